This is an optimization exercise on Yosys and OpenROAD, whose aim is small area, a short achievable clock period and few clock cycles, not a production implementation.
Where RTL was checked, it was by simulation tests only, not by an equivalence proof against the original.
Order is by start time. A run may have started before the one above it ended, and the first run may already hold edits.
Not every run is shown, and edits may drop behaviour that the tests do not exercise.
The RTL of runs 2 to 10 and 13 was laid out without a check of its function.

[design/flow/config.mk]
export PLATFORM = sky130hd
export DESIGN_NAME = booth_mul
export DESIGN_NICKNAME = booth_mul
export VERILOG_FILES = /design/flow/design.v
export SDC_FILE = /design/flow/constraint.sdc
export NUM_CORES = 4
export LEC_CHECK = 0
export CAP_MARGIN = 20
export CORE_MARGIN = 2
export CORE_UTILIZATION = 40
export PLACE_DENSITY = 0.6
export SLEW_MARGIN = 20
[design/flow/constraint.sdc]
create_clock -name core_clock -period 5.0 [get_ports {clk}]
set_input_delay 1.0000 -clock core_clock [delete_from_list [all_inputs] [get_ports {clk}]]
set_output_delay 1.0000 -clock core_clock [all_outputs]
set_load 0.01 [all_outputs]
[design/flow/design.v]
`timescale 1ns / 1ps
module ALU(out,in1,in2,add_sub);
input signed [32:0]in1;input signed [31:0]in2;input add_sub;output reg signed[32:0]out;
always @(*)begin 
if(add_sub) out<=in1+in2;
else out<=in1-in2;
end
endmodule
`timescale 1ns / 1ps
module COUNTER(count,eqz,Ld,dec,clk);
input clk,dec,Ld; output reg [5:0]count;output eqz;
assign eqz=~|count;
always @(posedge clk)begin 
if(Ld)count<=6'b100000;
else if(dec)count<=count-1;
end
endmodule
`timescale 1ns / 1ps
module D_FF(D,Q,clr,shift_en,clk);
input D,clk,clr,shift_en;output reg Q;
always @(posedge clk)begin 
if(clr)Q<=1'b0;
else if(shift_en)Q<=D;
end
endmodule
`timescale 1ns / 1ps
module PIPO(Ld,data_in,data_out,clk);
input Ld,clk;input signed[31:0]data_in; output  reg signed[31:0]data_out;
always @(posedge clk)begin 
if(Ld)data_out<=data_in;
end
endmodule
`timescale 1ns / 1ps
module shift_register(clr,Ld,shift_en,data_out,data_in,s_in,clk);
input clr,Ld,shift_en,s_in,clk;input signed[31:0]data_in;output reg signed[31:0]data_out;
always @(posedge clk)begin 
if(clr)data_out<=31'b0;
else if(Ld)data_out<=data_in;
else if(shift_en)data_out<={s_in,data_out[31:1]};
end
endmodule
`timescale 1ns / 1ps
module Data_path(LdA,LdQ,clrA,clrQ,LdM,add_sub,shift_en,A,Q,Q1,LdCNT,decCNT,eqz,data_in,clk);
input LdA,LdQ,clrA,clrQ,LdM,add_sub,shift_en,LdCNT,decCNT,clk; 
input signed[31:0]data_in; 
output signed[31:0]A,Q; 
output eqz,Q1;
wire signed [31:0]M;wire signed [32:0]Z;wire[5:0]count;
reg Ag;  
always @(posedge clk)begin 
if(clrA)Ag<=1'b0;
else if(LdA)Ag<=Z[32];
end
shift_register AR(clrA,LdA,shift_en,A,Z[31:0],Ag,clk);
shift_register QR(clrQ,LdQ,shift_en,Q,data_in,A[0],clk);
PIPO MR(LdM,data_in,M,clk);
ALU alu(Z,{Ag,A},M,add_sub);
COUNTER counter(count,eqz,LdCNT,decCNT,clk);
D_FF q_1(Q[0],Q1,LdQ,shift_en,clk);
endmodule
`timescale 1ns / 1ps
module Controller(Done,LdA,LdQ,LdM,clrA,clrQ,add_sub,shift_en,LdCNT,decCNT,Q1,Q0,eqz,Start,rst,clk);
input Start,rst,clk,eqz,Q1,Q0;
output reg Done,LdA,LdQ,LdM,clrA,clrQ,add_sub,shift_en,LdCNT,decCNT;
parameter S0=3'b000,S1=3'b001,S2=3'b010,S3=3'b011,S4=3'b100,S5=3'b101,S6=3'b110; 
reg [2:0]state,next;
always @(posedge clk)begin 
if(rst)state<=S0;
else state<=next;
end
always @(*)begin 
next=state;
Done=0;LdA=0;LdQ=0;LdM=0;clrA=0;clrQ=0;add_sub=0;shift_en=0;LdCNT=0;decCNT=0;
case(state)
S0:begin if(Start)next=S1;
end
S1:begin clrA=1;LdCNT=1;LdM=1;next=S2;
end
S2:begin LdQ=1;next=S5;
end
S5:begin if(eqz)next=S6;
         else if({Q0,Q1}==2'b01)begin LdA=1;add_sub=1;next=S3;end
         else if({Q0,Q1}==2'b10)begin LdA=1;add_sub=0;next=S3;end
         else begin shift_en=1;decCNT=1;end
end
S3:begin shift_en=1;decCNT=1;next=S5;
end
S6:begin Done=1;if(Start)next=S1;
end
default:begin next=S0;
end
endcase
end
endmodule
`timescale 1ns / 1ps
module booth_mul(clk,rst,start,data_in,done,product);
input clk,rst,start; input signed[31:0]data_in;
output done; output signed[63:0]product;
wire LdA,LdQ,LdM,clrA,clrQ,add_sub,shift_en,LdCNT,decCNT,Q1,eqz;
wire signed[31:0]A,Q;
Controller CNTRL(done,LdA,LdQ,LdM,clrA,clrQ,add_sub,shift_en,LdCNT,decCNT,Q1,Q[0],eqz,start,rst,clk);
Data_path DP(LdA,LdQ,clrA,clrQ,LdM,add_sub,shift_en,A,Q,Q1,LdCNT,decCNT,eqz,data_in,clk);
assign product={A,Q};
endmodule
[design/flow/run.sh]
#!/bin/bash
# synth_recipe.tcl (not shown) runs the flow's synth.tcl, then flattens the netlist and writes it again
# the make line also repeats each setting of config.mk as NAME=value (left out here)
make -C /OpenROAD-flow-scripts/flow DESIGN_CONFIG=/design/flow/config.mk WORK_HOME=/design/flow/orfs CLKGATE_MAP_FILE= SYNTH_SCRIPT=/design/flow/synth_recipe.tcl finish
==> summary.md, run 1 <==
| Metric | Value |
|---|---|
| Status | no timing/DRC/antenna violations |
| Syn_area_per_cell | slightly below 10 sq um |
| Clock root buffer | clkbuf_16 |
| Maximum fanout along the worst path | 7 |
| DR vias | roughly 5300 |
| Crit path required time | 5.21 ns |
| Post-Synth XOR/XNOR Area | 0.0807 |
| Die height | 133 microns |
| Post-synthesis cell count | 670 |
| Overall routed net length | 16700 microns |
| Post-route ant nets | 0 |
| Final Setup Violations | 0 |
| Hold_sp | DP.Ag$_SDFFE_PN0P_ |
| Worst Setup Start Kind | flop |
| Ys flop type | edfxtp_1 |
| Clock latency (worst-skew pair) | 0.35 ns |
| Grt total ovfl | 0 |
| Avg Vias per Cell | ~5.4 |
| Final hold viol count | 0 |
| Largest family of logic cells by synthesized area | compound AO/OA/AOI/OAI gates |
| Share of layout cells above drive strength 1 | 0.100 |
| Max Cap Viol | 0 |
| ANT cells | 0 |
| Synthesized flop and latch total | 107 |
| Hold_buf cts | 0 |
| CTS resizes | 0 |
| Core Box Area | 16400 sq um |
| FF-to-FF Start | DP.MR.data_out[6]$_DFFE_PN_ |
| Max-slew headroom | 0.421 |
| Total negative slack | 0 ns |
| Post-synthesis cell area | 6620 sq um |
| Detailed Route Iter0 Violations | between 300 and 400 |
| CTS Sinks | 107 |
| First-pass GRT wire length | 27200 microns |
| Compound-gate portion of the synthesized area | 0.202 |
| Area taken by multi-input logic gates | 3630 sq um |
| Initial antenna violation count | 0 |
| Critical path class | flop to flop |
| EDFF count, synth | 64 |
| Ys async rst share | 0 |
| CTS buffer count | 9 |
| Final Max Tran Viols | 0 |
| Clock Tree Buf Depth | 2 |
| GR Util All Layers | 0.192 |
| Area Overhead vs Synth | 22.7% |
| Worst Skew | 0.0124 ns |
| Vias in the first global route | 5254 |
| Post-synthesis sequential area ratio | 0.420 |
| Fmax | 220 MHz |
| Chip width | 133 microns |
| Die area | approximately 18000 sq um |
| Port Buffer Count | 99 |
| RD Place Congestion | 0.928 |
| Minimum clock period | ~4.5 ns |
| Largest net degree at the start of global routing | 41 |
| Post-Synth Adder-Cell Area | 0.0767 |
| # IOs | 100 |
| Register area | approximately 2800 sq um |
| Filler instances | 1497 |
| Post-synthesis mux area share | 0.0576 |
| Worst Hold End | DP.Ag$_SDFFE_PN0P_ |
| WHS Path Cells | 1 |
| FF-to-FF setup slack | 0.45 ns |
| Per-cell routed wire length | 17.1 microns |
| Unique cell type count in the Yosys netlist | 69 |
| Worst-Margin Slew | approximately 0.87 ns |
| Synth Warn # | 7 |
| R2r worst-path depth | 16 |
| Crit path capture type | flop |
| Worst reg2reg endpoint | DP.AR.data_out[29]$_SDFFE_PN0P_ |
| Yosys top cell area share | 0.290 |
| Initial Utilization | 0.404 |
| CP arrival | 4.76 ns |
| CTS tree | done |
| Nets | 829 |
| DRT Pass-1 Iters | 5 |
| Hold crit path type | flop to flop |
| RSZ-0062 raised after global routing | false |
| Post-CTS Setup Bufs | 0 |
| Synthesized net count | 745 |
| # rows | 47 |
| Drc violations | 0 |
| Dpl hpwl | 12500 microns |
| Fin crit share | 0.909 |
| Leading cell type in the layout, fill and taps excluded | clkdlybuf4s50_1 |
| Clk pin slew, worst setup/hold paths | 0.08 ns |
| Post-synthesis simple-gate area fraction | 0.130 |
| Biggest area consumer among synthesized cells | edfxtp_1 |
| Most frequent cells in the layout | clkdlybuf4s50_1, edfxtp_1, a21oi_1 |
| Area contributors post-synth | edfxtp_1, dfxtp_1, ha_1, xnor2_1, mux2_2 |
| H-tree levels | 3 |
## flip-flops by register name, summed over array words and instances, names as in the netlist
name,cells
DP.Ag,1
DP.q_1.Q,1
DP.AR.data_out,32
DP.counter.count,6
DP.QR.data_out,32
CNTRL.state,3
DP.MR.data_out,32
## cells by family after synthesis
logic type,after synthesis
AOI/OAI and AO/OA,194
and+or+nand+nor,178
DFF,107
xor gates and xnor gates,61
buffers and inverters,56
adders and majority gates,40
muxes,34
## how the worst max path moves through the flow
stage          depth (start not counted)                               to                         from
2_1_floorplan                         17  DP.AR.data_out[29]$_SDFFE_PN0P_  DP.MR.data_out[6]$_DFFE_PN_
3_3_place_gp                          16  DP.AR.data_out[29]$_SDFFE_PN0P_  DP.MR.data_out[6]$_DFFE_PN_
3_5_place_dp                          16  DP.AR.data_out[29]$_SDFFE_PN0P_  DP.MR.data_out[6]$_DFFE_PN_
4_1_cts                               16  DP.AR.data_out[29]$_SDFFE_PN0P_  DP.MR.data_out[6]$_DFFE_PN_
5_1_grt                               17  DP.AR.data_out[29]$_SDFFE_PN0P_  DP.MR.data_out[2]$_DFFE_PN_
6_report                              16  DP.AR.data_out[29]$_SDFFE_PN0P_  DP.MR.data_out[6]$_DFFE_PN_
## worst max-delay path, cell delays in order, from the launching register on
cell	delay [ns]
edfxtp_1	0.44
or4_4	0.57
or4_1	0.48
nor2_1	0.21
nand2_1	0.15
o41ai_1	0.36
xnor2_1	0.18
ha_1	0.32
and3_1	0.24
nand2_1	0.16
nor2_1	0.06
a211oi_1	0.30
a21o_1	0.20
o41ai_4	0.11
a221oi_2	0.32
xor2_1	0.21
o22ai_2	0.10
## synth_stat cells, types with 7 or more instances
library cell and n:
o21ai_1 8, o31ai_1 8, and3_1 9, clkbuf_1 31, nand2b_1 9, nand2_1 54
inv_1 19, a22oi_1 21, nand3_1 15, o22ai_1 7, nor3_1 11, edfxtp_1 64
a21o_1 21, a21oi_1 59, a31oi_1 7, xnor2_1 43, ha_1 39, xor2_1 18
nor4_1 7, dfxtp_1 43, nor2_1 49, mux2_2 33, o21ai_0 18
## stage by stage
step | hold slack, ns | utilization | worst slack, ns | instance area, sq um | cells
2_1_floorplan | 0.438 | - | 0.859 | 6620 | 670
3_3_place_gp | 0.451 | 0.477 | 0.599 | 7820 | 962
3_5_place_dp | 0.471 | 0.477 | 0.446 | 7820 | 962
4_1_cts | 0.482 | 0.495 | 0.436 | 8120 | 978
5_1_grt | 0.490 | 0.495 | 0.0971 | 8130 | 979
6_report | 0.479 | 0.495 | 0.453 | 8130 | 979
## area by class of cell
| class | count | share of cell area |
|---|---|---|
| inverters | 21 | 0.00970 |
| flip-flops and latches | 107 | 0.342 |
| clock inverters | 7 | 0.00924 |
| repair buffers | 108 | 0.130 |
| well taps | 220 | 0.0339 |
| clock buffers | 9 | 0.0277 |
| multi-input cells | 507 | 0.447 |
## metal layers
metal  GRT usage  part of all wire
met1       0.277              0.50
met2       0.298              0.44
met3      0.0326             0.046
met4      0.0544             0.014
met5           0                 0
Testbench counts, summed over its fixed seeds: cycles 79,223.
Power of run 1 is not shown: the default activity estimate is doubtful for this run.
==> inputs of run 2 (changes only) <==
==> design/flow/design.v (replaced) <==
module booth_mul(clk, rst, start, data_in, done, product);
  input clk, rst, start;
  input [31:0] data_in;
  output done;
  output [63:0] product;
  reg [31:0] M;             
  reg [31:0] Q;             
  reg        qm1;           
  reg [32:0] AS, AC;        
  reg        c;             
  reg        s_lm, s_lq, s_it, s_fin, s_dn;
  reg [3:0] cnt;
  assign done = s_dn;
  assign product = {AS[31:0], Q};
  wire idle = ~(s_lm | s_lq | s_it | s_fin);
  wire [3:0] x = s_lq ? data_in[3:0] : Q[3:0];
  wire xm1 = s_lq ? 1'b0 : qm1;
  wire [31:0] qin = s_lq ? data_in : Q;
  wire b0_2 = x[1], b0_1 = x[0], b0_0 = xm1;
  wire one0 = b0_1 ^ b0_0;
  wire two0 = (b0_2 & ~b0_1 & ~b0_0) | (~b0_2 & b0_1 & b0_0);
  wire ng0 = b0_2;
  wire [33:0] pp0;
  wire [32:0] mg0 = ({33{one0}} & {M[31], M}) | ({33{two0}} & {M, 1'b0});
  assign pp0[32:0] = mg0 ^ {33{ng0}};
  assign pp0[33] = ~pp0[32];
  wire b1_2 = x[3], b1_1 = x[2], b1_0 = x[1];
  wire one1 = b1_1 ^ b1_0;
  wire two1 = (b1_2 & ~b1_1 & ~b1_0) | (~b1_2 & b1_1 & b1_0);
  wire ng1 = b1_2;
  wire [33:0] pp1;
  wire [32:0] mg1 = ({33{one1}} & {M[31], M}) | ({33{two1}} & {M, 1'b0});
  assign pp1[32:0] = mg1 ^ {33{ng1}};
  assign pp1[33] = ~pp1[32];
  wire s1, k2, s3, k4, s5, k6, s7, k8, s9, k10, s11, k12, s13, k14, s15, k16, s17, k18, s19, k20, s21, k22, s23, k24, s25, k26, s27, k28, s29, k30, s31, k32, s33, k34, s35, k36, s37, k38, s39, k40, s41, k42, s43, k44, s45, k46, s47, k48, s49, k50, s51, k52, s53, k54, s55, k56, s57, k58, s59, k60, s61, k62, s63, k64, s65, k66, s67, k68, s69, k70, s71, k72, s73, k74, s75, k76, s77, k78, s79, k80, s81, k82, s83, k84, s85, k86, s87, k88, s89, k90, s91, k92, s93, k94, s95, k96, s97, k98, s99, k100, s101, k102, s103, k104, s105, k106, s107, k108, s109, k110, s111, k112, s113, k114, s115, k116, s117, k118, s119, k120, s121, k122, s123, k124, s125, k126, s127, k128, s129, k130, s131, k132, s133, k134, s135, k136, s137, k138, s139, k140, s141, k142, s143, k144, s145, k146, s147, k148, s149, k150, s151, k152, s153, k154, s155, k156, s157, k158, s159, k160, s161, k162, s163, k164, s165, k166, s167, k168, s169, k170, s171, k172, s173, k174, s175, k176, s177, k178, s179, k180, s181, k182, s183, k184, s185, k186, s187, k188, s189, k190, s191, k192, s193, k194;
  assign s1 = AS[0] ^ AC[0];
  assign k2 = AS[0] & AC[0];
  assign s3 = AS[2] ^ AC[2];
  assign k4 = AS[2] & AC[2];
  assign s5 = AS[3] ^ AC[3];
  assign k6 = AS[3] & AC[3];
  assign s7 = AS[4] ^ AC[4];
  assign k8 = AS[4] & AC[4];
  assign s9 = AS[5] ^ AC[5];
  assign k10 = AS[5] & AC[5];
  assign s11 = AS[6] ^ AC[6];
  assign k12 = AS[6] & AC[6];
  assign s13 = AS[7] ^ AC[7];
  assign k14 = AS[7] & AC[7];
  assign s15 = AS[8] ^ AC[8];
  assign k16 = AS[8] & AC[8];
  assign s17 = AS[9] ^ AC[9];
  assign k18 = AS[9] & AC[9];
  assign s19 = AS[10] ^ AC[10];
  assign k20 = AS[10] & AC[10];
  assign s21 = AS[11] ^ AC[11];
  assign k22 = AS[11] & AC[11];
  assign s23 = AS[12] ^ AC[12];
  assign k24 = AS[12] & AC[12];
  assign s25 = AS[13] ^ AC[13];
  assign k26 = AS[13] & AC[13];
  assign s27 = AS[14] ^ AC[14];
  assign k28 = AS[14] & AC[14];
  assign s29 = AS[15] ^ AC[15];
  assign k30 = AS[15] & AC[15];
  assign s31 = AS[16] ^ AC[16];
  assign k32 = AS[16] & AC[16];
  assign s33 = AS[17] ^ AC[17];
  assign k34 = AS[17] & AC[17];
  assign s35 = AS[18] ^ AC[18];
  assign k36 = AS[18] & AC[18];
  assign s37 = AS[19] ^ AC[19];
  assign k38 = AS[19] & AC[19];
  assign s39 = AS[20] ^ AC[20];
  assign k40 = AS[20] & AC[20];
  assign s41 = AS[21] ^ AC[21];
  assign k42 = AS[21] & AC[21];
  assign s43 = AS[22] ^ AC[22];
  assign k44 = AS[22] & AC[22];
  assign s45 = AS[23] ^ AC[23];
  assign k46 = AS[23] & AC[23];
  assign s47 = AS[24] ^ AC[24];
  assign k48 = AS[24] & AC[24];
  assign s49 = AS[25] ^ AC[25];
  assign k50 = AS[25] & AC[25];
  assign s51 = AS[26] ^ AC[26];
  assign k52 = AS[26] & AC[26];
  assign s53 = AS[27] ^ AC[27];
  assign k54 = AS[27] & AC[27];
  assign s55 = AS[28] ^ AC[28];
  assign k56 = AS[28] & AC[28];
  assign s57 = AS[29] ^ AC[29];
  assign k58 = AS[29] & AC[29];
  assign s59 = AS[30] ^ AC[30];
  assign k60 = AS[30] & AC[30];
  assign s61 = c ^ pp0[0];
  assign k62 = c & pp0[0];
  assign s63 = AS[1] ^ AC[1] ^ pp0[1];
  assign k64 = (AS[1] & AC[1]) | (AS[1] & pp0[1]) | (AC[1] & pp0[1]);
  assign s65 = pp0[2] ^ pp1[0] ^ ng1;
  assign k66 = (pp0[2] & pp1[0]) | (pp0[2] & ng1) | (pp1[0] & ng1);
  assign s67 = pp0[3] ^ pp1[1] ^ s5;
  assign k68 = (pp0[3] & pp1[1]) | (pp0[3] & s5) | (pp1[1] & s5);
  assign s69 = pp0[4] ^ pp1[2] ^ s7;
  assign k70 = (pp0[4] & pp1[2]) | (pp0[4] & s7) | (pp1[2] & s7);
  assign s71 = pp0[5] ^ pp1[3] ^ s9;
  assign k72 = (pp0[5] & pp1[3]) | (pp0[5] & s9) | (pp1[3] & s9);
  assign s73 = pp0[6] ^ pp1[4] ^ s11;
  assign k74 = (pp0[6] & pp1[4]) | (pp0[6] & s11) | (pp1[4] & s11);
  assign s75 = pp0[7] ^ pp1[5] ^ s13;
  assign k76 = (pp0[7] & pp1[5]) | (pp0[7] & s13) | (pp1[5] & s13);
  assign s77 = pp0[8] ^ pp1[6] ^ s15;
  assign k78 = (pp0[8] & pp1[6]) | (pp0[8] & s15) | (pp1[6] & s15);
  assign s79 = pp0[9] ^ pp1[7] ^ s17;
  assign k80 = (pp0[9] & pp1[7]) | (pp0[9] & s17) | (pp1[7] & s17);
  assign s81 = pp0[10] ^ pp1[8] ^ s19;
  assign k82 = (pp0[10] & pp1[8]) | (pp0[10] & s19) | (pp1[8] & s19);
  assign s83 = pp0[11] ^ pp1[9] ^ s21;
  assign k84 = (pp0[11] & pp1[9]) | (pp0[11] & s21) | (pp1[9] & s21);
  assign s85 = pp0[12] ^ pp1[10] ^ s23;
  assign k86 = (pp0[12] & pp1[10]) | (pp0[12] & s23) | (pp1[10] & s23);
  assign s87 = pp0[13] ^ pp1[11] ^ s25;
  assign k88 = (pp0[13] & pp1[11]) | (pp0[13] & s25) | (pp1[11] & s25);
  assign s89 = pp0[14] ^ pp1[12] ^ s27;
  assign k90 = (pp0[14] & pp1[12]) | (pp0[14] & s27) | (pp1[12] & s27);
  assign s91 = pp0[15] ^ pp1[13] ^ s29;
  assign k92 = (pp0[15] & pp1[13]) | (pp0[15] & s29) | (pp1[13] & s29);
  assign s93 = pp0[16] ^ pp1[14] ^ s31;
  assign k94 = (pp0[16] & pp1[14]) | (pp0[16] & s31) | (pp1[14] & s31);
  assign s95 = pp0[17] ^ pp1[15] ^ s33;
  assign k96 = (pp0[17] & pp1[15]) | (pp0[17] & s33) | (pp1[15] & s33);
  assign s97 = pp0[18] ^ pp1[16] ^ s35;
  assign k98 = (pp0[18] & pp1[16]) | (pp0[18] & s35) | (pp1[16] & s35);
  assign s99 = pp0[19] ^ pp1[17] ^ s37;
  assign k100 = (pp0[19] & pp1[17]) | (pp0[19] & s37) | (pp1[17] & s37);
  assign s101 = pp0[20] ^ pp1[18] ^ s39;
  assign k102 = (pp0[20] & pp1[18]) | (pp0[20] & s39) | (pp1[18] & s39);
  assign s103 = pp0[21] ^ pp1[19] ^ s41;
  assign k104 = (pp0[21] & pp1[19]) | (pp0[21] & s41) | (pp1[19] & s41);
  assign s105 = pp0[22] ^ pp1[20] ^ s43;
  assign k106 = (pp0[22] & pp1[20]) | (pp0[22] & s43) | (pp1[20] & s43);
  assign s107 = pp0[23] ^ pp1[21] ^ s45;
  assign k108 = (pp0[23] & pp1[21]) | (pp0[23] & s45) | (pp1[21] & s45);
  assign s109 = pp0[24] ^ pp1[22] ^ s47;
  assign k110 = (pp0[24] & pp1[22]) | (pp0[24] & s47) | (pp1[22] & s47);
  assign s111 = pp0[25] ^ pp1[23] ^ s49;
  assign k112 = (pp0[25] & pp1[23]) | (pp0[25] & s49) | (pp1[23] & s49);
  assign s113 = pp0[26] ^ pp1[24] ^ s51;
  assign k114 = (pp0[26] & pp1[24]) | (pp0[26] & s51) | (pp1[24] & s51);
  assign s115 = pp0[27] ^ pp1[25] ^ s53;
  assign k116 = (pp0[27] & pp1[25]) | (pp0[27] & s53) | (pp1[25] & s53);
  assign s117 = pp0[28] ^ pp1[26] ^ s55;
  assign k118 = (pp0[28] & pp1[26]) | (pp0[28] & s55) | (pp1[26] & s55);
  assign s119 = pp0[29] ^ pp1[27] ^ s57;
  assign k120 = (pp0[29] & pp1[27]) | (pp0[29] & s57) | (pp1[27] & s57);
  assign s121 = pp0[30] ^ pp1[28] ^ s59;
  assign k122 = (pp0[30] & pp1[28]) | (pp0[30] & s59) | (pp1[28] & s59);
  assign s123 = AS[31] ^ pp0[31] ^ pp1[29];
  assign k124 = (AS[31] & pp0[31]) | (AS[31] & pp1[29]) | (pp0[31] & pp1[29]);
  assign s125 = AS[32] ^ pp0[32];
  assign k126 = AS[32] & pp0[32];
  assign s127 = ng0 ^ s1;
  assign k128 = ng0 & s1;
  assign s129 = k2 ^ s63 ^ k62;
  assign k130 = (k2 & s63) | (k2 & k62) | (s63 & k62);
  assign s131 = s3 ^ s65 ^ k64;
  assign k132 = (s3 & s65) | (s3 & k64) | (s65 & k64);
  assign s133 = k4 ^ s67 ^ k66;
  assign k134 = (k4 & s67) | (k4 & k66) | (s67 & k66);
  assign s135 = k6 ^ s69 ^ k68;
  assign k136 = (k6 & s69) | (k6 & k68) | (s69 & k68);
  assign s137 = k8 ^ s71 ^ k70;
  assign k138 = (k8 & s71) | (k8 & k70) | (s71 & k70);
  assign s139 = k10 ^ s73 ^ k72;
  assign k140 = (k10 & s73) | (k10 & k72) | (s73 & k72);
  assign s141 = k12 ^ s75 ^ k74;
  assign k142 = (k12 & s75) | (k12 & k74) | (s75 & k74);
  assign s143 = k14 ^ s77 ^ k76;
  assign k144 = (k14 & s77) | (k14 & k76) | (s77 & k76);
  assign s145 = k16 ^ s79 ^ k78;
  assign k146 = (k16 & s79) | (k16 & k78) | (s79 & k78);
  assign s147 = k18 ^ s81 ^ k80;
  assign k148 = (k18 & s81) | (k18 & k80) | (s81 & k80);
  assign s149 = k20 ^ s83 ^ k82;
  assign k150 = (k20 & s83) | (k20 & k82) | (s83 & k82);
  assign s151 = k22 ^ s85 ^ k84;
  assign k152 = (k22 & s85) | (k22 & k84) | (s85 & k84);
  assign s153 = k24 ^ s87 ^ k86;
  assign k154 = (k24 & s87) | (k24 & k86) | (s87 & k86);
  assign s155 = k26 ^ s89 ^ k88;
  assign k156 = (k26 & s89) | (k26 & k88) | (s89 & k88);
  assign s157 = k28 ^ s91 ^ k90;
  assign k158 = (k28 & s91) | (k28 & k90) | (s91 & k90);
  assign s159 = k30 ^ s93 ^ k92;
  assign k160 = (k30 & s93) | (k30 & k92) | (s93 & k92);
  assign s161 = k32 ^ s95 ^ k94;
  assign k162 = (k32 & s95) | (k32 & k94) | (s95 & k94);
  assign s163 = k34 ^ s97 ^ k96;
  assign k164 = (k34 & s97) | (k34 & k96) | (s97 & k96);
  assign s165 = k36 ^ s99 ^ k98;
  assign k166 = (k36 & s99) | (k36 & k98) | (s99 & k98);
  assign s167 = k38 ^ s101 ^ k100;
  assign k168 = (k38 & s101) | (k38 & k100) | (s101 & k100);
  assign s169 = k40 ^ s103 ^ k102;
  assign k170 = (k40 & s103) | (k40 & k102) | (s103 & k102);
  assign s171 = k42 ^ s105 ^ k104;
  assign k172 = (k42 & s105) | (k42 & k104) | (s105 & k104);
  assign s173 = k44 ^ s107 ^ k106;
  assign k174 = (k44 & s107) | (k44 & k106) | (s107 & k106);
  assign s175 = k46 ^ s109 ^ k108;
  assign k176 = (k46 & s109) | (k46 & k108) | (s109 & k108);
  assign s177 = k48 ^ s111 ^ k110;
  assign k178 = (k48 & s111) | (k48 & k110) | (s111 & k110);
  assign s179 = k50 ^ s113 ^ k112;
  assign k180 = (k50 & s113) | (k50 & k112) | (s113 & k112);
  assign s181 = k52 ^ s115 ^ k114;
  assign k182 = (k52 & s115) | (k52 & k114) | (s115 & k114);
  assign s183 = k54 ^ s117 ^ k116;
  assign k184 = (k54 & s117) | (k54 & k116) | (s117 & k116);
  assign s185 = k56 ^ s119 ^ k118;
  assign k186 = (k56 & s119) | (k56 & k118) | (s119 & k118);
  assign s187 = k58 ^ s121 ^ k120;
  assign k188 = (k58 & s121) | (k58 & k120) | (s121 & k120);
  assign s189 = k60 ^ s123 ^ k122;
  assign k190 = (k60 & s123) | (k60 & k122) | (s123 & k122);
  assign s191 = pp1[30] ^ s125 ^ k124;
  assign k192 = (pp1[30] & s125) | (pp1[30] & k124) | (s125 & k124);
  assign s193 = pp0[33] ^ pp1[31] ^ k126;
  assign k194 = (pp0[33] & pp1[31]) | (pp0[33] & k126) | (pp1[31] & k126);
  wire [3:0] lr1 = {s133, s131, s129, s61};
  wire [3:0] lr2 = {k132, k130, k128, s127};
  wire [4:0] lo = lr1 + lr2;
  wire [32:0] nas = {1'b0, pp1[33], pp1[32], s193, s191, s189, s187, s185, s183, s181, s179, s177, s175, s173, s171, s169, s167, s165, s163, s161, s159, s157, s155, s153, s151, s149, s147, s145, s143, s141, s139, s137, s135};
  wire [32:0] nac = {1'b0, 1'b0, k194, k192, k190, k188, k186, k184, k182, k180, k178, k176, k174, k172, k170, k168, k166, k164, k162, k160, k158, k156, k154, k152, k150, k148, k146, k144, k142, k140, k138, k136, k134};
  localparam [31:0] KOFF = 32'h55555556;
  wire [31:0] fs = AS[31:0] ^ AC[31:0] ^ KOFF;
  wire [31:0] fc = (AS[31:0] & AC[31:0]) | (AS[31:0] & KOFF) | (AC[31:0] & KOFF);
  wire [31:0] phi = fs + {fc[30:0], 1'b0} + {31'd0, c};
  always @(posedge clk) begin
    if (rst) begin
      s_lm <= 1'b0; s_lq <= 1'b0; s_it <= 1'b0; s_fin <= 1'b0; s_dn <= 1'b0;
    end else begin
      s_lm <= idle & start;
      s_lq <= s_lm;
      s_it <= s_lq | (s_it & (cnt != 4'd7));
      s_fin <= s_it & (cnt == 4'd7);
      if (idle & start) s_dn <= 1'b0;
      else if (s_fin) s_dn <= 1'b1;
    end
  end
  always @(posedge clk) begin
    if (s_lq) cnt <= 4'd1;
    else if (s_it) cnt <= cnt + 4'd1;
  end
  always @(posedge clk) begin
    if (s_lm) M <= data_in;
  end
  always @(posedge clk) begin
    if (s_lq | s_it) begin
      Q <= {lo[3:0], qin[31:4]};
      qm1 <= x[3];
    end
  end
  always @(posedge clk) begin
    if (s_lm) begin
      AS <= 33'd0; AC <= 33'd0; c <= 1'b0;
    end else if (s_lq | s_it) begin
      AS <= nas; AC <= nac; c <= lo[4];
    end else if (s_fin) begin
      AS <= {1'b0, phi};
    end
  end
endmodule
==> run 2 against run 1 <==
  * Still clean on timing, DRC and antenna
  * Sequential cell count increased by 31
  * Design area up 53%
  * Via count up 57%
  * Cell count is 58% higher
  * Die area rose by 56%
  * Critical endpoint is now c$_SDFFE_PP0N_
  * Largest cell class unchanged
==> summary.md, run 2 <==
| Metric | Value |
|---|---|
| Area contributors post-synth | edfxtp_1, dfxtp_1, fa_1, ha_1, nor2_1 |
| CP peak stage delay | about 0.51 ns |
| Leading cell type in the layout, fill and taps excluded | nor2_1 |
| Crit path capture type | flop |
| Grt total ovfl | 0 |
| Synth Warn # | 1 |
| Die area | 27500 sq um |
| R2r worst-path depth | 13 |
| Post-route ant nets | 0 |
| First-pass GRT wire length | 44100 microns |
| Area Overhead vs Synth | 19.0% |
| FF-to-FF setup slack | around 1.0 ns |
| Hold_buf cts | 0 |
| Fin crit share | 0.829 |
| Yosys top cell area share | 0.187 |
| Clock Tree Buf Depth | 2 |
| # rows | a little under 60 |
| Initial antenna violation count | 0 |
| Setup crit start | data_in[2] |
| Crit-path leading delay family | adder cells |
| Worst Setup EP | c$_SDFFE_PP0N_ |
| Synthesized net count | 1307 |
| Max-slew headroom | 0.431 |
| Area taken by multi-input logic gates | 6500 sq um |
| Drc violations | 0 |
| Worst-Margin Slew | 0.854 ns |
| Buf/Inv on CP | 1 |
| Dpl hpwl | 20600 microns |
| Maximum fanout along the worst path | 14 |
| Detailed Route Iter0 Violations | 631 |
| Unique cell type count in the Yosys netlist | 55 |
| Post-CTS Setup Bufs | 0 |
| RSZ-0062 raised after global routing | false |
| Register area | 3420 sq um |
| DRT Pass-1 Iters | 6 |
| Cells along the critical path | clkdlybuf4s50_1, mux2i_1, or2_2, o21ai_0, nor2_1, nor2_1, a221oi_1, fa_1, fa_1, ha_1, a211oi_1, nor3_1 |
| Chip width | 166 microns |
| Crit path required time | 5.29 ns |
| Worst Setup Start Kind | input port |
| Initial Utilization | 0.405 |
| Per-cell routed wire length | 17.9 microns |
| Clk pin slew, worst setup/hold paths | about 0.070 ns |
| Most frequent cells in the layout | nor2_1, clkdlybuf4s50_1, nand2_1 |
| Fmax | ~240 MHz |
| EDFF count, synth | 65 |
| Slowest stage cell, crit path | fa_1 |
| Minimum clock period | 4.14 ns |
| Status | no timing/DRC/antenna violations |
| Final Setup Violations | 0 |
| Post-synthesis cell count | 1123 |
| Nets | approximately 1400 |
| Clock root buffer | clkbuf_16 |
| CTS Sinks | 138 |
| Largest regs | AS x32, M x32, Q x32 |
| Post-synthesis cell area | roughly 10000 sq um |
| Vias in the first global route | 8112 |
| Ys async rst share | 0 |
| Commonest cells in the netlist | nor2_1, nand2_1, ha_1, inv_1, a21oi_1 |
| Overall routed net length | 27700 microns |
| Final hold viol count | 0 |
| DR vias | around 8400 |
| # IOs | 100 |
| Worst Skew | 0.0138 ns |
| Critical path class | input port to flop |
| Syn_area_per_cell | between 9 and 10 sq um |
| Crit path depth | 12 |
| Port Buffer Count | 99 |
| Most common cell in the netlist | nor2_1 |
| Ys flop type | dfxtp_1 |
| Synthesized flop and latch total | 138 |
| H-tree levels | 4 |
| CTS buffer count | 17 |
| Total negative slack | 0 ns |
| Layout Cells excl Fill | 1545 |
| ANT cells | 0 |
| Biggest area consumer among synthesized cells | edfxtp_1 |
| Post-synthesis sequential area ratio | 0.326 |
| FF-to-FF Start | AS[0]$_SDFFE_PP0P_ |
| CP arrival | about 4.4 ns |
| CTS tree | done |
| CTS resizes | 0 |
| Share of layout cells above drive strength 1 | 0.0793 |
| Core Box Area | 25800 sq um |
| Hold crit path type | flop to flop |
| Die height | around 170 microns |
| Filler instances | 2474 |
| Total placed cells including tap cells | 1513 |
| Avg Vias per Cell | 5.43 |
| Largest net degree at the start of global routing | 78 |
| RD Place Congestion | 0.905 |
| GR Util All Layers | 0.200 |
| WHS Path Cells | 2 |
| Max Cap Viol | 0 |
| Final Max Tran Viols | 0 |
| Worst reg2reg endpoint | AS[30]$_SDFFE_PP0P_ |
| Clock latency (worst-skew pair) | 0.43 ns |
run 2: area by class of cell:
class	count	share of cell area
Clock buffer	20	0.0402
Clock inverter	12	0.0107
Inverter	86	0.0259
Multi-Input combinational cell	834	0.522
Sequential cell	138	0.275
Tap cell	335	0.0337
Timing Repair Buffer	120	0.0932
run 2: layer usage:
layer / share of wire / up-vias / global-route usage
met1: 0.51 / 3999 / 0.304
met2: 0.42 / 272 / 0.290
li1: - / 4080 / -
met5: 0 / - / 0
met3: 0.059 / 35 / 0.0331
met4: 0.019 / 0 / 0.0612
run 2: metrics by stage:
stage	hold WS (ns)	util	setup slack [ns]	instance area (sq um)
after floorplan	0.431	-	1.15	10500
after global placement	0.440	0.457	0.556	11800
after detailed placement	0.444	0.457	0.436	11800
after CTS	0.454	0.482	0.877	12500
after global routing	0.468	0.482	0.606	12500
final	0.453	0.482	0.855	12500
run 2: worst min path at each step:
stage,start,slack (ns),endpoint
finish,AC[1]$_SDFFE_PP0N_,0.45,AC[1]$_SDFFE_PP0N_
global placement,AC[1]$_SDFFE_PP0N_,0.44,AC[1]$_SDFFE_PP0N_
CTS,AC[1]$_SDFFE_PP0N_,0.45,AC[1]$_SDFFE_PP0N_
detailed placement,AC[1]$_SDFFE_PP0N_,0.44,AC[1]$_SDFFE_PP0N_
global route,AC[1]$_SDFFE_PP0N_,0.47,AC[1]$_SDFFE_PP0N_
floorplan,cnt[3]$_SDFFE_PP0P_,0.43,s_fin$_SDFF_PP0_
run 2: cell families (layout without fill, tap and decap cells):
| logic type | after synthesis | after routing | share of synthesized area |
|---|---|---|---|
| buf+inv | 151 | 238 | 0.0550 |
| simple gates | 277 | 277 | 0.110 |
| compound gates | 294 | 294 | 0.181 |
| mux | 44 | 44 | 0.0454 |
| flops | 138 | 138 | 0.326 |
| xor+xnor | 70 | 70 | 0.0586 |
| fa+ha+maj | 149 | 149 | 0.224 |
run 2: tightest hold or removal path, cell delays in order (launching register included):
cell     delay [ns]
dfxtp_1        0.31
nand2_1        0.05
a21oi_1        0.05
Power of run 2 is not shown: the default activity estimate is doubtful for this run.
==> inputs of run 3 (changes only) <==
==> design/flow/design.v (replaced) <==
module booth_mul(clk, rst, start, data_in, done, product);
  input clk, rst, start;
  input [31:0] data_in;
  output done;
  output [63:0] product;
  reg [31:0] M;             
  reg [31:0] Q;             
  reg        qm1;           
  reg [32:0] AS, AC;        
  reg        c;             
  reg        s_lm, s_lq, s_it, s_fin, s_dn;
  reg [2:0] cnt;
  assign done = s_dn;
  assign product = {AS[31:0], Q};
  wire idle = ~(s_lm | s_lq | s_it | s_fin);
  wire [7:0] x = s_lq ? data_in[7:0] : Q[7:0];
  wire xm1 = s_lq ? 1'b0 : qm1;
  wire [31:0] qin = s_lq ? data_in : Q;
  wire b0_2 = x[1], b0_1 = x[0], b0_0 = xm1;
  wire one0 = b0_1 ^ b0_0;
  wire two0 = (b0_2 & ~b0_1 & ~b0_0) | (~b0_2 & b0_1 & b0_0);
  wire ng0 = b0_2;
  wire [33:0] pp0;
  wire [32:0] mg0 = ({33{one0}} & {M[31], M}) | ({33{two0}} & {M, 1'b0});
  assign pp0[32:0] = mg0 ^ {33{ng0}};
  assign pp0[33] = ~pp0[32];
  wire b1_2 = x[3], b1_1 = x[2], b1_0 = x[1];
  wire one1 = b1_1 ^ b1_0;
  wire two1 = (b1_2 & ~b1_1 & ~b1_0) | (~b1_2 & b1_1 & b1_0);
  wire ng1 = b1_2;
  wire [33:0] pp1;
  wire [32:0] mg1 = ({33{one1}} & {M[31], M}) | ({33{two1}} & {M, 1'b0});
  assign pp1[32:0] = mg1 ^ {33{ng1}};
  assign pp1[33] = ~pp1[32];
  wire b2_2 = x[5], b2_1 = x[4], b2_0 = x[3];
  wire one2 = b2_1 ^ b2_0;
  wire two2 = (b2_2 & ~b2_1 & ~b2_0) | (~b2_2 & b2_1 & b2_0);
  wire ng2 = b2_2;
  wire [33:0] pp2;
  wire [32:0] mg2 = ({33{one2}} & {M[31], M}) | ({33{two2}} & {M, 1'b0});
  assign pp2[32:0] = mg2 ^ {33{ng2}};
  assign pp2[33] = ~pp2[32];
  wire b3_2 = x[7], b3_1 = x[6], b3_0 = x[5];
  wire one3 = b3_1 ^ b3_0;
  wire two3 = (b3_2 & ~b3_1 & ~b3_0) | (~b3_2 & b3_1 & b3_0);
  wire ng3 = b3_2;
  wire [33:0] pp3;
  wire [32:0] mg3 = ({33{one3}} & {M[31], M}) | ({33{two3}} & {M, 1'b0});
  assign pp3[32:0] = mg3 ^ {33{ng3}};
  assign pp3[33] = ~pp3[32];
  wire s1, k2, s3, k4, s5, k6, s7, k8, s9, k10, s11, k12, s13, k14, s15, k16, s17, k18, s19, k20, s21, k22, s23, k24, s25, k26, s27, k28, s29, k30, s31, k32, s33, k34, s35, k36, s37, k38, s39, k40, s41, k42, s43, k44, s45, k46, s47, k48, s49, k50, s51, k52, s53, k54, s55, k56, s57, k58, s59, k60, s61, k62, s63, k64, s65, k66, s67, k68, s69, k70, s71, k72, s73, k74, s75, k76, s77, k78, s79, k80, s81, k82, s83, k84, s85, k86, s87, k88, s89, k90, s91, k92, s93, k94, s95, k96, s97, k98, s99, k100, s101, k102, s103, k104, s105, k106, s107, k108, s109, k110, s111, k112, s113, k114, s115, k116, s117, k118, s119, k120, s121, k122, s123, k124, s125, k126, s127, k128, s129, k130, s131, k132, s133, k134, s135, k136, s137, k138, s139, k140, s141, k142, s143, k144, s145, k146, s147, k148, s149, k150, s151, k152, s153, k154, s155, k156, s157, k158, s159, k160, s161, k162, s163, k164, s165, k166, s167, k168, s169, k170, s171, k172, s173, k174, s175, k176, s177, k178, s179, k180, s181, k182, s183, k184, s185, k186, s187, k188, s189, k190, s191, k192, s193, k194, s195, k196, s197, k198, s199, k200, s201, k202, s203, k204, s205, k206, s207, k208, s209, k210, s211, k212, s213, k214, s215, k216, s217, k218, s219, k220, s221, k222, s223, k224, s225, k226, s227, k228, s229, k230, s231, k232, s233, k234, s235, k236, s237, k238, s239, k240, s241, k242, s243, k244, s245, k246, s247, k248, s249, k250, s251, k252, s253, k254, s255, k256, s257, k258, s259, k260, s261, k262, s263, k264, s265, k266, s267, k268, s269, k270, s271, k272, s273, k274, s275, k276, s277, k278, s279, k280, s281, k282, s283, k284, s285, k286, s287, k288, s289, k290, s291, k292, s293, k294, s295, k296, s297, k298, s299, k300, s301, k302, s303, k304, s305, k306, s307, k308, s309, k310, s311, k312, s313, k314, s315, k316, s317, k318, s319, k320, s321, k322;
  assign s1 = AS[6] ^ AC[6];
  assign k2 = AS[6] & AC[6];
  assign s3 = AS[7] ^ AC[7];
  assign k4 = AS[7] & AC[7];
  assign s5 = AS[8] ^ AC[8];
  assign k6 = AS[8] & AC[8];
  assign s7 = AS[9] ^ AC[9];
  assign k8 = AS[9] & AC[9];
  assign s9 = AS[10] ^ AC[10];
  assign k10 = AS[10] & AC[10];
  assign s11 = AS[11] ^ AC[11];
  assign k12 = AS[11] & AC[11];
  assign s13 = AS[12] ^ AC[12];
  assign k14 = AS[12] & AC[12];
  assign s15 = AS[13] ^ AC[13];
  assign k16 = AS[13] & AC[13];
  assign s17 = AS[14] ^ AC[14];
  assign k18 = AS[14] & AC[14];
  assign s19 = AS[15] ^ AC[15];
  assign k20 = AS[15] & AC[15];
  assign s21 = AS[16] ^ AC[16];
  assign k22 = AS[16] & AC[16];
  assign s23 = AS[17] ^ AC[17];
  assign k24 = AS[17] & AC[17];
  assign s25 = AS[18] ^ AC[18];
  assign k26 = AS[18] & AC[18];
  assign s27 = AS[19] ^ AC[19];
  assign k28 = AS[19] & AC[19];
  assign s29 = AS[20] ^ AC[20];
  assign k30 = AS[20] & AC[20];
  assign s31 = AS[21] ^ AC[21];
  assign k32 = AS[21] & AC[21];
  assign s33 = AS[22] ^ AC[22];
  assign k34 = AS[22] & AC[22];
  assign s35 = AS[23] ^ AC[23];
  assign k36 = AS[23] & AC[23];
  assign s37 = AS[24] ^ AC[24];
  assign k38 = AS[24] & AC[24];
  assign s39 = AS[25] ^ AC[25];
  assign k40 = AS[25] & AC[25];
  assign s41 = AS[26] ^ AC[26];
  assign k42 = AS[26] & AC[26];
  assign s43 = AS[27] ^ AC[27];
  assign k44 = AS[27] & AC[27];
  assign s45 = AS[28] ^ AC[28];
  assign k46 = AS[28] & AC[28];
  assign s47 = AS[29] ^ AC[29];
  assign k48 = AS[29] & AC[29];
  assign s49 = AS[30] ^ AC[30];
  assign k50 = AS[30] & AC[30];
  assign s51 = AS[0] ^ AC[0];
  assign k52 = AS[0] & AC[0];
  assign s53 = AS[2] ^ AC[2];
  assign k54 = AS[2] & AC[2];
  assign s55 = AS[3] ^ AC[3];
  assign k56 = AS[3] & AC[3];
  assign s57 = AS[4] ^ AC[4] ^ pp0[4];
  assign k58 = (AS[4] & AC[4]) | (AS[4] & pp0[4]) | (AC[4] & pp0[4]);
  assign s59 = pp1[2] ^ pp2[0];
  assign k60 = pp1[2] & pp2[0];
  assign s61 = AS[5] ^ AC[5] ^ pp0[5];
  assign k62 = (AS[5] & AC[5]) | (AS[5] & pp0[5]) | (AC[5] & pp0[5]);
  assign s63 = pp1[3] ^ pp2[1];
  assign k64 = pp1[3] & pp2[1];
  assign s65 = pp0[6] ^ pp1[4] ^ pp2[2];
  assign k66 = (pp0[6] & pp1[4]) | (pp0[6] & pp2[2]) | (pp1[4] & pp2[2]);
  assign s67 = pp3[0] ^ ng3 ^ s1;
  assign k68 = (pp3[0] & ng3) | (pp3[0] & s1) | (ng3 & s1);
  assign s69 = pp0[7] ^ pp1[5] ^ pp2[3];
  assign k70 = (pp0[7] & pp1[5]) | (pp0[7] & pp2[3]) | (pp1[5] & pp2[3]);
  assign s71 = pp3[1] ^ s3 ^ k2;
  assign k72 = (pp3[1] & s3) | (pp3[1] & k2) | (s3 & k2);
  assign s73 = pp0[8] ^ pp1[6] ^ pp2[4];
  assign k74 = (pp0[8] & pp1[6]) | (pp0[8] & pp2[4]) | (pp1[6] & pp2[4]);
  assign s75 = pp3[2] ^ s5 ^ k4;
  assign k76 = (pp3[2] & s5) | (pp3[2] & k4) | (s5 & k4);
  assign s77 = pp0[9] ^ pp1[7] ^ pp2[5];
  assign k78 = (pp0[9] & pp1[7]) | (pp0[9] & pp2[5]) | (pp1[7] & pp2[5]);
  assign s79 = pp3[3] ^ s7 ^ k6;
  assign k80 = (pp3[3] & s7) | (pp3[3] & k6) | (s7 & k6);
  assign s81 = pp0[10] ^ pp1[8] ^ pp2[6];
  assign k82 = (pp0[10] & pp1[8]) | (pp0[10] & pp2[6]) | (pp1[8] & pp2[6]);
  assign s83 = pp3[4] ^ s9 ^ k8;
  assign k84 = (pp3[4] & s9) | (pp3[4] & k8) | (s9 & k8);
  assign s85 = pp0[11] ^ pp1[9] ^ pp2[7];
  assign k86 = (pp0[11] & pp1[9]) | (pp0[11] & pp2[7]) | (pp1[9] & pp2[7]);
  assign s87 = pp3[5] ^ s11 ^ k10;
  assign k88 = (pp3[5] & s11) | (pp3[5] & k10) | (s11 & k10);
  assign s89 = pp0[12] ^ pp1[10] ^ pp2[8];
  assign k90 = (pp0[12] & pp1[10]) | (pp0[12] & pp2[8]) | (pp1[10] & pp2[8]);
  assign s91 = pp3[6] ^ s13 ^ k12;
  assign k92 = (pp3[6] & s13) | (pp3[6] & k12) | (s13 & k12);
  assign s93 = pp0[13] ^ pp1[11] ^ pp2[9];
  assign k94 = (pp0[13] & pp1[11]) | (pp0[13] & pp2[9]) | (pp1[11] & pp2[9]);
  assign s95 = pp3[7] ^ s15 ^ k14;
  assign k96 = (pp3[7] & s15) | (pp3[7] & k14) | (s15 & k14);
  assign s97 = pp0[14] ^ pp1[12] ^ pp2[10];
  assign k98 = (pp0[14] & pp1[12]) | (pp0[14] & pp2[10]) | (pp1[12] & pp2[10]);
  assign s99 = pp3[8] ^ s17 ^ k16;
  assign k100 = (pp3[8] & s17) | (pp3[8] & k16) | (s17 & k16);
  assign s101 = pp0[15] ^ pp1[13] ^ pp2[11];
  assign k102 = (pp0[15] & pp1[13]) | (pp0[15] & pp2[11]) | (pp1[13] & pp2[11]);
  assign s103 = pp3[9] ^ s19 ^ k18;
  assign k104 = (pp3[9] & s19) | (pp3[9] & k18) | (s19 & k18);
  assign s105 = pp0[16] ^ pp1[14] ^ pp2[12];
  assign k106 = (pp0[16] & pp1[14]) | (pp0[16] & pp2[12]) | (pp1[14] & pp2[12]);
  assign s107 = pp3[10] ^ s21 ^ k20;
  assign k108 = (pp3[10] & s21) | (pp3[10] & k20) | (s21 & k20);
  assign s109 = pp0[17] ^ pp1[15] ^ pp2[13];
  assign k110 = (pp0[17] & pp1[15]) | (pp0[17] & pp2[13]) | (pp1[15] & pp2[13]);
  assign s111 = pp3[11] ^ s23 ^ k22;
  assign k112 = (pp3[11] & s23) | (pp3[11] & k22) | (s23 & k22);
  assign s113 = pp0[18] ^ pp1[16] ^ pp2[14];
  assign k114 = (pp0[18] & pp1[16]) | (pp0[18] & pp2[14]) | (pp1[16] & pp2[14]);
  assign s115 = pp3[12] ^ s25 ^ k24;
  assign k116 = (pp3[12] & s25) | (pp3[12] & k24) | (s25 & k24);
  assign s117 = pp0[19] ^ pp1[17] ^ pp2[15];
  assign k118 = (pp0[19] & pp1[17]) | (pp0[19] & pp2[15]) | (pp1[17] & pp2[15]);
  assign s119 = pp3[13] ^ s27 ^ k26;
  assign k120 = (pp3[13] & s27) | (pp3[13] & k26) | (s27 & k26);
  assign s121 = pp0[20] ^ pp1[18] ^ pp2[16];
  assign k122 = (pp0[20] & pp1[18]) | (pp0[20] & pp2[16]) | (pp1[18] & pp2[16]);
  assign s123 = pp3[14] ^ s29 ^ k28;
  assign k124 = (pp3[14] & s29) | (pp3[14] & k28) | (s29 & k28);
  assign s125 = pp0[21] ^ pp1[19] ^ pp2[17];
  assign k126 = (pp0[21] & pp1[19]) | (pp0[21] & pp2[17]) | (pp1[19] & pp2[17]);
  assign s127 = pp3[15] ^ s31 ^ k30;
  assign k128 = (pp3[15] & s31) | (pp3[15] & k30) | (s31 & k30);
  assign s129 = pp0[22] ^ pp1[20] ^ pp2[18];
  assign k130 = (pp0[22] & pp1[20]) | (pp0[22] & pp2[18]) | (pp1[20] & pp2[18]);
  assign s131 = pp3[16] ^ s33 ^ k32;
  assign k132 = (pp3[16] & s33) | (pp3[16] & k32) | (s33 & k32);
  assign s133 = pp0[23] ^ pp1[21] ^ pp2[19];
  assign k134 = (pp0[23] & pp1[21]) | (pp0[23] & pp2[19]) | (pp1[21] & pp2[19]);
  assign s135 = pp3[17] ^ s35 ^ k34;
  assign k136 = (pp3[17] & s35) | (pp3[17] & k34) | (s35 & k34);
  assign s137 = pp0[24] ^ pp1[22] ^ pp2[20];
  assign k138 = (pp0[24] & pp1[22]) | (pp0[24] & pp2[20]) | (pp1[22] & pp2[20]);
  assign s139 = pp3[18] ^ s37 ^ k36;
  assign k140 = (pp3[18] & s37) | (pp3[18] & k36) | (s37 & k36);
  assign s141 = pp0[25] ^ pp1[23] ^ pp2[21];
  assign k142 = (pp0[25] & pp1[23]) | (pp0[25] & pp2[21]) | (pp1[23] & pp2[21]);
  assign s143 = pp3[19] ^ s39 ^ k38;
  assign k144 = (pp3[19] & s39) | (pp3[19] & k38) | (s39 & k38);
  assign s145 = pp0[26] ^ pp1[24] ^ pp2[22];
  assign k146 = (pp0[26] & pp1[24]) | (pp0[26] & pp2[22]) | (pp1[24] & pp2[22]);
  assign s147 = pp3[20] ^ s41 ^ k40;
  assign k148 = (pp3[20] & s41) | (pp3[20] & k40) | (s41 & k40);
  assign s149 = pp0[27] ^ pp1[25] ^ pp2[23];
  assign k150 = (pp0[27] & pp1[25]) | (pp0[27] & pp2[23]) | (pp1[25] & pp2[23]);
  assign s151 = pp3[21] ^ s43 ^ k42;
  assign k152 = (pp3[21] & s43) | (pp3[21] & k42) | (s43 & k42);
  assign s153 = pp0[28] ^ pp1[26] ^ pp2[24];
  assign k154 = (pp0[28] & pp1[26]) | (pp0[28] & pp2[24]) | (pp1[26] & pp2[24]);
  assign s155 = pp3[22] ^ s45 ^ k44;
  assign k156 = (pp3[22] & s45) | (pp3[22] & k44) | (s45 & k44);
  assign s157 = pp0[29] ^ pp1[27] ^ pp2[25];
  assign k158 = (pp0[29] & pp1[27]) | (pp0[29] & pp2[25]) | (pp1[27] & pp2[25]);
  assign s159 = pp3[23] ^ s47 ^ k46;
  assign k160 = (pp3[23] & s47) | (pp3[23] & k46) | (s47 & k46);
  assign s161 = pp0[30] ^ pp1[28] ^ pp2[26];
  assign k162 = (pp0[30] & pp1[28]) | (pp0[30] & pp2[26]) | (pp1[28] & pp2[26]);
  assign s163 = pp3[24] ^ s49 ^ k48;
  assign k164 = (pp3[24] & s49) | (pp3[24] & k48) | (s49 & k48);
  assign s165 = AS[31] ^ pp0[31] ^ pp1[29];
  assign k166 = (AS[31] & pp0[31]) | (AS[31] & pp1[29]) | (pp0[31] & pp1[29]);
  assign s167 = pp2[27] ^ pp3[25] ^ k50;
  assign k168 = (pp2[27] & pp3[25]) | (pp2[27] & k50) | (pp3[25] & k50);
  assign s169 = AS[32] ^ pp0[32] ^ pp1[30];
  assign k170 = (AS[32] & pp0[32]) | (AS[32] & pp1[30]) | (pp0[32] & pp1[30]);
  assign s171 = pp2[28] ^ pp3[26];
  assign k172 = pp2[28] & pp3[26];
  assign s173 = pp0[33] ^ pp1[31] ^ pp2[29];
  assign k174 = (pp0[33] & pp1[31]) | (pp0[33] & pp2[29]) | (pp1[31] & pp2[29]);
  assign s175 = c ^ pp0[0];
  assign k176 = c & pp0[0];
  assign s177 = AS[1] ^ AC[1] ^ pp0[1];
  assign k178 = (AS[1] & AC[1]) | (AS[1] & pp0[1]) | (AC[1] & pp0[1]);
  assign s179 = pp0[2] ^ pp1[0] ^ ng1;
  assign k180 = (pp0[2] & pp1[0]) | (pp0[2] & ng1) | (pp1[0] & ng1);
  assign s181 = pp0[3] ^ pp1[1] ^ s55;
  assign k182 = (pp0[3] & pp1[1]) | (pp0[3] & s55) | (pp1[1] & s55);
  assign s183 = ng2 ^ s57 ^ s59;
  assign k184 = (ng2 & s57) | (ng2 & s59) | (s57 & s59);
  assign s185 = s61 ^ s63 ^ k58;
  assign k186 = (s61 & s63) | (s61 & k58) | (s63 & k58);
  assign s187 = s65 ^ s67 ^ k62;
  assign k188 = (s65 & s67) | (s65 & k62) | (s67 & k62);
  assign s189 = s69 ^ s71 ^ k66;
  assign k190 = (s69 & s71) | (s69 & k66) | (s71 & k66);
  assign s191 = s73 ^ s75 ^ k70;
  assign k192 = (s73 & s75) | (s73 & k70) | (s75 & k70);
  assign s193 = s77 ^ s79 ^ k74;
  assign k194 = (s77 & s79) | (s77 & k74) | (s79 & k74);
  assign s195 = s81 ^ s83 ^ k78;
  assign k196 = (s81 & s83) | (s81 & k78) | (s83 & k78);
  assign s197 = s85 ^ s87 ^ k82;
  assign k198 = (s85 & s87) | (s85 & k82) | (s87 & k82);
  assign s199 = s89 ^ s91 ^ k86;
  assign k200 = (s89 & s91) | (s89 & k86) | (s91 & k86);
  assign s201 = s93 ^ s95 ^ k90;
  assign k202 = (s93 & s95) | (s93 & k90) | (s95 & k90);
  assign s203 = s97 ^ s99 ^ k94;
  assign k204 = (s97 & s99) | (s97 & k94) | (s99 & k94);
  assign s205 = s101 ^ s103 ^ k98;
  assign k206 = (s101 & s103) | (s101 & k98) | (s103 & k98);
  assign s207 = s105 ^ s107 ^ k102;
  assign k208 = (s105 & s107) | (s105 & k102) | (s107 & k102);
  assign s209 = s109 ^ s111 ^ k106;
  assign k210 = (s109 & s111) | (s109 & k106) | (s111 & k106);
  assign s211 = s113 ^ s115 ^ k110;
  assign k212 = (s113 & s115) | (s113 & k110) | (s115 & k110);
  assign s213 = s117 ^ s119 ^ k114;
  assign k214 = (s117 & s119) | (s117 & k114) | (s119 & k114);
  assign s215 = s121 ^ s123 ^ k118;
  assign k216 = (s121 & s123) | (s121 & k118) | (s123 & k118);
  assign s217 = s125 ^ s127 ^ k122;
  assign k218 = (s125 & s127) | (s125 & k122) | (s127 & k122);
  assign s219 = s129 ^ s131 ^ k126;
  assign k220 = (s129 & s131) | (s129 & k126) | (s131 & k126);
  assign s221 = s133 ^ s135 ^ k130;
  assign k222 = (s133 & s135) | (s133 & k130) | (s135 & k130);
  assign s223 = s137 ^ s139 ^ k134;
  assign k224 = (s137 & s139) | (s137 & k134) | (s139 & k134);
  assign s225 = s141 ^ s143 ^ k138;
  assign k226 = (s141 & s143) | (s141 & k138) | (s143 & k138);
  assign s227 = s145 ^ s147 ^ k142;
  assign k228 = (s145 & s147) | (s145 & k142) | (s147 & k142);
  assign s229 = s149 ^ s151 ^ k146;
  assign k230 = (s149 & s151) | (s149 & k146) | (s151 & k146);
  assign s231 = s153 ^ s155 ^ k150;
  assign k232 = (s153 & s155) | (s153 & k150) | (s155 & k150);
  assign s233 = s157 ^ s159 ^ k154;
  assign k234 = (s157 & s159) | (s157 & k154) | (s159 & k154);
  assign s235 = s161 ^ s163 ^ k158;
  assign k236 = (s161 & s163) | (s161 & k158) | (s163 & k158);
  assign s237 = s165 ^ s167 ^ k162;
  assign k238 = (s165 & s167) | (s165 & k162) | (s167 & k162);
  assign s239 = s169 ^ s171 ^ k166;
  assign k240 = (s169 & s171) | (s169 & k166) | (s171 & k166);
  assign s241 = pp3[27] ^ s173 ^ k170;
  assign k242 = (pp3[27] & s173) | (pp3[27] & k170) | (s173 & k170);
  assign s243 = pp1[32] ^ pp2[30] ^ pp3[28];
  assign k244 = (pp1[32] & pp2[30]) | (pp1[32] & pp3[28]) | (pp2[30] & pp3[28]);
  assign s245 = pp1[33] ^ pp2[31];
  assign k246 = pp1[33] & pp2[31];
  assign s247 = ng0 ^ s51;
  assign k248 = ng0 & s51;
  assign s249 = k52 ^ s177 ^ k176;
  assign k250 = (k52 & s177) | (k52 & k176) | (s177 & k176);
  assign s251 = s53 ^ s179 ^ k178;
  assign k252 = (s53 & s179) | (s53 & k178) | (s179 & k178);
  assign s253 = k54 ^ s181 ^ k180;
  assign k254 = (k54 & s181) | (k54 & k180) | (s181 & k180);
  assign s255 = k56 ^ s183 ^ k182;
  assign k256 = (k56 & s183) | (k56 & k182) | (s183 & k182);
  assign s257 = k60 ^ s185 ^ k184;
  assign k258 = (k60 & s185) | (k60 & k184) | (s185 & k184);
  assign s259 = k64 ^ s187 ^ k186;
  assign k260 = (k64 & s187) | (k64 & k186) | (s187 & k186);
  assign s261 = k68 ^ s189 ^ k188;
  assign k262 = (k68 & s189) | (k68 & k188) | (s189 & k188);
  assign s263 = k72 ^ s191 ^ k190;
  assign k264 = (k72 & s191) | (k72 & k190) | (s191 & k190);
  assign s265 = k76 ^ s193 ^ k192;
  assign k266 = (k76 & s193) | (k76 & k192) | (s193 & k192);
  assign s267 = k80 ^ s195 ^ k194;
  assign k268 = (k80 & s195) | (k80 & k194) | (s195 & k194);
  assign s269 = k84 ^ s197 ^ k196;
  assign k270 = (k84 & s197) | (k84 & k196) | (s197 & k196);
  assign s271 = k88 ^ s199 ^ k198;
  assign k272 = (k88 & s199) | (k88 & k198) | (s199 & k198);
  assign s273 = k92 ^ s201 ^ k200;
  assign k274 = (k92 & s201) | (k92 & k200) | (s201 & k200);
  assign s275 = k96 ^ s203 ^ k202;
  assign k276 = (k96 & s203) | (k96 & k202) | (s203 & k202);
  assign s277 = k100 ^ s205 ^ k204;
  assign k278 = (k100 & s205) | (k100 & k204) | (s205 & k204);
  assign s279 = k104 ^ s207 ^ k206;
  assign k280 = (k104 & s207) | (k104 & k206) | (s207 & k206);
  assign s281 = k108 ^ s209 ^ k208;
  assign k282 = (k108 & s209) | (k108 & k208) | (s209 & k208);
  assign s283 = k112 ^ s211 ^ k210;
  assign k284 = (k112 & s211) | (k112 & k210) | (s211 & k210);
  assign s285 = k116 ^ s213 ^ k212;
  assign k286 = (k116 & s213) | (k116 & k212) | (s213 & k212);
  assign s287 = k120 ^ s215 ^ k214;
  assign k288 = (k120 & s215) | (k120 & k214) | (s215 & k214);
  assign s289 = k124 ^ s217 ^ k216;
  assign k290 = (k124 & s217) | (k124 & k216) | (s217 & k216);
  assign s291 = k128 ^ s219 ^ k218;
  assign k292 = (k128 & s219) | (k128 & k218) | (s219 & k218);
  assign s293 = k132 ^ s221 ^ k220;
  assign k294 = (k132 & s221) | (k132 & k220) | (s221 & k220);
  assign s295 = k136 ^ s223 ^ k222;
  assign k296 = (k136 & s223) | (k136 & k222) | (s223 & k222);
  assign s297 = k140 ^ s225 ^ k224;
  assign k298 = (k140 & s225) | (k140 & k224) | (s225 & k224);
  assign s299 = k144 ^ s227 ^ k226;
  assign k300 = (k144 & s227) | (k144 & k226) | (s227 & k226);
  assign s301 = k148 ^ s229 ^ k228;
  assign k302 = (k148 & s229) | (k148 & k228) | (s229 & k228);
  assign s303 = k152 ^ s231 ^ k230;
  assign k304 = (k152 & s231) | (k152 & k230) | (s231 & k230);
  assign s305 = k156 ^ s233 ^ k232;
  assign k306 = (k156 & s233) | (k156 & k232) | (s233 & k232);
  assign s307 = k160 ^ s235 ^ k234;
  assign k308 = (k160 & s235) | (k160 & k234) | (s235 & k234);
  assign s309 = k164 ^ s237 ^ k236;
  assign k310 = (k164 & s237) | (k164 & k236) | (s237 & k236);
  assign s311 = k168 ^ s239 ^ k238;
  assign k312 = (k168 & s239) | (k168 & k238) | (s239 & k238);
  assign s313 = k172 ^ s241 ^ k240;
  assign k314 = (k172 & s241) | (k172 & k240) | (s241 & k240);
  assign s315 = k174 ^ s243 ^ k242;
  assign k316 = (k174 & s243) | (k174 & k242) | (s243 & k242);
  assign s317 = pp3[29] ^ s245 ^ k244;
  assign k318 = (pp3[29] & s245) | (pp3[29] & k244) | (s245 & k244);
  assign s319 = pp2[32] ^ pp3[30] ^ k246;
  assign k320 = (pp2[32] & pp3[30]) | (pp2[32] & k246) | (pp3[30] & k246);
  assign s321 = pp2[33] ^ pp3[31];
  assign k322 = pp2[33] & pp3[31];
  wire [7:0] lr1 = {s261, s259, s257, s255, s253, s251, s249, s175};
  wire [7:0] lr2 = {k260, k258, k256, k254, k252, k250, k248, s247};
  wire [8:0] lo = lr1 + lr2;
  wire [32:0] nas = {1'b0, pp3[33], pp3[32], s321, s319, s317, s315, s313, s311, s309, s307, s305, s303, s301, s299, s297, s295, s293, s291, s289, s287, s285, s283, s281, s279, s277, s275, s273, s271, s269, s267, s265, s263};
  wire [32:0] nac = {1'b0, 1'b0, k322, k320, k318, k316, k314, k312, k310, k308, k306, k304, k302, k300, k298, k296, k294, k292, k290, k288, k286, k284, k282, k280, k278, k276, k274, k272, k270, k268, k266, k264, k262};
  localparam [31:0] KOFF = 32'h55555556;
  wire [31:0] fs = AS[31:0] ^ AC[31:0] ^ KOFF;
  wire [31:0] fc = (AS[31:0] & AC[31:0]) | (AS[31:0] & KOFF) | (AC[31:0] & KOFF);
  wire [31:0] phi = fs + {fc[30:0], 1'b0} + {31'd0, c};
  always @(posedge clk) begin
    if (rst) begin
      s_lm <= 1'b0; s_lq <= 1'b0; s_it <= 1'b0; s_fin <= 1'b0; s_dn <= 1'b0;
    end else begin
      s_lm <= idle & start;
      s_lq <= s_lm;
      s_it <= s_lq | (s_it & (cnt != 3'd3));
      s_fin <= s_it & (cnt == 3'd3);
      if (idle & start) s_dn <= 1'b0;
      else if (s_fin) s_dn <= 1'b1;
    end
  end
  always @(posedge clk) begin
    if (s_lq) cnt <= 3'd1;
    else if (s_it) cnt <= cnt + 3'd1;
  end
  always @(posedge clk) begin
    if (s_lm) M <= data_in;
  end
  always @(posedge clk) begin
    if (s_lq | s_it) begin
      Q <= {lo[7:0], qin[31:8]};
      qm1 <= x[7];
    end
  end
  always @(posedge clk) begin
    if (s_lm) begin
      AS <= 33'd0; AC <= 33'd0; c <= 1'b0;
    end else if (s_lq | s_it) begin
      AS <= nas; AC <= nac; c <= lo[8];
    end else if (s_fin) begin
      AS <= {1'b0, phi};
    end
  end
endmodule
==> run 3 against run 2 <==
  * Sequential cell count fell by 1
  * Fmax decreased by 12%
  * Via count is 52% higher
  * Clock skew grew 0.0016 ns
  * Hold slack improved by 0.0027 ns
  * Critical path type unchanged
  * Highest routed layer unchanged
==> summary.md, run 3 <==
| Metric | Value |
|---|---|
| Maximum fanout along the worst path | 4 |
| Post-synthesis cell area | 14600 sq um |
| Initial Utilization | 0.408 |
| Yosys top cell area share | 0.172 |
| Clk pin slew, worst setup/hold paths | 0.06 ns |
| H-tree levels | 4 |
| Largest regs | AS x32, M x32, Q x32 |
| Synth Warn # | 1 |
| # rows | 69 |
| Fmax | approximately 210 MHz |
| Unique cell type count in the Yosys netlist | 66 |
| Crit path capture type | flop |
| Core Util, Final | 0.471 |
| Most frequent cells in the layout | nand2_1, inv_1, a21oi_1 |
| Leading cell type in the layout, fill and taps excluded | nand2_1 |
| Total negative slack | 0 ns |
| Worst-Margin Slew | 0.970 ns |
| Largest net degree at the start of global routing | 73 |
| Fin crit share | 0.938 |
| Most common cell in the netlist | nand2_1 |
| Max Cap Viol | 0 |
| Detailed Route Iter0 Violations | 1008 |
| Synthesized net count | 2046 |
| Avg Vias per Cell | ~5.5 |
| Hold crit path type | flop to flop |
| Minimum clock period | ~4.7 ns |
| Post-synthesis sequential area ratio | 0.233 |
| Area contributors post-synth | fa_1, edfxtp_1, dfxtp_1, ha_1, nand2_1 |
| DRT Pass-1 Iters | 5 |
| CTS resizes | 0 |
| Crit path required time | 5.32 ns |
| EDFF count, synth | 65 |
| Clock Tree Buf Depth | 2 |
| Worst Skew | 0.0155 ns |
| Post-route ant nets | 0 |
| First-pass GRT wire length | 71800 microns |
| Final Setup Violations | 0 |
| RD Place Congestion | 0.883 |
| CTS buffer count | 17 |
| Vias in the first global route | 12702 |
| Die height | 195 microns |
| Grt total ovfl | 0 |
| Post-CTS Setup Bufs | 0 |
| Nets | 2100 |
| Port Buffer Count | 99 |
| Syn_area_per_cell | 8.20 sq um |
| CP arrival | 5.01 ns |
| Commonest cells in the netlist | nand2_1, inv_1, a21oi_1 |
| Post-synthesis cell count | approximately 1800 |
| CTS Sinks | 137 |
| ANT cells | 0 |
| Max-slew headroom | 0.354 |
| Critical path class | input port to flop |
| # IOs | 100 |
| Biggest area consumer among synthesized cells | fa_1 |
| Chip width | between 150 and 200 microns |
| GR Util All Layers | 0.241 |
| Die area | 38000 sq um |
| Clock latency (worst-skew pair) | 0.45 ns |
| Dpl hpwl | 34200 microns |
| Clock root buffer | clkbuf_16 |
| Worst Setup Start Kind | input port |
| RSZ-0062 raised after global routing | false |
| Core Box Area | 35700 sq um |
| CTS tree | done |
| Filler instances | 3493 |
| Overall routed net length | 44900 microns |
| Hold_buf cts | 0 |
| Share of layout cells above drive strength 1 | 0.0904 |
| DR vias | 12783 |
| Initial antenna violation count | 0 |
| Area Overhead vs Synth | 15.5% |
| Per-cell routed wire length | 19.5 microns |
| Final hold viol count | 0 |
| Ys async rst share | 0 |
| Synthesized flop and latch total | 137 |
| Ys flop type | dfxtp_1 |
| Final Max Tran Viols | 0 |
| Status | no timing/DRC/antenna violations |
| Drc violations | 0 |
run 3: cells by family after synthesis:
group | count (synthesis) | synth area share
AOI/OAI and AO/OA | 501 | 0.217
and+or+nand+nor | 425 | 0.120
buffers and inverters | 376 | 0.0973
adders and majority gates | 231 | 0.262
DFF | 137 | 0.233
xor gates and xnor gates | 72 | 0.0432
muxes | 38 | 0.0284
run 3: routing by layer:
layer	up-vias	GRT usage	part of all wire
li1	6057	-	-
met1	6241	0.324	0.45
met2	420	0.405	0.48
met3	65	0.0307	0.047
met4	0	0.0727	0.023
met5	-	0	0
run 3: worst paths after layout:
check / cells past startpoint / endpoint / startpoint / slack [ns]
hold / removal: 2 / AC[4]$_SDFFE_PP0N_ / AC[4]$_SDFFE_PP0N_ / 0.46
hold reg to reg: 2 / AC[4]$_SDFFE_PP0N_ / AC[4]$_SDFFE_PP0N_ / 0.46
setup reg to reg: 14 / AS[26]$_SDFFE_PP0P_ / s_lq$_SDFF_PP0_ / 0.57
setup / recovery: 17 / c$_SDFFE_PP0N_ / data_in[2] / 0.31
run 3: cell type report:
class,instances,area (sq um),share of cell area
Clock inverter,15,140,0.00832
Clock buffer,17,425,0.0253
Multi-Input combinational cell,1267,9830,0.583
Timing Repair Buffer,169,1570,0.0930
Inverter,242,910,0.0540
Tap cell,461,577,0.0342
Sequential cell,137,3400,0.202
run 3: per-stage QoR:
stage / instance area, sq um / worst slack (ns) / hold WS (ns) / cells
after detailed placement: 16300 / -0.102 / 0.450 / 2276
after CTS: 16800 / 0.326 / 0.457 / 2308
after global placement: 16300 / -0.0197 / 0.439 / 2276
after global routing: 16800 / 0.0253 / 0.477 / 2308
final: 16800 / 0.309 / 0.455 / 2308
after floorplan: 14600 / 0.284 / 0.432 / 1780
run 3: worst max-delay path: stages:
cell and delay, ns:
clkdlybuf4s50_1 0.48, mux2i_1 0.15, buf_4 0.19, nor2_2 0.11, buf_4 0.14, nand2_1 0.05
a21oi_1 0.17, nor2_1 0.06, a221oi_1 0.28, fa_1 0.53, fa_1 0.59, fa_1 0.43
ha_1 0.33, o21ai_0 0.08, nand2b_1 0.08, a211oi_1 0.25, nor3_1 0.08
Power of run 3 is not shown: the default activity estimate is doubtful for this run.
==> inputs of run 4 (changes only) <==
==> design/flow/design.v (replaced) <==
module booth_mul(clk, rst, start, data_in, done, product);
  input clk, rst, start;
  input [31:0] data_in;
  output done;
  output [63:0] product;
  reg [31:0] M;              
  reg [31:0] Q;              
  reg [32:0] AS, AC;         
  reg [7:0] L1, L2;          
  reg [3:0] ONE, TWO, NEG;   
  reg [3:0] NG;              
  reg [1:0]  c;              
  reg        s_lm, s_lq, s_st, s_fin, s_dn;
  reg [1:0] cnt;
  assign done = s_dn;
  assign product = {AS[31:0], Q};
  wire idle = ~(s_lm | s_lq | s_st | s_fin);
  wire [8:0] nx = s_lq ? {data_in[7:0], 1'b0} : Q[15:7];
  wire nb0_2 = nx[2], nb0_1 = nx[1], nb0_0 = nx[0];
  wire nb1_2 = nx[4], nb1_1 = nx[3], nb1_0 = nx[2];
  wire nb2_2 = nx[6], nb2_1 = nx[5], nb2_0 = nx[4];
  wire nb3_2 = nx[8], nb3_1 = nx[7], nb3_0 = nx[6];
  wire [3:0] n_one = {nb3_1 ^ nb3_0, nb2_1 ^ nb2_0, nb1_1 ^ nb1_0, nb0_1 ^ nb0_0};
  wire [3:0] n_two = {(nb3_2 & ~nb3_1 & ~nb3_0) | (~nb3_2 & nb3_1 & nb3_0), (nb2_2 & ~nb2_1 & ~nb2_0) | (~nb2_2 & nb2_1 & nb2_0), (nb1_2 & ~nb1_1 & ~nb1_0) | (~nb1_2 & nb1_1 & nb1_0), (nb0_2 & ~nb0_1 & ~nb0_0) | (~nb0_2 & nb0_1 & nb0_0)};
  wire [3:0] n_neg = {nb3_2 & ~(nb3_1 & nb3_0), nb2_2 & ~(nb2_1 & nb2_0), nb1_2 & ~(nb1_1 & nb1_0), nb0_2 & ~(nb0_1 & nb0_0)};
  wire [32:0] x0 = {M[31], M} ^ {33{NEG[0]}};
  wire [33:0] pp0;
  assign pp0[32:0] = ({33{ONE[0]}} & x0) | ({33{TWO[0]}} & {x0[31:0], NEG[0]});
  assign pp0[33] = ~pp0[32];
  wire [32:0] x1 = {M[31], M} ^ {33{NEG[1]}};
  wire [33:0] pp1;
  assign pp1[32:0] = ({33{ONE[1]}} & x1) | ({33{TWO[1]}} & {x1[31:0], NEG[1]});
  assign pp1[33] = ~pp1[32];
  wire [32:0] x2 = {M[31], M} ^ {33{NEG[2]}};
  wire [33:0] pp2;
  assign pp2[32:0] = ({33{ONE[2]}} & x2) | ({33{TWO[2]}} & {x2[31:0], NEG[2]});
  assign pp2[33] = ~pp2[32];
  wire [32:0] x3 = {M[31], M} ^ {33{NEG[3]}};
  wire [33:0] pp3;
  assign pp3[32:0] = ({33{ONE[3]}} & x3) | ({33{TWO[3]}} & {x3[31:0], NEG[3]});
  assign pp3[33] = ~pp3[32];
  wire s1, k2, s3, k4, s5, k6, s7, k8, s9, k10, s11, k12, s13, k14, s15, k16, s17, k18, s19, k20, s21, k22, s23, k24, s25, k26, s27, k28, s29, k30, s31, k32, s33, k34, s35, k36, s37, k38, s39, k40, s41, k42, s43, k44, s45, k46, s47, k48, s49, k50, s51, k52, s53, k54, s55, k56, s57, k58, s59, k60, s61, k62, s63, k64, s65, k66, s67, k68, s69, k70, s71, k72, s73, k74, s75, k76, s77, k78, s79, k80, s81, k82, s83, k84, s85, k86, s87, k88, s89, k90, s91, k92, s93, k94, s95, k96, s97, k98, s99, k100, s101, k102, s103, k104, s105, k106, s107, k108, s109, k110, s111, k112, s113, k114, s115, k116, s117, k118, s119, k120, s121, k122, s123, k124, s125, k126, s127, k128, s129, k130, s131, k132, s133, k134, s135, k136, s137, k138, s139, k140, s141, k142, s143, k144, s145, k146, s147, k148, s149, k150, s151, k152, s153, k154, s155, k156, s157, k158, s159, k160, s161, k162, s163, k164, s165, k166, s167, k168, s169, k170, s171, k172, s173, k174, s175, k176, s177, k178, s179, k180, s181, k182, s183, k184, s185, k186, s187, k188, s189, k190, s191, k192, s193, k194, s195, k196, s197, k198, s199, k200, s201, k202, s203, k204, s205, k206, s207, k208, s209, k210, s211, k212, s213, k214, s215, k216, s217, k218, s219, k220, s221, k222, s223, k224, s225, k226, s227, k228, s229, k230, s231, k232, s233, k234, s235, k236, s237, k238, s239, k240, s241, k242, s243, k244, s245, k246, s247, k248, s249, k250, s251, k252, s253, k254, s255, k256, s257, k258;
  assign s1 = AS[4] ^ AC[4];
  assign k2 = AS[4] & AC[4];
  assign s3 = AS[5] ^ AC[5] ^ pp0[5];
  assign k4 = (AS[5] & AC[5]) | (AS[5] & pp0[5]) | (AC[5] & pp0[5]);
  assign s5 = AS[6] ^ AC[6] ^ pp0[6];
  assign k6 = (AS[6] & AC[6]) | (AS[6] & pp0[6]) | (AC[6] & pp0[6]);
  assign s7 = pp1[4] ^ pp2[2];
  assign k8 = pp1[4] & pp2[2];
  assign s9 = AS[7] ^ AC[7] ^ pp0[7];
  assign k10 = (AS[7] & AC[7]) | (AS[7] & pp0[7]) | (AC[7] & pp0[7]);
  assign s11 = pp1[5] ^ pp2[3] ^ pp3[1];
  assign k12 = (pp1[5] & pp2[3]) | (pp1[5] & pp3[1]) | (pp2[3] & pp3[1]);
  assign s13 = AS[8] ^ AC[8] ^ pp0[8];
  assign k14 = (AS[8] & AC[8]) | (AS[8] & pp0[8]) | (AC[8] & pp0[8]);
  assign s15 = pp1[6] ^ pp2[4] ^ pp3[2];
  assign k16 = (pp1[6] & pp2[4]) | (pp1[6] & pp3[2]) | (pp2[4] & pp3[2]);
  assign s17 = AS[9] ^ AC[9] ^ pp0[9];
  assign k18 = (AS[9] & AC[9]) | (AS[9] & pp0[9]) | (AC[9] & pp0[9]);
  assign s19 = pp1[7] ^ pp2[5] ^ pp3[3];
  assign k20 = (pp1[7] & pp2[5]) | (pp1[7] & pp3[3]) | (pp2[5] & pp3[3]);
  assign s21 = AS[10] ^ AC[10] ^ pp0[10];
  assign k22 = (AS[10] & AC[10]) | (AS[10] & pp0[10]) | (AC[10] & pp0[10]);
  assign s23 = pp1[8] ^ pp2[6] ^ pp3[4];
  assign k24 = (pp1[8] & pp2[6]) | (pp1[8] & pp3[4]) | (pp2[6] & pp3[4]);
  assign s25 = AS[11] ^ AC[11] ^ pp0[11];
  assign k26 = (AS[11] & AC[11]) | (AS[11] & pp0[11]) | (AC[11] & pp0[11]);
  assign s27 = pp1[9] ^ pp2[7] ^ pp3[5];
  assign k28 = (pp1[9] & pp2[7]) | (pp1[9] & pp3[5]) | (pp2[7] & pp3[5]);
  assign s29 = AS[12] ^ AC[12] ^ pp0[12];
  assign k30 = (AS[12] & AC[12]) | (AS[12] & pp0[12]) | (AC[12] & pp0[12]);
  assign s31 = pp1[10] ^ pp2[8] ^ pp3[6];
  assign k32 = (pp1[10] & pp2[8]) | (pp1[10] & pp3[6]) | (pp2[8] & pp3[6]);
  assign s33 = AS[13] ^ AC[13] ^ pp0[13];
  assign k34 = (AS[13] & AC[13]) | (AS[13] & pp0[13]) | (AC[13] & pp0[13]);
  assign s35 = pp1[11] ^ pp2[9] ^ pp3[7];
  assign k36 = (pp1[11] & pp2[9]) | (pp1[11] & pp3[7]) | (pp2[9] & pp3[7]);
  assign s37 = AS[14] ^ AC[14] ^ pp0[14];
  assign k38 = (AS[14] & AC[14]) | (AS[14] & pp0[14]) | (AC[14] & pp0[14]);
  assign s39 = pp1[12] ^ pp2[10] ^ pp3[8];
  assign k40 = (pp1[12] & pp2[10]) | (pp1[12] & pp3[8]) | (pp2[10] & pp3[8]);
  assign s41 = AS[15] ^ AC[15] ^ pp0[15];
  assign k42 = (AS[15] & AC[15]) | (AS[15] & pp0[15]) | (AC[15] & pp0[15]);
  assign s43 = pp1[13] ^ pp2[11] ^ pp3[9];
  assign k44 = (pp1[13] & pp2[11]) | (pp1[13] & pp3[9]) | (pp2[11] & pp3[9]);
  assign s45 = AS[16] ^ AC[16] ^ pp0[16];
  assign k46 = (AS[16] & AC[16]) | (AS[16] & pp0[16]) | (AC[16] & pp0[16]);
  assign s47 = pp1[14] ^ pp2[12] ^ pp3[10];
  assign k48 = (pp1[14] & pp2[12]) | (pp1[14] & pp3[10]) | (pp2[12] & pp3[10]);
  assign s49 = AS[17] ^ AC[17] ^ pp0[17];
  assign k50 = (AS[17] & AC[17]) | (AS[17] & pp0[17]) | (AC[17] & pp0[17]);
  assign s51 = pp1[15] ^ pp2[13] ^ pp3[11];
  assign k52 = (pp1[15] & pp2[13]) | (pp1[15] & pp3[11]) | (pp2[13] & pp3[11]);
  assign s53 = AS[18] ^ AC[18] ^ pp0[18];
  assign k54 = (AS[18] & AC[18]) | (AS[18] & pp0[18]) | (AC[18] & pp0[18]);
  assign s55 = pp1[16] ^ pp2[14] ^ pp3[12];
  assign k56 = (pp1[16] & pp2[14]) | (pp1[16] & pp3[12]) | (pp2[14] & pp3[12]);
  assign s57 = AS[19] ^ AC[19] ^ pp0[19];
  assign k58 = (AS[19] & AC[19]) | (AS[19] & pp0[19]) | (AC[19] & pp0[19]);
  assign s59 = pp1[17] ^ pp2[15] ^ pp3[13];
  assign k60 = (pp1[17] & pp2[15]) | (pp1[17] & pp3[13]) | (pp2[15] & pp3[13]);
  assign s61 = AS[20] ^ AC[20] ^ pp0[20];
  assign k62 = (AS[20] & AC[20]) | (AS[20] & pp0[20]) | (AC[20] & pp0[20]);
  assign s63 = pp1[18] ^ pp2[16] ^ pp3[14];
  assign k64 = (pp1[18] & pp2[16]) | (pp1[18] & pp3[14]) | (pp2[16] & pp3[14]);
  assign s65 = AS[21] ^ AC[21] ^ pp0[21];
  assign k66 = (AS[21] & AC[21]) | (AS[21] & pp0[21]) | (AC[21] & pp0[21]);
  assign s67 = pp1[19] ^ pp2[17] ^ pp3[15];
  assign k68 = (pp1[19] & pp2[17]) | (pp1[19] & pp3[15]) | (pp2[17] & pp3[15]);
  assign s69 = AS[22] ^ AC[22] ^ pp0[22];
  assign k70 = (AS[22] & AC[22]) | (AS[22] & pp0[22]) | (AC[22] & pp0[22]);
  assign s71 = pp1[20] ^ pp2[18] ^ pp3[16];
  assign k72 = (pp1[20] & pp2[18]) | (pp1[20] & pp3[16]) | (pp2[18] & pp3[16]);
  assign s73 = AS[23] ^ AC[23] ^ pp0[23];
  assign k74 = (AS[23] & AC[23]) | (AS[23] & pp0[23]) | (AC[23] & pp0[23]);
  assign s75 = pp1[21] ^ pp2[19] ^ pp3[17];
  assign k76 = (pp1[21] & pp2[19]) | (pp1[21] & pp3[17]) | (pp2[19] & pp3[17]);
  assign s77 = AS[24] ^ AC[24] ^ pp0[24];
  assign k78 = (AS[24] & AC[24]) | (AS[24] & pp0[24]) | (AC[24] & pp0[24]);
  assign s79 = pp1[22] ^ pp2[20] ^ pp3[18];
  assign k80 = (pp1[22] & pp2[20]) | (pp1[22] & pp3[18]) | (pp2[20] & pp3[18]);
  assign s81 = AS[25] ^ AC[25] ^ pp0[25];
  assign k82 = (AS[25] & AC[25]) | (AS[25] & pp0[25]) | (AC[25] & pp0[25]);
  assign s83 = pp1[23] ^ pp2[21] ^ pp3[19];
  assign k84 = (pp1[23] & pp2[21]) | (pp1[23] & pp3[19]) | (pp2[21] & pp3[19]);
  assign s85 = AS[26] ^ AC[26] ^ pp0[26];
  assign k86 = (AS[26] & AC[26]) | (AS[26] & pp0[26]) | (AC[26] & pp0[26]);
  assign s87 = pp1[24] ^ pp2[22] ^ pp3[20];
  assign k88 = (pp1[24] & pp2[22]) | (pp1[24] & pp3[20]) | (pp2[22] & pp3[20]);
  assign s89 = AS[27] ^ AC[27] ^ pp0[27];
  assign k90 = (AS[27] & AC[27]) | (AS[27] & pp0[27]) | (AC[27] & pp0[27]);
  assign s91 = pp1[25] ^ pp2[23] ^ pp3[21];
  assign k92 = (pp1[25] & pp2[23]) | (pp1[25] & pp3[21]) | (pp2[23] & pp3[21]);
  assign s93 = AS[28] ^ AC[28] ^ pp0[28];
  assign k94 = (AS[28] & AC[28]) | (AS[28] & pp0[28]) | (AC[28] & pp0[28]);
  assign s95 = pp1[26] ^ pp2[24] ^ pp3[22];
  assign k96 = (pp1[26] & pp2[24]) | (pp1[26] & pp3[22]) | (pp2[24] & pp3[22]);
  assign s97 = AS[29] ^ AC[29] ^ pp0[29];
  assign k98 = (AS[29] & AC[29]) | (AS[29] & pp0[29]) | (AC[29] & pp0[29]);
  assign s99 = pp1[27] ^ pp2[25] ^ pp3[23];
  assign k100 = (pp1[27] & pp2[25]) | (pp1[27] & pp3[23]) | (pp2[25] & pp3[23]);
  assign s101 = AS[30] ^ AC[30] ^ pp0[30];
  assign k102 = (AS[30] & AC[30]) | (AS[30] & pp0[30]) | (AC[30] & pp0[30]);
  assign s103 = pp1[28] ^ pp2[26] ^ pp3[24];
  assign k104 = (pp1[28] & pp2[26]) | (pp1[28] & pp3[24]) | (pp2[26] & pp3[24]);
  assign s105 = AS[31] ^ pp0[31] ^ pp1[29];
  assign k106 = (AS[31] & pp0[31]) | (AS[31] & pp1[29]) | (pp0[31] & pp1[29]);
  assign s107 = pp2[27] ^ pp3[25];
  assign k108 = pp2[27] & pp3[25];
  assign s109 = AS[32] ^ pp0[32] ^ pp1[30];
  assign k110 = (AS[32] & pp0[32]) | (AS[32] & pp1[30]) | (pp0[32] & pp1[30]);
  assign s111 = pp2[28] ^ pp3[26];
  assign k112 = pp2[28] & pp3[26];
  assign s113 = pp0[33] ^ pp1[31] ^ pp2[29];
  assign k114 = (pp0[33] & pp1[31]) | (pp0[33] & pp2[29]) | (pp1[31] & pp2[29]);
  assign s115 = AS[2] ^ AC[2];
  assign k116 = AS[2] & AC[2];
  assign s117 = AS[3] ^ AC[3] ^ pp0[3];
  assign k118 = (AS[3] & AC[3]) | (AS[3] & pp0[3]) | (AC[3] & pp0[3]);
  assign s119 = pp0[4] ^ pp1[2] ^ pp2[0];
  assign k120 = (pp0[4] & pp1[2]) | (pp0[4] & pp2[0]) | (pp1[2] & pp2[0]);
  assign s121 = pp1[3] ^ pp2[1] ^ s3;
  assign k122 = (pp1[3] & pp2[1]) | (pp1[3] & s3) | (pp2[1] & s3);
  assign s123 = pp3[0] ^ s5 ^ s7;
  assign k124 = (pp3[0] & s5) | (pp3[0] & s7) | (s5 & s7);
  assign s125 = s9 ^ s11 ^ k6;
  assign k126 = (s9 & s11) | (s9 & k6) | (s11 & k6);
  assign s127 = s13 ^ s15 ^ k10;
  assign k128 = (s13 & s15) | (s13 & k10) | (s15 & k10);
  assign s129 = s17 ^ s19 ^ k14;
  assign k130 = (s17 & s19) | (s17 & k14) | (s19 & k14);
  assign s131 = s21 ^ s23 ^ k18;
  assign k132 = (s21 & s23) | (s21 & k18) | (s23 & k18);
  assign s133 = s25 ^ s27 ^ k22;
  assign k134 = (s25 & s27) | (s25 & k22) | (s27 & k22);
  assign s135 = s29 ^ s31 ^ k26;
  assign k136 = (s29 & s31) | (s29 & k26) | (s31 & k26);
  assign s137 = s33 ^ s35 ^ k30;
  assign k138 = (s33 & s35) | (s33 & k30) | (s35 & k30);
  assign s139 = s37 ^ s39 ^ k34;
  assign k140 = (s37 & s39) | (s37 & k34) | (s39 & k34);
  assign s141 = s41 ^ s43 ^ k38;
  assign k142 = (s41 & s43) | (s41 & k38) | (s43 & k38);
  assign s143 = s45 ^ s47 ^ k42;
  assign k144 = (s45 & s47) | (s45 & k42) | (s47 & k42);
  assign s145 = s49 ^ s51 ^ k46;
  assign k146 = (s49 & s51) | (s49 & k46) | (s51 & k46);
  assign s147 = s53 ^ s55 ^ k50;
  assign k148 = (s53 & s55) | (s53 & k50) | (s55 & k50);
  assign s149 = s57 ^ s59 ^ k54;
  assign k150 = (s57 & s59) | (s57 & k54) | (s59 & k54);
  assign s151 = s61 ^ s63 ^ k58;
  assign k152 = (s61 & s63) | (s61 & k58) | (s63 & k58);
  assign s153 = s65 ^ s67 ^ k62;
  assign k154 = (s65 & s67) | (s65 & k62) | (s67 & k62);
  assign s155 = s69 ^ s71 ^ k66;
  assign k156 = (s69 & s71) | (s69 & k66) | (s71 & k66);
  assign s157 = s73 ^ s75 ^ k70;
  assign k158 = (s73 & s75) | (s73 & k70) | (s75 & k70);
  assign s159 = s77 ^ s79 ^ k74;
  assign k160 = (s77 & s79) | (s77 & k74) | (s79 & k74);
  assign s161 = s81 ^ s83 ^ k78;
  assign k162 = (s81 & s83) | (s81 & k78) | (s83 & k78);
  assign s163 = s85 ^ s87 ^ k82;
  assign k164 = (s85 & s87) | (s85 & k82) | (s87 & k82);
  assign s165 = s89 ^ s91 ^ k86;
  assign k166 = (s89 & s91) | (s89 & k86) | (s91 & k86);
  assign s167 = s93 ^ s95 ^ k90;
  assign k168 = (s93 & s95) | (s93 & k90) | (s95 & k90);
  assign s169 = s97 ^ s99 ^ k94;
  assign k170 = (s97 & s99) | (s97 & k94) | (s99 & k94);
  assign s171 = s101 ^ s103 ^ k98;
  assign k172 = (s101 & s103) | (s101 & k98) | (s103 & k98);
  assign s173 = s105 ^ s107 ^ k102;
  assign k174 = (s105 & s107) | (s105 & k102) | (s107 & k102);
  assign s175 = s109 ^ s111 ^ k106;
  assign k176 = (s109 & s111) | (s109 & k106) | (s111 & k106);
  assign s177 = pp3[27] ^ s113 ^ k110;
  assign k178 = (pp3[27] & s113) | (pp3[27] & k110) | (s113 & k110);
  assign s179 = pp1[32] ^ pp2[30] ^ pp3[28];
  assign k180 = (pp1[32] & pp2[30]) | (pp1[32] & pp3[28]) | (pp2[30] & pp3[28]);
  assign s181 = pp1[33] ^ pp2[31];
  assign k182 = pp1[33] & pp2[31];
  assign s183 = AS[0] ^ AC[0];
  assign k184 = AS[0] & AC[0];
  assign s185 = AS[1] ^ AC[1] ^ pp0[1];
  assign k186 = (AS[1] & AC[1]) | (AS[1] & pp0[1]) | (AC[1] & pp0[1]);
  assign s187 = pp0[2] ^ pp1[0] ^ s115;
  assign k188 = (pp0[2] & pp1[0]) | (pp0[2] & s115) | (pp1[0] & s115);
  assign s189 = pp1[1] ^ s117 ^ k116;
  assign k190 = (pp1[1] & s117) | (pp1[1] & k116) | (s117 & k116);
  assign s191 = s1 ^ s119 ^ k118;
  assign k192 = (s1 & s119) | (s1 & k118) | (s119 & k118);
  assign s193 = k2 ^ s121 ^ k120;
  assign k194 = (k2 & s121) | (k2 & k120) | (s121 & k120);
  assign s195 = k4 ^ s123 ^ k122;
  assign k196 = (k4 & s123) | (k4 & k122) | (s123 & k122);
  assign s197 = k8 ^ s125 ^ k124;
  assign k198 = (k8 & s125) | (k8 & k124) | (s125 & k124);
  assign s199 = k12 ^ s127 ^ k126;
  assign k200 = (k12 & s127) | (k12 & k126) | (s127 & k126);
  assign s201 = k16 ^ s129 ^ k128;
  assign k202 = (k16 & s129) | (k16 & k128) | (s129 & k128);
  assign s203 = k20 ^ s131 ^ k130;
  assign k204 = (k20 & s131) | (k20 & k130) | (s131 & k130);
  assign s205 = k24 ^ s133 ^ k132;
  assign k206 = (k24 & s133) | (k24 & k132) | (s133 & k132);
  assign s207 = k28 ^ s135 ^ k134;
  assign k208 = (k28 & s135) | (k28 & k134) | (s135 & k134);
  assign s209 = k32 ^ s137 ^ k136;
  assign k210 = (k32 & s137) | (k32 & k136) | (s137 & k136);
  assign s211 = k36 ^ s139 ^ k138;
  assign k212 = (k36 & s139) | (k36 & k138) | (s139 & k138);
  assign s213 = k40 ^ s141 ^ k140;
  assign k214 = (k40 & s141) | (k40 & k140) | (s141 & k140);
  assign s215 = k44 ^ s143 ^ k142;
  assign k216 = (k44 & s143) | (k44 & k142) | (s143 & k142);
  assign s217 = k48 ^ s145 ^ k144;
  assign k218 = (k48 & s145) | (k48 & k144) | (s145 & k144);
  assign s219 = k52 ^ s147 ^ k146;
  assign k220 = (k52 & s147) | (k52 & k146) | (s147 & k146);
  assign s221 = k56 ^ s149 ^ k148;
  assign k222 = (k56 & s149) | (k56 & k148) | (s149 & k148);
  assign s223 = k60 ^ s151 ^ k150;
  assign k224 = (k60 & s151) | (k60 & k150) | (s151 & k150);
  assign s225 = k64 ^ s153 ^ k152;
  assign k226 = (k64 & s153) | (k64 & k152) | (s153 & k152);
  assign s227 = k68 ^ s155 ^ k154;
  assign k228 = (k68 & s155) | (k68 & k154) | (s155 & k154);
  assign s229 = k72 ^ s157 ^ k156;
  assign k230 = (k72 & s157) | (k72 & k156) | (s157 & k156);
  assign s231 = k76 ^ s159 ^ k158;
  assign k232 = (k76 & s159) | (k76 & k158) | (s159 & k158);
  assign s233 = k80 ^ s161 ^ k160;
  assign k234 = (k80 & s161) | (k80 & k160) | (s161 & k160);
  assign s235 = k84 ^ s163 ^ k162;
  assign k236 = (k84 & s163) | (k84 & k162) | (s163 & k162);
  assign s237 = k88 ^ s165 ^ k164;
  assign k238 = (k88 & s165) | (k88 & k164) | (s165 & k164);
  assign s239 = k92 ^ s167 ^ k166;
  assign k240 = (k92 & s167) | (k92 & k166) | (s167 & k166);
  assign s241 = k96 ^ s169 ^ k168;
  assign k242 = (k96 & s169) | (k96 & k168) | (s169 & k168);
  assign s243 = k100 ^ s171 ^ k170;
  assign k244 = (k100 & s171) | (k100 & k170) | (s171 & k170);
  assign s245 = k104 ^ s173 ^ k172;
  assign k246 = (k104 & s173) | (k104 & k172) | (s173 & k172);
  assign s247 = k108 ^ s175 ^ k174;
  assign k248 = (k108 & s175) | (k108 & k174) | (s175 & k174);
  assign s249 = k112 ^ s177 ^ k176;
  assign k250 = (k112 & s177) | (k112 & k176) | (s177 & k176);
  assign s251 = k114 ^ s179 ^ k178;
  assign k252 = (k114 & s179) | (k114 & k178) | (s179 & k178);
  assign s253 = pp3[29] ^ s181 ^ k180;
  assign k254 = (pp3[29] & s181) | (pp3[29] & k180) | (s181 & k180);
  assign s255 = pp2[32] ^ pp3[30] ^ k182;
  assign k256 = (pp2[32] & pp3[30]) | (pp2[32] & k182) | (pp3[30] & k182);
  assign s257 = pp2[33] ^ pp3[31];
  assign k258 = pp2[33] & pp3[31];
  wire [7:0] t_l1 = {s197, s195, s193, s191, s189, s187, s185, pp0[0]};
  wire [7:0] t_l2 = {k196, k194, k192, k190, k188, k186, k184, s183};
  wire [32:0] t_h1 = {1'b0, pp3[33], pp3[32], s257, s255, s253, s251, s249, s247, s245, s243, s241, s239, s237, s235, s233, s231, s229, s227, s225, s223, s221, s219, s217, s215, s213, s211, s209, s207, s205, s203, s201, s199};
  wire [32:0] t_h2 = {1'b0, 1'b0, k258, k256, k254, k252, k250, k248, k246, k244, k242, k240, k238, k236, k234, k232, k230, k228, k226, k224, k222, k220, k218, k216, k214, k212, k210, k208, k206, k204, k202, k200, k198};
  wire [7:0] ngp = {1'b0, NG[3], 1'b0, NG[2], 1'b0, NG[1], c[1], NG[0]};
  wire [9:0] lo = L1 + L2 + ngp + {9'd0, c[0]};
  localparam [31:0] KOFF = 32'h55555556;
  wire [39:0] fa_a = {AS[31:0], L1};
  wire [39:0] fa_b = {AC[31:0], L2};
  wire [39:0] fa_k = {KOFF, ngp};
  wire [39:0] f_s = fa_a ^ fa_b ^ fa_k;
  wire [39:0] f_c = (fa_a & fa_b) | (fa_a & fa_k) | (fa_b & fa_k);
  wire [39:0] fin = f_s + {f_c[38:0], 1'b0} + {39'd0, c[0]};
  always @(posedge clk) begin
    if (rst) begin
      s_lm <= 1'b0; s_lq <= 1'b0; s_st <= 1'b0; s_fin <= 1'b0; s_dn <= 1'b0;
    end else begin
      s_lm <= idle & start;
      s_lq <= s_lm;
      s_st <= s_lq | (s_st & (cnt != 2'd3));
      s_fin <= s_st & (cnt == 2'd3);
      if (idle & start) s_dn <= 1'b0;
      else if (s_fin) s_dn <= 1'b1;
    end
  end
  always @(posedge clk) begin
    if (s_lq) cnt <= 2'd0;
    else if (s_st) cnt <= cnt + 2'd1;
  end
  always @(posedge clk) begin
    if (s_lm) M <= data_in;
  end
  always @(posedge clk) begin
    ONE <= n_one; TWO <= n_two; NEG <= n_neg;
    NG <= s_st ? NEG : 4'd0;
    L1 <= s_st ? t_l1 : 8'd0;
    L2 <= s_st ? t_l2 : 8'd0;
    AC <= s_st ? t_h2 : 33'd0;
    c <= s_st ? lo[9:8] : 2'd0;
  end
  always @(posedge clk) begin
    if (s_lq) Q <= data_in;
    else if (s_st | s_fin) Q <= {lo[7:0], Q[31:8]};
  end
  always @(posedge clk) begin
    if (s_lq) AS <= 33'd0;
    else if (s_st) AS <= t_h1;
    else if (s_fin) AS <= {1'b0, fin[39:8]};
  end
endmodule
==> run 4 against run 3 <==
  * Design area fell by 1.6%
  * Non-clock buffer count fell by 55
  * Worst setup slack improved by 0.87 ns
  * Via count fell by 8.2%
  * Sequential cell count rose by 31
  * Critical path type is now flop to flop
  * Global-route usage fell by 1.5 points
==> summary.md, run 4 <==
| Metric | Value |
|---|---|
| Crit path required time | 5.32 ns |
| CTS Sinks | 168 |
| Fmax | 261 MHz |
| Synthesized net count | 1810 |
| Initial Utilization | 0.405 |
| Worst-Margin Slew | 1.09 ns |
| Most frequent cells in the layout | inv_1, fa_1, nand2_1 |
| Final hold viol count | 0 |
| Crit path capture type | flop |
| Grt total ovfl | 0 |
| Ys flop type | dfxtp_1 |
| Commonest cells in the netlist | inv_1, fa_1, dfxtp_1 |
| Syn_area_per_cell | 9.51 sq um |
| First-pass GRT wire length | 67600 microns |
| Max-slew headroom | 0.271 |
| Total negative slack | 0 ns |
| Largest net degree at the start of global routing | 67 |
| Nets | 1805 |
| PnR worst setup slack | 1.17 ns |
| Initial antenna violation count | 0 |
| Dpl hpwl | 32400 microns |
| Slowest stage cell, crit path | inv_1 |
| Most common cell in the netlist | inv_1 |
| CP arrival | 4.14 ns |
| Minimum clock period | roughly 3.8 ns |
| H-tree levels | 4 |
| Share of layout cells above drive strength 1 | 0.0575 |
| Post-synthesis sequential area ratio | 0.271 |
| Area contributors post-synth | fa_1, dfxtp_1, edfxtp_1, ha_1, inv_1 |
| FF-to-FF setup slack | 1.17 ns |
| Max Cap Viol | 0 |
| Port Buffer Count | 99 |
| EDFF count, synth | 64 |
| Largest regs | AS x32, M x32, Q x32 |
| Worst Skew | ~0.016 ns |
| Ys async rst share | 0 |
| Buf/Inv on CP | 3 |
| Post-CTS Setup Bufs | 0 |
| RSZ-0062 raised after global routing | false |
| Overall routed net length | 42600 microns |
| RD Place Congestion | 0.881 |
| Clk pin slew, worst setup/hold paths | 0.08 ns |
| Final Max Tran Viols | 0 |
| DRT Pass-1 Iters | 7 |
| Maximum fanout along the worst path | 34 |
| Fin crit share | 0.765 |
| Clock Tree Buf Depth | 2 |
| CP peak stage delay | 0.57 ns |
| Synth Warn # | 1 |
| CTS buffer count | 17 |
| Clock root buffer | clkbuf_16 |
| Pre-CTS setup slack | 1.25 ns |
| Cells along the critical path | buf_4, inv_1, o221ai_1, nand2_1, fa_1, fa_1, inv_1, fa_1, a221oi_1, nor2_1 |
| Per-cell routed wire length | 20.9 microns |
| Detailed Route Iter0 Violations | 1185 |
| Post-synthesis cell area | 14800 sq um |
| Post-synthesis cell count | approximately 1600 |
| Post-route ant nets | 0 |
| # IOs | 100 |
| Crit-path leading delay family | adder cells |
| CTS resizes | 0 |
| # rows | 70 |
| Synthesized flop and latch total | roughly 170 |
| Status | no timing/DRC/antenna violations |
| Drc violations | 0 |
| Cell repeated most along the worst path | fa_1 |
| Hold_buf cts | 0 |
| Final Setup Violations | 0 |
| Biggest area consumer among synthesized cells | fa_1 |
| Chip width | 196 microns |
| Yosys top cell area share | 0.172 |
| Unique cell type count in the Yosys netlist | 73 |
| Area Overhead vs Synth | 12.0% |
| Avg Vias per Cell | 5.77 |
| ANT cells | 0 |
| DR vias | 11732 |
| CTS tree | done |
| Worst Setup Start Kind | flop |
| Clock latency (worst-skew pair) | between 0.4 and 0.5 ns |
| Leading cell type in the layout, fill and taps excluded | inv_1 |
| GR Util All Layers | 0.226 |
| Vias in the first global route | 11545 |
| Die height | 196 microns |
| Critical path class | flop to flop |
| Die area | 38600 sq um |
| Core Box Area | 36500 sq um |
| Hold crit path type | flop to flop |
run 4: metrics by stage:
step	hold slack [ns]	util	area (sq um)	cells
after detailed placement	0.497	0.436	15900	2001
after global placement	0.479	0.436	15900	2001
after CTS	0.514	0.454	16600	2033
after global routing	0.554	0.454	16600	2033
final	0.503	0.454	16600	2033
after floorplan	0.465	-	14800	1557
run 4: final cells by class:
cell class,instances,area [sq um]
multi-input combinational,1038,9440
timing repair buffer,114,1100
inverter,213,800
clock buffer,17,425
fill,3442,20000
tap,468,586
clock inverter,15,204
sequential,168,4020
run 4: kinds of logic (layout without fill, tap and decap cells):
family | Yosys count | after routing | synth area share
fa+ha+maj | 218 | 218 | 0.249
compound gates | 394 | 394 | 0.207
simple gates | 286 | 286 | 0.0943
buf+inv | 351 | 359 | 0.0919
flops | 168 | 168 | 0.271
mux | 40 | 40 | 0.0288
xor+xnor | 100 | 100 | 0.0592
run 4: layer usage:
metal | track usage | routed length, microns | up-vias
met5 | 0 | 0 | -
li1 | - | - | 5435
met3 | 0.0346 | 2640 | 35
met4 | 0.0497 | 539 | 0
met2 | 0.348 | 19000 | 450
met1 | 0.335 | 20400 | 5812
run 4: final timing paths:
check,start,end,cells past startpoint
max,ONE[1]$_DFF_P_,AS[9]$_SDFFE_PP0P_,10
min,cnt[1]$_SDFFE_PP0P_,cnt[1]$_SDFFE_PP0P_,2
max reg2reg,ONE[1]$_DFF_P_,AS[9]$_SDFFE_PP0P_,10
min reg2reg,cnt[1]$_SDFFE_PP0P_,cnt[1]$_SDFFE_PP0P_,2
run 4: tightest hold or removal path, stage by stage (launching register included):
cell and delay (ns):
dfxtp_1 0.33, mux2i_1 0.07, nor2_1 0.07
Power of run 4 is not shown: the default activity estimate is doubtful for this run.
==> inputs of run 5 (changes only) <==
==> design/flow/design.v (replaced) <==
module booth_mul(clk, rst, start, data_in, done, product);
  input clk, rst, start;
  input [31:0] data_in;
  output done;
  output [63:0] product;
  reg [31:0] M;              
  reg [31:0] Q;              
  reg [32:0] AS, AC;         
  reg [3:0] L1, L2;          
  reg [1:0] ONE, TWO, NEG;   
  reg [1:0] NG;              
  reg [1:0]  c;              
  reg        s_lm, s_lq, s_st, s_fin, s_dn;
  reg [2:0] cnt;
  assign done = s_dn;
  assign product = {AS[31:0], Q};
  wire idle = ~(s_lm | s_lq | s_st | s_fin);
  wire [4:0] nx = s_lq ? {data_in[3:0], 1'b0} : Q[7:3];
  wire nb0_2 = nx[2], nb0_1 = nx[1], nb0_0 = nx[0];
  wire nb1_2 = nx[4], nb1_1 = nx[3], nb1_0 = nx[2];
  wire [1:0] n_one = {nb1_1 ^ nb1_0, nb0_1 ^ nb0_0};
  wire [1:0] n_two = {(nb1_2 & ~nb1_1 & ~nb1_0) | (~nb1_2 & nb1_1 & nb1_0), (nb0_2 & ~nb0_1 & ~nb0_0) | (~nb0_2 & nb0_1 & nb0_0)};
  wire [1:0] n_neg = {nb1_2 & ~(nb1_1 & nb1_0), nb0_2 & ~(nb0_1 & nb0_0)};
  wire [32:0] x0 = {M[31], M} ^ {33{NEG[0]}};
  wire [33:0] pp0;
  assign pp0[32:0] = ({33{ONE[0]}} & x0) | ({33{TWO[0]}} & {x0[31:0], NEG[0]});
  assign pp0[33] = ~pp0[32];
  wire [32:0] x1 = {M[31], M} ^ {33{NEG[1]}};
  wire [33:0] pp1;
  assign pp1[32:0] = ({33{ONE[1]}} & x1) | ({33{TWO[1]}} & {x1[31:0], NEG[1]});
  assign pp1[33] = ~pp1[32];
  wire s1, k2, s3, k4, s5, k6, s7, k8, s9, k10, s11, k12, s13, k14, s15, k16, s17, k18, s19, k20, s21, k22, s23, k24, s25, k26, s27, k28, s29, k30, s31, k32, s33, k34, s35, k36, s37, k38, s39, k40, s41, k42, s43, k44, s45, k46, s47, k48, s49, k50, s51, k52, s53, k54, s55, k56, s57, k58, s59, k60, s61, k62, s63, k64, s65, k66, s67, k68, s69, k70, s71, k72, s73, k74, s75, k76, s77, k78, s79, k80, s81, k82, s83, k84, s85, k86, s87, k88, s89, k90, s91, k92, s93, k94, s95, k96, s97, k98, s99, k100, s101, k102, s103, k104, s105, k106, s107, k108, s109, k110, s111, k112, s113, k114, s115, k116, s117, k118, s119, k120, s121, k122, s123, k124, s125, k126, s127, k128, s129, k130;
  assign s1 = AS[2] ^ AC[2];
  assign k2 = AS[2] & AC[2];
  assign s3 = AS[3] ^ AC[3] ^ pp0[3];
  assign k4 = (AS[3] & AC[3]) | (AS[3] & pp0[3]) | (AC[3] & pp0[3]);
  assign s5 = AS[4] ^ AC[4] ^ pp0[4];
  assign k6 = (AS[4] & AC[4]) | (AS[4] & pp0[4]) | (AC[4] & pp0[4]);
  assign s7 = AS[5] ^ AC[5] ^ pp0[5];
  assign k8 = (AS[5] & AC[5]) | (AS[5] & pp0[5]) | (AC[5] & pp0[5]);
  assign s9 = AS[6] ^ AC[6] ^ pp0[6];
  assign k10 = (AS[6] & AC[6]) | (AS[6] & pp0[6]) | (AC[6] & pp0[6]);
  assign s11 = AS[7] ^ AC[7] ^ pp0[7];
  assign k12 = (AS[7] & AC[7]) | (AS[7] & pp0[7]) | (AC[7] & pp0[7]);
  assign s13 = AS[8] ^ AC[8] ^ pp0[8];
  assign k14 = (AS[8] & AC[8]) | (AS[8] & pp0[8]) | (AC[8] & pp0[8]);
  assign s15 = AS[9] ^ AC[9] ^ pp0[9];
  assign k16 = (AS[9] & AC[9]) | (AS[9] & pp0[9]) | (AC[9] & pp0[9]);
  assign s17 = AS[10] ^ AC[10] ^ pp0[10];
  assign k18 = (AS[10] & AC[10]) | (AS[10] & pp0[10]) | (AC[10] & pp0[10]);
  assign s19 = AS[11] ^ AC[11] ^ pp0[11];
  assign k20 = (AS[11] & AC[11]) | (AS[11] & pp0[11]) | (AC[11] & pp0[11]);
  assign s21 = AS[12] ^ AC[12] ^ pp0[12];
  assign k22 = (AS[12] & AC[12]) | (AS[12] & pp0[12]) | (AC[12] & pp0[12]);
  assign s23 = AS[13] ^ AC[13] ^ pp0[13];
  assign k24 = (AS[13] & AC[13]) | (AS[13] & pp0[13]) | (AC[13] & pp0[13]);
  assign s25 = AS[14] ^ AC[14] ^ pp0[14];
  assign k26 = (AS[14] & AC[14]) | (AS[14] & pp0[14]) | (AC[14] & pp0[14]);
  assign s27 = AS[15] ^ AC[15] ^ pp0[15];
  assign k28 = (AS[15] & AC[15]) | (AS[15] & pp0[15]) | (AC[15] & pp0[15]);
  assign s29 = AS[16] ^ AC[16] ^ pp0[16];
  assign k30 = (AS[16] & AC[16]) | (AS[16] & pp0[16]) | (AC[16] & pp0[16]);
  assign s31 = AS[17] ^ AC[17] ^ pp0[17];
  assign k32 = (AS[17] & AC[17]) | (AS[17] & pp0[17]) | (AC[17] & pp0[17]);
  assign s33 = AS[18] ^ AC[18] ^ pp0[18];
  assign k34 = (AS[18] & AC[18]) | (AS[18] & pp0[18]) | (AC[18] & pp0[18]);
  assign s35 = AS[19] ^ AC[19] ^ pp0[19];
  assign k36 = (AS[19] & AC[19]) | (AS[19] & pp0[19]) | (AC[19] & pp0[19]);
  assign s37 = AS[20] ^ AC[20] ^ pp0[20];
  assign k38 = (AS[20] & AC[20]) | (AS[20] & pp0[20]) | (AC[20] & pp0[20]);
  assign s39 = AS[21] ^ AC[21] ^ pp0[21];
  assign k40 = (AS[21] & AC[21]) | (AS[21] & pp0[21]) | (AC[21] & pp0[21]);
  assign s41 = AS[22] ^ AC[22] ^ pp0[22];
  assign k42 = (AS[22] & AC[22]) | (AS[22] & pp0[22]) | (AC[22] & pp0[22]);
  assign s43 = AS[23] ^ AC[23] ^ pp0[23];
  assign k44 = (AS[23] & AC[23]) | (AS[23] & pp0[23]) | (AC[23] & pp0[23]);
  assign s45 = AS[24] ^ AC[24] ^ pp0[24];
  assign k46 = (AS[24] & AC[24]) | (AS[24] & pp0[24]) | (AC[24] & pp0[24]);
  assign s47 = AS[25] ^ AC[25] ^ pp0[25];
  assign k48 = (AS[25] & AC[25]) | (AS[25] & pp0[25]) | (AC[25] & pp0[25]);
  assign s49 = AS[26] ^ AC[26] ^ pp0[26];
  assign k50 = (AS[26] & AC[26]) | (AS[26] & pp0[26]) | (AC[26] & pp0[26]);
  assign s51 = AS[27] ^ AC[27] ^ pp0[27];
  assign k52 = (AS[27] & AC[27]) | (AS[27] & pp0[27]) | (AC[27] & pp0[27]);
  assign s53 = AS[28] ^ AC[28] ^ pp0[28];
  assign k54 = (AS[28] & AC[28]) | (AS[28] & pp0[28]) | (AC[28] & pp0[28]);
  assign s55 = AS[29] ^ AC[29] ^ pp0[29];
  assign k56 = (AS[29] & AC[29]) | (AS[29] & pp0[29]) | (AC[29] & pp0[29]);
  assign s57 = AS[30] ^ AC[30] ^ pp0[30];
  assign k58 = (AS[30] & AC[30]) | (AS[30] & pp0[30]) | (AC[30] & pp0[30]);
  assign s59 = AS[31] ^ pp0[31];
  assign k60 = AS[31] & pp0[31];
  assign s61 = AS[32] ^ pp0[32];
  assign k62 = AS[32] & pp0[32];
  assign s63 = AS[0] ^ AC[0];
  assign k64 = AS[0] & AC[0];
  assign s65 = AS[1] ^ AC[1] ^ pp0[1];
  assign k66 = (AS[1] & AC[1]) | (AS[1] & pp0[1]) | (AC[1] & pp0[1]);
  assign s67 = pp0[2] ^ pp1[0] ^ s1;
  assign k68 = (pp0[2] & pp1[0]) | (pp0[2] & s1) | (pp1[0] & s1);
  assign s69 = pp1[1] ^ s3 ^ k2;
  assign k70 = (pp1[1] & s3) | (pp1[1] & k2) | (s3 & k2);
  assign s71 = pp1[2] ^ s5 ^ k4;
  assign k72 = (pp1[2] & s5) | (pp1[2] & k4) | (s5 & k4);
  assign s73 = pp1[3] ^ s7 ^ k6;
  assign k74 = (pp1[3] & s7) | (pp1[3] & k6) | (s7 & k6);
  assign s75 = pp1[4] ^ s9 ^ k8;
  assign k76 = (pp1[4] & s9) | (pp1[4] & k8) | (s9 & k8);
  assign s77 = pp1[5] ^ s11 ^ k10;
  assign k78 = (pp1[5] & s11) | (pp1[5] & k10) | (s11 & k10);
  assign s79 = pp1[6] ^ s13 ^ k12;
  assign k80 = (pp1[6] & s13) | (pp1[6] & k12) | (s13 & k12);
  assign s81 = pp1[7] ^ s15 ^ k14;
  assign k82 = (pp1[7] & s15) | (pp1[7] & k14) | (s15 & k14);
  assign s83 = pp1[8] ^ s17 ^ k16;
  assign k84 = (pp1[8] & s17) | (pp1[8] & k16) | (s17 & k16);
  assign s85 = pp1[9] ^ s19 ^ k18;
  assign k86 = (pp1[9] & s19) | (pp1[9] & k18) | (s19 & k18);
  assign s87 = pp1[10] ^ s21 ^ k20;
  assign k88 = (pp1[10] & s21) | (pp1[10] & k20) | (s21 & k20);
  assign s89 = pp1[11] ^ s23 ^ k22;
  assign k90 = (pp1[11] & s23) | (pp1[11] & k22) | (s23 & k22);
  assign s91 = pp1[12] ^ s25 ^ k24;
  assign k92 = (pp1[12] & s25) | (pp1[12] & k24) | (s25 & k24);
  assign s93 = pp1[13] ^ s27 ^ k26;
  assign k94 = (pp1[13] & s27) | (pp1[13] & k26) | (s27 & k26);
  assign s95 = pp1[14] ^ s29 ^ k28;
  assign k96 = (pp1[14] & s29) | (pp1[14] & k28) | (s29 & k28);
  assign s97 = pp1[15] ^ s31 ^ k30;
  assign k98 = (pp1[15] & s31) | (pp1[15] & k30) | (s31 & k30);
  assign s99 = pp1[16] ^ s33 ^ k32;
  assign k100 = (pp1[16] & s33) | (pp1[16] & k32) | (s33 & k32);
  assign s101 = pp1[17] ^ s35 ^ k34;
  assign k102 = (pp1[17] & s35) | (pp1[17] & k34) | (s35 & k34);
  assign s103 = pp1[18] ^ s37 ^ k36;
  assign k104 = (pp1[18] & s37) | (pp1[18] & k36) | (s37 & k36);
  assign s105 = pp1[19] ^ s39 ^ k38;
  assign k106 = (pp1[19] & s39) | (pp1[19] & k38) | (s39 & k38);
  assign s107 = pp1[20] ^ s41 ^ k40;
  assign k108 = (pp1[20] & s41) | (pp1[20] & k40) | (s41 & k40);
  assign s109 = pp1[21] ^ s43 ^ k42;
  assign k110 = (pp1[21] & s43) | (pp1[21] & k42) | (s43 & k42);
  assign s111 = pp1[22] ^ s45 ^ k44;
  assign k112 = (pp1[22] & s45) | (pp1[22] & k44) | (s45 & k44);
  assign s113 = pp1[23] ^ s47 ^ k46;
  assign k114 = (pp1[23] & s47) | (pp1[23] & k46) | (s47 & k46);
  assign s115 = pp1[24] ^ s49 ^ k48;
  assign k116 = (pp1[24] & s49) | (pp1[24] & k48) | (s49 & k48);
  assign s117 = pp1[25] ^ s51 ^ k50;
  assign k118 = (pp1[25] & s51) | (pp1[25] & k50) | (s51 & k50);
  assign s119 = pp1[26] ^ s53 ^ k52;
  assign k120 = (pp1[26] & s53) | (pp1[26] & k52) | (s53 & k52);
  assign s121 = pp1[27] ^ s55 ^ k54;
  assign k122 = (pp1[27] & s55) | (pp1[27] & k54) | (s55 & k54);
  assign s123 = pp1[28] ^ s57 ^ k56;
  assign k124 = (pp1[28] & s57) | (pp1[28] & k56) | (s57 & k56);
  assign s125 = pp1[29] ^ s59 ^ k58;
  assign k126 = (pp1[29] & s59) | (pp1[29] & k58) | (s59 & k58);
  assign s127 = pp1[30] ^ s61 ^ k60;
  assign k128 = (pp1[30] & s61) | (pp1[30] & k60) | (s61 & k60);
  assign s129 = pp0[33] ^ pp1[31] ^ k62;
  assign k130 = (pp0[33] & pp1[31]) | (pp0[33] & k62) | (pp1[31] & k62);
  wire [3:0] t_l1 = {s69, s67, s65, pp0[0]};
  wire [3:0] t_l2 = {k68, k66, k64, s63};
  wire [32:0] t_h1 = {1'b0, pp1[33], pp1[32], s129, s127, s125, s123, s121, s119, s117, s115, s113, s111, s109, s107, s105, s103, s101, s99, s97, s95, s93, s91, s89, s87, s85, s83, s81, s79, s77, s75, s73, s71};
  wire [32:0] t_h2 = {1'b0, 1'b0, k130, k128, k126, k124, k122, k120, k118, k116, k114, k112, k110, k108, k106, k104, k102, k100, k98, k96, k94, k92, k90, k88, k86, k84, k82, k80, k78, k76, k74, k72, k70};
  wire [3:0] ngp = {1'b0, NG[1], c[1], NG[0]};
  wire [5:0] lo = L1 + L2 + ngp + {5'd0, c[0]};
  localparam [31:0] KOFF = 32'h55555556;
  wire [35:0] fa_a = {AS[31:0], L1};
  wire [35:0] fa_b = {AC[31:0], L2};
  wire [35:0] fa_k = {KOFF, ngp};
  wire [35:0] f_s = fa_a ^ fa_b ^ fa_k;
  wire [35:0] f_c = (fa_a & fa_b) | (fa_a & fa_k) | (fa_b & fa_k);
  wire [35:0] fin = f_s + {f_c[34:0], 1'b0} + {35'd0, c[0]};
  always @(posedge clk) begin
    if (rst) begin
      s_lm <= 1'b0; s_lq <= 1'b0; s_st <= 1'b0; s_fin <= 1'b0; s_dn <= 1'b0;
    end else begin
      s_lm <= idle & start;
      s_lq <= s_lm;
      s_st <= s_lq | (s_st & (cnt != 3'd7));
      s_fin <= s_st & (cnt == 3'd7);
      if (idle & start) s_dn <= 1'b0;
      else if (s_fin) s_dn <= 1'b1;
    end
  end
  always @(posedge clk) begin
    if (s_lq) cnt <= 3'd0;
    else if (s_st) cnt <= cnt + 3'd1;
  end
  always @(posedge clk) begin
    if (s_lm) M <= data_in;
  end
  always @(posedge clk) begin
    ONE <= n_one; TWO <= n_two; NEG <= n_neg;
    NG <= s_st ? NEG : 2'd0;
    L1 <= s_st ? t_l1 : 4'd0;
    L2 <= s_st ? t_l2 : 4'd0;
    AC <= s_st ? t_h2 : 33'd0;
    c <= s_st ? lo[5:4] : 2'd0;
  end
  always @(posedge clk) begin
    if (s_lq) Q <= data_in;
    else if (s_st | s_fin) Q <= {lo[3:0], Q[31:4]};
  end
  always @(posedge clk) begin
    if (s_lq) AS <= 33'd0;
    else if (s_st) AS <= t_h1;
    else if (s_fin) AS <= {1'b0, fin[35:4]};
  end
endmodule
==> run 5 against run 4 <==
  * Worst setup slack improved by 0.50 ns
  * Sequential share of layout area up 5.2 points
  * Fmax grew 15%
  * Largest cell class unchanged
  * Cell count is 26% lower
==> summary.md, run 5 <==
| Metric | Value |
|---|---|
| Status | no timing/DRC/antenna violations |
| Total placed cells including tap cells | 1465 |
| Vias in the first global route | 8123 |
| Post-synthesis cell count | ~1100 |
| Chip width | 168 microns |
| Share of layout cells above drive strength 1 | 0.0740 |
| Post-route ant nets | 0 |
| Post-synthesis sequential area ratio | 0.345 |
| Detailed Route Iter0 Violations | 430 |
| Post-synthesis simple-gate area fraction | 0.108 |
| Post-Synth XOR/XNOR Area | 0.0661 |
| Synthesized net count | 1253 |
| GR Util All Layers | 0.195 |
| Dpl hpwl | roughly 20000 microns |
| Met3 WL post-DR | roughly 1100 microns |
| RD Place Congestion | ~0.84 |
| Overall routed net length | 26700 microns |
| Post-synthesis cell area | 10700 sq um |
| Register area | 3710 sq um |
| Post-Synth Adder-Cell Area | 0.211 |
| DRT Pass-1 Iters | 5 |
| Clock root buffer | clkbuf_16 |
| Synthesized flop and latch total | about 150 |
| Fmax | 301 MHz |
| Clock latency (worst-skew pair) | 0.44 ns |
| Commonest cells in the netlist | inv_1, dfxtp_1, ha_1 |
| Worst Setup Start Kind | flop |
| # IOs | 100 |
| Area contributors post-synth | edfxtp_1, dfxtp_1, fa_1, ha_1, inv_1 |
| Initial Utilization | 0.409 |
| Largest net degree at the start of global routing | 61 |
| Layout Cells excl Fill | 1497 |
| FF-to-FF Start | L1[2]$_SDFF_PN0_ |
| Worst reg2reg endpoint | AS[27]$_SDFFE_PP0P_ |
| Clk pin slew, worst setup/hold paths | ~0.080 ns |
| Die area | approximately 28000 sq um |
| Hold_sp | s_dn$_SDFFE_PP0P_ |
| Fin crit share | 0.665 |
| Port Buffer Count | a little under 100 |
| Crit path capture type | flop |
| Initial antenna violation count | 0 |
| Avg Vias per Cell | 5.22 |
| FF-to-FF setup slack | 1.67 ns |
| RSZ-0062 raised after global routing | false |
| Largest regs | AS x32, M x32, Q x32 |
| Ys flop type | dfxtp_1 |
| EDFF count, synth | 64 |
| Maximum fanout along the worst path | 5 |
| M1 WL | 13200 microns |
| Per-cell routed wire length | 17.9 microns |
| CTS buffer count | 17 |
| Area Overhead vs Synth | 17.4% |
| Hold crit path type | flop to flop |
| R2r worst-path depth | 10 |
| Most frequent cells in the layout | inv_1, clkdlybuf4s50_1, dfxtp_1 |
| Drc violations | 0 |
| Largest family of logic cells by synthesized area | adder cells |
| Leading cell type in the layout, fill and taps excluded | inv_1 |
| Core Box Area | 26200 sq um |
| DR vias | 7810 |
| Critical path class | flop to flop |
| Compound-gate portion of the synthesized area | 0.151 |
| CTS resizes | 0 |
| Worst Skew | 0.0161 ns |
| Yosys top cell area share | 0.179 |
| Die height | 168 microns |
| WHS Path Cells | 2 |
| Top Layer Used | met4 |
| CTS Sinks | about 150 |
| Met2 wire len | 12200 microns |
| First-pass GRT wire length | around 43000 microns |
| Filler instances | 2428 |
| Crit path required time | 5.33 ns |
| # rows | 59 |
| Area taken by multi-input logic gates | 6160 sq um |
| Most common cell in the netlist | inv_1 |
| Synth Warn # | 1 |
| Core Util, Final | 0.481 |
| Final hold viol count | 0 |
| Biggest area consumer among synthesized cells | edfxtp_1 |
| Worst-Margin Slew | ~1.0 ns |
| Hold_buf cts | 0 |
| Minimum clock period | 3.33 ns |
| CTS tree | done |
| CP arrival | 3.66 ns |
| H-tree levels | 4 |
| Ys async rst share | 0 |
| Max Cap Viol | 0 |
| Nets | between 1000 and 1500 |
| Clock Tree Buf Depth | 2 |
| Final Setup Violations | 0 |
| Post-CTS Setup Bufs | 0 |
| ANT cells | 0 |
| Final Max Tran Viols | 0 |
| WHS | 0.491 ns |
| Unique cell type count in the Yosys netlist | between 60 and 70 |
| Post-synthesis mux area share | 0.0386 |
| Max-slew headroom | 0.310 |
| Syn_area_per_cell | 9.97 sq um |
| Grt total ovfl | 0 |
| Worst Hold End | s_dn$_SDFFE_PP0P_ |
| Total negative slack | 0 ns |
## run 5: cell types whose count changed after synthesis, moves of 31 or more
cell,before,now
o221ai_1,54,0
inv_1,212,171
buf_1,41,8
a22oi_1,63,32
fa_1,127,65
nand2_1,100,27
clkbuf_1,89,43
a221o_1,54,2
## run 5: layout make-up
type / count / share of cell area
multi-input cells: 697 / 0.490
flip-flops and latches: 153 / 0.295
repair buffers: 109 / 0.0846
inverters: 171 / 0.0510
clock buffers: 17 / 0.0338
well taps: 335 / 0.0333
clock inverters: 15 / 0.0131
## run 5: metal layers
layer	track usage	vias up
li1	-	3820
met1	0.274	3801
met2	0.315	172
met3	0.0364	17
met4	0.0401	0
met5	0	-
## run 5: how the worst max path moves through the flow
stage | to | startpoint | slack (ns) | depth (start not counted)
2_1_floorplan | AS[21]$_SDFFE_PP0P_ | AS[8]$_SDFFE_PP0P_ | 1.96 | 13
3_3_place_gp | AS[31]$_SDFFE_PP0P_ | L1[2]$_SDFF_PN0_ | 1.77 | 10
3_5_place_dp | AS[31]$_SDFFE_PP0P_ | L1[2]$_SDFF_PN0_ | 1.70 | 10
4_1_cts | AS[24]$_SDFFE_PP0P_ | L1[2]$_SDFF_PN0_ | 1.67 | 10
5_1_grt | AS[30]$_SDFFE_PP0P_ | AS[8]$_SDFFE_PP0P_ | 1.45 | 12
6_report | AS[27]$_SDFFE_PP0P_ | L1[2]$_SDFF_PN0_ | 1.67 | 10
## run 5: metrics by stage
| step | cell area (sq um) | setup WS [ns] |
|---|---|---|
| after floorplan | 10700 | 1.96 |
| after global placement | 12000 | 1.77 |
| after detailed placement | 12000 | 1.70 |
| after CTS | 12600 | 1.67 |
| after global routing | 12600 | 1.45 |
| final | 12600 | 1.67 |
## run 5: logic make-up (layout without fill, tap and decap cells)
| logic type | count (synthesis) | in the layout |
|---|---|---|
| AOI/OAI and AO/OA | 224 | 224 |
| xor gates and xnor gates | 81 | 81 |
| adders and majority gates | 142 | 142 |
| buffers and inverters | 226 | 312 |
| DFF | 153 | 153 |
| muxes | 38 | 38 |
| and+or+nand+nor | 212 | 212 |
## run 5: critical path: stages, from the launching register on
cell      delay (ns)
dfxtp_1         0.32
fa_1            0.51
ha_1            0.32
a21oi_1         0.24
a21oi_1         0.17
a211oi_2        0.41
a211oi_1        0.26
o311ai_2        0.43
nand3_1         0.11
nor3b_1         0.15
o31a_1          0.31
Power of run 5 is not shown: the default activity estimate is doubtful for this run.
==> inputs of run 6 (changes only) <==
--- a/design/flow/config.mk
+++ b/design/flow/config.mk
@@ -8,5 +8,6 @@
 export CAP_MARGIN = 20
 export CORE_MARGIN = 2
-export CORE_UTILIZATION = 40
-export PLACE_DENSITY = 0.6
+export CORE_UTILIZATION = 60
+export PLACE_DENSITY = 0.75
+export SETUP_SLACK_MARGIN = 2.0
 export SLEW_MARGIN = 20
==> run 6 against run 5 <==
  * Critical path depth unchanged
  * Global-route usage grew 9.2 points
  * Non-clock buffer count increased by 8
  * Synthesized cell count stayed put
  * Critical path type unchanged
  * Still clean
  * Core utilization grew 26 points
  * Worst setup slack better by 0.27 ns
  * Via count up 3.7%
  * Count of clock-buffer cells in the layout is 2 higher
==> summary.md, run 6 <==
| Metric | Value |
|---|---|
| Die area | 19000 sq um |
| Max-slew headroom | 0.310 |
| FF-to-FF Start | c[1]$_SDFF_PN0_ |
| Yosys top cell area share | 0.179 |
| Largest net degree at the start of global routing | 67 |
| Post-synthesis sequential area ratio | 0.345 |
| Vias in the first global route | 8165 |
| Share of layout cells above drive strength 1 | 0.128 |
| Per-cell routed wire length | 18.7 microns |
| Most frequent cells in the layout | inv_1, clkdlybuf4s50_1, dfxtp_1 |
| Initial Utilization | 0.616 |
| Status | no timing/DRC/antenna violations |
| # rows | 48 |
| Ys async rst share | 0 |
| Largest regs | AS x32, M x32, Q x32 |
| Chip width | 138 microns |
| Drc violations | 0 |
| First-pass GRT wire length | 41500 microns |
| Area Overhead vs Synth | 20.0% |
| Setup crit start | c[1]$_SDFF_PN0_ |
| Core Util, Final | 0.739 |
| Clk pin slew, worst setup/hold paths | 0.07 ns |
| DR vias | 8098 |
| ANT cells | 0 |
| Die height | 138 microns |
| Pre-CTS setup slack | 1.70 ns |
| Filler instances | roughly 1300 |
| Detailed Route Iter0 Violations | 474 |
| RSZ-0062 raised after global routing | true |
| H-tree levels | 4 |
| Clock root buffer | clkbuf_16 |
| Area contributors post-synth | edfxtp_1, dfxtp_1, fa_1, ha_1, inv_1 |
| Clock Tree Buf Depth | 2 |
| Crit path required time | 5.35 ns |
| Initial antenna violation count | 0 |
| Clock latency (worst-skew pair) | 0.43 ns |
| Grt total ovfl | 0 |
| Synth Warn # | 1 |
| Synthesized flop and latch total | 153 |
| Syn_area_per_cell | about 10 sq um |
| Leading cell type in the layout, fill and taps excluded | inv_1 |
| Biggest area consumer among synthesized cells | edfxtp_1 |
| GR Util All Layers | 0.287 |
| Worst Skew | 0.0106 ns |
| DRT Pass-1 Iters | 5 |
| Fmax | 327 MHz |
| Critical path class | flop to flop |
| Total negative slack | 0 ns |
| Hold_sp | s_dn$_SDFFE_PP0P_ |
| Nets | 1334 |
| Most common cell in the netlist | inv_1 |
| RD Place Congestion | around 0.93 |
| Max Cap Viol | 0 |
| Core Box Area | 17400 sq um |
| CTS Sinks | 153 |
| Hold crit path type | flop to flop |
| Overall routed net length | 26100 microns |
| Minimum clock period | 3.06 ns |
| Commonest cells in the netlist | inv_1, dfxtp_1, ha_1 |
| Maximum fanout along the worst path | 3 |
| WHS | slightly above 0.5 ns |
| Final hold viol count | 0 |
| CP arrival | 3.40 ns |
| Post-route ant nets | 0 |
| Ys flop type | dfxtp_1 |
| PnR worst setup slack | 1.94 ns |
| CTS tree | done |
| Unique cell type count in the Yosys netlist | 64 |
| Crit path capture type | flop |
| Worst Setup Start Kind | flop |
| Dpl hpwl | 18900 microns |
| Fin crit share | 0.611 |
| Synthesized net count | 1253 |
| # IOs | 100 |
| Worst-Margin Slew | 1.03 ns |
| Final Max Tran Viols | 0 |
| CTS buffer count | 17 |
| Port Buffer Count | 99 |
| EDFF count, synth | 64 |
| Post-synthesis cell area | 10700 sq um |
| Final Setup Violations | 0 |
| Avg Vias per Cell | 5.81 |
| Post-synthesis cell count | ~1100 |
==> run 6: cell count changes in the layout (fill, tap and decap cells not counted), sizes merged <==
cell	change
clkbuf	+2
buf	+8
bufinv	+1
clkinv	-4
clkinvlp	+1
==> run 6: cells by family (layout without fill, tap and decap cells) <==
logic type | count (synthesis) | in the layout | share of synthesized area
compound gates | 224 | 224 | 0.151
xor+xnor | 81 | 81 | 0.0661
fa+ha+maj | 142 | 142 | 0.211
buf+inv | 226 | 320 | 0.0801
flops | 153 | 153 | 0.345
mux | 38 | 38 | 0.0386
simple gates | 212 | 212 | 0.108
==> run 6: final timing paths <==
check	to	slack, ns	cells after the start
max reg2reg	AS[21]$_SDFFE_PP0P_	1.94	10
min	s_dn$_SDFFE_PP0P_	0.51	2
min reg2reg	s_dn$_SDFFE_PP0P_	0.51	2
max	AS[21]$_SDFFE_PP0P_	1.94	10
==> run 6: worst max-delay path: stages, from the launching register on <==
cell	delay (ns)
dfxtp_1	0.32
fa_1	0.50
ha_1	0.30
nand4_1	0.12
a21o_1	0.22
a21o_1	0.20
and3b_2	0.25
a2111oi_4	0.42
nor3_1	0.09
or3_1	0.35
a221oi_2	0.21
==> run 6: stage by stage <==
| step | area (sq um) | cells |
|---|---|---|
| global placement | 11900 | 1354 |
| floorplan | 10700 | 1076 |
| global route | 12900 | 1395 |
| finish | 12900 | 1395 |
| CTS | 12600 | 1391 |
| detailed placement | 11900 | 1354 |
==> run 6: area by class of cell <==
type / count / area [sq um] / share of cell area
Tap cell: 225 / 282 / 0.0219
Timing Repair Buffer: 117 / 1130 / 0.0878
Clock buffer: 19 / 443 / 0.0344
Multi-Input combinational cell: 697 / 6500 / 0.505
Clock inverter: 13 / 149 / 0.0116
Sequential cell: 153 / 3720 / 0.289
Inverter: 171 / 642 / 0.0499
==> run 6: per-layer routing <==
metal / vias up / GRT usage / wire length [microns] / part of all wire
met5: - / 0 / 0 / 0
met2: 270 / 0.467 / 12400 / 0.48
met3: 26 / 0.0736 / 1760 / 0.068
met4: 0 / 0.0612 / 265 / 0.010
met1: 3961 / 0.390 / 11700 / 0.45
li1: 3841 / - / - / -
==> run 6: timing repair <==
| action | in CTS | in global routing |
|---|---|---|
| setup buffers | 5 | 4 |
| hold buffers | 0 | 0 |
| cloned | 0 | 0 |
| resized for setup | 24 | 45 |
| setup endpoints to repair | 13 | 26 |
| pin swaps | 22 | 23 |
Power of run 6 is not shown: the default activity estimate is doubtful for this run.
==> inputs of run 7 (changes only) <==
==> design/flow/design.v (replaced) <==
module booth_mul(clk, rst, start, data_in, done, product);
  input clk, rst, start;
  input [31:0] data_in;
  output done;
  output [63:0] product;
  reg [31:0] M;              
  reg [31:0] Q;              
  reg [33:0] AS, AC;         
  reg [7:0] L1, L2;          
  reg [3:0] ONE, TWO, NEG;   
  reg        NGL;            
  reg [1:0]  cl;             
  reg        s_lm, s_lq, s_st, s_f1, s_fin, s_dn;
  reg [1:0] cnt;
  assign done = s_dn;
  assign product = {M, Q};
  wire idle = ~(s_lm | s_lq | s_st | s_fin);
  wire [8:0] nx = s_lq ? {data_in[7:0], 1'b0} : Q[15:7];
  wire nb0_2 = nx[2], nb0_1 = nx[1], nb0_0 = nx[0];
  wire nb1_2 = nx[4], nb1_1 = nx[3], nb1_0 = nx[2];
  wire nb2_2 = nx[6], nb2_1 = nx[5], nb2_0 = nx[4];
  wire nb3_2 = nx[8], nb3_1 = nx[7], nb3_0 = nx[6];
  wire [3:0] n_one = {nb3_1 ^ nb3_0, nb2_1 ^ nb2_0, nb1_1 ^ nb1_0, nb0_1 ^ nb0_0};
  wire [3:0] n_two = {(nb3_2 & ~nb3_1 & ~nb3_0) | (~nb3_2 & nb3_1 & nb3_0), (nb2_2 & ~nb2_1 & ~nb2_0) | (~nb2_2 & nb2_1 & nb2_0), (nb1_2 & ~nb1_1 & ~nb1_0) | (~nb1_2 & nb1_1 & nb1_0), (nb0_2 & ~nb0_1 & ~nb0_0) | (~nb0_2 & nb0_1 & nb0_0)};
  wire [3:0] n_neg = {nb3_2 & ~(nb3_1 & nb3_0), nb2_2 & ~(nb2_1 & nb2_0), nb1_2 & ~(nb1_1 & nb1_0), nb0_2 & ~(nb0_1 & nb0_0)};
  wire [33:0] as_i = s_f1 ? {1'b1, 33'd0} : AS;
  wire [33:0] ac_i = s_f1 ? 34'd0 : AC;
  wire [32:0] x0 = {M[31], M} ^ {33{NEG[0]}};
  wire [33:0] pp0;
  assign pp0[32:0] = ({33{ONE[0]}} & x0) | ({33{TWO[0]}} & {x0[31:0], NEG[0]});
  assign pp0[33] = ~pp0[32];
  wire [32:0] x1 = {M[31], M} ^ {33{NEG[1]}};
  wire [33:0] pp1;
  assign pp1[32:0] = ({33{ONE[1]}} & x1) | ({33{TWO[1]}} & {x1[31:0], NEG[1]});
  assign pp1[33] = ~pp1[32];
  wire [32:0] x2 = {M[31], M} ^ {33{NEG[2]}};
  wire [33:0] pp2;
  assign pp2[32:0] = ({33{ONE[2]}} & x2) | ({33{TWO[2]}} & {x2[31:0], NEG[2]});
  assign pp2[33] = ~pp2[32];
  wire [32:0] x3 = {M[31], M} ^ {33{NEG[3]}};
  wire [33:0] pp3;
  assign pp3[32:0] = ({33{ONE[3]}} & x3) | ({33{TWO[3]}} & {x3[31:0], NEG[3]});
  assign pp3[33] = ~pp3[32];
  wire s1, k2, s3, k4, s5, k6, s7, k8, s9, k10, s11, k12, s13, k14, s15, k16, s17, k18, s19, k20, s21, k22, s23, k24, s25, k26, s27, k28, s29, k30, s31, k32, s33, k34, s35, k36, s37, k38, s39, k40, s41, k42, s43, k44, s45, k46, s47, k48, s49, k50, s51, k52, s53, k54, s55, k56, s57, k58, s59, k60, s61, k62, s63, k64, s65, k66, s67, k68, s69, k70, s71, k72, s73, k74, s75, k76, s77, k78, s79, k80, s81, k82, s83, k84, s85, k86, s87, k88, s89, k90, s91, k92, s93, k94, s95, k96, s97, k98, s99, k100, s101, k102, s103, k104, s105, k106, s107, k108, s109, k110, s111, k112, s113, k114, s115, k116, s117, k118, s119, k120, s121, k122, s123, k124, s125, k126, s127, k128, s129, k130, s131, k132, s133, k134, s135, k136, s137, k138, s139, k140, s141, k142, s143, k144, s145, k146, s147, k148, s149, k150, s151, k152, s153, k154, s155, k156, s157, k158, s159, k160, s161, k162, s163, k164, s165, k166, s167, k168, s169, k170, s171, k172, s173, k174, s175, k176, s177, k178, s179, k180, s181, k182, s183, k184, s185, k186, s187, k188, s189, k190, s191, k192, s193, k194, s195, k196, s197, k198, s199, k200, s201, k202, s203, k204, s205, k206, s207, k208, s209, k210, s211, k212, s213, k214, s215, k216, s217, k218, s219, k220, s221, k222, s223, k224, s225, k226, s227, k228, s229, k230, s231, k232, s233, k234, s235, k236, s237, k238, s239, k240, s241, k242, s243, k244, s245, k246, s247, k248, s249, k250, s251, k252, s253, k254, s255, k256, s257, k258, s259, k260, s261, k262, s263, k264, s265, k266, s267, k268, s269, k270, s271, k272, s273, k274, s275, k276, s277, k278;
  assign s1 = as_i[2] ^ ac_i[2];
  assign k2 = as_i[2] & ac_i[2];
  assign s3 = as_i[3] ^ ac_i[3];
  assign k4 = as_i[3] & ac_i[3];
  assign s5 = as_i[4] ^ ac_i[4] ^ pp0[4];
  assign k6 = (as_i[4] & ac_i[4]) | (as_i[4] & pp0[4]) | (ac_i[4] & pp0[4]);
  assign s7 = pp1[2] ^ pp2[0];
  assign k8 = pp1[2] & pp2[0];
  assign s9 = as_i[5] ^ ac_i[5] ^ pp0[5];
  assign k10 = (as_i[5] & ac_i[5]) | (as_i[5] & pp0[5]) | (ac_i[5] & pp0[5]);
  assign s11 = pp1[3] ^ pp2[1];
  assign k12 = pp1[3] & pp2[1];
  assign s13 = as_i[6] ^ ac_i[6] ^ pp0[6];
  assign k14 = (as_i[6] & ac_i[6]) | (as_i[6] & pp0[6]) | (ac_i[6] & pp0[6]);
  assign s15 = pp1[4] ^ pp2[2] ^ pp3[0];
  assign k16 = (pp1[4] & pp2[2]) | (pp1[4] & pp3[0]) | (pp2[2] & pp3[0]);
  assign s17 = as_i[7] ^ ac_i[7] ^ pp0[7];
  assign k18 = (as_i[7] & ac_i[7]) | (as_i[7] & pp0[7]) | (ac_i[7] & pp0[7]);
  assign s19 = pp1[5] ^ pp2[3] ^ pp3[1];
  assign k20 = (pp1[5] & pp2[3]) | (pp1[5] & pp3[1]) | (pp2[3] & pp3[1]);
  assign s21 = as_i[8] ^ ac_i[8] ^ pp0[8];
  assign k22 = (as_i[8] & ac_i[8]) | (as_i[8] & pp0[8]) | (ac_i[8] & pp0[8]);
  assign s23 = pp1[6] ^ pp2[4] ^ pp3[2];
  assign k24 = (pp1[6] & pp2[4]) | (pp1[6] & pp3[2]) | (pp2[4] & pp3[2]);
  assign s25 = as_i[9] ^ ac_i[9] ^ pp0[9];
  assign k26 = (as_i[9] & ac_i[9]) | (as_i[9] & pp0[9]) | (ac_i[9] & pp0[9]);
  assign s27 = pp1[7] ^ pp2[5] ^ pp3[3];
  assign k28 = (pp1[7] & pp2[5]) | (pp1[7] & pp3[3]) | (pp2[5] & pp3[3]);
  assign s29 = as_i[10] ^ ac_i[10] ^ pp0[10];
  assign k30 = (as_i[10] & ac_i[10]) | (as_i[10] & pp0[10]) | (ac_i[10] & pp0[10]);
  assign s31 = pp1[8] ^ pp2[6] ^ pp3[4];
  assign k32 = (pp1[8] & pp2[6]) | (pp1[8] & pp3[4]) | (pp2[6] & pp3[4]);
  assign s33 = as_i[11] ^ ac_i[11] ^ pp0[11];
  assign k34 = (as_i[11] & ac_i[11]) | (as_i[11] & pp0[11]) | (ac_i[11] & pp0[11]);
  assign s35 = pp1[9] ^ pp2[7] ^ pp3[5];
  assign k36 = (pp1[9] & pp2[7]) | (pp1[9] & pp3[5]) | (pp2[7] & pp3[5]);
  assign s37 = as_i[12] ^ ac_i[12] ^ pp0[12];
  assign k38 = (as_i[12] & ac_i[12]) | (as_i[12] & pp0[12]) | (ac_i[12] & pp0[12]);
  assign s39 = pp1[10] ^ pp2[8] ^ pp3[6];
  assign k40 = (pp1[10] & pp2[8]) | (pp1[10] & pp3[6]) | (pp2[8] & pp3[6]);
  assign s41 = as_i[13] ^ ac_i[13] ^ pp0[13];
  assign k42 = (as_i[13] & ac_i[13]) | (as_i[13] & pp0[13]) | (ac_i[13] & pp0[13]);
  assign s43 = pp1[11] ^ pp2[9] ^ pp3[7];
  assign k44 = (pp1[11] & pp2[9]) | (pp1[11] & pp3[7]) | (pp2[9] & pp3[7]);
  assign s45 = as_i[14] ^ ac_i[14] ^ pp0[14];
  assign k46 = (as_i[14] & ac_i[14]) | (as_i[14] & pp0[14]) | (ac_i[14] & pp0[14]);
  assign s47 = pp1[12] ^ pp2[10] ^ pp3[8];
  assign k48 = (pp1[12] & pp2[10]) | (pp1[12] & pp3[8]) | (pp2[10] & pp3[8]);
  assign s49 = as_i[15] ^ ac_i[15] ^ pp0[15];
  assign k50 = (as_i[15] & ac_i[15]) | (as_i[15] & pp0[15]) | (ac_i[15] & pp0[15]);
  assign s51 = pp1[13] ^ pp2[11] ^ pp3[9];
  assign k52 = (pp1[13] & pp2[11]) | (pp1[13] & pp3[9]) | (pp2[11] & pp3[9]);
  assign s53 = as_i[16] ^ ac_i[16] ^ pp0[16];
  assign k54 = (as_i[16] & ac_i[16]) | (as_i[16] & pp0[16]) | (ac_i[16] & pp0[16]);
  assign s55 = pp1[14] ^ pp2[12] ^ pp3[10];
  assign k56 = (pp1[14] & pp2[12]) | (pp1[14] & pp3[10]) | (pp2[12] & pp3[10]);
  assign s57 = as_i[17] ^ ac_i[17] ^ pp0[17];
  assign k58 = (as_i[17] & ac_i[17]) | (as_i[17] & pp0[17]) | (ac_i[17] & pp0[17]);
  assign s59 = pp1[15] ^ pp2[13] ^ pp3[11];
  assign k60 = (pp1[15] & pp2[13]) | (pp1[15] & pp3[11]) | (pp2[13] & pp3[11]);
  assign s61 = as_i[18] ^ ac_i[18] ^ pp0[18];
  assign k62 = (as_i[18] & ac_i[18]) | (as_i[18] & pp0[18]) | (ac_i[18] & pp0[18]);
  assign s63 = pp1[16] ^ pp2[14] ^ pp3[12];
  assign k64 = (pp1[16] & pp2[14]) | (pp1[16] & pp3[12]) | (pp2[14] & pp3[12]);
  assign s65 = as_i[19] ^ ac_i[19] ^ pp0[19];
  assign k66 = (as_i[19] & ac_i[19]) | (as_i[19] & pp0[19]) | (ac_i[19] & pp0[19]);
  assign s67 = pp1[17] ^ pp2[15] ^ pp3[13];
  assign k68 = (pp1[17] & pp2[15]) | (pp1[17] & pp3[13]) | (pp2[15] & pp3[13]);
  assign s69 = as_i[20] ^ ac_i[20] ^ pp0[20];
  assign k70 = (as_i[20] & ac_i[20]) | (as_i[20] & pp0[20]) | (ac_i[20] & pp0[20]);
  assign s71 = pp1[18] ^ pp2[16] ^ pp3[14];
  assign k72 = (pp1[18] & pp2[16]) | (pp1[18] & pp3[14]) | (pp2[16] & pp3[14]);
  assign s73 = as_i[21] ^ ac_i[21] ^ pp0[21];
  assign k74 = (as_i[21] & ac_i[21]) | (as_i[21] & pp0[21]) | (ac_i[21] & pp0[21]);
  assign s75 = pp1[19] ^ pp2[17] ^ pp3[15];
  assign k76 = (pp1[19] & pp2[17]) | (pp1[19] & pp3[15]) | (pp2[17] & pp3[15]);
  assign s77 = as_i[22] ^ ac_i[22] ^ pp0[22];
  assign k78 = (as_i[22] & ac_i[22]) | (as_i[22] & pp0[22]) | (ac_i[22] & pp0[22]);
  assign s79 = pp1[20] ^ pp2[18] ^ pp3[16];
  assign k80 = (pp1[20] & pp2[18]) | (pp1[20] & pp3[16]) | (pp2[18] & pp3[16]);
  assign s81 = as_i[23] ^ ac_i[23] ^ pp0[23];
  assign k82 = (as_i[23] & ac_i[23]) | (as_i[23] & pp0[23]) | (ac_i[23] & pp0[23]);
  assign s83 = pp1[21] ^ pp2[19] ^ pp3[17];
  assign k84 = (pp1[21] & pp2[19]) | (pp1[21] & pp3[17]) | (pp2[19] & pp3[17]);
  assign s85 = as_i[24] ^ ac_i[24] ^ pp0[24];
  assign k86 = (as_i[24] & ac_i[24]) | (as_i[24] & pp0[24]) | (ac_i[24] & pp0[24]);
  assign s87 = pp1[22] ^ pp2[20] ^ pp3[18];
  assign k88 = (pp1[22] & pp2[20]) | (pp1[22] & pp3[18]) | (pp2[20] & pp3[18]);
  assign s89 = as_i[25] ^ ac_i[25] ^ pp0[25];
  assign k90 = (as_i[25] & ac_i[25]) | (as_i[25] & pp0[25]) | (ac_i[25] & pp0[25]);
  assign s91 = pp1[23] ^ pp2[21] ^ pp3[19];
  assign k92 = (pp1[23] & pp2[21]) | (pp1[23] & pp3[19]) | (pp2[21] & pp3[19]);
  assign s93 = as_i[26] ^ ac_i[26] ^ pp0[26];
  assign k94 = (as_i[26] & ac_i[26]) | (as_i[26] & pp0[26]) | (ac_i[26] & pp0[26]);
  assign s95 = pp1[24] ^ pp2[22] ^ pp3[20];
  assign k96 = (pp1[24] & pp2[22]) | (pp1[24] & pp3[20]) | (pp2[22] & pp3[20]);
  assign s97 = as_i[27] ^ ac_i[27] ^ pp0[27];
  assign k98 = (as_i[27] & ac_i[27]) | (as_i[27] & pp0[27]) | (ac_i[27] & pp0[27]);
  assign s99 = pp1[25] ^ pp2[23] ^ pp3[21];
  assign k100 = (pp1[25] & pp2[23]) | (pp1[25] & pp3[21]) | (pp2[23] & pp3[21]);
  assign s101 = as_i[28] ^ ac_i[28] ^ pp0[28];
  assign k102 = (as_i[28] & ac_i[28]) | (as_i[28] & pp0[28]) | (ac_i[28] & pp0[28]);
  assign s103 = pp1[26] ^ pp2[24] ^ pp3[22];
  assign k104 = (pp1[26] & pp2[24]) | (pp1[26] & pp3[22]) | (pp2[24] & pp3[22]);
  assign s105 = as_i[29] ^ ac_i[29] ^ pp0[29];
  assign k106 = (as_i[29] & ac_i[29]) | (as_i[29] & pp0[29]) | (ac_i[29] & pp0[29]);
  assign s107 = pp1[27] ^ pp2[25] ^ pp3[23];
  assign k108 = (pp1[27] & pp2[25]) | (pp1[27] & pp3[23]) | (pp2[25] & pp3[23]);
  assign s109 = as_i[30] ^ ac_i[30] ^ pp0[30];
  assign k110 = (as_i[30] & ac_i[30]) | (as_i[30] & pp0[30]) | (ac_i[30] & pp0[30]);
  assign s111 = pp1[28] ^ pp2[26] ^ pp3[24];
  assign k112 = (pp1[28] & pp2[26]) | (pp1[28] & pp3[24]) | (pp2[26] & pp3[24]);
  assign s113 = as_i[31] ^ ac_i[31] ^ pp0[31];
  assign k114 = (as_i[31] & ac_i[31]) | (as_i[31] & pp0[31]) | (ac_i[31] & pp0[31]);
  assign s115 = pp1[29] ^ pp2[27] ^ pp3[25];
  assign k116 = (pp1[29] & pp2[27]) | (pp1[29] & pp3[25]) | (pp2[27] & pp3[25]);
  assign s117 = as_i[32] ^ pp0[32] ^ pp1[30];
  assign k118 = (as_i[32] & pp0[32]) | (as_i[32] & pp1[30]) | (pp0[32] & pp1[30]);
  assign s119 = pp2[28] ^ pp3[26];
  assign k120 = pp2[28] & pp3[26];
  assign s121 = as_i[33] ^ pp0[33] ^ pp1[31];
  assign k122 = (as_i[33] & pp0[33]) | (as_i[33] & pp1[31]) | (pp0[33] & pp1[31]);
  assign s123 = pp2[29] ^ pp3[27];
  assign k124 = pp2[29] & pp3[27];
  assign s125 = 1'b1 ^ pp1[32] ^ pp2[30];
  assign k126 = (1'b1 & pp1[32]) | (1'b1 & pp2[30]) | (pp1[32] & pp2[30]);
  assign s127 = as_i[0] ^ ac_i[0];
  assign k128 = as_i[0] & ac_i[0];
  assign s129 = as_i[1] ^ ac_i[1];
  assign k130 = as_i[1] & ac_i[1];
  assign s131 = pp0[2] ^ pp1[0] ^ NEG[1];
  assign k132 = (pp0[2] & pp1[0]) | (pp0[2] & NEG[1]) | (pp1[0] & NEG[1]);
  assign s133 = pp0[3] ^ pp1[1] ^ s3;
  assign k134 = (pp0[3] & pp1[1]) | (pp0[3] & s3) | (pp1[1] & s3);
  assign s135 = NEG[2] ^ s5 ^ s7;
  assign k136 = (NEG[2] & s5) | (NEG[2] & s7) | (s5 & s7);
  assign s137 = s9 ^ s11 ^ k6;
  assign k138 = (s9 & s11) | (s9 & k6) | (s11 & k6);
  assign s139 = s13 ^ s15 ^ k10;
  assign k140 = (s13 & s15) | (s13 & k10) | (s15 & k10);
  assign s141 = s17 ^ s19 ^ k14;
  assign k142 = (s17 & s19) | (s17 & k14) | (s19 & k14);
  assign s143 = s21 ^ s23 ^ k18;
  assign k144 = (s21 & s23) | (s21 & k18) | (s23 & k18);
  assign s145 = s25 ^ s27 ^ k22;
  assign k146 = (s25 & s27) | (s25 & k22) | (s27 & k22);
  assign s147 = s29 ^ s31 ^ k26;
  assign k148 = (s29 & s31) | (s29 & k26) | (s31 & k26);
  assign s149 = s33 ^ s35 ^ k30;
  assign k150 = (s33 & s35) | (s33 & k30) | (s35 & k30);
  assign s151 = s37 ^ s39 ^ k34;
  assign k152 = (s37 & s39) | (s37 & k34) | (s39 & k34);
  assign s153 = s41 ^ s43 ^ k38;
  assign k154 = (s41 & s43) | (s41 & k38) | (s43 & k38);
  assign s155 = s45 ^ s47 ^ k42;
  assign k156 = (s45 & s47) | (s45 & k42) | (s47 & k42);
  assign s157 = s49 ^ s51 ^ k46;
  assign k158 = (s49 & s51) | (s49 & k46) | (s51 & k46);
  assign s159 = s53 ^ s55 ^ k50;
  assign k160 = (s53 & s55) | (s53 & k50) | (s55 & k50);
  assign s161 = s57 ^ s59 ^ k54;
  assign k162 = (s57 & s59) | (s57 & k54) | (s59 & k54);
  assign s163 = s61 ^ s63 ^ k58;
  assign k164 = (s61 & s63) | (s61 & k58) | (s63 & k58);
  assign s165 = s65 ^ s67 ^ k62;
  assign k166 = (s65 & s67) | (s65 & k62) | (s67 & k62);
  assign s167 = s69 ^ s71 ^ k66;
  assign k168 = (s69 & s71) | (s69 & k66) | (s71 & k66);
  assign s169 = s73 ^ s75 ^ k70;
  assign k170 = (s73 & s75) | (s73 & k70) | (s75 & k70);
  assign s171 = s77 ^ s79 ^ k74;
  assign k172 = (s77 & s79) | (s77 & k74) | (s79 & k74);
  assign s173 = s81 ^ s83 ^ k78;
  assign k174 = (s81 & s83) | (s81 & k78) | (s83 & k78);
  assign s175 = s85 ^ s87 ^ k82;
  assign k176 = (s85 & s87) | (s85 & k82) | (s87 & k82);
  assign s177 = s89 ^ s91 ^ k86;
  assign k178 = (s89 & s91) | (s89 & k86) | (s91 & k86);
  assign s179 = s93 ^ s95 ^ k90;
  assign k180 = (s93 & s95) | (s93 & k90) | (s95 & k90);
  assign s181 = s97 ^ s99 ^ k94;
  assign k182 = (s97 & s99) | (s97 & k94) | (s99 & k94);
  assign s183 = s101 ^ s103 ^ k98;
  assign k184 = (s101 & s103) | (s101 & k98) | (s103 & k98);
  assign s185 = s105 ^ s107 ^ k102;
  assign k186 = (s105 & s107) | (s105 & k102) | (s107 & k102);
  assign s187 = s109 ^ s111 ^ k106;
  assign k188 = (s109 & s111) | (s109 & k106) | (s111 & k106);
  assign s189 = s113 ^ s115 ^ k110;
  assign k190 = (s113 & s115) | (s113 & k110) | (s115 & k110);
  assign s191 = s117 ^ s119 ^ k114;
  assign k192 = (s117 & s119) | (s117 & k114) | (s119 & k114);
  assign s193 = s121 ^ s123 ^ k118;
  assign k194 = (s121 & s123) | (s121 & k118) | (s123 & k118);
  assign s195 = pp3[28] ^ s125 ^ k122;
  assign k196 = (pp3[28] & s125) | (pp3[28] & k122) | (s125 & k122);
  assign s197 = pp1[33] ^ pp2[31] ^ pp3[29];
  assign k198 = (pp1[33] & pp2[31]) | (pp1[33] & pp3[29]) | (pp2[31] & pp3[29]);
  assign s199 = 1'b1 ^ pp2[32];
  assign k200 = 1'b1 & pp2[32];
  assign s201 = pp0[0] ^ NEG[0];
  assign k202 = pp0[0] & NEG[0];
  assign s203 = pp0[1] ^ s129 ^ k128;
  assign k204 = (pp0[1] & s129) | (pp0[1] & k128) | (s129 & k128);
  assign s205 = s1 ^ s131 ^ k130;
  assign k206 = (s1 & s131) | (s1 & k130) | (s131 & k130);
  assign s207 = k2 ^ s133 ^ k132;
  assign k208 = (k2 & s133) | (k2 & k132) | (s133 & k132);
  assign s209 = k4 ^ s135 ^ k134;
  assign k210 = (k4 & s135) | (k4 & k134) | (s135 & k134);
  assign s211 = k8 ^ s137 ^ k136;
  assign k212 = (k8 & s137) | (k8 & k136) | (s137 & k136);
  assign s213 = k12 ^ s139 ^ k138;
  assign k214 = (k12 & s139) | (k12 & k138) | (s139 & k138);
  assign s215 = k16 ^ s141 ^ k140;
  assign k216 = (k16 & s141) | (k16 & k140) | (s141 & k140);
  assign s217 = k20 ^ s143 ^ k142;
  assign k218 = (k20 & s143) | (k20 & k142) | (s143 & k142);
  assign s219 = k24 ^ s145 ^ k144;
  assign k220 = (k24 & s145) | (k24 & k144) | (s145 & k144);
  assign s221 = k28 ^ s147 ^ k146;
  assign k222 = (k28 & s147) | (k28 & k146) | (s147 & k146);
  assign s223 = k32 ^ s149 ^ k148;
  assign k224 = (k32 & s149) | (k32 & k148) | (s149 & k148);
  assign s225 = k36 ^ s151 ^ k150;
  assign k226 = (k36 & s151) | (k36 & k150) | (s151 & k150);
  assign s227 = k40 ^ s153 ^ k152;
  assign k228 = (k40 & s153) | (k40 & k152) | (s153 & k152);
  assign s229 = k44 ^ s155 ^ k154;
  assign k230 = (k44 & s155) | (k44 & k154) | (s155 & k154);
  assign s231 = k48 ^ s157 ^ k156;
  assign k232 = (k48 & s157) | (k48 & k156) | (s157 & k156);
  assign s233 = k52 ^ s159 ^ k158;
  assign k234 = (k52 & s159) | (k52 & k158) | (s159 & k158);
  assign s235 = k56 ^ s161 ^ k160;
  assign k236 = (k56 & s161) | (k56 & k160) | (s161 & k160);
  assign s237 = k60 ^ s163 ^ k162;
  assign k238 = (k60 & s163) | (k60 & k162) | (s163 & k162);
  assign s239 = k64 ^ s165 ^ k164;
  assign k240 = (k64 & s165) | (k64 & k164) | (s165 & k164);
  assign s241 = k68 ^ s167 ^ k166;
  assign k242 = (k68 & s167) | (k68 & k166) | (s167 & k166);
  assign s243 = k72 ^ s169 ^ k168;
  assign k244 = (k72 & s169) | (k72 & k168) | (s169 & k168);
  assign s245 = k76 ^ s171 ^ k170;
  assign k246 = (k76 & s171) | (k76 & k170) | (s171 & k170);
  assign s247 = k80 ^ s173 ^ k172;
  assign k248 = (k80 & s173) | (k80 & k172) | (s173 & k172);
  assign s249 = k84 ^ s175 ^ k174;
  assign k250 = (k84 & s175) | (k84 & k174) | (s175 & k174);
  assign s251 = k88 ^ s177 ^ k176;
  assign k252 = (k88 & s177) | (k88 & k176) | (s177 & k176);
  assign s253 = k92 ^ s179 ^ k178;
  assign k254 = (k92 & s179) | (k92 & k178) | (s179 & k178);
  assign s255 = k96 ^ s181 ^ k180;
  assign k256 = (k96 & s181) | (k96 & k180) | (s181 & k180);
  assign s257 = k100 ^ s183 ^ k182;
  assign k258 = (k100 & s183) | (k100 & k182) | (s183 & k182);
  assign s259 = k104 ^ s185 ^ k184;
  assign k260 = (k104 & s185) | (k104 & k184) | (s185 & k184);
  assign s261 = k108 ^ s187 ^ k186;
  assign k262 = (k108 & s187) | (k108 & k186) | (s187 & k186);
  assign s263 = k112 ^ s189 ^ k188;
  assign k264 = (k112 & s189) | (k112 & k188) | (s189 & k188);
  assign s265 = k116 ^ s191 ^ k190;
  assign k266 = (k116 & s191) | (k116 & k190) | (s191 & k190);
  assign s267 = k120 ^ s193 ^ k192;
  assign k268 = (k120 & s193) | (k120 & k192) | (s193 & k192);
  assign s269 = k124 ^ s195 ^ k194;
  assign k270 = (k124 & s195) | (k124 & k194) | (s195 & k194);
  assign s271 = k126 ^ s197 ^ k196;
  assign k272 = (k126 & s197) | (k126 & k196) | (s197 & k196);
  assign s273 = pp3[30] ^ s199 ^ k198;
  assign k274 = (pp3[30] & s199) | (pp3[30] & k198) | (s199 & k198);
  assign s275 = pp2[33] ^ pp3[31] ^ k200;
  assign k276 = (pp2[33] & pp3[31]) | (pp2[33] & k200) | (pp3[31] & k200);
  assign s277 = 1'b1 ^ pp3[32];
  assign k278 = 1'b1 & pp3[32];
  wire [7:0] t_l1 = {s215, s213, s211, s209, s207, s205, s203, s127};
  wire [7:0] t_l2 = {k214, k212, k210, k208, k206, k204, k202, s201};
  wire [33:0] t_h1 = {1'b0, 1'b1, pp3[33], s277, s275, s273, s271, s269, s267, s265, s263, s261, s259, s257, s255, s253, s251, s249, s247, s245, s243, s241, s239, s237, s235, s233, s231, s229, s227, s225, s223, s221, s219, s217};
  wire [33:0] t_h2 = {1'b0, 1'b0, k278, k276, k274, k272, k270, k268, k266, k264, k262, k260, k258, k256, k254, k252, k250, k248, k246, k244, k242, k240, k238, k236, k234, k232, k230, k228, k226, k224, k222, k220, k218, k216};
  wire [7:0] l1 = s_f1 ? 8'd0 : L1;
  wire [7:0] l2 = s_f1 ? 8'd0 : L2;
  wire [7:0] spr = s_f1 ? 8'd0 : {1'b0, NGL, 1'b0, 1'b0, 1'b0, 1'b0, cl[1], 1'b0};
  wire cl0 = ~s_f1 & cl[0];
  wire [9:0] lo = l1 + l2 + spr + {9'd0, cl0};
  wire [39:0] fin = {AS[31:0], L1} + {AC[31:0], L2} + {32'd0, spr} + {39'd0, cl0};
  wire [31:0] phi = fin[39:8];
  always @(posedge clk) begin
    if (rst) begin
      s_lm <= 1'b0; s_lq <= 1'b0; s_st <= 1'b0; s_f1 <= 1'b0; s_fin <= 1'b0; s_dn <= 1'b0;
    end else begin
      s_lm <= idle & start;
      s_lq <= s_lm;
      s_st <= s_lq | (s_st & (cnt != 2'd3));
      s_f1 <= s_lq;
      s_fin <= s_st & (cnt == 2'd3);
      if (idle & start) s_dn <= 1'b0;
      else if (s_fin) s_dn <= 1'b1;
    end
  end
  always @(posedge clk) begin
    if (s_lq) cnt <= 2'd0;
    else if (s_st) cnt <= cnt + 2'd1;
  end
  always @(posedge clk) begin
    ONE <= n_one; TWO <= n_two; NEG <= n_neg;
    NGL <= NEG[3];
    AS <= t_h1; AC <= t_h2;
    L1 <= t_l1; L2 <= t_l2;
    cl <= lo[9:8];
  end
  always @(posedge clk) begin
    if (s_lm) M <= data_in;
    else if (s_fin) M <= phi;
  end
  always @(posedge clk) begin
    if (s_lq) Q <= data_in;
    else if (s_st | s_fin) Q <= {lo[7:0], Q[31:8]};
  end
endmodule
--- a/design/flow/config.mk
+++ b/design/flow/config.mk
@@ -8,6 +8,5 @@
 export CAP_MARGIN = 20
 export CORE_MARGIN = 2
-export CORE_UTILIZATION = 60
-export PLACE_DENSITY = 0.75
-export SETUP_SLACK_MARGIN = 2.0
+export CORE_UTILIZATION = 40
+export PLACE_DENSITY = 0.6
 export SLEW_MARGIN = 20
==> run 7 against run 6 <==
  * Count of clock-buffer cells in the layout fell by 2
  * Critical path depth rose by 4
  * Worst setup slack got worse by 0.86 ns
  * Fmax fell by 22%
  * Largest cell class unchanged
  * Hold slack worse by 0.017 ns
  * Critical endpoint is now M[23]$_DFFE_PP_
  * Synthesized cell count up 25%
  * Core utilization shrank 27 points
  * Still clean on timing, DRC and antenna
  * Sequential share of layout area is 3.5 points lower
  * Register-to-register slack worse by 0.86 ns
  * Non-clock buffer count down 6
==> summary.md, run 7 <==
| Metric | Value |
|---|---|
| Status | no timing/DRC/antenna violations |
| Post-synthesis sequential area ratio | 0.290 |
| FF-to-FF Start | s_f1$_SDFF_PP0_ |
| Post-synthesis cell area | ~14000 sq um |
| Port Buffer Count | 99 |
| CP peak stage delay | 0.49 ns |
| DR vias | 10330 |
| Final Max Tran Viols | 0 |
| Met3 WL post-DR | about 2500 microns |
| Clk pin slew, worst setup/hold paths | 0.08 ns |
| Fin crit share | 0.783 |
| Placed instance area | 15100 sq um |
| Commonest cells in the netlist | xor2_1, fa_1, inv_1 |
| Max-slew headroom | 0.237 |
| Maximum fanout along the worst path | 61 |
| Nets | 1666 |
| Cell repeated most along the worst path | nand2_1 |
| Ys flop type | dfxtp_1 |
| Slowest stage cell, crit path | buf_4 |
| Most frequent cells in the layout | xor2_1, fa_1, inv_1 |
| CTS buffer count | 17 |
| Post-route ant nets | 0 |
| Avg Vias per Cell | 5.56 |
| Met2 wire len | between 15000 and 20000 microns |
| Grt total ovfl | 0 |
| Post-route cell area | between 15000 and 20000 sq um |
| Post-synthesis cell count | 1340 |
| GR Util All Layers | 0.230 |
| M1 WL | 18600 microns |
| First-pass GRT wire length | approximately 63000 microns |
| ANT cells | 0 |
| Largest family of logic cells by synthesized area | adder cells |
| Post-CTS Setup Bufs | 0 |
| Minimum clock period | 3.91 ns |
| Worst Skew | between 0.015 and 0.02 ns |
| Fmax | 256 MHz |
| Leading cell type in the layout, fill and taps excluded | xor2_1 |
| Post-synthesis simple-gate area fraction | 0.0879 |
| Post-Synth XOR/XNOR Area | 0.0999 |
| Total placed cells including tap cells | 1825 |
| DRT Pass-1 Iters | 6 |
| Compound-gate portion of the synthesized area | 0.152 |
| Top Layer Used | met4 |
| Critical path class | flop to flop |
| Hold_sp | s_dn$_SDFFE_PP0P_ |
| Dpl hpwl | 30900 microns |
| RD Place Congestion | around 0.87 |
| Share of layout cells above drive strength 1 | 0.0667 |
| Area contributors post-synth | fa_1, dfxtp_1, edfxtp_1, ha_1, xor2_1 |
| Most common cell in the netlist | xor2_1 |
| CTS Sinks | 166 |
| Detailed Route Iter0 Violations | 824 |
| Clock root buffer | clkbuf_16 |
| Initial Utilization | 0.407 |
| Area Overhead vs Synth | 14.6% |
| Largest net degree at the start of global routing | a little over 60 |
| Hold_buf cts | 0 |
| Synth Warn # | 1 |
| Clock latency (worst-skew pair) | 0.44 ns |
| Crit path required time | 5.17 ns |
| Setup crit start | s_f1$_SDFF_PP0_ |
| Post-Synth Adder-Cell Area | 0.287 |
| CTS resizes | 0 |
| Core Box Area | between 30000 and 40000 sq um |
| Buf/Inv on CP | 3 |
| Synthesized net count | 1610 |
| Hold crit path type | flop to flop |
| EDFF count, synth | 64 |
| Overall routed net length | 40500 microns |
| Layout Cells excl Fill | 1857 |
| Per-cell routed wire length | approximately 22 microns |
| # rows | 67 |
| Yosys top cell area share | 0.193 |
| Total negative slack | 0 ns |
| Final hold viol count | 0 |
| Chip width | 189 microns |
| Max Cap Viol | 0 |
| Crit path capture type | flop |
| Biggest area consumer among synthesized cells | fa_1 |
| Crit-path leading delay family | simple AND/OR/NAND/NOR gates |
| H-tree levels | 4 |
| Unique cell type count in the Yosys netlist | ~70 |
| Final Setup Violations | 0 |
| Largest regs | AC x32, M x32, Q x32 |
| Worst-Margin Slew | 1.14 ns |
| Drc violations | 0 |
| CP arrival | roughly 4 ns |
| Ys async rst share | 0 |
| Die height | 189 microns |
| Initial antenna violation count | 0 |
| Die area | approximately 36000 sq um |
| Cells along the critical path | inv_2, buf_4, nand2_1, fa_1, inv_1, ha_1, nor2b_1, o21a_1, o2111a_1, or3_4, and4_4, or4_1, nand2_1, o21ai_1 |
| # IOs | 100 |
| RSZ-0062 raised after global routing | false |
| Synthesized flop and latch total | 166 |
| Post-synthesis mux area share | 0.0254 |
| Clock Tree Buf Depth | 2 |
| Vias in the first global route | between 10000 and 15000 |
| Syn_area_per_cell | 10.2 sq um |
| Worst Setup Start Kind | flop |
| CTS tree | done |
## run 7: cell count changes in the layout (fill, tap and decap cells not counted), moves of 36 or more
cell     previous run  this run
a22oi_1            32       116
ha_1               58       103
xor2_1             72       141
fa_1               64       132
and2_1             39         3
nand2_1            27       120
## run 7: cell type report
type	count	area (sq um)
tap	448	561
clock inverter	15	196
inverter	133	499
sequential	166	3980
clock buffer	17	425
timing repair buffer	111	1080
multi-input combinational	967	8930
fill	3127	17900
## run 7: logic make-up (layout without fill, tap and decap cells)
family / Yosys count / after routing
fa+ha+maj: 235 / 235
buf+inv: 207 / 276
compound gates: 292 / 292
mux: 32 / 32
flops: 166 / 166
simple gates: 252 / 252
xor+xnor: 156 / 156
## run 7: worst paths after layout
kind	endpoint	slack [ns]	cells past startpoint
worst max-delay path	M[23]$_DFFE_PP_	1.09	14
worst min-delay path	s_dn$_SDFFE_PP0P_	0.50	2
worst max register to register	M[23]$_DFFE_PP_	1.09	14
worst min register to register	s_dn$_SDFFE_PP0P_	0.50	2
## run 7: worst reg2reg max path: stages, from the launching register on
cell and delay (ns):
dfxtp_1 0.33, inv_2 0.05, buf_4 0.49, nand2_1 0.24, fa_1 0.42, inv_1 0.06
ha_1 0.21, nor2b_1 0.12, o21a_1 0.18, o2111a_1 0.29, or3_4 0.43, and4_4 0.19
or4_1 0.48, nand2_1 0.09, o21ai_1 0.06
## run 7: layer usage
metal	vias to the layer above	track usage
met3	55	0.0432
li1	4725	-
met2	380	0.358
met5	-	0
met4	0	0.0772
met1	5170	0.322
## run 7: per-stage QoR
| stage | utilization | hold slack [ns] | setup slack, ns |
|---|---|---|---|
| finish | 0.466 | 0.497 | 1.09 |
| global route | 0.466 | 0.528 | 0.820 |
| CTS | 0.466 | 0.505 | 1.07 |
| detailed placement | 0.448 | 0.488 | 1.11 |
| global placement | 0.448 | 0.483 | 1.15 |
| floorplan | - | 0.329 | 1.22 |
Power of run 7 is not shown: the default activity estimate is doubtful for this run.
==> inputs of run 8 (changes only) <==
--- a/design/flow/config.mk
+++ b/design/flow/config.mk
@@ -8,5 +8,6 @@
 export CAP_MARGIN = 20
 export CORE_MARGIN = 2
-export CORE_UTILIZATION = 40
-export PLACE_DENSITY = 0.6
+export CORE_UTILIZATION = 60
+export PLACE_DENSITY = 0.75
+export SETUP_SLACK_MARGIN = 2.0
 export SLEW_MARGIN = 20
==> run 8 against run 7 <==
  * Still clean on timing, DRC and antenna
  * Synthesized cell count did not move
  * Register-to-register slack improved by 0.47 ns
  * Worst setup slack improved by 0.47 ns
  * First-iteration DRC count rose by 62%
  * Synthesized area did not move
  * Die area fell by 33%
  * Sequential cell count did not move
  * Critical endpoint is now M[29]$_DFFE_PP_
==> summary.md, run 8 <==
| Metric | Value |
|---|---|
| Status | no timing/DRC/antenna violations |
| Met3 WL post-DR | 3280 microns |
| Dpl hpwl | 28400 microns |
| GR Util All Layers | 0.344 |
| Ys flop type | dfxtp_1 |
| Overall routed net length | 40800 microns |
| Top Layer Used | met4 |
| Max-slew headroom | 0.328 |
| EDFF count, synth | 64 |
| Leading cell type in the layout, fill and taps excluded | xor2_1 |
| Post-Synth Adder-Cell Area | 0.287 |
| Initial antenna violation count | 0 |
| Port Buffer Count | 99 |
| Worst Skew | between 0.015 and 0.02 ns |
| Worst Setup Start Kind | flop |
| H-tree levels | 4 |
| Biggest area consumer among synthesized cells | fa_1 |
| RSZ-0062 raised after global routing | true |
| Post-Synth XOR/XNOR Area | 0.0999 |
| Compound-gate portion of the synthesized area | 0.152 |
| CTS tree | done |
| Core Box Area | 22500 sq um |
| Crit path capture type | flop |
| Grt total ovfl | 0 |
| Crit path required time | 5.28 ns |
| Synthesized flop and latch total | ~170 |
| Clk pin slew, worst setup/hold paths | 0.08 ns |
| Cells along the critical path | inv_16, nand2_4, fa_1, inv_2, ha_4, and3_4, a221o_1, or2_1, buf_4, o2111a_1, or2_4, a311oi_4, buf_4, nand4_1, o211ai_1 |
| Post-synthesis mux area share | 0.0254 |
| Detailed Route Iter0 Violations | around 1300 |
| Largest family of logic cells by synthesized area | adder cells |
| Final hold viol count | 0 |
| Initial Utilization | 0.608 |
| CP arrival | 3.73 ns |
| Most common cell in the netlist | xor2_1 |
| Fin crit share | 0.689 |
| Total negative slack | 0 ns |
| Yosys top cell area share | 0.193 |
| Ys async rst share | 0 |
| Per-cell routed wire length | roughly 23 microns |
| Post-synthesis cell area | 13700 sq um |
| Commonest cells in the netlist | xor2_1, fa_1, inv_1 |
| Largest regs | AC x32, M x32, Q x32 |
| Crit-path leading delay family | compound AO/OA/AOI/OAI gates |
| Minimum clock period | around 3.4 ns |
| Maximum fanout along the worst path | 3 |
| Drc violations | 0 |
| M1 WL | between 15000 and 20000 microns |
| Final Max Tran Viols | 0 |
| First-pass GRT wire length | 62900 microns |
| # rows | 55 |
| Met2 wire len | 18900 microns |
| Clock latency (worst-skew pair) | 0.45 ns |
| # IOs | 100 |
| Cell repeated most along the worst path | buf_4 |
| DR vias | 10911 |
| FF-to-FF Start | s_f1$_SDFF_PP0_ |
| Critical path class | flop to flop |
| Vias in the first global route | 11130 |
| Synth Warn # | 1 |
| Nets | 1714 |
| DRT Pass-1 Iters | 7 |
| Avg Vias per Cell | approximately 6.3 |
| Hold_buf cts | 0 |
| Slowest stage cell, crit path | fa_1 |
| Share of layout cells above drive strength 1 | 0.130 |
| Area Overhead vs Synth | 19.0% |
| Clock Tree Buf Depth | 2 |
| Chip width | 155 microns |
| Area contributors post-synth | fa_1, dfxtp_1, edfxtp_1, ha_1, xor2_1 |
| Buf/Inv on CP | 4 |
| Post-synthesis sequential area ratio | 0.290 |
| Hold crit path type | flop to flop |
| Post-synthesis simple-gate area fraction | 0.0879 |
| Syn_area_per_cell | just over 10 sq um |
| Unique cell type count in the Yosys netlist | 68 |
| Post-synthesis cell count | 1340 |
| Most frequent cells in the layout | xor2_1, fa_1, inv_1 |
| Core Util, Final | 0.723 |
| Die area | 24000 sq um |
| CTS buffer count | 17 |
| Final Setup Violations | 0 |
| Max Cap Viol | 0 |
| Worst-Margin Slew | 1.01 ns |
| Post-route ant nets | 0 |
| ANT cells | 0 |
| Setup crit start | s_f1$_SDFF_PP0_ |
| Filler instances | about 1600 |
| Synthesized net count | 1610 |
| Fmax | 290 MHz |
| CTS Sinks | about 170 |
| Hold_sp | cnt[1]$_SDFFE_PP0P_ |
| CP peak stage delay | 0.49 ns |
| Clock root buffer | clkbuf_16 |
| Largest net degree at the start of global routing | 44 |
| RD Place Congestion | 0.945 |
| Die height | about 160 microns |
run 8: metrics by stage:
| step | setup slack [ns] | area (sq um) | cells | hold WS [ns] |
|---|---|---|---|---|
| after floorplan | 1.67 | 13700 | 1340 | 0.329 |
| after global placement | 1.17 | 14900 | 1661 | 0.478 |
| after CTS | 1.61 | 15900 | 1715 | 0.515 |
| after detailed placement | 1.08 | 14900 | 1661 | 0.495 |
| final | 1.56 | 16300 | 1742 | 0.510 |
| after global routing | 1.48 | 16300 | 1742 | 0.538 |
run 8: tightest hold or removal path: cells and delay by family (launching register included):
kind / cells / cell delay, ns
flip-flops: 1 / 0.34
multiplexers: 1 / 0.07
AND/OR/NAND/NOR: 1 / 0.07
run 8: final cells by class:
type	instances	area, sq um	area share
flip-flops and latches	166	4000	0.246
clock buffers	17	425	0.0261
repair inverters	2	17.5	0.00108
multi-input cells	967	9210	0.565
clock inverters	15	206	0.0127
well taps	285	357	0.0219
inverters	133	515	0.0317
repair buffers	157	1550	0.0954
run 8: logic make-up after synthesis:
| family | Yosys count |
|---|---|
| AOI/OAI and AO/OA | 292 |
| xor gates and xnor gates | 156 |
| adders and majority gates | 235 |
| buffers and inverters | 207 |
| DFF | 166 |
| muxes | 32 |
| and+or+nand+nor | 252 |
run 8: worst paths after layout:
check                           slack [ns]  depth (start not counted)             endpoint
worst max-delay path                  1.56                         15      M[29]$_DFFE_PP_
worst min-delay path                  0.51                          2  cnt[1]$_SDFFE_PP0P_
worst max register to register        1.56                         15      M[29]$_DFFE_PP_
worst min register to register        0.51                          2  cnt[1]$_SDFFE_PP0P_
run 8: metal layers:
| metal | vias up | track usage |
|---|---|---|
| met5 | - | 0 |
| met3 | 80 | 0.0655 |
| met2 | 535 | 0.547 |
| li1 | 4841 | - |
| met4 | 0 | 0.121 |
| met1 | 5455 | 0.475 |
run 8: timing repair:
item                                    CTS  global route
gates cloned                              2             0
endpoints found under the setup margin  100            65
gates resized for setup                  40            44
setup buffers                            20            27
pin swaps                                18            23
Power of run 8 is not shown: the default activity estimate is doubtful for this run.
==> inputs of run 9 (changes only) <==
--- a/design/flow/design.v
+++ b/design/flow/design.v
@@ -329,6 +329,7 @@
   wire [7:0] spr = s_f1 ? 8'd0 : {1'b0, NGL, 1'b0, 1'b0, 1'b0, 1'b0, cl[1], 1'b0};
   wire cl0 = ~s_f1 & cl[0];
+  wire [7:0] spf = {1'b0, NGL, 1'b0, 1'b0, 1'b0, 1'b0, cl[1], 1'b0};
   wire [9:0] lo = l1 + l2 + spr + {9'd0, cl0};
-  wire [39:0] fin = {AS[31:0], L1} + {AC[31:0], L2} + {32'd0, spr} + {39'd0, cl0};
+  wire [39:0] fin = {AS[31:0], L1} + {AC[31:0], L2} + {32'd0, spf} + {39'd0, cl[0]};
   wire [31:0] phi = fin[39:8];
   always @(posedge clk) begin
==> design/flow/flow/run.sh (new file) <==
#!/bin/bash
# Own layout flow: the standard layout (standard.sh), with the input and
# output ports buffered by sky130_fd_sc_hd__buf_2 instead of the cell
# buffer_ports picks by default. Everything else is the standard flow.
# Runs in the standard flow's work folder; each tool's output goes to a log file here.
set -euo pipefail
work=$(pwd)
cp config.mk flow_config.mk
echo "export BUFFER_PORTS_ARGS = -buffer_cell sky130_fd_sc_hd__buf_2" >> flow_config.mk
sed "s#${work}/config.mk#${work}/flow_config.mk#g; s#DESIGN_CONFIG=config.mk#DESIGN_CONFIG=${work}/flow_config.mk#g" standard.sh > flow_standard.sh
grep -q flow_config.mk flow_standard.sh
bash flow_standard.sh > flow_standard.log 2>&1
==> design/flow/standard.sh (new file) <==
#!/bin/bash
# synth_recipe.tcl (not shown) runs the flow's synth.tcl, then flattens the netlist and writes it again
# the make line also repeats each setting of config.mk as NAME=value (left out here)
make -C /OpenROAD-flow-scripts/flow DESIGN_CONFIG=/design/flow/config.mk WORK_HOME=/design/flow/orfs CLKGATE_MAP_FILE= SYNTH_SCRIPT=/design/flow/synth_recipe.tcl "${@:-finish}"
removed: design/flow/run.sh
==> run 9 against run 8 <==
  * Critical path depth fell by 3
  * Synthesized area fell by 1.8%
  * Design area fell by 7.0%
  * Hold slack got worse by 0.0098 ns
  * Worst setup slack improved by 0.32 ns
  * Non-clock buffer count fell by 29
  * First-iteration DRC count fell by 14%
  * Die area fell by 1.7%
  * Via count fell by 5.8%
  * Global-route usage fell by 2.5 points
  * Still clean on timing, DRC and antenna
  * Fmax rose by 10%
  * Synthesized cell count fell by 2.1%
==> summary.md, run 9 <==
| Metric | Value |
|---|---|
| Avg Vias per Cell | 6.11 |
| Dpl hpwl | 26600 microns |
| Area contributors post-synth | fa_1, dfxtp_1, edfxtp_1, ha_1, xor2_1 |
| Yosys top cell area share | 0.197 |
| Largest regs | AC x32, M x32, Q x32 |
| CTS buffer count | 17 |
| Biggest area consumer among synthesized cells | fa_1 |
| Layout Cells excl Fill | 1682 |
| Total negative slack | 0 ns |
| Post-synthesis cell area | 13400 sq um |
| Most common cell in the netlist | inv_1 |
| Clock root buffer | clkbuf_16 |
| Final hold viol count | 0 |
| Post-synthesis sequential area ratio | 0.295 |
| Syn_area_per_cell | 10.2 sq um |
| Fin crit share | 0.625 |
| RD Place Congestion | 0.945 |
| Die height | 154 microns |
| Nets | between 1500 and 2000 |
| FF-to-FF setup slack | between 1.5 and 2 ns |
| Detailed Route Iter0 Violations | about 1200 |
| Clock Tree Buf Depth | 2 |
| First-pass GRT wire length | 57800 microns |
| Port Buffer Count | 99 |
| Hold crit path type | flop to flop |
| # rows | 54 |
| Vias in the first global route | 10323 |
| Grt total ovfl | 0 |
| Critical path class | flop to flop |
| Synth Warn # | 1 |
| Share of layout cells above drive strength 1 | 0.163 |
| Fmax | 320 MHz |
| Total placed cells including tap cells | 1630 |
| Maximum fanout along the worst path | 4 |
| Post-route ant nets | 0 |
| Synthesized flop and latch total | 166 |
| CTS tree | done |
| Final Setup Violations | 0 |
| Worst-Margin Slew | 0.985 ns |
| Synthesized net count | 1582 |
| EDFF count, synth | 64 |
| Crit path capture type | flop |
| Final Max Tran Viols | 0 |
| Ys async rst share | 0 |
| Clock latency (worst-skew pair) | between 0.4 and 0.5 ns |
| Status | no timing/DRC/antenna violations |
| Unique cell type count in the Yosys netlist | 55 |
| DRT Pass-1 Iters | 5 |
| Ys flop type | dfxtp_1 |
| Clk pin slew, worst setup/hold paths | about 0.080 ns |
| Worst reg2reg endpoint | M[8]$_DFFE_PP_ |
| GR Util All Layers | 0.319 |
| Commonest cells in the netlist | inv_1, xor2_1, fa_1 |
| CP arrival | 3.31 ns |
| Max Cap Viol | 0 |
| R2r worst-path depth | 12 |
| Die area | 23600 sq um |
| Hold_buf cts | 0 |
| Chip width | 154 microns |
| DR vias | 10282 |
| Overall routed net length | 37400 microns |
| Initial antenna violation count | 1 |
| Post-synthesis cell count | 1312 |
| Hold_sp | s_dn$_SDFFE_PP0P_ |
| Core Util, Final | 0.692 |
| Worst Skew | 0.0149 ns |
| Max-slew headroom | 0.344 |
| WHS Path Cells | 2 |
| Crit path required time | between 5 and 6 ns |
| # IOs | 100 |
| H-tree levels | 4 |
| CTS Sinks | about 170 |
| Largest net degree at the start of global routing | 44 |
| FF-to-FF Start | L1[1]$_DFF_P_ |
| Worst Hold End | s_dn$_SDFFE_PP0P_ |
| Worst Setup Start Kind | flop |
| Minimum clock period | ~3.1 ns |
| RSZ-0062 raised after global routing | true |
| Core Box Area | 21900 sq um |
| Area Overhead vs Synth | 12.7% |
| Most frequent cells in the layout | inv_1, xor2_1, fa_1 |
| Per-cell routed wire length | 22.2 microns |
| Drc violations | 0 |
| Initial Utilization | 0.614 |
[run 9: changes by cell type after synthesis, sizes merged, moves of 8 or more]
cell and delta:
a21o -19, a21oi +17, o21ai +10, xnor2 +10, nor2 -9, inv +8
[run 9: worst max-delay path by stage]
| stage | from | endpoint | slack (ns) | cells past startpoint |
|---|---|---|---|---|
| 6_report | L1[1]$_DFF_P_ | M[8]$_DFFE_PP_ | 1.88 | 12 |
| 5_1_grt | NGL$_DFF_P_ | M[28]$_DFFE_PP_ | 1.74 | 12 |
| 3_3_place_gp | NEG[1]$_DFF_P_ | AS[24]$_DFF_P_ | 1.58 | 6 |
| 4_1_cts | s_f1$_SDFF_PP0_ | Q[31]$_DFFE_PP_ | 1.88 | 16 |
| 2_1_floorplan | NEG[1]$_DFF_P_ | AS[24]$_DFF_P_ | 2.00 | 8 |
| 3_5_place_dp | NEG[1]$_DFF_P_ | AS[24]$_DFF_P_ | 1.52 | 6 |
[run 9: routing by layer]
layer	wire [microns]	GRT usage	part of all wire	up-vias
met2	16800	0.486	0.45	515
met5	0	0	0	-
li1	-	-	-	4630
met1	15800	0.451	0.42	5048
met3	3300	0.0598	0.088	89
met4	1480	0.130	0.040	0
[run 9: timing repair]
item / 4_1_cts / 5_1_grt
endpoints found under the setup margin: 86 / 52
cloned: 1 / 0
pin swaps: 22 / 16
resized for setup: 29 / 22
buffers inserted: 10 / 8
[run 9: critical path, cell delays in order (launching register included)]
cell      delay [ns]
dfxtp_1         0.35
inv_1           0.07
fa_1            0.41
inv_1           0.06
ha_1            0.22
nand4b_1        0.14
o22ai_1         0.16
a211oi_2        0.37
o31a_1          0.35
o21bai_1        0.15
a21oi_1         0.23
xor2_1          0.24
o21ai_0         0.12
[run 9: cell type report]
class	count	area [sq um]
clock inverter	14	178
fill	1661	6750
timing repair buffer	128	827
timing repair inverter	1	6.26
clock buffer	18	450
tap	280	350
multi-input combinational	934	8800
inverter	140	533
antenna	1	2.50
sequential	166	3990
[run 9: per-stage QoR]
stage | hold WS (ns) | setup slack [ns] | area, sq um
floorplan | 0.329 | 2.00 | 13400
global placement | 0.479 | 1.58 | 14100
detailed placement | 0.489 | 1.52 | 14100
CTS | 0.504 | 1.88 | 15000
global route | 0.547 | 1.74 | 15100
finish | 0.501 | 1.88 | 15100
[run 9: cells by family (layout without fill, tap and decap cells)]
logic type               Yosys count  count (layout)  synth area share
adder cells (fa/ha/maj)          235             235             0.293
AND/OR/NAND/NOR                  222             222            0.0771
multiplexers                      32              32            0.0260
XOR/XNOR                         163             163             0.106
flip-flops                       166             166             0.295
AO/OA/AOI/OAI                    282             282             0.144
buffers and inverters            212             301            0.0592
other                              0               1                 0
Power of run 9 is not shown: the default activity estimate is doubtful for this run.
==> inputs of run 10 (changes only) <==
==> design/flow/design.v (replaced) <==
module booth_mul(clk, rst, start, data_in, done, product);
  input clk, rst, start;
  input [31:0] data_in;
  output done;
  output [63:0] product;
  reg [31:0] M;              
  reg [31:0] Q;              
  reg [33:0] AS, AC;         
  reg [7:0] L1, L2;          
  reg [3:0] ONE, TWO, NEG;   
  reg        s_lm, s_lq, s_st, s_f1, s_fin, s_dn;
  reg [1:0] cnt;
  assign done = s_dn;
  assign product = {M, Q};
  wire idle = ~(s_lm | s_lq | s_st | s_fin);
  wire [8:0] nx = s_lm ? {data_in[7:0], 1'b0} : Q[15:7];
  wire nb0_2 = nx[2], nb0_1 = nx[1], nb0_0 = nx[0];
  wire nb1_2 = nx[4], nb1_1 = nx[3], nb1_0 = nx[2];
  wire nb2_2 = nx[6], nb2_1 = nx[5], nb2_0 = nx[4];
  wire nb3_2 = nx[8], nb3_1 = nx[7], nb3_0 = nx[6];
  wire [3:0] n_one = {nb3_1 ^ nb3_0, nb2_1 ^ nb2_0, nb1_1 ^ nb1_0, nb0_1 ^ nb0_0};
  wire [3:0] n_two = {(nb3_2 & ~nb3_1 & ~nb3_0) | (~nb3_2 & nb3_1 & nb3_0), (nb2_2 & ~nb2_1 & ~nb2_0) | (~nb2_2 & nb2_1 & nb2_0), (nb1_2 & ~nb1_1 & ~nb1_0) | (~nb1_2 & nb1_1 & nb1_0), (nb0_2 & ~nb0_1 & ~nb0_0) | (~nb0_2 & nb0_1 & nb0_0)};
  wire [3:0] n_neg = {nb3_2 & ~(nb3_1 & nb3_0), nb2_2 & ~(nb2_1 & nb2_0), nb1_2 & ~(nb1_1 & nb1_0), nb0_2 & ~(nb0_1 & nb0_0)};
  wire [33:0] as_i = s_f1 ? {1'b1, 33'd0} : AS;
  wire [33:0] ac_i = s_f1 ? 34'd0 : AC;
  wire [8:0] lo = s_f1 ? 9'd0 : L1 + L2;
  wire loc = lo[8];
  wire [31:0] mx = s_f1 ? data_in : M;
  wire [32:0] x0 = {mx[31], mx} ^ {33{NEG[0]}};
  wire [33:0] pp0;
  assign pp0[32:0] = ({33{ONE[0]}} & x0) | ({33{TWO[0]}} & {x0[31:0], NEG[0]});
  assign pp0[33] = ~pp0[32];
  wire [32:0] x1 = {mx[31], mx} ^ {33{NEG[1]}};
  wire [33:0] pp1;
  assign pp1[32:0] = ({33{ONE[1]}} & x1) | ({33{TWO[1]}} & {x1[31:0], NEG[1]});
  assign pp1[33] = ~pp1[32];
  wire [32:0] x2 = {mx[31], mx} ^ {33{NEG[2]}};
  wire [33:0] pp2;
  assign pp2[32:0] = ({33{ONE[2]}} & x2) | ({33{TWO[2]}} & {x2[31:0], NEG[2]});
  assign pp2[33] = ~pp2[32];
  wire [32:0] x3 = {mx[31], mx} ^ {33{NEG[3]}};
  wire [33:0] pp3;
  assign pp3[32:0] = ({33{ONE[3]}} & x3) | ({33{TWO[3]}} & {x3[31:0], NEG[3]});
  assign pp3[33] = ~pp3[32];
  wire s1, k2, s3, k4, s5, k6, s7, k8, s9, k10, s11, k12, s13, k14, s15, k16, s17, k18, s19, k20, s21, k22, s23, k24, s25, k26, s27, k28, s29, k30, s31, k32, s33, k34, s35, k36, s37, k38, s39, k40, s41, k42, s43, k44, s45, k46, s47, k48, s49, k50, s51, k52, s53, k54, s55, k56, s57, k58, s59, k60, s61, k62, s63, k64, s65, k66, s67, k68, s69, k70, s71, k72, s73, k74, s75, k76, s77, k78, s79, k80, s81, k82, s83, k84, s85, k86, s87, k88, s89, k90, s91, k92, s93, k94, s95, k96, s97, k98, s99, k100, s101, k102, s103, k104, s105, k106, s107, k108, s109, k110, s111, k112, s113, k114, s115, k116, s117, k118, s119, k120, s121, k122, s123, k124, s125, k126, s127, k128, s129, k130, s131, k132, s133, k134, s135, k136, s137, k138, s139, k140, s141, k142, s143, k144, s145, k146, s147, k148, s149, k150, s151, k152, s153, k154, s155, k156, s157, k158, s159, k160, s161, k162, s163, k164, s165, k166, s167, k168, s169, k170, s171, k172, s173, k174, s175, k176, s177, k178, s179, k180, s181, k182, s183, k184, s185, k186, s187, k188, s189, k190, s191, k192, s193, k194, s195, k196, s197, k198, s199, k200, s201, k202, s203, k204, s205, k206, s207, k208, s209, k210, s211, k212, s213, k214, s215, k216, s217, k218, s219, k220, s221, k222, s223, k224, s225, k226, s227, k228, s229, k230, s231, k232, s233, k234, s235, k236, s237, k238, s239, k240, s241, k242, s243, k244, s245, k246, s247, k248, s249, k250, s251, k252, s253, k254, s255, k256, s257, k258, s259, k260, s261, k262, s263, k264, s265, k266, s267, k268, s269, k270, s271, k272, s273, k274, s275, k276, s277, k278, s279, k280, s281, k282, s283, k284, s285, k286, s287, k288, s289, k290, s291, k292, s293, k294, s295, k296, s297, k298, s299, k300, s301, k302, s303, k304, s305, k306, s307, k308, s309, k310, s311, k312, s313, k314, s315, k316, s317, k318, s319, k320, s321, k322, s323, k324, s325, k326, s327, k328, s329, k330, s331, k332;
  assign s1 = ac_i[6] ^ as_i[6];
  assign k2 = ac_i[6] & as_i[6];
  assign s3 = ac_i[7] ^ as_i[7];
  assign k4 = ac_i[7] & as_i[7];
  assign s5 = ac_i[8] ^ as_i[8];
  assign k6 = ac_i[8] & as_i[8];
  assign s7 = ac_i[9] ^ as_i[9];
  assign k8 = ac_i[9] & as_i[9];
  assign s9 = ac_i[10] ^ as_i[10];
  assign k10 = ac_i[10] & as_i[10];
  assign s11 = ac_i[11] ^ as_i[11];
  assign k12 = ac_i[11] & as_i[11];
  assign s13 = ac_i[12] ^ as_i[12];
  assign k14 = ac_i[12] & as_i[12];
  assign s15 = ac_i[13] ^ as_i[13];
  assign k16 = ac_i[13] & as_i[13];
  assign s17 = ac_i[14] ^ as_i[14];
  assign k18 = ac_i[14] & as_i[14];
  assign s19 = ac_i[15] ^ as_i[15];
  assign k20 = ac_i[15] & as_i[15];
  assign s21 = ac_i[16] ^ as_i[16];
  assign k22 = ac_i[16] & as_i[16];
  assign s23 = ac_i[17] ^ as_i[17];
  assign k24 = ac_i[17] & as_i[17];
  assign s25 = ac_i[18] ^ as_i[18];
  assign k26 = ac_i[18] & as_i[18];
  assign s27 = ac_i[19] ^ as_i[19];
  assign k28 = ac_i[19] & as_i[19];
  assign s29 = ac_i[20] ^ as_i[20];
  assign k30 = ac_i[20] & as_i[20];
  assign s31 = ac_i[21] ^ as_i[21];
  assign k32 = ac_i[21] & as_i[21];
  assign s33 = ac_i[22] ^ as_i[22];
  assign k34 = ac_i[22] & as_i[22];
  assign s35 = ac_i[23] ^ as_i[23];
  assign k36 = ac_i[23] & as_i[23];
  assign s37 = ac_i[24] ^ as_i[24];
  assign k38 = ac_i[24] & as_i[24];
  assign s39 = ac_i[25] ^ as_i[25];
  assign k40 = ac_i[25] & as_i[25];
  assign s41 = ac_i[26] ^ as_i[26];
  assign k42 = ac_i[26] & as_i[26];
  assign s43 = ac_i[27] ^ as_i[27];
  assign k44 = ac_i[27] & as_i[27];
  assign s45 = ac_i[28] ^ as_i[28];
  assign k46 = ac_i[28] & as_i[28];
  assign s47 = ac_i[29] ^ as_i[29];
  assign k48 = ac_i[29] & as_i[29];
  assign s49 = ac_i[30] ^ as_i[30];
  assign k50 = ac_i[30] & as_i[30];
  assign s51 = ac_i[31] ^ as_i[31];
  assign k52 = ac_i[31] & as_i[31];
  assign s53 = ac_i[0] ^ as_i[0];
  assign k54 = ac_i[0] & as_i[0];
  assign s55 = ac_i[2] ^ as_i[2];
  assign k56 = ac_i[2] & as_i[2];
  assign s57 = ac_i[3] ^ as_i[3];
  assign k58 = ac_i[3] & as_i[3];
  assign s59 = ac_i[4] ^ as_i[4] ^ NEG[2];
  assign k60 = (ac_i[4] & as_i[4]) | (ac_i[4] & NEG[2]) | (as_i[4] & NEG[2]);
  assign s61 = pp0[4] ^ pp1[2];
  assign k62 = pp0[4] & pp1[2];
  assign s63 = ac_i[5] ^ as_i[5] ^ pp0[5];
  assign k64 = (ac_i[5] & as_i[5]) | (ac_i[5] & pp0[5]) | (as_i[5] & pp0[5]);
  assign s65 = pp1[3] ^ pp2[1];
  assign k66 = pp1[3] & pp2[1];
  assign s67 = NEG[3] ^ s1 ^ pp0[6];
  assign k68 = (NEG[3] & s1) | (NEG[3] & pp0[6]) | (s1 & pp0[6]);
  assign s69 = pp1[4] ^ pp2[2] ^ pp3[0];
  assign k70 = (pp1[4] & pp2[2]) | (pp1[4] & pp3[0]) | (pp2[2] & pp3[0]);
  assign s71 = k2 ^ s3 ^ pp0[7];
  assign k72 = (k2 & s3) | (k2 & pp0[7]) | (s3 & pp0[7]);
  assign s73 = pp1[5] ^ pp2[3] ^ pp3[1];
  assign k74 = (pp1[5] & pp2[3]) | (pp1[5] & pp3[1]) | (pp2[3] & pp3[1]);
  assign s75 = k4 ^ s5 ^ pp0[8];
  assign k76 = (k4 & s5) | (k4 & pp0[8]) | (s5 & pp0[8]);
  assign s77 = pp1[6] ^ pp2[4] ^ pp3[2];
  assign k78 = (pp1[6] & pp2[4]) | (pp1[6] & pp3[2]) | (pp2[4] & pp3[2]);
  assign s79 = k6 ^ s7 ^ pp0[9];
  assign k80 = (k6 & s7) | (k6 & pp0[9]) | (s7 & pp0[9]);
  assign s81 = pp1[7] ^ pp2[5] ^ pp3[3];
  assign k82 = (pp1[7] & pp2[5]) | (pp1[7] & pp3[3]) | (pp2[5] & pp3[3]);
  assign s83 = k8 ^ s9 ^ pp0[10];
  assign k84 = (k8 & s9) | (k8 & pp0[10]) | (s9 & pp0[10]);
  assign s85 = pp1[8] ^ pp2[6] ^ pp3[4];
  assign k86 = (pp1[8] & pp2[6]) | (pp1[8] & pp3[4]) | (pp2[6] & pp3[4]);
  assign s87 = k10 ^ s11 ^ pp0[11];
  assign k88 = (k10 & s11) | (k10 & pp0[11]) | (s11 & pp0[11]);
  assign s89 = pp1[9] ^ pp2[7] ^ pp3[5];
  assign k90 = (pp1[9] & pp2[7]) | (pp1[9] & pp3[5]) | (pp2[7] & pp3[5]);
  assign s91 = k12 ^ s13 ^ pp0[12];
  assign k92 = (k12 & s13) | (k12 & pp0[12]) | (s13 & pp0[12]);
  assign s93 = pp1[10] ^ pp2[8] ^ pp3[6];
  assign k94 = (pp1[10] & pp2[8]) | (pp1[10] & pp3[6]) | (pp2[8] & pp3[6]);
  assign s95 = k14 ^ s15 ^ pp0[13];
  assign k96 = (k14 & s15) | (k14 & pp0[13]) | (s15 & pp0[13]);
  assign s97 = pp1[11] ^ pp2[9] ^ pp3[7];
  assign k98 = (pp1[11] & pp2[9]) | (pp1[11] & pp3[7]) | (pp2[9] & pp3[7]);
  assign s99 = k16 ^ s17 ^ pp0[14];
  assign k100 = (k16 & s17) | (k16 & pp0[14]) | (s17 & pp0[14]);
  assign s101 = pp1[12] ^ pp2[10] ^ pp3[8];
  assign k102 = (pp1[12] & pp2[10]) | (pp1[12] & pp3[8]) | (pp2[10] & pp3[8]);
  assign s103 = k18 ^ s19 ^ pp0[15];
  assign k104 = (k18 & s19) | (k18 & pp0[15]) | (s19 & pp0[15]);
  assign s105 = pp1[13] ^ pp2[11] ^ pp3[9];
  assign k106 = (pp1[13] & pp2[11]) | (pp1[13] & pp3[9]) | (pp2[11] & pp3[9]);
  assign s107 = k20 ^ s21 ^ pp0[16];
  assign k108 = (k20 & s21) | (k20 & pp0[16]) | (s21 & pp0[16]);
  assign s109 = pp1[14] ^ pp2[12] ^ pp3[10];
  assign k110 = (pp1[14] & pp2[12]) | (pp1[14] & pp3[10]) | (pp2[12] & pp3[10]);
  assign s111 = k22 ^ s23 ^ pp0[17];
  assign k112 = (k22 & s23) | (k22 & pp0[17]) | (s23 & pp0[17]);
  assign s113 = pp1[15] ^ pp2[13] ^ pp3[11];
  assign k114 = (pp1[15] & pp2[13]) | (pp1[15] & pp3[11]) | (pp2[13] & pp3[11]);
  assign s115 = k24 ^ s25 ^ pp0[18];
  assign k116 = (k24 & s25) | (k24 & pp0[18]) | (s25 & pp0[18]);
  assign s117 = pp1[16] ^ pp2[14] ^ pp3[12];
  assign k118 = (pp1[16] & pp2[14]) | (pp1[16] & pp3[12]) | (pp2[14] & pp3[12]);
  assign s119 = k26 ^ s27 ^ pp0[19];
  assign k120 = (k26 & s27) | (k26 & pp0[19]) | (s27 & pp0[19]);
  assign s121 = pp1[17] ^ pp2[15] ^ pp3[13];
  assign k122 = (pp1[17] & pp2[15]) | (pp1[17] & pp3[13]) | (pp2[15] & pp3[13]);
  assign s123 = k28 ^ s29 ^ pp0[20];
  assign k124 = (k28 & s29) | (k28 & pp0[20]) | (s29 & pp0[20]);
  assign s125 = pp1[18] ^ pp2[16] ^ pp3[14];
  assign k126 = (pp1[18] & pp2[16]) | (pp1[18] & pp3[14]) | (pp2[16] & pp3[14]);
  assign s127 = k30 ^ s31 ^ pp0[21];
  assign k128 = (k30 & s31) | (k30 & pp0[21]) | (s31 & pp0[21]);
  assign s129 = pp1[19] ^ pp2[17] ^ pp3[15];
  assign k130 = (pp1[19] & pp2[17]) | (pp1[19] & pp3[15]) | (pp2[17] & pp3[15]);
  assign s131 = k32 ^ s33 ^ pp0[22];
  assign k132 = (k32 & s33) | (k32 & pp0[22]) | (s33 & pp0[22]);
  assign s133 = pp1[20] ^ pp2[18] ^ pp3[16];
  assign k134 = (pp1[20] & pp2[18]) | (pp1[20] & pp3[16]) | (pp2[18] & pp3[16]);
  assign s135 = k34 ^ s35 ^ pp0[23];
  assign k136 = (k34 & s35) | (k34 & pp0[23]) | (s35 & pp0[23]);
  assign s137 = pp1[21] ^ pp2[19] ^ pp3[17];
  assign k138 = (pp1[21] & pp2[19]) | (pp1[21] & pp3[17]) | (pp2[19] & pp3[17]);
  assign s139 = k36 ^ s37 ^ pp0[24];
  assign k140 = (k36 & s37) | (k36 & pp0[24]) | (s37 & pp0[24]);
  assign s141 = pp1[22] ^ pp2[20] ^ pp3[18];
  assign k142 = (pp1[22] & pp2[20]) | (pp1[22] & pp3[18]) | (pp2[20] & pp3[18]);
  assign s143 = k38 ^ s39 ^ pp0[25];
  assign k144 = (k38 & s39) | (k38 & pp0[25]) | (s39 & pp0[25]);
  assign s145 = pp1[23] ^ pp2[21] ^ pp3[19];
  assign k146 = (pp1[23] & pp2[21]) | (pp1[23] & pp3[19]) | (pp2[21] & pp3[19]);
  assign s147 = k40 ^ s41 ^ pp0[26];
  assign k148 = (k40 & s41) | (k40 & pp0[26]) | (s41 & pp0[26]);
  assign s149 = pp1[24] ^ pp2[22] ^ pp3[20];
  assign k150 = (pp1[24] & pp2[22]) | (pp1[24] & pp3[20]) | (pp2[22] & pp3[20]);
  assign s151 = k42 ^ s43 ^ pp0[27];
  assign k152 = (k42 & s43) | (k42 & pp0[27]) | (s43 & pp0[27]);
  assign s153 = pp1[25] ^ pp2[23] ^ pp3[21];
  assign k154 = (pp1[25] & pp2[23]) | (pp1[25] & pp3[21]) | (pp2[23] & pp3[21]);
  assign s155 = k44 ^ s45 ^ pp0[28];
  assign k156 = (k44 & s45) | (k44 & pp0[28]) | (s45 & pp0[28]);
  assign s157 = pp1[26] ^ pp2[24] ^ pp3[22];
  assign k158 = (pp1[26] & pp2[24]) | (pp1[26] & pp3[22]) | (pp2[24] & pp3[22]);
  assign s159 = k46 ^ s47 ^ pp0[29];
  assign k160 = (k46 & s47) | (k46 & pp0[29]) | (s47 & pp0[29]);
  assign s161 = pp1[27] ^ pp2[25] ^ pp3[23];
  assign k162 = (pp1[27] & pp2[25]) | (pp1[27] & pp3[23]) | (pp2[25] & pp3[23]);
  assign s163 = k48 ^ s49 ^ pp0[30];
  assign k164 = (k48 & s49) | (k48 & pp0[30]) | (s49 & pp0[30]);
  assign s165 = pp1[28] ^ pp2[26] ^ pp3[24];
  assign k166 = (pp1[28] & pp2[26]) | (pp1[28] & pp3[24]) | (pp2[26] & pp3[24]);
  assign s167 = k50 ^ s51 ^ pp0[31];
  assign k168 = (k50 & s51) | (k50 & pp0[31]) | (s51 & pp0[31]);
  assign s169 = pp1[29] ^ pp2[27] ^ pp3[25];
  assign k170 = (pp1[29] & pp2[27]) | (pp1[29] & pp3[25]) | (pp2[27] & pp3[25]);
  assign s171 = as_i[32] ^ k52 ^ pp0[32];
  assign k172 = (as_i[32] & k52) | (as_i[32] & pp0[32]) | (k52 & pp0[32]);
  assign s173 = pp1[30] ^ pp2[28] ^ pp3[26];
  assign k174 = (pp1[30] & pp2[28]) | (pp1[30] & pp3[26]) | (pp2[28] & pp3[26]);
  assign s175 = as_i[33] ^ pp0[33] ^ pp1[31];
  assign k176 = (as_i[33] & pp0[33]) | (as_i[33] & pp1[31]) | (pp0[33] & pp1[31]);
  assign s177 = pp2[29] ^ pp3[27];
  assign k178 = pp2[29] & pp3[27];
  assign s179 = 1'b1 ^ pp1[32] ^ pp2[30];
  assign k180 = (1'b1 & pp1[32]) | (1'b1 & pp2[30]) | (pp1[32] & pp2[30]);
  assign s181 = NEG[0] ^ s53;
  assign k182 = NEG[0] & s53;
  assign s183 = ac_i[1] ^ as_i[1] ^ k54;
  assign k184 = (ac_i[1] & as_i[1]) | (ac_i[1] & k54) | (as_i[1] & k54);
  assign s185 = NEG[1] ^ s55 ^ pp0[2];
  assign k186 = (NEG[1] & s55) | (NEG[1] & pp0[2]) | (s55 & pp0[2]);
  assign s187 = k56 ^ s57 ^ pp0[3];
  assign k188 = (k56 & s57) | (k56 & pp0[3]) | (s57 & pp0[3]);
  assign s189 = k58 ^ s59 ^ pp2[0];
  assign k190 = (k58 & s59) | (k58 & pp2[0]) | (s59 & pp2[0]);
  assign s191 = k60 ^ k62 ^ s65;
  assign k192 = (k60 & k62) | (k60 & s65) | (k62 & s65);
  assign s193 = k66 ^ k64 ^ s67;
  assign k194 = (k66 & k64) | (k66 & s67) | (k64 & s67);
  assign s195 = k68 ^ k70 ^ s71;
  assign k196 = (k68 & k70) | (k68 & s71) | (k70 & s71);
  assign s197 = k72 ^ k74 ^ s75;
  assign k198 = (k72 & k74) | (k72 & s75) | (k74 & s75);
  assign s199 = k76 ^ k78 ^ s79;
  assign k200 = (k76 & k78) | (k76 & s79) | (k78 & s79);
  assign s201 = k80 ^ k82 ^ s83;
  assign k202 = (k80 & k82) | (k80 & s83) | (k82 & s83);
  assign s203 = k84 ^ k86 ^ s87;
  assign k204 = (k84 & k86) | (k84 & s87) | (k86 & s87);
  assign s205 = k88 ^ k90 ^ s91;
  assign k206 = (k88 & k90) | (k88 & s91) | (k90 & s91);
  assign s207 = k92 ^ k94 ^ s95;
  assign k208 = (k92 & k94) | (k92 & s95) | (k94 & s95);
  assign s209 = k96 ^ k98 ^ s101;
  assign k210 = (k96 & k98) | (k96 & s101) | (k98 & s101);
  assign s211 = k100 ^ k102 ^ s103;
  assign k212 = (k100 & k102) | (k100 & s103) | (k102 & s103);
  assign s213 = k104 ^ k106 ^ s107;
  assign k214 = (k104 & k106) | (k104 & s107) | (k106 & s107);
  assign s215 = k108 ^ k110 ^ s111;
  assign k216 = (k108 & k110) | (k108 & s111) | (k110 & s111);
  assign s217 = k112 ^ k114 ^ s115;
  assign k218 = (k112 & k114) | (k112 & s115) | (k114 & s115);
  assign s219 = k116 ^ k118 ^ s119;
  assign k220 = (k116 & k118) | (k116 & s119) | (k118 & s119);
  assign s221 = k120 ^ k122 ^ s123;
  assign k222 = (k120 & k122) | (k120 & s123) | (k122 & s123);
  assign s223 = k124 ^ k126 ^ s127;
  assign k224 = (k124 & k126) | (k124 & s127) | (k126 & s127);
  assign s225 = k128 ^ k130 ^ s131;
  assign k226 = (k128 & k130) | (k128 & s131) | (k130 & s131);
  assign s227 = k132 ^ k134 ^ s135;
  assign k228 = (k132 & k134) | (k132 & s135) | (k134 & s135);
  assign s229 = k136 ^ k138 ^ s139;
  assign k230 = (k136 & k138) | (k136 & s139) | (k138 & s139);
  assign s231 = k140 ^ k142 ^ s143;
  assign k232 = (k140 & k142) | (k140 & s143) | (k142 & s143);
  assign s233 = k144 ^ k146 ^ s147;
  assign k234 = (k144 & k146) | (k144 & s147) | (k146 & s147);
  assign s235 = k148 ^ k150 ^ s151;
  assign k236 = (k148 & k150) | (k148 & s151) | (k150 & s151);
  assign s237 = k152 ^ k154 ^ s155;
  assign k238 = (k152 & k154) | (k152 & s155) | (k154 & s155);
  assign s239 = k156 ^ k158 ^ s159;
  assign k240 = (k156 & k158) | (k156 & s159) | (k158 & s159);
  assign s241 = k160 ^ k162 ^ s163;
  assign k242 = (k160 & k162) | (k160 & s163) | (k162 & s163);
  assign s243 = k164 ^ k166 ^ s167;
  assign k244 = (k164 & k166) | (k164 & s167) | (k166 & s167);
  assign s245 = k168 ^ k170 ^ s171;
  assign k246 = (k168 & k170) | (k168 & s171) | (k170 & s171);
  assign s247 = s177 ^ k172 ^ k174;
  assign k248 = (s177 & k172) | (s177 & k174) | (k172 & k174);
  assign s249 = pp3[28] ^ k178 ^ k176;
  assign k250 = (pp3[28] & k178) | (pp3[28] & k176) | (k178 & k176);
  assign s251 = pp1[33] ^ pp2[31] ^ pp3[29];
  assign k252 = (pp1[33] & pp2[31]) | (pp1[33] & pp3[29]) | (pp2[31] & pp3[29]);
  assign s253 = 1'b1 ^ pp2[32];
  assign k254 = 1'b1 & pp2[32];
  assign s255 = s181 ^ loc;
  assign k256 = s181 & loc;
  assign s257 = k182 ^ pp0[1] ^ s183;
  assign k258 = (k182 & pp0[1]) | (k182 & s183) | (pp0[1] & s183);
  assign s259 = k184 ^ pp1[0] ^ s185;
  assign k260 = (k184 & pp1[0]) | (k184 & s185) | (pp1[0] & s185);
  assign s261 = pp1[1] ^ k186 ^ s187;
  assign k262 = (pp1[1] & k186) | (pp1[1] & s187) | (k186 & s187);
  assign s263 = s61 ^ k188 ^ s189;
  assign k264 = (s61 & k188) | (s61 & s189) | (k188 & s189);
  assign s265 = k190 ^ s63 ^ s191;
  assign k266 = (k190 & s63) | (k190 & s191) | (s63 & s191);
  assign s267 = s69 ^ k192 ^ s193;
  assign k268 = (s69 & k192) | (s69 & s193) | (k192 & s193);
  assign s269 = s73 ^ k194 ^ s195;
  assign k270 = (s73 & k194) | (s73 & s195) | (k194 & s195);
  assign s271 = s77 ^ k196 ^ s197;
  assign k272 = (s77 & k196) | (s77 & s197) | (k196 & s197);
  assign s273 = s81 ^ k198 ^ s199;
  assign k274 = (s81 & k198) | (s81 & s199) | (k198 & s199);
  assign s275 = s85 ^ k200 ^ s201;
  assign k276 = (s85 & k200) | (s85 & s201) | (k200 & s201);
  assign s277 = s89 ^ k202 ^ s203;
  assign k278 = (s89 & k202) | (s89 & s203) | (k202 & s203);
  assign s279 = s93 ^ k204 ^ s205;
  assign k280 = (s93 & k204) | (s93 & s205) | (k204 & s205);
  assign s281 = s97 ^ k206 ^ s207;
  assign k282 = (s97 & k206) | (s97 & s207) | (k206 & s207);
  assign s283 = s99 ^ k208 ^ s209;
  assign k284 = (s99 & k208) | (s99 & s209) | (k208 & s209);
  assign s285 = s105 ^ k210 ^ s211;
  assign k286 = (s105 & k210) | (s105 & s211) | (k210 & s211);
  assign s287 = s109 ^ k212 ^ s213;
  assign k288 = (s109 & k212) | (s109 & s213) | (k212 & s213);
  assign s289 = s113 ^ k214 ^ s215;
  assign k290 = (s113 & k214) | (s113 & s215) | (k214 & s215);
  assign s291 = s117 ^ k216 ^ s217;
  assign k292 = (s117 & k216) | (s117 & s217) | (k216 & s217);
  assign s293 = s121 ^ k218 ^ s219;
  assign k294 = (s121 & k218) | (s121 & s219) | (k218 & s219);
  assign s295 = s125 ^ k220 ^ s221;
  assign k296 = (s125 & k220) | (s125 & s221) | (k220 & s221);
  assign s297 = s129 ^ k222 ^ s223;
  assign k298 = (s129 & k222) | (s129 & s223) | (k222 & s223);
  assign s299 = s133 ^ k224 ^ s225;
  assign k300 = (s133 & k224) | (s133 & s225) | (k224 & s225);
  assign s301 = s137 ^ k226 ^ s227;
  assign k302 = (s137 & k226) | (s137 & s227) | (k226 & s227);
  assign s303 = s141 ^ k228 ^ s229;
  assign k304 = (s141 & k228) | (s141 & s229) | (k228 & s229);
  assign s305 = s145 ^ k230 ^ s231;
  assign k306 = (s145 & k230) | (s145 & s231) | (k230 & s231);
  assign s307 = s149 ^ k232 ^ s233;
  assign k308 = (s149 & k232) | (s149 & s233) | (k232 & s233);
  assign s309 = s153 ^ k234 ^ s235;
  assign k310 = (s153 & k234) | (s153 & s235) | (k234 & s235);
  assign s311 = s157 ^ k236 ^ s237;
  assign k312 = (s157 & k236) | (s157 & s237) | (k236 & s237);
  assign s313 = s161 ^ k238 ^ s239;
  assign k314 = (s161 & k238) | (s161 & s239) | (k238 & s239);
  assign s315 = s165 ^ k240 ^ s241;
  assign k316 = (s165 & k240) | (s165 & s241) | (k240 & s241);
  assign s317 = s169 ^ k242 ^ s243;
  assign k318 = (s169 & k242) | (s169 & s243) | (k242 & s243);
  assign s319 = s173 ^ k244 ^ s245;
  assign k320 = (s173 & k244) | (s173 & s245) | (k244 & s245);
  assign s321 = s175 ^ k246 ^ s247;
  assign k322 = (s175 & k246) | (s175 & s247) | (k246 & s247);
  assign s323 = s179 ^ k248 ^ s249;
  assign k324 = (s179 & k248) | (s179 & s249) | (k248 & s249);
  assign s325 = k180 ^ s251 ^ k250;
  assign k326 = (k180 & s251) | (k180 & k250) | (s251 & k250);
  assign s327 = pp3[30] ^ s253 ^ k252;
  assign k328 = (pp3[30] & s253) | (pp3[30] & k252) | (s253 & k252);
  assign s329 = pp2[33] ^ pp3[31] ^ k254;
  assign k330 = (pp2[33] & pp3[31]) | (pp2[33] & k254) | (pp3[31] & k254);
  assign s331 = 1'b1 ^ pp3[32];
  assign k332 = 1'b1 & pp3[32];
  wire [7:0] t_l1 = {k268, k266, k264, k262, k260, k258, k256, pp0[0]};
  wire [7:0] t_l2 = {s269, s267, s265, s263, s261, s259, s257, s255};
  wire [33:0] t_h1 = {1'b0, 1'b1, pp3[33], s331, s329, s327, k324, k322, k320, k318, k316, k314, k312, k310, k308, k306, k304, k302, k300, k298, k296, k294, k292, k290, k288, k286, k284, k282, k280, k278, k276, k274, k272, k270};
  wire [33:0] t_h2 = {1'b0, 1'b0, k332, k330, k328, k326, s325, s323, s321, s319, s317, s315, s313, s311, s309, s307, s305, s303, s301, s299, s297, s295, s293, s291, s289, s287, s285, s283, s281, s279, s277, s275, s273, s271};
  wire [39:0] fsum;
  fadd u_fadd(.x({AS[31:0], L1}), .y({AC[31:0], L2}), .s(fsum));
  always @(posedge clk) begin
    if (rst) begin
      s_lm <= 1'b0; s_lq <= 1'b0; s_st <= 1'b0; s_f1 <= 1'b0; s_fin <= 1'b0; s_dn <= 1'b0;
    end else begin
      s_lm <= idle & start;
      s_lq <= 1'b0;
      s_st <= s_lm | (s_st & (cnt != 2'd3));
      s_f1 <= s_lm;
      s_fin <= s_st & (cnt == 2'd3);
      if (idle & start) s_dn <= 1'b0;
      else if (s_fin) s_dn <= 1'b1;
    end
  end
  always @(posedge clk) begin
    if (s_lm) cnt <= 2'd0;
    else if (s_st) cnt <= cnt + 2'd1;
  end
  always @(posedge clk) begin
    ONE <= n_one; TWO <= n_two; NEG <= n_neg;
    AS <= t_h1; AC <= t_h2;
    L1 <= t_l1; L2 <= t_l2;
  end
  always @(posedge clk) begin
    if (s_f1) M <= data_in;
    else if (s_fin) M <= fsum[39:8];
  end
  always @(posedge clk) begin
    if (s_lm) Q <= data_in;
    else if (s_st | s_fin) Q <= {lo[7:0], Q[31:8]};
  end
endmodule
module fadd_p(input [39:0] x, y, input cin, output [40:0] s);
  wire [39:0] g0 = x & y;
  wire [39:0] p0 = x ^ y;
  wire G1 = g0[0] | (p0[0] & cin);
  wire P1 = 1'b0;
  wire G2 = g0[2] | (p0[2] & g0[1]);
  wire P2 = p0[2] & p0[1];
  wire G3 = g0[4] | (p0[4] & g0[3]);
  wire P3 = p0[4] & p0[3];
  wire G4 = g0[6] | (p0[6] & g0[5]);
  wire P4 = p0[6] & p0[5];
  wire G5 = g0[8] | (p0[8] & g0[7]);
  wire P5 = p0[8] & p0[7];
  wire G6 = g0[10] | (p0[10] & g0[9]);
  wire P6 = p0[10] & p0[9];
  wire G7 = g0[12] | (p0[12] & g0[11]);
  wire P7 = p0[12] & p0[11];
  wire G8 = g0[14] | (p0[14] & g0[13]);
  wire P8 = p0[14] & p0[13];
  wire G9 = g0[16] | (p0[16] & g0[15]);
  wire P9 = p0[16] & p0[15];
  wire G10 = g0[18] | (p0[18] & g0[17]);
  wire P10 = p0[18] & p0[17];
  wire G11 = g0[20] | (p0[20] & g0[19]);
  wire P11 = p0[20] & p0[19];
  wire G12 = g0[22] | (p0[22] & g0[21]);
  wire P12 = p0[22] & p0[21];
  wire G13 = g0[24] | (p0[24] & g0[23]);
  wire P13 = p0[24] & p0[23];
  wire G14 = g0[26] | (p0[26] & g0[25]);
  wire P14 = p0[26] & p0[25];
  wire G15 = g0[28] | (p0[28] & g0[27]);
  wire P15 = p0[28] & p0[27];
  wire G16 = g0[30] | (p0[30] & g0[29]);
  wire P16 = p0[30] & p0[29];
  wire G17 = g0[32] | (p0[32] & g0[31]);
  wire P17 = p0[32] & p0[31];
  wire G18 = g0[34] | (p0[34] & g0[33]);
  wire P18 = p0[34] & p0[33];
  wire G19 = g0[36] | (p0[36] & g0[35]);
  wire P19 = p0[36] & p0[35];
  wire G20 = g0[38] | (p0[38] & g0[37]);
  wire P20 = p0[38] & p0[37];
  wire G21 = g0[1] | (p0[1] & G1);
  wire P21 = p0[1] & P1;
  wire G22 = G2 | (P2 & G1);
  wire P22 = P2 & P1;
  wire G23 = g0[5] | (p0[5] & G3);
  wire P23 = p0[5] & P3;
  wire G24 = G4 | (P4 & G3);
  wire P24 = P4 & P3;
  wire G25 = g0[9] | (p0[9] & G5);
  wire P25 = p0[9] & P5;
  wire G26 = G6 | (P6 & G5);
  wire P26 = P6 & P5;
  wire G27 = g0[13] | (p0[13] & G7);
  wire P27 = p0[13] & P7;
  wire G28 = G8 | (P8 & G7);
  wire P28 = P8 & P7;
  wire G29 = g0[17] | (p0[17] & G9);
  wire P29 = p0[17] & P9;
  wire G30 = G10 | (P10 & G9);
  wire P30 = P10 & P9;
  wire G31 = g0[21] | (p0[21] & G11);
  wire P31 = p0[21] & P11;
  wire G32 = G12 | (P12 & G11);
  wire P32 = P12 & P11;
  wire G33 = g0[25] | (p0[25] & G13);
  wire P33 = p0[25] & P13;
  wire G34 = G14 | (P14 & G13);
  wire P34 = P14 & P13;
  wire G35 = g0[29] | (p0[29] & G15);
  wire P35 = p0[29] & P15;
  wire G36 = G16 | (P16 & G15);
  wire P36 = P16 & P15;
  wire G37 = g0[33] | (p0[33] & G17);
  wire P37 = p0[33] & P17;
  wire G38 = G18 | (P18 & G17);
  wire P38 = P18 & P17;
  wire G39 = g0[37] | (p0[37] & G19);
  wire P39 = p0[37] & P19;
  wire G40 = G20 | (P20 & G19);
  wire P40 = P20 & P19;
  wire G41 = g0[3] | (p0[3] & G22);
  wire P41 = p0[3] & P22;
  wire G42 = G3 | (P3 & G22);
  wire P42 = P3 & P22;
  wire G43 = G23 | (P23 & G22);
  wire P43 = P23 & P22;
  wire G44 = G24 | (P24 & G22);
  wire P44 = P24 & P22;
  wire G45 = g0[11] | (p0[11] & G26);
  wire P45 = p0[11] & P26;
  wire G46 = G7 | (P7 & G26);
  wire P46 = P7 & P26;
  wire G47 = G27 | (P27 & G26);
  wire P47 = P27 & P26;
  wire G48 = G28 | (P28 & G26);
  wire P48 = P28 & P26;
  wire G49 = g0[19] | (p0[19] & G30);
  wire P49 = p0[19] & P30;
  wire G50 = G11 | (P11 & G30);
  wire P50 = P11 & P30;
  wire G51 = G31 | (P31 & G30);
  wire P51 = P31 & P30;
  wire G52 = G32 | (P32 & G30);
  wire P52 = P32 & P30;
  wire G53 = g0[27] | (p0[27] & G34);
  wire P53 = p0[27] & P34;
  wire G54 = G15 | (P15 & G34);
  wire P54 = P15 & P34;
  wire G55 = G35 | (P35 & G34);
  wire P55 = P35 & P34;
  wire G56 = G36 | (P36 & G34);
  wire P56 = P36 & P34;
  wire G57 = g0[35] | (p0[35] & G38);
  wire P57 = p0[35] & P38;
  wire G58 = G19 | (P19 & G38);
  wire P58 = P19 & P38;
  wire G59 = G39 | (P39 & G38);
  wire P59 = P39 & P38;
  wire G60 = G40 | (P40 & G38);
  wire P60 = P40 & P38;
  wire G61 = g0[7] | (p0[7] & G44);
  wire P61 = p0[7] & P44;
  wire G62 = G5 | (P5 & G44);
  wire P62 = P5 & P44;
  wire G63 = G25 | (P25 & G44);
  wire P63 = P25 & P44;
  wire G64 = G26 | (P26 & G44);
  wire P64 = P26 & P44;
  wire G65 = G45 | (P45 & G44);
  wire P65 = P45 & P44;
  wire G66 = G46 | (P46 & G44);
  wire P66 = P46 & P44;
  wire G67 = G47 | (P47 & G44);
  wire P67 = P47 & P44;
  wire G68 = G48 | (P48 & G44);
  wire P68 = P48 & P44;
  wire G69 = g0[23] | (p0[23] & G52);
  wire P69 = p0[23] & P52;
  wire G70 = G13 | (P13 & G52);
  wire P70 = P13 & P52;
  wire G71 = G33 | (P33 & G52);
  wire P71 = P33 & P52;
  wire G72 = G34 | (P34 & G52);
  wire P72 = P34 & P52;
  wire G73 = G53 | (P53 & G52);
  wire P73 = P53 & P52;
  wire G74 = G54 | (P54 & G52);
  wire P74 = P54 & P52;
  wire G75 = G55 | (P55 & G52);
  wire P75 = P55 & P52;
  wire G76 = G56 | (P56 & G52);
  wire P76 = P56 & P52;
  wire G77 = g0[39] | (p0[39] & G60);
  wire P77 = p0[39] & P60;
  wire G78 = g0[15] | (p0[15] & G68);
  wire P78 = p0[15] & P68;
  wire G79 = G9 | (P9 & G68);
  wire P79 = P9 & P68;
  wire G80 = G29 | (P29 & G68);
  wire P80 = P29 & P68;
  wire G81 = G30 | (P30 & G68);
  wire P81 = P30 & P68;
  wire G82 = G49 | (P49 & G68);
  wire P82 = P49 & P68;
  wire G83 = G50 | (P50 & G68);
  wire P83 = P50 & P68;
  wire G84 = G51 | (P51 & G68);
  wire P84 = P51 & P68;
  wire G85 = G52 | (P52 & G68);
  wire P85 = P52 & P68;
  wire G86 = G69 | (P69 & G68);
  wire P86 = P69 & P68;
  wire G87 = G70 | (P70 & G68);
  wire P87 = P70 & P68;
  wire G88 = G71 | (P71 & G68);
  wire P88 = P71 & P68;
  wire G89 = G72 | (P72 & G68);
  wire P89 = P72 & P68;
  wire G90 = G73 | (P73 & G68);
  wire P90 = P73 & P68;
  wire G91 = G74 | (P74 & G68);
  wire P91 = P74 & P68;
  wire G92 = G75 | (P75 & G68);
  wire P92 = P75 & P68;
  wire G93 = G76 | (P76 & G68);
  wire P93 = P76 & P68;
  wire G94 = g0[31] | (p0[31] & G93);
  wire P94 = p0[31] & P93;
  wire G95 = G17 | (P17 & G93);
  wire P95 = P17 & P93;
  wire G96 = G37 | (P37 & G93);
  wire P96 = P37 & P93;
  wire G97 = G38 | (P38 & G93);
  wire P97 = P38 & P93;
  wire G98 = G57 | (P57 & G93);
  wire P98 = P57 & P93;
  wire G99 = G58 | (P58 & G93);
  wire P99 = P58 & P93;
  wire G100 = G59 | (P59 & G93);
  wire P100 = P59 & P93;
  wire G101 = G60 | (P60 & G93);
  wire P101 = P60 & P93;
  wire G102 = G77 | (P77 & G93);
  wire P102 = P77 & P93;
  assign s = {G102, p0[39] ^ G101, p0[38] ^ G100, p0[37] ^ G99, p0[36] ^ G98, p0[35] ^ G97, p0[34] ^ G96, p0[33] ^ G95, p0[32] ^ G94, p0[31] ^ G93, p0[30] ^ G92, p0[29] ^ G91, p0[28] ^ G90, p0[27] ^ G89, p0[26] ^ G88, p0[25] ^ G87, p0[24] ^ G86, p0[23] ^ G85, p0[22] ^ G84, p0[21] ^ G83, p0[20] ^ G82, p0[19] ^ G81, p0[18] ^ G80, p0[17] ^ G79, p0[16] ^ G78, p0[15] ^ G68, p0[14] ^ G67, p0[13] ^ G66, p0[12] ^ G65, p0[11] ^ G64, p0[10] ^ G63, p0[9] ^ G62, p0[8] ^ G61, p0[7] ^ G44, p0[6] ^ G43, p0[5] ^ G42, p0[4] ^ G41, p0[3] ^ G22, p0[2] ^ G21, p0[1] ^ G1, p0[0] ^ cin};
endmodule
module fadd(x, y, s);
  input [39:0] x, y;
  output [39:0] s;
  wire [40:0] w;
  fadd_p u(.x(x), .y(y), .cin(1'b0), .s(w));
  assign s = w[39:0];
endmodule
==> run 10 against run 9 <==
  * Clock skew shrank 0.0016 ns
  * Global-route usage grew 4.1 points
  * Design area grew 11%
  * Die area shrank 0.16%
  * Critical endpoint is now AC[24]$_DFF_P_
  * Count of clock-buffer cells in the layout shrank 1
  * Wire length grew 18%
  * Worst setup slack lost 0.043 ns
  * Critical path type unchanged
  * Non-clock buffer count grew 95
  * Sequential share of layout area shrank 3.2 points
  * First-iteration DRC count grew 29%
  * Critical path depth shrank 1
==> summary.md, run 10 <==
| Metric | Value |
|---|---|
| Dpl hpwl | between 20000 and 30000 microns |
| CP arrival | 3.55 ns |
| CTS buffer count | 17 |
| Ys flop type | dfxtp_1 |
| First-pass GRT wire length | between 60000 and 70000 microns |
| Per-cell routed wire length | 24.6 microns |
| Die height | 154 microns |
| Clk pin slew, worst setup/hold paths | 0.08 ns |
| Final Max Tran Viols | 0 |
| Post-route ant nets | 0 |
| PnR worst setup slack | 1.83 ns |
| EDFF count, synth | 64 |
| Post-route cell area | ~17000 sq um |
| Worst-Margin Slew | 1.11 ns |
| Vias in the first global route | 11547 |
| GRT busiest layer | met2 |
| Max-slew headroom | 0.259 |
| Syn_area_per_cell | roughly 10 sq um |
| Post-synthesis cell count | 1337 |
| Maximum fanout along the worst path | 8 |
| Clock latency (worst-skew pair) | around 0.45 ns |
| CTS Sinks | 162 |
| Nets | around 1700 |
| Synthesized flop and latch total | ~160 |
| Unique cell type count in the Yosys netlist | 63 |
| Minimum clock period | 3.17 ns |
| Pre-CTS setup slack | 1.28 ns |
| Avg Vias per Cell | 6.47 |
| Overall routed net length | 44200 microns |
| Fin crit share | 0.633 |
| Most frequent cells in the layout | inv_1, buf_4, buf_2 |
| Biggest area consumer among synthesized cells | fa_1 |
| Hold crit path type | flop to flop |
| Initial Utilization | 0.613 |
| DR vias | between 10000 and 15000 |
| Status | no timing/DRC/antenna violations |
| Chip width | 154 microns |
| Final hold viol count | 0 |
| GR Util All Layers | 0.359 |
| Ys async rst share | 0 |
| Synthesized net count | around 1600 |
| CTS tree | done |
| Post-synthesis sequential area ratio | 0.289 |
| Commonest cells in the netlist | inv_1, fa_1, xnor2_1 |
| Most common cell in the netlist | inv_1 |
| Core Util, Final | 0.770 |
| Grt total ovfl | 0 |
| Total negative slack | 0 ns |
| Port Buffer Count | approximately 100 |
| Synth Warn # | 1 |
| ANT cells | 0 |
| Detailed Route Iter0 Violations | 1487 |
| Die area | 23600 sq um |
| M2 GR Usage | 0.590 |
| Area Overhead vs Synth | 25.6% |
| Share of layout cells above drive strength 1 | 0.298 |
| # rows | 54 |
| Drc violations | 0 |
| Filler instances | roughly 1400 |
| Area contributors post-synth | fa_1, dfxtp_1, edfxtp_1, ha_1, xnor2_1 |
| Hold_buf cts | 0 |
| Met3 Track Usage GR | 0.0682 |
| Critical path class | flop to flop |
| H-tree levels | 4 |
| Largest net degree at the start of global routing | 40 |
| RD Place Congestion | 0.940 |
| Core Box Area | 21900 sq um |
| # IOs | 100 |
| Max Cap Viol | 0 |
| Worst Setup Start Kind | flop |
| Largest regs | AC x32, M x32, Q x32 |
| Placed instance area | 14600 sq um |
| Leading cell type in the layout, fill and taps excluded | inv_1 |
| Post-synthesis cell area | 13400 sq um |
| Final Setup Violations | 0 |
| Fmax | 316 MHz |
| Clock Tree Buf Depth | 2 |
| Yosys top cell area share | 0.197 |
| DRT Pass-1 Iters | 9 |
| Crit path required time | 5.39 ns |
| Initial antenna violation count | 0 |
| Clock root buffer | clkbuf_16 |
| Crit path capture type | flop |
| Worst Skew | about 0.013 ns |
| M1 GR Usage | 0.452 |
| RSZ-0062 raised after global routing | true |
## run 10: final timing paths
| path | from | endpoint | slack [ns] | cells after the start |
|---|---|---|---|---|
| setup / recovery | s_f1$_SDFF_PP0_ | AC[24]$_DFF_P_ | 1.83 | 11 |
| hold / removal | s_lm$_SDFF_PP0_ | cnt[0]$_SDFFE_PP0P_ | 0.46 | 1 |
| setup reg to reg | s_f1$_SDFF_PP0_ | AC[24]$_DFF_P_ | 1.83 | 11 |
| hold reg to reg | s_lm$_SDFF_PP0_ | cnt[0]$_SDFFE_PP0P_ | 0.46 | 1 |
## run 10: metrics by stage
stage,std cells,hold WS (ns)
6_report,1794,0.458
5_1_grt,1794,0.487
4_1_cts,1756,0.461
3_5_place_dp,1657,0.462
3_3_place_gp,1657,0.445
2_1_floorplan,1337,0.465
## run 10: metal layers
layer,part of all wire,routed length [microns]
met1,0.36,15900
met2,0.47,20700
met3,0.095,4200
met4,0.076,3340
met5,0,0
## run 10: layout make-up
type	instances	area, sq um	area share
multi-input combinational	907	9490	0.563
sequential	162	3910	0.232
timing repair buffer	223	1770	0.105
inverter	188	731	0.0434
clock buffer	17	425	0.0252
tap	280	350	0.0208
clock inverter	15	160	0.00950
timing repair inverter	2	15.0	0.000891
## run 10: cell families after synthesis
| group | share of synthesized area |
|---|---|
| AOI/OAI and AO/OA | 0.188 |
| buffers and inverters | 0.0750 |
| adders and majority gates | 0.272 |
| and+or+nand+nor | 0.0751 |
| DFF | 0.289 |
| xor gates and xnor gates | 0.0777 |
| muxes | 0.0227 |
## run 10: repair_timing
item,4_1_cts,5_1_grt
resized for setup,88,62
buffers inserted,59,35
pin swaps,17,52
setup endpoints to repair,73,74
gates cloned,8,3
## run 10: worst max-delay path: stages, from the launching register on
cell      delay, ns
dfxtp_4        0.48
buf_6          0.17
buf_6          0.13
nand2_4        0.05
a21boi_4       0.16
buf_4          0.15
xnor2_1        0.28
a22oi_1        0.17
fa_2           0.45
fa_1           0.51
inv_1          0.05
fa_2           0.51
Power of run 10 is not shown: the default activity estimate is doubtful for this run.
==> inputs of run 11 (changes only) <==
--- a/design/flow/design.v
+++ b/design/flow/design.v
@@ -14,5 +14,5 @@
   assign product = {M, Q};
   wire idle = ~(s_lm | s_lq | s_st | s_fin);
-  wire [8:0] nx = s_lm ? {data_in[7:0], 1'b0} : Q[15:7];
+  wire [8:0] nx = s_lq ? {data_in[7:0], 1'b0} : Q[15:7];
   wire nb0_2 = nx[2], nb0_1 = nx[1], nb0_0 = nx[0];
   wire nb1_2 = nx[4], nb1_1 = nx[3], nb1_0 = nx[2];
@@ -26,5 +26,5 @@
   wire [8:0] lo = s_f1 ? 9'd0 : L1 + L2;
   wire loc = lo[8];
-  wire [31:0] mx = s_f1 ? data_in : M;
+  wire [31:0] mx = M;
   wire [32:0] x0 = {mx[31], mx} ^ {33{NEG[0]}};
   wire [33:0] pp0;
@@ -387,7 +387,7 @@
     end else begin
       s_lm <= idle & start;
-      s_lq <= 1'b0;
-      s_st <= s_lm | (s_st & (cnt != 2'd3));
-      s_f1 <= s_lm;
+      s_lq <= s_lm;
+      s_st <= s_lq | (s_st & (cnt != 2'd3));
+      s_f1 <= s_lq;
       s_fin <= s_st & (cnt == 2'd3);
       if (idle & start) s_dn <= 1'b0;
@@ -396,5 +396,5 @@
   end
   always @(posedge clk) begin
-    if (s_lm) cnt <= 2'd0;
+    if (s_lq) cnt <= 2'd0;
     else if (s_st) cnt <= cnt + 2'd1;
   end
@@ -405,9 +405,9 @@
   end
   always @(posedge clk) begin
-    if (s_f1) M <= data_in;
+    if (s_lm) M <= data_in;
     else if (s_fin) M <= fsum[39:8];
   end
   always @(posedge clk) begin
-    if (s_lm) Q <= data_in;
+    if (s_lq) Q <= data_in;
     else if (s_st | s_fin) Q <= {lo[7:0], Q[31:8]};
   end
--- a/design/flow/config.mk
+++ b/design/flow/config.mk
@@ -8,6 +8,6 @@
 export CAP_MARGIN = 20
 export CORE_MARGIN = 2
-export CORE_UTILIZATION = 60
-export PLACE_DENSITY = 0.75
-export SETUP_SLACK_MARGIN = 2.0
+export CORE_UTILIZATION = 50
+export PLACE_DENSITY = 0.7
+export SETUP_SLACK_MARGIN = 2.4
 export SLEW_MARGIN = 20
==> run 11 against run 10 <==
  * Synthesized area rose by 3.5%
  * Critical path type unchanged
  * Design area rose by 6.1%
  * Cell count rose by 9.8%
  * Sequential cell count rose by 1
  * Clock skew rose by 0.0025 ns
  * Global-route usage fell by 2.8 points
  * Register-to-register slack improved by 0.35 ns
  * Critical path depth fell by 3
  * Fmax rose by 12%
  * Wire length rose by 16%
  * Non-clock buffer count rose by 37
  * Count of clock-buffer cells in the layout did not move
==> summary.md, run 11 <==
| Metric | Value |
|---|---|
| Status | no timing/DRC/antenna violations |
| Die area | 29100 sq um |
| Max-slew headroom | 0.351 |
| Leading cell type in the layout, fill and taps excluded | inv_1 |
| CTS tree | done |
| Chip width | ~170 microns |
| Initial Utilization | 0.504 |
| CP arrival | 3.21 ns |
| Maximum fanout along the worst path | 27 |
| WHS Path Cells | 2 |
| Ys flop type | dfxtp_1 |
| Grt total ovfl | 0 |
| WHS | 0.500 ns |
| Port Buffer Count | 99 |
| Hold crit path type | flop to flop |
| Share of layout cells above drive strength 1 | 0.360 |
| Minimum clock period | 2.82 ns |
| Critical path class | flop to flop |
| Unique cell type count in the Yosys netlist | 64 |
| Synth Warn # | 1 |
| Clock latency (worst-skew pair) | ~0.46 ns |
| Final hold viol count | 0 |
| FF-to-FF setup slack | roughly 2.2 ns |
| Filler instances | a little over 2000 |
| Layout Cells excl Fill | 1970 |
| Post-synthesis sequential area ratio | 0.281 |
| Cells along the critical path | buf_8, o221a_2, nor2_2, fa_1, inv_2, fa_1, inv_2, fa_1 |
| Detailed Route Iter0 Violations | 1614 |
| Most frequent cells in the layout | inv_1, nand2_1, buf_4 |
| Clk pin slew, worst setup/hold paths | around 0.08 ns |
| EDFF count, synth | between 60 and 70 |
| Die height | 171 microns |
| Crit path capture type | flop |
| Clock Tree Buf Depth | 2 |
| RD Place Congestion | 0.917 |
| Avg Vias per Cell | 6.49 |
| Worst Skew | 0.0157 ns |
| # rows | around 60 |
| Yosys top cell area share | 0.190 |
| Total negative slack | 0 ns |
| Final Setup Violations | 0 |
| CTS Sinks | 163 |
| RSZ-0062 raised after global routing | true |
| Worst Setup Start Kind | flop |
| DRT Pass-1 Iters | 7 |
| Post-route ant nets | 0 |
| Synthesized flop and latch total | 163 |
| Largest net degree at the start of global routing | 44 |
| Worst reg2reg endpoint | AC[10]$_DFF_P_ |
| R2r worst-path depth | 8 |
| Register area | 3970 sq um |
| Vias in the first global route | approximately 12000 |
| Dpl hpwl | between 20000 and 30000 microns |
| Commonest cells in the netlist | inv_1, fa_1, nand2_1 |
| Area taken by multi-input logic gates | around 9700 sq um |
| DR vias | 12787 |
| Area contributors post-synth | fa_1, dfxtp_1, edfxtp_1, ha_1, inv_1 |
| Worst-Margin Slew | 0.973 ns |
| Fmax | 355 MHz |
| Buf/Inv on CP | 3 |
| Largest regs | AC x32, M x32, Q x32 |
| Biggest area consumer among synthesized cells | fa_1 |
| Cell repeated most along the worst path | fa_1 |
| H-tree levels | 4 |
| GR Util All Layers | 0.331 |
| Nets | approximately 1800 |
| Post-synthesis cell area | 13900 sq um |
| Total placed cells including tap cells | 1796 |
| Synthesized net count | between 1500 and 2000 |
| Syn_area_per_cell | ~9.8 sq um |
| Clock root buffer | clkbuf_16 |
| Crit-path leading delay family | adder cells |
| Slowest stage cell, crit path | fa_1 |
| First-pass GRT wire length | 71400 microns |
| Hold_sp | s_dn$_SDFFE_PP0P_ |
| Area Overhead vs Synth | 28.7% |
| Post-synthesis cell count | 1422 |
| Max Cap Viol | 0 |
| FF-to-FF Start | NEG[0]$_DFF_P_ |
| Final Max Tran Viols | 0 |
| Overall routed net length | roughly 50000 microns |
| Initial antenna violation count | 1 |
| Ys async rst share | 0 |
| Worst Hold End | s_dn$_SDFFE_PP0P_ |
| Crit path required time | about 5.4 ns |
| Per-cell routed wire length | 26.0 microns |
| ANT cells | 0 |
| Most common cell in the netlist | inv_1 |
| Fin crit share | 0.564 |
| # IOs | 100 |
| CTS buffer count | 17 |
| CP peak stage delay | between 0.5 and 0.6 ns |
| Core Box Area | 27600 sq um |
| Drc violations | 0 |
-- run 11: changes by cell type after synthesis, moves of 37 or more --
cell,previous run,this run
xnor2_1,109,14
nand2_1,57,114
o221ai_1,0,56
clkbuf_1,68,110
a22o_1,46,6
nor2_1,38,75
o221a_2,0,37
-- run 11: routing by layer --
layer  GRT usage  up-vias  wire, microns
met5           0        -             77
li1            -     5354              -
met3      0.0805      267           5790
met4       0.191        5           3710
met1       0.414     6226          18400
met2       0.524      935          23200
-- run 11: kinds of logic after synthesis --
| family | after synthesis | synth area share |
|---|---|---|
| AOI/OAI and AO/OA | 346 | 0.211 |
| buffers and inverters | 314 | 0.0849 |
| and+or+nand+nor | 301 | 0.102 |
| adders and majority gates | 213 | 0.263 |
| DFF | 163 | 0.281 |
| xor gates and xnor gates | 57 | 0.0359 |
| muxes | 28 | 0.0219 |
-- run 11: area by class of cell --
cell class	count	share of cell area
multi-input cells	945	0.541
flip-flops and latches	163	0.222
repair buffers	260	0.132
inverters	190	0.0411
well taps	378	0.0265
clock buffers	17	0.0238
clock inverters	15	0.0118
repair inverters	2	0.000840
-- run 11: how the worst max path moves through the flow --
stage,start,end,slack [ns],cells past startpoint
CTS,s_f1$_SDFF_PP0_,AC[3]$_DFF_P_,2.30,8
global route,AC[0]$_DFF_P_,M[22]$_DFFE_PP_,2.14,11
finish,NEG[0]$_DFF_P_,AC[10]$_DFF_P_,2.18,8
global placement,ONE[0]$_DFF_P_,AC[24]$_DFF_P_,1.53,8
detailed placement,ONE[0]$_DFF_P_,AC[24]$_DFF_P_,1.43,8
floorplan,NEG[2]$_DFF_P_,AC[6]$_DFF_P_,2.35,8
-- run 11: timing repair --
item / CTS / global route
gates resized for setup: 137 / 147
cloned: 8 / 4
endpoints found under the setup margin: 85 / 83
setup buffers: 102 / 28
pin swaps: 37 / 71
hold buffers: 0 / 0
-- run 11: per-stage QoR --
stage | utilization | setup slack, ns | area (sq um)
after detailed placement | 0.531 | 1.43 | 14600
after CTS | 0.616 | 2.30 | 17000
after global placement | 0.531 | 1.53 | 14600
final | 0.649 | 2.18 | 17900
after global routing | 0.649 | 2.14 | 17900
after floorplan | - | 2.35 | 14200
-- run 11: tightest hold or removal path, cell delays in order, from the launching register on --
cell     delay, ns
dfxtp_1       0.32
nor2_1        0.10
nor3_1        0.04
Testbench counts for the RTL of run 11, summed over its fixed seeds: cycles 12,800.
Power of run 11 is not shown: the default activity estimate is doubtful for this run.
==> inputs of run 12 (changes only) <==
--- a/design/flow/config.mk
+++ b/design/flow/config.mk
@@ -9,5 +9,6 @@
 export CORE_MARGIN = 2
 export CORE_UTILIZATION = 50
+export CTS_BUF_LIST = sky130_fd_sc_hd__clkbuf_4 sky130_fd_sc_hd__clkbuf_8
 export PLACE_DENSITY = 0.7
-export SETUP_SLACK_MARGIN = 2.4
+export SETUP_SLACK_MARGIN = 2.0
 export SLEW_MARGIN = 20
==> run 12 against run 11 <==
  * Die area did not move
  * Wire length fell by 16%
  * Synthesized area did not move
  * Fmax shrank 5.0%
  * Critical path depth increased by 2
  * Still clean on timing, DRC and antenna
  * Via count fell by 9.2%
  * Highest routed layer unchanged
  * Worst setup slack got worse by 0.15 ns
  * Design area shrank 13%
==> summary.md, run 12 <==
| Metric | Value |
|---|---|
| Per-cell routed wire length | 23.0 microns |
| Drc violations | 0 |
| Minimum clock period | around 3.0 ns |
| Clock root buffer | clkbuf_8 |
| Yosys top cell area share | 0.190 |
| Final Max Tran Viols | 0 |
| Critical path class | flop to flop |
| Clock latency (worst-skew pair) | roughly 0.51 ns |
| FF-to-FF Start | ONE[0]$_DFF_P_ |
| CP peak stage delay | 0.54 ns |
| Clk pin slew, worst setup/hold paths | approximately 0.12 ns |
| Largest regs | AC x32, M x32, Q x32 |
| EDFF count, synth | 64 |
| Port Buffer Count | 99 |
| Initial antenna violation count | 2 |
| PnR worst setup slack | approximately 2 ns |
| Status | no timing/DRC/antenna violations |
| Die area | 29100 sq um |
| Die height | ~170 microns |
| Worst reg2reg endpoint | L2[7]$_DFF_P_ |
| First-pass GRT wire length | 63800 microns |
| Synthesized net count | 1670 |
| Worst Skew | 0.0191 ns |
| Most common cell in the netlist | inv_1 |
| Chip width | 171 microns |
| Initial Utilization | 0.504 |
| Total negative slack | 0 ns |
| Final hold viol count | 0 |
| Post-route ant nets | 0 |
| Area taken by multi-input logic gates | around 8800 sq um |
| Overall routed net length | approximately 43000 microns |
| Crit path required time | 5.44 ns |
| Core Util, Final | 0.562 |
| Ys flop type | dfxtp_1 |
| Vias in the first global route | 11110 |
| Ys async rst share | 0 |
| Fin crit share | 0.594 |
| Max Cap Viol | 0 |
| Synthesized flop and latch total | 163 |
| Hold_sp | s_st$_SDFF_PP0_ |
| Max-slew headroom | 0.359 |
| Hold_buf cts | 0 |
| Post-synthesis cell area | 13900 sq um |
| H-tree levels | 4 |
| RSZ-0062 raised after global routing | true |
| Filler instances | 2439 |
| Dpl hpwl | 29500 microns |
| Unique cell type count in the Yosys netlist | 64 |
| Fmax | 337 MHz |
| Avg Vias per Cell | 6.23 |
| Leading cell type in the layout, fill and taps excluded | inv_1 |
| CP arrival | 3.41 ns |
| GR Util All Layers | 0.291 |
| Syn_area_per_cell | 9.77 sq um |
| Largest net degree at the start of global routing | 67 |
| Commonest cells in the netlist | inv_1, fa_1, nand2_1 |
| Maximum fanout along the worst path | 30 |
| Area contributors post-synth | fa_1, dfxtp_1, edfxtp_1, ha_1, inv_1 |
| Worst Hold End | s_fin$_SDFF_PP0_ |
| FF-to-FF setup slack | 2.03 ns |
| Final Setup Violations | 0 |
| Nets | roughly 1700 |
| Pre-CTS setup slack | 1.56 ns |
| RD Place Congestion | 0.914 |
| # IOs | 100 |
| Post-synthesis cell count | 1422 |
| Crit path capture type | flop |
| CTS buffer count | 17 |
| Post-synthesis sequential area ratio | 0.281 |
| Core Box Area | ~28000 sq um |
| Most frequent cells in the layout | inv_1, fa_1, nand2_1 |
| Worst-Margin Slew | roughly 0.96 ns |
| Slowest stage cell, crit path | fa_1 |
| Hold crit path type | flop to flop |
| DRT Pass-1 Iters | 8 |
| # rows | 61 |
| Area Overhead vs Synth | 11.5% |
| Worst Setup Start Kind | flop |
| Grt total ovfl | 0 |
| CTS tree | done |
| DR vias | 11616 |
| Biggest area consumer among synthesized cells | fa_1 |
| Detailed Route Iter0 Violations | 1281 |
| Synth Warn # | 1 |
| R2r worst-path depth | 10 |
| CTS Sinks | 163 |
| Clock Tree Buf Depth | 2 |
| Cells along the critical path | buf_12, inv_1, buf_12, o221a_2, nor2_1, fa_1, inv_1, fa_1, inv_1, fa_1 |
| WHS Path Cells | 2 |
| Share of layout cells above drive strength 1 | 0.193 |
| Register area | 3930 sq um |
-- run 12: worst max-delay path by stage --
| stage | start | to | slack, ns |
|---|---|---|---|
| 6_report | ONE[0]$_DFF_P_ | L2[7]$_DFF_P_ | 2.03 |
| 5_1_grt | ONE[0]$_DFF_P_ | AC[10]$_DFF_P_ | 1.92 |
| 4_1_cts | ONE[0]$_DFF_P_ | AC[9]$_DFF_P_ | 2.00 |
| 3_5_place_dp | TWO[0]$_DFF_P_ | AC[9]$_DFF_P_ | 1.56 |
| 3_3_place_gp | TWO[0]$_DFF_P_ | AC[7]$_DFF_P_ | 1.66 |
| 2_1_floorplan | s_f1$_SDFF_PP0_ | L2[7]$_DFF_P_ | 2.06 |
-- run 12: area by class of cell --
type | instances | share of cell area
well taps | 378 | 0.0306
clock buffers | 17 | 0.0151
repair buffers | 156 | 0.0706
inverters | 190 | 0.0470
multi-input cells | 945 | 0.569
clock inverters | 15 | 0.0129
repair inverters | 1 | 0.000485
flip-flops and latches | 163 | 0.254
diodes | 1 | 0.000162
-- run 12: kinds of logic (layout without fill, tap and decap cells) --
| family | after synthesis | count (layout) | share of synthesized area |
|---|---|---|---|
| buf+inv | 314 | 379 | 0.0849 |
| mux | 28 | 28 | 0.0219 |
| flops | 163 | 163 | 0.281 |
| fa+ha+maj | 213 | 213 | 0.263 |
| xor+xnor | 57 | 57 | 0.0359 |
| simple gates | 301 | 301 | 0.102 |
| other cells | 0 | 1 | 0 |
| compound gates | 346 | 346 | 0.211 |
-- run 12: per-stage QoR --
step | hold slack, ns | instance area (sq um) | cells
floorplan | 0.457 | 13900 | 1422
global placement | 0.476 | 14600 | 1794
detailed placement | 0.488 | 14600 | 1794
CTS | 0.502 | 15100 | 1835
global route | 0.521 | 15500 | 1865
finish | 0.504 | 15500 | 1866
-- run 12: what timing repair did --
action / in CTS / in global routing
gates cloned: 1 / 2
setup endpoints to repair: 61 / 50
resized for setup: 18 / 15
endpoints found under the hold margin: 0 / 0
buffers inserted: 8 / 28
-- run 12: routing by layer --
| metal | share of wire | vias to the layer above | routed length, microns | GRT usage |
|---|---|---|---|---|
| li1 | - | 5129 | - | - |
| met1 | 0.39 | 5688 | 16700 | 0.380 |
| met2 | 0.47 | 668 | 20200 | 0.466 |
| met3 | 0.10 | 129 | 4340 | 0.0641 |
| met4 | 0.040 | 2 | 1710 | 0.124 |
| met5 | 0.00044 | - | 19 | 0 |
-- run 12: worst max-delay path, delay by kind of cell, from the launching register on --
kind            cells  cell delay (ns)
flops               1             0.38
fa+ha+maj           3             1.58
compound gates      1             0.22
buf+inv             5             0.63
simple gates        1             0.07
Power of run 12 is not shown: the default activity estimate is doubtful for this run.
==> inputs of run 13 (changes only) <==
--- a/design/flow/design.v
+++ b/design/flow/design.v
@@ -9,10 +9,12 @@
   reg [7:0] L1, L2;          
   reg [3:0] ONE, TWO, NEG;   
-  reg        s_lm, s_lq, s_st, s_f1, s_fin, s_dn;
-  reg [1:0] cnt;
+  reg        s_lm, s_lq, s_fin, s_dn;
+  reg [3:0] st;             
   assign done = s_dn;
   assign product = {M, Q};
+  wire s_st = |st;
   wire idle = ~(s_lm | s_lq | s_st | s_fin);
-  wire [8:0] nx = s_lq ? {data_in[7:0], 1'b0} : Q[15:7];
+  wire g = ~(|st[3:1] | s_fin);
+  wire [8:0] nx = s_lm ? {data_in[7:0], 1'b0} : Q[15:7];
   wire nb0_2 = nx[2], nb0_1 = nx[1], nb0_0 = nx[0];
   wire nb1_2 = nx[4], nb1_1 = nx[3], nb1_0 = nx[2];
@@ -22,9 +24,9 @@
   wire [3:0] n_two = {(nb3_2 & ~nb3_1 & ~nb3_0) | (~nb3_2 & nb3_1 & nb3_0), (nb2_2 & ~nb2_1 & ~nb2_0) | (~nb2_2 & nb2_1 & nb2_0), (nb1_2 & ~nb1_1 & ~nb1_0) | (~nb1_2 & nb1_1 & nb1_0), (nb0_2 & ~nb0_1 & ~nb0_0) | (~nb0_2 & nb0_1 & nb0_0)};
   wire [3:0] n_neg = {nb3_2 & ~(nb3_1 & nb3_0), nb2_2 & ~(nb2_1 & nb2_0), nb1_2 & ~(nb1_1 & nb1_0), nb0_2 & ~(nb0_1 & nb0_0)};
-  wire [33:0] as_i = s_f1 ? {1'b1, 33'd0} : AS;
-  wire [33:0] ac_i = s_f1 ? 34'd0 : AC;
-  wire [8:0] lo = s_f1 ? 9'd0 : L1 + L2;
+  wire [33:0] as_i = g ? {1'b1, 33'd0} : AS;
+  wire [33:0] ac_i = g ? 34'd0 : AC;
+  wire [8:0] lo = g ? 9'd0 : L1 + L2;
   wire loc = lo[8];
-  wire [31:0] mx = M;
+  wire [31:0] mx = st[0] ? data_in : M;
   wire [32:0] x0 = {mx[31], mx} ^ {33{NEG[0]}};
   wire [33:0] pp0;
@@ -384,11 +386,10 @@
   always @(posedge clk) begin
     if (rst) begin
-      s_lm <= 1'b0; s_lq <= 1'b0; s_st <= 1'b0; s_f1 <= 1'b0; s_fin <= 1'b0; s_dn <= 1'b0;
+      s_lm <= 1'b0; s_lq <= 1'b0; st <= 4'd0; s_fin <= 1'b0; s_dn <= 1'b0;
     end else begin
       s_lm <= idle & start;
-      s_lq <= s_lm;
-      s_st <= s_lq | (s_st & (cnt != 2'd3));
-      s_f1 <= s_lq;
-      s_fin <= s_st & (cnt == 2'd3);
+      s_lq <= 1'b0;
+      st <= {st[2:0], s_lm};
+      s_fin <= st[3];
       if (idle & start) s_dn <= 1'b0;
       else if (s_fin) s_dn <= 1'b1;
@@ -396,8 +397,4 @@
   end
   always @(posedge clk) begin
-    if (s_lq) cnt <= 2'd0;
-    else if (s_st) cnt <= cnt + 2'd1;
-  end
-  always @(posedge clk) begin
     ONE <= n_one; TWO <= n_two; NEG <= n_neg;
     AS <= t_h1; AC <= t_h2;
@@ -405,9 +402,9 @@
   end
   always @(posedge clk) begin
-    if (s_lm) M <= data_in;
+    if (st[0]) M <= data_in;
     else if (s_fin) M <= fsum[39:8];
   end
   always @(posedge clk) begin
-    if (s_lq) Q <= data_in;
+    if (s_lm) Q <= data_in;
     else if (s_st | s_fin) Q <= {lo[7:0], Q[31:8]};
   end
--- a/design/flow/config.mk
+++ b/design/flow/config.mk
@@ -9,5 +9,4 @@
 export CORE_MARGIN = 2
 export CORE_UTILIZATION = 50
-export CTS_BUF_LIST = sky130_fd_sc_hd__clkbuf_4 sky130_fd_sc_hd__clkbuf_8
 export PLACE_DENSITY = 0.7
 export SETUP_SLACK_MARGIN = 2.0
==> run 13 against run 12 <==
  * Synthesized area increased by 0.61%
  * Highest routed layer is now met4
  * First-iteration DRC count decreased by 10%
  * Core utilization increased by 6.2 points
  * Clock skew increased by 0.0020 ns
  * Sequential share of layout area decreased by 2.6 points
  * Design area increased by 11%
  * Hold slack got worse by 0.00098 ns
  * Still clean
  * Register-to-register slack got worse by 0.21 ns
==> summary.md, run 13 <==
| Metric | Value |
|---|---|
| Syn_area_per_cell | 9.78 sq um |
| Total negative slack | 0 ns |
| Largest regs | AC x32, M x32, Q x32 |
| Port Buffer Count | 99 |
| Crit path capture type | flop |
| Hold crit path type | flop to flop |
| Overall routed net length | 41900 microns |
| Critical path class | flop to flop |
| DR vias | 11374 |
| Die area | 29300 sq um |
| Most common cell in the netlist | inv_1 |
| Post-route ant nets | 0 |
| First-pass GRT wire length | 63900 microns |
| Initial antenna violation count | 0 |
| Area contributors post-synth | fa_1, dfxtp_1, edfxtp_1, ha_1, inv_1 |
| # rows | 61 |
| Most frequent cells in the layout | inv_1, buf_2, fa_1 |
| Clk pin slew, worst setup/hold paths | about 0.080 ns |
| Per-cell routed wire length | 21.8 microns |
| EDFF count, synth | 64 |
| Worst-Margin Slew | 0.934 ns |
| Biggest area consumer among synthesized cells | fa_1 |
| Final Setup Violations | 0 |
| Final Max Tran Viols | 0 |
| Synthesized net count | 1676 |
| CP arrival | 3.57 ns |
| Fin crit share | 0.636 |
| Leading cell type in the layout, fill and taps excluded | inv_1 |
| Ys async rst share | 0 |
| Initial Utilization | 0.506 |
| Commonest cells in the netlist | inv_1, fa_1, dfxtp_1 |
| Die height | roughly 170 microns |
| Compound-gate portion of the synthesized area | 0.225 |
| CTS tree | done |
| Clock latency (worst-skew pair) | 0.44 ns |
| CTS Sinks | 162 |
| Detailed Route Iter0 Violations | 1151 |
| Core Box Area | 27600 sq um |
| Post-synthesis sequential area ratio | 0.278 |
| DRT Pass-1 Iters | 6 |
| Largest family of logic cells by synthesized area | adder cells |
| Post-synthesis cell area | 14000 sq um |
| Vias in the first global route | around 11000 |
| Clock root buffer | clkbuf_16 |
| CTS buffer count | 17 |
| Post-synthesis cell count | 1429 |
| Crit path required time | 5.39 ns |
| Worst Skew | 0.0211 ns |
| Max Cap Viol | 0 |
| Post-synthesis mux area share | 0.0246 |
| Chip width | between 150 and 200 microns |
| Area Overhead vs Synth | 23.4% |
| Synth Warn # | 1 |
| ANT cells | 0 |
| H-tree levels | 4 |
| RD Place Congestion | 0.915 |
| Grt total ovfl | 0 |
| Maximum fanout along the worst path | 8 |
| Post-Synth XOR/XNOR Area | 0.0596 |
| Hold_buf cts | 0 |
| Status | no timing/DRC/antenna violations |
| Nets | 1780 |
| Fmax | 315 MHz |
| Filler instances | 2264 |
| Final hold viol count | 0 |
| Avg Vias per Cell | a little under 6 |
| Drc violations | 0 |
| GR Util All Layers | 0.290 |
| Minimum clock period | 3.18 ns |
| Unique cell type count in the Yosys netlist | 57 |
| Worst Setup Start Kind | flop |
| Dpl hpwl | 30900 microns |
| Largest net degree at the start of global routing | 65 |
| # IOs | 100 |
| RSZ-0062 raised after global routing | true |
| Max-slew headroom | 0.377 |
| Share of layout cells above drive strength 1 | 0.293 |
| Synthesized flop and latch total | 162 |
| Yosys top cell area share | 0.188 |
| Post-synthesis simple-gate area fraction | 0.0714 |
| Post-Synth Adder-Cell Area | 0.260 |
| Ys flop type | dfxtp_1 |
| Clock Tree Buf Depth | 2 |
-- run 13: logic make-up (layout without fill, tap and decap cells) --
kind of cell    count (synthesis)  in the layout
mux                            32             32
simple gates                  196            196
xor+xnor                       95             95
flops                         162            162
fa+ha+maj                     212            212
compound gates                430            430
buf+inv                       302            419
-- run 13: metal layers --
layer  up-vias  global-route usage  part of all wire
met5         -                   0                 0
met2       456               0.509              0.51
li1       5183                   -                 -
met4         0               0.112             0.037
met1      5647               0.358              0.39
met3        88              0.0444             0.065
-- run 13: layout make-up --
class / instances / area, sq um / share of cell area
timing repair inverter: 1 / 7.51 / 0.000435
clock inverter: 14 / 106 / 0.00617
multi-input combinational: 965 / 10200 / 0.591
timing repair buffer: 176 / 1300 / 0.0756
tap: 378 / 473 / 0.0274
clock buffer: 18 / 429 / 0.0249
inverter: 210 / 793 / 0.0460
sequential: 162 / 3930 / 0.228
-- run 13: path summary, 6_finish.rpt --
| check | depth (start not counted) | to | startpoint | slack, ns |
|---|---|---|---|---|
| worst max-delay path | 11 | AC[17]$_DFF_P_ | st[0]$_SDFF_PP0_ | 1.82 |
| worst min register to register | 1 | s_fin$_SDFF_PP0_ | st[3]$_SDFF_PP0_ | 0.50 |
| worst min-delay path | 1 | s_fin$_SDFF_PP0_ | st[3]$_SDFF_PP0_ | 0.50 |
| worst max register to register | 11 | AC[17]$_DFF_P_ | st[0]$_SDFF_PP0_ | 1.82 |
-- run 13: repair_timing --
item,CTS,global route
gates resized for setup,61,91
pin swaps,22,32
cloned,3,2
buffers inserted,25,28
setup endpoints to repair,80,74
-- run 13: through the flow --
step	utilization	instance area, sq um	setup slack [ns]	cells	hold slack, ns
after floorplan	-	14700	1.81	1429	0.476
after global placement	0.562	15500	1.40	1834	0.485
after detailed placement	0.562	15500	1.35	1834	0.494
after CTS	0.600	16600	1.85	1894	0.509
after global routing	0.624	17200	1.73	1924	0.520
final	0.624	17200	1.82	1924	0.503
-- run 13: critical path, stage by stage, from the launching register on --
cell	delay [ns]
dfxtp_4	0.41
buf_12	0.14
buf_16	0.14
buf_12	0.13
nand2_8	0.05
a21boi_4	0.27
xnor2_1	0.15
a22oi_1	0.24
fa_1	0.49
fa_1	0.50
inv_1	0.06
fa_2	0.52
Power of run 13 is not shown: the default activity estimate is doubtful for this run.
==> inputs of run 14 (changes only) <==
==> design/flow/design.v: back to that of run 11 <==
==> run 14 against run 13 <==
  * Synthesized area down 0.61%
  * Count of clock-buffer cells in the layout shrank 1
  * Non-clock buffer count fell by 12
  * Die area decreased by 0.60%
  * Register-to-register slack better by 0.24 ns
  * First-iteration DRC count grew 4.9%
  * Still clean
  * Clock skew hardly changed
  * Hold slack worse by 0.0039 ns
  * Synthesized cell count is 0.49% lower
  * Core utilization fell by 5.3 points
  * Highest routed layer is now met5
  * Via count increased by 2.1%
  * Design area shrank 8.8%
==> summary.md, run 14 <==
| Metric | Value |
|---|---|
| Post-synthesis sequential area ratio | 0.281 |
| Compound-gate portion of the synthesized area | 0.211 |
| Most common cell in the netlist | inv_1 |
| Post-synthesis mux area share | 0.0219 |
| Avg Vias per Cell | 6.19 |
| Leading cell type in the layout, fill and taps excluded | inv_1 |
| Vias in the first global route | 11167 |
| First-pass GRT wire length | 64100 microns |
| Total negative slack | 0 ns |
| Detailed Route Iter0 Violations | 1207 |
| Worst Skew | between 0.02 and 0.025 ns |
| Biggest area consumer among synthesized cells | fa_1 |
| Commonest cells in the netlist | inv_1, fa_1, nand2_1 |
| Port Buffer Count | 99 |
| Most frequent cells in the layout | inv_1, fa_1, nand2_1 |
| Clk pin slew, worst setup/hold paths | ~0.090 ns |
| CTS Sinks | 163 |
| Worst-Margin Slew | ~0.97 ns |
| H-tree levels | 4 |
| Chip width | ~170 microns |
| CTS buffer count | 17 |
| CP arrival | 3.27 ns |
| Area contributors post-synth | fa_1, dfxtp_1, edfxtp_1, ha_1, inv_1 |
| Post-route ant nets | 0 |
| RSZ-0062 raised after global routing | true |
| Fin crit share | 0.588 |
| Minimum clock period | 2.94 ns |
| Area Overhead vs Synth | 13.2% |
| Nets | between 1500 and 2000 |
| # IOs | 100 |
| Post-synthesis cell count | 1422 |
| Total placed cells including tap cells | 1794 |
| Ys async rst share | 0 |
| Max-slew headroom | 0.354 |
| Die area | roughly 29000 sq um |
| Largest regs | AC x32, M x32, Q x32 |
| Synth Warn # | 1 |
| Dpl hpwl | 29500 microns |
| Maximum fanout along the worst path | 17 |
| Grt total ovfl | 0 |
| Yosys top cell area share | 0.190 |
| Status | no timing/DRC/antenna violations |
| WHS | 0.499 ns |
| GR Util All Layers | 0.292 |
| Placed instance area | 14600 sq um |
| Synthesized flop and latch total | approximately 160 |
| Ys flop type | dfxtp_1 |
| Largest net degree at the start of global routing | 67 |
| Die height | 171 microns |
| Clock Tree Buf Depth | 2 |
| Synthesized net count | 1670 |
| Unique cell type count in the Yosys netlist | 64 |
| Crit path capture type | flop |
| CTS tree | done |
| EDFF count, synth | 64 |
| Crit path required time | 5.33 ns |
| Initial Utilization | 0.504 |
| RD Place Congestion | 0.914 |
| Post-synthesis cell area | 13900 sq um |
| Clock latency (worst-skew pair) | 0.45 ns |
| Post-Synth Adder-Cell Area | 0.263 |
| Max Cap Viol | 0 |
| Final hold viol count | 0 |
| Drc violations | 0 |
| Post-synthesis simple-gate area fraction | 0.102 |
| Final Max Tran Viols | 0 |
| Post-route cell area | approximately 16000 sq um |
| Core Box Area | 27600 sq um |
| Final Setup Violations | 0 |
| Share of layout cells above drive strength 1 | 0.197 |
| Hold crit path type | flop to flop |
| # rows | 61 |
| DR vias | 11609 |
| DRT Pass-1 Iters | 7 |
| Per-cell routed wire length | 23.0 microns |
| Worst Setup Start Kind | flop |
| Initial antenna violation count | 2 |
| Fmax | ~340 MHz |
| Post-Synth XOR/XNOR Area | 0.0359 |
| Layout Cells excl Fill | 1874 |
| Critical path class | flop to flop |
| Largest family of logic cells by synthesized area | adder cells |
| Clock root buffer | clkbuf_16 |
| Overall routed net length | 43200 microns |
| Syn_area_per_cell | 9.77 sq um |
-- run 14: changes by cell type in the layout (fill, tap and decap cells not counted), sizes merged, moves of 51 or more --
cell    previous run  this run
a22oi             83        32
nor2b             10        63
o221ai             0        56
o21ai             99        42
xnor2             79        14
and2              58         1
-- run 14: worst paths after layout --
kind	cells past startpoint	from	to	slack, ns
min	2	s_st$_SDFF_PP0_	s_fin$_SDFF_PP0_	0.50
max	10	TWO[0]$_DFF_P_	AC[21]$_DFF_P_	2.06
min reg2reg	2	s_st$_SDFF_PP0_	s_fin$_SDFF_PP0_	0.50
max reg2reg	10	TWO[0]$_DFF_P_	AC[21]$_DFF_P_	2.06
-- run 14: cell type report --
type	count	area, sq um
fillers	2389	11800
clock inverters	15	199
flip-flops and latches	163	3930
multi-input cells	945	8810
well taps	378	473
diodes	1	2.50
inverters	190	728
repair buffers	164	1150
repair inverters	1	7.51
clock buffers	17	425
-- run 14: timing repair --
action                     in CTS  in global routing
buffers inserted                9                 35
gates resized for setup        19                 10
setup endpoints to repair      62                 43
hold endpoints to repair        0                  0
hold buffers                    0                  0
gates cloned                    1                  2
-- run 14: cells by family after synthesis --
group           count (synthesis)
simple gates                  301
mux                            28
buf+inv                       314
fa+ha+maj                     213
compound gates                346
flops                         163
xor+xnor                       57
-- run 14: worst max-delay path, cell delays in order, from the launching register on --
cell        delay (ns)
dfxtp_4           0.39
buf_12            0.17
clkinvlp_4        0.14
buf_6             0.18
o221a_2           0.29
nor2_1            0.16
fa_1              0.43
inv_1             0.13
fa_1              0.43
inv_1             0.08
fa_1              0.40
-- run 14: metrics by stage --
| step | utilization | setup slack (ns) |
|---|---|---|
| after CTS | 0.556 | 2.00 |
| after global routing | 0.571 | 1.95 |
| after detailed placement | 0.528 | 1.56 |
| after global placement | 0.528 | 1.66 |
| after floorplan | - | 2.06 |
| final | 0.571 | 2.06 |
-- run 14: metal layers --
| metal | track usage | vias to the layer above | wire [microns] |
|---|---|---|---|
| met5 | 0 | - | 10 |
| met1 | 0.382 | 5706 | 17100 |
| met2 | 0.469 | 632 | 20300 |
| li1 | - | 5151 | - |
| met3 | 0.0625 | 118 | 3990 |
| met4 | 0.129 | 2 | 1790 |
Testbench counts for the RTL of run 14, summed over its fixed seeds: cycles 12,800.
Power of run 14 is not shown: the default activity estimate is doubtful for this run.
==> inputs of run 15 (changes only) <==
--- a/design/flow/config.mk
+++ b/design/flow/config.mk
@@ -10,4 +10,4 @@
 export CORE_UTILIZATION = 50
 export PLACE_DENSITY = 0.7
-export SETUP_SLACK_MARGIN = 2.0
+export SETUP_SLACK_MARGIN = 1.7
 export SLEW_MARGIN = 20
==> run 15 against run 14 <==
  * Worst setup slack worse by 0.24 ns
  * Cell count decreased by 2.4%
  * Clock skew down 0.0034 ns
  * Wire length down 6.8%
  * First-iteration DRC count down 4.6%
  * Sequential share of layout area rose by 0.79 points
  * Core utilization fell by 1.8 points
  * Global-route usage fell by 0.91 points
  * Die area is the same
  * Count of clock-buffer cells in the layout stayed put
  * Non-clock buffer count fell by 43
==> summary.md, run 15 <==
| Metric | Value |
|---|---|
| Final Setup Violations | 0 |
| Grt total ovfl | 0 |
| Overall routed net length | 40300 microns |
| Critical path class | flop to flop |
| Max-slew headroom | 0.358 |
| Synthesized net count | 1670 |
| Unique cell type count in the Yosys netlist | 64 |
| Commonest cells in the netlist | inv_1, fa_1, nand2_1 |
| Clock latency (worst-skew pair) | 0.45 ns |
| Detailed Route Iter0 Violations | 1151 |
| Max Cap Viol | 0 |
| Per-cell routed wire length | 22.0 microns |
| Compound-gate portion of the synthesized area | 0.211 |
| Area contributors post-synth | fa_1, dfxtp_1, edfxtp_1, ha_1, inv_1 |
| CTS tree | done |
| Crit path capture type | flop |
| H-tree levels | 4 |
| Most frequent cells in the layout | inv_1, fa_1, nand2_1 |
| Ys async rst share | 0 |
| Pre-CTS setup slack | 1.64 ns |
| Fmax | 315 MHz |
| Post-Synth XOR/XNOR Area | 0.0359 |
| Worst-Margin Slew | around 0.96 ns |
| Biggest area consumer among synthesized cells | fa_1 |
| # rows | 61 |
| CP arrival | roughly 3.5 ns |
| RD Place Congestion | about 0.92 |
| GR Util All Layers | 0.283 |
| Total placed cells including tap cells | 1796 |
| Clock root buffer | clkbuf_16 |
| Initial antenna violation count | 0 |
| FF-to-FF setup slack | 1.82 ns |
| Fin crit share | 0.636 |
| Initial Utilization | 0.504 |
| Status | no timing/DRC/antenna violations |
| Post-synthesis simple-gate area fraction | 0.102 |
| ANT cells | 0 |
| # IOs | 100 |
| Post-synthesis sequential area ratio | 0.281 |
| Core Box Area | between 20000 and 30000 sq um |
| Leading cell type in the layout, fill and taps excluded | inv_1 |
| Drc violations | 0 |
| Die height | 171 microns |
| Hold crit path type | flop to flop |
| WHS | 0.503 ns |
| Post-route ant nets | 0 |
| PnR worst setup slack | 1.82 ns |
| First-pass GRT wire length | 62500 microns |
| Largest family of logic cells by synthesized area | adder cells |
| Chip width | 171 microns |
| Die area | a little under 30000 sq um |
| Nets | around 1700 |
| Yosys top cell area share | 0.190 |
| Post-synthesis mux area share | 0.0219 |
| Final hold viol count | 0 |
| Crit path required time | 5.31 ns |
| Post-synthesis cell count | 1422 |
| Syn_area_per_cell | about 10 sq um |
| Share of layout cells above drive strength 1 | 0.169 |
| EDFF count, synth | 64 |
| Dpl hpwl | 29400 microns |
| Ys flop type | dfxtp_1 |
| Post-synthesis cell area | 13900 sq um |
| CTS buffer count | 17 |
| Final Max Tran Viols | 0 |
| Avg Vias per Cell | ~6 |
| Layout Cells excl Fill | 1829 |
| Minimum clock period | 3.18 ns |
| Largest net degree at the start of global routing | 57 |
| Post-Synth Adder-Cell Area | 0.263 |
| Maximum fanout along the worst path | 40 |
| Port Buffer Count | 99 |
| Most common cell in the netlist | inv_1 |
| Vias in the first global route | 10992 |
| RSZ-0062 raised after global routing | false |
| DR vias | 11293 |
| Largest regs | AC x32, M x32, Q x32 |
| Clk pin slew, worst setup/hold paths | 0.08 ns |
| Area Overhead vs Synth | 9.60% |
| Clock Tree Buf Depth | 2 |
| CTS Sinks | 163 |
| Synth Warn # | 1 |
| Worst Setup Start Kind | flop |
| Synthesized flop and latch total | approximately 160 |
| DRT Pass-1 Iters | 5 |
| Total negative slack | 0 ns |
| Worst Skew | 0.0180 ns |
## run 15: area by class of cell
cell class	instances	area, sq um
clock buffers	17	425
clock inverters	15	206
fillers	2373	12300
inverters	190	721
multi-input cells	945	8800
flip-flops and latches	163	3930
well taps	378	473
repair buffers	121	664
## run 15: kinds of logic (layout without fill, tap and decap cells)
kind of cell,Yosys count,in the layout
compound gates,346,346
buf+inv,314,343
simple gates,301,301
fa+ha+maj,213,213
flops,163,163
xor+xnor,57,57
mux,28,28
## run 15: stage by stage
stage / area, sq um / util
after floorplan: 13900 / -
after global placement: 14600 / 0.528
after detailed placement: 14600 / 0.528
after CTS: 15200 / 0.552
after global routing: 15200 / 0.552
final: 15200 / 0.552
## run 15: worst max-delay path, cell delays in order, from the launching register on
cell     delay, ns
dfxtp_2       0.92
buf_4         0.37
a221o_1       0.14
nand2_1       0.09
fa_1          0.48
fa_1          0.52
inv_1         0.05
fa_1          0.45
## run 15: path summary, 6_finish.rpt
check        depth (start not counted)                end              from
min                                  2  s_dn$_SDFFE_PP0P_  s_fin$_SDFF_PP0_
min reg2reg                          2  s_dn$_SDFFE_PP0P_  s_fin$_SDFF_PP0_
max reg2reg                          7     AC[22]$_DFF_P_    NEG[1]$_DFF_P_
max                                  7     AC[22]$_DFF_P_    NEG[1]$_DFF_P_
## run 15: repair_timing
item | in CTS | in global routing
pin swaps | 0 | 0
buffers inserted | 1 | 0
cloned | 0 | 0
endpoints found under the hold margin | 0 | 0
hold buffers | 0 | 0
resized for setup | 4 | 4
endpoints found under the setup margin | 18 | 38
## run 15: routing by layer
layer,track usage,part of all wire,routed length (microns),vias to the layer above
met5,0,0,0,-
met2,0.463,0.48,19400,596
met4,0.110,0.028,1120,0
met1,0.376,0.41,16300,5572
met3,0.0497,0.085,3430,78
li1,-,-,-,5047
Power of run 15 is not shown: the default activity estimate is doubtful for this run.
==> inputs of run 16 (changes only) <==
--- a/design/flow/design.v
+++ b/design/flow/design.v
@@ -9,10 +9,12 @@
   reg [7:0] L1, L2;          
   reg [3:0] ONE, TWO, NEG;   
-  reg        s_lm, s_lq, s_st, s_f1, s_fin, s_dn;
-  reg [1:0] cnt;
+  reg        s_lm, s_lq, s_fin, s_dn;
+  reg [3:0] st;             
   assign done = s_dn;
   assign product = {M, Q};
+  wire s_st = |st;
   wire idle = ~(s_lm | s_lq | s_st | s_fin);
-  wire [8:0] nx = s_lq ? {data_in[7:0], 1'b0} : Q[15:7];
+  reg g;
+  wire [8:0] nx = s_lm ? {data_in[7:0], 1'b0} : Q[15:7];
   wire nb0_2 = nx[2], nb0_1 = nx[1], nb0_0 = nx[0];
   wire nb1_2 = nx[4], nb1_1 = nx[3], nb1_0 = nx[2];
@@ -22,9 +24,9 @@
   wire [3:0] n_two = {(nb3_2 & ~nb3_1 & ~nb3_0) | (~nb3_2 & nb3_1 & nb3_0), (nb2_2 & ~nb2_1 & ~nb2_0) | (~nb2_2 & nb2_1 & nb2_0), (nb1_2 & ~nb1_1 & ~nb1_0) | (~nb1_2 & nb1_1 & nb1_0), (nb0_2 & ~nb0_1 & ~nb0_0) | (~nb0_2 & nb0_1 & nb0_0)};
   wire [3:0] n_neg = {nb3_2 & ~(nb3_1 & nb3_0), nb2_2 & ~(nb2_1 & nb2_0), nb1_2 & ~(nb1_1 & nb1_0), nb0_2 & ~(nb0_1 & nb0_0)};
-  wire [33:0] as_i = s_f1 ? {1'b1, 33'd0} : AS;
-  wire [33:0] ac_i = s_f1 ? 34'd0 : AC;
-  wire [8:0] lo = s_f1 ? 9'd0 : L1 + L2;
+  wire [33:0] as_i = g ? {1'b1, 33'd0} : AS;
+  wire [33:0] ac_i = g ? 34'd0 : AC;
+  wire [8:0] lo = g ? 9'd0 : L1 + L2;
   wire loc = lo[8];
-  wire [31:0] mx = M;
+  wire [31:0] mx = st[0] ? data_in : M;
   wire [32:0] x0 = {mx[31], mx} ^ {33{NEG[0]}};
   wire [33:0] pp0;
@@ -384,11 +386,11 @@
   always @(posedge clk) begin
     if (rst) begin
-      s_lm <= 1'b0; s_lq <= 1'b0; s_st <= 1'b0; s_f1 <= 1'b0; s_fin <= 1'b0; s_dn <= 1'b0;
+      s_lm <= 1'b0; s_lq <= 1'b0; st <= 4'd0; s_fin <= 1'b0; s_dn <= 1'b0; g <= 1'b1;
     end else begin
       s_lm <= idle & start;
-      s_lq <= s_lm;
-      s_st <= s_lq | (s_st & (cnt != 2'd3));
-      s_f1 <= s_lq;
-      s_fin <= s_st & (cnt == 2'd3);
+      s_lq <= 1'b0;
+      st <= {st[2:0], s_lm};
+      s_fin <= st[3];
+      g <= ~s_st;
       if (idle & start) s_dn <= 1'b0;
       else if (s_fin) s_dn <= 1'b1;
@@ -396,8 +398,4 @@
   end
   always @(posedge clk) begin
-    if (s_lq) cnt <= 2'd0;
-    else if (s_st) cnt <= cnt + 2'd1;
-  end
-  always @(posedge clk) begin
     ONE <= n_one; TWO <= n_two; NEG <= n_neg;
     AS <= t_h1; AC <= t_h2;
@@ -405,9 +403,9 @@
   end
   always @(posedge clk) begin
-    if (s_lm) M <= data_in;
+    if (s_st) M <= mx;
     else if (s_fin) M <= fsum[39:8];
   end
   always @(posedge clk) begin
-    if (s_lq) Q <= data_in;
+    if (s_lm) Q <= data_in;
     else if (s_st | s_fin) Q <= {lo[7:0], Q[31:8]};
   end
--- a/design/flow/config.mk
+++ b/design/flow/config.mk
@@ -10,4 +10,4 @@
 export CORE_UTILIZATION = 50
 export PLACE_DENSITY = 0.7
-export SETUP_SLACK_MARGIN = 1.7
+export SETUP_SLACK_MARGIN = 1.8
 export SLEW_MARGIN = 20
==> run 16 against run 15 <==
  * Synthesized cell count down 1.4%
  * Design area increased by 10%
  * Sequential cell count stayed put
  * Critical path depth rose by 2
  * Largest cell class unchanged
  * Die area up 2.5%
  * Fmax shrank 1.0%
  * Clock skew rose by 0.0018 ns
  * Hold slack got worse by 0.020 ns
  * Wire length increased by 7.9%
  * Critical path type unchanged
  * Sequential share of layout area shrank 2.3 points
  * First-iteration DRC count rose by 1.8%
  * Register-to-register slack got worse by 0.03 ns
==> summary.md, run 16 <==
| Metric | Value |
|---|---|
| Dpl hpwl | 31600 microns |
| Per-cell routed wire length | 23.0 microns |
| Largest regs | AC x32, M x32, Q x32 |
| Slowest stage cell, crit path | fa_1 |
| Worst Skew | 0.0197 ns |
| Worst reg2reg endpoint | AC[6]$_DFF_P_ |
| Register area | 3940 sq um |
| Port Buffer Count | 99 |
| RD Place Congestion | 0.891 |
| Final Setup Violations | 0 |
| Max-slew headroom | 0.216 |
| Most frequent cells in the layout | inv_1, fa_1, buf_2 |
| Yosys top cell area share | 0.186 |
| Area contributors post-synth | fa_1, dfxtp_1, edfxtp_1, ha_1, xnor2_1 |
| Synth Warn # | 1 |
| Area taken by multi-input logic gates | 9850 sq um |
| Clock latency (worst-skew pair) | between 0.4 and 0.5 ns |
| Setup crit start | st[0]$_SDFF_PP0_ |
| Synthesized net count | roughly 1600 |
| Synthesized flop and latch total | around 160 |
| Filler instances | 2323 |
| FF-to-FF setup slack | about 1.8 ns |
| Total negative slack | 0 ns |
| R2r worst-path depth | 9 |
| Final hold viol count | 0 |
| First-pass GRT wire length | about 66000 microns |
| Nets | 1745 |
| Clock root buffer | clkbuf_16 |
| Crit path required time | roughly 5.3 ns |
| Initial Utilization | 0.510 |
| Area Overhead vs Synth | 17.7% |
| Biggest area consumer among synthesized cells | fa_1 |
| DRT Pass-1 Iters | 5 |
| Critical path class | flop to flop |
| H-tree levels | 4 |
| Die height | 173 microns |
| CP peak stage delay | 0.51 ns |
| Largest net degree at the start of global routing | 53 |
| CTS Sinks | 163 |
| Chip width | 173 microns |
| Ys flop type | dfxtp_1 |
| CTS tree | done |
| Maximum fanout along the worst path | 6 |
| Core Box Area | 27900 sq um |
| Crit-path leading delay family | adder cells |
| Grt total ovfl | 0 |
| Overall routed net length | 43400 microns |
| CP arrival | 3.55 ns |
| Max Cap Viol | 0 |
| Post-synthesis cell area | 14200 sq um |
| Cells along the critical path | buf_12, buf_12, mux2_2, a221o_1, o21ai_1, fa_1, fa_1, inv_1, fa_1 |
| Post-synthesis cell count | 1402 |
| Worst Setup Start Kind | flop |
| Status | no timing/DRC/antenna violations |
| Avg Vias per Cell | slightly above 6 |
| Post-route ant nets | 0 |
| RSZ-0062 raised after global routing | true |
| FF-to-FF Start | st[0]$_SDFF_PP0_ |
| GR Util All Layers | 0.286 |
| Clk pin slew, worst setup/hold paths | 0.09 ns |
| Crit path depth | 9 |
| Unique cell type count in the Yosys netlist | 60 |
| Final Max Tran Viols | 0 |
| EDFF count, synth | 64 |
| Leading cell type in the layout, fill and taps excluded | inv_1 |
| Most common cell in the netlist | inv_1 |
| Detailed Route Iter0 Violations | roughly 1200 |
| Drc violations | 0 |
| Vias in the first global route | about 11000 |
| Clock Tree Buf Depth | 2 |
| Minimum clock period | 3.21 ns |
| Fin crit share | 0.642 |
| Cell repeated most along the worst path | fa_1 |
| Fmax | 311 MHz |
| Worst Setup EP | AC[6]$_DFF_P_ |
| # IOs | 100 |
| ANT cells | 0 |
| Die area | between 20000 and 30000 sq um |
| Hold crit path type | flop to flop |
| Buf/Inv on CP | 3 |
| # rows | 61 |
| Initial antenna violation count | 0 |
| DR vias | 11680 |
| Crit path capture type | flop |
| CTS buffer count | 17 |
| Worst-Margin Slew | ~1.2 ns |
| Syn_area_per_cell | ~10 sq um |
| Hold_sp | st[2]$_SDFF_PP0_ |
| Commonest cells in the netlist | inv_1, fa_1, dfxtp_1 |
| Share of layout cells above drive strength 1 | 0.215 |
| Ys async rst share | 0 |
| Post-synthesis sequential area ratio | 0.274 |
[run 16: area by class of cell]
type / instances / share of cell area
Tap cell: 378 / 0.0282
Sequential cell: 163 / 0.235
Multi-Input combinational cell: 961 / 0.588
Timing Repair Buffer: 168 / 0.0684
Inverter: 187 / 0.0421
Clock inverter: 15 / 0.0129
Clock buffer: 17 / 0.0254
[run 16: kinds of logic after synthesis]
group                    synth area share
buffers and inverters              0.0733
flip-flops                          0.274
multiplexers                       0.0676
AND/OR/NAND/NOR                    0.0754
XOR/XNOR                           0.0529
AO/OA/AOI/OAI                       0.201
adder cells (fa/ha/maj)             0.256
[run 16: per-layer routing]
layer	GRT usage	up-vias	wire length, microns
li1	-	5156	-
met4	0.116	0	1730
met5	0	-	0
met2	0.468	539	20400
met3	0.0446	118	3120
met1	0.383	5867	18200
[run 16: per-stage QoR]
stage | cell area (sq um) | utilization | setup WS [ns] | instances | hold slack, ns
2_1_floorplan | 14600 | - | 1.77 | 1402 | 0.451
3_3_place_gp | 15400 | 0.552 | 1.37 | 1807 | 0.467
3_5_place_dp | 15400 | 0.552 | 1.37 | 1807 | 0.478
4_1_cts | 16400 | 0.586 | 1.76 | 1860 | 0.486
5_1_grt | 16800 | 0.600 | 1.72 | 1889 | 0.517
6_report | 16800 | 0.600 | 1.79 | 1889 | 0.483
[run 16: worst register-to-register path: stages, from the launching register on]
cell,delay (ns)
dfxtp_4,0.46
buf_12,0.15
buf_12,0.14
mux2_2,0.39
a221o_1,0.31
o21ai_1,0.17
fa_1,0.51
fa_1,0.49
inv_1,0.05
fa_1,0.42
[run 16: repair_timing]
action	4_1_cts	5_1_grt
endpoints found under the setup margin	63	52
buffers inserted	20	27
pin swaps	2	9
resized for setup	19	27
hold buffers	0	0
gates cloned	1	2
endpoints found under the hold margin	0	0
[run 16: worst min path at each step]
stage               cells past startpoint  slack, ns                 to
global placement                        2       0.47  s_dn$_SDFFE_PP0P_
finish                                  1       0.48   st[3]$_SDFF_PP0_
CTS                                     1       0.49   st[3]$_SDFF_PP0_
global route                            1       0.52   st[2]$_SDFF_PP0_
detailed placement                      2       0.48  s_dn$_SDFFE_PP0P_
floorplan                               1       0.45   st[2]$_SDFF_PP0_
Testbench counts for the RTL of run 16, summed over its fixed seeds: cycles 11,200.
Power of run 16 is not shown: the default activity estimate is doubtful for this run.
==> inputs of run 17 (changes only) <==
==> design/flow/design.v: back to that of run 11 <==
==> design/flow/flow/run.sh (replaced) <==
#!/bin/bash
# Own layout flow: the standard layout (standard.sh) with two changes:
#  - the input and output ports are buffered by sky130_fd_sc_hd__buf_2 instead
#    of the cell buffer_ports picks by default;
#  - after the standard synthesis, flow/polarity.py removes inverters around
#    the full-adder cells (a full adder is self-dual), keeping every register.
# Runs in the standard flow's work folder; each tool's output goes to a log file here.
set -euo pipefail
work=$(pwd)
res=$work/orfs/results/sky130hd/booth_mul/base
cp config.mk flow_config.mk
echo "export BUFFER_PORTS_ARGS = -buffer_cell sky130_fd_sc_hd__buf_2" >> flow_config.mk
sed "s#${work}/config.mk#${work}/flow_config.mk#g" standard.sh > flow_standard.sh
grep -q flow_config.mk flow_standard.sh
bash flow_standard.sh "$res/1_2_yosys.v" > flow_synth.log 2>&1
cp "$res/1_2_yosys.v" yosys_standard.v
python3 flow/polarity.py yosys_standard.v "$res/1_2_yosys.v" > flow_polarity.log 2>&1
touch "$res/1_2_yosys.v"
bash flow_standard.sh > flow_standard.log 2>&1
==> design/flow/flow/polarity.py (new file) <==
#!/usr/bin/env python3
"""Remove inverters around full-adder cells in a mapped Yosys netlist.

A full adder is self-dual: FA(~a, ~b, ~c) = (~sum, ~cout). Yosys's extract_fa
often leaves fa cells with inverters on their inputs or outputs. This pass
chooses, for each fa cell, whether to use it "flipped" (its input pins take the
complement of the logical inputs and its output nets carry the complement of
the logical outputs), so as to minimise the number of inverters, and rebuilds
the inverters: one per signal that some pin needs inverted.

usage: polarity.py IN.v OUT.v
"""
import re
import sys

INV = re.compile(r"^sky130_fd_sc_hd__(inv|clkinv)_\d+$")
FA = re.compile(r"^sky130_fd_sc_hd__fa_\d+$")
OUTPINS = {"X", "Y", "Q", "Q_N", "SUM", "COUT", "HI", "LO", "GCLK"}

src = open(sys.argv[1]).read()
m = re.search(r"^module\s+(\w+)\s*\((.*?)\);", src, re.S | re.M)
top_start = m.start()
body_start = m.end()
end = src.rindex("endmodule")
body = src[body_start:end]

decls = []
cells = []
pos = 0
cell_re = re.compile(r"\s*(sky130_fd_sc_hd__\w+)\s+(\S+)\s*\((.*?)\);", re.S)
decl_re = re.compile(r"\s*(input|output|wire|inout)\b[^;]*;", re.S)
while True:
    mm = decl_re.match(body, pos)
    if mm:
        decls.append(mm.group(0).strip())
        pos = mm.end()
        continue
    mm = cell_re.match(body, pos)
    if mm:
        pins = re.findall(r"\.(\w+)\(([^()]*)\)", mm.group(3))
        cells.append([mm.group(1), mm.group(2), [(p, n.strip()) for p, n in pins]])
        pos = mm.end()
        continue
    if body[pos:].strip() == "":
        break
    raise SystemExit("polarity.py: cannot parse netlist near: " + body[pos:pos + 200])

# output port nets
outports = set()
for d in decls:
    mo = re.match(r"output\s*(\[(\d+):(\d+)\])?\s*(\w+)\s*;", d)
    if mo:
        if mo.group(1):
            hi, lo = int(mo.group(2)), int(mo.group(3))
            for i in range(min(hi, lo), max(hi, lo) + 1):
                outports.add("%s[%d]" % (mo.group(4), i))
        else:
            outports.add(mo.group(4))

driver = {}
for idx, (typ, name, pins) in enumerate(cells):
    for p, n in pins:
        if p in OUTPINS:
            driver[n] = (idx, p)

# collapsible inverters: output not a port net
collapse = set()
for idx, (typ, name, pins) in enumerate(cells):
    if INV.match(typ):
        d = dict(pins)
        if d["Y"] not in outports:
            collapse.add(idx)


def resolve(n):
    ph = 0
    seen = 0
    while n in driver and driver[n][0] in collapse:
        n = dict(cells[driver[n][0]][2])["A"]
        ph ^= 1
        seen += 1
        if seen > 100:
            raise SystemExit("inverter loop")
    return n, ph


fa_cells = [i for i, c in enumerate(cells) if FA.match(c[0])]
# fa cells driving a port net directly are not flipped
fixed = set()
for i in fa_cells:
    for p, n in cells[i][2]:
        if p in OUTPINS and n in outports:
            fixed.add(i)

# sinks: (cell idx, pin) -> (base, phase); every input pin of a kept cell
sinks = []
for idx, (typ, name, pins) in enumerate(cells):
    if idx in collapse:
        continue
    for k, (p, n) in enumerate(pins):
        if p in OUTPINS:
            continue
        if re.match(r"^\d+'", n) or n == "":
            continue
        b, ph = resolve(n)
        sinks.append([idx, k, b, ph])

fa_out = {}
for i in fa_cells:
    for p, n in cells[i][2]:
        if p in OUTPINS:
            fa_out[n] = i

flip = set()
by_base = {}
for s in sinks:
    by_base.setdefault(s[2], []).append(s)
by_cell = {}
for s in sinks:
    by_cell.setdefault(s[0], []).append(s)


def need(s):
    """physical phase sink s needs from its base net"""
    ph = s[3]
    if s[0] in flip:
        ph ^= 1
    if s[2] in fa_out and fa_out[s[2]] in flip:
        ph ^= 1
    return ph


def cost_bases(bases):
    return sum(1 for b in bases if any(need(s) for s in by_base.get(b, [])))


def affected(i):
    bs = set(s[2] for s in by_cell.get(i, []))
    for p, n in cells[i][2]:
        if p in OUTPINS:
            bs.add(n)
    return bs


before = cost_bases(by_base.keys())
changed = True
rounds = 0
while changed and rounds < 50:
    changed = False
    rounds += 1
    for i in fa_cells:
        if i in fixed:
            continue
        bs = affected(i)
        c0 = cost_bases(bs)
        flip.symmetric_difference_update({i})
        c1 = cost_bases(bs)
        if c1 < c0:
            changed = True
        else:
            flip.symmetric_difference_update({i})
after = cost_bases(by_base.keys())

# rebuild: inverted copy of each base that needs one
invnet = {}
# reuse an existing collapsed inverter output net that carries ~base
for idx in collapse:
    d = dict(cells[idx][2])
    b, ph = resolve(d["Y"])
    if ph == 1 and b not in invnet:
        invnet[b] = d["Y"]
newwires = []
newcells = []
cnt = 0
for b, ss in by_base.items():
    if any(need(s) for s in ss):
        if b not in invnet:
            cnt += 1
            w = "_polw%d_" % cnt
            invnet[b] = w
            newwires.append(w)
for s in sinks:
    idx, k, b, ph = s
    p, n = cells[idx][2][k]
    cells[idx][2][k] = (p, invnet[b] if need(s) else b)
k = 0
for b, ss in by_base.items():
    if any(need(s) for s in ss):
        k += 1
        newcells.append(("sky130_fd_sc_hd__inv_1", "_polinv%d_" % k, [("A", b), ("Y", invnet[b])]))

def nm(n):
    return n + " " if n.startswith("\\") else n


out = [src[:body_start]]
for d in decls:
    out.append("  " + d)
for w in newwires:
    out.append("  wire %s;" % w)
for idx, (typ, name, pins) in enumerate(cells):
    if idx in collapse:
        continue
    out.append("  %s %s (\n%s\n  );" % (typ, name, ",\n".join("    .%s(%s)" % (p, nm(n)) for p, n in pins)))
for typ, name, pins in newcells:
    out.append("  %s %s (\n%s\n  );" % (typ, name, ",\n".join("    .%s(%s)" % (p, nm(n)) for p, n in pins)))
out.append("endmodule\n")
open(sys.argv[2], "w").write("\n".join(out))
print("polarity.py: %d fa cells, %d flipped; inverters %d -> %d (collapsed %d)" %
      (len(fa_cells), len(flip), len(collapse), after, len(collapse)))
--- a/design/flow/config.mk
+++ b/design/flow/config.mk
@@ -10,4 +10,4 @@
 export CORE_UTILIZATION = 50
 export PLACE_DENSITY = 0.7
-export SETUP_SLACK_MARGIN = 1.8
+export SETUP_SLACK_MARGIN = 2.0
 export SLEW_MARGIN = 20
==> run 17 against run 16 <==
  * Critical endpoint is now AC[10]$_DFF_P_
  * Via count fell by 4.5%
  * Fmax rose by 9.1%
  * Hold slack improved by 0.010 ns
  * Sequential share of layout area rose by 2.4 points
  * Clock skew fell by 0.0078 ns
  * Count of clock-buffer cells in the layout did not move
  * Register-to-register slack improved by 0.27 ns
  * First-iteration DRC count rose by 16%
  * Die area fell by 4.8%
  * Largest cell class unchanged
  * Design area fell by 9.5%
==> summary.md, run 17 <==
| Metric | Value |
|---|---|
| FF-to-FF setup slack | 2.06 ns |
| Share of layout cells above drive strength 1 | 0.195 |
| DRT Pass-1 Iters | 6 |
| Filler instances | 2266 |
| Initial Utilization | 0.505 |
| Clock root buffer | clkbuf_16 |
| Worst Hold End | s_dn$_SDFFE_PP0P_ |
| Total negative slack | 0 ns |
| CTS buffer count | 17 |
| R2r worst-path depth | 6 |
| Final Max Tran Viols | 0 |
| WHS Path Cells | 2 |
| Post-route ant nets | 0 |
| Grt total ovfl | 0 |
| RSZ-0062 raised after global routing | false |
| Worst-Margin Slew | 0.906 ns |
| Worst Setup Start Kind | flop |
| CP arrival | ~3.3 ns |
| Nets | 1613 |
| Final hold viol count | 0 |
| Dpl hpwl | 29400 microns |
| Initial antenna violation count | 1 |
| CTS tree | done |
| Status | no timing/DRC/antenna violations |
| Largest regs | AC x32, M x32, Q x32 |
| Die area | 28400 sq um |
| Per-cell routed wire length | 24.5 microns |
| Hold crit path type | flop to flop |
| Worst reg2reg endpoint | AC[10]$_DFF_P_ |
| Worst Skew | 0.0119 ns |
| Port Buffer Count | 99 |
| Hold_sp | s_dn$_SDFFE_PP0P_ |
| GR Util All Layers | 0.290 |
| H-tree levels | 4 |
| Layout Cells excl Fill | roughly 1700 |
| Clock latency (worst-skew pair) | 0.45 ns |
| Detailed Route Iter0 Violations | 1363 |
| Fin crit share | 0.589 |
| # rows | 60 |
| Largest net degree at the start of global routing | 68 |
| RD Place Congestion | 0.934 |
| Synth Warn # | 1 |
| Syn_area_per_cell | 10.2 sq um |
| Hold_buf cts | 0 |
| Crit path required time | approximately 5.3 ns |
| Overall routed net length | between 40000 and 50000 microns |
| Clk pin slew, worst setup/hold paths | 0.08 ns |
| Max-slew headroom | 0.396 |
| FF-to-FF Start | TWO[2]$_DFF_P_ |
| Area Overhead vs Synth | 12.0% |
| Leading cell type in the layout, fill and taps excluded | fa_1 |
| Clock Tree Buf Depth | 2 |
| Minimum clock period | 2.94 ns |
| First-pass GRT wire length | 62700 microns |
| Total placed cells including tap cells | around 1700 |
| Core Box Area | 26800 sq um |
| ANT cells | 0 |
| Chip width | 169 microns |
| Critical path class | flop to flop |
| CTS Sinks | 163 |
| DR vias | 11159 |
| Synthesized net count | 1579 |
| # IOs | 100 |
| Post-synthesis cell count | 1331 |
| Most frequent cells in the layout | fa_1, nand2_1, buf_2 |
| Avg Vias per Cell | 6.49 |
| Crit path capture type | flop |
| Final Setup Violations | 0 |
| Max Cap Viol | 0 |
| Fmax | between 300 and 400 MHz |
| Drc violations | 0 |
| Die height | roughly 170 microns |
| Maximum fanout along the worst path | 21 |
| Post-synthesis cell area | 13500 sq um |
| Vias in the first global route | 10915 |
[run 17: metal layers]
layer,global-route usage,up-vias,share of wire
met3,0.0465,121,0.086
met5,0,-,0
li1,-,4900,-
met4,0.120,0,0.040
met1,0.389,5528,0.40
met2,0.472,610,0.47
[run 17: worst max-delay path, cell delays in order (launching register included)]
cell and delay [ns]:
dfxtp_1 0.77, buf_4 0.39, a22oi_1 0.16, fa_1 0.42, inv_1 0.09, fa_1 0.45
fa_1 0.50
[run 17: through the flow]
stage,hold slack (ns),worst slack [ns],utilization,area (sq um)
finish,0.493,2.06,0.566,15200
global route,0.528,2.00,0.566,15200
CTS,0.498,2.01,0.558,15000
detailed placement,0.482,1.59,0.530,14200
global placement,0.480,1.53,0.529,14200
floorplan,0.457,2.01,-,13500
[run 17: how the worst max path moves through the flow]
stage                     slack, ns        endpoint  depth (start not counted)            from
after floorplan                2.01   AC[6]$_DFF_P_                          8  NEG[2]$_DFF_P_
after global placement         1.53  AC[10]$_DFF_P_                          7  ONE[0]$_DFF_P_
after detailed placement       1.59  AC[10]$_DFF_P_                          8  ONE[0]$_DFF_P_
after CTS                      2.01   AC[0]$_DFF_P_                          8  ONE[0]$_DFF_P_
after global routing           2.00   L2[7]$_DFF_P_                          9  ONE[1]$_DFF_P_
final                          2.06  AC[10]$_DFF_P_                          6  TWO[2]$_DFF_P_
[run 17: cell type report]
type,count,area (sq um),share of cell area
multi-input cells,945,8820,0.582
well taps,341,427,0.0281
inverters,99,383,0.0252
clock inverters,15,196,0.0130
repair inverters,2,15.0,0.000990
clock buffers,17,425,0.0280
repair buffers,137,963,0.0635
flip-flops and latches,163,3940,0.260
[run 17: what timing repair did]
action	in CTS	in global routing
setup buffers	5	5
resized for setup	23	16
gates cloned	2	4
endpoints found under the setup margin	66	53
pin swaps	0	1
Testbench counts for the RTL of run 17, summed over its fixed seeds: cycles 12,800.
Power of run 17 is not shown: the default activity estimate is doubtful for this run.
==> inputs of run 18 (changes only) <==
--- a/design/flow/flow/run.sh
+++ b/design/flow/flow/run.sh
@@ -1,5 +1,5 @@
 #!/bin/bash
 # Own layout flow: the standard layout (standard.sh) with two changes:
-#  - the input and output ports are buffered by sky130_fd_sc_hd__buf_2 instead
+#  - the input and output ports are buffered by sky130_fd_sc_hd__buf_1 instead
 #    of the cell buffer_ports picks by default;
 #  - after the standard synthesis, flow/polarity.py removes inverters around
@@ -10,5 +10,5 @@
 res=$work/orfs/results/sky130hd/booth_mul/base
 cp config.mk flow_config.mk
-echo "export BUFFER_PORTS_ARGS = -buffer_cell sky130_fd_sc_hd__buf_2" >> flow_config.mk
+echo "export BUFFER_PORTS_ARGS = -buffer_cell sky130_fd_sc_hd__buf_1" >> flow_config.mk
 sed "s#${work}/config.mk#${work}/flow_config.mk#g" standard.sh > flow_standard.sh
 grep -q flow_config.mk flow_standard.sh
==> run 18 against run 17 <==
  * Worst setup slack worse by 0.0047 ns
  * Design area is 1.0% lower
  * Hold slack better by 0.0037 ns
  * Largest cell class unchanged
==> summary.md, run 18 <==
| Metric | Value |
|---|---|
| Cells along the critical path | ha_1, nand4_1, nor3_1, a22oi_2, buf_4, nand4_2, nand2_1, fa_1, mux2i_1 |
| Share of layout cells above drive strength 1 | 0.126 |
| CP peak stage delay | roughly 0.55 ns |
| Minimum clock period | roughly 2.9 ns |
| Met3 Track Usage GR | 0.0643 |
| First-pass GRT wire length | between 60000 and 70000 microns |
| Nets | roughly 1600 |
| Clk pin slew, worst setup/hold paths | 0.08 ns |
| Clock latency (worst-skew pair) | ~0.45 ns |
| Hold crit path type | flop to flop |
| Register area | 3930 sq um |
| Critical path class | flop to flop |
| Clock Tree Buf Depth | 2 |
| Most frequent cells in the layout | fa_1, nand2_1, buf_1 |
| Initial antenna violation count | 0 |
| RD Place Congestion | between 0.9 and 1 |
| Port Buffer Count | 99 |
| Chip width | 169 microns |
| Vias in the first global route | around 11000 |
| GRT busiest layer | met2 |
| Final hold viol count | 0 |
| M2 GR Usage | 0.474 |
| Avg Vias per Cell | ~6.5 |
| Syn_area_per_cell | about 10 sq um |
| Largest net degree at the start of global routing | 68 |
| Maximum fanout along the worst path | 6 |
| Max-slew headroom | 0.332 |
| CP arrival | 3.12 ns |
| Post-synthesis cell count | roughly 1300 |
| Max Cap Viol | 0 |
| Dpl hpwl | 29400 microns |
| Slowest stage cell, crit path | fa_1 |
| GR Util All Layers | 0.287 |
| CTS Sinks | 163 |
| Leading cell type in the layout, fill and taps excluded | fa_1 |
| WHS Path Cells | 2 |
| Crit path capture type | flop |
| Overall routed net length | 41700 microns |
| Synth Warn # | 1 |
| Final Max Tran Viols | 0 |
| Clock root buffer | clkbuf_16 |
| Die area | ~28000 sq um |
| Worst Skew | 0.00962 ns |
| Area Overhead vs Synth | 10.9% |
| R2r worst-path depth | 9 |
| Post-route ant nets | 0 |
| Filler instances | 2284 |
| Core Box Area | 26800 sq um |
| Area taken by multi-input logic gates | 8820 sq um |
| Drc violations | 0 |
| # rows | 60 |
| CTS buffer count | 17 |
| Worst Setup Start Kind | flop |
| H-tree levels | 4 |
| Detailed Route Iter0 Violations | around 1100 |
| DR vias | 11148 |
| RSZ-0062 raised after global routing | true |
| Final Setup Violations | 0 |
| Fmax | ~340 MHz |
| FF-to-FF setup slack | between 2 and 2.5 ns |
| Synthesized net count | 1579 |
| Worst-Margin Slew | approximately 1.0 ns |
| CTS tree | done |
| # IOs | 100 |
| Grt total ovfl | 0 |
| M1 GR Usage | 0.368 |
| Post-synthesis cell area | around 14000 sq um |
| Largest regs | AC x32, M x32, Q x32 |
| ANT cells | 0 |
| Crit path required time | roughly 5.2 ns |
| Die height | 169 microns |
| Total negative slack | 0 ns |
| Status | no timing/DRC/antenna violations |
| Per-cell routed wire length | 24.2 microns |
| Fin crit share | 0.590 |
| Initial Utilization | 0.505 |
| Hold_buf cts | 0 |
| DRT Pass-1 Iters | 9 |
[run 18: per-layer routing]
layer / routed length [microns] / up-vias
li1: - / 4919
met1: 16100 / 5562
met5: 0 / -
met3: 4150 / 96
met4: 1390 / 0
met2: 20100 / 571
[run 18: worst paths after layout]
kind | startpoint | endpoint
setup reg to reg | AC[13]$_DFF_P_ | M[23]$_DFFE_PP_
hold reg to reg | s_dn$_SDFFE_PP0P_ | s_dn$_SDFFE_PP0P_
hold / removal | s_dn$_SDFFE_PP0P_ | s_dn$_SDFFE_PP0P_
setup / recovery | AC[13]$_DFF_P_ | M[23]$_DFFE_PP_
[run 18: area by class of cell]
class                           count  area share
Multi-Input combinational cell    945       0.587
Sequential cell                   163       0.262
Timing Repair Buffer              143      0.0542
Tap cell                          341      0.0284
Clock buffer                       17      0.0283
Inverter                           99      0.0257
Clock inverter                     15      0.0134
Timing Repair inverter              2    0.000833
[run 18: worst max-delay path, delay by kind of cell (launching register included)]
kind / cells / cell delay, ns
AOI/OAI and AO/OA: 1 / 0.08
adders and majority gates: 2 / 0.96
buffers and inverters: 1 / 0.21
DFF: 1 / 0.35
muxes: 1 / 0.11
and+or+nand+nor: 4 / 0.96
[run 18: what timing repair did]
item	CTS	global route
setup buffers	10	9
resized for setup	16	18
gates cloned	1	3
pin swaps	0	1
setup endpoints to repair	67	41
[run 18: through the flow]
step | hold slack [ns] | cells | worst slack [ns] | utilization | instance area (sq um)
floorplan | 0.457 | 1331 | 2.01 | - | 13500
global placement | 0.479 | 1670 | 1.57 | 0.525 | 14100
detailed placement | 0.484 | 1670 | 1.48 | 0.525 | 14100
CTS | 0.498 | 1713 | 2.01 | 0.553 | 14800
global route | 0.558 | 1725 | 1.99 | 0.560 | 15000
finish | 0.497 | 1725 | 2.05 | 0.560 | 15000
Power of run 18 is not shown: the default activity estimate is doubtful for this run.
==> inputs of run 19 (changes only) <==
==> design/flow/flow/run.sh (replaced) <==
#!/bin/bash
# Own layout flow: the standard layout (standard.sh) with three changes:
#  - synthesis: the same script (synth_recipe.tcl), except that Yosys's synth
#    runs its fine stage without its quick "abc -fast" mapping, so that the
#    full adders of the carry-save tree reach ORFS's extract_fa step intact;
#    ORFS's own abc mapping afterwards is unchanged. Registers, their names and
#    cells are those of the standard synthesis.
#  - after synthesis, flow/polarity.py removes inverters around the full-adder
#    cells (a full adder is self-dual);
#  - the input and output ports are buffered by sky130_fd_sc_hd__buf_2.
# Runs in the standard flow's work folder; each tool's output goes to a log file here.
set -euo pipefail
work=$(pwd)
res=$work/orfs/results/sky130hd/booth_mul/base
cp config.mk flow_config.mk
echo "export BUFFER_PORTS_ARGS = -buffer_cell sky130_fd_sc_hd__buf_2" >> flow_config.mk
sed 's#^proc synth {args} { yosys synth -nofsm -noshare {\*}\$args }#proc synth {args} { if {[lsearch -exact $args fine:] >= 0} { yosys synth -nofsm -noshare -noabc {*}$args } else { yosys synth -nofsm -noshare {*}$args } }#' synth_recipe.tcl > flow_synth.tcl
grep -q -- "-noabc" flow_synth.tcl
sed "s#${work}/config.mk#${work}/flow_config.mk#g; s#${work}/synth_recipe.tcl#${work}/flow_synth.tcl#g" standard.sh > flow_standard.sh
grep -q flow_config.mk flow_standard.sh
grep -q flow_synth.tcl flow_standard.sh
bash flow_standard.sh "$res/1_2_yosys.v" > flow_synth.log 2>&1
cp "$res/1_2_yosys.v" yosys_synth.v
python3 flow/polarity.py yosys_synth.v "$res/1_2_yosys.v" > flow_polarity.log 2>&1
touch "$res/1_2_yosys.v"
bash flow_standard.sh > flow_standard.log 2>&1
--- a/design/flow/flow/polarity.py
+++ b/design/flow/flow/polarity.py
@@ -143,21 +143,39 @@
 
 
-before = cost_bases(by_base.keys())
-changed = True
-rounds = 0
-while changed and rounds < 50:
-    changed = False
-    rounds += 1
-    for i in fa_cells:
-        if i in fixed:
-            continue
-        bs = affected(i)
-        c0 = cost_bases(bs)
-        flip.symmetric_difference_update({i})
-        c1 = cost_bases(bs)
-        if c1 < c0:
-            changed = True
-        else:
+import random
+
+
+def descend():
+    changed = True
+    rounds = 0
+    while changed and rounds < 50:
+        changed = False
+        rounds += 1
+        for i in fa_cells:
+            if i in fixed:
+                continue
+            bs = affected(i)
+            c0 = cost_bases(bs)
             flip.symmetric_difference_update({i})
+            c1 = cost_bases(bs)
+            if c1 < c0:
+                changed = True
+            else:
+                flip.symmetric_difference_update({i})
+
+
+rng = random.Random(1)
+free = [i for i in fa_cells if i not in fixed]
+descend()
+best = (cost_bases(by_base.keys()), set(flip))
+for trial in range(60):
+    flip.clear()
+    flip.update(i for i in free if rng.random() < 0.5)
+    descend()
+    c = cost_bases(by_base.keys())
+    if c < best[0]:
+        best = (c, set(flip))
+flip.clear()
+flip.update(best[1])
 after = cost_bases(by_base.keys())
 
==> run 19 against run 18 <==
  * Cell count down 13%
  * Core utilization rose by 2.2 points
  * Die area fell by 7.9%
  * Synthesized cell count fell by 19%
  * Highest routed layer unchanged
==> summary.md, run 19 <==
| Metric | Value |
|---|---|
| Clock Tree Buf Depth | 2 |
| RD Place Congestion | 0.864 |
| Largest regs | AC x32, M x32, Q x32 |
| Fin crit share | 0.638 |
| Total negative slack | 0 ns |
| Share of layout cells above drive strength 1 | 0.201 |
| CTS tree | done |
| Synthesized net count | 1330 |
| Max-slew headroom | 0.323 |
| CTS buffer count | 17 |
| GRT busiest layer | met2 |
| CP arrival | roughly 3.4 ns |
| Crit path required time | 5.18 ns |
| Final hold viol count | 0 |
| CTS Sinks | 163 |
| Dpl hpwl | 25100 microns |
| Die area | 26200 sq um |
| Clock latency (worst-skew pair) | 0.44 ns |
| ANT cells | 0 |
| Initial antenna violation count | 0 |
| M1 GR Usage | 0.353 |
| Critical path class | flop to flop |
| Drc violations | 0 |
| Fmax | 313 MHz |
| Met3 Track Usage GR | 0.0380 |
| # rows | 57 |
| Synth Warn # | 1 |
| RSZ-0062 raised after global routing | true |
| Port Buffer Count | 99 |
| Final Max Tran Viols | 0 |
| Chip width | 162 microns |
| Worst Skew | 0.0186 ns |
| Clk pin slew, worst setup/hold paths | 0.07 ns |
| Pre-CTS setup slack | 1.73 ns |
| Overall routed net length | around 34000 microns |
| Leading cell type in the layout, fill and taps excluded | xor2_1 |
| Grt total ovfl | 0 |
| Status | no timing/DRC/antenna violations |
| Die height | 162 microns |
| Total placed cells including tap cells | 1455 |
| Max Cap Viol | 0 |
| GR Util All Layers | 0.259 |
| Vias in the first global route | 9142 |
| M2 GR Usage | 0.429 |
| Placed instance area | 13200 sq um |
| Core Box Area | 24400 sq um |
| First-pass GRT wire length | 52000 microns |
| Clock root buffer | clkbuf_16 |
| Filler instances | between 2000 and 2500 |
| Worst-Margin Slew | a little over 1 ns |
| Most frequent cells in the layout | xor2_1, fa_1, a22o_1 |
| # IOs | 100 |
| Area Overhead vs Synth | 14.0% |
| Post-route ant nets | 0 |
| Post-route cell area | 14200 sq um |
| Avg Vias per Cell | 5.91 |
| Layout Cells excl Fill | between 1500 and 2000 |
| Final Setup Violations | 0 |
| PnR worst setup slack | 1.81 ns |
| DR vias | 8887 |
| Worst Setup Start Kind | flop |
| Nets | ~1400 |
| Post-synthesis cell area | 12400 sq um |
| Syn_area_per_cell | 11.5 sq um |
| Post-synthesis cell count | around 1100 |
| H-tree levels | 4 |
| Maximum fanout along the worst path | 3 |
| Initial Utilization | 0.510 |
| Crit path capture type | flop |
| DRT Pass-1 Iters | 6 |
| Per-cell routed wire length | 22.3 microns |
| Detailed Route Iter0 Violations | roughly 660 |
| Minimum clock period | 3.19 ns |
| Largest net degree at the start of global routing | 63 |
| Hold crit path type | flop to flop |
| Hold_buf cts | 0 |
run 19: timing repair:
item	4_1_cts	5_1_grt
buffers inserted	9	7
cloned	0	0
setup endpoints to repair	68	27
pin swaps	17	16
gates resized for setup	26	38
run 19: cell type report:
type / instances / area (sq um) / area share
inverters: 27 / 101 / 0.00714
multi-input cells: 826 / 8440 / 0.595
repair buffers: 131 / 747 / 0.0526
clock inverters: 14 / 135 / 0.00952
clock buffers: 18 / 429 / 0.0302
well taps: 324 / 405 / 0.0286
flip-flops and latches: 163 / 3930 / 0.277
run 19: worst paths after layout:
path                startpoint                 to  depth (start not counted)  slack (ns)
max              AS[0]$_DFF_P_    M[20]$_DFFE_PP_                         11        1.81
min          s_dn$_SDFFE_PP0P_  s_dn$_SDFFE_PP0P_                          2        0.50
max reg2reg      AS[0]$_DFF_P_    M[20]$_DFFE_PP_                         11        1.81
min reg2reg  s_dn$_SDFFE_PP0P_  s_dn$_SDFFE_PP0P_                          2        0.50
run 19: per-stage QoR:
stage	utilization	hold WS [ns]
3_5_place_dp	0.542	0.485
3_3_place_gp	0.542	0.472
4_1_cts	0.573	0.497
5_1_grt	0.582	0.539
6_report	0.582	0.498
2_1_floorplan	-	0.457
run 19: critical path: stages (launching register included):
cell and delay, ns:
dfxtp_2 0.34, ha_4 0.24, a21o_1 0.17, a221o_1 0.35, a221oi_4 0.37, a21oi_4 0.12
o21a_4 0.21, o21a_4 0.20, o21a_4 0.22, o41ai_4 0.32, xnor2_2 0.11, mux2_4 0.27
run 19: per-layer routing:
| layer | routed length, microns | part of all wire |
|---|---|---|
| met2 | 16500 | 0.49 |
| met3 | 1700 | 0.051 |
| met4 | 755 | 0.023 |
| met1 | 14600 | 0.44 |
| met5 | 0 | 0 |
Power of run 19 is not shown: the default activity estimate is doubtful for this run.
==> inputs of run 20 (changes only) <==
==> design/flow/flow/run.sh (replaced) <==
#!/bin/bash
# Own layout flow: the standard layout (standard.sh) with three changes:
#  - synthesis: the same script (synth_recipe.tcl), except that in Yosys's
#    synth fine stage the full adders are extracted (extract_fa and ORFS's
#    adder map) before its quick "abc -fast" mapping instead of after it, so
#    that the adders of the carry-save tree are kept whole; ORFS's own steps
#    afterwards are unchanged. Registers, their names and cells are those of
#    the standard synthesis.
#  - after synthesis, flow/polarity.py removes inverters around the full-adder
#    cells (a full adder is self-dual);
#  - the input and output ports are buffered by sky130_fd_sc_hd__buf_1.
# Runs in the standard flow's work folder; each tool's output goes to a log file here.
set -euo pipefail
work=$(pwd)
res=$work/orfs/results/sky130hd/booth_mul/base
cp config.mk flow_config.mk
echo "export BUFFER_PORTS_ARGS = -buffer_cell sky130_fd_sc_hd__buf_1" >> flow_config.mk
python3 - <<'PY'
s = open("synth_recipe.tcl").read()
old = "proc synth {args} { yosys synth -nofsm -noshare {*}$args }"
new = ("proc synth {args} { if {[lsearch -exact $args fine:] >= 0} { "
       "yosys synth -nofsm -noshare -noabc {*}$args; yosys extract_fa; "
       "yosys techmap -map $::env(ADDER_MAP_FILE); yosys techmap; yosys opt -fast; "
       "yosys abc -fast; yosys opt -fast } else { yosys synth -nofsm -noshare {*}$args } }")
assert old in s
open("flow_synth.tcl", "w").write(s.replace(old, new))
PY
sed "s#${work}/config.mk#${work}/flow_config.mk#g; s#${work}/synth_recipe.tcl#${work}/flow_synth.tcl#g" standard.sh > flow_standard.sh
grep -q flow_config.mk flow_standard.sh
grep -q flow_synth.tcl flow_standard.sh
bash flow_standard.sh "$res/1_2_yosys.v" > flow_synth.log 2>&1
cp "$res/1_2_yosys.v" yosys_synth.v
python3 flow/polarity.py yosys_synth.v "$res/1_2_yosys.v" > flow_polarity.log 2>&1
touch "$res/1_2_yosys.v"
bash flow_standard.sh > flow_standard.log 2>&1
==> run 20 against run 19 <==
  * Count of clock-buffer cells in the layout stayed put
  * Register-to-register slack better by 0.20 ns
  * Die area is 11% higher
  * Hold slack better by 0.011 ns
  * Fmax is 6.7% higher
  * Sequential cell count stayed put
  * Non-clock buffer count is 11 higher
  * Synthesized area is 11% higher
==> summary.md, run 20 <==
| Metric | Value |
|---|---|
| Crit path required time | 5.19 ns |
| DR vias | 11661 |
| Vias in the first global route | 11536 |
| Fmax | 334 MHz |
| Post-route ant nets | 0 |
| Clk pin slew, worst setup/hold paths | 0.07 ns |
| Maximum fanout along the worst path | 4 |
| Initial Utilization | 0.511 |
| Total negative slack | 0 ns |
| Crit path capture type | flop |
| Buf/Inv on CP | 0 |
| Slowest stage cell, crit path | fa_1 |
| RSZ-0062 raised after global routing | true |
| Largest regs | AC x32, M x32, Q x32 |
| Fin crit share | 0.599 |
| Overall routed net length | approximately 44000 microns |
| Per-cell routed wire length | 25.7 microns |
| Nets | 1613 |
| H-tree levels | 4 |
| Port Buffer Count | 99 |
| CTS tree | done |
| CTS Sinks | about 160 |
| Clock Tree Buf Depth | 2 |
| GR Util All Layers | 0.309 |
| Largest net degree at the start of global routing | 57 |
| # rows | 60 |
| Post-route cell area | between 15000 and 20000 sq um |
| Hold_buf cts | 0 |
| Final Max Tran Viols | 0 |
| Avg Vias per Cell | 6.78 |
| CTS buffer count | 17 |
| Synth Warn # | 1 |
| Cell repeated most along the worst path | o21ai_2 |
| Grt total ovfl | 0 |
| Syn_area_per_cell | 10.3 sq um |
| Crit-path leading delay family | compound AO/OA/AOI/OAI gates |
| Synthesized net count | 1584 |
| CP arrival | roughly 3.2 ns |
| Cells along the critical path | ha_1, o21ai_2, nor4_4, o21ai_2, a21bo_2, a2111oi_4, o21ai_2, nand2b_1, fa_1, mux2_2 |
| Share of layout cells above drive strength 1 | 0.171 |
| Hold crit path type | flop to flop |
| Worst Setup Start Kind | flop |
| Post-synthesis cell count | roughly 1300 |
| Minimum clock period | 2.99 ns |
| RD Place Congestion | about 0.90 |
| Worst-Margin Slew | 1.00 ns |
| Clock latency (worst-skew pair) | 0.44 ns |
| Clock root buffer | clkbuf_16 |
| Die height | 170 microns |
| Core Box Area | 27000 sq um |
| Initial antenna violation count | 0 |
| Status | no timing/DRC/antenna violations |
| Worst Skew | 0.0119 ns |
| Max Cap Viol | 0 |
| Most frequent cells in the layout | fa_1, a221oi_1, nor2_1 |
| Max-slew headroom | 0.330 |
| Dpl hpwl | 30300 microns |
| Leading cell type in the layout, fill and taps excluded | fa_1 |
| Critical path class | flop to flop |
| DRT Pass-1 Iters | 6 |
| CP peak stage delay | approximately 0.42 ns |
| Placed instance area | between 10000 and 15000 sq um |
| # IOs | 100 |
| Detailed Route Iter0 Violations | 1362 |
| First-pass GRT wire length | around 68000 microns |
| Post-synthesis cell area | 13800 sq um |
| Die area | 29000 sq um |
| Drc violations | 0 |
| Final Setup Violations | 0 |
| Area Overhead vs Synth | 10.8% |
| Final hold viol count | 0 |
| Chip width | approximately 170 microns |
[run 20: cell type report]
| cell class | count | area [sq um] |
|---|---|---|
| fillers | 2335 | 11700 |
| well taps | 341 | 427 |
| diodes | 1 | 2.50 |
| clock inverters | 14 | 169 |
| repair buffers | 142 | 786 |
| repair inverters | 2 | 15.0 |
| flip-flops and latches | 163 | 3930 |
| multi-input cells | 998 | 9370 |
| clock buffers | 18 | 429 |
| inverters | 41 | 169 |
[run 20: final timing paths]
kind	slack, ns	cells past startpoint	endpoint	start
max reg2reg	2.01	10	M[23]$_DFFE_PP_	L1[2]$_DFF_P_
min reg2reg	0.51	2	cnt[1]$_SDFFE_PP0P_	cnt[1]$_SDFFE_PP0P_
max	2.01	10	M[23]$_DFFE_PP_	L1[2]$_DFF_P_
min	0.51	2	cnt[1]$_SDFFE_PP0P_	cnt[1]$_SDFFE_PP0P_
[run 20: timing repair]
| action | in CTS | in global routing |
|---|---|---|
| pin swaps | 2 | 3 |
| gates resized for setup | 19 | 23 |
| cloned | 2 | 0 |
| buffers inserted | 12 | 10 |
| setup endpoints to repair | 62 | 52 |
[run 20: per-layer routing]
metal / GRT usage / up-vias / part of all wire
li1: - / 5081 / -
met2: 0.503 / 598 / 0.49
met3: 0.0563 / 98 / 0.080
met1: 0.415 / 5884 / 0.40
met5: 0 / - / 0
met4: 0.110 / 0 / 0.032
[run 20: metrics by stage]
step | util | setup WS (ns) | hold slack [ns] | std cells
2_1_floorplan | - | 2.09 | 0.457 | 1336
3_3_place_gp | 0.528 | 1.68 | 0.474 | 1663
3_5_place_dp | 0.528 | 1.58 | 0.494 | 1663
4_1_cts | 0.558 | 1.95 | 0.509 | 1709
5_1_grt | 0.566 | 1.92 | 0.539 | 1719
6_report | 0.566 | 2.01 | 0.509 | 1720
[run 20: tightest hold or removal path, stage by stage (launching register included)]
cell	delay, ns
dfxtp_1	0.33
mux2i_1	0.07
nor2_1	0.08
Power of run 20 is not shown: the default activity estimate is doubtful for this run.
==> inputs of run 21 (changes only) <==
==> design/flow/flow/run.sh (replaced) <==
#!/bin/bash
# Own layout flow: the standard layout (standard.sh) with three changes:
#  - synthesis: the same script (synth_recipe.tcl), except that Yosys's synth
#    runs its fine stage without its quick "abc -fast" mapping, so that the
#    full adders of the carry-save tree reach ORFS's extract_fa step intact;
#    ORFS's own abc mapping afterwards is unchanged. Registers, their names and
#    cells are those of the standard synthesis.
#  - after synthesis, flow/polarity.py removes inverters around the full-adder
#    cells (a full adder is self-dual);
#  - the input and output ports are buffered by sky130_fd_sc_hd__buf_1.
# Runs in the standard flow's work folder; each tool's output goes to a log file here.
set -euo pipefail
work=$(pwd)
res=$work/orfs/results/sky130hd/booth_mul/base
cp config.mk flow_config.mk
echo "export BUFFER_PORTS_ARGS = -buffer_cell sky130_fd_sc_hd__buf_1" >> flow_config.mk
sed 's#^proc synth {args} { yosys synth -nofsm -noshare {\*}\$args }#proc synth {args} { if {[lsearch -exact $args fine:] >= 0} { yosys synth -nofsm -noshare -noabc {*}$args } else { yosys synth -nofsm -noshare {*}$args } }#' synth_recipe.tcl > flow_synth.tcl
grep -q -- "-noabc" flow_synth.tcl
sed "s#${work}/config.mk#${work}/flow_config.mk#g; s#${work}/synth_recipe.tcl#${work}/flow_synth.tcl#g" standard.sh > flow_standard.sh
grep -q flow_config.mk flow_standard.sh
grep -q flow_synth.tcl flow_standard.sh
bash flow_standard.sh "$res/1_2_yosys.v" > flow_synth.log 2>&1
cp "$res/1_2_yosys.v" yosys_synth.v
python3 flow/polarity.py yosys_synth.v "$res/1_2_yosys.v" > flow_polarity.log 2>&1
touch "$res/1_2_yosys.v"
bash flow_standard.sh > flow_standard.log 2>&1
--- a/design/flow/config.mk
+++ b/design/flow/config.mk
@@ -10,4 +10,4 @@
 export CORE_UTILIZATION = 50
 export PLACE_DENSITY = 0.7
-export SETUP_SLACK_MARGIN = 2.0
+export SETUP_SLACK_MARGIN = 2.25
 export SLEW_MARGIN = 20
==> run 21 against run 20 <==
  * Clock skew rose by 0.0056 ns
  * Fmax fell by 5.6%
  * Critical path depth rose by 2
  * Sequential share of layout area up 1.5 points
  * Critical endpoint is now M[20]$_DFFE_PP_
==> summary.md, run 21 <==
| Metric | Value |
|---|---|
| Clk pin slew, worst setup/hold paths | approximately 0.090 ns |
| Filler instances | around 2000 |
| First-pass GRT wire length | between 50000 and 60000 microns |
| Crit path capture type | flop |
| Worst Setup Start Kind | flop |
| Crit-path leading delay family | compound AO/OA/AOI/OAI gates |
| Per-cell routed wire length | approximately 23 microns |
| Fin crit share | 0.634 |
| Die height | 162 microns |
| Vias in the first global route | 9496 |
| Chip width | 162 microns |
| Initial Utilization | 0.510 |
| Avg Vias per Cell | 5.95 |
| Syn_area_per_cell | 11.5 sq um |
| Share of layout cells above drive strength 1 | 0.151 |
| CTS Sinks | 163 |
| Largest net degree at the start of global routing | 64 |
| CP peak stage delay | between 0.3 and 0.4 ns |
| DR vias | 9091 |
| Worst Skew | ~0.017 ns |
| Synth Warn # | 1 |
| Clock Tree Buf Depth | 2 |
| Slowest stage cell, crit path | a221o_1 |
| Hold_buf cts | 0 |
| CTS tree | done |
| Clock latency (worst-skew pair) | 0.44 ns |
| Max-slew headroom | 0.433 |
| Final hold viol count | 0 |
| Most frequent cells in the layout | xor2_1, fa_1, a22o_1 |
| Port Buffer Count | 99 |
| Post-route ant nets | 0 |
| Minimum clock period | between 3 and 4 ns |
| Status | no timing/DRC/antenna violations |
| Hold crit path type | flop to flop |
| Pre-CTS setup slack | 1.70 ns |
| Area Overhead vs Synth | 16.6% |
| Cells along the critical path | ha_4, and2_4, a221o_1, a221oi_4, buf_4, a21oi_4, o21a_4, o21a_4, o21a_4, o41ai_4, xnor2_2, mux2_4 |
| Overall routed net length | between 30000 and 40000 microns |
| Worst-Margin Slew | 0.851 ns |
| Leading cell type in the layout, fill and taps excluded | xor2_1 |
| Core Box Area | 24400 sq um |
| Largest regs | AC x32, M x32, Q x32 |
| Max Cap Viol | 0 |
| Final Max Tran Viols | 0 |
| Post-synthesis cell count | approximately 1100 |
| # rows | 57 |
| DRT Pass-1 Iters | 5 |
| Detailed Route Iter0 Violations | around 800 |
| CP arrival | 3.37 ns |
| Initial antenna violation count | 0 |
| Synthesized net count | 1330 |
| Cell repeated most along the worst path | o21a_4 |
| Fmax | 316 MHz |
| GR Util All Layers | 0.274 |
| RSZ-0062 raised after global routing | true |
| H-tree levels | 4 |
| ANT cells | 0 |
| Total negative slack | 0 ns |
| Crit path required time | 5.20 ns |
| # IOs | 100 |
| Dpl hpwl | 25200 microns |
| Maximum fanout along the worst path | 4 |
| Grt total ovfl | 0 |
| Nets | 1438 |
| Clock root buffer | clkbuf_16 |
| Post-synthesis cell area | 12400 sq um |
| PnR worst setup slack | 1.83 ns |
| Buf/Inv on CP | 1 |
| Final Setup Violations | 0 |
| CTS buffer count | 17 |
| RD Place Congestion | 0.861 |
| Die area | 26200 sq um |
| Drc violations | 0 |
| Critical path class | flop to flop |
## run 21: final cells by class
cell class / count / area (sq um) / share of cell area
clock inverter: 15 / 211 / 0.0146
multi-input combinational: 826 / 8510 / 0.586
tap: 324 / 405 / 0.0279
clock buffer: 17 / 425 / 0.0293
timing repair buffer: 155 / 917 / 0.0632
sequential: 163 / 3950 / 0.272
inverter: 27 / 101 / 0.00698
## run 21: final timing paths
path | start | to | slack, ns | cells past startpoint
hold / removal | s_fin$_SDFF_PP0_ | s_dn$_SDFFE_PP0P_ | 0.49 | 2
setup / recovery | AS[1]$_DFF_P_ | M[20]$_DFFE_PP_ | 1.83 | 12
setup reg to reg | AS[1]$_DFF_P_ | M[20]$_DFFE_PP_ | 1.83 | 12
hold reg to reg | s_fin$_SDFF_PP0_ | s_dn$_SDFFE_PP0P_ | 0.49 | 2
## run 21: per-stage QoR
stage	hold WS, ns	area [sq um]	cells	util
2_1_floorplan	0.457	12500	1082	-
3_3_place_gp	0.470	13100	1454	0.539
3_5_place_dp	0.475	13100	1454	0.539
4_1_cts	0.491	14200	1506	0.582
5_1_grt	0.538	14500	1527	0.595
6_report	0.491	14500	1527	0.595
## run 21: routing by layer
metal / global-route usage / part of all wire
met1: 0.350 / 0.41
met2: 0.471 / 0.50
met3: 0.0498 / 0.058
met4: 0.0893 / 0.028
met5: 0 / 0
## run 21: tightest hold or removal path, stage by stage (launching register included)
cell     delay [ns]
dfxtp_1        0.32
nor2_1         0.08
nor3_1         0.05
## run 21: repair_timing
item | CTS | global route
hold endpoints to repair | 0 | 0
setup buffers | 20 | 21
endpoints found under the setup margin | 85 | 53
pin swaps | 13 | 35
gates resized for setup | 48 | 36
Power of run 21 is not shown: the default activity estimate is doubtful for this run.
==> inputs of run 22 (changes only) <==
--- a/design/flow/config.mk
+++ b/design/flow/config.mk
@@ -10,4 +10,4 @@
 export CORE_UTILIZATION = 50
 export PLACE_DENSITY = 0.7
-export SETUP_SLACK_MARGIN = 2.25
+export SETUP_SLACK_MARGIN = 2.0
 export SLEW_MARGIN = 20
==> run 22 against run 21 <==
  * Synthesized cell count unchanged
  * Count of clock-buffer cells in the layout increased by 1
  * Via count decreased by 1.6%
  * Critical path type unchanged
==> summary.md, run 22 <==
| Metric | Value |
|---|---|
| Register area | slightly below 4000 sq um |
| Worst reg2reg endpoint | M[20]$_DFFE_PP_ |
| ANT cells | 0 |
| Clock latency (worst-skew pair) | around 0.44 ns |
| Share of layout cells above drive strength 1 | 0.110 |
| Maximum fanout along the worst path | 4 |
| Clock Tree Buf Depth | 2 |
| Layout Cells excl Fill | 1505 |
| Syn_area_per_cell | between 10 and 15 sq um |
| Die height | between 150 and 200 microns |
| Status | no timing/DRC/antenna violations |
| R2r worst-path depth | 11 |
| Filler instances | a little over 2000 |
| Avg Vias per Cell | 5.95 |
| Max Cap Viol | 0 |
| Hold_buf cts | 0 |
| FF-to-FF setup slack | 1.88 ns |
| DRT Pass-1 Iters | 5 |
| Worst Skew | ~0.016 ns |
| CTS tree | done |
| Worst Setup EP | M[20]$_DFFE_PP_ |
| Die area | 26200 sq um |
| Chip width | 162 microns |
| DR vias | 8949 |
| FF-to-FF Start | AC[0]$_DFF_P_ |
| Grt total ovfl | 0 |
| Core Util, Final | 0.576 |
| Setup crit start | AC[0]$_DFF_P_ |
| Synthesized net count | around 1300 |
| Area taken by multi-input logic gates | 8360 sq um |
| WHS | about 0.49 ns |
| Worst Setup Start Kind | flop |
| CTS Sinks | 163 |
| Per-cell routed wire length | 23.1 microns |
| Initial Utilization | 0.510 |
| Overall routed net length | 34800 microns |
| H-tree levels | 4 |
| Fmax | approximately 320 MHz |
| Crit path required time | 5.19 ns |
| Clock root buffer | clkbuf_16 |
| Final hold viol count | 0 |
| Crit path capture type | flop |
| Largest regs | AC x32, M x32, Q x32 |
| Area Overhead vs Synth | 12.8% |
| Total placed cells including tap cells | 1455 |
| Nets | 1416 |
| Most frequent cells in the layout | xor2_1, fa_1, a22o_1 |
| GR Util All Layers | 0.271 |
| RSZ-0062 raised after global routing | true |
| Detailed Route Iter0 Violations | 705 |
| Critical path class | flop to flop |
| Total negative slack | 0 ns |
| Post-synthesis cell count | 1082 |
| Clk pin slew, worst setup/hold paths | ~0.080 ns |
| Max-slew headroom | 0.255 |
| Minimum clock period | 3.12 ns |
| CP arrival | 3.31 ns |
| Dpl hpwl | 26300 microns |
| # IOs | 100 |
| Final Setup Violations | 0 |
| Vias in the first global route | 9246 |
| Worst-Margin Slew | around 1.1 ns |
| Drc violations | 0 |
| Post-synthesis cell area | 12400 sq um |
| Initial antenna violation count | 0 |
| CTS buffer count | 17 |
| RD Place Congestion | between 0.8 and 0.9 |
| Hold crit path type | flop to flop |
| First-pass GRT wire length | 53600 microns |
| Synth Warn # | 1 |
| Core Box Area | 24400 sq um |
| Fin crit share | 0.624 |
| # rows | 57 |
| Final Max Tran Viols | 0 |
| Leading cell type in the layout, fill and taps excluded | xor2_1 |
| Largest net degree at the start of global routing | 63 |
| Post-route ant nets | 0 |
| Port Buffer Count | 99 |
run 22: worst min path at each step:
stage	start	endpoint	slack [ns]	depth (start not counted)
5_1_grt	cnt[1]$_SDFFE_PP0P_	cnt[1]$_SDFFE_PP0P_	0.54	2
3_3_place_gp	s_fin$_SDFF_PP0_	s_dn$_SDFFE_PP0P_	0.47	2
2_1_floorplan	s_fin$_SDFF_PP0_	s_dn$_SDFFE_PP0P_	0.46	2
3_5_place_dp	s_fin$_SDFF_PP0_	s_dn$_SDFFE_PP0P_	0.47	2
4_1_cts	s_fin$_SDFF_PP0_	s_dn$_SDFFE_PP0P_	0.48	2
6_report	s_fin$_SDFF_PP0_	s_dn$_SDFFE_PP0P_	0.49	2
run 22: stage by stage:
| stage | instance area, sq um | setup slack [ns] |
|---|---|---|
| global placement | 13100 | 1.77 |
| finish | 14000 | 1.88 |
| global route | 14000 | 1.80 |
| detailed placement | 13100 | 1.75 |
| CTS | 13800 | 1.87 |
| floorplan | 12400 | 2.04 |
run 22: final cells by class:
type	instances	share of cell area
clock inverter	14	0.0107
multi-input combinational	826	0.595
clock buffer	18	0.0313
inverter	27	0.00722
tap	324	0.0289
timing repair buffer	133	0.0457
sequential	163	0.281
run 22: worst max-delay path, stage by stage (launching register included):
cell and delay, ns:
dfxtp_4 0.39, ha_4 0.21, a21o_1 0.18, a221o_1 0.34
a221oi_4 0.35, a21oi_4 0.12, o21a_4 0.23, o21a_4 0.20
o21a_4 0.21, o41ai_4 0.22, xnor2_1 0.15, mux2_4 0.27
run 22: repair_timing:
| action | in CTS | in global routing |
|---|---|---|
| endpoints found under the setup margin | 74 | 26 |
| pin swaps | 10 | 2 |
| gates resized for setup | 30 | 19 |
| setup buffers | 4 | 14 |
run 22: routing by layer:
metal | up-vias | global-route usage | part of all wire
met3 | 59 | 0.0521 | 0.061
li1 | 4005 | - | -
met1 | 4565 | 0.357 | 0.42
met5 | - | 0 | 0
met4 | 0 | 0.0813 | 0.025
met2 | 320 | 0.455 | 0.49
Power of run 22 is not shown: the default activity estimate is doubtful for this run.
==> inputs of run 23 (changes only) <==
--- a/design/flow/config.mk
+++ b/design/flow/config.mk
@@ -9,4 +9,5 @@
 export CORE_MARGIN = 2
 export CORE_UTILIZATION = 50
+export CTS_BUF_LIST = sky130_fd_sc_hd__clkbuf_8
 export PLACE_DENSITY = 0.7
 export SETUP_SLACK_MARGIN = 2.0
==> run 23 against run 22 <==
  * Cell count up 0.53%
  * Via count fell by 0.36%
  * Worst setup slack got worse by 0.13 ns
  * Hold slack better by 0.00064 ns
  * Synthesized area unchanged
  * Wire length down 0.93%
  * First-iteration DRC count is 7.4% lower
  * Highest routed layer is now met5
==> summary.md, run 23 <==
| Metric | Value |
|---|---|
| Status | no timing/DRC/antenna violations |
| Syn_area_per_cell | approximately 12 sq um |
| Area Overhead vs Synth | 11.6% |
| Pre-CTS setup slack | 1.75 ns |
| Chip width | 162 microns |
| Worst Hold End | s_dn$_SDFFE_PP0P_ |
| CP arrival | 3.49 ns |
| CTS tree | done |
| # IOs | 100 |
| Most frequent cells in the layout | xor2_1, fa_1, a22o_1 |
| Register area | ~3900 sq um |
| Clock root buffer | clkbuf_8 |
| Fmax | 307 MHz |
| Fin crit share | 0.651 |
| Hold_sp | s_fin$_SDFF_PP0_ |
| DRT Pass-1 Iters | 5 |
| Port Buffer Count | 99 |
| Detailed Route Iter0 Violations | 653 |
| Final Setup Violations | 0 |
| Post-route ant nets | 0 |
| Critical path class | flop to flop |
| Total placed cells including tap cells | 1455 |
| Clock latency (worst-skew pair) | approximately 0.5 ns |
| GR Util All Layers | 0.268 |
| Leading cell type in the layout, fill and taps excluded | xor2_1 |
| Core Box Area | 24400 sq um |
| Overall routed net length | 34500 microns |
| Initial Utilization | 0.510 |
| Initial antenna violation count | 1 |
| Clock Tree Buf Depth | 2 |
| Clk pin slew, worst setup/hold paths | 0.12 ns |
| Worst Skew | 0.0252 ns |
| Post-synthesis cell area | 12400 sq um |
| Hold crit path type | flop to flop |
| CTS Sinks | roughly 160 |
| FF-to-FF Start | AC[2]$_DFF_P_ |
| WHS Path Cells | 2 |
| Nets | 1424 |
| Final Max Tran Viols | 0 |
| H-tree levels | 4 |
| Grt total ovfl | 0 |
| Avg Vias per Cell | 5.89 |
| Per-cell routed wire length | 22.8 microns |
| Layout Cells excl Fill | 1513 |
| Die height | 162 microns |
| Vias in the first global route | 9162 |
| Largest regs | AC x32, M x32, Q x32 |
| Crit path capture type | flop |
| Crit path required time | approximately 5.2 ns |
| Total negative slack | 0 ns |
| Share of layout cells above drive strength 1 | 0.119 |
| Filler instances | 2099 |
| Maximum fanout along the worst path | 4 |
| Worst reg2reg endpoint | M[20]$_DFFE_PP_ |
| Hold_buf cts | 0 |
| FF-to-FF setup slack | 1.75 ns |
| R2r worst-path depth | 12 |
| Placed instance area | 13100 sq um |
| RSZ-0062 raised after global routing | true |
| Drc violations | 0 |
| DR vias | roughly 8900 |
| RD Place Congestion | 0.860 |
| PnR worst setup slack | around 1.7 ns |
| Die area | ~26000 sq um |
| Synthesized net count | 1330 |
| Dpl hpwl | 26300 microns |
| Worst-Margin Slew | 1.11 ns |
| Largest net degree at the start of global routing | 63 |
| Minimum clock period | approximately 3.3 ns |
| Post-synthesis cell count | 1082 |
| ANT cells | 0 |
| First-pass GRT wire length | 52900 microns |
| Worst Setup Start Kind | flop |
| # rows | 57 |
| Max-slew headroom | 0.259 |
| Synth Warn # | 1 |
| Max Cap Viol | 0 |
| Post-route cell area | 13900 sq um |
| Final hold viol count | 0 |
| CTS buffer count | 17 |
| Area taken by multi-input logic gates | 8340 sq um |
-- run 23: timing repair --
item | 4_1_cts | 5_1_grt
pin swaps | 9 | 14
buffers inserted | 6 | 20
endpoints found under the setup margin | 74 | 30
gates resized for setup | 29 | 24
-- run 23: final cells by class --
cell class | instances | area share
Clock buffer | 18 | 0.0178
Tap cell | 324 | 0.0292
Timing Repair Buffer | 141 | 0.0508
Clock inverter | 14 | 0.0108
Sequential cell | 163 | 0.284
Multi-Input combinational cell | 826 | 0.600
Inverter | 27 | 0.00729
-- run 23: worst max-delay path, cell delays in order (launching register included) --
cell	delay, ns
dfxtp_2	0.40
ha_4	0.22
and2_1	0.15
a221o_1	0.33
a221oi_2	0.35
a21oi_2	0.14
buf_4	0.16
o21a_4	0.21
o21a_4	0.20
o21a_4	0.21
o41ai_4	0.26
xnor2_2	0.11
mux2_4	0.27
-- run 23: metal layers --
metal	GRT usage	routed length, microns	vias up
met4	0.0833	962	2
met3	0.0541	2000	69
met5	0	10	-
met1	0.350	14600	4522
li1	-	-	4016
met2	0.452	16900	308
-- run 23: metrics by stage --
stage | hold WS [ns] | util
after global routing | 0.539 | 0.570
after floorplan | 0.457 | -
after detailed placement | 0.475 | 0.537
after CTS | 0.479 | 0.560
after global placement | 0.468 | 0.537
final | 0.487 | 0.570
-- run 23: worst max path at each step --
stage	from	endpoint	slack (ns)
5_1_grt	AC[0]$_DFF_P_	M[20]$_DFFE_PP_	1.66
3_5_place_dp	AC[0]$_DFF_P_	M[20]$_DFFE_PP_	1.75
3_3_place_gp	AC[0]$_DFF_P_	M[20]$_DFFE_PP_	1.77
2_1_floorplan	AS[0]$_DFF_P_	M[20]$_DFFE_PP_	2.04
6_report	AC[2]$_DFF_P_	M[20]$_DFFE_PP_	1.75
4_1_cts	AS[1]$_DFF_P_	M[20]$_DFFE_PP_	1.87
Power of run 23 is not shown: the default activity estimate is doubtful for this run.
==> inputs of run 24 (changes only) <==
--- a/design/flow/flow/polarity.py
+++ b/design/flow/flow/polarity.py
@@ -7,5 +7,6 @@
 complement of the logical inputs and its output nets carry the complement of
 the logical outputs), so as to minimise the number of inverters, and rebuilds
-the inverters: one per signal that some pin needs inverted.
+the inverters: one per signal that some pin needs inverted. It also gives
+flip-flops (dfxtp) that drive many pins the strongest drive of their cell.
 
 usage: polarity.py IN.v OUT.v
@@ -14,4 +15,5 @@
 import sys
 
+UPSIZE_FANOUT = 12
 INV = re.compile(r"^sky130_fd_sc_hd__(inv|clkinv)_\d+$")
 FA = re.compile(r"^sky130_fd_sc_hd__fa_\d+$")
@@ -208,4 +210,35 @@
         newcells.append(("sky130_fd_sc_hd__inv_1", "_polinv%d_" % k, [("A", b), ("Y", invnet[b])]))
 
+# flip-flops that drive many pins (through synthesis buffers, which the
+# placement step removes) get the strongest drive of their cell type
+BUF = re.compile(r"^sky130_fd_sc_hd__(buf|clkbuf)_\d+$")
+sinkcount = {}
+for idx, (typ, name, pins) in enumerate(cells):
+    for p, n in pins:
+        if p not in OUTPINS:
+            sinkcount[n] = sinkcount.get(n, 0) + 1
+bufout = {}
+for idx, (typ, name, pins) in enumerate(cells):
+    if BUF.match(typ):
+        d = dict(pins)
+        bufout.setdefault(d["A"], []).append(d["X"])
+
+
+def fanout(n, depth=0):
+    tot = 0
+    for o in bufout.get(n, []):
+        tot += fanout(o, depth + 1) - 1
+    return sinkcount.get(n, 0) + tot
+
+
+upsized = 0
+for c in cells:
+    if c[0] == "sky130_fd_sc_hd__dfxtp_1":
+        q = dict(c[2]).get("Q")
+        if q is not None and fanout(q) >= UPSIZE_FANOUT:
+            c[0] = "sky130_fd_sc_hd__dfxtp_4"
+            upsized += 1
+
+
 def nm(n):
     return n + " " if n.startswith("\\") else n
@@ -225,4 +258,5 @@
 out.append("endmodule\n")
 open(sys.argv[2], "w").write("\n".join(out))
+print("polarity.py: %d flip-flops upsized" % upsized)
 print("polarity.py: %d fa cells, %d flipped; inverters %d -> %d (collapsed %d)" %
       (len(fa_cells), len(flip), len(collapse), after, len(collapse)))
--- a/design/flow/config.mk
+++ b/design/flow/config.mk
@@ -9,5 +9,4 @@
 export CORE_MARGIN = 2
 export CORE_UTILIZATION = 50
-export CTS_BUF_LIST = sky130_fd_sc_hd__clkbuf_8
 export PLACE_DENSITY = 0.7
 export SETUP_SLACK_MARGIN = 2.0
==> run 24 against run 23 <==
  * Synthesized area is 0.45% higher
  * Sequential cell count stayed put
  * Still clean
  * Critical path type unchanged
  * Via count is 0.37% lower
  * Count of clock-buffer cells in the layout is 1 lower
==> summary.md, run 24 <==
| Metric | Value |
|---|---|
| Most frequent cells in the layout | xor2_1, fa_1, a22o_1 |
| Core Box Area | approximately 24000 sq um |
| RD Place Congestion | 0.860 |
| Initial Utilization | 0.511 |
| Layout Cells excl Fill | 1485 |
| Synth Warn # | 1 |
| First-pass GRT wire length | about 53000 microns |
| CP arrival | 3.35 ns |
| Post-synthesis cell area | 12500 sq um |
| CTS tree | done |
| Max Cap Viol | 0 |
| Minimum clock period | between 3 and 4 ns |
| Critical path class | flop to flop |
| Total negative slack | 0 ns |
| CTS buffer count | 17 |
| Final Max Tran Viols | 0 |
| Final hold viol count | 0 |
| Worst-Margin Slew | 0.858 ns |
| Fin crit share | 0.633 |
| Detailed Route Iter0 Violations | 726 |
| Worst Setup Start Kind | flop |
| Final Setup Violations | 0 |
| Total placed cells including tap cells | approximately 1400 |
| H-tree levels | 4 |
| Port Buffer Count | 99 |
| Core Util, Final | 0.570 |
| Post-synthesis cell count | 1082 |
| Post-route ant nets | 0 |
| Largest net degree at the start of global routing | 69 |
| Crit path required time | 5.19 ns |
| Synthesized net count | 1330 |
| Chip width | around 160 microns |
| CTS Sinks | roughly 160 |
| # rows | 57 |
| Drc violations | 0 |
| Largest regs | AC x32, M x32, Q x32 |
| Clock latency (worst-skew pair) | roughly 0.44 ns |
| Overall routed net length | 33900 microns |
| Fmax | about 320 MHz |
| Initial antenna violation count | 0 |
| Max-slew headroom | 0.428 |
| Per-cell routed wire length | ~23 microns |
| Clock root buffer | clkbuf_16 |
| WHS | slightly below 0.5 ns |
| Filler instances | 2049 |
| Nets | 1395 |
| Vias in the first global route | 9296 |
| Maximum fanout along the worst path | 6 |
| Hold crit path type | flop to flop |
| Syn_area_per_cell | 11.6 sq um |
| DRT Pass-1 Iters | 5 |
| Avg Vias per Cell | 5.98 |
| GR Util All Layers | 0.263 |
| Clk pin slew, worst setup/hold paths | 0.08 ns |
| RSZ-0062 raised after global routing | true |
| Status | no timing/DRC/antenna violations |
| # IOs | 100 |
| Area Overhead vs Synth | 11.5% |
| Crit path capture type | flop |
| Worst Skew | 0.0123 ns |
| Clock Tree Buf Depth | 2 |
| Die area | 26300 sq um |
| Share of layout cells above drive strength 1 | 0.102 |
| Dpl hpwl | approximately 25000 microns |
| DR vias | 8884 |
| Leading cell type in the layout, fill and taps excluded | xor2_1 |
| Grt total ovfl | 0 |
| Die height | 162 microns |
==> run 24: worst max-delay path, stage by stage (launching register included) <==
cell,delay (ns)
dfxtp_1,0.32
ha_2,0.39
nand4_1,0.18
nor4_4,0.32
o211ai_1,0.14
buf_4,0.16
a21oi_4,0.20
buf_4,0.15
o21ai_4,0.06
a21boi_2,0.16
nor2_1,0.06
inv_1,0.06
fa_2,0.42
mux2_2,0.26
==> run 24: what timing repair did <==
item | in CTS | in global routing
endpoints found under the setup margin | 11 | 26
setup buffers | 5 | 7
gates resized for setup | 14 | 26
hold buffers | 0 | 0
pin swaps | 6 | 15
==> run 24: routing by layer <==
layer / global-route usage / wire (microns) / up-vias
met1: 0.341 / 14500 / 4562
li1: - / - / 3978
met5: 0 / 0 / -
met2: 0.445 / 16700 / 278
met3: 0.0544 / 1780 / 66
met4: 0.0817 / 884 / 0
==> run 24: cell type report <==
cell class | count | area [sq um] | area share
Antenna cell | 1 | 2.50 | 0.000179
Clock buffer | 17 | 425 | 0.0305
Clock inverter | 15 | 204 | 0.0146
Inverter | 27 | 101 | 0.00727
Multi-Input combinational cell | 826 | 8350 | 0.599
Sequential cell | 163 | 3970 | 0.285
Tap cell | 324 | 405 | 0.0291
Timing Repair Buffer | 112 | 485 | 0.0348
==> run 24: final timing paths <==
| check | startpoint | end | slack, ns | depth (start not counted) |
|---|---|---|---|---|
| worst max-delay path | L2[6]$_DFF_P_ | M[23]$_DFFE_PP_ | 1.84 | 13 |
| worst min-delay path | s_fin$_SDFF_PP0_ | s_dn$_SDFFE_PP0P_ | 0.49 | 2 |
| worst max register to register | L2[6]$_DFF_P_ | M[23]$_DFFE_PP_ | 1.84 | 13 |
| worst min register to register | s_fin$_SDFF_PP0_ | s_dn$_SDFFE_PP0P_ | 0.49 | 2 |
==> run 24: through the flow <==
stage	setup WS (ns)	instance area [sq um]
CTS	1.96	13800
global route	1.68	13900
global placement	1.90	13000
detailed placement	1.82	13000
finish	1.84	13900
floorplan	2.04	12500
Power of run 24 is not shown: the default activity estimate is doubtful for this run.
==> inputs of run 25 (changes only) <==
--- a/design/flow/flow/polarity.py
+++ b/design/flow/flow/polarity.py
@@ -7,6 +7,5 @@
 complement of the logical inputs and its output nets carry the complement of
 the logical outputs), so as to minimise the number of inverters, and rebuilds
-the inverters: one per signal that some pin needs inverted. It also gives
-flip-flops (dfxtp) that drive many pins the strongest drive of their cell.
+the inverters: one per signal that some pin needs inverted.
 
 usage: polarity.py IN.v OUT.v
@@ -15,5 +14,4 @@
 import sys
 
-UPSIZE_FANOUT = 12
 INV = re.compile(r"^sky130_fd_sc_hd__(inv|clkinv)_\d+$")
 FA = re.compile(r"^sky130_fd_sc_hd__fa_\d+$")
@@ -210,35 +208,4 @@
         newcells.append(("sky130_fd_sc_hd__inv_1", "_polinv%d_" % k, [("A", b), ("Y", invnet[b])]))
 
-# flip-flops that drive many pins (through synthesis buffers, which the
-# placement step removes) get the strongest drive of their cell type
-BUF = re.compile(r"^sky130_fd_sc_hd__(buf|clkbuf)_\d+$")
-sinkcount = {}
-for idx, (typ, name, pins) in enumerate(cells):
-    for p, n in pins:
-        if p not in OUTPINS:
-            sinkcount[n] = sinkcount.get(n, 0) + 1
-bufout = {}
-for idx, (typ, name, pins) in enumerate(cells):
-    if BUF.match(typ):
-        d = dict(pins)
-        bufout.setdefault(d["A"], []).append(d["X"])
-
-
-def fanout(n, depth=0):
-    tot = 0
-    for o in bufout.get(n, []):
-        tot += fanout(o, depth + 1) - 1
-    return sinkcount.get(n, 0) + tot
-
-
-upsized = 0
-for c in cells:
-    if c[0] == "sky130_fd_sc_hd__dfxtp_1":
-        q = dict(c[2]).get("Q")
-        if q is not None and fanout(q) >= UPSIZE_FANOUT:
-            c[0] = "sky130_fd_sc_hd__dfxtp_4"
-            upsized += 1
-
-
 def nm(n):
     return n + " " if n.startswith("\\") else n
@@ -258,5 +225,4 @@
 out.append("endmodule\n")
 open(sys.argv[2], "w").write("\n".join(out))
-print("polarity.py: %d flip-flops upsized" % upsized)
 print("polarity.py: %d fa cells, %d flipped; inverters %d -> %d (collapsed %d)" %
       (len(fa_cells), len(flip), len(collapse), after, len(collapse)))
--- a/design/flow/config.mk
+++ b/design/flow/config.mk
@@ -9,4 +9,5 @@
 export CORE_MARGIN = 2
 export CORE_UTILIZATION = 50
+export GPL_TIMING_DRIVEN = 0
 export PLACE_DENSITY = 0.7
 export SETUP_SLACK_MARGIN = 2.0
==> run 25 against run 24 <==
  * Sequential cell count unchanged
  * Critical path type unchanged
  * Core utilization grew 1.9 points
  * First-iteration DRC count up 37%
  * Still clean
==> summary.md, run 25 <==
| Metric | Value |
|---|---|
| Final Max Tran Viols | 0 |
| Crit path capture type | flop |
| Leading cell type in the layout, fill and taps excluded | xor2_1 |
| Dpl hpwl | 29500 microns |
| Worst Setup Start Kind | flop |
| Total negative slack | 0 ns |
| Die height | 162 microns |
| Share of layout cells above drive strength 1 | 0.126 |
| Hold_buf cts | 0 |
| # rows | 57 |
| FF-to-FF setup slack | 1.70 ns |
| Core Box Area | 24400 sq um |
| Chip width | 162 microns |
| Vias in the first global route | 9677 |
| Fin crit share | 0.660 |
| DRT Pass-1 Iters | 6 |
| Grt total ovfl | 0 |
| RD Place Congestion | roughly 0.96 |
| Hold crit path type | flop to flop |
| RSZ-0062 raised after global routing | true |
| Worst Skew | 0.0137 ns |
| Crit path required time | 5.20 ns |
| Syn_area_per_cell | 11.5 sq um |
| Initial Utilization | 0.510 |
| Per-cell routed wire length | 24.9 microns |
| Avg Vias per Cell | 6.02 |
| FF-to-FF Start | AS[0]$_DFF_P_ |
| Clock root buffer | clkbuf_16 |
| Final hold viol count | 0 |
| Worst Hold End | s_dn$_SDFFE_PP0P_ |
| Max Cap Viol | 0 |
| CP arrival | 3.50 ns |
| GR Util All Layers | 0.302 |
| H-tree levels | 4 |
| Worst-Margin Slew | 1.07 ns |
| Synthesized net count | ~1300 |
| Drc violations | 0 |
| Clk pin slew, worst setup/hold paths | approximately 0.080 ns |
| Clock Tree Buf Depth | 2 |
| Final Setup Violations | 0 |
| Detailed Route Iter0 Violations | ~990 |
| Nets | 1467 |
| Clock latency (worst-skew pair) | 0.45 ns |
| CTS buffer count | 17 |
| Status | no timing/DRC/antenna violations |
| Most frequent cells in the layout | xor2_1, fa_1, a22o_1 |
| Post-synthesis cell area | roughly 12000 sq um |
| CTS Sinks | 163 |
| DR vias | ~9400 |
| Largest regs | AC x32, M x32, Q x32 |
| Area Overhead vs Synth | 15.4% |
| CTS tree | done |
| Synth Warn # | 1 |
| Minimum clock period | between 3 and 4 ns |
| # IOs | 100 |
| Die area | 26200 sq um |
| First-pass GRT wire length | 58100 microns |
| Hold_sp | s_dn$_SDFFE_PP0P_ |
| Port Buffer Count | 99 |
| R2r worst-path depth | 11 |
| Post-synthesis cell count | 1082 |
| Maximum fanout along the worst path | 3 |
| WHS Path Cells | 2 |
| Overall routed net length | around 39000 microns |
| Critical path class | flop to flop |
| Post-route ant nets | 0 |
| Initial antenna violation count | 1 |
| Worst reg2reg endpoint | M[20]$_DFFE_PP_ |
| Fmax | 303 MHz |
| Largest net degree at the start of global routing | 34 |
| Max-slew headroom | 0.285 |
## run 25: per-stage QoR
| step | std cells | worst slack [ns] | utilization | cell area, sq um | hold WS (ns) |
|---|---|---|---|---|---|
| 4_1_cts | 1549 | 1.73 | 0.581 | 14200 | 0.497 |
| 3_3_place_gp | 1505 | 1.29 | 0.542 | 13200 | 0.479 |
| 5_1_grt | 1556 | 1.62 | 0.589 | 14400 | 0.549 |
| 3_5_place_dp | 1505 | 1.33 | 0.542 | 13200 | 0.482 |
| 2_1_floorplan | 1082 | 2.04 | - | 12400 | 0.457 |
| 6_report | 1557 | 1.70 | 0.589 | 14400 | 0.500 |
## run 25: per-layer routing
| metal | vias up | global-route usage | routed length, microns |
|---|---|---|---|
| met5 | - | 0 | 0 |
| met4 | 0 | 0.134 | 1600 |
| met3 | 84 | 0.0580 | 3190 |
| met2 | 463 | 0.477 | 18000 |
| met1 | 4707 | 0.408 | 15900 |
| li1 | 4115 | - | - |
## run 25: final cells by class
type,instances,area (sq um)
clock inverters,15,158
multi-input cells,826,8490
inverters,27,101
repair buffers,118,526
fillers,2044,10000
diodes,1,2.50
flip-flops and latches,163,3910
clock buffers,17,425
plain buffers,66,348
well taps,324,405
## run 25: how the worst max path moves through the flow
| stage | start | end | cells after the start |
|---|---|---|---|
| global route | AS[0]$_DFF_P_ | M[23]$_DFFE_PP_ | 15 |
| floorplan | AS[0]$_DFF_P_ | M[20]$_DFFE_PP_ | 11 |
| global placement | NEG[0]$_DFF_P_ | AC[23]$_DFF_P_ | 7 |
| detailed placement | NEG[0]$_DFF_P_ | AC[9]$_DFF_P_ | 7 |
| finish | AS[0]$_DFF_P_ | M[20]$_DFFE_PP_ | 11 |
| CTS | AS[0]$_DFF_P_ | M[20]$_DFFE_PP_ | 11 |
## run 25: timing repair
item / in CTS / in global routing
pin swaps: 11 / 20
buffers inserted: 12 / 7
gates resized for setup: 81 / 52
setup endpoints to repair: 86 / 41
cloned: 0 / 0
## run 25: critical path: stages (launching register included)
cell	delay (ns)
dfxtp_2	0.34
ha_4	0.24
a21o_1	0.18
a221o_1	0.35
a221oi_4	0.42
a21oi_4	0.16
o21a_4	0.25
o21a_4	0.20
o21a_4	0.20
o41ai_4	0.25
xnor2_2	0.17
mux2_4	0.28
Power of run 25 is not shown: the default activity estimate is doubtful for this run.
==> inputs of run 26 (changes only) <==
==> design/flow/design.v: back to that of run 16 <==
--- a/design/flow/config.mk
+++ b/design/flow/config.mk
@@ -9,5 +9,4 @@
 export CORE_MARGIN = 2
 export CORE_UTILIZATION = 50
-export GPL_TIMING_DRIVEN = 0
 export PLACE_DENSITY = 0.7
 export SETUP_SLACK_MARGIN = 2.0
==> run 26 against run 25 <==
  * Worst setup slack better by 0.27 ns
  * Clock skew shrank 0.0028 ns
  * First-iteration DRC count is 31% lower
  * Via count shrank 0.81%
  * Critical endpoint is now AC[6]$_DFF_P_
  * Highest routed layer unchanged
==> summary.md, run 26 <==
| Metric | Value |
|---|---|
| Final hold viol count | 0 |
| Area Overhead vs Synth | 21.8% |
| WHS | 0.496 ns |
| RSZ-0062 raised after global routing | true |
| Hold_sp | st[1]$_SDFF_PP0_ |
| CTS buffer count | 17 |
| Hold crit path type | flop to flop |
| Clock root buffer | clkbuf_16 |
| Minimum clock period | approximately 3 ns |
| Vias in the first global route | 9662 |
| Leading cell type in the layout, fill and taps excluded | a22o_1 |
| ANT cells | 0 |
| Fmax | 330 MHz |
| FF-to-FF Start | st[0]$_SDFF_PP0_ |
| Synth Warn # | 1 |
| CTS Sinks | 163 |
| Final Setup Violations | 0 |
| Maximum fanout along the worst path | 5 |
| Cell repeated most along the worst path | fa_1 |
| Setup crit start | data_in[11] |
| Fin crit share | 0.607 |
| Synthesized net count | 1355 |
| GR Util All Layers | 0.275 |
| Worst Skew | ~0.011 ns |
| Crit-path leading delay family | adder cells |
| Hold_buf cts | 0 |
| CP peak stage delay | 0.56 ns |
| # rows | 58 |
| Detailed Route Iter0 Violations | 685 |
| RD Place Congestion | 0.918 |
| FF-to-FF setup slack | 1.99 ns |
| Worst reg2reg endpoint | AC[22]$_DFF_P_ |
| Max-slew headroom | 0.456 |
| Avg Vias per Cell | 5.89 |
| Grt total ovfl | 0 |
| Chip width | 164 microns |
| Port Buffer Count | 99 |
| Worst-Margin Slew | 0.815 ns |
| Syn_area_per_cell | 11.5 sq um |
| Status | no timing/DRC/antenna violations |
| Crit path capture type | flop |
| Dpl hpwl | 27500 microns |
| Critical path class | input port to flop |
| Per-cell routed wire length | 23.1 microns |
| Clk pin slew, worst setup/hold paths | roughly 0.07 ns |
| Nets | 1482 |
| Share of layout cells above drive strength 1 | 0.207 |
| Crit path required time | 5.32 ns |
| Die area | approximately 27000 sq um |
| Crit path depth | 8 |
| Total negative slack | 0 ns |
| Drc violations | 0 |
| # IOs | 100 |
| Post-route ant nets | 0 |
| Post-synthesis cell count | 1108 |
| Core Box Area | 25100 sq um |
| Buf/Inv on CP | 2 |
| Final Max Tran Viols | 0 |
| Initial antenna violation count | 0 |
| Die height | 164 microns |
| Post-synthesis cell area | about 13000 sq um |
| Largest regs | AC x32, M x32, Q x32 |
| DR vias | 9293 |
| Slowest stage cell, crit path | fa_1 |
| Worst Setup Start Kind | input port |
| Clock latency (worst-skew pair) | approximately 0.44 ns |
| Cells along the critical path | buf_1, mux2i_4, buf_12, xnor2_2, a22o_1, fa_1, fa_1, fa_1 |
| Largest net degree at the start of global routing | 40 |
| Clock Tree Buf Depth | 2 |
| CP arrival | 3.35 ns |
| Most frequent cells in the layout | a22o_1, xnor2_1, fa_1 |
| CTS tree | done |
| Overall routed net length | 36400 microns |
| H-tree levels | 4 |
| R2r worst-path depth | 8 |
| DRT Pass-1 Iters | 6 |
| First-pass GRT wire length | 54600 microns |
| Worst Setup EP | AC[6]$_DFF_P_ |
| Initial Utilization | 0.508 |
| Max Cap Viol | 0 |
-- run 26: through the flow --
stage,instances,setup WS [ns],util,area (sq um)
5_1_grt,1578,1.91,0.619,15500
6_report,1578,1.97,0.619,15500
3_3_place_gp,1486,1.45,0.553,13900
4_1_cts,1548,2.00,0.594,14900
3_5_place_dp,1486,1.43,0.553,13900
2_1_floorplan,1108,1.90,-,13200
-- run 26: what timing repair did --
item | CTS | global route
pin swaps | 6 | 29
setup buffers | 29 | 30
endpoints found under the setup margin | 86 | 53
cloned | 1 | 0
gates resized for setup | 32 | 69
-- run 26: worst min-delay path by stage --
stage	cells past startpoint	end
2_1_floorplan	1	st[2]$_SDFF_PP0_
3_3_place_gp	1	st[3]$_SDFF_PP0_
3_5_place_dp	1	st[3]$_SDFF_PP0_
4_1_cts	1	st[3]$_SDFF_PP0_
5_1_grt	1	st[3]$_SDFF_PP0_
6_report	1	st[2]$_SDFF_PP0_
-- run 26: area by class of cell --
| type | instances | area, sq um |
|---|---|---|
| clock buffer | 21 | 503 |
| clock inverter | 11 | 110 |
| fill | 1961 | 9560 |
| inverter | 27 | 101 |
| multi-input combinational | 849 | 9290 |
| sequential | 163 | 3930 |
| tap | 330 | 413 |
| timing repair buffer | 177 | 1200 |
-- run 26: per-layer routing --
layer,up-vias,part of all wire,GRT usage
li1,4196,-,-
met1,4684,0.40,0.330
met2,336,0.52,0.496
met3,77,0.049,0.0449
met4,0,0.034,0.0993
met5,-,0,0
Testbench counts for the RTL of run 26, summed over its fixed seeds: cycles 11,200.
Power of run 26 is not shown: the default activity estimate is doubtful for this run.
==> inputs of run 27 (changes only) <==
--- a/design/flow/config.mk
+++ b/design/flow/config.mk
@@ -10,4 +10,4 @@
 export CORE_UTILIZATION = 50
 export PLACE_DENSITY = 0.7
-export SETUP_SLACK_MARGIN = 2.0
+export SETUP_SLACK_MARGIN = 1.8
 export SLEW_MARGIN = 20
==> run 27 against run 26 <==
  * Wire length shrank 3.7%
  * Register-to-register slack worse by 0.13 ns
  * Worst setup slack worse by 0.12 ns
  * Synthesized cell count unchanged
  * Clock skew rose by 0.0024 ns
  * Fmax decreased by 3.7%
  * Count of clock-buffer cells in the layout down 3
  * Largest cell class unchanged
==> summary.md, run 27 <==
| Metric | Value |
|---|---|
| Worst Skew | approximately 0.013 ns |
| Worst Setup Start Kind | input port |
| Nets | 1434 |
| Crit path capture type | flop |
| Total negative slack | 0 ns |
| Grt total ovfl | 0 |
| Chip width | 164 microns |
| ANT cells | 0 |
| # IOs | 100 |
| Status | no timing/DRC/antenna violations |
| Hold crit path type | flop to flop |
| Drc violations | 0 |
| CP peak stage delay | 0.56 ns |
| Slowest stage cell, crit path | fa_1 |
| Area Overhead vs Synth | 14.3% |
| FF-to-FF setup slack | 1.86 ns |
| CTS buffer count | 17 |
| Final hold viol count | 0 |
| Per-cell routed wire length | 22.9 microns |
| CTS Sinks | 163 |
| Die area | between 20000 and 30000 sq um |
| Worst-Margin Slew | 0.759 ns |
| Initial Utilization | 0.508 |
| # rows | 58 |
| First-pass GRT wire length | 53900 microns |
| Post-route ant nets | 0 |
| RD Place Congestion | 0.893 |
| R2r worst-path depth | 7 |
| Post-synthesis cell area | 12800 sq um |
| Fin crit share | 0.630 |
| Critical path class | input port to flop |
| Detailed Route Iter0 Violations | 808 |
| Leading cell type in the layout, fill and taps excluded | xnor2_1 |
| Clk pin slew, worst setup/hold paths | 0.07 ns |
| Most frequent cells in the layout | xnor2_1, fa_1, a22o_1 |
| Max-slew headroom | 0.494 |
| WHS Path Cells | 1 |
| Port Buffer Count | 99 |
| H-tree levels | 4 |
| DRT Pass-1 Iters | 6 |
| Buf/Inv on CP | 1 |
| Clock Tree Buf Depth | 2 |
| GR Util All Layers | 0.271 |
| Core Box Area | 25100 sq um |
| Avg Vias per Cell | 5.94 |
| Cell repeated most along the worst path | fa_1 |
| Overall routed net length | roughly 35000 microns |
| Minimum clock period | 3.15 ns |
| Share of layout cells above drive strength 1 | 0.113 |
| Crit-path leading delay family | adder cells |
| Final Setup Violations | 0 |
| CP arrival | 3.46 ns |
| Hold_buf cts | 0 |
| Dpl hpwl | 27300 microns |
| Filler instances | 2075 |
| Worst Hold End | st[3]$_SDFF_PP0_ |
| Max Cap Viol | 0 |
| Vias in the first global route | 9363 |
| Post-synthesis cell count | 1108 |
| FF-to-FF Start | st[0]$_SDFF_PP0_ |
| Clock root buffer | clkbuf_16 |
| Die height | 164 microns |
| Final Max Tran Viols | 0 |
| Fmax | about 320 MHz |
| Synthesized net count | 1355 |
| CTS tree | done |
| RSZ-0062 raised after global routing | true |
| Largest regs | AC x32, M x32, Q x32 |
| Syn_area_per_cell | 11.5 sq um |
| Clock latency (worst-skew pair) | about 0.44 ns |
| Synth Warn # | 1 |
| Crit path required time | 5.31 ns |
| Maximum fanout along the worst path | 5 |
| Hold_sp | st[2]$_SDFF_PP0_ |
| Worst reg2reg endpoint | AC[1]$_DFF_P_ |
| DR vias | 9082 |
| Largest net degree at the start of global routing | 38 |
| Initial antenna violation count | 0 |
| Cells along the critical path | buf_1, mux2i_2, xnor2_1, a22o_1, fa_1, fa_1, fa_1 |
-- run 27: repair_timing --
| item | 4_1_cts | 5_1_grt |
|---|---|---|
| endpoints found under the setup margin | 83 | 33 |
| setup buffers | 5 | 9 |
| gates resized for setup | 9 | 15 |
| pin swaps | 0 | 2 |
-- run 27: worst register-to-register path: cells and delay by family, from the launching register on --
family,cells,cell delay (ns)
AO/OA/AOI/OAI,1,0.28
multiplexers,1,0.42
buffers and inverters,1,0.27
XOR/XNOR,1,0.15
flip-flops,1,0.45
adder cells (fa/ha/maj),3,1.45
-- run 27: worst max path at each step --
stage                          start              end  slack (ns)  cells after the start
floorplan                data_in[23]   AC[17]$_DFF_P_        1.79                      6
global placement    st[0]$_SDFF_PP0_   AC[21]$_DFF_P_        1.19                      6
detailed placement  st[0]$_SDFF_PP0_   AC[21]$_DFF_P_        1.27                      6
CTS                      data_in[27]   AC[21]$_DFF_P_        1.78                      7
global route           AC[8]$_DFF_P_  M[24]$_DFFE_PP_        1.78                     11
finish                   data_in[29]   AC[21]$_DFF_P_        1.85                      7
-- run 27: layout make-up --
| class | count | area, sq um | share of cell area |
|---|---|---|---|
| repair buffers | 129 | 642 | 0.0440 |
| flip-flops and latches | 163 | 3930 | 0.269 |
| inverters | 27 | 101 | 0.00695 |
| well taps | 330 | 413 | 0.0283 |
| multi-input cells | 849 | 8900 | 0.611 |
| clock inverters | 14 | 145 | 0.00995 |
| clock buffers | 18 | 450 | 0.0309 |
-- run 27: per-stage QoR --
| step | util | hold WS, ns | setup slack, ns | area [sq um] | cells |
|---|---|---|---|---|---|
| floorplan | - | 0.451 | 1.79 | 13100 | 1108 |
| global placement | 0.546 | 0.474 | 1.19 | 13700 | 1484 |
| detailed placement | 0.546 | 0.479 | 1.27 | 13700 | 1484 |
| CTS | 0.574 | 0.490 | 1.78 | 14400 | 1521 |
| global route | 0.581 | 0.509 | 1.78 | 14600 | 1530 |
| finish | 0.581 | 0.486 | 1.85 | 14600 | 1530 |
-- run 27: layer usage --
layer,wire [microns],global-route usage,vias up,part of all wire
met5,0,0,-,0
met4,878,0.0825,0,0.025
met3,1900,0.0485,59,0.054
met2,18400,0.487,323,0.52
met1,13900,0.332,4586,0.40
li1,-,-,4114,-
Power of run 27 is not shown: the default activity estimate is doubtful for this run.
==> inputs of run 28 (changes only) <==
--- a/design/flow/config.mk
+++ b/design/flow/config.mk
@@ -10,4 +10,4 @@
 export CORE_UTILIZATION = 50
 export PLACE_DENSITY = 0.7
-export SETUP_SLACK_MARGIN = 1.8
+export SETUP_SLACK_MARGIN = 1.6
 export SLEW_MARGIN = 20
==> run 28 against run 27 <==
  * Still clean
  * Cell count is 0.65% lower
  * Register-to-register slack lost 0.12 ns
  * Count of clock-buffer cells in the layout is the same
  * Sequential share of layout area up 0.74 points
  * Clock skew rose by 0.0087 ns
  * Synthesized cell count unchanged
  * Design area is 2.8% lower
  * Core utilization fell by 1.6 points
  * Via count fell by 1.4%
  * Wire length is 1.2% lower
  * Critical endpoint is now AC[18]$_DFF_P_
  * Highest routed layer unchanged
==> summary.md, run 28 <==
| Metric | Value |
|---|---|
| Status | no timing/DRC/antenna violations |
| CP arrival | 3.63 ns |
| Chip width | 164 microns |
| Total negative slack | 0 ns |
| # IOs | 100 |
| Hold crit path type | flop to flop |
| Detailed Route Iter0 Violations | 692 |
| Per-cell routed wire length | 22.8 microns |
| Drc violations | 0 |
| Final Setup Violations | 0 |
| Area Overhead vs Synth | 11.0% |
| RSZ-0062 raised after global routing | false |
| Minimum clock period | between 3 and 4 ns |
| Nets | between 1000 and 1500 |
| Largest regs | AC x32, M x32, Q x32 |
| Max-slew headroom | 0.293 |
| Setup crit start | data_in[25] |
| Clock latency (worst-skew pair) | between 0.4 and 0.5 ns |
| Vias in the first global route | 9379 |
| Maximum fanout along the worst path | 5 |
| Share of layout cells above drive strength 1 | 0.0933 |
| Filler instances | ~2100 |
| Grt total ovfl | 0 |
| Crit path depth | 7 |
| GR Util All Layers | 0.266 |
| Crit path capture type | flop |
| RD Place Congestion | 0.922 |
| FF-to-FF Start | AS[8]$_DFF_P_ |
| Synth Warn # | 1 |
| Die area | around 27000 sq um |
| Avg Vias per Cell | 5.89 |
| Clock root buffer | clkbuf_16 |
| Core Box Area | 25100 sq um |
| Worst reg2reg endpoint | M[24]$_DFFE_PP_ |
| ANT cells | 0 |
| Worst Setup Start Kind | input port |
| Dpl hpwl | 26900 microns |
| # rows | 58 |
| Critical path class | input port to flop |
| Syn_area_per_cell | 11.5 sq um |
| Max Cap Viol | 0 |
| Port Buffer Count | 99 |
| Cell repeated most along the worst path | fa_1 |
| Core Util, Final | 0.564 |
| Fmax | 300 MHz |
| CTS Sinks | 163 |
| First-pass GRT wire length | between 50000 and 60000 microns |
| Post-synthesis cell count | 1108 |
| Final hold viol count | 0 |
| Cells along the critical path | buf_1, mux2i_1, xnor2_1, a22o_1, fa_1, fa_1, fa_1 |
| CTS tree | done |
| Most frequent cells in the layout | xnor2_1, fa_1, a22o_1 |
| Post-synthesis cell area | 12800 sq um |
| Area taken by multi-input logic gates | approximately 8600 sq um |
| Largest net degree at the start of global routing | 42 |
| Worst Setup EP | AC[18]$_DFF_P_ |
| Fin crit share | 0.667 |
| Overall routed net length | roughly 35000 microns |
| H-tree levels | 4 |
| Hold_buf cts | 0 |
| Synthesized net count | approximately 1400 |
| Post-route ant nets | 0 |
| Initial Utilization | 0.508 |
| Slowest stage cell, crit path | fa_1 |
| R2r worst-path depth | 11 |
| DR vias | approximately 9000 |
| Buf/Inv on CP | 1 |
| Clk pin slew, worst setup/hold paths | 0.08 ns |
| Leading cell type in the layout, fill and taps excluded | xnor2_1 |
| Worst-Margin Slew | 1.06 ns |
| WHS | 0.490 ns |
| Initial antenna violation count | 1 |
| Crit-path leading delay family | adder cells |
| FF-to-FF setup slack | 1.74 ns |
| Clock Tree Buf Depth | 2 |
| CTS buffer count | 17 |
| Die height | 164 microns |
| CP peak stage delay | 0.57 ns |
| Crit path required time | ~5.3 ns |
| Worst Skew | roughly 0.022 ns |
| Final Max Tran Viols | 0 |
| DRT Pass-1 Iters | 5 |
| Register area | between 3000 and 4000 sq um |
[run 28: metal layers]
| layer | up-vias | routed length, microns | GRT usage |
|---|---|---|---|
| met1 | 4510 | 13900 | 0.333 |
| met5 | - | 0 | 0 |
| met3 | 82 | 1840 | 0.0505 |
| met2 | 294 | 17500 | 0.453 |
| met4 | 0 | 1430 | 0.111 |
| li1 | 4073 | - | - |
[run 28: final cells by class]
type                    instances  share of cell area
clock buffers                  18              0.0303
clock inverters                14             0.00989
inverters                      27             0.00715
multi-input cells             849               0.607
flip-flops and latches        163               0.277
well taps                     330              0.0291
repair buffers                119              0.0395
[run 28: worst min path at each step]
stage	startpoint	end	slack, ns	cells after the start
finish	st[3]$_SDFF_PP0_	s_fin$_SDFF_PP0_	0.49	1
global route	s_fin$_SDFF_PP0_	s_dn$_SDFFE_PP0P_	0.50	2
CTS	s_fin$_SDFF_PP0_	s_dn$_SDFFE_PP0P_	0.49	2
detailed placement	s_fin$_SDFF_PP0_	s_dn$_SDFFE_PP0P_	0.48	2
global placement	s_fin$_SDFF_PP0_	s_dn$_SDFFE_PP0P_	0.47	2
floorplan	st[1]$_SDFF_PP0_	st[2]$_SDFF_PP0_	0.45	1
[run 28: stage by stage]
step	instances	instance area, sq um	setup WS [ns]
floorplan	1108	12800	1.69
global placement	1484	13400	1.10
detailed placement	1484	13400	1.10
CTS	1520	14100	1.62
global route	1520	14200	1.62
finish	1520	14200	1.66
[run 28: repair_timing]
action	CTS	global route
resized for setup	21	7
pin swaps	0	0
buffers inserted	4	0
endpoints found under the setup margin	62	33
cloned	0	0
[run 28: worst reg2reg max path, cell delays in order (launching register included)]
cell     delay (ns)
dfxtp_1        0.31
ha_1           0.33
a21oi_1        0.23
o21ai_0        0.18
a221o_1        0.45
a311o_1        0.47
nor2_4         0.20
inv_1          0.07
fa_1           0.37
xor2_1         0.16
nor2_1         0.15
a21oi_1        0.06
Power of run 28 is not shown: the default activity estimate is doubtful for this run.
==> inputs of run 29 (changes only) <==
--- a/design/flow/config.mk
+++ b/design/flow/config.mk
@@ -10,4 +10,4 @@
 export CORE_UTILIZATION = 50
 export PLACE_DENSITY = 0.7
-export SETUP_SLACK_MARGIN = 1.6
+export SETUP_SLACK_MARGIN = 1.7
 export SLEW_MARGIN = 20
==> run 29 against run 28 <==
  * Via count is 1.8% higher
  * Sequential cell count stayed put
  * Highest routed layer unchanged
  * Global-route usage grew 0.66 points
  * Synthesized cell count stayed put
  * Critical path depth did not move
  * First-iteration DRC count grew 4.9%
  * Largest cell class unchanged
==> summary.md, run 29 <==
| Metric | Value |
|---|---|
| Status | no timing/DRC/antenna violations |
| Largest net degree at the start of global routing | 49 |
| Syn_area_per_cell | 11.5 sq um |
| WHS Path Cells | 1 |
| Detailed Route Iter0 Violations | roughly 730 |
| Worst Skew | 0.0167 ns |
| Die area | around 27000 sq um |
| DR vias | 9122 |
| Drc violations | 0 |
| DRT Pass-1 Iters | 7 |
| Nets | 1428 |
| Share of layout cells above drive strength 1 | 0.106 |
| Clock root buffer | clkbuf_16 |
| Worst Hold End | s_fin$_SDFF_PP0_ |
| Max Cap Viol | 0 |
| Minimum clock period | 3.22 ns |
| First-pass GRT wire length | ~54000 microns |
| Grt total ovfl | 0 |
| Crit path required time | 5.31 ns |
| FF-to-FF setup slack | 1.80 ns |
| RD Place Congestion | 0.887 |
| Clock latency (worst-skew pair) | 0.44 ns |
| Total negative slack | 0 ns |
| RSZ-0062 raised after global routing | true |
| # rows | 58 |
| Most frequent cells in the layout | xnor2_1, fa_1, a22o_1 |
| Vias in the first global route | 9416 |
| Hold crit path type | flop to flop |
| Final hold viol count | 0 |
| Max-slew headroom | 0.267 |
| Post-synthesis cell area | 12800 sq um |
| CTS Sinks | approximately 160 |
| Hold_buf cts | 0 |
| Largest regs | AC x32, M x32, Q x32 |
| # IOs | 100 |
| Core Box Area | 25100 sq um |
| Initial antenna violation count | 1 |
| FF-to-FF Start | st[0]$_SDFF_PP0_ |
| Chip width | about 160 microns |
| Die height | ~160 microns |
| Core Util, Final | 0.573 |
| Maximum fanout along the worst path | 5 |
| Clk pin slew, worst setup/hold paths | 0.08 ns |
| Crit path capture type | flop |
| Leading cell type in the layout, fill and taps excluded | xnor2_1 |
| Initial Utilization | 0.508 |
| Dpl hpwl | 27200 microns |
| Port Buffer Count | 99 |
| Overall routed net length | 35000 microns |
| Avg Vias per Cell | 5.98 |
| Post-route ant nets | 0 |
| Fmax | 310 MHz |
| Final Max Tran Viols | 0 |
| Hold_sp | st[3]$_SDFF_PP0_ |
| Area Overhead vs Synth | 12.7% |
| CTS tree | done |
| Critical path class | input port to flop |
| Worst-Margin Slew | 1.10 ns |
| CTS buffer count | 17 |
| Post-synthesis cell count | 1108 |
| Worst reg2reg endpoint | AC[6]$_DFF_P_ |
| Filler instances | 2137 |
| Worst Setup Start Kind | input port |
| GR Util All Layers | 0.273 |
| R2r worst-path depth | 8 |
| Final Setup Violations | 0 |
| Synth Warn # | 1 |
| H-tree levels | 4 |
| Synthesized net count | 1355 |
| Clock Tree Buf Depth | 2 |
| CP arrival | 3.54 ns |
| Per-cell routed wire length | 23.0 microns |
| Fin crit share | 0.645 |
[run 29: changes by cell type in the layout (fill, tap and decap cells not counted), moves of 4 or more]
cell     delta
buf_4       +5
mux2i_1    -10
mux2i_2     -4
mux2i_4    +14
[run 29: area by class of cell]
class                      count  area, sq um  share of cell area
tap                          330          413              0.0287
antenna                        1         2.50            0.000174
sequential                   163         3920               0.273
clock inverter                13          136             0.00949
inverter                      27          101             0.00705
clock buffer                  19          443              0.0308
timing repair buffer         123          577              0.0401
multi-input combinational    849         8780               0.611
[run 29: per-layer routing]
layer	up-vias	part of all wire	wire length [microns]	global-route usage
li1	4095	-	-	-
met1	4585	0.41	14200	0.342
met2	349	0.49	17100	0.463
met3	93	0.061	2150	0.0467
met4	0	0.044	1540	0.123
met5	-	0	0	0
[run 29: worst max path at each step]
stage,start,to,slack (ns),depth (start not counted)
after CTS,data_in[30],AC[26]$_DFF_P_,1.70,8
after detailed placement,st[0]$_SDFF_PP0_,L2[7]$_DFF_P_,1.06,7
after floorplan,data_in[7],AC[1]$_DFF_P_,1.69,6
final,data_in[20],AC[13]$_DFF_P_,1.78,7
after global routing,data_in[31],AC[25]$_DFF_P_,1.70,8
after global placement,data_in[21],AC[21]$_DFF_P_,1.07,7
[run 29: metrics by stage]
stage	setup slack, ns	hold slack, ns	cell area (sq um)	cells
final	1.78	0.491	14400	1525
after global routing	1.70	0.507	14400	1524
after CTS	1.70	0.491	14300	1523
after detailed placement	1.06	0.480	13500	1487
after global placement	1.07	0.473	13500	1487
after floorplan	1.69	0.451	12800	1108
[run 29: repair_timing]
item                       in CTS  in global routing
buffers inserted                4                  1
setup endpoints to repair     103                 74
resized for setup              28                 18
pin swaps                       0                  1
[run 29: critical path, stage by stage]
cell	delay, ns
buf_1	0.15
mux2i_2	0.48
xnor2_1	0.16
a22o_1	0.28
fa_1	0.58
fa_1	0.45
fa_1	0.45
Power of run 29 is not shown: the default activity estimate is doubtful for this run.
==> inputs of run 30 (changes only) <==
--- a/design/flow/config.mk
+++ b/design/flow/config.mk
@@ -10,4 +10,4 @@
 export CORE_UTILIZATION = 50
 export PLACE_DENSITY = 0.7
-export SETUP_SLACK_MARGIN = 1.7
+export SETUP_SLACK_MARGIN = 1.9
 export SLEW_MARGIN = 20
==> run 30 against run 29 <==
  * Still clean
  * Synthesized area is the same
  * Cell count grew 0.52%
  * Wire length grew 2.1%
  * Register-to-register slack gained 0.14 ns
  * Largest cell class unchanged
  * Highest routed layer unchanged
==> summary.md, run 30 <==
| Metric | Value |
|---|---|
| Status | no timing/DRC/antenna violations |
| Share of layout cells above drive strength 1 | 0.121 |
| R2r worst-path depth | 7 |
| Initial Utilization | 0.508 |
| FF-to-FF Start | st[0]$_SDFF_PP0_ |
| RSZ-0062 raised after global routing | true |
| Syn_area_per_cell | about 12 sq um |
| Most frequent cells in the layout | xnor2_1, fa_1, a22o_1 |
| Leading cell type in the layout, fill and taps excluded | xnor2_1 |
| Post-synthesis cell area | 12800 sq um |
| Worst Skew | 0.0160 ns |
| Post-route ant nets | 0 |
| Worst-Margin Slew | a little over 1 ns |
| Worst Setup EP | AC[2]$_DFF_P_ |
| Overall routed net length | 35800 microns |
| Fin crit share | 0.615 |
| Critical path class | input port to flop |
| Fmax | between 300 and 400 MHz |
| Pre-CTS setup slack | 1.20 ns |
| Drc violations | 0 |
| Core Box Area | ~25000 sq um |
| Initial antenna violation count | 0 |
| Crit path required time | approximately 5.3 ns |
| Worst reg2reg endpoint | AC[2]$_DFF_P_ |
| Nets | between 1000 and 1500 |
| FF-to-FF setup slack | 1.94 ns |
| Minimum clock period | around 3.1 ns |
| Max Cap Viol | 0 |
| Grt total ovfl | 0 |
| Max-slew headroom | 0.324 |
| CTS buffer count | 17 |
| PnR worst setup slack | around 1.9 ns |
| DRT Pass-1 Iters | 7 |
| Worst Setup Start Kind | input port |
| RD Place Congestion | between 0.9 and 1 |
| Clock root buffer | clkbuf_16 |
| # IOs | 100 |
| Hold crit path type | flop to flop |
| CTS tree | done |
| Maximum fanout along the worst path | 5 |
| Synth Warn # | 1 |
| ANT cells | 0 |
| GR Util All Layers | 0.273 |
| Per-cell routed wire length | roughly 23 microns |
| DR vias | 9156 |
| Vias in the first global route | 9428 |
| Post-synthesis cell count | 1108 |
| Detailed Route Iter0 Violations | 784 |
| Total negative slack | 0 ns |
| Avg Vias per Cell | 5.97 |
| Synthesized net count | approximately 1400 |
| Hold_buf cts | 0 |
| Dpl hpwl | 27200 microns |
| Final Max Tran Viols | 0 |
| Final Setup Violations | 0 |
| Clock Tree Buf Depth | 2 |
| Largest regs | AC x32, M x32, Q x32 |
| Setup crit start | data_in[4] |
| H-tree levels | 4 |
| First-pass GRT wire length | 54100 microns |
| Final hold viol count | 0 |
| Chip width | 164 microns |
| Clock latency (worst-skew pair) | 0.43 ns |
| Area Overhead vs Synth | 15.4% |
| Largest net degree at the start of global routing | 39 |
| # rows | 58 |
| Die area | 26800 sq um |
| Crit path capture type | flop |
| CTS Sinks | 163 |
| CP arrival | 3.38 ns |
| Clk pin slew, worst setup/hold paths | 0.07 ns |
| Port Buffer Count | 99 |
| Die height | 164 microns |
-- run 30: cell types whose count changed in the layout (fill, tap and decap cells not counted), sizes merged --
cell,previous run,this run
buf,123,131
clkbuf,19,20
clkinv,2,3
clkinvlp,2,1
diode,1,0
-- run 30: cell type report --
type / count / area, sq um
Inverter: 27 / 101
Multi-Input combinational cell: 849 / 8980
Clock inverter: 13 / 138
Fill cell: 2099 / 10400
Tap cell: 330 / 413
Timing Repair Buffer: 132 / 707
Sequential cell: 163 / 3930
Clock buffer: 19 / 453
-- run 30: worst min path at each step --
| stage | from | end | cells after the start |
|---|---|---|---|
| floorplan | st[1]$_SDFF_PP0_ | st[2]$_SDFF_PP0_ | 1 |
| global placement | st[2]$_SDFF_PP0_ | st[3]$_SDFF_PP0_ | 1 |
| detailed placement | st[1]$_SDFF_PP0_ | st[2]$_SDFF_PP0_ | 1 |
| CTS | st[2]$_SDFF_PP0_ | st[3]$_SDFF_PP0_ | 1 |
| global route | st[2]$_SDFF_PP0_ | st[3]$_SDFF_PP0_ | 1 |
| finish | st[2]$_SDFF_PP0_ | st[3]$_SDFF_PP0_ | 1 |
-- run 30: worst max-delay path: stages --
cell and delay [ns]:
buf_1 0.28, mux2i_4 0.18, xnor2_1 0.20, a22o_1 0.30, fa_1 0.43, fa_1 0.57
fa_1 0.41
-- run 30: routing by layer --
metal  track usage  share of wire  vias up
met5             0              0        -
met1         0.332           0.40     4635
met4         0.126          0.046        0
met3        0.0490          0.053       84
met2         0.473           0.50      330
li1              -              -     4107
-- run 30: what timing repair did --
action | 4_1_cts | 5_1_grt
pin swaps | 3 | 2
gates resized for setup | 9 | 18
hold endpoints to repair | 0 | 0
endpoints found under the setup margin | 80 | 37
setup buffers | 7 | 11
-- run 30: per-stage QoR --
step                cells  utilization  instance area [sq um]  hold WS (ns)
finish               1533        0.586                  14700         0.503
global route         1533        0.586                  14700         0.510
CTS                  1522        0.578                  14500         0.497
detailed placement   1483        0.550                  13800         0.488
global placement     1483        0.550                  13800         0.474
floorplan            1108            -                  13200         0.451
Power of run 30 is not shown: the default activity estimate is doubtful for this run.
==> inputs of run 31 (changes only) <==
--- a/design/flow/config.mk
+++ b/design/flow/config.mk
@@ -8,6 +8,6 @@
 export CAP_MARGIN = 20
 export CORE_MARGIN = 2
-export CORE_UTILIZATION = 50
-export PLACE_DENSITY = 0.7
+export CORE_UTILIZATION = 40
+export PLACE_DENSITY = 0.6
 export SETUP_SLACK_MARGIN = 1.9
 export SLEW_MARGIN = 20
==> run 31 against run 30 <==
  * Global-route usage down 5.2 points
  * Count of clock-buffer cells in the layout up 5
  * Hold slack worse by 0.013 ns
  * Wire length up 2.4%
  * Worst setup slack worse by 0.034 ns
  * Cell count up 5.9%
  * Non-clock buffer count up 19
  * Critical path depth up 1
  * Register-to-register slack about the same
  * Synthesized area unchanged
  * Core utilization down 11 points
  * Die area up 24%
  * Critical endpoint is now AC[3]$_DFF_P_
==> summary.md, run 31 <==
| Metric | Value |
|---|---|
| Port Buffer Count | between 90 and 100 |
| Worst Setup Start Kind | input port |
| RD Place Congestion | 0.866 |
| Vias in the first global route | between 9000 and 10000 |
| M1 WL | roughly 15000 microns |
| Grt total ovfl | 0 |
| Final Setup Violations | 0 |
| Top Layer Used | met4 |
| Clock Tree Buf Depth | 2 |
| Per-cell routed wire length | approximately 23 microns |
| Post-route ant nets | 0 |
| Register area | about 3900 sq um |
| Clock latency (worst-skew pair) | 0.44 ns |
| Crit path required time | 5.30 ns |
| Cells along the critical path | buf_1, mux2i_4, buf_12, xnor2_2, a22o_1, fa_1, fa_1, fa_1 |
| Crit-path leading delay family | adder cells |
| GR Util All Layers | 0.221 |
| DRT Pass-1 Iters | 5 |
| Worst-Margin Slew | 1.06 ns |
| Clk pin slew, worst setup/hold paths | 0.06 ns |
| Overall routed net length | 36600 microns |
| H-tree levels | 4 |
| Dpl hpwl | 28400 microns |
| ANT cells | 0 |
| Worst Skew | around 0.015 ns |
| # rows | 65 |
| CTS tree | done |
| Fin crit share | 0.622 |
| Largest regs | AC x32, M x32, Q x32 |
| Buf/Inv on CP | 2 |
| Syn_area_per_cell | 11.5 sq um |
| Share of layout cells above drive strength 1 | 0.147 |
| Crit path capture type | flop |
| First-pass GRT wire length | roughly 54000 microns |
| Largest net degree at the start of global routing | 41 |
| Area taken by multi-input logic gates | 9090 sq um |
| CP peak stage delay | around 0.55 ns |
| Die area | 33300 sq um |
| Filler instances | 2861 |
| Minimum clock period | between 3 and 4 ns |
| Post-synthesis cell count | between 1000 and 1500 |
| CTS Sinks | 163 |
| DR vias | ~9000 |
| Final hold viol count | 0 |
| Core Box Area | 31500 sq um |
| Nets | ~1500 |
| Total negative slack | 0 ns |
| Initial Utilization | 0.405 |
| Status | no timing/DRC/antenna violations |
| Initial antenna violation count | 1 |
| Area Overhead vs Synth | 18.4% |
| CP arrival | 3.41 ns |
| Fmax | 321 MHz |
| Avg Vias per Cell | 5.58 |
| Met3 WL post-DR | 1860 microns |
| Die height | 183 microns |
| Slowest stage cell, crit path | fa_1 |
| Chip width | about 180 microns |
| Met2 wire len | 18900 microns |
| Synthesized net count | ~1400 |
| Drc violations | 0 |
| Final Max Tran Viols | 0 |
| RSZ-0062 raised after global routing | true |
| Hold crit path type | flop to flop |
| CTS buffer count | 17 |
| Most frequent cells in the layout | a22o_1, xnor2_1, fa_1 |
| Leading cell type in the layout, fill and taps excluded | a22o_1 |
| Max Cap Viol | 0 |
| Post-synthesis cell area | 12800 sq um |
| Synth Warn # | 1 |
| Maximum fanout along the worst path | 5 |
| Clock root buffer | clkbuf_16 |
| Cell repeated most along the worst path | fa_1 |
| Detailed Route Iter0 Violations | 603 |
| Critical path class | input port to flop |
| # IOs | 100 |
| Max-slew headroom | 0.290 |
==> run 31: final cells by class <==
| type | count | area share |
|---|---|---|
| well taps | 402 | 0.0333 |
| multi-input cells | 849 | 0.602 |
| inverters | 27 | 0.00671 |
| repair buffers | 151 | 0.0618 |
| flip-flops and latches | 163 | 0.260 |
| clock buffers | 24 | 0.0313 |
| clock inverters | 8 | 0.00522 |
==> run 31: what timing repair did <==
item	CTS	global route
buffers inserted	2	29
endpoints found under the hold margin	0	0
gates resized for setup	13	36
endpoints found under the setup margin	77	44
hold buffers	0	0
cloned	0	4
pin swaps	3	13
==> run 31: worst paths after layout <==
kind / startpoint / end / slack (ns) / cells past startpoint
worst min-delay path: st[1]$_SDFF_PP0_ / st[2]$_SDFF_PP0_ / 0.49 / 1
worst max-delay path: data_in[8] / AC[3]$_DFF_P_ / 1.89 / 8
worst min register to register: st[1]$_SDFF_PP0_ / st[2]$_SDFF_PP0_ / 0.49 / 1
worst max register to register: st[0]$_SDFF_PP0_ / AC[17]$_DFF_P_ / 1.93 / 7
==> run 31: worst reg2reg max path: stages (launching register included) <==
cell and delay (ns):
dfxtp_4 0.48, buf_16 0.19, mux2i_4 0.40, xnor2_1 0.16, a22o_1 0.27, fa_1 0.58, fa_1 0.45, fa_1 0.43
==> run 31: routing by layer <==
metal  vias to the layer above  GRT usage
li1                       4156          -
met1                      4584      0.270
met2                       271      0.390
met3                        50     0.0459
met4                         0     0.0700
met5                         -          0
==> run 31: stage by stage <==
stage / cell area [sq um] / setup WS [ns] / instances / hold slack, ns / util
2_1_floorplan: 13200 / 1.90 / 1108 / 0.451 / -
3_3_place_gp: 13900 / 1.29 / 1556 / 0.473 / 0.442
3_5_place_dp: 13900 / 1.43 / 1557 / 0.478 / 0.443
4_1_cts: 14500 / 1.90 / 1591 / 0.490 / 0.462
5_1_grt: 15100 / 1.86 / 1624 / 0.506 / 0.480
6_report: 15100 / 1.89 / 1624 / 0.490 / 0.480
Power of run 31 is not shown: the default activity estimate is doubtful for this run.
==> inputs of run 32 (changes only) <==
--- a/design/flow/flow/polarity.py
+++ b/design/flow/flow/polarity.py
@@ -7,5 +7,6 @@
 complement of the logical inputs and its output nets carry the complement of
 the logical outputs), so as to minimise the number of inverters, and rebuilds
-the inverters: one per signal that some pin needs inverted.
+the inverters: one per signal that some pin needs inverted. It also gives
+flip-flops (dfxtp) that drive many pins the strongest drive of their cell.
 
 usage: polarity.py IN.v OUT.v
@@ -14,4 +15,5 @@
 import sys
 
+UPSIZE_FANOUT = 12
 INV = re.compile(r"^sky130_fd_sc_hd__(inv|clkinv)_\d+$")
 FA = re.compile(r"^sky130_fd_sc_hd__fa_\d+$")
@@ -208,4 +210,35 @@
         newcells.append(("sky130_fd_sc_hd__inv_1", "_polinv%d_" % k, [("A", b), ("Y", invnet[b])]))
 
+# flip-flops that drive many pins (through synthesis buffers, which the
+# placement step removes) get the strongest drive of their cell type
+BUF = re.compile(r"^sky130_fd_sc_hd__(buf|clkbuf)_\d+$")
+sinkcount = {}
+for idx, (typ, name, pins) in enumerate(cells):
+    for p, n in pins:
+        if p not in OUTPINS:
+            sinkcount[n] = sinkcount.get(n, 0) + 1
+bufout = {}
+for idx, (typ, name, pins) in enumerate(cells):
+    if BUF.match(typ):
+        d = dict(pins)
+        bufout.setdefault(d["A"], []).append(d["X"])
+
+
+def fanout(n, depth=0):
+    tot = 0
+    for o in bufout.get(n, []):
+        tot += fanout(o, depth + 1) - 1
+    return sinkcount.get(n, 0) + tot
+
+
+upsized = 0
+for c in cells:
+    if c[0] == "sky130_fd_sc_hd__dfxtp_1":
+        q = dict(c[2]).get("Q")
+        if q is not None and fanout(q) >= UPSIZE_FANOUT:
+            c[0] = "sky130_fd_sc_hd__dfxtp_4"
+            upsized += 1
+
+
 def nm(n):
     return n + " " if n.startswith("\\") else n
@@ -225,4 +258,5 @@
 out.append("endmodule\n")
 open(sys.argv[2], "w").write("\n".join(out))
+print("polarity.py: %d flip-flops upsized" % upsized)
 print("polarity.py: %d fa cells, %d flipped; inverters %d -> %d (collapsed %d)" %
       (len(fa_cells), len(flip), len(collapse), after, len(collapse)))
--- a/design/flow/config.mk
+++ b/design/flow/config.mk
@@ -8,6 +8,6 @@
 export CAP_MARGIN = 20
 export CORE_MARGIN = 2
-export CORE_UTILIZATION = 40
-export PLACE_DENSITY = 0.6
+export CORE_UTILIZATION = 50
+export PLACE_DENSITY = 0.7
 export SETUP_SLACK_MARGIN = 1.9
 export SLEW_MARGIN = 20
==> run 32 against run 31 <==
  * Largest cell class unchanged
  * Register-to-register slack improved by 0.04 ns
  * Design area fell by 3.5%
  * Critical path depth fell by 1
  * Critical path type unchanged
==> summary.md, run 32 <==
| Metric | Value |
|---|---|
| Status | no timing/DRC/antenna violations |
| FF-to-FF Start | st[0]$_SDFF_PP0_ |
| Area Overhead vs Synth | 13.8% |
| Final Setup Violations | 0 |
| Clock Tree Buf Depth | 2 |
| CTS buffer count | 17 |
| Fmax | approximately 330 MHz |
| Crit path required time | 5.31 ns |
| Share of layout cells above drive strength 1 | 0.117 |
| Post-route ant nets | 0 |
| PnR worst setup slack | 1.94 ns |
| Clock latency (worst-skew pair) | 0.45 ns |
| Clk pin slew, worst setup/hold paths | about 0.070 ns |
| GR Util All Layers | 0.269 |
| Total negative slack | 0 ns |
| First-pass GRT wire length | roughly 54000 microns |
| Leading cell type in the layout, fill and taps excluded | xnor2_1 |
| Total placed cells including tap cells | 1472 |
| Max Cap Viol | 0 |
| Synth Warn # | 1 |
| Core Box Area | 25200 sq um |
| Fin crit share | 0.612 |
| Overall routed net length | about 35000 microns |
| Buf/Inv on CP | 1 |
| Hold_sp | st[1]$_SDFF_PP0_ |
| Cells along the critical path | buf_1, mux2i_4, xnor2_1, a22o_1, fa_1, fa_1, fa_1 |
| Final hold viol count | 0 |
| Avg Vias per Cell | 5.92 |
| Initial Utilization | 0.509 |
| Most frequent cells in the layout | xnor2_1, fa_1, a22o_1 |
| Worst Skew | 0.0167 ns |
| DR vias | 9005 |
| Per-cell routed wire length | approximately 23 microns |
| R2r worst-path depth | 7 |
| Critical path class | input port to flop |
| Maximum fanout along the worst path | 5 |
| DRT Pass-1 Iters | 5 |
| Hold crit path type | flop to flop |
| Syn_area_per_cell | around 12 sq um |
| Dpl hpwl | 26500 microns |
| Pre-CTS setup slack | ~1.3 ns |
| Worst-Margin Slew | ~1.1 ns |
| Port Buffer Count | 99 |
| FF-to-FF setup slack | around 2.0 ns |
| CTS Sinks | 163 |
| Drc violations | 0 |
| Cell repeated most along the worst path | fa_1 |
| Die area | around 27000 sq um |
| Largest net degree at the start of global routing | 69 |
| Final Max Tran Viols | 0 |
| Chip width | 164 microns |
| Post-synthesis cell count | 1108 |
| Grt total ovfl | 0 |
| Worst reg2reg endpoint | AC[22]$_DFF_P_ |
| Max-slew headroom | 0.288 |
| Layout Cells excl Fill | between 1500 and 2000 |
| Post-synthesis cell area | 12800 sq um |
| CP arrival | 3.37 ns |
| RSZ-0062 raised after global routing | true |
| Worst Hold End | st[2]$_SDFF_PP0_ |
| Initial antenna violation count | 0 |
| Crit path capture type | flop |
| ANT cells | 0 |
| # IOs | 100 |
| Largest regs | AC x32, M x32, Q x32 |
| Vias in the first global route | 9266 |
| RD Place Congestion | about 0.95 |
| Clock root buffer | clkbuf_16 |
| Slowest stage cell, crit path | fa_1 |
| WHS Path Cells | 1 |
| Detailed Route Iter0 Violations | 662 |
| Crit-path leading delay family | adder cells |
| Worst Setup Start Kind | input port |
| Synthesized net count | 1355 |
| CP peak stage delay | 0.58 ns |
| # rows | 58 |
| Nets | 1425 |
| Die height | 164 microns |
| Minimum clock period | a little over 3 ns |
| H-tree levels | 4 |
| Hold_buf cts | 0 |
| CTS tree | done |
## run 32: area by class of cell
cell class              instances  area (sq um)
clock buffers                  17           425
clock inverters                15           136
fillers                      2116         10600
inverters                      27           101
multi-input cells             849          8930
flip-flops and latches        163          3960
well taps                     330           413
repair buffers                120           623
## run 32: how the worst max path moves through the flow
stage | from | end | slack (ns) | cells past startpoint
2_1_floorplan | st[0]$_SDFF_PP0_ | AC[17]$_DFF_P_ | 1.89 | 8
3_3_place_gp | st[0]$_SDFF_PP0_ | AC[1]$_DFF_P_ | 1.30 | 6
3_5_place_dp | st[0]$_SDFF_PP0_ | AC[2]$_DFF_P_ | 1.30 | 6
4_1_cts | AS[12]$_DFF_P_ | M[24]$_DFFE_PP_ | 1.93 | 11
5_1_grt | AC[2]$_DFF_P_ | M[23]$_DFFE_PP_ | 1.87 | 12
6_report | data_in[19] | AC[13]$_DFF_P_ | 1.94 | 7
## run 32: metal layers
metal / GRT usage / wire length, microns / vias up
met5: 0 / 0 / -
met4: 0.104 / 1180 / 0
met3: 0.0424 / 1810 / 63
met2: 0.470 / 17800 / 295
met1: 0.333 / 13800 / 4551
li1: - / - / 4096
## run 32: repair_timing
action	4_1_cts	5_1_grt
buffers inserted	6	9
gates resized for setup	4	9
pin swaps	2	0
setup endpoints to repair	118	26
cloned	0	2
## run 32: per-stage QoR
| stage | area, sq um | hold WS, ns | utilization |
|---|---|---|---|
| 2_1_floorplan | 13200 | 0.451 | - |
| 3_3_place_gp | 13800 | 0.474 | 0.547 |
| 3_5_place_dp | 13800 | 0.479 | 0.547 |
| 4_1_cts | 14400 | 0.485 | 0.573 |
| 5_1_grt | 14600 | 0.516 | 0.579 |
| 6_report | 14600 | 0.486 | 0.579 |
Power of run 32 is not shown: the default activity estimate is doubtful for this run.

[re-timing with driven ports]
Ports are ideal in the flow. The routed layouts listed here were re-timed in OpenROAD. Step 1 sets driving cells, clkbuf_16 on the clock port and buf_2 on the other inputs (assumed; they add their load-dependent delay and slew). Step 2 also shifts input and output timing later by t, the mid clock arrival at the registers, as if the neighbouring blocks saw the same clock. a / b / c = no drivers / after step 1 / after step 2; a / b = the first two.
run | shift t [ns] | setup WS [ns] | hold slack, ns | worst register clock-pin slew, ns | worst slew at a driven data input, ns
run 1 | 0.390 | 0.453 / 0.453 / 0.453 | 0.479 / 0.479 / 0.479 | 0.08 / 0.08 | 0.04
run 2 | 0.469 | 0.855 / 0.867 / 0.398 | 0.453 / 0.453 / 0.453 | 0.07 / 0.07 | 0.04
run 3 | 0.493 | 0.309 / 0.317 / -0.176 | 0.455 / 0.455 / 0.455 | 0.07 / 0.07 | 0.05
run 4 | 0.496 | 1.175 / 1.175 / 1.175 | 0.503 / 0.503 / 0.503 | 0.08 / 0.08 | 0.05
run 5 | 0.481 | 1.673 / 1.673 / 1.673 | 0.491 / 0.491 / 0.491 | 0.08 / 0.08 | 0.04
run 6 | 0.475 | 1.943 / 1.943 / 1.943 | 0.514 / 0.514 / 0.514 | 0.07 / 0.07 | 0.05
run 7 | 0.484 | 1.087 / 1.087 / 1.087 | 0.497 / 0.497 / 0.497 | 0.09 / 0.09 | 0.04
run 8 | 0.495 | 1.557 / 1.557 / 1.557 | 0.510 / 0.510 / 0.510 | 0.09 / 0.09 | 0.06
run 9 | 0.492 | 1.877 / 1.877 / 1.877 | 0.501 / 0.501 / 0.501 | 0.08 / 0.08 | 0.04
run 10 | 0.488 | 1.834 / 1.834 / 1.364 | 0.458 / 0.458 / 0.458 | 0.08 / 0.08 | 0.06
run 11 | 0.502 | 2.181 / 2.181 / 2.181 | 0.500 / 0.500 / 0.500 | 0.08 / 0.08 | 0.04
run 12 | 0.548 | 2.031 / 2.031 / 2.031 | 0.504 / 0.504 / 0.504 | 0.12 / 0.12 | 0.03
run 13 | 0.482 | 1.822 / 1.822 / 1.430 | 0.503 / 0.503 / 0.503 | 0.08 / 0.08 | 0.05
run 14 | 0.495 | 2.060 / 2.060 / 2.060 | 0.499 / 0.499 / 0.499 | 0.09 / 0.09 | 0.04
run 15 | 0.493 | 1.821 / 1.821 / 1.821 | 0.503 / 0.503 / 0.503 | 0.08 / 0.08 | 0.04
run 16 | 0.493 | 1.789 / 1.789 / 1.433 | 0.483 / 0.483 / 0.483 | 0.09 / 0.09 | 0.04
run 17 | 0.495 | 2.056 / 2.056 / 2.056 | 0.493 / 0.493 / 0.493 | 0.08 / 0.08 | 0.04
run 18 | 0.500 | 2.052 / 2.052 / 2.052 | 0.497 / 0.497 / 0.497 | 0.08 / 0.08 | 0.05
run 19 | 0.478 | 1.808 / 1.808 / 1.808 | 0.498 / 0.498 / 0.498 | 0.08 / 0.08 | 0.04
run 20 | 0.481 | 2.007 / 2.007 / 2.007 | 0.509 / 0.509 / 0.509 | 0.07 / 0.07 | 0.05
run 21 | 0.486 | 1.831 / 1.831 / 1.831 | 0.491 / 0.491 / 0.491 | 0.09 / 0.09 | 0.05
run 22 | 0.484 | 1.879 / 1.879 / 1.879 | 0.486 / 0.486 / 0.486 | 0.08 / 0.08 | 0.05
run 23 | 0.519 | 1.747 / 1.747 / 1.747 | 0.487 / 0.487 / 0.487 | 0.12 / 0.12 | 0.05
run 24 | 0.481 | 1.837 / 1.837 / 1.837 | 0.491 / 0.491 / 0.491 | 0.08 / 0.08 | 0.06
run 25 | 0.489 | 1.699 / 1.699 / 1.699 | 0.500 / 0.500 / 0.500 | 0.08 / 0.08 | 0.05
run 26 | 0.486 | 1.965 / 1.992 / 1.510 | 0.496 / 0.496 / 0.496 | 0.07 / 0.07 | 0.04
run 27 | 0.483 | 1.850 / 1.865 / 1.393 | 0.486 / 0.486 / 0.486 | 0.08 / 0.08 | 0.04
run 28 | 0.484 | 1.664 / 1.693 / 1.209 | 0.490 / 0.490 / 0.490 | 0.08 / 0.08 | 0.06
run 29 | 0.481 | 1.775 / 1.795 / 1.320 | 0.491 / 0.491 / 0.491 | 0.08 / 0.08 | 0.05
run 30 | 0.473 | 1.923 / 1.937 / 1.472 | 0.503 / 0.503 / 0.503 | 0.08 / 0.08 | 0.04
run 31 | 0.481 | 1.889 / 1.914 / 1.433 | 0.490 / 0.490 / 0.490 | 0.07 / 0.07 | 0.03
run 32 | 0.485 | 1.940 / 1.957 / 1.472 | 0.486 / 0.486 / 0.486 | 0.08 / 0.08 | 0.04
With both steps, setup timing fails in run 3, where it was met with ideal ports. For run 3, which loses most, drivers alone change the setup slack by +0.008 ns; drivers and shift together by -0.485 ns.
